This is an optimization exercise on Yosys and OpenROAD, whose aim is small area, not a production implementation.
The RTL was checked by simulation tests, not by an equivalence proof against the original design.
The runs stand in the order in which they began. Some may have run side by side, so a run need not build on the results above it, and the first need not be the original design.
Some runs may be left out. An edit can pass the tests and still lose a function that they never use.
Power figures rest on the tool's default switching activity, not on a simulated workload.

==> design.v <==
module rx_fullsuma_error_top(
	input [31:0] rx_data,   
	input rx_clk,
	input reset,
	input trans_en,
	output reg tx_serial,
	output reg led_3c,
	input aligned,
	input [3:0] rx_k
);
wire rx_clk_1;
wire rx_rst;
reg [7:0] total_error;
reg [10:0] tx_counter;
reg tx_serial1;
reg [7:0] tx_data;
wire tx_strobe;
reg [2:0] tx_bitn;
reg tx_ready;
reg [7:0] tx_latch;
reg tx_done;
wire [31:0] rx_data1;
reg [4:0] error;
reg enable0;
wire reset1 = 1'd0;
wire k0;
reg [31:0] o;
wire enable1;
reg [6:0] state;
wire [31:0] i_data_payload;
reg i_data_strobe;
wire [19:0] o_crc;
wire reset2 = 1'd0;
wire [31:0] crc_dat;
reg [19:0] crc_cur;
reg [19:0] crc_next;
reg [31:0] data_r;
reg [31:0] error_xor;
reg k0_r;
reg [31:0] rx_data_r;
reg sop;
reg eop;
reg [15:0] wait_1;
reg error_send_done;
reg aux;
reg [1:0] clockdomainsrenamer0_state;
reg [1:0] clockdomainsrenamer0_next_state;
reg [7:0] tx_latch_clockdomainsrenamer0_t_next_value0;
reg tx_latch_clockdomainsrenamer0_t_next_value_ce0;
reg [10:0] tx_counter_clockdomainsrenamer0_t_next_value1;
reg tx_counter_clockdomainsrenamer0_t_next_value_ce1;
reg tx_serial1_clockdomainsrenamer0_f_next_value;
reg tx_serial1_clockdomainsrenamer0_f_next_value_ce;
reg [2:0] tx_bitn_clockdomainsrenamer0_t_next_value2;
reg tx_bitn_clockdomainsrenamer0_t_next_value_ce2;
reg tx_done_clockdomainsrenamer0_t_next_value3;
reg tx_done_clockdomainsrenamer0_t_next_value_ce3;
reg [1:0] clockdomainsrenamer1_state;
reg [1:0] clockdomainsrenamer1_next_state;
reg i_data_strobe_clockdomainsrenamer1_next_value;
reg i_data_strobe_clockdomainsrenamer1_next_value_ce;
reg [2:0] clockdomainsrenamer2_state;
reg [2:0] clockdomainsrenamer2_next_state;
reg enable0_clockdomainsrenamer2_t_next_value0;
reg enable0_clockdomainsrenamer2_t_next_value_ce0;
reg sop_clockdomainsrenamer2_t_next_value1;
reg sop_clockdomainsrenamer2_t_next_value_ce1;
reg [7:0] total_error_clockdomainsrenamer2_next_value0;
reg total_error_clockdomainsrenamer2_next_value_ce0;
reg aux_clockdomainsrenamer2_next_value1;
reg aux_clockdomainsrenamer2_next_value_ce1;
reg [15:0] wait_clockdomainsrenamer2_next_value2;
reg wait_clockdomainsrenamer2_next_value_ce2;
reg eop_clockdomainsrenamer2_f_next_value;
reg eop_clockdomainsrenamer2_f_next_value_ce;
reg [1:0] clockdomainsrenamer3_state;
reg [1:0] clockdomainsrenamer3_next_state;
reg error_send_done_clockdomainsrenamer3_next_value0;
reg error_send_done_clockdomainsrenamer3_next_value_ce0;
reg [7:0] tx_data_clockdomainsrenamer3_next_value1;
reg tx_data_clockdomainsrenamer3_next_value_ce1;
reg tx_ready_clockdomainsrenamer3_next_value2;
reg tx_ready_clockdomainsrenamer3_next_value_ce2;
assign rx_rst = reset;
assign rx_clk_1 = rx_clk;
assign rx_data1 = rx_data;
assign k0 = rx_k[0];
always @(*) begin
	tx_serial <= 1'd0;
	tx_serial <= tx_serial1;
	tx_serial <= tx_serial1;
end
assign tx_strobe = (tx_counter == 1'd0);
always @(*) begin
	clockdomainsrenamer0_next_state <= 2'd0;
	tx_latch_clockdomainsrenamer0_t_next_value0 <= 8'd0;
	tx_latch_clockdomainsrenamer0_t_next_value_ce0 <= 1'd0;
	tx_counter_clockdomainsrenamer0_t_next_value1 <= 11'd0;
	tx_counter_clockdomainsrenamer0_t_next_value_ce1 <= 1'd0;
	tx_serial1_clockdomainsrenamer0_f_next_value <= 1'd0;
	tx_serial1_clockdomainsrenamer0_f_next_value_ce <= 1'd0;
	tx_bitn_clockdomainsrenamer0_t_next_value2 <= 3'd0;
	tx_bitn_clockdomainsrenamer0_t_next_value_ce2 <= 1'd0;
	tx_done_clockdomainsrenamer0_t_next_value3 <= 1'd0;
	tx_done_clockdomainsrenamer0_t_next_value_ce3 <= 1'd0;
	clockdomainsrenamer0_next_state <= clockdomainsrenamer0_state;
	case (clockdomainsrenamer0_state)
		1'd1: begin
			if (tx_strobe) begin
				tx_serial1_clockdomainsrenamer0_f_next_value <= 1'd0;
				tx_serial1_clockdomainsrenamer0_f_next_value_ce <= 1'd1;
				clockdomainsrenamer0_next_state <= 2'd2;
			end
		end
		2'd2: begin
			if (tx_strobe) begin
				tx_serial1_clockdomainsrenamer0_f_next_value <= tx_latch[0];
				tx_serial1_clockdomainsrenamer0_f_next_value_ce <= 1'd1;
				tx_latch_clockdomainsrenamer0_t_next_value0 <= {1'd0, tx_latch[7:1]};
				tx_latch_clockdomainsrenamer0_t_next_value_ce0 <= 1'd1;
				tx_bitn_clockdomainsrenamer0_t_next_value2 <= (tx_bitn + 1'd1);
				tx_bitn_clockdomainsrenamer0_t_next_value_ce2 <= 1'd1;
				if ((tx_bitn == 3'd7)) begin
					clockdomainsrenamer0_next_state <= 2'd3;
					tx_bitn_clockdomainsrenamer0_t_next_value2 <= 1'd0;
					tx_bitn_clockdomainsrenamer0_t_next_value_ce2 <= 1'd1;
					tx_done_clockdomainsrenamer0_t_next_value3 <= 1'd1;
					tx_done_clockdomainsrenamer0_t_next_value_ce3 <= 1'd1;
				end
			end
		end
		2'd3: begin
			if (tx_strobe) begin
				tx_serial1_clockdomainsrenamer0_f_next_value <= 1'd1;
				tx_serial1_clockdomainsrenamer0_f_next_value_ce <= 1'd1;
				tx_done_clockdomainsrenamer0_t_next_value3 <= 1'd0;
				tx_done_clockdomainsrenamer0_t_next_value_ce3 <= 1'd1;
				clockdomainsrenamer0_next_state <= 1'd0;
			end
		end
		default: begin
			if (tx_ready) begin
				tx_latch_clockdomainsrenamer0_t_next_value0 <= tx_data;
				tx_latch_clockdomainsrenamer0_t_next_value_ce0 <= 1'd1;
				tx_counter_clockdomainsrenamer0_t_next_value1 <= 11'd1040;
				tx_counter_clockdomainsrenamer0_t_next_value_ce1 <= 1'd1;
				clockdomainsrenamer0_next_state <= 1'd1;
			end else begin
				tx_serial1_clockdomainsrenamer0_f_next_value <= 1'd1;
				tx_serial1_clockdomainsrenamer0_f_next_value_ce <= 1'd1;
			end
		end
	endcase
end
assign enable1 = enable0;
assign i_data_payload = data_r;
assign crc_dat = i_data_payload;
assign o_crc = crc_cur;
always @(*) begin
	crc_next <= 20'd151419;
	crc_next[0] <= ((((((((((((((((((((((((((((crc_dat[0] ^ crc_dat[1]) ^ crc_dat[3]) ^ crc_dat[4]) ^ crc_dat[6]) ^ crc_dat[7]) ^ crc_dat[8]) ^ crc_dat[12]) ^ crc_dat[13]) ^ crc_dat[15]) ^ crc_dat[21]) ^ crc_dat[22]) ^ crc_dat[23]) ^ crc_dat[24]) ^ crc_dat[26]) ^ crc_dat[28]) ^ crc_dat[30]) ^ crc_dat[31]) ^ crc_cur[0]) ^ crc_cur[1]) ^ crc_cur[3]) ^ crc_cur[9]) ^ crc_cur[10]) ^ crc_cur[11]) ^ crc_cur[12]) ^ crc_cur[14]) ^ crc_cur[16]) ^ crc_cur[18]) ^ crc_cur[19]);
	crc_next[1] <= (((((((((((((((((((((((((((crc_dat[0] ^ crc_dat[2]) ^ crc_dat[3]) ^ crc_dat[5]) ^ crc_dat[6]) ^ crc_dat[9]) ^ crc_dat[12]) ^ crc_dat[14]) ^ crc_dat[15]) ^ crc_dat[16]) ^ crc_dat[21]) ^ crc_dat[25]) ^ crc_dat[26]) ^ crc_dat[27]) ^ crc_dat[28]) ^ crc_dat[29]) ^ crc_dat[30]) ^ crc_cur[0]) ^ crc_cur[2]) ^ crc_cur[3]) ^ crc_cur[4]) ^ crc_cur[9]) ^ crc_cur[13]) ^ crc_cur[14]) ^ crc_cur[15]) ^ crc_cur[16]) ^ crc_cur[17]) ^ crc_cur[18]);
	crc_next[2] <= ((((((((((((((((((crc_dat[0] ^ crc_dat[8]) ^ crc_dat[10]) ^ crc_dat[12]) ^ crc_dat[16]) ^ crc_dat[17]) ^ crc_dat[21]) ^ crc_dat[23]) ^ crc_dat[24]) ^ crc_dat[27]) ^ crc_dat[29]) ^ crc_cur[0]) ^ crc_cur[4]) ^ crc_cur[5]) ^ crc_cur[9]) ^ crc_cur[11]) ^ crc_cur[12]) ^ crc_cur[15]) ^ crc_cur[17]);
	crc_next[3] <= (((((((((((((((((((((((((crc_dat[0] ^ crc_dat[3]) ^ crc_dat[4]) ^ crc_dat[6]) ^ crc_dat[7]) ^ crc_dat[8]) ^ crc_dat[9]) ^ crc_dat[11]) ^ crc_dat[12]) ^ crc_dat[15]) ^ crc_dat[17]) ^ crc_dat[18]) ^ crc_dat[21]) ^ crc_dat[23]) ^ crc_dat[25]) ^ crc_dat[26]) ^ crc_dat[31]) ^ crc_cur[0]) ^ crc_cur[3]) ^ crc_cur[5]) ^ crc_cur[6]) ^ crc_cur[9]) ^ crc_cur[11]) ^ crc_cur[13]) ^ crc_cur[14]) ^ crc_cur[19]);
	crc_next[4] <= ((((((((((((((((((((((((crc_dat[1] ^ crc_dat[4]) ^ crc_dat[5]) ^ crc_dat[7]) ^ crc_dat[8]) ^ crc_dat[9]) ^ crc_dat[10]) ^ crc_dat[12]) ^ crc_dat[13]) ^ crc_dat[16]) ^ crc_dat[18]) ^ crc_dat[19]) ^ crc_dat[22]) ^ crc_dat[24]) ^ crc_dat[26]) ^ crc_dat[27]) ^ crc_cur[0]) ^ crc_cur[1]) ^ crc_cur[4]) ^ crc_cur[6]) ^ crc_cur[7]) ^ crc_cur[10]) ^ crc_cur[12]) ^ crc_cur[14]) ^ crc_cur[15]);
	crc_next[5] <= ((((((((((((((((((((((((crc_dat[2] ^ crc_dat[5]) ^ crc_dat[6]) ^ crc_dat[8]) ^ crc_dat[9]) ^ crc_dat[10]) ^ crc_dat[11]) ^ crc_dat[13]) ^ crc_dat[14]) ^ crc_dat[17]) ^ crc_dat[19]) ^ crc_dat[20]) ^ crc_dat[23]) ^ crc_dat[25]) ^ crc_dat[27]) ^ crc_dat[28]) ^ crc_cur[1]) ^ crc_cur[2]) ^ crc_cur[5]) ^ crc_cur[7]) ^ crc_cur[8]) ^ crc_cur[11]) ^ crc_cur[13]) ^ crc_cur[15]) ^ crc_cur[16]);
	crc_next[6] <= ((((((((((((((((((((((((crc_dat[0] ^ crc_dat[1]) ^ crc_dat[4]) ^ crc_dat[8]) ^ crc_dat[9]) ^ crc_dat[10]) ^ crc_dat[11]) ^ crc_dat[13]) ^ crc_dat[14]) ^ crc_dat[18]) ^ crc_dat[20]) ^ crc_dat[22]) ^ crc_dat[23]) ^ crc_dat[29]) ^ crc_dat[30]) ^ crc_dat[31]) ^ crc_cur[1]) ^ crc_cur[2]) ^ crc_cur[6]) ^ crc_cur[8]) ^ crc_cur[10]) ^ crc_cur[11]) ^ crc_cur[17]) ^ crc_cur[18]) ^ crc_cur[19]);
	crc_next[7] <= ((((((((((((((((((((((crc_dat[0] ^ crc_dat[2]) ^ crc_dat[3]) ^ crc_dat[4]) ^ crc_dat[5]) ^ crc_dat[6]) ^ crc_dat[7]) ^ crc_dat[8]) ^ crc_dat[9]) ^ crc_dat[10]) ^ crc_dat[11]) ^ crc_dat[13]) ^ crc_dat[14]) ^ crc_dat[19]) ^ crc_dat[22]) ^ crc_dat[26]) ^ crc_dat[28]) ^ crc_cur[1]) ^ crc_cur[2]) ^ crc_cur[7]) ^ crc_cur[10]) ^ crc_cur[14]) ^ crc_cur[16]);
	crc_next[8] <= (((((((((((((((((((((((crc_dat[1] ^ crc_dat[3]) ^ crc_dat[4]) ^ crc_dat[5]) ^ crc_dat[6]) ^ crc_dat[7]) ^ crc_dat[8]) ^ crc_dat[9]) ^ crc_dat[10]) ^ crc_dat[11]) ^ crc_dat[12]) ^ crc_dat[14]) ^ crc_dat[15]) ^ crc_dat[20]) ^ crc_dat[23]) ^ crc_dat[27]) ^ crc_dat[29]) ^ crc_cur[0]) ^ crc_cur[2]) ^ crc_cur[3]) ^ crc_cur[8]) ^ crc_cur[11]) ^ crc_cur[15]) ^ crc_cur[17]);
	crc_next[9] <= (((((((((((((((((crc_dat[0] ^ crc_dat[1]) ^ crc_dat[2]) ^ crc_dat[3]) ^ crc_dat[5]) ^ crc_dat[9]) ^ crc_dat[10]) ^ crc_dat[11]) ^ crc_dat[16]) ^ crc_dat[22]) ^ crc_dat[23]) ^ crc_dat[26]) ^ crc_dat[31]) ^ crc_cur[4]) ^ crc_cur[10]) ^ crc_cur[11]) ^ crc_cur[14]) ^ crc_cur[19]);
	crc_next[10] <= ((((((((((((((((crc_dat[1] ^ crc_dat[2]) ^ crc_dat[3]) ^ crc_dat[4]) ^ crc_dat[6]) ^ crc_dat[10]) ^ crc_dat[11]) ^ crc_dat[12]) ^ crc_dat[17]) ^ crc_dat[23]) ^ crc_dat[24]) ^ crc_dat[27]) ^ crc_cur[0]) ^ crc_cur[5]) ^ crc_cur[11]) ^ crc_cur[12]) ^ crc_cur[15]);
	crc_next[11] <= ((((((((((((((((((((((((crc_dat[0] ^ crc_dat[1]) ^ crc_dat[2]) ^ crc_dat[5]) ^ crc_dat[6]) ^ crc_dat[8]) ^ crc_dat[11]) ^ crc_dat[15]) ^ crc_dat[18]) ^ crc_dat[21]) ^ crc_dat[22]) ^ crc_dat[23]) ^ crc_dat[25]) ^ crc_dat[26]) ^ crc_dat[30]) ^ crc_dat[31]) ^ crc_cur[3]) ^ crc_cur[6]) ^ crc_cur[9]) ^ crc_cur[10]) ^ crc_cur[11]) ^ crc_cur[13]) ^ crc_cur[14]) ^ crc_cur[18]) ^ crc_cur[19]);
	crc_next[12] <= ((((((((((((((((((((crc_dat[0] ^ crc_dat[2]) ^ crc_dat[4]) ^ crc_dat[8]) ^ crc_dat[9]) ^ crc_dat[13]) ^ crc_dat[15]) ^ crc_dat[16]) ^ crc_dat[19]) ^ crc_dat[21]) ^ crc_dat[27]) ^ crc_dat[28]) ^ crc_dat[30]) ^ crc_cur[1]) ^ crc_cur[3]) ^ crc_cur[4]) ^ crc_cur[7]) ^ crc_cur[9]) ^ crc_cur[15]) ^ crc_cur[16]) ^ crc_cur[18]);
	crc_next[13] <= ((((((((((((((((((((crc_dat[1] ^ crc_dat[3]) ^ crc_dat[5]) ^ crc_dat[9]) ^ crc_dat[10]) ^ crc_dat[14]) ^ crc_dat[16]) ^ crc_dat[17]) ^ crc_dat[20]) ^ crc_dat[22]) ^ crc_dat[28]) ^ crc_dat[29]) ^ crc_dat[31]) ^ crc_cur[2]) ^ crc_cur[4]) ^ crc_cur[5]) ^ crc_cur[8]) ^ crc_cur[10]) ^ crc_cur[16]) ^ crc_cur[17]) ^ crc_cur[19]);
	crc_next[14] <= ((((((((((((((((((crc_dat[2] ^ crc_dat[4]) ^ crc_dat[6]) ^ crc_dat[10]) ^ crc_dat[11]) ^ crc_dat[15]) ^ crc_dat[17]) ^ crc_dat[18]) ^ crc_dat[21]) ^ crc_dat[23]) ^ crc_dat[29]) ^ crc_dat[30]) ^ crc_cur[3]) ^ crc_cur[5]) ^ crc_cur[6]) ^ crc_cur[9]) ^ crc_cur[11]) ^ crc_cur[17]) ^ crc_cur[18]);
	crc_next[15] <= (((((((((((((((((((crc_dat[3] ^ crc_dat[5]) ^ crc_dat[7]) ^ crc_dat[11]) ^ crc_dat[12]) ^ crc_dat[16]) ^ crc_dat[18]) ^ crc_dat[19]) ^ crc_dat[22]) ^ crc_dat[24]) ^ crc_dat[30]) ^ crc_dat[31]) ^ crc_cur[0]) ^ crc_cur[4]) ^ crc_cur[6]) ^ crc_cur[7]) ^ crc_cur[10]) ^ crc_cur[12]) ^ crc_cur[18]) ^ crc_cur[19]);
	crc_next[16] <= ((((((((((((((((((crc_dat[4] ^ crc_dat[6]) ^ crc_dat[8]) ^ crc_dat[12]) ^ crc_dat[13]) ^ crc_dat[17]) ^ crc_dat[19]) ^ crc_dat[20]) ^ crc_dat[23]) ^ crc_dat[25]) ^ crc_dat[31]) ^ crc_cur[0]) ^ crc_cur[1]) ^ crc_cur[5]) ^ crc_cur[7]) ^ crc_cur[8]) ^ crc_cur[11]) ^ crc_cur[13]) ^ crc_cur[19]);
	crc_next[17] <= ((((((((((((((((crc_dat[5] ^ crc_dat[7]) ^ crc_dat[9]) ^ crc_dat[13]) ^ crc_dat[14]) ^ crc_dat[18]) ^ crc_dat[20]) ^ crc_dat[21]) ^ crc_dat[24]) ^ crc_dat[26]) ^ crc_cur[1]) ^ crc_cur[2]) ^ crc_cur[6]) ^ crc_cur[8]) ^ crc_cur[9]) ^ crc_cur[12]) ^ crc_cur[14]);
	crc_next[18] <= (((((((((((((((((((((((((((((crc_dat[0] ^ crc_dat[1]) ^ crc_dat[3]) ^ crc_dat[4]) ^ crc_dat[7]) ^ crc_dat[10]) ^ crc_dat[12]) ^ crc_dat[13]) ^ crc_dat[14]) ^ crc_dat[19]) ^ crc_dat[23]) ^ crc_dat[24]) ^ crc_dat[25]) ^ crc_dat[26]) ^ crc_dat[27]) ^ crc_dat[28]) ^ crc_dat[30]) ^ crc_dat[31]) ^ crc_cur[0]) ^ crc_cur[1]) ^ crc_cur[2]) ^ crc_cur[7]) ^ crc_cur[11]) ^ crc_cur[12]) ^ crc_cur[13]) ^ crc_cur[14]) ^ crc_cur[15]) ^ crc_cur[16]) ^ crc_cur[18]) ^ crc_cur[19]);
	crc_next[19] <= ((((((((((((((((((((((((((crc_dat[0] ^ crc_dat[2]) ^ crc_dat[3]) ^ crc_dat[5]) ^ crc_dat[6]) ^ crc_dat[7]) ^ crc_dat[11]) ^ crc_dat[12]) ^ crc_dat[14]) ^ crc_dat[20]) ^ crc_dat[21]) ^ crc_dat[22]) ^ crc_dat[23]) ^ crc_dat[25]) ^ crc_dat[27]) ^ crc_dat[29]) ^ crc_dat[30]) ^ crc_cur[0]) ^ crc_cur[2]) ^ crc_cur[8]) ^ crc_cur[9]) ^ crc_cur[10]) ^ crc_cur[11]) ^ crc_cur[13]) ^ crc_cur[15]) ^ crc_cur[17]) ^ crc_cur[18]);
end
always @(*) begin
	error_xor <= 32'd0;
	clockdomainsrenamer1_next_state <= 2'd0;
	i_data_strobe_clockdomainsrenamer1_next_value <= 1'd0;
	i_data_strobe_clockdomainsrenamer1_next_value_ce <= 1'd0;
	clockdomainsrenamer1_next_state <= clockdomainsrenamer1_state;
	case (clockdomainsrenamer1_state)
		1'd1: begin
			if (enable0) begin
				clockdomainsrenamer1_next_state <= 2'd2;
				i_data_strobe_clockdomainsrenamer1_next_value <= 1'd1;
				i_data_strobe_clockdomainsrenamer1_next_value_ce <= 1'd1;
			end
		end
		2'd2: begin
			if ((data_r[7:0] != 8'd220)) begin
				error_xor <= (data_r ^ o);
				clockdomainsrenamer1_next_state <= 2'd2;
			end else begin
				if (((data_r[7:0] == 8'd220) & k0_r)) begin
					error_xor <= (o_crc ^ data_r[27:8]);
					i_data_strobe_clockdomainsrenamer1_next_value <= 1'd0;
					i_data_strobe_clockdomainsrenamer1_next_value_ce <= 1'd1;
					clockdomainsrenamer1_next_state <= 1'd1;
				end
			end
		end
		default: begin
			if ((~reset1)) begin
				clockdomainsrenamer1_next_state <= 1'd1;
			end
		end
	endcase
end
always @(*) begin
	clockdomainsrenamer2_next_state <= 3'd0;
	enable0_clockdomainsrenamer2_t_next_value0 <= 1'd0;
	enable0_clockdomainsrenamer2_t_next_value_ce0 <= 1'd0;
	sop_clockdomainsrenamer2_t_next_value1 <= 1'd0;
	sop_clockdomainsrenamer2_t_next_value_ce1 <= 1'd0;
	total_error_clockdomainsrenamer2_next_value0 <= 8'd0;
	total_error_clockdomainsrenamer2_next_value_ce0 <= 1'd0;
	aux_clockdomainsrenamer2_next_value1 <= 1'd0;
	aux_clockdomainsrenamer2_next_value_ce1 <= 1'd0;
	wait_clockdomainsrenamer2_next_value2 <= 16'd0;
	wait_clockdomainsrenamer2_next_value_ce2 <= 1'd0;
	eop_clockdomainsrenamer2_f_next_value <= 1'd0;
	eop_clockdomainsrenamer2_f_next_value_ce <= 1'd0;
	clockdomainsrenamer2_next_state <= clockdomainsrenamer2_state;
	case (clockdomainsrenamer2_state)
		1'd1: begin
			if (((rx_data[7:0] == 6'd60) & rx_k[0])) begin
				enable0_clockdomainsrenamer2_t_next_value0 <= 1'd1;
				enable0_clockdomainsrenamer2_t_next_value_ce0 <= 1'd1;
				sop_clockdomainsrenamer2_t_next_value1 <= 1'd1;
				sop_clockdomainsrenamer2_t_next_value_ce1 <= 1'd1;
				clockdomainsrenamer2_next_state <= 2'd3;
			end
		end
		2'd2: begin
			clockdomainsrenamer2_next_state <= 2'd3;
		end
		2'd3: begin
			sop_clockdomainsrenamer2_t_next_value1 <= 1'd0;
			sop_clockdomainsrenamer2_t_next_value_ce1 <= 1'd1;
			total_error_clockdomainsrenamer2_next_value0 <= (total_error + error);
			total_error_clockdomainsrenamer2_next_value_ce0 <= 1'd1;
			if (((rx_data[7:0] == 8'd220) & rx_k[0])) begin
				enable0_clockdomainsrenamer2_t_next_value0 <= 1'd0;
				enable0_clockdomainsrenamer2_t_next_value_ce0 <= 1'd1;
				clockdomainsrenamer2_next_state <= 3'd4;
			end else begin
				clockdomainsrenamer2_next_state <= 2'd3;
				enable0_clockdomainsrenamer2_t_next_value0 <= 1'd1;
				enable0_clockdomainsrenamer2_t_next_value_ce0 <= 1'd1;
			end
		end
		3'd4: begin
			total_error_clockdomainsrenamer2_next_value0 <= (total_error + error);
			total_error_clockdomainsrenamer2_next_value_ce0 <= 1'd1;
			aux_clockdomainsrenamer2_next_value1 <= 1'd1;
			aux_clockdomainsrenamer2_next_value_ce1 <= 1'd1;
			if (aux) begin
				clockdomainsrenamer2_next_state <= 3'd5;
			end
		end
		3'd5: begin
			wait_clockdomainsrenamer2_next_value2 <= (wait_1 + 1'd1);
			wait_clockdomainsrenamer2_next_value_ce2 <= 1'd1;
			if ((wait_1 <= 16'd5200)) begin
				if (((rx_data[7:0] == 6'd60) & rx_k[0])) begin
					sop_clockdomainsrenamer2_t_next_value1 <= 1'd1;
					sop_clockdomainsrenamer2_t_next_value_ce1 <= 1'd1;
					clockdomainsrenamer2_next_state <= 2'd3;
					wait_clockdomainsrenamer2_next_value2 <= 'd0;
			        wait_clockdomainsrenamer2_next_value_ce2 <= 1'd1;
				end
			end else begin
				clockdomainsrenamer2_next_state <= 3'd6;
				eop_clockdomainsrenamer2_f_next_value <= 1'd1;
				eop_clockdomainsrenamer2_f_next_value_ce <= 1'd1;
				wait_clockdomainsrenamer2_next_value2 <= 'd0;
				wait_clockdomainsrenamer2_next_value_ce2 <= 1'd1;
			end
		end
		3'd6: begin
			if (error_send_done) begin
				eop_clockdomainsrenamer2_f_next_value <= 1'd0;
				eop_clockdomainsrenamer2_f_next_value_ce <= 1'd1;
				clockdomainsrenamer2_next_state <= 1'd1;
				total_error_clockdomainsrenamer2_next_value0 <= 1'd0;
				total_error_clockdomainsrenamer2_next_value_ce0 <= 1'd1;
			end
		end
		default: begin
			if ((~reset)) begin
				clockdomainsrenamer2_next_state <= 1'd1;
			end
		end
	endcase
end
always @(*) begin
	clockdomainsrenamer3_next_state <= 2'd0;
	error_send_done_clockdomainsrenamer3_next_value0 <= 1'd0;
	error_send_done_clockdomainsrenamer3_next_value_ce0 <= 1'd0;
	tx_data_clockdomainsrenamer3_next_value1 <= 8'd0;
	tx_data_clockdomainsrenamer3_next_value_ce1 <= 1'd0;
	tx_ready_clockdomainsrenamer3_next_value2 <= 1'd0;
	tx_ready_clockdomainsrenamer3_next_value_ce2 <= 1'd0;
	clockdomainsrenamer3_next_state <= clockdomainsrenamer3_state;
	case (clockdomainsrenamer3_state)
		1'd1: begin
			tx_ready_clockdomainsrenamer3_next_value2 <= 1'd0;
			tx_ready_clockdomainsrenamer3_next_value_ce2 <= 1'd1;
			if (tx_done) begin
				clockdomainsrenamer3_next_state <= 2'd2;
				tx_data_clockdomainsrenamer3_next_value1 <= total_error;
				tx_data_clockdomainsrenamer3_next_value_ce1 <= 1'd1;
			end
		end
		2'd2: begin
			tx_data_clockdomainsrenamer3_next_value1 <= total_error;
			tx_data_clockdomainsrenamer3_next_value_ce1 <= 1'd1;
			if (eop) begin
				if ((~tx_done)) begin
					tx_ready_clockdomainsrenamer3_next_value2 <= 1'd1;
					tx_ready_clockdomainsrenamer3_next_value_ce2 <= 1'd1;
					clockdomainsrenamer3_next_state <= 2'd3;
				end
			end else begin
				tx_ready_clockdomainsrenamer3_next_value2 <= 1'd0;
				tx_ready_clockdomainsrenamer3_next_value_ce2 <= 1'd1;
			end
		end
		2'd3: begin
			if (tx_done) begin
				clockdomainsrenamer3_next_state <= 1'd0;
				error_send_done_clockdomainsrenamer3_next_value0 <= 1'd1;
				error_send_done_clockdomainsrenamer3_next_value_ce0 <= 1'd1;
				tx_ready_clockdomainsrenamer3_next_value2 <= 1'd0;
				tx_ready_clockdomainsrenamer3_next_value_ce2 <= 1'd1;
			end
		end
		default: begin
			error_send_done_clockdomainsrenamer3_next_value0 <= 1'd0;
			error_send_done_clockdomainsrenamer3_next_value_ce0 <= 1'd1;
			if (sop) begin
				tx_data_clockdomainsrenamer3_next_value1 <= 6'd60;
				tx_data_clockdomainsrenamer3_next_value_ce1 <= 1'd1;
				tx_ready_clockdomainsrenamer3_next_value2 <= 1'd1;
				tx_ready_clockdomainsrenamer3_next_value_ce2 <= 1'd1;
				clockdomainsrenamer3_next_state <= 1'd1;
			end
		end
	endcase
end
always @(posedge rx_clk_1) begin
	rx_data_r <= rx_data;
	if ((tx_counter == 1'd0)) begin
		tx_counter <= 11'd1040;
	end else begin
		tx_counter <= (tx_counter - 1'd1);
	end
	clockdomainsrenamer0_state <= clockdomainsrenamer0_next_state;
	if (tx_latch_clockdomainsrenamer0_t_next_value_ce0) begin
		tx_latch <= tx_latch_clockdomainsrenamer0_t_next_value0;
	end
	if (tx_counter_clockdomainsrenamer0_t_next_value_ce1) begin
		tx_counter <= tx_counter_clockdomainsrenamer0_t_next_value1;
	end
	if (tx_serial1_clockdomainsrenamer0_f_next_value_ce) begin
		tx_serial1 <= tx_serial1_clockdomainsrenamer0_f_next_value;
	end
	if (tx_bitn_clockdomainsrenamer0_t_next_value_ce2) begin
		tx_bitn <= tx_bitn_clockdomainsrenamer0_t_next_value2;
	end
	if (tx_done_clockdomainsrenamer0_t_next_value_ce3) begin
		tx_done <= tx_done_clockdomainsrenamer0_t_next_value3;
	end
	k0_r <= k0;
	error <= (((((((((((((((((((((((((((((((error_xor[0] + error_xor[1]) + error_xor[2]) + error_xor[3]) + error_xor[4]) + error_xor[5]) + error_xor[6]) + error_xor[7]) + error_xor[8]) + error_xor[9]) + error_xor[10]) + error_xor[11]) + error_xor[12]) + error_xor[13]) + error_xor[14]) + error_xor[15]) + error_xor[16]) + error_xor[17]) + error_xor[18]) + error_xor[19]) + error_xor[20]) + error_xor[21]) + error_xor[22]) + error_xor[23]) + error_xor[24]) + error_xor[25]) + error_xor[26]) + error_xor[27]) + error_xor[28]) + error_xor[29]) + error_xor[30]) + error_xor[31]);
	data_r <= rx_data1;
	if (enable1) begin
		state <= {(((((state[4] ^ state[5]) ^ (state[5] ^ state[6])) ^ ((state[5] ^ state[6]) ^ state[0])) ^ (((state[5] ^ state[6]) ^ state[0]) ^ (state[0] ^ state[1]))) ^ ((((state[5] ^ state[6]) ^ state[0]) ^ (state[0] ^ state[1])) ^ ((state[0] ^ state[1]) ^ (state[1] ^ state[2])))), (((((state[3] ^ state[4]) ^ (state[4] ^ state[5])) ^ ((state[4] ^ state[5]) ^ (state[5] ^ state[6]))) ^ (((state[4] ^ state[5]) ^ (state[5] ^ state[6])) ^ ((state[5] ^ state[6]) ^ state[0]))) ^ ((((state[4] ^ state[5]) ^ (state[5] ^ state[6])) ^ ((state[5] ^ state[6]) ^ state[0])) ^ (((state[5] ^ state[6]) ^ state[0]) ^ (state[0] ^ state[1])))), (((((state[2] ^ state[3]) ^ (state[3] ^ state[4])) ^ ((state[3] ^ state[4]) ^ (state[4] ^ state[5]))) ^ (((state[3] ^ state[4]) ^ (state[4] ^ state[5])) ^ ((state[4] ^ state[5]) ^ (state[5] ^ state[6])))) ^ ((((state[3] ^ state[4]) ^ (state[4] ^ state[5])) ^ ((state[4] ^ state[5]) ^ (state[5] ^ state[6]))) ^ (((state[4] ^ state[5]) ^ (state[5] ^ state[6])) ^ ((state[5] ^ state[6]) ^ state[0])))), (((((state[1] ^ state[2]) ^ (state[2] ^ state[3])) ^ ((state[2] ^ state[3]) ^ (state[3] ^ state[4]))) ^ (((state[2] ^ state[3]) ^ (state[3] ^ state[4])) ^ ((state[3] ^ state[4]) ^ (state[4] ^ state[5])))) ^ ((((state[2] ^ state[3]) ^ (state[3] ^ state[4])) ^ ((state[3] ^ state[4]) ^ (state[4] ^ state[5]))) ^ (((state[3] ^ state[4]) ^ (state[4] ^ state[5])) ^ ((state[4] ^ state[5]) ^ (state[5] ^ state[6]))))), (((((state[0] ^ state[1]) ^ (state[1] ^ state[2])) ^ ((state[1] ^ state[2]) ^ (state[2] ^ state[3]))) ^ (((state[1] ^ state[2]) ^ (state[2] ^ state[3])) ^ ((state[2] ^ state[3]) ^ (state[3] ^ state[4])))) ^ ((((state[1] ^ state[2]) ^ (state[2] ^ state[3])) ^ ((state[2] ^ state[3]) ^ (state[3] ^ state[4]))) ^ (((state[2] ^ state[3]) ^ (state[3] ^ state[4])) ^ ((state[3] ^ state[4]) ^ (state[4] ^ state[5]))))), ((((((state[5] ^ state[6]) ^ state[0]) ^ (state[0] ^ state[1])) ^ ((state[0] ^ state[1]) ^ (state[1] ^ state[2]))) ^ (((state[0] ^ state[1]) ^ (state[1] ^ state[2])) ^ ((state[1] ^ state[2]) ^ (state[2] ^ state[3])))) ^ ((((state[0] ^ state[1]) ^ (state[1] ^ state[2])) ^ ((state[1] ^ state[2]) ^ (state[2] ^ state[3]))) ^ (((state[1] ^ state[2]) ^ (state[2] ^ state[3])) ^ ((state[2] ^ state[3]) ^ (state[3] ^ state[4]))))), ((((((state[4] ^ state[5]) ^ (state[5] ^ state[6])) ^ ((state[5] ^ state[6]) ^ state[0])) ^ (((state[5] ^ state[6]) ^ state[0]) ^ (state[0] ^ state[1]))) ^ ((((state[5] ^ state[6]) ^ state[0]) ^ (state[0] ^ state[1])) ^ ((state[0] ^ state[1]) ^ (state[1] ^ state[2])))) ^ (((((state[5] ^ state[6]) ^ state[0]) ^ (state[0] ^ state[1])) ^ ((state[0] ^ state[1]) ^ (state[1] ^ state[2]))) ^ (((state[0] ^ state[1]) ^ (state[1] ^ state[2])) ^ ((state[1] ^ state[2]) ^ (state[2] ^ state[3])))))};
		o <= {(state[5] ^ state[6]), (state[4] ^ state[5]), (state[3] ^ state[4]), (state[2] ^ state[3]), (state[1] ^ state[2]), (state[0] ^ state[1]), ((state[5] ^ state[6]) ^ state[0]), ((state[4] ^ state[5]) ^ (state[5] ^ state[6])), ((state[3] ^ state[4]) ^ (state[4] ^ state[5])), ((state[2] ^ state[3]) ^ (state[3] ^ state[4])), ((state[1] ^ state[2]) ^ (state[2] ^ state[3])), ((state[0] ^ state[1]) ^ (state[1] ^ state[2])), (((state[5] ^ state[6]) ^ state[0]) ^ (state[0] ^ state[1])), (((state[4] ^ state[5]) ^ (state[5] ^ state[6])) ^ ((state[5] ^ state[6]) ^ state[0])), (((state[3] ^ state[4]) ^ (state[4] ^ state[5])) ^ ((state[4] ^ state[5]) ^ (state[5] ^ state[6]))), (((state[2] ^ state[3]) ^ (state[3] ^ state[4])) ^ ((state[3] ^ state[4]) ^ (state[4] ^ state[5]))), (((state[1] ^ state[2]) ^ (state[2] ^ state[3])) ^ ((state[2] ^ state[3]) ^ (state[3] ^ state[4]))), (((state[0] ^ state[1]) ^ (state[1] ^ state[2])) ^ ((state[1] ^ state[2]) ^ (state[2] ^ state[3]))), ((((state[5] ^ state[6]) ^ state[0]) ^ (state[0] ^ state[1])) ^ ((state[0] ^ state[1]) ^ (state[1] ^ state[2]))), ((((state[4] ^ state[5]) ^ (state[5] ^ state[6])) ^ ((state[5] ^ state[6]) ^ state[0])) ^ (((state[5] ^ state[6]) ^ state[0]) ^ (state[0] ^ state[1]))), ((((state[3] ^ state[4]) ^ (state[4] ^ state[5])) ^ ((state[4] ^ state[5]) ^ (state[5] ^ state[6]))) ^ (((state[4] ^ state[5]) ^ (state[5] ^ state[6])) ^ ((state[5] ^ state[6]) ^ state[0]))), ((((state[2] ^ state[3]) ^ (state[3] ^ state[4])) ^ ((state[3] ^ state[4]) ^ (state[4] ^ state[5]))) ^ (((state[3] ^ state[4]) ^ (state[4] ^ state[5])) ^ ((state[4] ^ state[5]) ^ (state[5] ^ state[6])))), ((((state[1] ^ state[2]) ^ (state[2] ^ state[3])) ^ ((state[2] ^ state[3]) ^ (state[3] ^ state[4]))) ^ (((state[2] ^ state[3]) ^ (state[3] ^ state[4])) ^ ((state[3] ^ state[4]) ^ (state[4] ^ state[5])))), ((((state[0] ^ state[1]) ^ (state[1] ^ state[2])) ^ ((state[1] ^ state[2]) ^ (state[2] ^ state[3]))) ^ (((state[1] ^ state[2]) ^ (state[2] ^ state[3])) ^ ((state[2] ^ state[3]) ^ (state[3] ^ state[4])))), (((((state[5] ^ state[6]) ^ state[0]) ^ (state[0] ^ state[1])) ^ ((state[0] ^ state[1]) ^ (state[1] ^ state[2]))) ^ (((state[0] ^ state[1]) ^ (state[1] ^ state[2])) ^ ((state[1] ^ state[2]) ^ (state[2] ^ state[3])))), (((((state[4] ^ state[5]) ^ (state[5] ^ state[6])) ^ ((state[5] ^ state[6]) ^ state[0])) ^ (((state[5] ^ state[6]) ^ state[0]) ^ (state[0] ^ state[1]))) ^ ((((state[5] ^ state[6]) ^ state[0]) ^ (state[0] ^ state[1])) ^ ((state[0] ^ state[1]) ^ (state[1] ^ state[2])))), (((((state[3] ^ state[4]) ^ (state[4] ^ state[5])) ^ ((state[4] ^ state[5]) ^ (state[5] ^ state[6]))) ^ (((state[4] ^ state[5]) ^ (state[5] ^ state[6])) ^ ((state[5] ^ state[6]) ^ state[0]))) ^ ((((state[4] ^ state[5]) ^ (state[5] ^ state[6])) ^ ((state[5] ^ state[6]) ^ state[0])) ^ (((state[5] ^ state[6]) ^ state[0]) ^ (state[0] ^ state[1])))), (((((state[2] ^ state[3]) ^ (state[3] ^ state[4])) ^ ((state[3] ^ state[4]) ^ (state[4] ^ state[5]))) ^ (((state[3] ^ state[4]) ^ (state[4] ^ state[5])) ^ ((state[4] ^ state[5]) ^ (state[5] ^ state[6])))) ^ ((((state[3] ^ state[4]) ^ (state[4] ^ state[5])) ^ ((state[4] ^ state[5]) ^ (state[5] ^ state[6]))) ^ (((state[4] ^ state[5]) ^ (state[5] ^ state[6])) ^ ((state[5] ^ state[6]) ^ state[0])))), (((((state[1] ^ state[2]) ^ (state[2] ^ state[3])) ^ ((state[2] ^ state[3]) ^ (state[3] ^ state[4]))) ^ (((state[2] ^ state[3]) ^ (state[3] ^ state[4])) ^ ((state[3] ^ state[4]) ^ (state[4] ^ state[5])))) ^ ((((state[2] ^ state[3]) ^ (state[3] ^ state[4])) ^ ((state[3] ^ state[4]) ^ (state[4] ^ state[5]))) ^ (((state[3] ^ state[4]) ^ (state[4] ^ state[5])) ^ ((state[4] ^ state[5]) ^ (state[5] ^ state[6]))))), (((((state[0] ^ state[1]) ^ (state[1] ^ state[2])) ^ ((state[1] ^ state[2]) ^ (state[2] ^ state[3]))) ^ (((state[1] ^ state[2]) ^ (state[2] ^ state[3])) ^ ((state[2] ^ state[3]) ^ (state[3] ^ state[4])))) ^ ((((state[1] ^ state[2]) ^ (state[2] ^ state[3])) ^ ((state[2] ^ state[3]) ^ (state[3] ^ state[4]))) ^ (((state[2] ^ state[3]) ^ (state[3] ^ state[4])) ^ ((state[3] ^ state[4]) ^ (state[4] ^ state[5]))))), ((((((state[5] ^ state[6]) ^ state[0]) ^ (state[0] ^ state[1])) ^ ((state[0] ^ state[1]) ^ (state[1] ^ state[2]))) ^ (((state[0] ^ state[1]) ^ (state[1] ^ state[2])) ^ ((state[1] ^ state[2]) ^ (state[2] ^ state[3])))) ^ ((((state[0] ^ state[1]) ^ (state[1] ^ state[2])) ^ ((state[1] ^ state[2]) ^ (state[2] ^ state[3]))) ^ (((state[1] ^ state[2]) ^ (state[2] ^ state[3])) ^ ((state[2] ^ state[3]) ^ (state[3] ^ state[4]))))), ((((((state[4] ^ state[5]) ^ (state[5] ^ state[6])) ^ ((state[5] ^ state[6]) ^ state[0])) ^ (((state[5] ^ state[6]) ^ state[0]) ^ (state[0] ^ state[1]))) ^ ((((state[5] ^ state[6]) ^ state[0]) ^ (state[0] ^ state[1])) ^ ((state[0] ^ state[1]) ^ (state[1] ^ state[2])))) ^ (((((state[5] ^ state[6]) ^ state[0]) ^ (state[0] ^ state[1])) ^ ((state[0] ^ state[1]) ^ (state[1] ^ state[2]))) ^ (((state[0] ^ state[1]) ^ (state[1] ^ state[2])) ^ ((state[1] ^ state[2]) ^ (state[2] ^ state[3])))))};
	end
	if (i_data_strobe) begin
		crc_cur <= crc_next;
	end
	if (reset2) begin
		crc_cur <= 20'd1048575;
	end
	clockdomainsrenamer1_state <= clockdomainsrenamer1_next_state;
	if (i_data_strobe_clockdomainsrenamer1_next_value_ce) begin
		i_data_strobe <= i_data_strobe_clockdomainsrenamer1_next_value;
	end
	clockdomainsrenamer2_state <= clockdomainsrenamer2_next_state;
	if (enable0_clockdomainsrenamer2_t_next_value_ce0) begin
		enable0 <= enable0_clockdomainsrenamer2_t_next_value0;
	end
	if (sop_clockdomainsrenamer2_t_next_value_ce1) begin
		sop <= sop_clockdomainsrenamer2_t_next_value1;
	end
	if (total_error_clockdomainsrenamer2_next_value_ce0) begin
		total_error <= total_error_clockdomainsrenamer2_next_value0;
	end
	if (aux_clockdomainsrenamer2_next_value_ce1) begin
		aux <= aux_clockdomainsrenamer2_next_value1;
	end
	if (wait_clockdomainsrenamer2_next_value_ce2) begin
		wait_1 <= wait_clockdomainsrenamer2_next_value2;
	end
	if (eop_clockdomainsrenamer2_f_next_value_ce) begin
		eop <= eop_clockdomainsrenamer2_f_next_value;
	end
	clockdomainsrenamer3_state <= clockdomainsrenamer3_next_state;
	if (error_send_done_clockdomainsrenamer3_next_value_ce0) begin
		error_send_done <= error_send_done_clockdomainsrenamer3_next_value0;
	end
	if (tx_data_clockdomainsrenamer3_next_value_ce1) begin
		tx_data <= tx_data_clockdomainsrenamer3_next_value1;
	end
	if (tx_ready_clockdomainsrenamer3_next_value_ce2) begin
		tx_ready <= tx_ready_clockdomainsrenamer3_next_value2;
	end
	if ((((clockdomainsrenamer2_state == 3'd1) & (rx_data[7:0] == 6'd60)) & rx_k[0])) begin
		led_3c <= 1'd1;
	end
	if (rx_rst) begin
		led_3c <= 1'd0;
		total_error <= 8'd0;
		tx_counter <= 11'd0;
		tx_serial1 <= 1'd1;
		tx_data <= 8'd0;
		tx_bitn <= 3'd0;
		tx_ready <= 1'd0;
		tx_latch <= 8'd0;
		tx_done <= 1'd0;
		error <= 5'd0;
		enable0 <= 1'd0;
		o <= 32'd0;
		state <= 7'd1;
		i_data_strobe <= 1'd0;
		crc_cur <= 20'd1048575;
		data_r <= 32'd0;
		k0_r <= 1'd0;
		rx_data_r <= 32'd0;
		sop <= 1'd0;
		eop <= 1'd0;
		wait_1 <= 16'd0;
		error_send_done <= 1'd0;
		aux <= 1'd0;
		clockdomainsrenamer0_state <= 2'd0;
		clockdomainsrenamer1_state <= 2'd0;
		clockdomainsrenamer2_state <= 3'd0;
		clockdomainsrenamer3_state <= 2'd0;
	end
end
endmodule
==> run.sh <==
#!/bin/bash
# synth_recipe.tcl (not shown) runs the flow's synth.tcl, then flattens the netlist and writes it again
# the make line also repeats each setting of config.mk as NAME=value (left out here)
make -C /OpenROAD-flow-scripts/flow DESIGN_CONFIG=/design/flow/config.mk WORK_HOME=/design/flow/orfs CLKGATE_MAP_FILE= SYNTH_SCRIPT=/design/flow/synth_recipe.tcl finish
==> config.mk <==
export PLATFORM = sky130hd
export DESIGN_NAME = rx_fullsuma_error_top
export DESIGN_NICKNAME = rx_fullsuma_error_top
export VERILOG_FILES = /design/flow/design.v
export SDC_FILE = /design/flow/constraint.sdc
export NUM_CORES = 4
export LEC_CHECK = 0
export CAP_MARGIN = 20
export CORE_MARGIN = 2
export CORE_UTILIZATION = 40
export PLACE_DENSITY = 0.6
export SLEW_MARGIN = 20
==> constraint.sdc <==
create_clock -name core_clock -period 7.0 [get_ports {rx_clk}]
set_input_delay 1.4000 -clock core_clock [delete_from_list [all_inputs] [get_ports {rx_clk}]]
set_output_delay 1.4000 -clock core_clock [all_outputs]
set_load 0.01 [all_outputs]
==> flow_metrics.py, run 1 <==
metrics = {
    "status": {
        "status": "no timing/DRC/antenna violations",
    },
    "die": {
        "ioPinCount": 42,
        "die_w_microns": 164,
        "rows": 58,
        "fp.dieArea_sq_um": 26700,
        "core_area_sq_um": 25100,
        "start_util": 0.405,
        "die_h_microns": 164,
    },
    "logic_synthesis": {
        "synth_async_sr_flop_share": 0,
        "synth.most_common_cell": "xnor2_1",
        "synthTopCellsByArea": "dfxtp_1 (32%), xnor2_1 (14%), xor2_1 (5.8%), fa_1 (4.9%), xnor2_2 (3.5%)",
        "synth-edff-count": 0,
        "syn_area_sq_um": 10200,
        "syn_avg_cell_area_sq_um": 9.39,
        "synth_top_area_share": 0.323,
        "ys_seq_area_frac": 0.323,
        "syn_inst": 1084,
        "synth_commonest_cells": "xnor2_1 (167), dfxtp_1 (164), nor2_1 (83), xor2_1 (67), a21oi_1 (59)",
        "synth_seq_cells": 164,
        "synth_fp_nets": 1177,
        "ys.warnings.count": 1,
        "dominantRegCellSynth": "dfxtp_1",
        "synth.largest_area_cell": "dfxtp_1",
        "ys_types": 57,
    },
    "route": {
        "ant_nets": 0,
        "wl_per_cell_microns": 16.9,
        "drc": 0,
        "avgViaCountPerCell": 5.04,
        "drt_wl_total_microns": 24100,
        "drtPass1Iterations": 5,
        "vias": 7196,
        "drt-initial-drc-count": 408,
    },
    "global_route": {
        "grt_use_total": 0.188,
        "grt_max_degree": 98,
        "grt_pass1_wl_microns": 38600,
        "antenna_found_initial": 0,
        "overflow": 0,
        "grt_pass1_vias": 7113,
    },
    "timing": {
        "slew_violations": 0,
        "final-setup-viol-count": 0,
        "hold_viol_final": 0,
        "fin_tns_setup_ns": 0,
        "fin_crit_ns": 6.53,
        "worst_pin_slew_ns": 1.06,
        "timing.hold.ws_ns": 0.459,
        "fin_crit_sh": 0.933,
        "fin_skew_ns": 0.0188,
        "rsz0062_at_grt": "false",
        "slew_headroom": 0.294,
        "fmax_mhz": 153,
    },
    "clock_network": {
        "cts_root_buffer": "clkbuf_16",
        "clock_latency_ns": 0.45,
        "clock_path_buffers": 2,
        "cts_inserted_buffers": 17,
        "holdBufCountCts": 0,
        "cts.sinks": 164,
        "clk_pin_slew_ns": 0.07,
        "h-tree-depth": 4,
        "post_cts_resized": 0,
        "tritoncts": "done",
        "post-cts-setup-buffer-count": 0,
    },
    "place": {
        "gp_congestion": 0.860,
        "place_hpwl_microns": 17500,
        "place.port_buffers": 36,
        "dpl_cell_area_sq_um": 10800,
    },
    "setup_path": {
        "end_kind": "register",
        "cp_max_fo": 10,
        "path_class": "reg -> reg",
        "critPathLaunchType": "register",
        "worstPathRequired_ns": 7.27,
        "arrival_ns": 6.80,
    },
    "final_layout": {
        "fin_util": 0.452,
        "area_delta_synth_final_pct": 11.6,
        "nets": 1178,
        "design_area_sq_um": 11400,
        "drive_gt1_frac": 0.0738,
        "n_fill_cell": 2465,
        "diodes": 0,
    },
    "power": {
        "powerDensity_nw_per_um2": 248,
        "vdd_drop_max_mv": 0.197,
        "power_mw": 2.81,
        "leakage_nw": 4.20,
    },
    "min_path": {
        "hp-class": "reg -> reg",
    },
    "job": {
        "maxCapViolCount": 0,
    },
}
-- worst max-delay path, stage by stage (launching register included) --
cell	delay [ns]
dfxtp_1	0.45
inv_1	0.11
ha_1	0.14
nand3_1	0.09
nor2_1	0.42
and3_1	0.46
a22oi_1	0.19
fa_1	0.54
fa_1	0.56
inv_1	0.06
fa_1	0.49
inv_1	0.05
fa_1	0.48
fa_1	0.57
inv_1	0.06
fa_1	0.48
ha_1	0.23
fa_1	0.41
a21o_1	0.17
a21oi_1	0.17
xor2_1	0.16
nor2_1	0.06
-- metrics by stage --
stage               setup WS (ns)  std cells
finish                      0.471       1428
global route               0.0925       1428
CTS                         0.506       1428
detailed placement          0.564       1396
global placement            0.622       1396
floorplan                   0.950       1084
-- registers in the layout, summed over array words and instances (netlist names), 3 cells and up --
register / count
tx_bitn: 3
tx_latch: 8
tx_counter: 11
total_error: 8
o: 27
state: 6
tx_data: 8
crc_cur: 20
error: 5
data_r: 32
wait_1: 16
clockdomainsrenamer2_state: 3
-- placed cells by master, fill, tap and decap left out, types with 16 or more instances in the layout --
master / instances
inv_1: 47
xor2_1: 67
a22oi_1: 19
nand3_1: 19
nor2b_1: 56
dfxtp_1: 163
a211oi_1: 34
o21ai_0: 16
a21oi_1: 59
xnor2_2: 22
nand2_1: 52
clkdlybuf4s50_1: 35
xnor2_1: 167
nor2_1: 83
ha_1: 28
nor3_1: 23
clkbuf_16: 17
fa_1: 25
-- metal layers --
metal	wire length [microns]	global-route usage	up-vias
li1	-	-	3622
met1	10900	0.236	3450
met2	12000	0.322	90
met3	610	0.0330	34
met4	609	0.0702	0
met5	0	0	-
-- report_power, final --
| group | switching, mW | internal, mW |
|---|---|---|
| sequential | 0.0743 | 0.993 |
| combinational | 0.405 | 0.377 |
| clock | 0.432 | 0.532 |
-- final timing paths --
check             cells after the start                        to                startpoint  slack, ns
setup / recovery                     21       error[4]$_SDFF_PP0_      data_r[1]$_SDFF_PP0_       0.47
hold reg to reg                       2  tx_latch[5]$_SDFFE_PP0P_  tx_latch[5]$_SDFFE_PP0P_       0.46
hold / removal                        2  tx_latch[5]$_SDFFE_PP0P_  tx_latch[5]$_SDFFE_PP0P_       0.46
setup reg to reg                     21       error[4]$_SDFF_PP0_      data_r[1]$_SDFF_PP0_       0.47
-- cell type report --
type	instances	area, sq um	area share
clock inverters	12	134	0.0118
flip-flops and latches	164	3280	0.289
repair buffers	48	448	0.0394
well taps	330	413	0.0364
clock buffers	20	467	0.0411
inverters	47	176	0.0155
multi-input cells	807	6430	0.567
-- cell families after synthesis --
kind of cell	Yosys count	share of synthesized area
mux	10	0.00984
simple gates	281	0.141
compound gates	188	0.121
flops	164	0.323
fa+ha+maj	53	0.0836
xor+xnor	275	0.277
buf+inv	113	0.0454
==> run 2, diff against run 1 <==
==> design.v (replaced) <==
module rx_fullsuma_error_top(
	input [31:0] rx_data,
	input rx_clk,
	input reset,
	input trans_en,
	output reg tx_serial,
	output reg led_3c,
	input aligned,
	input [3:0] rx_k
);
localparam [2:0] S_RST = 3'd0, S_IDLE = 3'd1, S_PKT = 3'd2, S_PKTA = 3'd3,
                 S_EOP = 3'd4, S_WAIT = 3'd5, S_SEND = 3'd6;
localparam [1:0] F_IDLE = 2'd0, F_SOP = 2'd1, F_WAIT = 2'd2, F_ERR = 2'd3;
localparam [3:0] U_IDLE = 4'd0, U_WAIT = 4'd1, U_STOP = 4'd2, U_B0 = 4'd8, U_B7 = 4'd15;
reg [2:0] st;
reg aux;
reg [1:0] f3;
reg [3:0] up;
reg [10:0] bc;
reg [6:0] ps;
reg [19:0] cw;
reg [7:0] tot;
wire k0 = rx_k[0];
wire low_dc = rx_data[7:0] == 8'hDC;
wire is_sop = (rx_data[7:0] == 8'h3C) & k0;
wire is_eop = low_dc & k0;
wire en = st == S_PKT;
wire [31:0] o;
assign o[31] = ps[5] ^ ps[6];
assign o[30] = ps[4] ^ ps[5];
assign o[29] = ps[3] ^ ps[4];
assign o[28] = ps[2] ^ ps[3];
assign o[27] = ps[1] ^ ps[2];
assign o[26] = ps[0] ^ ps[1];
assign o[25] = o[31] ^ ps[0];
genvar gi;
generate for (gi = 0; gi < 25; gi = gi + 1) begin : g_prbs
	assign o[gi] = o[gi + 6] ^ o[gi + 7];
end endgenerate
wire [31:0] w = rx_data ^ {cw, 12'd0};
wire [19:0] crc_upd;
wire cx0 = w[6] ^ w[23];
wire cx1 = w[5] ^ w[9];
wire cx2 = w[4] ^ w[8];
wire cx3 = w[3] ^ w[12];
wire cx4 = w[2] ^ w[11];
wire cx5 = w[0] ^ w[30];
wire cx6 = w[1] ^ w[10];
wire cx7 = w[14] ^ w[20];
wire cx8 = w[13] ^ w[19];
wire cx9 = w[7] ^ cx3;
wire cx10 = w[15] ^ w[21];
wire cx11 = w[22] ^ w[31];
wire cx12 = cx0 ^ cx4;
wire cx13 = w[26] ^ cx1;
wire cx14 = w[27] ^ cx5;
wire cx15 = w[29] ^ cx7;
wire cx16 = cx2 ^ cx8;
wire cx17 = w[16] ^ w[28];
wire cx18 = w[27] ^ cx6;
wire cx19 = w[16] ^ w[24];
wire cx20 = w[10] ^ w[17];
wire cx21 = w[7] ^ cx13;
wire cx22 = cx0 ^ cx2;
wire cx23 = w[25] ^ cx12;
wire cx24 = w[26] ^ cx10;
wire cx25 = cx6 ^ cx11;
wire cx26 = cx9 ^ cx22;
wire cx27 = w[25] ^ w[31];
wire cx28 = w[11] ^ w[18];
wire cx29 = w[27] ^ cx20;
wire cx30 = w[4] ^ w[24];
wire cx31 = w[1] ^ cx24;
wire cx32 = w[5] ^ cx11;
wire cx33 = w[22] ^ cx21;
wire cx34 = w[0] ^ w[23];
wire cx35 = w[12] ^ cx19;
wire cx36 = w[2] ^ cx14;
wire cx37 = cx16 ^ cx33;
wire cx38 = w[28] ^ cx8;
wire cx39 = cx5 ^ cx31;
wire cx40 = w[9] ^ cx28;
wire cx41 = w[6] ^ w[14];
wire cx42 = w[3] ^ cx4;
wire cx43 = w[13] ^ w[24];
wire cx44 = w[29] ^ cx10;
wire cx45 = w[8] ^ cx29;
wire cx46 = cx1 ^ cx15;
wire cx47 = w[17] ^ cx27;
wire cx48 = cx9 ^ cx14;
wire cx49 = cx17 ^ cx36;
wire cx50 = w[28] ^ cx11;
wire cx51 = cx50 ^ cx26;
wire cx52 = cx51 ^ cx39;
wire cx53 = cx52 ^ cx43;
wire cx54 = w[25] ^ cx3;
wire cx55 = cx54 ^ cx13;
wire cx56 = cx55 ^ cx41;
wire cx57 = cx56 ^ cx44;
wire cx58 = cx57 ^ cx49;
wire cx59 = w[21] ^ w[29];
wire cx60 = cx59 ^ cx34;
wire cx61 = cx60 ^ cx35;
wire cx62 = cx61 ^ cx45;
wire cx63 = w[0] ^ cx24;
wire cx64 = cx63 ^ cx26;
wire cx65 = cx64 ^ cx40;
wire cx66 = cx65 ^ cx47;
wire cx67 = w[18] ^ cx18;
wire cx68 = cx67 ^ cx35;
wire cx69 = cx68 ^ cx37;
wire cx70 = cx1 ^ cx7;
wire cx71 = cx70 ^ cx23;
wire cx72 = cx71 ^ cx38;
wire cx73 = cx72 ^ cx45;
wire cx74 = w[13] ^ w[23];
wire cx75 = cx74 ^ cx2;
wire cx76 = cx75 ^ cx5;
wire cx77 = cx76 ^ cx15;
wire cx78 = cx77 ^ cx25;
wire cx79 = cx78 ^ cx40;
wire cx80 = w[0] ^ w[10];
wire cx81 = cx80 ^ w[28];
wire cx82 = cx81 ^ cx37;
wire cx83 = cx82 ^ cx41;
wire cx84 = cx83 ^ cx42;
wire cx85 = w[11] ^ w[15];
wire cx86 = cx85 ^ cx18;
wire cx87 = cx86 ^ cx26;
wire cx88 = cx87 ^ cx46;
wire cx89 = w[16] ^ cx13;
wire cx90 = cx89 ^ cx25;
wire cx91 = cx90 ^ cx34;
wire cx92 = cx91 ^ cx42;
wire cx93 = w[17] ^ cx3;
wire cx94 = cx93 ^ cx12;
wire cx95 = cx94 ^ cx18;
wire cx96 = cx95 ^ cx30;
wire cx97 = w[8] ^ w[18];
wire cx98 = cx97 ^ cx23;
wire cx99 = cx98 ^ cx32;
wire cx100 = cx99 ^ cx39;
wire cx101 = w[9] ^ cx10;
wire cx102 = cx101 ^ cx16;
wire cx103 = cx102 ^ cx49;
wire cx104 = w[3] ^ w[17];
wire cx105 = cx104 ^ cx17;
wire cx106 = cx105 ^ cx25;
wire cx107 = cx106 ^ cx46;
wire cx108 = w[4] ^ w[18];
wire cx109 = cx108 ^ w[30];
wire cx110 = cx109 ^ cx12;
wire cx111 = cx110 ^ cx20;
wire cx112 = cx111 ^ cx44;
wire cx113 = w[19] ^ w[30];
wire cx114 = cx113 ^ cx9;
wire cx115 = cx114 ^ cx19;
wire cx116 = cx115 ^ cx28;
wire cx117 = cx116 ^ cx32;
wire cx118 = w[12] ^ w[20];
wire cx119 = cx118 ^ cx0;
wire cx120 = cx119 ^ cx16;
wire cx121 = cx120 ^ cx47;
wire cx122 = w[18] ^ w[21];
wire cx123 = cx122 ^ cx7;
wire cx124 = cx123 ^ cx21;
wire cx125 = cx124 ^ cx43;
wire cx126 = w[14] ^ w[23];
wire cx127 = cx126 ^ w[26];
wire cx128 = cx127 ^ cx6;
wire cx129 = cx128 ^ cx27;
wire cx130 = cx129 ^ cx30;
wire cx131 = cx130 ^ cx38;
wire cx132 = cx131 ^ cx48;
wire cx133 = w[5] ^ w[21];
wire cx134 = cx133 ^ w[22];
wire cx135 = cx134 ^ cx15;
wire cx136 = cx135 ^ cx23;
wire cx137 = cx136 ^ cx48;
assign crc_upd[0] = cx53;
assign crc_upd[1] = cx58;
assign crc_upd[2] = cx62;
assign crc_upd[3] = cx66;
assign crc_upd[4] = cx69;
assign crc_upd[5] = cx73;
assign crc_upd[6] = cx79;
assign crc_upd[7] = cx84;
assign crc_upd[8] = cx88;
assign crc_upd[9] = cx92;
assign crc_upd[10] = cx96;
assign crc_upd[11] = cx100;
assign crc_upd[12] = cx103;
assign crc_upd[13] = cx107;
assign crc_upd[14] = cx112;
assign crc_upd[15] = cx117;
assign crc_upd[16] = cx121;
assign crc_upd[17] = cx125;
assign crc_upd[18] = cx132;
assign crc_upd[19] = cx137;
wire wait_done = ~cw[1] & ~cw[4] & ~cw[5] & cw[7] & cw[9] & cw[10] & cw[11] & ~cw[12] & cw[14];
wire [31:0] m = {o[31:28], low_dc ? cw : o[27:8], low_dc ? 8'hDC : o[7:0]};
wire [31:0] x = (rx_data ^ m) & {{4{~low_dc}}, 28'hfffffff};
wire cnt_en = en & (~low_dc | (k0 & ~aux));
wire [4:0] pc = x[0] + x[1] + x[2] + x[3] + x[4] + x[5] + x[6] + x[7] + x[8] + x[9] + x[10] + x[11] + x[12] + x[13] + x[14] + x[15] + x[16] + x[17] + x[18] + x[19] + x[20] + x[21] + x[22] + x[23] + x[24] + x[25] + x[26] + x[27] + x[28] + x[29] + x[30] + x[31];
wire [4:0] add = cnt_en ? pc : 5'd0;
wire tx_ready = f3[0];
wire strobe = bc[0] & bc[2] & bc[3] & ~bc[5] & bc[7] & bc[9] & ~bc[10];
wire tx_done = up == U_STOP;
wire [7:0] tx_byte = (f3 == F_ERR) ? tot : 8'h3C;
wire start = (up == U_IDLE) & tx_ready;
always @(*) begin
	led_3c = aux | (st != S_RST && st != S_IDLE);
end
always @(posedge rx_clk) begin
	tot <= (st == S_IDLE ? 8'd0 : tot) + {3'd0, add};
	if (start | strobe)
		bc <= 11'd475;
	else
		bc <= {bc[9:0], bc[10] ^ bc[8]};
	if (reset) begin
		st <= S_RST;
		aux <= 1'b0;
		f3 <= F_IDLE;
		up <= U_IDLE;
		tx_serial <= 1'b1;
		ps <= 7'd1;
		cw <= 20'hfffff;
	end else begin
		case (st)
			S_RST: st <= S_IDLE;
			S_IDLE: if (is_sop) st <= S_PKT;
			S_PKT, S_PKTA: st <= is_eop ? S_EOP : S_PKT;
			S_EOP: begin
				aux <= 1'b1;
				if (aux) st <= S_WAIT;
			end
			S_WAIT: if (wait_done) st <= S_SEND; else if (is_sop) st <= S_PKTA;
			S_SEND: if (f3 == F_IDLE) st <= S_IDLE;
			default: st <= S_RST;
		endcase
		case (f3)
			F_IDLE: if (st == S_PKT) f3 <= F_SOP;
			F_SOP: if (tx_done) f3 <= F_WAIT;
			F_WAIT: if (st == S_SEND && !tx_done) f3 <= F_ERR;
			F_ERR: if (tx_done) f3 <= F_IDLE;
		endcase
		if (up == U_IDLE) begin
			if (tx_ready) up <= U_WAIT;
		end else if (strobe) begin
			if (up == U_WAIT) begin
				up <= U_B0;
				tx_serial <= 1'b0;
			end else if (up == U_STOP) begin
				up <= U_IDLE;
				tx_serial <= 1'b1;
			end else begin
				up <= (up == U_B7) ? U_STOP : up + 4'd1;
				tx_serial <= tx_byte[up[2:0]];
			end
		end
		if (en) ps <= o[6:0];
		if (st == S_RST || st == S_IDLE || st == S_EOP)
			cw <= 20'hfffff;
		else if (st == S_WAIT)
			cw <= {crc_upd[19:16], cw[14:0], cw[4] ^ cw[15]};
		else
			cw <= crc_upd;
	end
end
endmodule
==> run 2 against run 1 <==
  * The layout now fails its checks (setup timing)
  * Clock skew down 0.0048 ns
  * Global-route usage up 3.4 points
  * Register-to-register slack worse by 0.26 ns
  * First-iteration DRC count down 14%
  * Non-clock buffer count up 41
  * Utilization up 5.9 points
  * Final cell count down 38%
  * Count of clock-buffer cells in the layout down 7
  * Critical path type is now in -> reg
  * Largest cell class unchanged
==> flow_metrics.py, run 2 <==
metrics = {
    "status": {
        "status": "complete, but fails checks",
        "check.faults": "setup timing",
    },
    "clock_network": {
        "clock_latency_ns": 0.32,
        "clock_path_buffers": 2,
        "cts_root_buffer": "clkbuf_16",
        "h-tree-depth": 3,
        "cts.sinks": 57,
        "tritoncts": "done",
        "cts_inserted_buffers": 9,
        "clk_pin_slew_ns": 0.05,
    },
    "setup_path": {
        "worstPathRequired_ns": 7.18,
        "crit_path_start": "rx_data[1]",
        "r2r-start": "ps[3]$_SDFFE_PP0N_",
        "arrival_ns": 7.65,
        "path_class": "in -> reg",
        "critPathLaunchType": "primary input",
        "cp_max_fo": 4,
        "end_kind": "register",
    },
    "die": {
        "fp.dieArea_sq_um": 15300,
        "die_w_microns": 124,
        "rows": 43,
        "ioPinCount": 42,
        "start_util": 0.411,
        "core_area_sq_um": 13900,
        "die_h_microns": 124,
    },
    "global_route": {
        "grt_pass1_vias": 4631,
        "grt_max_degree": 27,
        "grt_pass1_wl_microns": 25200,
        "overflow": 0,
        "grt_use_total": 0.222,
        "antenna_found_initial": 0,
    },
    "timing": {
        "worst_pin_slew_ns": 0.850,
        "slew_headroom": 0.434,
        "rsz0062_at_grt": "true",
        "fin_crit_sh": 1.07,
        "hold_viol_final": 0,
        "final-setup-viol-count": 6,
        "fmax_mhz": 134,
        "timing.hold.ws_ns": 0.418,
        "fin_skew_ns": 0.0140,
        "fin_tns_setup_ns": -1.79,
        "slew_violations": 0,
        "worst_slack_ns": -0.465,
        "fin_crit_ns": 7.46,
    },
    "final_layout": {
        "final_common_cell": "xnor2_1",
        "nets": 780,
        "top_register": "cw",
        "mostFrequentLayoutCells": "xnor2_1 (125), dfxtp_1 (57), xor2_1 (43)",
        "diodes": 0,
        "reg_top3": "cw: 20 flops, bc: 11 flops, tot: 8 flops",
        "largest_reg_flops": 20,
        "drive_gt1_frac": 0.173,
        "final_cells": 879,
        "area_delta_synth_final_pct": 24.3,
    },
    "logic_synthesis": {
        "ys_types": 49,
        "synth_commonest_cells": "xnor2_1 (131), dfxtp_1 (57), nor2_1 (46), xor2_1 (43), nand2_1 (41)",
        "synth_async_sr_flop_share": 0,
        "synth_top_area_share": 0.200,
        "synth_fp_nets": 712,
        "ys_seq_area_frac": 0.199,
        "synth.most_common_cell": "xnor2_1",
        "synth-edff-count": 0,
        "synth.largest_area_cell": "xnor2_1",
        "syn_avg_cell_area_sq_um": 9.13,
        "syn_inst": 627,
        "syn_area_sq_um": 5720,
        "synth_seq_cells": 57,
        "ys.warnings.count": 1,
        "synthTopCellsByArea": "xnor2_1 (20%), dfxtp_1 (20%), fa_1 (8.7%), xnor3_1 (7.1%), xor2_1 (6.6%)",
        "dominantRegCellSynth": "dfxtp_1",
    },
    "route": {
        "avgViaCountPerCell": 5.20,
        "ant_nets": 0,
        "drt_wl_total_microns": 16000,
        "wl_per_cell_microns": 18.2,
        "drtPass1Iterations": 4,
        "vias": 4567,
        "drc": 0,
        "drt-initial-drc-count": 349,
    },
    "place": {
        "gp_congestion": 0.960,
        "pre_cts_slack_ns": -1.24,
        "place.port_buffers": 36,
        "numPlacedInstances": 852,
        "place_hpwl_microns": 12700,
    },
    "job": {
        "maxCapViolCount": 0,
    },
    "min_path": {
        "min_from": "bc[6]$_SDFF_PP1_",
        "hp-class": "reg -> reg",
    },
}
run 2: cell count changes after synthesis, sizes merged, moves of 18 or more:
cell,delta
xnor2,-55
nor2b,-44
nor2,-37
a21oi,-26
dfxtp,-107
buf,-20
xor2,-28
nor3,-18
a22oi,-19
a211oi,-30
run 2: critical path, stage by stage:
cell and delay, ns:
buf_6 0.09, nor2_2 0.09, nand4_1 0.13, or2_4 0.34, buf_6 0.13, mux2i_2 0.17, xor2_1 0.20, fa_1 0.47
fa_1 0.57, inv_1 0.06, fa_1 0.49, inv_2 0.04, fa_1 0.48, fa_1 0.50, inv_2 0.04, fa_1 0.54
ha_2 0.19, fa_2 0.44, inv_2 0.08, nor2_4 0.05, fa_2 0.41, a21o_1 0.20, a21oi_4 0.14, nor2b_1 0.06
o21ai_1 0.14, xor2_1 0.16, nor2_1 0.05
run 2: kinds of logic after synthesis:
logic type	Yosys count	synth area share
xor+xnor	205	0.386
simple gates	145	0.121
compound gates	99	0.103
buf+inv	69	0.0466
flops	57	0.199
fa+ha+maj	45	0.131
mux	7	0.0125
run 2: metrics by stage:
stage / utilization / instance area [sq um]
after floorplan: - / 5800
after global placement: 0.469 / 6540
after detailed placement: 0.469 / 6540
after CTS: 0.504 / 7020
after global routing: 0.511 / 7120
final: 0.511 / 7120
run 2: timing repair:
action,CTS,global route
setup endpoints to repair,7,7
buffers inserted,9,2
resized for setup,47,28
hold buffers,0,0
gates cloned,2,0
pin swaps,33,24
run 2: path summary, 6_finish.rpt:
path	end	slack [ns]	cells past startpoint
hold reg to reg	bc[7]$_SDFF_PP1_	0.42	1
setup reg to reg	tot[6]$_DFF_P_	0.21	25
hold / removal	bc[7]$_SDFF_PP1_	0.42	1
setup / recovery	tot[6]$_DFF_P_	-0.46	27
run 2: routing by layer:
metal | part of all wire | global-route usage | vias to the layer above
met2 | 0.47 | 0.364 | 163
met4 | 0.032 | 0.0902 | 0
li1 | - | - | 2176
met1 | 0.43 | 0.288 | 2194
met5 | 0 | 0 | -
met3 | 0.064 | 0.0421 | 34
run 2: area by class of cell:
type                       instances  area [sq um]
tap                              180           225
fill                            1259          6820
sequential                        57          1140
timing repair buffer              89           797
inverter                          37           139
clock inverter                     2          60.1
multi-input combinational        501          4480
clock buffer                      13           270
Power of run 2 is not shown: default switching activity piles up to over one toggle a cycle in this logic, so the estimate is an artifact.
==> run 3, diff against run 2 <==
==> design.v (replaced) <==
module rx_fullsuma_error_top(
	input [31:0] rx_data,
	input rx_clk,
	input reset,
	input trans_en,
	output reg tx_serial,
	output reg led_3c,
	input aligned,
	input [3:0] rx_k
);
localparam [2:0] S_RST = 3'd0, S_IDLE = 3'd1, S_PKT = 3'd2, S_PKTA = 3'd3,
                 S_EOP = 3'd4, S_WAIT = 3'd5, S_SEND = 3'd6;
localparam [1:0] F_IDLE = 2'd0, F_SOP = 2'd1, F_WAIT = 2'd2, F_ERR = 2'd3;
localparam [3:0] U_IDLE = 4'd0, U_WAIT = 4'd1, U_STOP = 4'd2, U_B0 = 4'd8, U_B7 = 4'd15;
reg [2:0] st;
reg aux;
reg [1:0] f3;
reg [3:0] up;
reg [10:0] bc;
reg [6:0] ps;
reg [19:0] cw;
reg [7:0] tot;
reg [4:0] err;
wire k0 = rx_k[0];
wire low_dc = rx_data[7:0] == 8'hDC;
wire is_sop = (rx_data[7:0] == 8'h3C) & k0;
wire is_eop = low_dc & k0;
wire en = st == S_PKT;
wire [31:0] o;
bx2 u_o31 (.a(ps[5]), .b(ps[6]), .y(o[31]));
bx2 u_o30 (.a(ps[4]), .b(ps[5]), .y(o[30]));
bx2 u_o29 (.a(ps[3]), .b(ps[4]), .y(o[29]));
bx2 u_o28 (.a(ps[2]), .b(ps[3]), .y(o[28]));
bx2 u_o27 (.a(ps[1]), .b(ps[2]), .y(o[27]));
bx2 u_o26 (.a(ps[0]), .b(ps[1]), .y(o[26]));
bx2 u_o25 (.a(o[31]), .b(ps[0]), .y(o[25]));
genvar gi;
generate for (gi = 0; gi < 25; gi = gi + 1) begin : g_prbs
	bx2 u_o (.a(o[gi + 6]), .b(o[gi + 7]), .y(o[gi]));
end endgenerate
wire [31:0] x;
generate for (gi = 0; gi < 8; gi = gi + 1) begin : g_xl
	if ((8'hDC >> gi) & 1)
		bc1 u_x (.d(rx_data[gi]), .o(o[gi]), .s(low_dc), .x(x[gi]));
	else
		bc0 u_x (.d(rx_data[gi]), .o(o[gi]), .s(low_dc), .x(x[gi]));
end endgenerate
generate for (gi = 8; gi < 28; gi = gi + 1) begin : g_xm
	bcm u_x (.d(rx_data[gi]), .o(o[gi]), .c(cw[gi - 8]), .s(low_dc), .x(x[gi]));
end endgenerate
generate for (gi = 28; gi < 32; gi = gi + 1) begin : g_xh
	bcg u_x (.d(rx_data[gi]), .o(o[gi]), .s(low_dc), .x(x[gi]));
end endgenerate
wire [19:0] crc_upd;
wire [4:0] pc;
wire [154:0] cx;
bx2 u_cx0 (.a(rx_data[23]), .b(cw[11]), .y(cx[0]));
bx2 u_cx1 (.a(rx_data[12]), .b(cw[0]), .y(cx[1]));
bx2 u_cx2 (.a(rx_data[22]), .b(cw[10]), .y(cx[2]));
bx2 u_cx3 (.a(rx_data[6]), .b(cx[0]), .y(cx[3]));
bx2 u_cx4 (.a(rx_data[26]), .b(cw[14]), .y(cx[4]));
bx2 u_cx5 (.a(rx_data[14]), .b(cw[2]), .y(cx[5]));
bx2 u_cx6 (.a(rx_data[13]), .b(cw[1]), .y(cx[6]));
bx2 u_cx7 (.a(rx_data[30]), .b(cw[18]), .y(cx[7]));
bx2 u_cx8 (.a(rx_data[21]), .b(cw[9]), .y(cx[8]));
bx2 u_cx9 (.a(rx_data[27]), .b(cw[15]), .y(cx[9]));
bx2 u_cx10 (.a(rx_data[31]), .b(cw[19]), .y(cx[10]));
bx2 u_cx11 (.a(rx_data[3]), .b(cx[1]), .y(cx[11]));
bx2 u_cx12 (.a(rx_data[5]), .b(rx_data[9]), .y(cx[12]));
bx2 u_cx13 (.a(rx_data[4]), .b(rx_data[8]), .y(cx[13]));
bx2 u_cx14 (.a(rx_data[2]), .b(rx_data[11]), .y(cx[14]));
bx2 u_cx15 (.a(rx_data[17]), .b(cw[5]), .y(cx[15]));
bx2 u_cx16 (.a(rx_data[0]), .b(cx[8]), .y(cx[16]));
bx2 u_cx17 (.a(rx_data[1]), .b(rx_data[10]), .y(cx[17]));
bx2 u_cx18 (.a(rx_data[15]), .b(cw[3]), .y(cx[18]));
bx2 u_cx19 (.a(rx_data[18]), .b(cw[6]), .y(cx[19]));
bx2 u_cx20 (.a(rx_data[24]), .b(cw[12]), .y(cx[20]));
bx2 u_cx21 (.a(rx_data[25]), .b(cw[13]), .y(cx[21]));
bx2 u_cx22 (.a(rx_data[16]), .b(cw[4]), .y(cx[22]));
bx2 u_cx23 (.a(rx_data[29]), .b(cw[17]), .y(cx[23]));
bx2 u_cx24 (.a(rx_data[20]), .b(cw[8]), .y(cx[24]));
bx2 u_cx25 (.a(rx_data[28]), .b(cw[16]), .y(cx[25]));
bx2 u_cx26 (.a(rx_data[19]), .b(cw[7]), .y(cx[26]));
bx2 u_cx27 (.a(cx[6]), .b(cx[26]), .y(cx[27]));
bx2 u_cx28 (.a(cx[5]), .b(cx[24]), .y(cx[28]));
bx2 u_cx29 (.a(cx[2]), .b(cx[10]), .y(cx[29]));
bx2 u_cx30 (.a(rx_data[7]), .b(cx[11]), .y(cx[30]));
bx2 u_cx31 (.a(cx[7]), .b(cx[18]), .y(cx[31]));
bx2 u_cx32 (.a(cx[3]), .b(cx[14]), .y(cx[32]));
bx2 u_cx33 (.a(cx[4]), .b(cx[12]), .y(cx[33]));
bx2 u_cx34 (.a(cx[9]), .b(cx[22]), .y(cx[34]));
bx2 u_cx35 (.a(cx[23]), .b(cx[28]), .y(cx[35]));
bx2 u_cx36 (.a(cx[3]), .b(cx[13]), .y(cx[36]));
bx2 u_cx37 (.a(cx[16]), .b(cx[31]), .y(cx[37]));
bx2 u_cx38 (.a(cx[25]), .b(cx[27]), .y(cx[38]));
bx2 u_cx39 (.a(cx[10]), .b(cx[21]), .y(cx[39]));
bx2 u_cx40 (.a(cx[17]), .b(cx[20]), .y(cx[40]));
bx2 u_cx41 (.a(rx_data[11]), .b(cx[19]), .y(cx[41]));
bx2 u_cx42 (.a(cx[15]), .b(cx[32]), .y(cx[42]));
bx2 u_cx43 (.a(cx[7]), .b(cx[30]), .y(cx[43]));
bx2 u_cx44 (.a(rx_data[7]), .b(cx[33]), .y(cx[44]));
bx2 u_cx45 (.a(cx[17]), .b(cx[35]), .y(cx[45]));
bx2 u_cx46 (.a(rx_data[0]), .b(cx[0]), .y(cx[46]));
bx2 u_cx47 (.a(cx[22]), .b(cx[29]), .y(cx[47]));
bx2 u_cx48 (.a(cx[30]), .b(cx[36]), .y(cx[48]));
bx2 u_cx49 (.a(rx_data[8]), .b(cx[21]), .y(cx[49]));
bx2 u_cx50 (.a(cx[2]), .b(cx[13]), .y(cx[50]));
bx2 u_cx51 (.a(cx[9]), .b(cx[43]), .y(cx[51]));
bx2 u_cx52 (.a(rx_data[1]), .b(cx[4]), .y(cx[52]));
bx2 u_cx53 (.a(rx_data[10]), .b(cx[23]), .y(cx[53]));
bx2 u_cx54 (.a(cx[6]), .b(cx[20]), .y(cx[54]));
bx2 u_cx55 (.a(cx[34]), .b(cx[37]), .y(cx[55]));
bx2 u_cx56 (.a(cx[37]), .b(cx[52]), .y(cx[56]));
bx2 u_cx57 (.a(cx[15]), .b(cx[16]), .y(cx[57]));
bx2 u_cx58 (.a(cx[12]), .b(cx[45]), .y(cx[58]));
bx2 u_cx59 (.a(cx[8]), .b(cx[19]), .y(cx[59]));
bx2 u_cx60 (.a(rx_data[9]), .b(cx[13]), .y(cx[60]));
bx2 u_cx61 (.a(cx[4]), .b(cx[39]), .y(cx[61]));
bx2 u_cx62 (.a(rx_data[4]), .b(cx[40]), .y(cx[62]));
bx2 u_cx63 (.a(cx[5]), .b(cx[38]), .y(cx[63]));
bx2 u_cx64 (.a(rx_data[3]), .b(cx[47]), .y(cx[64]));
bx2 u_cx65 (.a(cx[44]), .b(cx[50]), .y(cx[65]));
bx2 u_cx66 (.a(cx[9]), .b(cx[42]), .y(cx[66]));
bx2 u_cx67 (.a(cx[1]), .b(cx[27]), .y(cx[67]));
bx2 u_cx68 (.a(rx_data[5]), .b(cx[32]), .y(cx[68]));
bx2 u_cx69 (.a(rx_data[2]), .b(cx[55]), .y(cx[69]));
bx2 u_cx70 (.a(cx[18]), .b(cx[48]), .y(cx[70]));
bx2 u_cx71 (.a(cx[29]), .b(cx[56]), .y(cx[71]));
bx2 u_cx72 (.a(cx[25]), .b(cx[48]), .y(cx[72]));
bx2 u_cx73 (.a(cx[72]), .b(cx[54]), .y(cx[73]));
bx2 u_cx74 (.a(cx[73]), .b(cx[71]), .y(cx[74]));
bx2 u_cx75 (.a(rx_data[6]), .b(cx[5]), .y(cx[75]));
bx2 u_cx76 (.a(cx[75]), .b(cx[11]), .y(cx[76]));
bx2 u_cx77 (.a(cx[76]), .b(cx[21]), .y(cx[77]));
bx2 u_cx78 (.a(cx[77]), .b(cx[23]), .y(cx[78]));
bx2 u_cx79 (.a(cx[78]), .b(cx[25]), .y(cx[79]));
bx2 u_cx80 (.a(cx[79]), .b(cx[33]), .y(cx[80]));
bx2 u_cx81 (.a(cx[80]), .b(cx[69]), .y(cx[81]));
bx2 u_cx82 (.a(rx_data[8]), .b(cx[0]), .y(cx[82]));
bx2 u_cx83 (.a(cx[82]), .b(cx[1]), .y(cx[83]));
bx2 u_cx84 (.a(cx[83]), .b(cx[20]), .y(cx[84]));
bx2 u_cx85 (.a(cx[84]), .b(cx[34]), .y(cx[85]));
bx2 u_cx86 (.a(cx[85]), .b(cx[53]), .y(cx[86]));
bx2 u_cx87 (.a(cx[86]), .b(cx[57]), .y(cx[87]));
bx2 u_cx88 (.a(rx_data[9]), .b(cx[41]), .y(cx[88]));
bx2 u_cx89 (.a(cx[88]), .b(cx[57]), .y(cx[89]));
bx2 u_cx90 (.a(cx[89]), .b(cx[61]), .y(cx[90]));
bx2 u_cx91 (.a(cx[90]), .b(cx[70]), .y(cx[91]));
bx2 u_cx92 (.a(cx[19]), .b(cx[34]), .y(cx[92]));
bx2 u_cx93 (.a(cx[92]), .b(cx[40]), .y(cx[93]));
bx2 u_cx94 (.a(cx[93]), .b(cx[65]), .y(cx[94]));
bx2 u_cx95 (.a(cx[94]), .b(cx[67]), .y(cx[95]));
bx2 u_cx96 (.a(rx_data[10]), .b(cx[12]), .y(cx[96]));
bx2 u_cx97 (.a(cx[96]), .b(cx[28]), .y(cx[97]));
bx2 u_cx98 (.a(cx[97]), .b(cx[38]), .y(cx[98]));
bx2 u_cx99 (.a(cx[98]), .b(cx[49]), .y(cx[99]));
bx2 u_cx100 (.a(cx[99]), .b(cx[66]), .y(cx[100]));
bx2 u_cx101 (.a(cx[6]), .b(cx[7]), .y(cx[101]));
bx2 u_cx102 (.a(cx[101]), .b(cx[29]), .y(cx[102]));
bx2 u_cx103 (.a(cx[102]), .b(cx[41]), .y(cx[103]));
bx2 u_cx104 (.a(cx[103]), .b(cx[45]), .y(cx[104]));
bx2 u_cx105 (.a(cx[104]), .b(cx[46]), .y(cx[105]));
bx2 u_cx106 (.a(cx[105]), .b(cx[60]), .y(cx[106]));
bx2 u_cx107 (.a(rx_data[0]), .b(rx_data[3]), .y(cx[107]));
bx2 u_cx108 (.a(cx[107]), .b(rx_data[6]), .y(cx[108]));
bx2 u_cx109 (.a(cx[108]), .b(rx_data[10]), .y(cx[109]));
bx2 u_cx110 (.a(cx[109]), .b(cx[14]), .y(cx[110]));
bx2 u_cx111 (.a(cx[110]), .b(cx[63]), .y(cx[111]));
bx2 u_cx112 (.a(cx[111]), .b(cx[65]), .y(cx[112]));
bx2 u_cx113 (.a(rx_data[11]), .b(cx[9]), .y(cx[113]));
bx2 u_cx114 (.a(cx[113]), .b(cx[58]), .y(cx[114]));
bx2 u_cx115 (.a(cx[114]), .b(cx[70]), .y(cx[115]));
bx2 u_cx116 (.a(cx[14]), .b(cx[17]), .y(cx[116]));
bx2 u_cx117 (.a(cx[116]), .b(cx[33]), .y(cx[117]));
bx2 u_cx118 (.a(cx[117]), .b(cx[46]), .y(cx[118]));
bx2 u_cx119 (.a(cx[118]), .b(cx[64]), .y(cx[119]));
bx2 u_cx120 (.a(cx[11]), .b(cx[62]), .y(cx[120]));
bx2 u_cx121 (.a(cx[120]), .b(cx[66]), .y(cx[121]));
bx2 u_cx122 (.a(cx[19]), .b(cx[49]), .y(cx[122]));
bx2 u_cx123 (.a(cx[122]), .b(cx[68]), .y(cx[123]));
bx2 u_cx124 (.a(cx[123]), .b(cx[71]), .y(cx[124]));
bx2 u_cx125 (.a(cx[38]), .b(cx[60]), .y(cx[125]));
bx2 u_cx126 (.a(cx[125]), .b(cx[69]), .y(cx[126]));
bx2 u_cx127 (.a(cx[15]), .b(cx[25]), .y(cx[127]));
bx2 u_cx128 (.a(cx[127]), .b(cx[58]), .y(cx[128]));
bx2 u_cx129 (.a(cx[128]), .b(cx[64]), .y(cx[129]));
bx2 u_cx130 (.a(rx_data[4]), .b(cx[31]), .y(cx[130]));
bx2 u_cx131 (.a(cx[130]), .b(cx[42]), .y(cx[131]));
bx2 u_cx132 (.a(cx[131]), .b(cx[53]), .y(cx[132]));
bx2 u_cx133 (.a(cx[132]), .b(cx[59]), .y(cx[133]));
bx2 u_cx134 (.a(rx_data[5]), .b(cx[20]), .y(cx[134]));
bx2 u_cx135 (.a(cx[134]), .b(cx[26]), .y(cx[135]));
bx2 u_cx136 (.a(cx[135]), .b(cx[41]), .y(cx[136]));
bx2 u_cx137 (.a(cx[136]), .b(cx[43]), .y(cx[137]));
bx2 u_cx138 (.a(cx[137]), .b(cx[47]), .y(cx[138]));
bx2 u_cx139 (.a(cx[15]), .b(cx[24]), .y(cx[139]));
bx2 u_cx140 (.a(cx[139]), .b(cx[36]), .y(cx[140]));
bx2 u_cx141 (.a(cx[140]), .b(cx[39]), .y(cx[141]));
bx2 u_cx142 (.a(cx[141]), .b(cx[67]), .y(cx[142]));
bx2 u_cx143 (.a(cx[28]), .b(cx[44]), .y(cx[143]));
bx2 u_cx144 (.a(cx[143]), .b(cx[54]), .y(cx[144]));
bx2 u_cx145 (.a(cx[144]), .b(cx[59]), .y(cx[145]));
bx2 u_cx146 (.a(cx[46]), .b(cx[51]), .y(cx[146]));
bx2 u_cx147 (.a(cx[146]), .b(cx[61]), .y(cx[147]));
bx2 u_cx148 (.a(cx[147]), .b(cx[62]), .y(cx[148]));
bx2 u_cx149 (.a(cx[148]), .b(cx[63]), .y(cx[149]));
bx2 u_cx150 (.a(cx[2]), .b(cx[16]), .y(cx[150]));
bx2 u_cx151 (.a(cx[150]), .b(cx[21]), .y(cx[151]));
bx2 u_cx152 (.a(cx[151]), .b(cx[35]), .y(cx[152]));
bx2 u_cx153 (.a(cx[152]), .b(cx[51]), .y(cx[153]));
bx2 u_cx154 (.a(cx[153]), .b(cx[68]), .y(cx[154]));
assign crc_upd[0] = cx[74];
assign crc_upd[1] = cx[81];
assign crc_upd[2] = cx[87];
assign crc_upd[3] = cx[91];
assign crc_upd[4] = cx[95];
assign crc_upd[5] = cx[100];
assign crc_upd[6] = cx[106];
assign crc_upd[7] = cx[112];
assign crc_upd[8] = cx[115];
assign crc_upd[9] = cx[119];
assign crc_upd[10] = cx[121];
assign crc_upd[11] = cx[124];
assign crc_upd[12] = cx[126];
assign crc_upd[13] = cx[129];
assign crc_upd[14] = cx[133];
assign crc_upd[15] = cx[138];
assign crc_upd[16] = cx[142];
assign crc_upd[17] = cx[145];
assign crc_upd[18] = cx[149];
assign crc_upd[19] = cx[154];
wire pf0_s, pf0_c; bfa u_pf0 (.a(x[0]), .b(x[1]), .c(x[2]), .s(pf0_s), .co(pf0_c));
wire pf1_s, pf1_c; bfa u_pf1 (.a(x[3]), .b(x[4]), .c(x[5]), .s(pf1_s), .co(pf1_c));
wire pf2_s, pf2_c; bfa u_pf2 (.a(x[6]), .b(x[7]), .c(x[8]), .s(pf2_s), .co(pf2_c));
wire pf3_s, pf3_c; bfa u_pf3 (.a(x[9]), .b(x[10]), .c(x[11]), .s(pf3_s), .co(pf3_c));
wire pf4_s, pf4_c; bfa u_pf4 (.a(x[12]), .b(x[13]), .c(x[14]), .s(pf4_s), .co(pf4_c));
wire pf5_s, pf5_c; bfa u_pf5 (.a(x[15]), .b(x[16]), .c(x[17]), .s(pf5_s), .co(pf5_c));
wire pf6_s, pf6_c; bfa u_pf6 (.a(x[18]), .b(x[19]), .c(x[20]), .s(pf6_s), .co(pf6_c));
wire pf7_s, pf7_c; bfa u_pf7 (.a(x[21]), .b(x[22]), .c(x[23]), .s(pf7_s), .co(pf7_c));
wire pf8_s, pf8_c; bfa u_pf8 (.a(x[24]), .b(x[25]), .c(x[26]), .s(pf8_s), .co(pf8_c));
wire pf9_s, pf9_c; bfa u_pf9 (.a(x[27]), .b(x[28]), .c(x[29]), .s(pf9_s), .co(pf9_c));
wire pf10_s, pf10_c; bfa u_pf10 (.a(x[30]), .b(x[31]), .c(pf0_s), .s(pf10_s), .co(pf10_c));
wire pf11_s, pf11_c; bfa u_pf11 (.a(pf1_s), .b(pf2_s), .c(pf3_s), .s(pf11_s), .co(pf11_c));
wire pf12_s, pf12_c; bfa u_pf12 (.a(pf4_s), .b(pf5_s), .c(pf6_s), .s(pf12_s), .co(pf12_c));
wire pf13_s, pf13_c; bfa u_pf13 (.a(pf7_s), .b(pf8_s), .c(pf9_s), .s(pf13_s), .co(pf13_c));
wire pf14_s, pf14_c; bfa u_pf14 (.a(pf10_s), .b(pf11_s), .c(pf12_s), .s(pf14_s), .co(pf14_c));
wire ph0_s, ph0_c; bha u_ph0 (.a(pf13_s), .b(pf14_s), .s(ph0_s), .co(ph0_c));
wire pf15_s, pf15_c; bfa u_pf15 (.a(pf0_c), .b(pf1_c), .c(pf2_c), .s(pf15_s), .co(pf15_c));
wire pf16_s, pf16_c; bfa u_pf16 (.a(pf3_c), .b(pf4_c), .c(pf5_c), .s(pf16_s), .co(pf16_c));
wire pf17_s, pf17_c; bfa u_pf17 (.a(pf6_c), .b(pf7_c), .c(pf8_c), .s(pf17_s), .co(pf17_c));
wire pf18_s, pf18_c; bfa u_pf18 (.a(pf9_c), .b(pf10_c), .c(pf11_c), .s(pf18_s), .co(pf18_c));
wire pf19_s, pf19_c; bfa u_pf19 (.a(pf12_c), .b(pf13_c), .c(pf15_s), .s(pf19_s), .co(pf19_c));
wire pf20_s, pf20_c; bfa u_pf20 (.a(pf16_s), .b(pf17_s), .c(pf14_c), .s(pf20_s), .co(pf20_c));
wire pf21_s, pf21_c; bfa u_pf21 (.a(pf18_s), .b(pf19_s), .c(ph0_c), .s(pf21_s), .co(pf21_c));
wire ph1_s, ph1_c; bha u_ph1 (.a(pf20_s), .b(pf21_s), .s(ph1_s), .co(ph1_c));
wire pf22_s, pf22_c; bfa u_pf22 (.a(pf15_c), .b(pf16_c), .c(pf17_c), .s(pf22_s), .co(pf22_c));
wire pf23_s, pf23_c; bfa u_pf23 (.a(pf18_c), .b(pf19_c), .c(pf22_s), .s(pf23_s), .co(pf23_c));
wire pf24_s, pf24_c; bfa u_pf24 (.a(pf20_c), .b(pf23_s), .c(pf21_c), .s(pf24_s), .co(pf24_c));
wire ph2_s, ph2_c; bha u_ph2 (.a(ph1_c), .b(pf24_s), .s(ph2_s), .co(ph2_c));
wire pf25_s, pf25_c; bfa u_pf25 (.a(pf22_c), .b(pf23_c), .c(pf24_c), .s(pf25_s), .co(pf25_c));
wire ph3_s, ph3_c; bha u_ph3 (.a(ph2_c), .b(pf25_s), .s(ph3_s), .co(ph3_c));
wire pcx0; bx2 u_pcx0 (.a(pf25_c), .b(ph3_c), .y(pcx0));
assign pc[0] = ph0_s;
assign pc[1] = ph1_s;
assign pc[2] = ph2_s;
assign pc[3] = ph3_s;
assign pc[4] = pcx0;
wire wait_done = ~cw[1] & ~cw[4] & ~cw[5] & cw[7] & cw[9] & cw[10] & cw[11] & ~cw[12] & cw[14];
wire cnt_en = en & (~low_dc | (k0 & ~aux));
wire tx_ready = f3[0];
wire strobe = bc[0] & bc[2] & bc[3] & ~bc[5] & bc[7] & bc[9] & ~bc[10];
wire tx_done = up == U_STOP;
wire [7:0] tx_byte = (f3 == F_ERR) ? tot : 8'h3C;
wire start = (up == U_IDLE) & tx_ready;
wire [4:0] err_d;
generate for (gi = 0; gi < 5; gi = gi + 1) begin : g_err
	band u_e (.a(pc[gi]), .b(cnt_en), .y(err_d[gi]));
end endgenerate
wire clr = st == S_IDLE;
wire [7:0] tot_s;
wire [7:0] tc;
bha u_t0 (.a(tot[0]), .b(err[0]), .s(tot_s[0]), .co(tc[0]));
generate for (gi = 1; gi < 5; gi = gi + 1) begin : g_tf
	bfa u_t (.a(tot[gi]), .b(err[gi]), .c(tc[gi - 1]), .s(tot_s[gi]), .co(tc[gi]));
end endgenerate
bha u_t5 (.a(tot[5]), .b(tc[4]), .s(tot_s[5]), .co(tc[5]));
bha u_t6 (.a(tot[6]), .b(tc[5]), .s(tot_s[6]), .co(tc[6]));
bx2 u_t7 (.a(tot[7]), .b(tc[6]), .y(tot_s[7]));
wire [7:0] tot_d;
generate for (gi = 0; gi < 8; gi = gi + 1) begin : g_tc
	bandn u_c (.a(tot_s[gi]), .bn(clr), .y(tot_d[gi]));
end endgenerate
localparam [10:0] BC_LOAD = 11'd475;
wire bc_ld = start | strobe;
wire bc_fb;
bx2 u_bcf (.a(bc[10]), .b(bc[8]), .y(bc_fb));
wire [10:0] bc_d;
wire [10:0] bc_sh = {bc[9:0], bc_fb};
generate for (gi = 0; gi < 11; gi = gi + 1) begin : g_bc
	if ((BC_LOAD >> gi) & 1)
		bor u_b (.a(bc_sh[gi]), .b(bc_ld), .y(bc_d[gi]));
	else
		bandn u_b (.a(bc_sh[gi]), .bn(bc_ld), .y(bc_d[gi]));
end endgenerate
wire [6:0] ps_d;
bps1 u_ps0 (.o(o[0]), .q(ps[0]), .en(en), .rst(reset), .d(ps_d[0]));
generate for (gi = 1; gi < 7; gi = gi + 1) begin : g_ps
	bps0 u_p (.o(o[gi]), .q(ps[gi]), .en(en), .rst(reset), .d(ps_d[gi]));
end endgenerate
wire cw_set = reset | st == S_RST | st == S_IDLE | st == S_EOP;
wire cw_wt = st == S_WAIT;
wire cw_fb;
bx2 u_cwf (.a(cw[4]), .b(cw[15]), .y(cw_fb));
wire [15:0] cw_sh = {cw[14:0], cw_fb};
wire [19:0] cw_d;
generate for (gi = 0; gi < 16; gi = gi + 1) begin : g_cw
	bcw u_c (.set(cw_set), .wt(cw_wt), .sh(cw_sh[gi]), .c(crc_upd[gi]), .d(cw_d[gi]));
end endgenerate
generate for (gi = 16; gi < 20; gi = gi + 1) begin : g_cwh
	bor u_c (.a(crc_upd[gi]), .b(cw_set), .y(cw_d[gi]));
end endgenerate
always @(*) begin
	led_3c = aux | (st != S_RST && st != S_IDLE);
end
always @(posedge rx_clk) begin
	ps <= ps_d;
	cw <= cw_d;
	err <= err_d;
	tot <= tot_d;
	bc <= bc_d;
	if (reset) begin
		st <= S_RST;
		aux <= 1'b0;
		f3 <= F_IDLE;
		up <= U_IDLE;
		tx_serial <= 1'b1;
	end else begin
		case (st)
			S_RST: st <= S_IDLE;
			S_IDLE: if (is_sop) st <= S_PKT;
			S_PKT, S_PKTA: st <= is_eop ? S_EOP : S_PKT;
			S_EOP: begin
				aux <= 1'b1;
				if (aux) st <= S_WAIT;
			end
			S_WAIT: if (wait_done) st <= S_SEND; else if (is_sop) st <= S_PKTA;
			S_SEND: if (f3 == F_IDLE) st <= S_IDLE;
			default: st <= S_RST;
		endcase
		case (f3)
			F_IDLE: if (st == S_PKT) f3 <= F_SOP;
			F_SOP: if (tx_done) f3 <= F_WAIT;
			F_WAIT: if (st == S_SEND && !tx_done) f3 <= F_ERR;
			F_ERR: if (tx_done) f3 <= F_IDLE;
		endcase
		if (up == U_IDLE) begin
			if (tx_ready) up <= U_WAIT;
		end else if (strobe) begin
			if (up == U_WAIT) begin
				up <= U_B0;
				tx_serial <= 1'b0;
			end else if (up == U_STOP) begin
				up <= U_IDLE;
				tx_serial <= 1'b1;
			end else begin
				up <= (up == U_B7) ? U_STOP : up + 4'd1;
				tx_serial <= tx_byte[up[2:0]];
			end
		end
	end
end
endmodule
module bx2(input a, input b, output y);
	assign y = a ^ b;
endmodule
module bfa(input a, input b, input c, output s, output co);
	assign s = a ^ b ^ c;
	assign co = (a & b) | (a & c) | (b & c);
endmodule
module bha(input a, input b, output s, output co);
	assign s = a ^ b;
	assign co = a & b;
endmodule
module bcm(input d, input o, input c, input s, output x);
	assign x = d ^ (s ? c : o);
endmodule
module bc1(input d, input o, input s, output x);
	assign x = d ^ (s | o);
endmodule
module bc0(input d, input o, input s, output x);
	assign x = d ^ (~s & o);
endmodule
module bcg(input d, input o, input s, output x);
	assign x = ~s & (d ^ o);
endmodule
module band(input a, input b, output y);
	assign y = a & b;
endmodule
module bandn(input a, input bn, output y);
	assign y = a & ~bn;
endmodule
module bor(input a, input b, output y);
	assign y = a | b;
endmodule
module bps1(input o, input q, input en, input rst, output d);
	assign d = rst | (en ? o : q);
endmodule
module bps0(input o, input q, input en, input rst, output d);
	assign d = ~rst & (en ? o : q);
endmodule
module bcw(input set, input wt, input sh, input c, output d);
	assign d = set | (wt ? sh : c);
endmodule
--- a/config.mk
+++ b/config.mk
@@ -10,3 +10,4 @@
 export CORE_UTILIZATION = 40
 export PLACE_DENSITY = 0.6
 export SLEW_MARGIN = 20
+export SYNTH_HIERARCHICAL = 1
==> run 3 against run 2 <==
  * Now clean on timing, DRC and antenna
  * Count of clock-buffer cells in the layout shrank 2
  * Critical path type is now reg -> reg
  * Setup slack gained 1.1 ns
  * Non-clock buffer count shrank 41
  * Synthesized cell count shrank 13%
  * Via count shrank 13%
  * Utilization shrank 3.5 points
  * Synthesized area shrank 2.4%
  * Fmax grew 17%
  * Final cell count shrank 11%
==> flow_metrics.py, run 3 <==
metrics = {
    "route": {
        "wl_per_cell_microns": 18.5,
        "avgViaCountPerCell": 5.09,
        "drt_wl_total_microns": 14500,
        "drtPass1Iterations": 5,
        "ant_nets": 0,
        "drt-initial-drc-count": 259,
        "vias": 3984,
        "drc": 0,
    },
    "setup_path": {
        "r2r_slack_ns": 0.64,
        "r2r-start": "ps[4]$_DFF_P_",
        "slowest_delay_ns": 0.59,
        "crit_family": "adder cells",
        "ff2ff_path_depth": 18,
        "timing.rr.end": "err[4]$_DFF_P_",
        "cp.depth": 18,
        "path_buf_inv": 0,
        "end_kind": "register",
        "critPathMostFrequentCell": "xor2_1",
        "worstPathRequired_ns": 7.24,
        "path_class": "reg -> reg",
        "crit_slowest_cell": "fa_1",
        "cp_max_fo": 3,
        "critPathLaunchType": "register",
        "crit_chain": "xor2_1 -> xor2_1 -> xor2_1 -> xor2_1 -> xor2_1 -> xor2_1 -> nand2b_4 -> xnor2_2 -> fa_1 -> fa_1 -> fa_1 -> ha_2 -> fa_2 -> fa_2 -> fa_1 -> ha_1 -> xor2_1 -> and2_1",
        "arrival_ns": 6.60,
    },
    "final_layout": {
        "largest_reg_flops": 20,
        "drive_gt1_frac": 0.105,
        "n_fill_cell": 1338,
        "diodes": 0,
        "area_delta_synth_final_pct": 17.4,
        "final_common_cell": "xor2_1",
        "reg_top3": "cw: 20 flops, bc: 11 flops, tot: 8 flops",
        "top_register": "cw",
        "mostFrequentLayoutCells": "xor2_1 (191), dfxtp_1 (62), clkdlybuf4s50_1 (36)",
        "nets": 682,
    },
    "logic_synthesis": {
        "synth_top_area_share": 0.299,
        "dominantRegCellSynth": "dfxtp_1",
        "synth_seq_cells": 62,
        "synth_async_sr_flop_share": 0,
        "synth.most_common_cell": "xor2_1",
        "synth.largest_area_cell": "xor2_1",
        "ys_seq_area_frac": 0.222,
        "synth_commonest_cells": "xor2_1 (191), dfxtp_1 (62), fa_1 (30), mux2i_1 (30), xnor2_1 (29)",
        "syn_inst": 544,
        "synthTopCellsByArea": "xor2_1 (30%), dfxtp_1 (22%), fa_1 (11%), mux2i_1 (5.4%), xnor2_1 (4.5%)",
        "synth-edff-count": 0,
        "ys_types": 56,
        "synth_fp_nets": 629,
        "ys.warnings.count": 7,
        "syn_area_sq_um": 5590,
        "syn_avg_cell_area_sq_um": 10.3,
    },
    "clock_network": {
        "holdBufCountCts": 0,
        "post_cts_resized": 0,
        "cts.sinks": 62,
        "cts_inserted_buffers": 9,
        "clk_pin_slew_ns": 0.05,
        "post-cts-setup-buffer-count": 0,
        "h-tree-depth": 3,
        "tritoncts": "done",
        "clock_path_buffers": 2,
        "clock_latency_ns": 0.35,
        "cts_root_buffer": "clkbuf_16",
    },
    "job": {
        "maxCapViolCount": 0,
    },
    "place": {
        "gp_congestion": 0.916,
        "place.port_buffers": 36,
        "place_hpwl_microns": 11800,
    },
    "min_path": {
        "min_from": "bc[6]$_DFF_P_",
        "hold_path_depth": 1,
        "hp-class": "reg -> reg",
        "hold_path_end": "bc[7]$_DFF_P_",
    },
    "timing": {
        "fin_skew_ns": 0.00590,
        "fin_tns_setup_ns": 0,
        "final-setup-viol-count": 0,
        "fin_crit_sh": 0.909,
        "rsz0062_at_grt": "false",
        "fmax_mhz": 157,
        "hold_viol_final": 0,
        "slew_headroom": 0.502,
        "fin_crit_ns": 6.36,
        "slew_violations": 0,
        "worst_pin_slew_ns": 0.746,
    },
    "die": {
        "die_h_microns": 122,
        "die_w_microns": 122,
        "start_util": 0.406,
        "fp.dieArea_sq_um": 14900,
        "core_area_sq_um": 13800,
        "ioPinCount": 42,
        "rows": 43,
    },
    "global_route": {
        "grt_max_degree": 36,
        "overflow": 0,
        "antenna_found_initial": 0,
        "grt_pass1_wl_microns": 23000,
        "grt_use_total": 0.208,
        "grt_pass1_vias": 4186,
    },
    "status": {
        "status": "no timing/DRC/antenna violations",
    },
}
## run 3: worst max path at each step
stage / start / endpoint
4_1_cts: ps[4]$_DFF_P_ / err[4]$_DFF_P_
3_3_place_gp: rx_data[0] / err[4]$_DFF_P_
3_5_place_dp: rx_data[0] / err[4]$_DFF_P_
6_report: ps[4]$_DFF_P_ / err[4]$_DFF_P_
5_1_grt: ps[5]$_DFF_P_ / err[4]$_DFF_P_
2_1_floorplan: rx_data[0] / err[4]$_DFF_P_
## run 3: through the flow
| stage | cell area [sq um] | cells | hold slack (ns) | utilization | setup slack, ns |
|---|---|---|---|---|---|
| 2_1_floorplan | 5600 | 544 | 0.383 | - | 0.00706 |
| 3_5_place_dp | 6260 | 766 | 0.401 | 0.454 | 0.376 |
| 4_1_cts | 6560 | 782 | 0.406 | 0.476 | 0.642 |
| 3_3_place_gp | 6260 | 766 | 0.386 | 0.454 | 0.466 |
| 5_1_grt | 6560 | 782 | 0.447 | 0.476 | 0.333 |
| 6_report | 6560 | 782 | 0.402 | 0.476 | 0.637 |
## run 3: cell type report
type / instances / area, sq um / area share
Clock inverter: 5 / 58.8 / 0.00897
Sequential cell: 62 / 1240 / 0.189
Multi-Input combinational cell: 465 / 4290 / 0.654
Clock buffer: 11 / 243 / 0.0370
Inverter: 11 / 41.3 / 0.00630
Tap cell: 180 / 225 / 0.0343
Timing Repair Buffer: 48 / 463 / 0.0706
## run 3: cell families after synthesis
group | Yosys count | synth area share
AOI/OAI and AO/OA | 51 | 0.0705
xor gates and xnor gates | 223 | 0.354
adders and majority gates | 45 | 0.141
buffers and inverters | 17 | 0.0141
DFF | 62 | 0.222
muxes | 32 | 0.0578
and+or+nand+nor | 114 | 0.141
## run 3: metal layers
metal  share of wire  vias up  GRT usage
met5               0        -          0
met4           0.020        0     0.0905
met3           0.046       15     0.0276
met2            0.49      104      0.340
met1            0.45     1949      0.275
li1                -     1916          -
## run 3: modules after synthesis, one instance, submodules excluded
module / area (sq um) / copies in the design / cells inside / flops+latches
bc1: 15.0 / 5 / 2 / 0
band: 6.26 / 5 / 1 / 0
bor: 6.26 / 11 / 1 / 0
bcm: 18.8 / 20 / 2 / 0
bha: 12.5 / 7 / 1 / 0
rx_fullsuma_error_top: 2030 / 1 / 178 / 62
bx2: 8.76 / 191 / 1 / 0
bandn: 13.8 / 12 / 1 / 0
bps0: 13.8 / 6 / 2 / 0
bps1: 15.0 / 1 / 2 / 0
bc0: 30.0 / 3 / 2 / 0
bcw: 15.0 / 16 / 2 / 0
bcg: 12.5 / 4 / 2 / 0
bfa: 20.0 / 30 / 1 / 0
Power of run 3 is left out for the same reason.
==> run 4, diff against run 3 <==
--- a/design.v
+++ b/design.v
@@ -17,39 +17,49 @@
 reg [1:0] f3;
 reg [3:0] up;
 reg [10:0] bc;
-reg [6:0] ps;
+reg [6:0] pq;       
 reg [19:0] cw;
 reg [7:0] tot;
 reg [4:0] err;
 wire k0 = rx_k[0];
 wire low_dc = rx_data[7:0] == 8'hDC;
+wire nlow_dc = ~low_dc;
 wire is_sop = (rx_data[7:0] == 8'h3C) & k0;
 wire is_eop = low_dc & k0;
 wire en = st == S_PKT;
+wire nen = ~en;
 wire [31:0] o;
-bx2 u_o31 (.a(ps[5]), .b(ps[6]), .y(o[31]));
-bx2 u_o30 (.a(ps[4]), .b(ps[5]), .y(o[30]));
-bx2 u_o29 (.a(ps[3]), .b(ps[4]), .y(o[29]));
-bx2 u_o28 (.a(ps[2]), .b(ps[3]), .y(o[28]));
-bx2 u_o27 (.a(ps[1]), .b(ps[2]), .y(o[27]));
-bx2 u_o26 (.a(ps[0]), .b(ps[1]), .y(o[26]));
-bx2 u_o25 (.a(o[31]), .b(ps[0]), .y(o[25]));
+wire [6:1] on;    
+bx2 u_o31 (.a(pq[5]), .b(pq[6]), .y(o[31]));
+bx2 u_o30 (.a(pq[4]), .b(pq[5]), .y(o[30]));
+bx2 u_o29 (.a(pq[3]), .b(pq[4]), .y(o[29]));
+bx2 u_o28 (.a(pq[2]), .b(pq[3]), .y(o[28]));
+bx2 u_o27 (.a(pq[1]), .b(pq[2]), .y(o[27]));
+bxn2 u_o26 (.a(pq[0]), .b(pq[1]), .y(o[26]));
+bx2 u_o25 (.a(o[31]), .b(pq[0]), .y(o[25]));
 genvar gi;
-generate for (gi = 0; gi < 25; gi = gi + 1) begin : g_prbs
+generate for (gi = 7; gi < 25; gi = gi + 1) begin : g_prbs
 	bx2 u_o (.a(o[gi + 6]), .b(o[gi + 7]), .y(o[gi]));
 end endgenerate
-wire [31:0] x;
-generate for (gi = 0; gi < 8; gi = gi + 1) begin : g_xl
-	if ((8'hDC >> gi) & 1)
-		bc1 u_x (.d(rx_data[gi]), .o(o[gi]), .s(low_dc), .x(x[gi]));
-	else
-		bc0 u_x (.d(rx_data[gi]), .o(o[gi]), .s(low_dc), .x(x[gi]));
+bxn2 u_on6 (.a(o[12]), .b(o[13]), .y(on[6]));
+generate for (gi = 1; gi < 6; gi = gi + 1) begin : g_prbsn
+	bxn2 u_o (.a(o[gi + 6]), .b(o[gi + 7]), .y(on[gi]));
 end endgenerate
+bxn2 u_o0 (.a(on[6]), .b(o[7]), .y(o[0]));
+wire [31:0] x;
+bc0 u_xl0 (.d(rx_data[0]), .o(o[0]), .ns(nlow_dc), .x(x[0]));
+bc0n u_xl1 (.d(rx_data[1]), .on(on[1]), .s(low_dc), .x(x[1]));
+bc1n u_xl2 (.d(rx_data[2]), .on(on[2]), .ns(nlow_dc), .x(x[2]));
+bc1n u_xl3 (.d(rx_data[3]), .on(on[3]), .ns(nlow_dc), .x(x[3]));
+bc1n u_xl4 (.d(rx_data[4]), .on(on[4]), .ns(nlow_dc), .x(x[4]));
+bc0n u_xl5 (.d(rx_data[5]), .on(on[5]), .s(low_dc), .x(x[5]));
+bc1n u_xl6 (.d(rx_data[6]), .on(on[6]), .ns(nlow_dc), .x(x[6]));
+bc1 u_xl7 (.d(rx_data[7]), .o(o[7]), .s(low_dc), .x(x[7]));
 generate for (gi = 8; gi < 28; gi = gi + 1) begin : g_xm
 	bcm u_x (.d(rx_data[gi]), .o(o[gi]), .c(cw[gi - 8]), .s(low_dc), .x(x[gi]));
 end endgenerate
 generate for (gi = 28; gi < 32; gi = gi + 1) begin : g_xh
-	bcg u_x (.d(rx_data[gi]), .o(o[gi]), .s(low_dc), .x(x[gi]));
+	bcg u_x (.d(rx_data[gi]), .o(o[gi]), .ns(nlow_dc), .x(x[gi]));
 end endgenerate
 wire [19:0] crc_upd;
 wire [4:0] pc;
@@ -266,17 +276,17 @@
 assign pc[3] = ph3_s;
 assign pc[4] = pcx0;
 wire wait_done = ~cw[1] & ~cw[4] & ~cw[5] & cw[7] & cw[9] & cw[10] & cw[11] & ~cw[12] & cw[14];
-wire cnt_en = en & (~low_dc | (k0 & ~aux));
-wire tx_ready = f3[0];
+wire cnt_en = en & (nlow_dc | (k0 & ~aux));
+wire tx_ready = f3 == F_SOP || f3 == F_ERR;
 wire strobe = bc[0] & bc[2] & bc[3] & ~bc[5] & bc[7] & bc[9] & ~bc[10];
 wire tx_done = up == U_STOP;
-wire [7:0] tx_byte = (f3 == F_ERR) ? tot : 8'h3C;
+wire f_err = f3 == F_ERR;
 wire start = (up == U_IDLE) & tx_ready;
 wire [4:0] err_d;
 generate for (gi = 0; gi < 5; gi = gi + 1) begin : g_err
 	band u_e (.a(pc[gi]), .b(cnt_en), .y(err_d[gi]));
 end endgenerate
-wire clr = st == S_IDLE;
+wire nclr = st != S_IDLE;
 wire [7:0] tot_s;
 wire [7:0] tc;
 bha u_t0 (.a(tot[0]), .b(err[0]), .s(tot_s[0]), .co(tc[0]));
@@ -288,10 +298,11 @@
 bx2 u_t7 (.a(tot[7]), .b(tc[6]), .y(tot_s[7]));
 wire [7:0] tot_d;
 generate for (gi = 0; gi < 8; gi = gi + 1) begin : g_tc
-	bandn u_c (.a(tot_s[gi]), .bn(clr), .y(tot_d[gi]));
+	band u_c (.a(tot_s[gi]), .b(nclr), .y(tot_d[gi]));
 end endgenerate
 localparam [10:0] BC_LOAD = 11'd475;
 wire bc_ld = start | strobe;
+wire nbc_ld = ~bc_ld;
 wire bc_fb;
 bx2 u_bcf (.a(bc[10]), .b(bc[8]), .y(bc_fb));
 wire [10:0] bc_d;
@@ -300,30 +311,32 @@
 	if ((BC_LOAD >> gi) & 1)
 		bor u_b (.a(bc_sh[gi]), .b(bc_ld), .y(bc_d[gi]));
 	else
-		bandn u_b (.a(bc_sh[gi]), .bn(bc_ld), .y(bc_d[gi]));
+		band u_b (.a(bc_sh[gi]), .b(nbc_ld), .y(bc_d[gi]));
 end endgenerate
-wire [6:0] ps_d;
-bps1 u_ps0 (.o(o[0]), .q(ps[0]), .en(en), .rst(reset), .d(ps_d[0]));
-generate for (gi = 1; gi < 7; gi = gi + 1) begin : g_ps
-	bps0 u_p (.o(o[gi]), .q(ps[gi]), .en(en), .rst(reset), .d(ps_d[gi]));
+wire [6:0] pq_n = {on[6:1], o[0]};
+wire [6:0] pq_d;
+generate for (gi = 0; gi < 7; gi = gi + 1) begin : g_ps
+	bsel1 u_p (.set(reset), .a(en), .an(nen), .x(pq_n[gi]), .y(pq[gi]), .d(pq_d[gi]));
 end endgenerate
-wire cw_set = reset | st == S_RST | st == S_IDLE | st == S_EOP;
+wire cw_set = reset | st == S_RST | st == S_IDLE | st == S_EOP | st == S_PKTA | st == S_SEND;
 wire cw_wt = st == S_WAIT;
+wire cw_nwt = ~cw_wt;
 wire cw_fb;
 bx2 u_cwf (.a(cw[4]), .b(cw[15]), .y(cw_fb));
 wire [15:0] cw_sh = {cw[14:0], cw_fb};
 wire [19:0] cw_d;
 generate for (gi = 0; gi < 16; gi = gi + 1) begin : g_cw
-	bcw u_c (.set(cw_set), .wt(cw_wt), .sh(cw_sh[gi]), .c(crc_upd[gi]), .d(cw_d[gi]));
+	bsel1 u_c (.set(cw_set), .a(cw_wt), .an(cw_nwt), .x(cw_sh[gi]), .y(crc_upd[gi]), .d(cw_d[gi]));
 end endgenerate
 generate for (gi = 16; gi < 20; gi = gi + 1) begin : g_cwh
 	bor u_c (.a(crc_upd[gi]), .b(cw_set), .y(cw_d[gi]));
 end endgenerate
+wire [7:0] tx_byte = f_err ? tot : 8'h3C;
 always @(*) begin
 	led_3c = aux | (st != S_RST && st != S_IDLE);
 end
 always @(posedge rx_clk) begin
-	ps <= ps_d;
+	pq <= pq_d;
 	cw <= cw_d;
 	err <= err_d;
 	tot <= tot_d;
@@ -373,6 +386,9 @@
 module bx2(input a, input b, output y);
 	assign y = a ^ b;
 endmodule
+module bxn2(input a, input b, output y);
+	assign y = ~(a ^ b);
+endmodule
 module bfa(input a, input b, input c, output s, output co);
 	assign s = a ^ b ^ c;
 	assign co = (a & b) | (a & c) | (b & c);
@@ -384,30 +400,27 @@
 module bcm(input d, input o, input c, input s, output x);
 	assign x = d ^ (s ? c : o);
 endmodule
+module bc1n(input d, input on, input ns, output x);
+	assign x = d ^ ~(ns & on);
+endmodule
+module bc0n(input d, input on, input s, output x);
+	assign x = d ^ ~(s | on);
+endmodule
 module bc1(input d, input o, input s, output x);
 	assign x = d ^ (s | o);
 endmodule
-module bc0(input d, input o, input s, output x);
-	assign x = d ^ (~s & o);
+module bc0(input d, input o, input ns, output x);
+	assign x = d ^ (ns & o);
 endmodule
-module bcg(input d, input o, input s, output x);
-	assign x = ~s & (d ^ o);
+module bcg(input d, input o, input ns, output x);
+	assign x = ns & (d ^ o);
 endmodule
 module band(input a, input b, output y);
 	assign y = a & b;
 endmodule
-module bandn(input a, input bn, output y);
-	assign y = a & ~bn;
-endmodule
 module bor(input a, input b, output y);
 	assign y = a | b;
 endmodule
-module bps1(input o, input q, input en, input rst, output d);
-	assign d = rst | (en ? o : q);
-endmodule
-module bps0(input o, input q, input en, input rst, output d);
-	assign d = ~rst & (en ? o : q);
-endmodule
-module bcw(input set, input wt, input sh, input c, output d);
-	assign d = set | (wt ? sh : c);
+module bsel1(input set, input a, input an, input x, input y, output d);
+	assign d = set | (a & x) | (an & y);
 endmodule
--- a/config.mk
+++ b/config.mk
@@ -5,9 +5,10 @@
 export SDC_FILE = /design/flow/constraint.sdc
 export NUM_CORES = 4
 export LEC_CHECK = 0
-export CAP_MARGIN = 20
+export CAP_MARGIN = 0
 export CORE_MARGIN = 2
 export CORE_UTILIZATION = 40
+export CTS_BUF_LIST = sky130_fd_sc_hd__clkbuf_4
 export PLACE_DENSITY = 0.6
-export SLEW_MARGIN = 20
+export SLEW_MARGIN = 0
 export SYNTH_HIERARCHICAL = 1
==> run 4 against run 3 <==
  * Final area decreased by 5.6%
  * Flip-flop and latch count unchanged
  * Utilization decreased by 0.70 points
  * Wire length decreased by 1.2%
  * Register-to-register slack about the same
  * Setup slack improved by 0.011 ns
  * Via count decreased by 2.9%
  * Sequential share of layout area increased by 1.1 points
==> flow_metrics.py, run 4 <==
metrics = {
    "status": {
        "status": "no timing/DRC/antenna violations",
    },
    "final_layout": {
        "mostFrequentLayoutCells": "xor2_1 (193), dfxtp_1 (62), clkdlybuf4s50_1 (36)",
        "area_delta_synth_final_pct": 14.9,
        "reg_top3": "cw: 20 flops, bc: 11 flops, tot: 8 flops",
        "largest_reg_flops": 20,
        "nets": 662,
        "drive_gt1_frac": 0.0653,
        "final_common_cell": "xor2_1",
        "top_register": "cw",
        "diodes": 0,
    },
    "job": {
        "maxCapViolCount": 0,
    },
    "logic_synthesis": {
        "synth-edff-count": 0,
        "synth.largest_area_cell": "xor2_1",
        "synth_seq_cells": 62,
        "synth_top_family_by_area": "XOR/XNOR gates",
        "synth_async_sr_flop_share": 0,
        "syn_area_sq_um": 5390,
        "synthTopCellsByArea": "xor2_1 (31%), dfxtp_1 (23%), fa_1 (11%), xnor2_1 (4.9%), a221o_1 (4.3%)",
        "syn_avg_cell_area_sq_um": 10.2,
        "synth.most_common_cell": "xor2_1",
        "dominantRegCellSynth": "dfxtp_1",
        "ys.warnings.count": 7,
        "synth-compound-area-share": 0.0862,
        "synth_xor_area_frac": 0.363,
        "ys_seq_area_frac": 0.230,
        "yosys.area_share.simple": 0.112,
        "synth_top_area_share": 0.314,
        "synth_mux_area_frac": 0.0469,
        "ys_types": 52,
        "syn_inst": 526,
        "synth_fp_nets": 611,
        "synth_commonest_cells": "xor2_1 (193), dfxtp_1 (62), fa_1 (30), xnor2_1 (30)",
        "synthAdderAreaFrac": 0.146,
    },
    "global_route": {
        "grt_pass1_vias": 4242,
        "grt_use_total": 0.214,
        "antenna_found_initial": 0,
        "use_met3": 0.0394,
        "grt_max_degree": 25,
        "grtUsageMet1": 0.258,
        "grt_busiest_layer": "met2",
        "overflow": 0,
        "met2_usage": 0.373,
        "grt_pass1_wl_microns": 23100,
    },
    "place": {
        "place.port_buffers": 36,
        "place_hpwl_microns": 12000,
        "gp_congestion": 0.952,
        "pre_cts_slack_ns": 0.323,
    },
    "route": {
        "ant_nets": 0,
        "avgViaCountPerCell": 5.10,
        "drt_wl_total_microns": 14300,
        "wl_per_cell_microns": 18.9,
        "vias": 3868,
        "drtPass1Iterations": 5,
        "drc": 0,
        "drt-initial-drc-count": 250,
    },
    "setup_path": {
        "slowest_delay_ns": 0.59,
        "crit_chain": "xor2_1 -> xor2_1 -> xor2_1 -> xor2_1 -> xor2_1 -> xnor2_1 -> nand2_1 -> xnor2_1 -> fa_1 -> fa_1 -> fa_1 -> ha_1 -> fa_1 -> fa_1 -> fa_1 -> ha_1 -> xor2_1 -> and2_1",
        "path_class": "reg -> reg",
        "cp_max_fo": 3,
        "ff2ff_path_depth": 18,
        "cp.depth": 18,
        "crit_family": "adder cells",
        "path_buf_inv": 0,
        "worstPathRequired_ns": 7.35,
        "crit_slowest_cell": "fa_1",
        "end_kind": "register",
        "critPathLaunchType": "register",
        "arrival_ns": 6.70,
    },
    "timing": {
        "rsz0062_at_grt": "false",
        "slew_headroom": 0.567,
        "fin_skew_ns": 0.0249,
        "fmax_mhz": 157,
        "hold_viol_final": 0,
        "fin_crit_sh": 0.907,
        "slew_violations": 0,
        "fin_tns_setup_ns": 0,
        "fin_crit_ns": 6.35,
        "final-setup-viol-count": 0,
        "worst_slack_ns": 0.648,
        "worst_pin_slew_ns": 0.647,
    },
    "clock_network": {
        "holdBufCountCts": 0,
        "post_cts_resized": 0,
        "clock_latency_ns": 0.45,
        "cts.sinks": 62,
        "tritoncts": "done",
        "cts_root_buffer": "clkbuf_4",
        "clk_pin_slew_ns": 0.11,
        "clock_path_buffers": 2,
        "h-tree-depth": 3,
        "post-cts-setup-buffer-count": 0,
        "cts_inserted_buffers": 9,
    },
    "die": {
        "core_area_sq_um": 13200,
        "rows": 42,
        "die_h_microns": 120,
        "start_util": 0.408,
        "ioPinCount": 42,
        "fp.dieArea_sq_um": 14400,
        "die_w_microns": 120,
    },
    "min_path": {
        "hold_path_depth": 1,
        "hp-class": "reg -> reg",
    },
}
[run 4: path summary, 6_finish.rpt]
kind,from,endpoint,slack [ns]
min,bc[6]$_DFF_P_,bc[7]$_DFF_P_,0.42
max,pq[5]$_DFF_P_,err[4]$_DFF_P_,0.65
max reg2reg,pq[5]$_DFF_P_,err[4]$_DFF_P_,0.65
min reg2reg,bc[6]$_DFF_P_,bc[7]$_DFF_P_,0.42
[run 4: metrics by stage]
step	std cells	hold slack [ns]	utilization	area, sq um
2_1_floorplan	526	0.383	-	5400
3_3_place_gp	742	0.388	0.457	6030
3_5_place_dp	742	0.403	0.457	6030
4_1_cts	758	0.428	0.469	6190
5_1_grt	758	0.439	0.469	6190
6_report	758	0.423	0.469	6190
[run 4: routing by layer]
metal	share of wire	vias up
met5	0	-
met2	0.50	85
li1	-	1873
met1	0.44	1882
met3	0.031	28
met4	0.033	0
[run 4: area by class of cell]
| type | instances | area [sq um] |
|---|---|---|
| sequential | 62 | 1240 |
| timing repair buffer | 46 | 448 |
| clock inverter | 6 | 86.3 |
| multi-input combinational | 446 | 4070 |
| tap | 176 | 220 |
| clock buffer | 10 | 75.1 |
| inverter | 12 | 45.0 |
| fill | 1265 | 7000 |
[run 4: logic make-up (layout without fill, tap and decap cells)]
family	after synthesis	in the layout
AND/OR/NAND/NOR	99	99
multiplexers	25	25
XOR/XNOR	223	223
adder cells (fa/ha/maj)	45	45
flip-flops	62	62
buffers and inverters	18	74
AO/OA/AOI/OAI	54	54
[run 4: Yosys stat by module, one instance, submodules excluded]
module | flops+latches | area, sq um | times used
band | 0 | 6.26 | 17
bc0 | 0 | 12.5 | 1
bc0n | 0 | 12.5 | 2
bc1 | 0 | 15.0 | 1
bc1n | 0 | 12.5 | 4
bcg | 0 | 15.0 | 4
bcm | 0 | 18.8 | 20
bfa | 0 | 20.0 | 30
bha | 0 | 12.5 | 7
bor | 0 | 6.26 | 11
bsel1 | 0 | 10.0 | 23
bx2 | 0 | 8.76 | 183
bxn2 | 0 | 8.76 | 8
rx_fullsuma_error_top | 62 | 2080 | 1
Power of run 4 is left out for the same reason.
==> run 5, diff against run 4 <==
--- a/config.mk
+++ b/config.mk
@@ -7,8 +7,8 @@
 export LEC_CHECK = 0
 export CAP_MARGIN = 0
 export CORE_MARGIN = 2
-export CORE_UTILIZATION = 40
-export CTS_BUF_LIST = sky130_fd_sc_hd__clkbuf_4
-export PLACE_DENSITY = 0.6
+export CORE_UTILIZATION = 60
+export CTS_BUF_LIST = sky130_fd_sc_hd__clkbuf_8
+export PLACE_DENSITY = 0.7
 export SLEW_MARGIN = 0
 export SYNTH_HIERARCHICAL = 1
==> run 5 against run 4 <==
  * Register-to-register slack improved by 0.09 ns
  * Sequential share of layout area increased by 0.27 points
  * Setup slack better by 0.079 ns
  * Worst hold slack lost 0.0062 ns
  * Critical path depth is 1 lower
  * Final area shrank 1.3%
  * Flip-flop and latch count stayed put
  * Critical path type is now in -> reg
  * Critical endpoint unchanged
  * Largest cell class unchanged
  * Highest routed layer unchanged
==> flow_metrics.py, run 5 <==
metrics = {
    "clock_network": {
        "cts_inserted_buffers": 9,
        "post-cts-setup-buffer-count": 0,
        "clock_latency_ns": 0.35,
        "tritoncts": "done",
        "h-tree-depth": 3,
        "cts_root_buffer": "clkbuf_8",
        "clock_path_buffers": 2,
        "cts.sinks": 62,
        "holdBufCountCts": 0,
        "post_cts_resized": 0,
        "clk_pin_slew_ns": 0.08,
    },
    "route": {
        "vias": 4023,
        "drt_wl_total_microns": 13700,
        "drc": 0,
        "drtPass1Iterations": 5,
        "drt-initial-drc-count": 256,
        "avgViaCountPerCell": 5.84,
        "ant_nets": 0,
        "wl_per_cell_microns": 19.9,
    },
    "final_layout": {
        "mostFrequentLayoutCells": "xor2_1 (193), dfxtp_1 (62), clkdlybuf4s50_1 (36)",
        "largest_reg_flops": 20,
        "final_cells": 689,
        "top_register": "cw",
        "nets": 661,
        "final_common_cell": "xor2_1",
        "diodes": 0,
        "n_fill_cell": 714,
        "area_delta_synth_final_pct": 13.4,
        "multi_input_area_sq_um": 4070,
        "drive_gt1_frac": 0.0637,
        "seq_area_sq_um": 1240,
        "reg_top3": "cw: 20 flops, bc: 11 flops, tot: 8 flops",
    },
    "timing": {
        "fin_crit_sh": 0.896,
        "final-setup-viol-count": 0,
        "fin_tns_setup_ns": 0,
        "worst_slack_ns": 0.726,
        "fin_crit_ns": 6.27,
        "worst_pin_slew_ns": 0.911,
        "rsz0062_at_grt": "false",
        "slew_violations": 0,
        "timing.hold.ws_ns": 0.417,
        "hold_viol_final": 0,
        "slew_headroom": 0.391,
        "fin_skew_ns": 0.0175,
        "fmax_mhz": 159,
    },
    "global_route": {
        "grt_use_total": 0.292,
        "grt_max_degree": 26,
        "grt_pass1_wl_microns": 21700,
        "antenna_found_initial": 0,
        "overflow": 0,
        "grt_pass1_vias": 4199,
    },
    "setup_path": {
        "crit_slowest_cell": "fa_1",
        "timing.rr.end": "err[4]$_DFF_P_",
        "slowest_delay_ns": 0.58,
        "path_buf_inv": 3,
        "crit_chain": "clkdlybuf4s50_1 -> nand4bb_1 -> nor3_4 -> buf_12 -> inv_1 -> nand2_1 -> xor2_1 -> fa_1 -> fa_1 -> fa_1 -> ha_1 -> fa_1 -> fa_1 -> fa_1 -> ha_1 -> xor2_1 -> and2_1",
        "critPathLaunchType": "primary input",
        "arrival_ns": 6.51,
        "worstPathRequired_ns": 7.24,
        "critPathMostFrequentCell": "fa_1",
        "path_class": "in -> reg",
        "crit_family": "adder cells",
        "cp_max_fo": 25,
        "r2r_slack_ns": 0.74,
        "r2r-start": "pq[5]$_DFF_P_",
        "ff2ff_path_depth": 18,
        "end_kind": "register",
    },
    "logic_synthesis": {
        "synth-edff-count": 0,
        "ys_types": 52,
        "ys.warnings.count": 7,
        "synth.largest_area_cell": "xor2_1",
        "ys_seq_area_frac": 0.230,
        "dominantRegCellSynth": "dfxtp_1",
        "synth_commonest_cells": "xor2_1 (193), dfxtp_1 (62), fa_1 (30), xnor2_1 (30)",
        "synth.most_common_cell": "xor2_1",
        "synth_async_sr_flop_share": 0,
        "syn_area_sq_um": 5390,
        "synthTopCellsByArea": "xor2_1 (31%), dfxtp_1 (23%), fa_1 (11%), xnor2_1 (4.9%), a221o_1 (4.3%)",
        "synth_seq_cells": 62,
        "synth_fp_nets": 611,
        "synth_top_area_share": 0.314,
        "syn_avg_cell_area_sq_um": 10.2,
        "syn_inst": 526,
    },
    "die": {
        "start_util": 0.618,
        "die_h_microns": 98.7,
        "core_area_sq_um": 8720,
        "fp.dieArea_sq_um": 9750,
        "die_w_microns": 98.7,
        "ioPinCount": 42,
        "rows": 34,
    },
    "place": {
        "place.port_buffers": 36,
        "place_hpwl_microns": 11200,
        "numPlacedInstances": 673,
        "pre_cts_slack_ns": 0.375,
        "gp_congestion": 0.986,
    },
    "min_path": {
        "hold_path_end": "bc[7]$_DFF_P_",
        "hp-class": "reg -> reg",
        "min_from": "bc[6]$_DFF_P_",
        "hold_path_depth": 1,
    },
    "status": {
        "status": "no timing/DRC/antenna violations",
    },
    "job": {
        "maxCapViolCount": 0,
    },
}
[run 5: changes by cell type in the layout (fill, tap and decap cells not counted), sizes merged]
cell,delta
inv,+1
buf,-1
bufinv,-2
clkbuf,-1
clkinv,+2
[run 5: worst max path at each step]
stage	endpoint	depth (start not counted)	startpoint
2_1_floorplan	err[4]$_DFF_P_	15	rx_data[0]
3_3_place_gp	err[4]$_DFF_P_	17	rx_data[0]
3_5_place_dp	err[4]$_DFF_P_	17	rx_data[0]
4_1_cts	err[4]$_DFF_P_	17	rx_data[0]
5_1_grt	err[4]$_DFF_P_	17	rx_data[0]
6_report	err[4]$_DFF_P_	17	rx_data[0]
[run 5: Yosys stat by module (local to each module, per instance), a selection]
module | flip-flops and latches | area, sq um | cells inside
bha | 0 | 12.5 | 1
band | 0 | 6.26 | 1
rx_fullsuma_error_top | 62 | 2080 | 183
bcg | 0 | 15.0 | 2
bfa | 0 | 20.0 | 1
bor | 0 | 6.26 | 1
bxn2 | 0 | 8.76 | 1
bc1n | 0 | 12.5 | 2
bcm | 0 | 18.8 | 2
bc0 | 0 | 12.5 | 2
bc0n | 0 | 12.5 | 2
[run 5: cell families after synthesis]
logic type	count (synthesis)	synth area share
xor+xnor	223	0.363
simple gates	99	0.112
mux	25	0.0469
fa+ha+maj	45	0.146
flops	62	0.230
compound gates	54	0.0862
buf+inv	18	0.0153
[run 5: layout make-up]
class	instances	area share
clock buffer	9	0.0203
multi-input combinational	446	0.667
timing repair buffer	45	0.0721
tap	108	0.0221
clock inverter	7	0.00799
inverter	12	0.00738
sequential	62	0.203
[run 5: layer usage]
layer | vias up | track usage | routed length (microns)
li1 | 1873 | - | -
met1 | 1956 | 0.369 | 5740
met3 | 34 | 0.0518 | 745
met2 | 160 | 0.503 | 6760
met4 | 0 | 0.105 | 465
met5 | - | 0 | 0
[run 5: stage by stage]
stage	cell area (sq um)	utilization
after floorplan	5400	-
after global placement	5930	0.680
after detailed placement	5930	0.680
after CTS	6110	0.700
after global routing	6110	0.700
final	6110	0.700
Power of run 5 is left out for the same reason.
==> run 6, diff against run 5 <==
==> flow/run.sh (new file) <==
#!/bin/bash
# The standard layout (standard.sh), with two changes:
# - the port buffers are the smallest buffer cell, buf_1, instead of the resizer's pick;
# - clock tree synthesis clusters sinks more coarsely and adds no dummy loads.
# make's output goes to make_finish.log here; ORFS keeps each step's log under orfs/logs.
set -euo pipefail
bash standard.sh \
  "BUFFER_PORTS_ARGS=-buffer_cell sky130_fd_sc_hd__buf_1" \
  "CTS_ARGS=-sink_clustering_enable -repair_clock_nets -root_buf sky130_fd_sc_hd__clkbuf_8 -buf_list sky130_fd_sc_hd__clkbuf_4 -dont_use_dummy_load" \
  finish > make_finish.log 2>&1
==> standard.sh (new file) <==
#!/bin/bash
# synth_recipe.tcl (not shown) runs the flow's synth.tcl, then flattens the netlist and writes it again
# the make line also repeats each setting of config.mk as NAME=value (left out here)
make -C /OpenROAD-flow-scripts/flow DESIGN_CONFIG=/design/flow/config.mk WORK_HOME=/design/flow/orfs CLKGATE_MAP_FILE= SYNTH_SCRIPT=/design/flow/synth_recipe.tcl "${@:-finish}"
--- a/config.mk
+++ b/config.mk
@@ -8,7 +8,6 @@
 export CAP_MARGIN = 0
 export CORE_MARGIN = 2
 export CORE_UTILIZATION = 60
-export CTS_BUF_LIST = sky130_fd_sc_hd__clkbuf_8
 export PLACE_DENSITY = 0.7
 export SLEW_MARGIN = 0
 export SYNTH_HIERARCHICAL = 1
removed: run.sh
==> run 6 against run 5 <==
  * Register-to-register slack worse by 0.06 ns
  * Largest cell class unchanged
  * Final area down 4.6%
  * Synthesized cell count unchanged
  * First-iteration DRC count down 38%
  * Global-route usage up 0.056 points
  * Wire length down 0.67%
  * Sequential share of layout area up 0.98 points
  * Non-clock buffer count down 1
  * Critical path depth up 1
  * Still clean
  * Count of clock-buffer cells in the layout unchanged
  * Fmax down 0.68%
  * Via count down 1.7%
==> flow_metrics.py, run 6 <==
metrics = {
    "timing": {
        "final-setup-viol-count": 0,
        "fmax_mhz": 158,
        "rsz0062_at_grt": "false",
        "worst_pin_slew_ns": 0.900,
        "worst_slack_ns": 0.683,
        "fin_crit_ns": 6.32,
        "fin_tns_setup_ns": 0,
        "slew_violations": 0,
        "fin_crit_sh": 0.902,
        "hold_viol_final": 0,
        "slew_headroom": 0.395,
        "fin_skew_ns": 0.0251,
    },
    "logic_synthesis": {
        "synth_commonest_cells": "xor2_1 (193), dfxtp_1 (62), fa_1 (30), xnor2_1 (30)",
        "syn_inst": 526,
        "synth-edff-count": 0,
        "ys_types": 52,
        "synth.largest_area_cell": "xor2_1",
        "synth_fp_nets": 611,
        "syn_area_sq_um": 5390,
        "synth_async_sr_flop_share": 0,
        "synth_seq_cells": 62,
        "synth.most_common_cell": "xor2_1",
        "synthTopCellsByArea": "xor2_1 (31%), dfxtp_1 (23%), fa_1 (11%), xnor2_1 (4.9%), a221o_1 (4.3%)",
        "ys_seq_area_frac": 0.230,
        "syn_avg_cell_area_sq_um": 10.2,
        "synth_top_area_share": 0.314,
        "ys.warnings.count": 7,
        "dominantRegCellSynth": "dfxtp_1",
    },
    "final_layout": {
        "top_register": "cw",
        "n_fill_cell": 753,
        "largest_reg_flops": 20,
        "diodes": 0,
        "reg_top3": "cw: 20 flops, bc: 11 flops, tot: 8 flops",
        "seq_area_sq_um": 1240,
        "drive_gt1_frac": 0.0506,
        "mostFrequentLayoutCells": "xor2_1 (193), dfxtp_1 (62), buf_1 (36)",
        "nets": 660,
        "final_common_cell": "xor2_1",
        "multi_input_area_sq_um": 4070,
        "area_delta_synth_final_pct": 8.18,
    },
    "global_route": {
        "grt_max_degree": 26,
        "grt_pass1_vias": 4031,
        "grt_pass1_wl_microns": 21800,
        "antenna_found_initial": 0,
        "grt_use_total": 0.293,
        "overflow": 0,
    },
    "clock_network": {
        "clk_pin_slew_ns": 0.05,
        "h-tree-depth": 3,
        "cts_inserted_buffers": 9,
        "post-cts-setup-buffer-count": 0,
        "tritoncts": "done",
        "clock_latency_ns": 0.34,
        "clock_path_buffers": 2,
        "post_cts_resized": 0,
        "cts_root_buffer": "clkbuf_8",
        "cts.sinks": 62,
        "holdBufCountCts": 0,
    },
    "setup_path": {
        "arrival_ns": 6.53,
        "critPathMostFrequentCell": "xor2_1",
        "crit_chain": "xor2_1 -> xor2_1 -> xor2_1 -> xor2_1 -> xor2_1 -> xnor2_1 -> nor2_1 -> xor2_1 -> fa_1 -> fa_1 -> fa_1 -> ha_1 -> fa_1 -> fa_1 -> fa_1 -> ha_1 -> xor2_1 -> and2_1",
        "worstPathRequired_ns": 7.21,
        "cp_max_fo": 3,
        "crit_family": "adder cells",
        "path_buf_inv": 0,
        "path_class": "reg -> reg",
        "critPathLaunchType": "register",
        "slowest_delay_ns": 0.51,
        "end_kind": "register",
        "crit_slowest_cell": "fa_1",
    },
    "die": {
        "ioPinCount": 42,
        "fp.dieArea_sq_um": 9750,
        "rows": 34,
        "die_w_microns": 98.7,
        "die_h_microns": 98.7,
        "start_util": 0.618,
        "core_area_sq_um": 8720,
    },
    "route": {
        "highest_layer": "met4",
        "vias": 3956,
        "ant_nets": 0,
        "wl_per_cell_microns": 20.0,
        "drt-initial-drc-count": 160,
        "drtPass1Iterations": 5,
        "wl_met1_microns": 6030,
        "wl_met2_microns": 6590,
        "drc": 0,
        "drt_wl_total_microns": 13600,
        "avgViaCountPerCell": 5.81,
        "wl_met3_microns": 705,
    },
    "min_path": {
        "hp-class": "reg -> reg",
    },
    "place": {
        "pre_cts_slack_ns": 0.633,
        "gp_congestion": 0.973,
        "place_hpwl_microns": 11100,
        "place.port_buffers": 36,
    },
    "status": {
        "status": "no timing/DRC/antenna violations",
    },
    "job": {
        "maxCapViolCount": 0,
    },
}
## run 6: cell count changes in the layout (fill, tap and decap cells not counted)
cell,delta
clkinvlp_4,-1
buf_1,+36
clkinv_2,-3
inv_6,-1
clkinv_4,-2
buf_4,-1
clkdlybuf4s50_1,-36
## run 6: worst paths after layout
| check | start | end | slack [ns] | depth (start not counted) |
|---|---|---|---|---|
| worst min-delay path | bc[6]$_DFF_P_ | bc[7]$_DFF_P_ | 0.40 | 1 |
| worst max-delay path | pq[5]$_DFF_P_ | err[4]$_DFF_P_ | 0.68 | 18 |
| worst max register to register | pq[5]$_DFF_P_ | err[4]$_DFF_P_ | 0.68 | 18 |
| worst min register to register | bc[6]$_DFF_P_ | bc[7]$_DFF_P_ | 0.40 | 1 |
## run 6: cells by family after synthesis
kind of cell | after synthesis | share of synthesized area
AO/OA/AOI/OAI | 54 | 0.0862
XOR/XNOR | 223 | 0.363
adder cells (fa/ha/maj) | 45 | 0.146
buffers and inverters | 18 | 0.0153
flip-flops | 62 | 0.230
multiplexers | 25 | 0.0469
AND/OR/NAND/NOR | 99 | 0.112
## run 6: Yosys stat by module (local to each module, per instance), excerpt
module	flip-flops and latches	cells inside	area [sq um]
rx_fullsuma_error_top	62	183	2080
bfa	0	1	20.0
bcg	0	2	15.0
bc0n	0	2	12.5
bc1n	0	2	12.5
bsel1	0	1	10.0
bx2	0	1	8.76
bor	0	1	6.26
## run 6: layout make-up
type                       count  area share
sequential                    62       0.213
timing repair buffer          44      0.0357
tap                          108      0.0232
multi-input combinational    446       0.699
clock buffer                   9      0.0213
inverter                      12     0.00773
## run 6: per-layer routing
metal / GRT usage / up-vias
met5: 0 / -
met4: 0.0822 / 0
met3: 0.0376 / 22
met2: 0.493 / 136
met1: 0.399 / 1942
li1: - / 1856
## run 6: through the flow
stage	hold WS [ns]	util	area (sq um)	cells
6_report	0.404	0.668	5830	681
5_1_grt	0.422	0.668	5830	681
4_1_cts	0.410	0.668	5830	681
3_5_place_dp	0.396	0.654	5700	672
3_3_place_gp	0.391	0.654	5700	672
2_1_floorplan	0.383	-	5400	526
Power of run 6 is left out for the same reason.
==> run 7, diff against run 6 <==
--- a/flow/run.sh
+++ b/flow/run.sh
@@ -6,5 +6,5 @@
 set -euo pipefail
 bash standard.sh \
   "BUFFER_PORTS_ARGS=-buffer_cell sky130_fd_sc_hd__buf_1" \
-  "CTS_ARGS=-sink_clustering_enable -repair_clock_nets -root_buf sky130_fd_sc_hd__clkbuf_8 -buf_list sky130_fd_sc_hd__clkbuf_4 -dont_use_dummy_load" \
+  "CTS_ARGS=-sink_clustering_enable -repair_clock_nets -sink_clustering_size 30 -sink_clustering_max_diameter 200 -buf_list sky130_fd_sc_hd__clkbuf_8 -dont_use_dummy_load" \
   finish > make_finish.log 2>&1
==> run 7 against run 6 <==
  * Final cell count is the same
  * Still clean
  * Count of clock-buffer cells in the layout is the same
  * First-iteration DRC count is the same
  * Synthesized cell count is the same
  * Sequential share of layout area is the same
  * Final area is the same
  * Register-to-register slack is essentially flat
  * Utilization is the same
  * Non-clock buffer count is the same
  * Via count is the same
  * Setup slack is the same
  * Critical endpoint unchanged
  * Critical path depth is the same
  * Largest cell class unchanged
  * Critical path type unchanged
==> flow_metrics.py, run 7 <==
metrics = {
    "status": {
        "status": "no timing/DRC/antenna violations",
    },
    "final_layout": {
        "mostFrequentLayoutCells": "xor2_1 (193), dfxtp_1 (62), buf_1 (36)",
        "area_delta_synth_final_pct": 8.18,
        "nets": 660,
        "final_common_cell": "xor2_1",
        "drive_gt1_frac": 0.0506,
        "n_fill_cell": 753,
        "diodes": 0,
        "reg_top3": "cw: 20 flops, bc: 11 flops, tot: 8 flops",
        "top_register": "cw",
        "largest_reg_flops": 20,
    },
    "clock_network": {
        "post-cts-setup-buffer-count": 0,
        "cts_inserted_buffers": 9,
        "clock_latency_ns": 0.34,
        "clk_pin_slew_ns": 0.05,
        "tritoncts": "done",
        "holdBufCountCts": 0,
        "cts.sinks": 62,
        "h-tree-depth": 3,
        "post_cts_resized": 0,
        "cts_root_buffer": "clkbuf_8",
        "clock_path_buffers": 2,
    },
    "setup_path": {
        "crit_slowest_cell": "fa_1",
        "critPathLaunchType": "register",
        "critPathMostFrequentCell": "xor2_1",
        "cp_max_fo": 3,
        "worstPathRequired_ns": 7.21,
        "path_class": "reg -> reg",
        "arrival_ns": 6.53,
        "slowest_delay_ns": 0.51,
        "crit_chain": "xor2_1 -> xor2_1 -> xor2_1 -> xor2_1 -> xor2_1 -> xnor2_1 -> nor2_1 -> xor2_1 -> fa_1 -> fa_1 -> fa_1 -> ha_1 -> fa_1 -> fa_1 -> fa_1 -> ha_1 -> xor2_1 -> and2_1",
        "r2r_slack_ns": 0.68,
        "end_kind": "register",
    },
    "timing": {
        "fin_crit_ns": 6.32,
        "fin_crit_sh": 0.902,
        "rsz0062_at_grt": "false",
        "fin_skew_ns": 0.0251,
        "fin_tns_setup_ns": 0,
        "worst_pin_slew_ns": 0.900,
        "final-setup-viol-count": 0,
        "slew_headroom": 0.395,
        "fmax_mhz": 158,
        "hold_viol_final": 0,
        "slew_violations": 0,
    },
    "place": {
        "place.port_buffers": 36,
        "gp_congestion": 0.973,
        "place_hpwl_microns": 11100,
    },
    "logic_synthesis": {
        "synth_commonest_cells": "xor2_1 (193), dfxtp_1 (62), fa_1 (30), xnor2_1 (30)",
        "syn_avg_cell_area_sq_um": 10.2,
        "synth.most_common_cell": "xor2_1",
        "dominantRegCellSynth": "dfxtp_1",
        "ys.warnings.count": 7,
        "syn_inst": 526,
        "syn_area_sq_um": 5390,
        "synthTopCellsByArea": "xor2_1 (31%), dfxtp_1 (23%), fa_1 (11%), xnor2_1 (4.9%), a221o_1 (4.3%)",
        "synth_async_sr_flop_share": 0,
        "synth_fp_nets": 611,
        "ys_types": 52,
        "synth.largest_area_cell": "xor2_1",
        "synth_seq_cells": 62,
        "ys_seq_area_frac": 0.230,
        "synth-edff-count": 0,
        "synth_top_area_share": 0.314,
    },
    "global_route": {
        "grt_use_total": 0.293,
        "grt_pass1_wl_microns": 21800,
        "antenna_found_initial": 0,
        "grt_max_degree": 26,
        "overflow": 0,
        "grt_pass1_vias": 4031,
    },
    "route": {
        "vias": 3956,
        "drc": 0,
        "drt-initial-drc-count": 160,
        "avgViaCountPerCell": 5.81,
        "wl_per_cell_microns": 20.0,
        "ant_nets": 0,
        "drtPass1Iterations": 5,
        "drt_wl_total_microns": 13600,
    },
    "die": {
        "rows": 34,
        "fp.dieArea_sq_um": 9750,
        "core_area_sq_um": 8720,
        "die_w_microns": 98.7,
        "ioPinCount": 42,
        "die_h_microns": 98.7,
        "start_util": 0.618,
    },
    "min_path": {
        "hp-class": "reg -> reg",
    },
    "job": {
        "maxCapViolCount": 0,
    },
}
## run 7: final timing paths
check,startpoint,to,depth (start not counted)
worst min-delay path,bc[6]$_DFF_P_,bc[7]$_DFF_P_,1
worst max-delay path,pq[5]$_DFF_P_,err[4]$_DFF_P_,18
worst max register to register,pq[5]$_DFF_P_,err[4]$_DFF_P_,18
worst min register to register,bc[6]$_DFF_P_,bc[7]$_DFF_P_,1
## run 7: final cells by class
class	count	area [sq um]	area share
clock buffer	9	124	0.0213
multi-input combinational	446	4070	0.699
sequential	62	1240	0.213
timing repair buffer	44	208	0.0357
tap	108	135	0.0232
inverter	12	45.0	0.00773
## run 7: modules after synthesis (local to each module, per instance)
module	area [sq um]	copies in the design	cells	flops+latches
band	6.26	17	1	0
bx2	8.76	183	1	0
bcm	18.8	20	2	0
bc0	12.5	1	2	0
bc1n	12.5	4	2	0
bxn2	8.76	8	1	0
bc0n	12.5	2	2	0
bha	12.5	7	1	0
bsel1	10.0	23	1	0
bfa	20.0	30	1	0
bc1	15.0	1	2	0
bcg	15.0	4	2	0
rx_fullsuma_error_top	2080	1	183	62
bor	6.26	11	1	0
## run 7: metal layers
| metal | wire, microns | GRT usage |
|---|---|---|
| met1 | 6030 | 0.399 |
| met2 | 6590 | 0.493 |
| met3 | 705 | 0.0376 |
| met4 | 284 | 0.0822 |
| met5 | 0 | 0 |
## run 7: logic make-up after synthesis
logic type      Yosys count  synth area share
xor+xnor                223             0.363
fa+ha+maj                45             0.146
compound gates           54            0.0862
flops                    62             0.230
simple gates             99             0.112
mux                      25            0.0469
buf+inv                  18            0.0153
## run 7: worst max-delay path: cells and delay by family, from the launching register on
family	cells	cell delay, ns
adders and majority gates	8	3.08
xor gates and xnor gates	8	2.42
DFF	1	0.38
and+or+nand+nor	2	0.31
## run 7: per-stage QoR
| stage | util | cell area (sq um) | hold slack [ns] | instances | setup slack, ns |
|---|---|---|---|---|---|
| 2_1_floorplan | - | 5400 | 0.383 | 526 | 0.445 |
| 3_3_place_gp | 0.654 | 5700 | 0.391 | 672 | 0.713 |
| 3_5_place_dp | 0.654 | 5700 | 0.396 | 672 | 0.633 |
| 4_1_cts | 0.668 | 5830 | 0.410 | 681 | 0.670 |
| 5_1_grt | 0.668 | 5830 | 0.422 | 681 | 0.295 |
| 6_report | 0.668 | 5830 | 0.404 | 681 | 0.683 |
Power of run 7 is left out for the same reason.
==> run 8, diff against run 7 <==
==> design.v (replaced) <==
module rx_fullsuma_error_top(
	input [31:0] rx_data,
	input rx_clk,
	input reset,
	input trans_en,
	output reg tx_serial,
	output reg led_3c,
	input aligned,
	input [3:0] rx_k
);
localparam [2:0] S_RST = 3'd1, S_IDLE = 3'd0, S_PKT = 3'd4, S_PKTA = 3'd5,
                 S_EOP = 3'd2, S_WAIT = 3'd6, S_SEND = 3'd7;
localparam [1:0] F_IDLE = 2'd0, F_SOP = 2'd1, F_WAIT = 2'd2, F_ERR = 2'd3;
localparam [3:0] U_IDLE = 4'd1, U_WAIT = 4'd7, U_STOP = 4'd0;
reg [2:0] st;
reg aux;
reg [1:0] f3;
reg [3:0] up;
reg [10:0] bc;
reg [6:0] pq;       
reg [19:0] cw;
reg [7:0] tot;
reg [4:0] err;
wire k0 = rx_k[0];
wire low_dc = rx_data[7:0] == 8'hDC;
wire nlow_dc = ~low_dc;
wire is_sop = (rx_data[7:0] == 8'h3C) & k0;
wire is_eop = low_dc & k0;
wire en = st == S_PKT;
wire nen = ~en;
wire [31:0] o;
wire [6:1] on;    
bx2 u_o31 (.a(pq[5]), .b(pq[6]), .y(o[31]));
bx2 u_o30 (.a(pq[4]), .b(pq[5]), .y(o[30]));
bx2 u_o29 (.a(pq[3]), .b(pq[4]), .y(o[29]));
bx2 u_o28 (.a(pq[2]), .b(pq[3]), .y(o[28]));
bx2 u_o27 (.a(pq[1]), .b(pq[2]), .y(o[27]));
bxn2 u_o26 (.a(pq[0]), .b(pq[1]), .y(o[26]));
bx2 u_o25 (.a(o[31]), .b(pq[0]), .y(o[25]));
genvar gi;
generate for (gi = 7; gi < 25; gi = gi + 1) begin : g_prbs
	bx2 u_o (.a(o[gi + 6]), .b(o[gi + 7]), .y(o[gi]));
end endgenerate
bxn2 u_on6 (.a(o[12]), .b(o[13]), .y(on[6]));
generate for (gi = 1; gi < 6; gi = gi + 1) begin : g_prbsn
	bxn2 u_o (.a(o[gi + 6]), .b(o[gi + 7]), .y(on[gi]));
end endgenerate
bxn2 u_o0 (.a(on[6]), .b(o[7]), .y(o[0]));
wire [31:0] x;
bc0 u_xl0 (.d(rx_data[0]), .o(o[0]), .ns(nlow_dc), .x(x[0]));
bc0n u_xl1 (.d(rx_data[1]), .on(on[1]), .s(low_dc), .x(x[1]));
bc1n u_xl2 (.d(rx_data[2]), .on(on[2]), .ns(nlow_dc), .x(x[2]));
bc1n u_xl3 (.d(rx_data[3]), .on(on[3]), .ns(nlow_dc), .x(x[3]));
bc1n u_xl4 (.d(rx_data[4]), .on(on[4]), .ns(nlow_dc), .x(x[4]));
bc0n u_xl5 (.d(rx_data[5]), .on(on[5]), .s(low_dc), .x(x[5]));
bc1n u_xl6 (.d(rx_data[6]), .on(on[6]), .ns(nlow_dc), .x(x[6]));
bc1 u_xl7 (.d(rx_data[7]), .o(o[7]), .s(low_dc), .x(x[7]));
generate for (gi = 8; gi < 28; gi = gi + 1) begin : g_xm
	bcm u_x (.d(rx_data[gi]), .o(o[gi]), .c(cw[gi - 8]), .s(low_dc), .x(x[gi]));
end endgenerate
generate for (gi = 28; gi < 32; gi = gi + 1) begin : g_xh
	bcg u_x (.d(rx_data[gi]), .o(o[gi]), .ns(nlow_dc), .x(x[gi]));
end endgenerate
wire [19:0] crc_upd;
wire [4:0] pc;
wire [153:0] cx;
bx2 u_cx0 (.a(rx_data[23]), .b(cw[11]), .y(cx[0]));
bx2 u_cx1 (.a(rx_data[12]), .b(cw[0]), .y(cx[1]));
bx2 u_cx2 (.a(rx_data[11]), .b(cx[0]), .y(cx[2]));
bx2 u_cx3 (.a(rx_data[31]), .b(cw[19]), .y(cx[3]));
bx2 u_cx4 (.a(rx_data[21]), .b(cw[9]), .y(cx[4]));
bx2 u_cx5 (.a(rx_data[14]), .b(cw[2]), .y(cx[5]));
bx2 u_cx6 (.a(rx_data[30]), .b(cw[18]), .y(cx[6]));
bx2 u_cx7 (.a(rx_data[13]), .b(cw[1]), .y(cx[7]));
bx2 u_cx8 (.a(rx_data[26]), .b(cw[14]), .y(cx[8]));
bx2 u_cx9 (.a(rx_data[27]), .b(cw[15]), .y(cx[9]));
bx2 u_cx10 (.a(rx_data[22]), .b(cw[10]), .y(cx[10]));
bx2 u_cx11 (.a(rx_data[4]), .b(rx_data[8]), .y(cx[11]));
bx2 u_cx12 (.a(rx_data[5]), .b(rx_data[9]), .y(cx[12]));
bx2 u_cx13 (.a(rx_data[3]), .b(cx[1]), .y(cx[13]));
bx2 u_cx14 (.a(rx_data[18]), .b(cw[6]), .y(cx[14]));
bx2 u_cx15 (.a(rx_data[2]), .b(rx_data[6]), .y(cx[15]));
bx2 u_cx16 (.a(rx_data[0]), .b(cx[8]), .y(cx[16]));
bx2 u_cx17 (.a(rx_data[17]), .b(cw[5]), .y(cx[17]));
bx2 u_cx18 (.a(rx_data[20]), .b(cw[8]), .y(cx[18]));
bx2 u_cx19 (.a(rx_data[19]), .b(cw[7]), .y(cx[19]));
bx2 u_cx20 (.a(rx_data[15]), .b(cw[3]), .y(cx[20]));
bx2 u_cx21 (.a(rx_data[16]), .b(cw[4]), .y(cx[21]));
bx2 u_cx22 (.a(rx_data[24]), .b(cw[12]), .y(cx[22]));
bx2 u_cx23 (.a(rx_data[29]), .b(cw[17]), .y(cx[23]));
bx2 u_cx24 (.a(rx_data[1]), .b(rx_data[10]), .y(cx[24]));
bx2 u_cx25 (.a(rx_data[25]), .b(cw[13]), .y(cx[25]));
bx2 u_cx26 (.a(rx_data[28]), .b(cw[16]), .y(cx[26]));
bx2 u_cx27 (.a(cx[3]), .b(cx[10]), .y(cx[27]));
bx2 u_cx28 (.a(cx[4]), .b(cx[20]), .y(cx[28]));
bx2 u_cx29 (.a(cx[5]), .b(cx[18]), .y(cx[29]));
bx2 u_cx30 (.a(rx_data[7]), .b(cx[13]), .y(cx[30]));
bx2 u_cx31 (.a(cx[7]), .b(cx[19]), .y(cx[31]));
bx2 u_cx32 (.a(cx[6]), .b(cx[28]), .y(cx[32]));
bx2 u_cx33 (.a(cx[2]), .b(cx[15]), .y(cx[33]));
bx2 u_cx34 (.a(cx[12]), .b(cx[24]), .y(cx[34]));
bx2 u_cx35 (.a(cx[9]), .b(cx[31]), .y(cx[35]));
bx2 u_cx36 (.a(cx[23]), .b(cx[29]), .y(cx[36]));
bx2 u_cx37 (.a(cx[16]), .b(cx[26]), .y(cx[37]));
bx2 u_cx38 (.a(rx_data[6]), .b(cx[11]), .y(cx[38]));
bx2 u_cx39 (.a(cx[0]), .b(cx[22]), .y(cx[39]));
bx2 u_cx40 (.a(cx[6]), .b(cx[30]), .y(cx[40]));
bx2 u_cx41 (.a(cx[25]), .b(cx[33]), .y(cx[41]));
bx2 u_cx42 (.a(cx[21]), .b(cx[27]), .y(cx[42]));
bx2 u_cx43 (.a(cx[30]), .b(cx[38]), .y(cx[43]));
bx2 u_cx44 (.a(cx[14]), .b(cx[22]), .y(cx[44]));
bx2 u_cx45 (.a(cx[3]), .b(cx[25]), .y(cx[45]));
bx2 u_cx46 (.a(rx_data[10]), .b(cx[17]), .y(cx[46]));
bx2 u_cx47 (.a(cx[5]), .b(cx[37]), .y(cx[47]));
bx2 u_cx48 (.a(rx_data[8]), .b(cx[41]), .y(cx[48]));
bx2 u_cx49 (.a(rx_data[7]), .b(cx[11]), .y(cx[49]));
bx2 u_cx50 (.a(cx[21]), .b(cx[32]), .y(cx[50]));
bx2 u_cx51 (.a(cx[17]), .b(cx[45]), .y(cx[51]));
bx2 u_cx52 (.a(rx_data[4]), .b(cx[24]), .y(cx[52]));
bx2 u_cx53 (.a(rx_data[3]), .b(cx[34]), .y(cx[53]));
bx2 u_cx54 (.a(cx[42]), .b(cx[53]), .y(cx[54]));
bx2 u_cx55 (.a(cx[2]), .b(cx[43]), .y(cx[55]));
bx2 u_cx56 (.a(cx[4]), .b(cx[9]), .y(cx[56]));
bx2 u_cx57 (.a(cx[12]), .b(cx[29]), .y(cx[57]));
bx2 u_cx58 (.a(rx_data[1]), .b(cx[27]), .y(cx[58]));
bx2 u_cx59 (.a(cx[15]), .b(cx[47]), .y(cx[59]));
bx2 u_cx60 (.a(cx[32]), .b(cx[58]), .y(cx[60]));
bx2 u_cx61 (.a(rx_data[9]), .b(cx[11]), .y(cx[61]));
bx2 u_cx62 (.a(cx[10]), .b(cx[49]), .y(cx[62]));
bx2 u_cx63 (.a(rx_data[5]), .b(cx[40]), .y(cx[63]));
bx2 u_cx64 (.a(cx[1]), .b(cx[21]), .y(cx[64]));
bx2 u_cx65 (.a(cx[26]), .b(cx[35]), .y(cx[65]));
bx2 u_cx66 (.a(cx[12]), .b(cx[59]), .y(cx[66]));
bx2 u_cx67 (.a(cx[9]), .b(cx[13]), .y(cx[67]));
bx2 u_cx68 (.a(cx[14]), .b(cx[16]), .y(cx[68]));
bx2 u_cx69 (.a(rx_data[0]), .b(cx[56]), .y(cx[69]));
bx2 u_cx70 (.a(cx[23]), .b(cx[46]), .y(cx[70]));
bx2 u_cx71 (.a(rx_data[0]), .b(cx[61]), .y(cx[71]));
bx2 u_cx72 (.a(cx[8]), .b(cx[44]), .y(cx[72]));
bx2 u_cx73 (.a(cx[7]), .b(cx[37]), .y(cx[73]));
bx2 u_cx74 (.a(cx[73]), .b(cx[39]), .y(cx[74]));
bx2 u_cx75 (.a(cx[74]), .b(cx[43]), .y(cx[75]));
bx2 u_cx76 (.a(cx[75]), .b(cx[60]), .y(cx[76]));
bx2 u_cx77 (.a(cx[23]), .b(cx[25]), .y(cx[77]));
bx2 u_cx78 (.a(cx[77]), .b(cx[50]), .y(cx[78]));
bx2 u_cx79 (.a(cx[78]), .b(cx[66]), .y(cx[79]));
bx2 u_cx80 (.a(cx[79]), .b(cx[67]), .y(cx[80]));
bx2 u_cx81 (.a(rx_data[8]), .b(cx[39]), .y(cx[81]));
bx2 u_cx82 (.a(cx[81]), .b(cx[64]), .y(cx[82]));
bx2 u_cx83 (.a(cx[82]), .b(cx[69]), .y(cx[83]));
bx2 u_cx84 (.a(cx[83]), .b(cx[70]), .y(cx[84]));
bx2 u_cx85 (.a(rx_data[9]), .b(cx[28]), .y(cx[85]));
bx2 u_cx86 (.a(cx[85]), .b(cx[51]), .y(cx[86]));
bx2 u_cx87 (.a(cx[86]), .b(cx[55]), .y(cx[87]));
bx2 u_cx88 (.a(cx[87]), .b(cx[68]), .y(cx[88]));
bx2 u_cx89 (.a(cx[34]), .b(cx[35]), .y(cx[89]));
bx2 u_cx90 (.a(cx[89]), .b(cx[62]), .y(cx[90]));
bx2 u_cx91 (.a(cx[90]), .b(cx[64]), .y(cx[91]));
bx2 u_cx92 (.a(cx[91]), .b(cx[72]), .y(cx[92]));
bx2 u_cx93 (.a(cx[46]), .b(cx[48]), .y(cx[93]));
bx2 u_cx94 (.a(cx[93]), .b(cx[57]), .y(cx[94]));
bx2 u_cx95 (.a(cx[94]), .b(cx[65]), .y(cx[95]));
bx2 u_cx96 (.a(cx[2]), .b(cx[6]), .y(cx[96]));
bx2 u_cx97 (.a(cx[96]), .b(cx[7]), .y(cx[97]));
bx2 u_cx98 (.a(cx[97]), .b(cx[14]), .y(cx[98]));
bx2 u_cx99 (.a(cx[98]), .b(cx[24]), .y(cx[99]));
bx2 u_cx100 (.a(cx[99]), .b(cx[27]), .y(cx[100]));
bx2 u_cx101 (.a(cx[100]), .b(cx[36]), .y(cx[101]));
bx2 u_cx102 (.a(cx[101]), .b(cx[71]), .y(cx[102]));
bx2 u_cx103 (.a(rx_data[3]), .b(rx_data[10]), .y(cx[103]));
bx2 u_cx104 (.a(cx[103]), .b(rx_data[11]), .y(cx[104]));
bx2 u_cx105 (.a(cx[104]), .b(cx[31]), .y(cx[105]));
bx2 u_cx106 (.a(cx[105]), .b(cx[62]), .y(cx[106]));
bx2 u_cx107 (.a(cx[106]), .b(cx[66]), .y(cx[107]));
bx2 u_cx108 (.a(cx[9]), .b(cx[20]), .y(cx[108]));
bx2 u_cx109 (.a(cx[108]), .b(cx[34]), .y(cx[109]));
bx2 u_cx110 (.a(cx[109]), .b(cx[36]), .y(cx[110]));
bx2 u_cx111 (.a(cx[110]), .b(cx[55]), .y(cx[111]));
bx2 u_cx112 (.a(rx_data[2]), .b(cx[2]), .y(cx[112]));
bx2 u_cx113 (.a(cx[112]), .b(cx[16]), .y(cx[113]));
bx2 u_cx114 (.a(cx[113]), .b(cx[54]), .y(cx[114]));
bx2 u_cx115 (.a(cx[17]), .b(cx[22]), .y(cx[115]));
bx2 u_cx116 (.a(cx[115]), .b(cx[33]), .y(cx[116]));
bx2 u_cx117 (.a(cx[116]), .b(cx[52]), .y(cx[117]));
bx2 u_cx118 (.a(cx[117]), .b(cx[67]), .y(cx[118]));
bx2 u_cx119 (.a(rx_data[5]), .b(cx[48]), .y(cx[119]));
bx2 u_cx120 (.a(cx[119]), .b(cx[60]), .y(cx[120]));
bx2 u_cx121 (.a(cx[120]), .b(cx[68]), .y(cx[121]));
bx2 u_cx122 (.a(rx_data[2]), .b(cx[50]), .y(cx[122]));
bx2 u_cx123 (.a(cx[122]), .b(cx[65]), .y(cx[123]));
bx2 u_cx124 (.a(cx[123]), .b(cx[71]), .y(cx[124]));
bx2 u_cx125 (.a(cx[17]), .b(cx[26]), .y(cx[125]));
bx2 u_cx126 (.a(cx[125]), .b(cx[36]), .y(cx[126]));
bx2 u_cx127 (.a(cx[126]), .b(cx[54]), .y(cx[127]));
bx2 u_cx128 (.a(rx_data[4]), .b(cx[14]), .y(cx[128]));
bx2 u_cx129 (.a(cx[128]), .b(cx[32]), .y(cx[129]));
bx2 u_cx130 (.a(cx[129]), .b(cx[33]), .y(cx[130]));
bx2 u_cx131 (.a(cx[130]), .b(cx[70]), .y(cx[131]));
bx2 u_cx132 (.a(rx_data[11]), .b(cx[19]), .y(cx[132]));
bx2 u_cx133 (.a(cx[132]), .b(cx[42]), .y(cx[133]));
bx2 u_cx134 (.a(cx[133]), .b(cx[44]), .y(cx[134]));
bx2 u_cx135 (.a(cx[134]), .b(cx[63]), .y(cx[135]));
bx2 u_cx136 (.a(cx[0]), .b(cx[1]), .y(cx[136]));
bx2 u_cx137 (.a(cx[136]), .b(cx[18]), .y(cx[137]));
bx2 u_cx138 (.a(cx[137]), .b(cx[31]), .y(cx[138]));
bx2 u_cx139 (.a(cx[138]), .b(cx[38]), .y(cx[139]));
bx2 u_cx140 (.a(cx[139]), .b(cx[51]), .y(cx[140]));
bx2 u_cx141 (.a(rx_data[7]), .b(cx[4]), .y(cx[141]));
bx2 u_cx142 (.a(cx[141]), .b(cx[7]), .y(cx[142]));
bx2 u_cx143 (.a(cx[142]), .b(cx[57]), .y(cx[143]));
bx2 u_cx144 (.a(cx[143]), .b(cx[72]), .y(cx[144]));
bx2 u_cx145 (.a(cx[35]), .b(cx[39]), .y(cx[145]));
bx2 u_cx146 (.a(cx[145]), .b(cx[40]), .y(cx[146]));
bx2 u_cx147 (.a(cx[146]), .b(cx[45]), .y(cx[147]));
bx2 u_cx148 (.a(cx[147]), .b(cx[47]), .y(cx[148]));
bx2 u_cx149 (.a(cx[148]), .b(cx[52]), .y(cx[149]));
bx2 u_cx150 (.a(cx[10]), .b(cx[36]), .y(cx[150]));
bx2 u_cx151 (.a(cx[150]), .b(cx[41]), .y(cx[151]));
bx2 u_cx152 (.a(cx[151]), .b(cx[63]), .y(cx[152]));
bx2 u_cx153 (.a(cx[152]), .b(cx[69]), .y(cx[153]));
assign crc_upd[0] = cx[76];
assign crc_upd[1] = cx[80];
assign crc_upd[2] = cx[84];
assign crc_upd[3] = cx[88];
assign crc_upd[4] = cx[92];
assign crc_upd[5] = cx[95];
assign crc_upd[6] = cx[102];
assign crc_upd[7] = cx[107];
assign crc_upd[8] = cx[111];
assign crc_upd[9] = cx[114];
assign crc_upd[10] = cx[118];
assign crc_upd[11] = cx[121];
assign crc_upd[12] = cx[124];
assign crc_upd[13] = cx[127];
assign crc_upd[14] = cx[131];
assign crc_upd[15] = cx[135];
assign crc_upd[16] = cx[140];
assign crc_upd[17] = cx[144];
assign crc_upd[18] = cx[149];
assign crc_upd[19] = cx[153];
wire pf0_s, pf0_c; bfa u_pf0 (.a(x[0]), .b(x[1]), .c(x[2]), .s(pf0_s), .co(pf0_c));
wire pf1_s, pf1_c; bfa u_pf1 (.a(x[3]), .b(x[4]), .c(x[5]), .s(pf1_s), .co(pf1_c));
wire pf2_s, pf2_c; bfa u_pf2 (.a(x[6]), .b(x[7]), .c(x[8]), .s(pf2_s), .co(pf2_c));
wire pf3_s, pf3_c; bfa u_pf3 (.a(x[9]), .b(x[10]), .c(x[11]), .s(pf3_s), .co(pf3_c));
wire pf4_s, pf4_c; bfa u_pf4 (.a(x[12]), .b(x[13]), .c(x[14]), .s(pf4_s), .co(pf4_c));
wire pf5_s, pf5_c; bfa u_pf5 (.a(x[15]), .b(x[16]), .c(x[17]), .s(pf5_s), .co(pf5_c));
wire pf6_s, pf6_c; bfa u_pf6 (.a(x[18]), .b(x[19]), .c(x[20]), .s(pf6_s), .co(pf6_c));
wire pf7_s, pf7_c; bfa u_pf7 (.a(x[21]), .b(x[22]), .c(x[23]), .s(pf7_s), .co(pf7_c));
wire pf8_s, pf8_c; bfa u_pf8 (.a(x[24]), .b(x[25]), .c(x[26]), .s(pf8_s), .co(pf8_c));
wire pf9_s, pf9_c; bfa u_pf9 (.a(x[27]), .b(x[28]), .c(x[29]), .s(pf9_s), .co(pf9_c));
wire pf10_s, pf10_c; bfa u_pf10 (.a(x[30]), .b(x[31]), .c(pf0_s), .s(pf10_s), .co(pf10_c));
wire pf11_s, pf11_c; bfa u_pf11 (.a(pf1_s), .b(pf2_s), .c(pf3_s), .s(pf11_s), .co(pf11_c));
wire pf12_s, pf12_c; bfa u_pf12 (.a(pf4_s), .b(pf5_s), .c(pf6_s), .s(pf12_s), .co(pf12_c));
wire pf13_s, pf13_c; bfa u_pf13 (.a(pf7_s), .b(pf8_s), .c(pf9_s), .s(pf13_s), .co(pf13_c));
wire pf14_s, pf14_c; bfa u_pf14 (.a(pf10_s), .b(pf11_s), .c(pf12_s), .s(pf14_s), .co(pf14_c));
wire ph0_s, ph0_c; bha u_ph0 (.a(pf13_s), .b(pf14_s), .s(ph0_s), .co(ph0_c));
wire pf15_s, pf15_c; bfa u_pf15 (.a(pf0_c), .b(pf1_c), .c(pf2_c), .s(pf15_s), .co(pf15_c));
wire pf16_s, pf16_c; bfa u_pf16 (.a(pf3_c), .b(pf4_c), .c(pf5_c), .s(pf16_s), .co(pf16_c));
wire pf17_s, pf17_c; bfa u_pf17 (.a(pf6_c), .b(pf7_c), .c(pf8_c), .s(pf17_s), .co(pf17_c));
wire pf18_s, pf18_c; bfa u_pf18 (.a(pf9_c), .b(pf10_c), .c(pf11_c), .s(pf18_s), .co(pf18_c));
wire pf19_s, pf19_c; bfa u_pf19 (.a(pf12_c), .b(pf13_c), .c(pf15_s), .s(pf19_s), .co(pf19_c));
wire pf20_s, pf20_c; bfa u_pf20 (.a(pf16_s), .b(pf17_s), .c(pf14_c), .s(pf20_s), .co(pf20_c));
wire pf21_s, pf21_c; bfa u_pf21 (.a(pf18_s), .b(pf19_s), .c(ph0_c), .s(pf21_s), .co(pf21_c));
wire ph1_s, ph1_c; bha u_ph1 (.a(pf20_s), .b(pf21_s), .s(ph1_s), .co(ph1_c));
wire pf22_s, pf22_c; bfa u_pf22 (.a(pf15_c), .b(pf16_c), .c(pf17_c), .s(pf22_s), .co(pf22_c));
wire pf23_s, pf23_c; bfa u_pf23 (.a(pf18_c), .b(pf19_c), .c(pf22_s), .s(pf23_s), .co(pf23_c));
wire pf24_s, pf24_c; bfa u_pf24 (.a(pf20_c), .b(pf23_s), .c(pf21_c), .s(pf24_s), .co(pf24_c));
wire ph2_s, ph2_c; bha u_ph2 (.a(ph1_c), .b(pf24_s), .s(ph2_s), .co(ph2_c));
wire pf25_s, pf25_c; bfa u_pf25 (.a(pf22_c), .b(pf23_c), .c(pf24_c), .s(pf25_s), .co(pf25_c));
wire ph3_s, ph3_c; bha u_ph3 (.a(ph2_c), .b(pf25_s), .s(ph3_s), .co(ph3_c));
wire pcx0; bx2 u_pcx0 (.a(pf25_c), .b(ph3_c), .y(pcx0));
assign pc[0] = ph0_s;
assign pc[1] = ph1_s;
assign pc[2] = ph2_s;
assign pc[3] = ph3_s;
assign pc[4] = pcx0;
wire wait_done = ~cw[1] & ~cw[4] & ~cw[5] & cw[7] & cw[9] & cw[10] & cw[11] & ~cw[12] & cw[14];
wire cnt_en = en & (nlow_dc | (k0 & ~aux));
wire tx_ready = f3 == F_SOP || f3 == F_ERR;
wire strobe = bc[0] & bc[2] & bc[3] & ~bc[5] & bc[7] & bc[9] & ~bc[10];
wire tx_done = up == U_STOP;
wire f_err = f3 == F_ERR;
wire start = (up == U_IDLE) & tx_ready;
wire [4:0] err_d;
generate for (gi = 0; gi < 5; gi = gi + 1) begin : g_err
	band u_e (.a(pc[gi]), .b(cnt_en), .y(err_d[gi]));
end endgenerate
wire nclr = st != S_IDLE;
wire [7:0] tot_s;
wire [7:0] tc;
bha u_t0 (.a(tot[0]), .b(err[0]), .s(tot_s[0]), .co(tc[0]));
generate for (gi = 1; gi < 5; gi = gi + 1) begin : g_tf
	bfa u_t (.a(tot[gi]), .b(err[gi]), .c(tc[gi - 1]), .s(tot_s[gi]), .co(tc[gi]));
end endgenerate
bha u_t5 (.a(tot[5]), .b(tc[4]), .s(tot_s[5]), .co(tc[5]));
bha u_t6 (.a(tot[6]), .b(tc[5]), .s(tot_s[6]), .co(tc[6]));
bx2 u_t7 (.a(tot[7]), .b(tc[6]), .y(tot_s[7]));
wire [7:0] tot_d;
generate for (gi = 0; gi < 8; gi = gi + 1) begin : g_tc
	band u_c (.a(tot_s[gi]), .b(nclr), .y(tot_d[gi]));
end endgenerate
localparam [10:0] BC_LOAD = 11'd475;
wire bc_ld = start | strobe;
wire nbc_ld = ~bc_ld;
wire bc_fb;
bx2 u_bcf (.a(bc[10]), .b(bc[8]), .y(bc_fb));
wire [10:0] bc_d;
wire [10:0] bc_sh = {bc[9:0], bc_fb};
generate for (gi = 0; gi < 11; gi = gi + 1) begin : g_bc
	if ((BC_LOAD >> gi) & 1)
		bor u_b (.a(bc_sh[gi]), .b(bc_ld), .y(bc_d[gi]));
	else
		band u_b (.a(bc_sh[gi]), .b(nbc_ld), .y(bc_d[gi]));
end endgenerate
wire [6:0] pq_n = {on[6:1], o[0]};
wire [6:0] pq_d;
generate for (gi = 0; gi < 7; gi = gi + 1) begin : g_ps
	bsel1 u_p (.set(reset), .a(en), .an(nen), .x(pq_n[gi]), .y(pq[gi]), .d(pq_d[gi]));
end endgenerate
wire cw_set = reset | st == S_RST | st == S_IDLE | st == S_EOP | st == S_PKTA | st == S_SEND;
wire cw_wt = st == S_WAIT;
wire cw_nwt = ~cw_wt;
wire cw_fb;
bx2 u_cwf (.a(cw[4]), .b(cw[15]), .y(cw_fb));
wire [15:0] cw_sh = {cw[14:0], cw_fb};
wire [19:0] cw_d;
generate for (gi = 0; gi < 16; gi = gi + 1) begin : g_cw
	bsel1 u_c (.set(cw_set), .a(cw_wt), .an(cw_nwt), .x(cw_sh[gi]), .y(crc_upd[gi]), .d(cw_d[gi]));
end endgenerate
generate for (gi = 16; gi < 20; gi = gi + 1) begin : g_cwh
	bor u_c (.a(crc_upd[gi]), .b(cw_set), .y(cw_d[gi]));
end endgenerate
wire tx_val = up[3] ? (f_err ? tot[up[2:0]] : up[2] ^ up[1]) : ~up[1];
always @(*) begin
	led_3c = aux | (st != S_RST && st != S_IDLE);
end
always @(posedge rx_clk) begin
	pq <= pq_d;
	cw <= cw_d;
	err <= err_d;
	tot <= tot_d;
	bc <= bc_d;
	if (reset) begin
		up <= U_IDLE;
		tx_serial <= 1'b1;
	end else begin
		if (up == U_IDLE)
			up <= tx_ready ? U_WAIT : U_IDLE;
		else if (strobe)
			up <= up + 4'd1;
		if (strobe)
			tx_serial <= tx_val;
	end
	if (reset) begin
		st <= S_RST;
		aux <= 1'b0;
		f3 <= F_IDLE;
	end else begin
		case (st)
			S_RST: st <= S_IDLE;
			S_IDLE: if (is_sop) st <= S_PKT;
			S_PKT, S_PKTA: st <= is_eop ? S_EOP : S_PKT;
			S_EOP: begin
				aux <= 1'b1;
				if (aux) st <= S_WAIT;
			end
			S_WAIT: if (wait_done) st <= S_SEND; else if (is_sop) st <= S_PKTA;
			S_SEND: if (f3 == F_IDLE) st <= S_IDLE;
			default: st <= S_RST;
		endcase
		case (f3)
			F_IDLE: if (st == S_PKT) f3 <= F_SOP;
			F_SOP: if (tx_done) f3 <= F_WAIT;
			F_WAIT: if (st == S_SEND && !tx_done) f3 <= F_ERR;
			F_ERR: if (tx_done) f3 <= F_IDLE;
		endcase
	end
end
endmodule
module bx2(input a, input b, output y);
	assign y = a ^ b;
endmodule
module bxn2(input a, input b, output y);
	assign y = ~(a ^ b);
endmodule
module bfa(input a, input b, input c, output s, output co);
	assign s = a ^ b ^ c;
	assign co = (a & b) | (a & c) | (b & c);
endmodule
module bha(input a, input b, output s, output co);
	assign s = a ^ b;
	assign co = a & b;
endmodule
module bcm(input d, input o, input c, input s, output x);
	assign x = d ^ (s ? c : o);
endmodule
module bc1n(input d, input on, input ns, output x);
	assign x = d ^ ~(ns & on);
endmodule
module bc0n(input d, input on, input s, output x);
	assign x = d ^ ~(s | on);
endmodule
module bc1(input d, input o, input s, output x);
	assign x = d ^ (s | o);
endmodule
module bc0(input d, input o, input ns, output x);
	assign x = d ^ (ns & o);
endmodule
module bcg(input d, input o, input ns, output x);
	assign x = ns & (d ^ o);
endmodule
module band(input a, input b, output y);
	assign y = a & b;
endmodule
module bor(input a, input b, output y);
	assign y = a | b;
endmodule
module bsel1(input set, input a, input an, input x, input y, output d);
	assign d = set | (a & x) | (an & y);
endmodule
==> run 8 against run 7 <==
  * Still clean
  * Flip-flop and latch count unchanged
  * Utilization up 1.7 points
  * Sequential share of layout area up 0.53 points
  * Final cell count down 3.2%
  * Critical path type unchanged
==> flow_metrics.py, run 8 <==
metrics = {
    "logic_synthesis": {
        "syn_inst": 500,
        "ys_seq_area_frac": 0.238,
        "synth_async_sr_flop_share": 0,
        "syn_avg_cell_area_sq_um": 10.4,
        "synth_fp_nets": 585,
        "synth_top_area_share": 0.323,
        "ys.warnings.count": 7,
        "synthTopCellsByArea": "xor2_1 (32%), dfxtp_1 (24%), fa_1 (12%), xnor2_1 (5.2%), a221o_1 (4.6%)",
        "synth_seq_cells": 62,
        "syn_area_sq_um": 5210,
        "synth_commonest_cells": "xor2_1 (192), dfxtp_1 (62), xnor2_1 (31), fa_1 (30), a221o_1 (24)",
        "synth-edff-count": 0,
        "synth.largest_area_cell": "xor2_1",
        "ys_types": 46,
        "synth.most_common_cell": "xor2_1",
        "dominantRegCellSynth": "dfxtp_1",
    },
    "clock_network": {
        "clock_latency_ns": 0.34,
        "h-tree-depth": 3,
        "post_cts_resized": 0,
        "post-cts-setup-buffer-count": 0,
        "clock_path_buffers": 2,
        "cts.sinks": 62,
        "cts_root_buffer": "clkbuf_8",
        "clk_pin_slew_ns": 0.06,
        "tritoncts": "done",
        "holdBufCountCts": 0,
        "cts_inserted_buffers": 9,
    },
    "route": {
        "drt-initial-drc-count": 263,
        "avgViaCountPerCell": 5.79,
        "wl_per_cell_microns": 20.2,
        "drt_wl_total_microns": 13300,
        "drtPass1Iterations": 7,
        "drc": 0,
        "vias": 3814,
        "ant_nets": 0,
    },
    "global_route": {
        "grt_max_degree": 21,
        "antenna_found_initial": 0,
        "grt_pass1_wl_microns": 21800,
        "overflow": 0,
        "grt_use_total": 0.298,
        "grt_pass1_vias": 4000,
    },
    "final_layout": {
        "top_register": "cw",
        "reg_top3": "cw: 20 flops, bc: 11 flops, tot: 8 flops",
        "area_delta_synth_final_pct": 9.13,
        "largest_reg_flops": 20,
        "diodes": 0,
        "n_fill_cell": 687,
        "nets": 641,
        "mostFrequentLayoutCells": "xor2_1 (192), dfxtp_1 (62), buf_1 (36)",
        "final_common_cell": "xor2_1",
        "drive_gt1_frac": 0.0469,
    },
    "place": {
        "place.port_buffers": 36,
        "place_hpwl_microns": 11100,
        "gp_congestion": 0.945,
    },
    "timing": {
        "fin_tns_setup_ns": 0,
        "fin_skew_ns": 0.0280,
        "rsz0062_at_grt": "false",
        "fmax_mhz": 160,
        "fin_crit_ns": 6.25,
        "worst_pin_slew_ns": 0.787,
        "final-setup-viol-count": 0,
        "slew_headroom": 0.475,
        "fin_crit_sh": 0.892,
        "hold_viol_final": 0,
        "slew_violations": 0,
    },
    "die": {
        "core_area_sq_um": 8300,
        "ioPinCount": 42,
        "die_h_microns": 97.2,
        "start_util": 0.628,
        "rows": 33,
        "fp.dieArea_sq_um": 9440,
        "die_w_microns": 97.2,
    },
    "min_path": {
        "hp-class": "reg -> reg",
    },
    "status": {
        "status": "no timing/DRC/antenna violations",
    },
    "job": {
        "maxCapViolCount": 0,
    },
    "setup_path": {
        "path_class": "reg -> reg",
        "crit_family": "adder cells",
        "arrival_ns": 6.47,
        "cp_max_fo": 3,
        "crit_chain": "xor2_1 -> xor2_1 -> xor2_1 -> xor2_1 -> xor2_1 -> xnor2_1 -> nand2_1 -> xnor2_1 -> fa_1 -> fa_1 -> fa_1 -> ha_1 -> fa_1 -> fa_1 -> fa_1 -> ha_1 -> xor2_1 -> and2_1",
        "end_kind": "register",
        "slowest_delay_ns": 0.56,
        "crit_slowest_cell": "fa_1",
        "worstPathRequired_ns": 7.23,
        "critPathLaunchType": "register",
        "path_buf_inv": 0,
    },
}
-- run 8: through the flow --
stage               cells  utilization  setup slack, ns  cell area [sq um]  hold slack, ns
detailed placement    650        0.670            0.508               5560           0.393
floorplan             500            -            0.384               5220           0.383
finish                659        0.685            0.755               5690           0.409
CTS                   659        0.685            0.763               5690           0.412
global placement      650        0.670            0.567               5560           0.394
global route          659        0.685            0.462               5690           0.450
-- run 8: cell families (layout without fill, tap and decap cells) --
kind of cell	Yosys count	count (layout)	share of synthesized area
XOR/XNOR	223	223	0.375
adder cells (fa/ha/maj)	45	45	0.151
AO/OA/AOI/OAI	47	47	0.0740
flip-flops	62	62	0.238
AND/OR/NAND/NOR	87	87	0.0999
multiplexers	25	25	0.0536
buffers and inverters	11	65	0.00816
-- run 8: per-module statistics from Yosys (local to each module, per instance), a selection --
module	flip-flops and latches	area, sq um	cells
bc1n	0	12.5	2
bcg	0	15.0	2
bcm	0	18.8	2
bfa	0	20.0	1
bha	0	12.5	1
bx2	0	8.76	1
-- run 8: worst reg2reg max path: cells and delay by family (launching register included) --
| family | cells | cell delay (ns) |
|---|---|---|
| simple gates | 2 | 0.25 |
| flops | 1 | 0.39 |
| xor+xnor | 8 | 2.40 |
| fa+ha+maj | 8 | 3.13 |
-- run 8: area by class of cell --
cell class              instances  area (sq um)  share of cell area
clock buffers                   9           124              0.0218
well taps                     105           131              0.0231
inverters                       9          33.8             0.00594
flip-flops and latches         62          1240               0.218
multi-input cells             427          3940               0.693
repair buffers                 47           218              0.0383
-- run 8: routing by layer --
| metal | vias up | wire, microns | GRT usage |
|---|---|---|---|
| li1 | 1788 | - | - |
| met1 | 1869 | 5700 | 0.383 |
| met2 | 126 | 6450 | 0.496 |
| met3 | 31 | 587 | 0.0410 |
| met4 | 0 | 580 | 0.138 |
| met5 | - | 0 | 0 |
-- run 8: path summary, 6_finish.rpt --
kind	to	cells after the start	slack, ns	startpoint
max	err[4]$_DFF_P_	18	0.75	pq[5]$_DFF_P_
min	bc[7]$_DFF_P_	1	0.41	bc[6]$_DFF_P_
max reg2reg	err[4]$_DFF_P_	18	0.75	pq[5]$_DFF_P_
min reg2reg	bc[7]$_DFF_P_	1	0.41	bc[6]$_DFF_P_
Power of run 8 is left out for the same reason.
==> run 9, diff against run 8 <==
--- a/design.v
+++ b/design.v
@@ -54,12 +54,14 @@
 bc1n u_xl4 (.d(rx_data[4]), .on(on[4]), .ns(nlow_dc), .x(x[4]));
 bc0n u_xl5 (.d(rx_data[5]), .on(on[5]), .s(low_dc), .x(x[5]));
 bc1n u_xl6 (.d(rx_data[6]), .on(on[6]), .ns(nlow_dc), .x(x[6]));
-bc1 u_xl7 (.d(rx_data[7]), .o(o[7]), .s(low_dc), .x(x[7]));
+wire xl7n; bnor u_xln7 (.a(o[7]), .b(low_dc), .y(xl7n)); bxn2 u_xl7 (.a(rx_data[7]), .b(xl7n), .y(x[7]));
 generate for (gi = 8; gi < 28; gi = gi + 1) begin : g_xm
 	bcm u_x (.d(rx_data[gi]), .o(o[gi]), .c(cw[gi - 8]), .s(low_dc), .x(x[gi]));
 end endgenerate
+wire [31:28] xhn;
 generate for (gi = 28; gi < 32; gi = gi + 1) begin : g_xh
-	bcg u_x (.d(rx_data[gi]), .o(o[gi]), .ns(nlow_dc), .x(x[gi]));
+	bxn2 u_n (.a(rx_data[gi]), .b(o[gi]), .y(xhn[gi]));
+	bnor u_x (.a(xhn[gi]), .b(low_dc), .y(x[gi]));
 end endgenerate
 wire [19:0] crc_upd;
 wire [4:0] pc;
@@ -409,6 +411,9 @@
 module bcg(input d, input o, input ns, output x);
 	assign x = ns & (d ^ o);
 endmodule
+module bnor(input a, input b, output y);
+	assign y = ~(a | b);
+endmodule
 module band(input a, input b, output y);
 	assign y = a & b;
 endmodule
==> run 9 against run 8 <==
  * Via count grew 0.29%
  * Final cell count grew 1.5%
  * Sequential share of layout area shrank 0.20 points
  * Flip-flop and latch count is the same
  * Wire length grew 3.1%
  * Utilization shrank 2.1 points
  * Clock skew shrank 0.0086 ns
  * Final area grew 0.90%
  * Register-to-register slack lost 0.10 ns
  * Critical path type unchanged
  * Highest routed layer unchanged
==> flow_metrics.py, run 9 <==
metrics = {
    "setup_path": {
        "crit_slowest_cell": "fa_1",
        "timing.rr.end": "err[4]$_DFF_P_",
        "end_kind": "register",
        "slowest_delay_ns": 0.61,
        "ff2ff_path_depth": 18,
        "worstPathRequired_ns": 7.23,
        "r2r-start": "pq[5]$_DFF_P_",
        "crit_chain": "xor2_1 -> xor2_1 -> xor2_1 -> xor2_1 -> xor2_1 -> xnor2_1 -> nand2_1 -> xnor2_1 -> fa_1 -> fa_1 -> fa_1 -> ha_1 -> fa_1 -> fa_1 -> fa_1 -> ha_1 -> xor2_1 -> and2_1",
        "arrival_ns": 6.58,
        "critPathLaunchType": "register",
        "r2r_slack_ns": 0.65,
        "cp_max_fo": 3,
        "path_class": "reg -> reg",
    },
    "logic_synthesis": {
        "synth_async_sr_flop_share": 0,
        "synth_top_area_share": 0.312,
        "synth_seq_cells": 62,
        "syn_inst": 511,
        "synth_fp_nets": 596,
        "synth-edff-count": 0,
        "ys.warnings.count": 7,
        "syn_area_sq_um": 5270,
        "synth.largest_area_cell": "xor2_1",
        "synth_commonest_cells": "xor2_1 (188), dfxtp_1 (62), xnor2_1 (35), fa_1 (30), a221o_1 (24)",
        "ys_seq_area_frac": 0.236,
        "synthTopCellsByArea": "xor2_1 (31%), dfxtp_1 (24%), fa_1 (11%), xnor2_1 (5.8%), a221o_1 (4.6%)",
        "synth.most_common_cell": "xor2_1",
        "syn_avg_cell_area_sq_um": 10.3,
        "dominantRegCellSynth": "dfxtp_1",
        "ys_types": 48,
    },
    "timing": {
        "final-setup-viol-count": 0,
        "hold_viol_final": 0,
        "fin_crit_sh": 0.907,
        "fin_tns_setup_ns": 0,
        "worst_pin_slew_ns": 0.773,
        "fin_crit_ns": 6.35,
        "fin_skew_ns": 0.0193,
        "rsz0062_at_grt": "false",
        "slew_headroom": 0.484,
        "fmax_mhz": 158,
        "slew_violations": 0,
    },
    "route": {
        "ant_nets": 0,
        "wl_per_cell_microns": 20.5,
        "drt-initial-drc-count": 203,
        "avgViaCountPerCell": 5.72,
        "drt_wl_total_microns": 13700,
        "drc": 0,
        "drtPass1Iterations": 4,
        "vias": 3825,
    },
    "global_route": {
        "grt_use_total": 0.300,
        "overflow": 0,
        "grt_max_degree": 32,
        "antenna_found_initial": 0,
        "grt_pass1_wl_microns": 21800,
        "grt_pass1_vias": 4033,
    },
    "final_layout": {
        "largest_reg_flops": 20,
        "drive_gt1_frac": 0.0410,
        "area_delta_synth_final_pct": 8.86,
        "top_register": "cw",
        "final_common_cell": "xor2_1",
        "mostFrequentLayoutCells": "xor2_1 (188), dfxtp_1 (62), buf_1 (36)",
        "nets": 648,
        "reg_top3": "cw: 20 flops, bc: 11 flops, tot: 8 flops",
        "diodes": 0,
    },
    "die": {
        "rows": 34,
        "die_w_microns": 97.7,
        "core_area_sq_um": 8640,
        "start_util": 0.610,
        "fp.dieArea_sq_um": 9550,
        "ioPinCount": 42,
        "die_h_microns": 97.7,
    },
    "clock_network": {
        "cts_inserted_buffers": 9,
        "clk_pin_slew_ns": 0.07,
        "clock_latency_ns": 0.34,
        "post-cts-setup-buffer-count": 0,
        "post_cts_resized": 0,
        "holdBufCountCts": 0,
        "clock_path_buffers": 2,
        "cts_root_buffer": "clkbuf_8",
        "h-tree-depth": 3,
        "cts.sinks": 62,
        "tritoncts": "done",
    },
    "place": {
        "place_hpwl_microns": 11200,
        "gp_congestion": 0.940,
        "place.port_buffers": 36,
    },
    "status": {
        "status": "no timing/DRC/antenna violations",
    },
    "job": {
        "maxCapViolCount": 0,
    },
    "min_path": {
        "hold_path_depth": 1,
        "hold_path_end": "bc[7]$_DFF_P_",
        "min_from": "bc[6]$_DFF_P_",
        "hp-class": "reg -> reg",
    },
}
run 9: changes by cell type after synthesis, sizes merged, moves of 3 or more:
cell | previous run | this run
and2 | 23 | 19
xnor2 | 31 | 35
xor2 | 192 | 188
nand2 | 11 | 14
nor2 | 12 | 15
nor2b | 1 | 4
run 9: area by class of cell:
| class | count | area [sq um] |
|---|---|---|
| Multi-Input combinational cell | 436 | 3990 |
| Fill cell | 749 | 2900 |
| Sequential cell | 62 | 1240 |
| Timing Repair Buffer | 45 | 215 |
| Tap cell | 108 | 135 |
| Clock buffer | 9 | 124 |
| Inverter | 9 | 33.8 |
run 9: logic make-up (layout without fill, tap and decap cells):
family | count (synthesis) | after routing | share of synthesized area
AO/OA/AOI/OAI | 51 | 51 | 0.0786
XOR/XNOR | 223 | 223 | 0.371
adder cells (fa/ha/maj) | 45 | 45 | 0.150
buffers and inverters | 13 | 63 | 0.00950
flip-flops | 62 | 62 | 0.236
multiplexers | 25 | 25 | 0.0532
AND/OR/NAND/NOR | 92 | 92 | 0.103
run 9: layer usage:
layer  vias to the layer above  GRT usage  share of wire
met1                      1868      0.376           0.41
met3                        26     0.0453          0.048
met4                         0      0.112          0.032
li1                       1819          -              -
met2                       112      0.523           0.51
met5                         -          0              0
run 9: Yosys stat by module, one instance, submodules excluded:
module                 copies in the design  cells inside  area, sq um  flip-flops and latches
rx_fullsuma_error_top                     1           169         1990                      62
bfa                                      30             1         20.0                       0
bcm                                      20             2         18.8                       0
bc0                                       1             2         12.5                       0
bc0n                                      2             2         12.5                       0
bc1n                                      4             2         12.5                       0
bha                                       7             1         12.5                       0
bsel1                                    23             1         10.0                       0
bx2                                     182             1         8.76                       0
bxn2                                     13             1         8.76                       0
band                                     17             1         6.26                       0
bor                                      11             1         6.26                       0
bnor                                      5             1         3.75                       0
run 9: metrics by stage:
stage,setup slack (ns),instances,instance area [sq um],hold slack (ns),util
detailed placement,0.577,660,5610,0.393,0.650
floorplan,0.0349,511,5280,0.383,-
finish,0.654,669,5740,0.400,0.664
global route,0.387,669,5740,0.444,0.664
global placement,0.645,660,5610,0.389,0.650
CTS,0.690,669,5740,0.405,0.664
run 9: worst max path at each step:
stage	cells after the start	slack, ns	endpoint	from
6_report	18	0.65	err[4]$_DFF_P_	pq[5]$_DFF_P_
5_1_grt	18	0.39	err[4]$_DFF_P_	pq[5]$_DFF_P_
4_1_cts	18	0.69	err[4]$_DFF_P_	pq[5]$_DFF_P_
3_5_place_dp	17	0.58	err[4]$_DFF_P_	rx_data[0]
3_3_place_gp	17	0.64	err[4]$_DFF_P_	rx_data[0]
2_1_floorplan	15	0.03	err[4]$_DFF_P_	rx_data[0]
run 9: worst max-delay path, delay by kind of cell (launching register included):
kind / cells / cell delay, ns
XOR/XNOR: 8 / 2.44
adder cells (fa/ha/maj): 8 / 3.18
flip-flops: 1 / 0.39
AND/OR/NAND/NOR: 2 / 0.25
Power of run 9 is left out for the same reason.
==> run 10, diff against run 9 <==
--- a/design.v
+++ b/design.v
@@ -332,7 +332,21 @@
 generate for (gi = 16; gi < 20; gi = gi + 1) begin : g_cwh
 	bor u_c (.a(crc_upd[gi]), .b(cw_set), .y(cw_d[gi]));
 end endgenerate
-wire tx_val = up[3] ? (f_err ? tot[up[2:0]] : up[2] ^ up[1]) : ~up[1];
+wire c3c;
+bx2 u_c3c (.a(up[2]), .b(up[1]), .y(c3c));
+wire tx_val = up[3] ? (f_err ? tot[up[2:0]] : c3c) : ~up[1];
+wire [3:0] up_s;
+wire [2:0] up_c;
+bha u_up0 (.a(up[0]), .b(strobe), .s(up_s[0]), .co(up_c[0]));
+bha u_up1 (.a(up[1]), .b(up_c[0]), .s(up_s[1]), .co(up_c[1]));
+bha u_up2 (.a(up[2]), .b(up_c[1]), .s(up_s[2]), .co(up_c[2]));
+bx2 u_up3 (.a(up[3]), .b(up_c[2]), .y(up_s[3]));
+wire up_idle = up == U_IDLE;
+wire [3:0] up_d = reset ? U_IDLE : up_idle ? (tx_ready ? U_WAIT : U_IDLE) : up_s;
+wire f3_t1;
+bx2 u_f31 (.a(f3[1]), .b(f3[0] & tx_done), .y(f3_t1));
+wire f3_n0 = f3[0] ? ~tx_done : f3[1] ? (st == S_SEND) & ~tx_done : en;
+wire [1:0] f3_d = reset ? 2'b00 : {f3_t1, f3_n0};
 always @(*) begin
 	led_3c = aux | (st != S_RST && st != S_IDLE);
 end
@@ -342,21 +356,15 @@
 	err <= err_d;
 	tot <= tot_d;
 	bc <= bc_d;
-	if (reset) begin
-		up <= U_IDLE;
+	if (reset)
 		tx_serial <= 1'b1;
-	end else begin
-		if (up == U_IDLE)
-			up <= tx_ready ? U_WAIT : U_IDLE;
-		else if (strobe)
-			up <= up + 4'd1;
-		if (strobe)
-			tx_serial <= tx_val;
-	end
+	else if (strobe)
+		tx_serial <= tx_val;
+	up <= up_d;
+	f3 <= f3_d;
 	if (reset) begin
 		st <= S_RST;
 		aux <= 1'b0;
-		f3 <= F_IDLE;
 	end else begin
 		case (st)
 			S_RST: st <= S_IDLE;
@@ -370,12 +378,6 @@
 			S_SEND: if (f3 == F_IDLE) st <= S_IDLE;
 			default: st <= S_RST;
 		endcase
-		case (f3)
-			F_IDLE: if (st == S_PKT) f3 <= F_SOP;
-			F_SOP: if (tx_done) f3 <= F_WAIT;
-			F_WAIT: if (st == S_SEND && !tx_done) f3 <= F_ERR;
-			F_ERR: if (tx_done) f3 <= F_IDLE;
-		endcase
 	end
 end
 endmodule
==> run 10 against run 9 <==
  * Die area is 3.0% lower
  * Flip-flop and latch count stayed put
  * Critical path type unchanged
  * Utilization is 1.5 points higher
  * Synthesized cell count is 4.1% lower
  * Critical path depth stayed put
  * Worst hold slack worse by 0.0042 ns
  * Fmax is 0.99% higher
  * First-iteration DRC count is 15% lower
  * Via count is 2.7% lower
  * Setup slack better by 0.062 ns
  * Still clean on timing, DRC and antenna
  * Register-to-register slack better by 0.06 ns
==> flow_metrics.py, run 10 <==
metrics = {
    "status": {
        "status": "no timing/DRC/antenna violations",
    },
    "timing": {
        "fin_skew_ns": 0.0266,
        "hold_viol_final": 0,
        "fmax_mhz": 159,
        "fin_crit_sh": 0.898,
        "rsz0062_at_grt": "false",
        "slew_violations": 0,
        "fin_crit_ns": 6.28,
        "slew_headroom": 0.481,
        "fin_tns_setup_ns": 0,
        "worst_pin_slew_ns": 0.776,
        "final-setup-viol-count": 0,
    },
    "setup_path": {
        "path_class": "reg -> reg",
        "r2r-start": "pq[5]$_DFF_P_",
        "worstPathRequired_ns": 7.22,
        "critPathLaunchType": "register",
        "cp_max_fo": 3,
        "crit_slowest_cell": "fa_1",
        "end_kind": "register",
        "crit_path_start": "pq[5]$_DFF_P_",
        "critPathMostFrequentCell": "xor2_1",
        "slowest_delay_ns": 0.51,
        "timing.rr.end": "err[4]$_DFF_P_",
        "r2r_slack_ns": 0.72,
        "crit_chain": "xor2_1 -> xor2_1 -> xor2_1 -> xor2_1 -> xor2_1 -> xnor2_1 -> nor2_1 -> xor2_1 -> fa_1 -> fa_1 -> fa_1 -> ha_1 -> fa_1 -> fa_1 -> fa_1 -> ha_1 -> xor2_1 -> and2_1",
        "crit_path_end": "err[4]$_DFF_P_",
        "ff2ff_path_depth": 18,
        "arrival_ns": 6.50,
    },
    "logic_synthesis": {
        "synth.most_common_cell": "xor2_1",
        "synth_top_area_share": 0.329,
        "synth_async_sr_flop_share": 0,
        "synth_commonest_cells": "xor2_1 (192), dfxtp_1 (62), xnor2_1 (34), fa_1 (30), a221o_1 (23)",
        "ys_types": 42,
        "synthAdderAreaFrac": 0.142,
        "synth-edff-count": 0,
        "synthTopCellsByArea": "xor2_1 (33%), dfxtp_1 (24%), fa_1 (12%), xnor2_1 (5.8%), a221o_1 (4.5%)",
        "synth-compound-area-share": 0.0715,
        "syn_inst": 490,
        "synth_mux_area_frac": 0.0500,
        "synth_top_family_by_area": "XOR/XNOR gates",
        "synth_seq_cells": 62,
        "syn_avg_cell_area_sq_um": 10.4,
        "dominantRegCellSynth": "dfxtp_1",
        "synth_xor_area_frac": 0.388,
        "ys.warnings.count": 7,
        "syn_area_sq_um": 5110,
        "synth_fp_nets": 570,
        "ys_seq_area_frac": 0.243,
        "synth.largest_area_cell": "xor2_1",
        "yosys.area_share.simple": 0.0951,
    },
    "job": {
        "maxCapViolCount": 0,
    },
    "final_layout": {
        "largest_reg_flops": 20,
        "nets": 624,
        "n_fill_cell": 709,
        "final_common_cell": "xor2_1",
        "mostFrequentLayoutCells": "xor2_1 (192), dfxtp_1 (62), buf_1 (36)",
        "diodes": 0,
        "drive_gt1_frac": 0.0461,
        "seq_area_sq_um": 1240,
        "area_delta_synth_final_pct": 9.24,
        "reg_top3": "cw: 20 flops, bc: 11 flops, tot: 8 flops",
        "multi_input_area_sq_um": 3820,
        "design_area_sq_um": 5580,
        "top_register": "cw",
    },
    "die": {
        "start_util": 0.622,
        "die_w_microns": 96.3,
        "die_h_microns": 96.3,
        "fp.dieArea_sq_um": 9270,
        "rows": 33,
        "ioPinCount": 42,
        "core_area_sq_um": 8220,
    },
    "global_route": {
        "grt_pass1_vias": 3851,
        "antenna_found_initial": 0,
        "grt_max_degree": 30,
        "met2_usage": 0.525,
        "grt_busiest_layer": "met2",
        "grt_pass1_wl_microns": 20200,
        "grt_use_total": 0.302,
        "grtUsageMet1": 0.358,
        "overflow": 0,
        "use_met3": 0.0572,
    },
    "route": {
        "drt_wl_total_microns": 13000,
        "vias": 3722,
        "drtPass1Iterations": 4,
        "wl_per_cell_microns": 20.2,
        "drt-initial-drc-count": 172,
        "avgViaCountPerCell": 5.75,
        "drc": 0,
        "ant_nets": 0,
    },
    "clock_network": {
        "tritoncts": "done",
        "post-cts-setup-buffer-count": 0,
        "post_cts_resized": 0,
        "holdBufCountCts": 0,
        "h-tree-depth": 3,
        "clock_path_buffers": 2,
        "cts_inserted_buffers": 9,
        "cts_root_buffer": "clkbuf_8",
        "clock_latency_ns": 0.33,
        "clk_pin_slew_ns": 0.07,
        "cts.sinks": 62,
    },
    "min_path": {
        "hp-class": "reg -> reg",
        "hold_path_depth": 1,
    },
    "place": {
        "dpl_cell_area_sq_um": 5460,
        "gp_congestion": 0.996,
        "place_hpwl_microns": 10800,
        "place.port_buffers": 36,
    },
}
==> run 10: changes by cell type in the layout (fill, tap and decap cells not counted), sizes merged, moves of 2 or more <==
cell	previous run	this run
nand2b	6	3
o21ai	7	2
ha	15	10
o21bai	0	2
nor2	15	13
xor2	188	192
or3	3	5
nor2b	4	2
buf	45	47
==> run 10: stage by stage <==
| stage | hold WS, ns | setup WS [ns] | cells | utilization |
|---|---|---|---|---|
| 2_1_floorplan | 0.383 | 0.401 | 490 | - |
| 3_3_place_gp | 0.391 | 0.715 | 638 | 0.664 |
| 3_5_place_dp | 0.399 | 0.595 | 638 | 0.664 |
| 4_1_cts | 0.399 | 0.743 | 647 | 0.679 |
| 5_1_grt | 0.405 | 0.494 | 647 | 0.679 |
| 6_report | 0.396 | 0.716 | 647 | 0.679 |
==> run 10: cell families (layout without fill, tap and decap cells) <==
family / count (synthesis) / after routing
AND/OR/NAND/NOR: 84 / 84
multiplexers: 23 / 23
adder cells (fa/ha/maj): 40 / 40
AO/OA/AOI/OAI: 43 / 43
XOR/XNOR: 226 / 226
buffers and inverters: 12 / 64
flip-flops: 62 / 62
==> run 10: per-layer routing <==
metal | part of all wire | routed length (microns)
met3 | 0.044 | 576
met5 | 0 | 0
met1 | 0.42 | 5460
met2 | 0.49 | 6400
met4 | 0.047 | 611
==> run 10: final cells by class <==
cell class                 instances  share of cell area
multi-input combinational        416               0.685
clock buffer                       9              0.0222
timing repair buffer              47              0.0413
tap                              105              0.0235
sequential                        62               0.222
inverter                           8             0.00538
==> run 10: how the worst min path moves through the flow <==
| stage | from | endpoint | slack, ns |
|---|---|---|---|
| 6_report | bc[6]$_DFF_P_ | bc[7]$_DFF_P_ | 0.40 |
| 2_1_floorplan | bc[6]$_DFF_P_ | bc[7]$_DFF_P_ | 0.38 |
| 4_1_cts | bc[6]$_DFF_P_ | bc[7]$_DFF_P_ | 0.40 |
| 3_5_place_dp | bc[6]$_DFF_P_ | bc[7]$_DFF_P_ | 0.40 |
| 3_3_place_gp | bc[6]$_DFF_P_ | bc[7]$_DFF_P_ | 0.39 |
| 5_1_grt | bc[6]$_DFF_P_ | bc[7]$_DFF_P_ | 0.40 |
==> run 10: Yosys stat by module (local to each module, per instance), a selection <==
module,times used,cells,flops+latches,area [sq um]
bc0,1,2,0,12.5
bsel1,23,1,0,10.0
bor,11,1,0,6.26
bcm,20,2,0,18.8
bnor,5,1,0,3.75
bx2,185,1,0,8.76
bxn2,13,1,0,8.76
bha,10,1,0,12.5
bfa,30,1,0,20.0
bc1n,4,2,0,12.5
rx_fullsuma_error_top,1,142,62,1760
==> run 10: worst max-delay path, delay by kind of cell, from the launching register on <==
family	cells	cell delay, ns
xor+xnor	8	2.37
fa+ha+maj	8	3.10
flops	1	0.42
simple gates	2	0.29
Power of run 10 is left out for the same reason.
==> run 11, diff against run 10 <==
--- a/design.v
+++ b/design.v
@@ -16,7 +16,7 @@
 reg aux;
 reg [1:0] f3;
 reg [3:0] up;
-reg [10:0] bc;
+reg [10:0] bcq;
 reg [6:0] pq;       
 reg [19:0] cw;
 reg [7:0] tot;
@@ -279,6 +279,7 @@
 wire wait_done = ~cw[1] & ~cw[4] & ~cw[5] & cw[7] & cw[9] & cw[10] & cw[11] & ~cw[12] & cw[14];
 wire cnt_en = en & (nlow_dc | (k0 & ~aux));
 wire tx_ready = f3 == F_SOP || f3 == F_ERR;
+wire [10:0] bc = bcq ^ 11'b01010101010;
 wire strobe = bc[0] & bc[2] & bc[3] & ~bc[5] & bc[7] & bc[9] & ~bc[10];
 wire tx_done = up == U_STOP;
 wire f_err = f3 == F_ERR;
@@ -302,17 +303,18 @@
 	band u_c (.a(tot_s[gi]), .b(nclr), .y(tot_d[gi]));
 end endgenerate
 localparam [10:0] BC_LOAD = 11'd475;
+localparam [10:0] BCQ_LOAD = BC_LOAD ^ 11'b01010101010;
 wire bc_ld = start | strobe;
 wire nbc_ld = ~bc_ld;
-wire bc_fb;
-bx2 u_bcf (.a(bc[10]), .b(bc[8]), .y(bc_fb));
-wire [10:0] bc_d;
-wire [10:0] bc_sh = {bc[9:0], bc_fb};
+wire bc_fbn;
+bxn2 u_bcf (.a(bcq[10]), .b(bcq[8]), .y(bc_fbn));
+wire [10:0] bcq_d;
+wire [10:0] bcq_shn = {bcq[9:0], bc_fbn};
 generate for (gi = 0; gi < 11; gi = gi + 1) begin : g_bc
-	if ((BC_LOAD >> gi) & 1)
-		bor u_b (.a(bc_sh[gi]), .b(bc_ld), .y(bc_d[gi]));
+	if ((BCQ_LOAD >> gi) & 1)
+		bnand u_b (.a(bcq_shn[gi]), .b(nbc_ld), .y(bcq_d[gi]));
 	else
-		band u_b (.a(bc_sh[gi]), .b(nbc_ld), .y(bc_d[gi]));
+		bnor u_b (.a(bcq_shn[gi]), .b(bc_ld), .y(bcq_d[gi]));
 end endgenerate
 wire [6:0] pq_n = {on[6:1], o[0]};
 wire [6:0] pq_d;
@@ -355,7 +357,7 @@
 	cw <= cw_d;
 	err <= err_d;
 	tot <= tot_d;
-	bc <= bc_d;
+	bcq <= bcq_d;
 	if (reset)
 		tx_serial <= 1'b1;
 	else if (strobe)
@@ -413,6 +415,9 @@
 module bcg(input d, input o, input ns, output x);
 	assign x = ns & (d ^ o);
 endmodule
+module bnand(input a, input b, output y);
+	assign y = ~(a & b);
+endmodule
 module bnor(input a, input b, output y);
 	assign y = ~(a | b);
 endmodule
==> run 11 against run 10 <==
  * Still clean
  * Setup slack worse by 0.042 ns
  * Global-route usage up 0.31 points
  * Register-to-register slack worse by 0.04 ns
  * Via count down 0.13%
  * Flip-flop and latch count unchanged
  * Final cell count down 0.31%
  * Final area down 0.45%
  * Fmax down 0.67%
  * Non-clock buffer count unchanged
==> flow_metrics.py, run 11 <==
metrics = {
    "status": {
        "status": "no timing/DRC/antenna violations",
    },
    "setup_path": {
        "crit_slowest_cell": "fa_1",
        "slowest_delay_ns": 0.57,
        "worstPathRequired_ns": 7.24,
        "crit_chain": "xor2_1 -> xor2_1 -> xor2_1 -> xor2_1 -> xor2_1 -> xnor2_1 -> nand2_1 -> xnor2_1 -> fa_1 -> fa_1 -> fa_1 -> ha_1 -> fa_1 -> fa_1 -> fa_1 -> ha_1 -> xor2_1 -> and2_1",
        "path_buf_inv": 0,
        "critPathLaunchType": "register",
        "end_kind": "register",
        "crit_family": "adder cells",
        "path_class": "reg -> reg",
        "cp_max_fo": 3,
        "arrival_ns": 6.57,
    },
    "global_route": {
        "grt_use_total": 0.306,
        "antenna_found_initial": 0,
        "grt_pass1_wl_microns": 20500,
        "overflow": 0,
        "grt_pass1_vias": 3803,
        "grt_max_degree": 29,
    },
    "final_layout": {
        "diodes": 0,
        "mostFrequentLayoutCells": "xor2_1 (190), dfxtp_1 (62), buf_1 (36)",
        "drive_gt1_frac": 0.0463,
        "largest_reg_flops": 20,
        "multi_input_area_sq_um": 3800,
        "top_register": "cw",
        "nets": 622,
        "n_fill_cell": 679,
        "reg_top3": "cw: 20 flops, bcq: 11 flops, tot: 8 flops",
        "final_common_cell": "xor2_1",
        "seq_area_sq_um": 1240,
        "area_delta_synth_final_pct": 9.23,
    },
    "route": {
        "drtPass1Iterations": 6,
        "wl_per_cell_microns": 20.3,
        "ant_nets": 0,
        "drc": 0,
        "drt-initial-drc-count": 220,
        "vias": 3717,
        "avgViaCountPerCell": 5.76,
        "drt_wl_total_microns": 13100,
    },
    "timing": {
        "final-setup-viol-count": 0,
        "rsz0062_at_grt": "false",
        "fin_tns_setup_ns": 0,
        "fin_skew_ns": 0.0221,
        "fin_crit_sh": 0.904,
        "slew_violations": 0,
        "fin_crit_ns": 6.33,
        "hold_viol_final": 0,
        "fmax_mhz": 158,
        "slew_headroom": 0.522,
        "worst_pin_slew_ns": 0.715,
    },
    "clock_network": {
        "cts_inserted_buffers": 9,
        "clk_pin_slew_ns": 0.08,
        "tritoncts": "done",
        "h-tree-depth": 3,
        "clock_latency_ns": 0.35,
        "clock_path_buffers": 2,
        "cts.sinks": 62,
        "holdBufCountCts": 0,
        "cts_root_buffer": "clkbuf_8",
        "post-cts-setup-buffer-count": 0,
        "post_cts_resized": 0,
    },
    "die": {
        "rows": 33,
        "core_area_sq_um": 8220,
        "start_util": 0.619,
        "fp.dieArea_sq_um": 9230,
        "ioPinCount": 42,
        "die_h_microns": 96.1,
        "die_w_microns": 96.1,
    },
    "place": {
        "gp_congestion": 0.969,
        "place_hpwl_microns": 10800,
        "place.port_buffers": 36,
    },
    "logic_synthesis": {
        "ys_seq_area_frac": 0.244,
        "synth.most_common_cell": "xor2_1",
        "dominantRegCellSynth": "dfxtp_1",
        "ys.warnings.count": 7,
        "synth_top_area_share": 0.327,
        "ys_types": 41,
        "synthTopCellsByArea": "xor2_1 (33%), dfxtp_1 (24%), fa_1 (12%), xnor2_1 (6.0%), a221o_1 (4.5%)",
        "synth_fp_nets": 568,
        "syn_avg_cell_area_sq_um": 10.4,
        "synth_seq_cells": 62,
        "synth_async_sr_flop_share": 0,
        "syn_area_sq_um": 5080,
        "synth.largest_area_cell": "xor2_1",
        "synth_commonest_cells": "xor2_1 (190), dfxtp_1 (62), xnor2_1 (35), fa_1 (30), a221o_1 (23)",
        "syn_inst": 488,
        "synth-edff-count": 0,
    },
    "min_path": {
        "hp-class": "reg -> reg",
    },
    "job": {
        "maxCapViolCount": 0,
    },
}
run 11: worst register-to-register path, stage by stage, from the launching register on:
cell and delay, ns:
dfxtp_1 0.39, xor2_1 0.33, xor2_1 0.38, xor2_1 0.41
xor2_1 0.41, xor2_1 0.36, xnor2_1 0.20, nand2_1 0.10
xnor2_1 0.17, fa_1 0.57, fa_1 0.45, fa_1 0.50
ha_1 0.20, fa_1 0.39, fa_1 0.39, fa_1 0.46
ha_1 0.21, xor2_1 0.16, and2_1 0.16
run 11: worst paths after layout:
| path | from | to | slack [ns] | cells past startpoint |
|---|---|---|---|---|
| worst min-delay path | bcq[7]$_DFF_P_ | bcq[8]$_DFF_P_ | 0.38 | 1 |
| worst max-delay path | pq[5]$_DFF_P_ | err[4]$_DFF_P_ | 0.67 | 18 |
| worst min register to register | bcq[7]$_DFF_P_ | bcq[8]$_DFF_P_ | 0.38 | 1 |
| worst max register to register | pq[5]$_DFF_P_ | err[4]$_DFF_P_ | 0.67 | 18 |
run 11: per-stage QoR:
step,setup WS [ns],utilization,std cells,area [sq um],hold slack [ns]
2_1_floorplan,0.0336,-,488,5080,0.352
3_3_place_gp,0.509,0.661,636,5430,0.365
3_5_place_dp,0.439,0.661,636,5430,0.370
4_1_cts,0.697,0.676,645,5550,0.377
5_1_grt,0.359,0.676,645,5550,0.403
6_report,0.674,0.676,645,5550,0.377
run 11: final cells by class:
class                           count  area share
Inverter                            6     0.00405
Sequential cell                    62       0.223
Tap cell                          105      0.0237
Clock buffer                        9      0.0223
Timing Repair Buffer               47      0.0415
Multi-Input combinational cell    416       0.685
run 11: cell families after synthesis:
logic type / after synthesis / synth area share
AO/OA/AOI/OAI: 43 / 0.0741
adder cells (fa/ha/maj): 40 / 0.143
flip-flops: 62 / 0.244
multiplexers: 22 / 0.0497
XOR/XNOR: 225 / 0.388
AND/OR/NAND/NOR: 86 / 0.0942
buffers and inverters: 10 / 0.00763
run 11: per-layer routing:
layer	up-vias	wire (microns)	global-route usage
met1	1823	5690	0.391
met4	0	385	0.105
met2	124	6300	0.513
li1	1743	-	-
met3	27	730	0.0619
met5	-	0	0
run 11: Yosys stat by module, one instance, submodules excluded, excerpt:
module                 copies in the design  flip-flops and latches  cell area [sq um]
rx_fullsuma_error_top                     1                      62               1770
bcm                                      20                       0               18.8
bc1n                                      4                       0               12.5
bc0n                                      2                       0               12.5
bha                                      10                       0               12.5
bsel1                                    23                       0               10.0
bx2                                     184                       0               8.76
bxn2                                     14                       0               8.76
bor                                       4                       0               6.26
band                                     13                       0               6.26
bnor                                     10                       0               3.75
bnand                                     6                       0               3.75
Power of run 11 is left out for the same reason.
==> run 12, diff against run 11 <==
--- a/flow/run.sh
+++ b/flow/run.sh
@@ -6,5 +6,5 @@
 set -euo pipefail
 bash standard.sh \
   "BUFFER_PORTS_ARGS=-buffer_cell sky130_fd_sc_hd__buf_1" \
-  "CTS_ARGS=-sink_clustering_enable -repair_clock_nets -sink_clustering_size 30 -sink_clustering_max_diameter 200 -buf_list sky130_fd_sc_hd__clkbuf_8 -dont_use_dummy_load" \
+  "CTS_ARGS=-sink_clustering_enable -repair_clock_nets -sink_clustering_size 30 -sink_clustering_max_diameter 200 -buf_list sky130_fd_sc_hd__clkbuf_4 -dont_use_dummy_load" \
   finish > make_finish.log 2>&1
==> run 12 against run 11 <==
  * Still clean on timing, DRC and antenna
  * Wire length decreased by 0.44%
  * Non-clock buffer count unchanged
  * Count of clock-buffer cells in the layout unchanged
  * Sequential share of layout area increased by 0.23 points
  * Flip-flop and latch count unchanged
  * Register-to-register slack about the same
  * Via count decreased by 0.19%
  * Fmax increased by 0.23%
  * Die area unchanged
  * Utilization decreased by 0.69 points
  * Highest routed layer unchanged
==> flow_metrics.py, run 12 <==
metrics = {
    "clock_network": {
        "clock_latency_ns": 0.41,
        "cts_inserted_buffers": 9,
        "post-cts-setup-buffer-count": 0,
        "holdBufCountCts": 0,
        "post_cts_resized": 0,
        "clock_path_buffers": 2,
        "clk_pin_slew_ns": 0.12,
        "tritoncts": "done",
        "cts_root_buffer": "clkbuf_4",
        "cts.sinks": 62,
        "h-tree-depth": 3,
    },
    "route": {
        "drt-initial-drc-count": 257,
        "drtPass1Iterations": 8,
        "drt_wl_total_microns": 13000,
        "vias": 3710,
        "wl_per_cell_microns": 20.2,
        "avgViaCountPerCell": 5.75,
        "drc": 0,
        "ant_nets": 0,
    },
    "final_layout": {
        "mostFrequentLayoutCells": "xor2_1 (190), dfxtp_1 (62), buf_1 (36)",
        "top_register": "cw",
        "final_common_cell": "xor2_1",
        "seq_area_sq_um": 1240,
        "drive_gt1_frac": 0.0463,
        "n_fill_cell": 686,
        "multi_input_area_sq_um": 3800,
        "nets": 622,
        "diodes": 0,
        "largest_reg_flops": 20,
        "reg_top3": "cw: 20 flops, bcq: 11 flops, tot: 8 flops",
        "area_delta_synth_final_pct": 8.12,
    },
    "timing": {
        "final-setup-viol-count": 0,
        "fin_crit_sh": 0.902,
        "slew_headroom": 0.522,
        "rsz0062_at_grt": "false",
        "worst_pin_slew_ns": 0.715,
        "fin_tns_setup_ns": 0,
        "fmax_mhz": 158,
        "hold_viol_final": 0,
        "fin_skew_ns": 0.0327,
        "fin_crit_ns": 6.31,
        "slew_violations": 0,
    },
    "setup_path": {
        "crit_path_start": "pq[5]$_DFF_P_",
        "end_kind": "register",
        "critPathLaunchType": "register",
        "arrival_ns": 6.62,
        "cp_max_fo": 3,
        "path_class": "reg -> reg",
        "r2r-start": "pq[5]$_DFF_P_",
        "worstPathRequired_ns": 7.31,
    },
    "min_path": {
        "hp-class": "reg -> reg",
        "min_from": "bcq[7]$_DFF_P_",
    },
    "logic_synthesis": {
        "syn_inst": 488,
        "ys_types": 41,
        "syn_area_sq_um": 5080,
        "dominantRegCellSynth": "dfxtp_1",
        "synth_top_area_share": 0.327,
        "synth_async_sr_flop_share": 0,
        "synth-edff-count": 0,
        "syn_avg_cell_area_sq_um": 10.4,
        "synth.largest_area_cell": "xor2_1",
        "synth.most_common_cell": "xor2_1",
        "synth_fp_nets": 568,
        "synthTopCellsByArea": "xor2_1 (33%), dfxtp_1 (24%), fa_1 (12%), xnor2_1 (6.0%), a221o_1 (4.5%)",
        "ys_seq_area_frac": 0.244,
        "synth_seq_cells": 62,
        "synth_commonest_cells": "xor2_1 (190), dfxtp_1 (62), xnor2_1 (35), fa_1 (30), a221o_1 (23)",
        "ys.warnings.count": 7,
    },
    "die": {
        "die_w_microns": 96.1,
        "rows": 33,
        "core_area_sq_um": 8220,
        "start_util": 0.619,
        "fp.dieArea_sq_um": 9230,
        "ioPinCount": 42,
        "die_h_microns": 96.1,
    },
    "place": {
        "place.port_buffers": 36,
        "place_hpwl_microns": 10800,
        "gp_congestion": 0.969,
    },
    "job": {
        "maxCapViolCount": 0,
    },
    "global_route": {
        "grt_max_degree": 29,
        "antenna_found_initial": 0,
        "grt_pass1_wl_microns": 20400,
        "grt_pass1_vias": 3765,
        "overflow": 0,
        "grt_use_total": 0.304,
    },
    "status": {
        "status": "no timing/DRC/antenna violations",
    },
}
## run 12: cell types whose count changed in the layout (fill, tap and decap cells not counted)
cell      previous run  this run
clkbuf_8             9         0
clkbuf_4             0         9
## run 12: path summary, 6_finish.rpt
check	endpoint	slack (ns)	cells past startpoint
max reg2reg	err[4]$_DFF_P_	0.69	18
min reg2reg	bcq[8]$_DFF_P_	0.37	1
min	bcq[8]$_DFF_P_	0.37	1
max	err[4]$_DFF_P_	0.69	18
## run 12: cells by family (layout without fill, tap and decap cells)
group,count (synthesis),in the layout,share of synthesized area
AO/OA/AOI/OAI,43,43,0.0741
AND/OR/NAND/NOR,86,86,0.0942
flip-flops,62,62,0.244
adder cells (fa/ha/maj),40,40,0.143
multiplexers,22,22,0.0497
buffers and inverters,10,62,0.00763
XOR/XNOR,225,225,0.388
## run 12: area by class of cell
| type | instances | share of cell area |
|---|---|---|
| Clock buffer | 9 | 0.0123 |
| Inverter | 6 | 0.00410 |
| Multi-Input combinational cell | 416 | 0.692 |
| Sequential cell | 62 | 0.226 |
| Tap cell | 105 | 0.0239 |
| Timing Repair Buffer | 47 | 0.0419 |
## run 12: metrics by stage
step            util  cell area [sq um]  cells  hold WS [ns]  worst slack (ns)
2_1_floorplan      -               5080    488         0.352            0.0336
3_3_place_gp   0.661               5430    636         0.365             0.509
3_5_place_dp   0.661               5430    636         0.370             0.439
4_1_cts        0.669               5500    645         0.374             0.700
5_1_grt        0.669               5500    645         0.411             0.367
6_report       0.669               5500    645         0.373             0.689
## run 12: routing by layer
metal	GRT usage	vias up	share of wire
met5	0	-	0
met4	0.0833	0	0.024
met3	0.0603	23	0.060
met2	0.514	116	0.48
met1	0.395	1824	0.43
li1	-	1747	-
## run 12: worst max-delay path, cell delays in order (launching register included)
cell and delay [ns]:
dfxtp_1 0.40, xor2_1 0.33, xor2_1 0.38, xor2_1 0.42
xor2_1 0.40, xor2_1 0.35, xnor2_1 0.20, nand2_1 0.10
xnor2_1 0.17, fa_1 0.57, fa_1 0.46, fa_1 0.50
ha_1 0.21, fa_1 0.39, fa_1 0.39, fa_1 0.45
ha_1 0.21, xor2_1 0.16, and2_1 0.16
## run 12: modules after synthesis (local to each module, per instance)
module,cell area [sq um],copies in the design,cells inside,flops+latches
bxn2,8.76,14,1,0
bnor,3.75,10,1,0
bx2,8.76,184,1,0
bha,12.5,10,1,0
bnand,3.75,6,1,0
bcm,18.8,20,2,0
bc0n,12.5,2,2,0
bsel1,10.0,23,1,0
bfa,20.0,30,1,0
band,6.26,13,1,0
bc0,12.5,1,2,0
bor,6.26,4,1,0
rx_fullsuma_error_top,1770,1,140,62
bc1n,12.5,4,2,0
Power of run 12 is left out for the same reason.
==> run 13, diff against run 12 <==
--- a/flow/run.sh
+++ b/flow/run.sh
@@ -6,5 +6,5 @@
 set -euo pipefail
 bash standard.sh \
   "BUFFER_PORTS_ARGS=-buffer_cell sky130_fd_sc_hd__buf_1" \
-  "CTS_ARGS=-sink_clustering_enable -repair_clock_nets -sink_clustering_size 30 -sink_clustering_max_diameter 200 -buf_list sky130_fd_sc_hd__clkbuf_4 -dont_use_dummy_load" \
+  "CTS_ARGS=-sink_clustering_enable -repair_clock_nets -sink_clustering_size 30 -sink_clustering_max_diameter 200 -buf_list sky130_fd_sc_hd__clkbuf_8 -dont_use_dummy_load" \
   finish > make_finish.log 2>&1
--- a/config.mk
+++ b/config.mk
@@ -8,6 +8,7 @@
 export CAP_MARGIN = 0
 export CORE_MARGIN = 2
 export CORE_UTILIZATION = 60
+export GPL_TIMING_DRIVEN = 0
 export PLACE_DENSITY = 0.7
 export SLEW_MARGIN = 0
 export SYNTH_HIERARCHICAL = 1
==> run 13 against run 12 <==
  * Synthesized cell count is the same
  * Count of clock-buffer cells in the layout is the same
  * Still clean on timing, DRC and antenna
  * Highest routed layer unchanged
  * Worst hold slack is essentially flat
  * Final area grew 0.27%
  * Wire length grew 0.18%
  * Critical path depth shrank 1
  * Largest cell class unchanged
==> flow_metrics.py, run 13 <==
metrics = {
    "status": {
        "status": "no timing/DRC/antenna violations",
    },
    "place": {
        "dpl_cell_area_sq_um": 5390,
        "pre_cts_slack_ns": 0.0400,
        "place_hpwl_microns": 10700,
        "gp_congestion": 1.01,
        "place.port_buffers": 36,
    },
    "timing": {
        "rsz0062_at_grt": "false",
        "worst_pin_slew_ns": 0.695,
        "slew_headroom": 0.534,
        "fin_skew_ns": 0.0226,
        "final-setup-viol-count": 0,
        "fin_crit_sh": 0.949,
        "fin_crit_ns": 6.64,
        "hold_viol_final": 0,
        "worst_slack_ns": 0.355,
        "slew_violations": 0,
        "timing.hold.ws_ns": 0.373,
        "fmax_mhz": 150,
    },
    "final_layout": {
        "diodes": 0,
        "reg_top3": "cw: 20 flops, bcq: 11 flops, tot: 8 flops",
        "design_area_sq_um": 5510,
        "final_common_cell": "xor2_1",
        "top_register": "cw",
        "n_fill_cell": 701,
        "drive_gt1_frac": 0.0336,
        "largest_reg_flops": 20,
        "area_delta_synth_final_pct": 8.42,
        "nets": 618,
        "mostFrequentLayoutCells": "xor2_1 (190), dfxtp_1 (62), buf_1 (36)",
    },
    "logic_synthesis": {
        "syn_avg_cell_area_sq_um": 10.4,
        "synth-edff-count": 0,
        "syn_inst": 488,
        "ys_types": 41,
        "ys_seq_area_frac": 0.244,
        "synth_top_area_share": 0.327,
        "synth_seq_cells": 62,
        "synth.most_common_cell": "xor2_1",
        "ys.warnings.count": 7,
        "dominantRegCellSynth": "dfxtp_1",
        "synthTopCellsByArea": "xor2_1 (33%), dfxtp_1 (24%), fa_1 (12%), xnor2_1 (6.0%), a221o_1 (4.5%)",
        "synth_async_sr_flop_share": 0,
        "synth_fp_nets": 568,
        "synth_commonest_cells": "xor2_1 (190), dfxtp_1 (62), xnor2_1 (35), fa_1 (30), a221o_1 (23)",
        "syn_area_sq_um": 5080,
        "synth.largest_area_cell": "xor2_1",
    },
    "clock_network": {
        "holdBufCountCts": 0,
        "cts_root_buffer": "clkbuf_8",
        "tritoncts": "done",
        "h-tree-depth": 3,
        "clock_latency_ns": 0.35,
        "post-cts-setup-buffer-count": 0,
        "cts_inserted_buffers": 9,
        "clk_pin_slew_ns": 0.06,
        "post_cts_resized": 0,
        "cts.sinks": 62,
        "clock_path_buffers": 2,
    },
    "setup_path": {
        "arrival_ns": 6.87,
        "end_kind": "register",
        "path_class": "in -> reg",
        "worstPathRequired_ns": 7.23,
        "critPathLaunchType": "primary input",
        "cp_max_fo": 14,
    },
    "global_route": {
        "grt_max_degree": 19,
        "grtUsageMet1": 0.397,
        "use_met3": 0.0454,
        "grt_pass1_vias": 3710,
        "grt_pass1_wl_microns": 20000,
        "overflow": 0,
        "met2_usage": 0.508,
        "antenna_found_initial": 0,
        "grt_busiest_layer": "met2",
        "grt_use_total": 0.299,
    },
    "die": {
        "start_util": 0.619,
        "die_w_microns": 96.1,
        "rows": 33,
        "die_h_microns": 96.1,
        "core_area_sq_um": 8220,
        "fp.dieArea_sq_um": 9230,
        "ioPinCount": 42,
    },
    "route": {
        "avgViaCountPerCell": 5.84,
        "drtPass1Iterations": 5,
        "drt-initial-drc-count": 208,
        "drc": 0,
        "drt_wl_total_microns": 13100,
        "wl_per_cell_microns": 20.4,
        "ant_nets": 0,
        "vias": 3742,
    },
    "min_path": {
        "hp-class": "reg -> reg",
    },
    "job": {
        "maxCapViolCount": 0,
    },
}
[run 13: cell count changes in the layout (fill, tap and decap cells not counted)]
cell,previous run,this run
clkbuf_1,0,3
buf_6,0,2
buf_2,0,1
clkbuf_4,9,0
buf_12,1,0
buf_4,10,0
buf_8,0,1
clkbuf_8,0,9
[run 13: cell type report]
cell class                 count  area (sq um)  share of cell area
timing repair buffer          39           173              0.0313
buffer                         4          16.3             0.00295
inverter                       6          22.5             0.00409
clock buffer                   9           124              0.0225
multi-input combinational    416          3800               0.690
sequential                    62          1240               0.225
tap                          105           131              0.0238
[run 13: cell families after synthesis]
group | Yosys count | synth area share
flip-flops | 62 | 0.244
AO/OA/AOI/OAI | 43 | 0.0741
buffers and inverters | 10 | 0.00763
adder cells (fa/ha/maj) | 40 | 0.143
multiplexers | 22 | 0.0497
AND/OR/NAND/NOR | 86 | 0.0942
XOR/XNOR | 225 | 0.388
[run 13: per-module statistics from Yosys (local to each module, per instance)]
| module | flops+latches | cells | times used | cell area (sq um) |
|---|---|---|---|---|
| bha | 0 | 1 | 10 | 12.5 |
| bfa | 0 | 1 | 30 | 20.0 |
| bx2 | 0 | 1 | 184 | 8.76 |
| bnor | 0 | 1 | 10 | 3.75 |
| bc0n | 0 | 2 | 2 | 12.5 |
| bcm | 0 | 2 | 20 | 18.8 |
| bxn2 | 0 | 1 | 14 | 8.76 |
| bc0 | 0 | 2 | 1 | 12.5 |
| bsel1 | 0 | 1 | 23 | 10.0 |
| bc1n | 0 | 2 | 4 | 12.5 |
| bor | 0 | 1 | 4 | 6.26 |
| rx_fullsuma_error_top | 62 | 140 | 1 | 1770 |
| band | 0 | 1 | 13 | 6.26 |
| bnand | 0 | 1 | 6 | 3.75 |
[run 13: final timing paths]
path / start / slack, ns / cells past startpoint / to
max: rx_data[4] / 0.36 / 17 / err[4]$_DFF_P_
min: bcq[4]$_DFF_P_ / 0.37 / 1 / bcq[5]$_DFF_P_
max reg2reg: pq[5]$_DFF_P_ / 0.64 / 18 / err[4]$_DFF_P_
min reg2reg: bcq[4]$_DFF_P_ / 0.37 / 1 / bcq[5]$_DFF_P_
[run 13: critical path: stages]
cell	delay, ns
buf_1	0.36
nand4b_1	0.28
nor4_4	0.57
buf_8	0.24
buf_6	0.20
mux2i_1	0.24
xnor2_1	0.17
fa_1	0.47
fa_1	0.54
fa_1	0.43
ha_1	0.20
fa_1	0.38
fa_1	0.39
fa_1	0.44
ha_1	0.21
xor2_1	0.17
and2_1	0.16
[run 13: per-stage QoR]
step | util | std cells | setup TNS (ns)
after floorplan | - | 488 | 0
after global placement | 0.651 | 629 | -2.27
after detailed placement | 0.656 | 632 | 0
after CTS | 0.671 | 641 | 0
after global routing | 0.671 | 641 | 0
final | 0.671 | 641 | 0
[run 13: per-layer routing]
layer	wire (microns)	vias to the layer above
met5	0	-
met1	5680	1846
li1	-	1737
met4	284	0
met3	735	26
met2	6370	133
Power of run 13 is left out for the same reason.
==> run 14, diff against run 13 <==
--- a/config.mk
+++ b/config.mk
@@ -8,6 +8,7 @@
 export CAP_MARGIN = 0
 export CORE_MARGIN = 2
 export CORE_UTILIZATION = 60
+export GPL_ROUTABILITY_DRIVEN = 0
 export GPL_TIMING_DRIVEN = 0
 export PLACE_DENSITY = 0.7
 export SLEW_MARGIN = 0
==> run 14 against run 13 <==
  * Worst hold slack better by 0.013 ns
  * Synthesized cell count unchanged
  * Final area about the same
  * Via count is 1.4% lower
  * Critical path type unchanged
==> flow_metrics.py, run 14 <==
metrics = {
    "status": {
        "status": "no timing/DRC/antenna violations",
    },
    "logic_synthesis": {
        "synth_top_area_share": 0.327,
        "synth-edff-count": 0,
        "synthTopCellsByArea": "xor2_1 (33%), dfxtp_1 (24%), fa_1 (12%), xnor2_1 (6.0%), a221o_1 (4.5%)",
        "syn_inst": 488,
        "syn_area_sq_um": 5080,
        "synth_async_sr_flop_share": 0,
        "synth_seq_cells": 62,
        "ys_seq_area_frac": 0.244,
        "synth_commonest_cells": "xor2_1 (190), dfxtp_1 (62), xnor2_1 (35), fa_1 (30), a221o_1 (23)",
        "ys.warnings.count": 7,
        "syn_avg_cell_area_sq_um": 10.4,
        "dominantRegCellSynth": "dfxtp_1",
        "ys_types": 41,
        "synth_fp_nets": 568,
        "synth.most_common_cell": "xor2_1",
        "synth.largest_area_cell": "xor2_1",
    },
    "setup_path": {
        "cp_max_fo": 15,
        "critPathLaunchType": "primary input",
        "crit_path_start": "rx_data[2]",
        "path_class": "in -> reg",
        "end_kind": "register",
        "worstPathRequired_ns": 7.25,
        "arrival_ns": 6.84,
        "r2r-start": "pq[5]$_DFF_P_",
    },
    "min_path": {
        "hp-class": "reg -> reg",
        "min_from": "bcq[1]$_DFF_P_",
    },
    "clock_network": {
        "post-cts-setup-buffer-count": 0,
        "clock_latency_ns": 0.35,
        "cts_inserted_buffers": 9,
        "holdBufCountCts": 0,
        "cts_root_buffer": "clkbuf_8",
        "clk_pin_slew_ns": 0.08,
        "cts.sinks": 62,
        "post_cts_resized": 0,
        "tritoncts": "done",
        "clock_path_buffers": 2,
        "h-tree-depth": 3,
    },
    "final_layout": {
        "fin_util": 0.670,
        "diodes": 0,
        "largest_reg_flops": 20,
        "final_common_cell": "xor2_1",
        "reg_top3": "cw: 20 flops, bcq: 11 flops, tot: 8 flops",
        "nets": 618,
        "multi_input_area_sq_um": 3800,
        "n_fill_cell": 688,
        "area_delta_synth_final_pct": 8.34,
        "top_register": "cw",
        "mostFrequentLayoutCells": "xor2_1 (190), dfxtp_1 (62), buf_1 (36)",
        "seq_area_sq_um": 1240,
        "drive_gt1_frac": 0.0336,
    },
    "route": {
        "wl_met2_microns": 6040,
        "wl_per_cell_microns": 19.7,
        "drc": 0,
        "wl_met1_microns": 5460,
        "highest_layer": "met4",
        "avgViaCountPerCell": 5.75,
        "wl_met3_microns": 790,
        "drt-initial-drc-count": 277,
        "ant_nets": 0,
        "vias": 3688,
        "drt_wl_total_microns": 12600,
        "drtPass1Iterations": 6,
    },
    "timing": {
        "slew_violations": 0,
        "worst_slack_ns": 0.417,
        "rsz0062_at_grt": "false",
        "final-setup-viol-count": 0,
        "hold_viol_final": 0,
        "fin_crit_sh": 0.940,
        "timing.hold.ws_ns": 0.386,
        "fin_crit_ns": 6.58,
        "worst_pin_slew_ns": 0.915,
        "fin_skew_ns": 0.0268,
        "fmax_mhz": 152,
        "slew_headroom": 0.386,
    },
    "global_route": {
        "grt_use_total": 0.294,
        "grt_max_degree": 19,
        "grt_pass1_vias": 3726,
        "antenna_found_initial": 0,
        "grt_pass1_wl_microns": 19700,
        "overflow": 0,
    },
    "die": {
        "die_w_microns": 96.1,
        "fp.dieArea_sq_um": 9230,
        "die_h_microns": 96.1,
        "ioPinCount": 42,
        "rows": 33,
        "core_area_sq_um": 8220,
        "start_util": 0.619,
    },
    "place": {
        "pre_cts_slack_ns": 0.0597,
        "place.port_buffers": 36,
        "place_hpwl_microns": 10400,
    },
    "job": {
        "maxCapViolCount": 0,
    },
}
## run 14: final timing paths
path	slack, ns	endpoint	cells after the start
max reg2reg	0.81	err[4]$_DFF_P_	18
min reg2reg	0.39	bcq[2]$_DFF_P_	1
min	0.39	bcq[2]$_DFF_P_	1
max	0.42	err[4]$_DFF_P_	17
## run 14: critical path, cell delays in order
cell and delay, ns:
buf_1 0.36, nand4b_1 0.30, nor4_4 0.49, buf_6 0.26, buf_6 0.21, mux2i_1 0.26, xnor2_1 0.12, fa_1 0.54
fa_1 0.54, fa_1 0.41, ha_1 0.20, fa_1 0.38, fa_1 0.39, fa_1 0.45, ha_1 0.20, xor2_1 0.16
and2_1 0.16
## run 14: kinds of logic (layout without fill, tap and decap cells)
| family | Yosys count | count (layout) | synth area share |
|---|---|---|---|
| XOR/XNOR | 225 | 225 | 0.388 |
| AND/OR/NAND/NOR | 86 | 86 | 0.0942 |
| AO/OA/AOI/OAI | 43 | 43 | 0.0741 |
| flip-flops | 62 | 62 | 0.244 |
| multiplexers | 22 | 22 | 0.0497 |
| buffers and inverters | 10 | 58 | 0.00763 |
| adder cells (fa/ha/maj) | 40 | 40 | 0.143 |
## run 14: modules after synthesis, one instance, submodules excluded, a selection
module / flops+latches / area, sq um / copies in the design
bc0: 0 / 12.5 / 1
bc0n: 0 / 12.5 / 2
bc1n: 0 / 12.5 / 4
bsel1: 0 / 10.0 / 23
bx2: 0 / 8.76 / 184
bxn2: 0 / 8.76 / 14
rx_fullsuma_error_top: 62 / 1770 / 1
## run 14: metrics by stage
step	instance area, sq um	instances	setup TNS (ns)
2_1_floorplan	5080	488	0
6_report	5510	641	0
4_1_cts	5510	641	0
3_5_place_dp	5390	632	0
5_1_grt	5510	641	0
3_3_place_gp	5350	629	-2.31
## run 14: layout make-up
type                    instances  area share
repair buffers                 39      0.0307
inverters                       6     0.00409
plain buffers                   4     0.00295
multi-input cells             416       0.691
flip-flops and latches         62       0.225
well taps                     105      0.0238
clock buffers                   9      0.0225
## run 14: metal layers
layer	global-route usage	vias to the layer above
met5	0	-
met2	0.492	137
met4	0.104	0
met1	0.379	1787
li1	-	1739
met3	0.0532	25
Power of run 14 is left out for the same reason.
==> run 15, diff against run 14 <==
--- a/design.v
+++ b/design.v
@@ -298,9 +298,12 @@
 bha u_t5 (.a(tot[5]), .b(tc[4]), .s(tot_s[5]), .co(tc[5]));
 bha u_t6 (.a(tot[6]), .b(tc[5]), .s(tot_s[6]), .co(tc[6]));
 bx2 u_t7 (.a(tot[7]), .b(tc[6]), .y(tot_s[7]));
+wire tot_sh = strobe & f_err & up[3];
+wire tot_keep = nclr & ~tot_sh;
 wire [7:0] tot_d;
+wire [8:0] tot_up = {1'b0, tot};
 generate for (gi = 0; gi < 8; gi = gi + 1) begin : g_tc
-	band u_c (.a(tot_s[gi]), .b(nclr), .y(tot_d[gi]));
+	bsel2 u_c (.a(tot_keep), .x(tot_s[gi]), .b(tot_sh), .y(tot_up[gi + 1]), .d(tot_d[gi]));
 end endgenerate
 localparam [10:0] BC_LOAD = 11'd475;
 localparam [10:0] BCQ_LOAD = BC_LOAD ^ 11'b01010101010;
@@ -336,7 +339,7 @@
 end endgenerate
 wire c3c;
 bx2 u_c3c (.a(up[2]), .b(up[1]), .y(c3c));
-wire tx_val = up[3] ? (f_err ? tot[up[2:0]] : c3c) : ~up[1];
+wire tx_val = up[3] ? (f_err ? tot[0] : c3c) : ~up[1];
 wire [3:0] up_s;
 wire [2:0] up_c;
 bha u_up0 (.a(up[0]), .b(strobe), .s(up_s[0]), .co(up_c[0]));
@@ -415,6 +418,9 @@
 module bcg(input d, input o, input ns, output x);
 	assign x = ns & (d ^ o);
 endmodule
+module bsel2(input a, input x, input b, input y, output d);
+	assign d = (a & x) | (b & y);
+endmodule
 module bnand(input a, input b, output y);
 	assign y = ~(a & b);
 endmodule
==> run 15 against run 14 <==
  * Register-to-register slack worse by 0.17 ns
  * Critical endpoint unchanged
  * First-iteration DRC count is 25% lower
  * Fmax is 2.2% lower
  * Worst hold slack worse by 0.0088 ns
==> flow_metrics.py, run 15 <==
metrics = {
    "clock_network": {
        "post_cts_resized": 0,
        "cts_root_buffer": "clkbuf_8",
        "cts.sinks": 62,
        "h-tree-depth": 3,
        "clock_latency_ns": 0.34,
        "clock_path_buffers": 2,
        "cts_inserted_buffers": 9,
        "clk_pin_slew_ns": 0.08,
        "post-cts-setup-buffer-count": 0,
        "tritoncts": "done",
        "holdBufCountCts": 0,
    },
    "route": {
        "drc": 0,
        "drt-initial-drc-count": 208,
        "vias": 3716,
        "drt_wl_total_microns": 12500,
        "drtPass1Iterations": 4,
        "ant_nets": 0,
        "avgViaCountPerCell": 5.78,
        "wl_per_cell_microns": 19.5,
    },
    "timing": {
        "rsz0062_at_grt": "false",
        "hold_viol_final": 0,
        "fmax_mhz": 149,
        "slew_violations": 0,
        "fin_crit_sh": 0.962,
        "slew_headroom": 0.469,
        "worst_pin_slew_ns": 0.791,
        "timing.hold.ws_ns": 0.377,
        "final-setup-viol-count": 0,
        "fin_skew_ns": 0.0250,
        "fin_crit_ns": 6.73,
    },
    "logic_synthesis": {
        "synth_top_area_share": 0.329,
        "synthTopCellsByArea": "xor2_1 (33%), dfxtp_1 (25%), fa_1 (12%), xnor2_1 (6.1%), a221o_1 (4.6%)",
        "ys_seq_area_frac": 0.245,
        "syn_inst": 491,
        "synth.largest_area_cell": "xor2_1",
        "ys.warnings.count": 7,
        "synth_fp_nets": 571,
        "syn_avg_cell_area_sq_um": 10.3,
        "synth_async_sr_flop_share": 0,
        "ys_types": 40,
        "synth_commonest_cells": "xor2_1 (190), dfxtp_1 (62), xnor2_1 (35), fa_1 (30), nand2_1 (26)",
        "synth.most_common_cell": "xor2_1",
        "dominantRegCellSynth": "dfxtp_1",
        "syn_area_sq_um": 5060,
        "synth-edff-count": 0,
        "synth_seq_cells": 62,
    },
    "final_layout": {
        "final_cells": 643,
        "drive_gt1_frac": 0.0297,
        "area_delta_synth_final_pct": 8.41,
        "reg_top3": "cw: 20 flops, bcq: 11 flops, tot: 8 flops",
        "diodes": 0,
        "top_register": "cw",
        "mostFrequentLayoutCells": "xor2_1 (190), dfxtp_1 (62), buf_1 (36)",
        "largest_reg_flops": 20,
        "nets": 620,
        "final_common_cell": "xor2_1",
    },
    "setup_path": {
        "crit_chain": "buf_1 -> nand4b_1 -> nor4_4 -> buf_8 -> buf_6 -> mux2i_1 -> xnor2_1 -> fa_1 -> fa_1 -> fa_1 -> ha_1 -> fa_1 -> fa_1 -> fa_1 -> ha_1 -> xor2_1 -> and2_1",
        "path_buf_inv": 3,
        "arrival_ns": 6.94,
        "path_class": "in -> reg",
        "crit_slowest_cell": "nor4_4",
        "crit_family": "adder cells",
        "worstPathRequired_ns": 7.21,
        "slowest_delay_ns": 0.73,
        "r2r_slack_ns": 0.64,
        "critPathMostFrequentCell": "fa_1",
        "critPathLaunchType": "primary input",
        "cp_max_fo": 12,
        "end_kind": "register",
    },
    "global_route": {
        "grt_pass1_wl_microns": 19600,
        "overflow": 0,
        "grt_use_total": 0.292,
        "antenna_found_initial": 0,
        "grt_max_degree": 21,
        "grt_pass1_vias": 3686,
    },
    "place": {
        "numPlacedInstances": 634,
        "place_hpwl_microns": 10400,
        "place.port_buffers": 36,
    },
    "die": {
        "fp.dieArea_sq_um": 9180,
        "ioPinCount": 42,
        "die_h_microns": 95.8,
        "die_w_microns": 95.8,
        "core_area_sq_um": 8180,
        "start_util": 0.619,
        "rows": 33,
    },
    "job": {
        "maxCapViolCount": 0,
    },
    "status": {
        "status": "no timing/DRC/antenna violations",
    },
    "min_path": {
        "hp-class": "reg -> reg",
    },
}
[run 15: cell families after synthesis]
| family | count (synthesis) | synth area share |
|---|---|---|
| AOI/OAI and AO/OA | 49 | 0.0821 |
| xor gates and xnor gates | 225 | 0.390 |
| adders and majority gates | 40 | 0.143 |
| buffers and inverters | 9 | 0.00668 |
| DFF | 62 | 0.245 |
| muxes | 23 | 0.0455 |
| other | 1 | 0.000741 |
| and+or+nand+nor | 82 | 0.0866 |
[run 15: Yosys stat by module (local to each module, per instance), excerpt]
| module | cells | area, sq um | flops+latches | times used |
|---|---|---|---|---|
| bx2 | 1 | 8.76 | 0 | 184 |
| bc0n | 2 | 12.5 | 0 | 2 |
| bsel1 | 1 | 10.0 | 0 | 23 |
| bc0 | 2 | 12.5 | 0 | 1 |
| bha | 1 | 12.5 | 0 | 10 |
| bor | 1 | 6.26 | 0 | 4 |
| bnand | 1 | 3.75 | 0 | 6 |
| band | 1 | 6.26 | 0 | 5 |
| bsel2 | 1 | 8.76 | 0 | 8 |
| rx_fullsuma_error_top | 143 | 1720 | 62 | 1 |
| bcm | 2 | 18.8 | 0 | 20 |
| bnor | 1 | 3.75 | 0 | 10 |
| bxn2 | 1 | 8.76 | 0 | 14 |
| bfa | 1 | 20.0 | 0 | 30 |
[run 15: per-stage QoR]
step	area, sq um	setup TNS [ns]	setup slack (ns)	utilization
2_1_floorplan	5070	0	0.0631	-
3_3_place_gp	5330	-2.29	-0.915	0.652
3_5_place_dp	5360	-0.0452	-0.0452	0.656
4_1_cts	5480	0	0.296	0.671
5_1_grt	5480	0	0.0450	0.671
6_report	5480	0	0.266	0.671
[run 15: worst paths after layout]
kind | start | endpoint | cells after the start
hold / removal | bcq[6]$_DFF_P_ | bcq[7]$_DFF_P_ | 1
hold reg to reg | bcq[6]$_DFF_P_ | bcq[7]$_DFF_P_ | 1
setup reg to reg | pq[5]$_DFF_P_ | err[4]$_DFF_P_ | 18
setup / recovery | rx_data[2] | err[4]$_DFF_P_ | 17
[run 15: area by class of cell]
type	count	area (sq um)
Multi-Input combinational cell	420	3790
Inverter	5	18.8
Sequential cell	62	1240
Buffer	4	15.0
Fill cell	712	2690
Timing Repair Buffer	38	161
Tap cell	105	131
Clock buffer	9	124
[run 15: metal layers]
metal | global-route usage | part of all wire | vias to the layer above
met2 | 0.488 | 0.49 | 140
met4 | 0.0964 | 0.020 | 0
met5 | 0 | 0 | -
met3 | 0.0462 | 0.059 | 24
li1 | - | - | 1742
met1 | 0.387 | 0.43 | 1810
Power of run 15 is left out for the same reason.
==> run 16, diff against run 15 <==
--- a/design.v
+++ b/design.v
@@ -301,10 +301,10 @@
 wire tot_sh = strobe & f_err & up[3];
 wire tot_keep = nclr & ~tot_sh;
 wire [7:0] tot_d;
-wire [8:0] tot_up = {1'b0, tot};
-generate for (gi = 0; gi < 8; gi = gi + 1) begin : g_tc
-	bsel2 u_c (.a(tot_keep), .x(tot_s[gi]), .b(tot_sh), .y(tot_up[gi + 1]), .d(tot_d[gi]));
+generate for (gi = 0; gi < 7; gi = gi + 1) begin : g_tc
+	bsel2 u_c (.a(tot_keep), .x(tot_s[gi]), .b(tot_sh), .y(tot[gi + 1]), .d(tot_d[gi]));
 end endgenerate
+band u_tc7 (.a(tot_keep), .b(tot_s[7]), .y(tot_d[7]));
 localparam [10:0] BC_LOAD = 11'd475;
 localparam [10:0] BCQ_LOAD = BC_LOAD ^ 11'b01010101010;
 wire bc_ld = start | strobe;
==> run 16 against run 15 <==
  * Count of clock-buffer cells in the layout unchanged
  * Critical endpoint unchanged
  * Critical path depth unchanged
  * Worst hold slack better by 0.010 ns
  * Largest cell class unchanged
  * Flip-flop and latch count unchanged
  * Utilization about the same
  * Clock skew shrank 0.0036 ns
  * First-iteration DRC count decreased by 4.8%
  * Wire length increased by 2.4%
  * Critical path type unchanged
  * Fmax increased by 0.25%
  * Register-to-register slack gained 0.02 ns
  * Die area down 0.11%
==> flow_metrics.py, run 16 <==
metrics = {
    "global_route": {
        "antenna_found_initial": 0,
        "grt_pass1_wl_microns": 19700,
        "grt_pass1_vias": 3764,
        "grt_use_total": 0.294,
        "overflow": 0,
        "grt_max_degree": 21,
    },
    "setup_path": {
        "r2r-start": "pq[5]$_DFF_P_",
        "path_class": "in -> reg",
        "r2r_slack_ns": 0.66,
        "arrival_ns": 6.95,
        "worstPathRequired_ns": 7.23,
        "cp_max_fo": 13,
        "ff2ff_path_depth": 18,
        "timing.rr.end": "err[4]$_DFF_P_",
        "end_kind": "register",
        "critPathLaunchType": "primary input",
    },
    "clock_network": {
        "clock_path_buffers": 2,
        "post-cts-setup-buffer-count": 0,
        "cts_root_buffer": "clkbuf_8",
        "post_cts_resized": 0,
        "cts_inserted_buffers": 9,
        "clock_latency_ns": 0.34,
        "holdBufCountCts": 0,
        "cts.sinks": 62,
        "h-tree-depth": 3,
        "clk_pin_slew_ns": 0.07,
        "tritoncts": "done",
    },
    "logic_synthesis": {
        "ys_seq_area_frac": 0.246,
        "synth-edff-count": 0,
        "ys_types": 39,
        "synth_seq_cells": 62,
        "syn_area_sq_um": 5050,
        "syn_inst": 490,
        "synth_commonest_cells": "xor2_1 (190), dfxtp_1 (62), xnor2_1 (35), fa_1 (30), nand2_1 (26)",
        "dominantRegCellSynth": "dfxtp_1",
        "synth_top_area_share": 0.329,
        "syn_avg_cell_area_sq_um": 10.3,
        "synth.largest_area_cell": "xor2_1",
        "synth.most_common_cell": "xor2_1",
        "ys.warnings.count": 7,
        "synthTopCellsByArea": "xor2_1 (33%), dfxtp_1 (25%), fa_1 (12%), xnor2_1 (6.1%), a221o_1 (4.6%)",
        "synth_async_sr_flop_share": 0,
        "synth_fp_nets": 570,
    },
    "final_layout": {
        "reg_top3": "cw: 20 flops, bcq: 11 flops, tot: 8 flops",
        "nets": 619,
        "diodes": 0,
        "largest_reg_flops": 20,
        "drive_gt1_frac": 0.0298,
        "top_register": "cw",
        "fin_util": 0.670,
        "mostFrequentLayoutCells": "xor2_1 (190), dfxtp_1 (62), buf_1 (36)",
        "area_delta_synth_final_pct": 8.49,
        "final_common_cell": "xor2_1",
    },
    "timing": {
        "rsz0062_at_grt": "false",
        "final-setup-viol-count": 0,
        "fmax_mhz": 149,
        "fin_crit_sh": 0.960,
        "fin_crit_ns": 6.72,
        "slew_headroom": 0.434,
        "worst_pin_slew_ns": 0.843,
        "slew_violations": 0,
        "fin_skew_ns": 0.0214,
        "worst_slack_ns": 0.283,
        "hold_viol_final": 0,
    },
    "route": {
        "ant_nets": 0,
        "wl_per_cell_microns": 20.0,
        "drtPass1Iterations": 5,
        "vias": 3726,
        "drt_wl_total_microns": 12800,
        "drt-initial-drc-count": 198,
        "drc": 0,
        "avgViaCountPerCell": 5.80,
    },
    "place": {
        "place_hpwl_microns": 10400,
        "pre_cts_slack_ns": -0.104,
        "place.port_buffers": 36,
    },
    "min_path": {
        "hp-class": "reg -> reg",
        "min_from": "bcq[4]$_DFF_P_",
        "hold_path_depth": 1,
        "hold_path_end": "bcq[5]$_DFF_P_",
    },
    "die": {
        "fp.dieArea_sq_um": 9170,
        "core_area_sq_um": 8180,
        "rows": 33,
        "ioPinCount": 42,
        "start_util": 0.618,
        "die_h_microns": 95.8,
        "die_w_microns": 95.8,
    },
    "status": {
        "status": "no timing/DRC/antenna violations",
    },
    "job": {
        "maxCapViolCount": 0,
    },
}
## run 16: cell count changes in the layout (fill, tap and decap cells not counted), sizes merged
cell	before	now
conb	1	0
a22o	8	7
and2	6	7
## run 16: how the worst max path moves through the flow
stage / start / slack (ns) / end / depth (start not counted)
CTS: rx_data[2] / 0.24 / err[4]$_DFF_P_ / 17
finish: rx_data[2] / 0.28 / err[4]$_DFF_P_ / 17
detailed placement: rx_data[2] / -0.10 / err[4]$_DFF_P_ / 17
global route: rx_data[2] / 0.02 / err[4]$_DFF_P_ / 17
global placement: rx_data[2] / -0.91 / err[4]$_DFF_P_ / 16
floorplan: rx_data[0] / 0.06 / err[4]$_DFF_P_ / 15
## run 16: through the flow
stage	hold WS (ns)	cell area, sq um	setup TNS (ns)	instances
after floorplan	0.352	5060	0	490
after global placement	0.356	5330	-2.27	631
after detailed placement	0.365	5360	-0.125	633
after CTS	0.384	5480	0	642
after global routing	0.405	5480	0	642
final	0.387	5480	0	642
## run 16: logic make-up after synthesis
group                      share of synthesized area
and+or+nand+nor                               0.0879
AOI/OAI and AO/OA                             0.0805
DFF                                            0.246
adders and majority gates                      0.144
muxes                                         0.0456
buffers and inverters                        0.00669
xor gates and xnor gates                       0.390
## run 16: routing by layer
| layer | wire length, microns | track usage |
|---|---|---|
| met5 | 0 | 0 |
| met4 | 510 | 0.131 |
| met3 | 790 | 0.0525 |
| met2 | 6000 | 0.474 |
| met1 | 5530 | 0.386 |
## run 16: area by class of cell
type / instances / area [sq um]
Fill cell: 690 / 2690
Multi-Input combinational cell: 419 / 3790
Sequential cell: 62 / 1240
Clock buffer: 9 / 124
Buffer: 4 / 15.0
Timing Repair Buffer: 38 / 165
Tap cell: 105 / 131
Inverter: 5 / 18.8
## run 16: critical path: stages
cell,delay [ns]
buf_1,0.37
nand4b_1,0.29
nor4_4,0.70
buf_8,0.24
buf_8,0.16
mux2i_1,0.22
xnor2_1,0.16
fa_1,0.47
fa_1,0.57
fa_1,0.42
ha_1,0.21
fa_1,0.38
fa_1,0.39
fa_1,0.45
ha_1,0.20
xor2_1,0.15
and2_1,0.15
## run 16: modules after synthesis, one instance, submodules excluded, excerpt
module	flip-flops and latches	times used	cells inside	area, sq um
bfa	0	30	1	20.0
bx2	0	184	1	8.76
bha	0	10	1	12.5
bsel2	0	7	1	8.76
bxn2	0	14	1	8.76
band	0	6	1	6.26
bnand	0	6	1	3.75
bnor	0	10	1	3.75
bcm	0	20	2	18.8
bc1n	0	4	2	12.5
bc0n	0	2	2	12.5
bor	0	4	1	6.26
Power of run 16 is left out for the same reason.
==> run 17, diff against run 16 <==
--- a/design.v
+++ b/design.v
@@ -65,181 +65,169 @@
 end endgenerate
 wire [19:0] crc_upd;
 wire [4:0] pc;
-wire [153:0] cx;
-bx2 u_cx0 (.a(rx_data[23]), .b(cw[11]), .y(cx[0]));
-bx2 u_cx1 (.a(rx_data[12]), .b(cw[0]), .y(cx[1]));
-bx2 u_cx2 (.a(rx_data[11]), .b(cx[0]), .y(cx[2]));
-bx2 u_cx3 (.a(rx_data[31]), .b(cw[19]), .y(cx[3]));
-bx2 u_cx4 (.a(rx_data[21]), .b(cw[9]), .y(cx[4]));
-bx2 u_cx5 (.a(rx_data[14]), .b(cw[2]), .y(cx[5]));
-bx2 u_cx6 (.a(rx_data[30]), .b(cw[18]), .y(cx[6]));
+wire [141:0] cx;
+bx2 u_cx0 (.a(rx_data[17]), .b(cw[5]), .y(cx[0]));
+bx2 u_cx1 (.a(rx_data[23]), .b(cw[11]), .y(cx[1]));
+bx2 u_cx2 (.a(rx_data[27]), .b(cw[15]), .y(cx[2]));
+bx2 u_cx3 (.a(rx_data[4]), .b(rx_data[8]), .y(cx[3]));
+bx2 u_cx4 (.a(rx_data[16]), .b(cw[4]), .y(cx[4]));
+bx2 u_cx5 (.a(cx[0]), .b(cx[1]), .y(cx[5]));
+bx2 u_cx6 (.a(rx_data[12]), .b(cw[0]), .y(cx[6]));
 bx2 u_cx7 (.a(rx_data[13]), .b(cw[1]), .y(cx[7]));
-bx2 u_cx8 (.a(rx_data[26]), .b(cw[14]), .y(cx[8]));
-bx2 u_cx9 (.a(rx_data[27]), .b(cw[15]), .y(cx[9]));
-bx2 u_cx10 (.a(rx_data[22]), .b(cw[10]), .y(cx[10]));
-bx2 u_cx11 (.a(rx_data[4]), .b(rx_data[8]), .y(cx[11]));
-bx2 u_cx12 (.a(rx_data[5]), .b(rx_data[9]), .y(cx[12]));
-bx2 u_cx13 (.a(rx_data[3]), .b(cx[1]), .y(cx[13]));
-bx2 u_cx14 (.a(rx_data[18]), .b(cw[6]), .y(cx[14]));
-bx2 u_cx15 (.a(rx_data[2]), .b(rx_data[6]), .y(cx[15]));
-bx2 u_cx16 (.a(rx_data[0]), .b(cx[8]), .y(cx[16]));
-bx2 u_cx17 (.a(rx_data[17]), .b(cw[5]), .y(cx[17]));
-bx2 u_cx18 (.a(rx_data[20]), .b(cw[8]), .y(cx[18]));
-bx2 u_cx19 (.a(rx_data[19]), .b(cw[7]), .y(cx[19]));
-bx2 u_cx20 (.a(rx_data[15]), .b(cw[3]), .y(cx[20]));
-bx2 u_cx21 (.a(rx_data[16]), .b(cw[4]), .y(cx[21]));
-bx2 u_cx22 (.a(rx_data[24]), .b(cw[12]), .y(cx[22]));
-bx2 u_cx23 (.a(rx_data[29]), .b(cw[17]), .y(cx[23]));
-bx2 u_cx24 (.a(rx_data[1]), .b(rx_data[10]), .y(cx[24]));
-bx2 u_cx25 (.a(rx_data[25]), .b(cw[13]), .y(cx[25]));
-bx2 u_cx26 (.a(rx_data[28]), .b(cw[16]), .y(cx[26]));
-bx2 u_cx27 (.a(cx[3]), .b(cx[10]), .y(cx[27]));
-bx2 u_cx28 (.a(cx[4]), .b(cx[20]), .y(cx[28]));
-bx2 u_cx29 (.a(cx[5]), .b(cx[18]), .y(cx[29]));
-bx2 u_cx30 (.a(rx_data[7]), .b(cx[13]), .y(cx[30]));
-bx2 u_cx31 (.a(cx[7]), .b(cx[19]), .y(cx[31]));
-bx2 u_cx32 (.a(cx[6]), .b(cx[28]), .y(cx[32]));
-bx2 u_cx33 (.a(cx[2]), .b(cx[15]), .y(cx[33]));
-bx2 u_cx34 (.a(cx[12]), .b(cx[24]), .y(cx[34]));
-bx2 u_cx35 (.a(cx[9]), .b(cx[31]), .y(cx[35]));
-bx2 u_cx36 (.a(cx[23]), .b(cx[29]), .y(cx[36]));
-bx2 u_cx37 (.a(cx[16]), .b(cx[26]), .y(cx[37]));
-bx2 u_cx38 (.a(rx_data[6]), .b(cx[11]), .y(cx[38]));
-bx2 u_cx39 (.a(cx[0]), .b(cx[22]), .y(cx[39]));
-bx2 u_cx40 (.a(cx[6]), .b(cx[30]), .y(cx[40]));
-bx2 u_cx41 (.a(cx[25]), .b(cx[33]), .y(cx[41]));
-bx2 u_cx42 (.a(cx[21]), .b(cx[27]), .y(cx[42]));
-bx2 u_cx43 (.a(cx[30]), .b(cx[38]), .y(cx[43]));
-bx2 u_cx44 (.a(cx[14]), .b(cx[22]), .y(cx[44]));
-bx2 u_cx45 (.a(cx[3]), .b(cx[25]), .y(cx[45]));
-bx2 u_cx46 (.a(rx_data[10]), .b(cx[17]), .y(cx[46]));
-bx2 u_cx47 (.a(cx[5]), .b(cx[37]), .y(cx[47]));
-bx2 u_cx48 (.a(rx_data[8]), .b(cx[41]), .y(cx[48]));
-bx2 u_cx49 (.a(rx_data[7]), .b(cx[11]), .y(cx[49]));
-bx2 u_cx50 (.a(cx[21]), .b(cx[32]), .y(cx[50]));
-bx2 u_cx51 (.a(cx[17]), .b(cx[45]), .y(cx[51]));
-bx2 u_cx52 (.a(rx_data[4]), .b(cx[24]), .y(cx[52]));
-bx2 u_cx53 (.a(rx_data[3]), .b(cx[34]), .y(cx[53]));
-bx2 u_cx54 (.a(cx[42]), .b(cx[53]), .y(cx[54]));
-bx2 u_cx55 (.a(cx[2]), .b(cx[43]), .y(cx[55]));
-bx2 u_cx56 (.a(cx[4]), .b(cx[9]), .y(cx[56]));
-bx2 u_cx57 (.a(cx[12]), .b(cx[29]), .y(cx[57]));
-bx2 u_cx58 (.a(rx_data[1]), .b(cx[27]), .y(cx[58]));
-bx2 u_cx59 (.a(cx[15]), .b(cx[47]), .y(cx[59]));
-bx2 u_cx60 (.a(cx[32]), .b(cx[58]), .y(cx[60]));
-bx2 u_cx61 (.a(rx_data[9]), .b(cx[11]), .y(cx[61]));
-bx2 u_cx62 (.a(cx[10]), .b(cx[49]), .y(cx[62]));
-bx2 u_cx63 (.a(rx_data[5]), .b(cx[40]), .y(cx[63]));
-bx2 u_cx64 (.a(cx[1]), .b(cx[21]), .y(cx[64]));
-bx2 u_cx65 (.a(cx[26]), .b(cx[35]), .y(cx[65]));
-bx2 u_cx66 (.a(cx[12]), .b(cx[59]), .y(cx[66]));
-bx2 u_cx67 (.a(cx[9]), .b(cx[13]), .y(cx[67]));
-bx2 u_cx68 (.a(cx[14]), .b(cx[16]), .y(cx[68]));
-bx2 u_cx69 (.a(rx_data[0]), .b(cx[56]), .y(cx[69]));
-bx2 u_cx70 (.a(cx[23]), .b(cx[46]), .y(cx[70]));
-bx2 u_cx71 (.a(rx_data[0]), .b(cx[61]), .y(cx[71]));
-bx2 u_cx72 (.a(cx[8]), .b(cx[44]), .y(cx[72]));
-bx2 u_cx73 (.a(cx[7]), .b(cx[37]), .y(cx[73]));
-bx2 u_cx74 (.a(cx[73]), .b(cx[39]), .y(cx[74]));
-bx2 u_cx75 (.a(cx[74]), .b(cx[43]), .y(cx[75]));
-bx2 u_cx76 (.a(cx[75]), .b(cx[60]), .y(cx[76]));
-bx2 u_cx77 (.a(cx[23]), .b(cx[25]), .y(cx[77]));
-bx2 u_cx78 (.a(cx[77]), .b(cx[50]), .y(cx[78]));
-bx2 u_cx79 (.a(cx[78]), .b(cx[66]), .y(cx[79]));
-bx2 u_cx80 (.a(cx[79]), .b(cx[67]), .y(cx[80]));
-bx2 u_cx81 (.a(rx_data[8]), .b(cx[39]), .y(cx[81]));
-bx2 u_cx82 (.a(cx[81]), .b(cx[64]), .y(cx[82]));
-bx2 u_cx83 (.a(cx[82]), .b(cx[69]), .y(cx[83]));
-bx2 u_cx84 (.a(cx[83]), .b(cx[70]), .y(cx[84]));
-bx2 u_cx85 (.a(rx_data[9]), .b(cx[28]), .y(cx[85]));
-bx2 u_cx86 (.a(cx[85]), .b(cx[51]), .y(cx[86]));
-bx2 u_cx87 (.a(cx[86]), .b(cx[55]), .y(cx[87]));
-bx2 u_cx88 (.a(cx[87]), .b(cx[68]), .y(cx[88]));
-bx2 u_cx89 (.a(cx[34]), .b(cx[35]), .y(cx[89]));
-bx2 u_cx90 (.a(cx[89]), .b(cx[62]), .y(cx[90]));
-bx2 u_cx91 (.a(cx[90]), .b(cx[64]), .y(cx[91]));
-bx2 u_cx92 (.a(cx[91]), .b(cx[72]), .y(cx[92]));
-bx2 u_cx93 (.a(cx[46]), .b(cx[48]), .y(cx[93]));
-bx2 u_cx94 (.a(cx[93]), .b(cx[57]), .y(cx[94]));
-bx2 u_cx95 (.a(cx[94]), .b(cx[65]), .y(cx[95]));
-bx2 u_cx96 (.a(cx[2]), .b(cx[6]), .y(cx[96]));
-bx2 u_cx97 (.a(cx[96]), .b(cx[7]), .y(cx[97]));
-bx2 u_cx98 (.a(cx[97]), .b(cx[14]), .y(cx[98]));
-bx2 u_cx99 (.a(cx[98]), .b(cx[24]), .y(cx[99]));
-bx2 u_cx100 (.a(cx[99]), .b(cx[27]), .y(cx[100]));
-bx2 u_cx101 (.a(cx[100]), .b(cx[36]), .y(cx[101]));
-bx2 u_cx102 (.a(cx[101]), .b(cx[71]), .y(cx[102]));
-bx2 u_cx103 (.a(rx_data[3]), .b(rx_data[10]), .y(cx[103]));
-bx2 u_cx104 (.a(cx[103]), .b(rx_data[11]), .y(cx[104]));
-bx2 u_cx105 (.a(cx[104]), .b(cx[31]), .y(cx[105]));
-bx2 u_cx106 (.a(cx[105]), .b(cx[62]), .y(cx[106]));
-bx2 u_cx107 (.a(cx[106]), .b(cx[66]), .y(cx[107]));
-bx2 u_cx108 (.a(cx[9]), .b(cx[20]), .y(cx[108]));
-bx2 u_cx109 (.a(cx[108]), .b(cx[34]), .y(cx[109]));
-bx2 u_cx110 (.a(cx[109]), .b(cx[36]), .y(cx[110]));
-bx2 u_cx111 (.a(cx[110]), .b(cx[55]), .y(cx[111]));
-bx2 u_cx112 (.a(rx_data[2]), .b(cx[2]), .y(cx[112]));
-bx2 u_cx113 (.a(cx[112]), .b(cx[16]), .y(cx[113]));
-bx2 u_cx114 (.a(cx[113]), .b(cx[54]), .y(cx[114]));
-bx2 u_cx115 (.a(cx[17]), .b(cx[22]), .y(cx[115]));
-bx2 u_cx116 (.a(cx[115]), .b(cx[33]), .y(cx[116]));
-bx2 u_cx117 (.a(cx[116]), .b(cx[52]), .y(cx[117]));
-bx2 u_cx118 (.a(cx[117]), .b(cx[67]), .y(cx[118]));
-bx2 u_cx119 (.a(rx_data[5]), .b(cx[48]), .y(cx[119]));
-bx2 u_cx120 (.a(cx[119]), .b(cx[60]), .y(cx[120]));
-bx2 u_cx121 (.a(cx[120]), .b(cx[68]), .y(cx[121]));
-bx2 u_cx122 (.a(rx_data[2]), .b(cx[50]), .y(cx[122]));
-bx2 u_cx123 (.a(cx[122]), .b(cx[65]), .y(cx[123]));
-bx2 u_cx124 (.a(cx[123]), .b(cx[71]), .y(cx[124]));
-bx2 u_cx125 (.a(cx[17]), .b(cx[26]), .y(cx[125]));
-bx2 u_cx126 (.a(cx[125]), .b(cx[36]), .y(cx[126]));
-bx2 u_cx127 (.a(cx[126]), .b(cx[54]), .y(cx[127]));
-bx2 u_cx128 (.a(rx_data[4]), .b(cx[14]), .y(cx[128]));
-bx2 u_cx129 (.a(cx[128]), .b(cx[32]), .y(cx[129]));
-bx2 u_cx130 (.a(cx[129]), .b(cx[33]), .y(cx[130]));
-bx2 u_cx131 (.a(cx[130]), .b(cx[70]), .y(cx[131]));
-bx2 u_cx132 (.a(rx_data[11]), .b(cx[19]), .y(cx[132]));
-bx2 u_cx133 (.a(cx[132]), .b(cx[42]), .y(cx[133]));
-bx2 u_cx134 (.a(cx[133]), .b(cx[44]), .y(cx[134]));
-bx2 u_cx135 (.a(cx[134]), .b(cx[63]), .y(cx[135]));
-bx2 u_cx136 (.a(cx[0]), .b(cx[1]), .y(cx[136]));
-bx2 u_cx137 (.a(cx[136]), .b(cx[18]), .y(cx[137]));
-bx2 u_cx138 (.a(cx[137]), .b(cx[31]), .y(cx[138]));
-bx2 u_cx139 (.a(cx[138]), .b(cx[38]), .y(cx[139]));
-bx2 u_cx140 (.a(cx[139]), .b(cx[51]), .y(cx[140]));
-bx2 u_cx141 (.a(rx_data[7]), .b(cx[4]), .y(cx[141]));
-bx2 u_cx142 (.a(cx[141]), .b(cx[7]), .y(cx[142]));
-bx2 u_cx143 (.a(cx[142]), .b(cx[57]), .y(cx[143]));
-bx2 u_cx144 (.a(cx[143]), .b(cx[72]), .y(cx[144]));
-bx2 u_cx145 (.a(cx[35]), .b(cx[39]), .y(cx[145]));
-bx2 u_cx146 (.a(cx[145]), .b(cx[40]), .y(cx[146]));
-bx2 u_cx147 (.a(cx[146]), .b(cx[45]), .y(cx[147]));
-bx2 u_cx148 (.a(cx[147]), .b(cx[47]), .y(cx[148]));
-bx2 u_cx149 (.a(cx[148]), .b(cx[52]), .y(cx[149]));
-bx2 u_cx150 (.a(cx[10]), .b(cx[36]), .y(cx[150]));
-bx2 u_cx151 (.a(cx[150]), .b(cx[41]), .y(cx[151]));
-bx2 u_cx152 (.a(cx[151]), .b(cx[63]), .y(cx[152]));
-bx2 u_cx153 (.a(cx[152]), .b(cx[69]), .y(cx[153]));
-assign crc_upd[0] = cx[76];
-assign crc_upd[1] = cx[80];
-assign crc_upd[2] = cx[84];
-assign crc_upd[3] = cx[88];
-assign crc_upd[4] = cx[92];
-assign crc_upd[5] = cx[95];
-assign crc_upd[6] = cx[102];
-assign crc_upd[7] = cx[107];
-assign crc_upd[8] = cx[111];
-assign crc_upd[9] = cx[114];
-assign crc_upd[10] = cx[118];
-assign crc_upd[11] = cx[121];
-assign crc_upd[12] = cx[124];
-assign crc_upd[13] = cx[127];
-assign crc_upd[14] = cx[131];
-assign crc_upd[15] = cx[135];
-assign crc_upd[16] = cx[140];
-assign crc_upd[17] = cx[144];
-assign crc_upd[18] = cx[149];
-assign crc_upd[19] = cx[153];
+bx2 u_cx8 (.a(rx_data[28]), .b(cw[16]), .y(cx[8]));
+bx2 u_cx9 (.a(rx_data[22]), .b(cw[10]), .y(cx[9]));
+bx2 u_cx10 (.a(rx_data[25]), .b(cw[13]), .y(cx[10]));
+bx2 u_cx11 (.a(rx_data[3]), .b(rx_data[11]), .y(cx[11]));
+bx2 u_cx12 (.a(rx_data[31]), .b(cw[19]), .y(cx[12]));
+bx2 u_cx13 (.a(rx_data[18]), .b(cw[6]), .y(cx[13]));
+bx2 u_cx14 (.a(rx_data[26]), .b(cw[14]), .y(cx[14]));
+bx2 u_cx15 (.a(rx_data[1]), .b(rx_data[10]), .y(cx[15]));
+bx2 u_cx16 (.a(rx_data[21]), .b(cw[9]), .y(cx[16]));
+bx2 u_cx17 (.a(rx_data[15]), .b(cw[3]), .y(cx[17]));
+bx2 u_cx18 (.a(cx[4]), .b(cx[8]), .y(cx[18]));
+bx2 u_cx19 (.a(rx_data[24]), .b(cw[12]), .y(cx[19]));
+bx2 u_cx20 (.a(rx_data[6]), .b(cx[5]), .y(cx[20]));
+bx2 u_cx21 (.a(rx_data[9]), .b(cx[14]), .y(cx[21]));
+bx2 u_cx22 (.a(rx_data[19]), .b(cw[7]), .y(cx[22]));
+bx2 u_cx23 (.a(rx_data[14]), .b(cw[2]), .y(cx[23]));
+bx2 u_cx24 (.a(rx_data[0]), .b(cx[3]), .y(cx[24]));
+bx2 u_cx25 (.a(rx_data[30]), .b(cw[18]), .y(cx[25]));
+bx2 u_cx26 (.a(cx[6]), .b(cx[19]), .y(cx[26]));
+bx2 u_cx27 (.a(rx_data[20]), .b(cw[8]), .y(cx[27]));
+bx2 u_cx28 (.a(rx_data[5]), .b(cx[7]), .y(cx[28]));
+bx2 u_cx29 (.a(cx[16]), .b(cx[17]), .y(cx[29]));
+bx2 u_cx30 (.a(cx[9]), .b(cx[15]), .y(cx[30]));
+bx2 u_cx31 (.a(cx[2]), .b(cx[22]), .y(cx[31]));
+bx2 u_cx32 (.a(rx_data[7]), .b(cx[13]), .y(cx[32]));
+bx2 u_cx33 (.a(rx_data[29]), .b(cw[17]), .y(cx[33]));
+bx2 u_cx34 (.a(rx_data[2]), .b(cx[11]), .y(cx[34]));
+bx2 u_cx35 (.a(cx[6]), .b(cx[12]), .y(cx[35]));
+bx2 u_cx36 (.a(cx[23]), .b(cx[27]), .y(cx[36]));
+bx2 u_cx37 (.a(rx_data[5]), .b(cx[12]), .y(cx[37]));
+bx2 u_cx38 (.a(cx[26]), .b(cx[34]), .y(cx[38]));
+bx2 u_cx39 (.a(cx[10]), .b(cx[29]), .y(cx[39]));
+bx2 u_cx40 (.a(rx_data[2]), .b(rx_data[9]), .y(cx[40]));
+bx2 u_cx41 (.a(cx[30]), .b(cx[37]), .y(cx[41]));
+bx2 u_cx42 (.a(cx[21]), .b(cx[32]), .y(cx[42]));
+bx2 u_cx43 (.a(rx_data[11]), .b(cx[20]), .y(cx[43]));
+bx2 u_cx44 (.a(cx[24]), .b(cx[25]), .y(cx[44]));
+bx2 u_cx45 (.a(rx_data[8]), .b(rx_data[10]), .y(cx[45]));
+bx2 u_cx46 (.a(rx_data[0]), .b(cx[2]), .y(cx[46]));
+bx2 u_cx47 (.a(cx[8]), .b(cx[28]), .y(cx[47]));
+bx2 u_cx48 (.a(cx[13]), .b(cx[18]), .y(cx[48]));
+bx2 u_cx49 (.a(cx[31]), .b(cx[40]), .y(cx[49]));
+bx2 u_cx50 (.a(rx_data[7]), .b(cx[18]), .y(cx[50]));
+bx2 u_cx51 (.a(cx[28]), .b(cx[42]), .y(cx[51]));
+bx2 u_cx52 (.a(cx[3]), .b(cx[35]), .y(cx[52]));
+bx2 u_cx53 (.a(cx[4]), .b(cx[26]), .y(cx[53]));
+bx2 u_cx54 (.a(cx[17]), .b(cx[50]), .y(cx[54]));
+bx2 u_cx55 (.a(cx[10]), .b(cx[47]), .y(cx[55]));
+bx2 u_cx56 (.a(rx_data[4]), .b(cx[38]), .y(cx[56]));
+bx2 u_cx57 (.a(cx[9]), .b(cx[54]), .y(cx[57]));
+bx2 u_cx58 (.a(cx[2]), .b(cx[15]), .y(cx[58]));
+bx2 u_cx59 (.a(cx[1]), .b(cx[21]), .y(cx[59]));
+bx2 u_cx60 (.a(cx[33]), .b(cx[41]), .y(cx[60]));
+bx2 u_cx61 (.a(rx_data[6]), .b(cx[23]), .y(cx[61]));
+bx2 u_cx62 (.a(cx[0]), .b(cx[60]), .y(cx[62]));
+bx2 u_cx63 (.a(cx[32]), .b(cx[55]), .y(cx[63]));
+bx2 u_cx64 (.a(cx[63]), .b(cx[56]), .y(cx[64]));
+bx2 u_cx65 (.a(rx_data[11]), .b(cx[27]), .y(cx[65]));
+bx2 u_cx66 (.a(cx[65]), .b(cx[57]), .y(cx[66]));
+bx2 u_cx67 (.a(cx[66]), .b(cx[59]), .y(cx[67]));
+bx2 u_cx68 (.a(cx[5]), .b(cx[16]), .y(cx[68]));
+bx2 u_cx69 (.a(cx[68]), .b(cx[33]), .y(cx[69]));
+bx2 u_cx70 (.a(cx[69]), .b(cx[45]), .y(cx[70]));
+bx2 u_cx71 (.a(cx[70]), .b(cx[46]), .y(cx[71]));
+bx2 u_cx72 (.a(cx[71]), .b(cx[53]), .y(cx[72]));
+bx2 u_cx73 (.a(cx[11]), .b(cx[20]), .y(cx[73]));
+bx2 u_cx74 (.a(cx[73]), .b(cx[24]), .y(cx[74]));
+bx2 u_cx75 (.a(cx[74]), .b(cx[35]), .y(cx[75]));
+bx2 u_cx76 (.a(cx[75]), .b(cx[39]), .y(cx[76]));
+bx2 u_cx77 (.a(cx[76]), .b(cx[42]), .y(cx[77]));
+bx2 u_cx78 (.a(cx[3]), .b(cx[30]), .y(cx[78]));
+bx2 u_cx79 (.a(cx[78]), .b(cx[31]), .y(cx[79]));
+bx2 u_cx80 (.a(cx[79]), .b(cx[51]), .y(cx[80]));
+bx2 u_cx81 (.a(cx[80]), .b(cx[53]), .y(cx[81]));
+bx2 u_cx82 (.a(cx[36]), .b(cx[43]), .y(cx[82]));
+bx2 u_cx83 (.a(cx[82]), .b(cx[45]), .y(cx[83]));
+bx2 u_cx84 (.a(cx[83]), .b(cx[49]), .y(cx[84]));
+bx2 u_cx85 (.a(cx[84]), .b(cx[55]), .y(cx[85]));
+bx2 u_cx86 (.a(cx[5]), .b(cx[11]), .y(cx[86]));
+bx2 u_cx87 (.a(cx[86]), .b(cx[28]), .y(cx[87]));
+bx2 u_cx88 (.a(cx[87]), .b(cx[44]), .y(cx[88]));
+bx2 u_cx89 (.a(cx[88]), .b(cx[48]), .y(cx[89]));
+bx2 u_cx90 (.a(rx_data[1]), .b(cx[38]), .y(cx[90]));
+bx2 u_cx91 (.a(cx[90]), .b(cx[46]), .y(cx[91]));
+bx2 u_cx92 (.a(cx[91]), .b(cx[48]), .y(cx[92]));
+bx2 u_cx93 (.a(cx[92]), .b(cx[61]), .y(cx[93]));
+bx2 u_cx94 (.a(cx[2]), .b(cx[43]), .y(cx[94]));
+bx2 u_cx95 (.a(cx[94]), .b(cx[52]), .y(cx[95]));
+bx2 u_cx96 (.a(cx[95]), .b(cx[57]), .y(cx[96]));
+bx2 u_cx97 (.a(rx_data[0]), .b(cx[4]), .y(cx[97]));
+bx2 u_cx98 (.a(cx[97]), .b(cx[34]), .y(cx[98]));
+bx2 u_cx99 (.a(cx[98]), .b(cx[41]), .y(cx[99]));
+bx2 u_cx100 (.a(cx[99]), .b(cx[59]), .y(cx[100]));
+bx2 u_cx101 (.a(cx[20]), .b(cx[56]), .y(cx[101]));
+bx2 u_cx102 (.a(cx[101]), .b(cx[58]), .y(cx[102]));
+bx2 u_cx103 (.a(cx[10]), .b(cx[14]), .y(cx[103]));
+bx2 u_cx104 (.a(cx[103]), .b(cx[24]), .y(cx[104]));
+bx2 u_cx105 (.a(cx[104]), .b(cx[62]), .y(cx[105]));
+bx2 u_cx106 (.a(cx[7]), .b(cx[18]), .y(cx[106]));
+bx2 u_cx107 (.a(cx[106]), .b(cx[29]), .y(cx[107]));
+bx2 u_cx108 (.a(cx[107]), .b(cx[44]), .y(cx[108]));
+bx2 u_cx109 (.a(cx[108]), .b(cx[49]), .y(cx[109]));
+bx2 u_cx110 (.a(rx_data[3]), .b(rx_data[9]), .y(cx[110]));
+bx2 u_cx111 (.a(cx[110]), .b(cx[18]), .y(cx[111]));
+bx2 u_cx112 (.a(cx[111]), .b(cx[36]), .y(cx[112]));
+bx2 u_cx113 (.a(cx[112]), .b(cx[62]), .y(cx[113]));
+bx2 u_cx114 (.a(rx_data[2]), .b(rx_data[4]), .y(cx[114]));
+bx2 u_cx115 (.a(cx[114]), .b(rx_data[10]), .y(cx[115]));
+bx2 u_cx116 (.a(cx[115]), .b(cx[13]), .y(cx[116]));
+bx2 u_cx117 (.a(cx[116]), .b(cx[25]), .y(cx[117]));
+bx2 u_cx118 (.a(cx[117]), .b(cx[29]), .y(cx[118]));
+bx2 u_cx119 (.a(cx[118]), .b(cx[33]), .y(cx[119]));
+bx2 u_cx120 (.a(cx[119]), .b(cx[43]), .y(cx[120]));
+bx2 u_cx121 (.a(cx[3]), .b(cx[7]), .y(cx[121]));
+bx2 u_cx122 (.a(cx[121]), .b(cx[11]), .y(cx[122]));
+bx2 u_cx123 (.a(cx[122]), .b(cx[12]), .y(cx[123]));
+bx2 u_cx124 (.a(cx[123]), .b(cx[21]), .y(cx[124]));
+bx2 u_cx125 (.a(cx[124]), .b(cx[25]), .y(cx[125]));
+bx2 u_cx126 (.a(cx[125]), .b(cx[58]), .y(cx[126]));
+bx2 u_cx127 (.a(cx[7]), .b(cx[10]), .y(cx[127]));
+bx2 u_cx128 (.a(cx[127]), .b(cx[20]), .y(cx[128]));
+bx2 u_cx129 (.a(cx[128]), .b(cx[22]), .y(cx[129]));
+bx2 u_cx130 (.a(cx[129]), .b(cx[27]), .y(cx[130]));
+bx2 u_cx131 (.a(cx[130]), .b(cx[52]), .y(cx[131]));
+bx2 u_cx132 (.a(cx[16]), .b(cx[19]), .y(cx[132]));
+bx2 u_cx133 (.a(cx[132]), .b(cx[36]), .y(cx[133]));
+bx2 u_cx134 (.a(cx[133]), .b(cx[51]), .y(cx[134]));
+bx2 u_cx135 (.a(cx[9]), .b(cx[31]), .y(cx[135]));
+bx2 u_cx136 (.a(cx[135]), .b(cx[39]), .y(cx[136]));
+bx2 u_cx137 (.a(cx[136]), .b(cx[45]), .y(cx[137]));
+bx2 u_cx138 (.a(cx[137]), .b(cx[61]), .y(cx[138]));
+bx2 u_cx139 (.a(cx[30]), .b(cx[39]), .y(cx[139]));
+bx2 u_cx140 (.a(cx[139]), .b(cx[40]), .y(cx[140]));
+bx2 u_cx141 (.a(cx[140]), .b(cx[44]), .y(cx[141]));
+bx2 u_cr0_0 (.a(cx[64]), .b(crc_upd[11]), .y(crc_upd[0]));
+bx2 u_cr1_0 (.a(cx[67]), .b(crc_upd[19]), .y(crc_upd[1]));
+assign crc_upd[2] = cx[72];
+assign crc_upd[3] = cx[77];
+assign crc_upd[4] = cx[81];
+assign crc_upd[5] = cx[85];
+bx2 u_cr6_0 (.a(cx[89]), .b(crc_upd[13]), .y(crc_upd[6]));
+bx2 u_cr7_0 (.a(cx[93]), .b(crc_upd[4]), .y(crc_upd[7]));
+bx2 u_cr8_0 (.a(cx[96]), .b(crc_upd[13]), .y(crc_upd[8]));
+assign crc_upd[9] = cx[100];
+assign crc_upd[10] = cx[102];
+bx2 u_cr11_0 (.a(cx[105]), .b(crc_upd[14]), .y(crc_upd[11]));
+assign crc_upd[12] = cx[109];
+assign crc_upd[13] = cx[113];
+assign crc_upd[14] = cx[120];
+bx2 u_cr15_0 (.a(cx[126]), .b(crc_upd[4]), .y(crc_upd[15]));
+assign crc_upd[16] = cx[131];
+assign crc_upd[17] = cx[134];
+bx2 u_cr18_0 (.a(cx[138]), .b(crc_upd[0]), .y(crc_upd[18]));
+bx2 u_cr19_0 (.a(cx[141]), .b(crc_upd[8]), .y(crc_upd[19]));
 wire pf0_s, pf0_c; bfa u_pf0 (.a(x[0]), .b(x[1]), .c(x[2]), .s(pf0_s), .co(pf0_c));
 wire pf1_s, pf1_c; bfa u_pf1 (.a(x[3]), .b(x[4]), .c(x[5]), .s(pf1_s), .co(pf1_c));
 wire pf2_s, pf2_c; bfa u_pf2 (.a(x[6]), .b(x[7]), .c(x[8]), .s(pf2_s), .co(pf2_c));
==> run 17 against run 16 <==
  * Utilization decreased by 0.37 points
  * Still clean on timing, DRC and antenna
  * Global-route usage about the same
  * Non-clock buffer count unchanged
  * Final area decreased by 0.55%
  * Largest cell class unchanged
  * Synthesized cell count decreased by 0.61%
  * Critical path type unchanged
  * Wire length decreased by 1.8%
  * Synthesized area decreased by 0.52%
  * Count of clock-buffer cells in the layout unchanged
  * Flip-flop and latch count unchanged
==> flow_metrics.py, run 17 <==
metrics = {
    "status": {
        "status": "no timing/DRC/antenna violations",
    },
    "logic_synthesis": {
        "synth_commonest_cells": "xor2_1 (187), dfxtp_1 (62), xnor2_1 (35), fa_1 (30), nand2_1 (26)",
        "ys.warnings.count": 7,
        "synth_seq_cells": 62,
        "synth_top_area_share": 0.326,
        "ys_types": 39,
        "syn_area_sq_um": 5030,
        "synth_async_sr_flop_share": 0,
        "synth.largest_area_cell": "xor2_1",
        "syn_avg_cell_area_sq_um": 10.3,
        "dominantRegCellSynth": "dfxtp_1",
        "synthTopCellsByArea": "xor2_1 (33%), dfxtp_1 (25%), fa_1 (12%), xnor2_1 (6.1%), a221o_1 (4.6%)",
        "synth.most_common_cell": "xor2_1",
        "syn_inst": 487,
        "ys_seq_area_frac": 0.247,
        "synth-edff-count": 0,
        "synth_fp_nets": 567,
    },
    "die": {
        "ioPinCount": 42,
        "die_w_microns": 95.5,
        "fp.dieArea_sq_um": 9130,
        "rows": 33,
        "die_h_microns": 95.5,
        "core_area_sq_um": 8180,
        "start_util": 0.615,
    },
    "route": {
        "ant_nets": 0,
        "wl_per_cell_microns": 19.7,
        "drtPass1Iterations": 5,
        "drt_wl_total_microns": 12600,
        "drt-initial-drc-count": 194,
        "drc": 0,
        "avgViaCountPerCell": 5.77,
        "vias": 3684,
    },
    "final_layout": {
        "diodes": 0,
        "area_delta_synth_final_pct": 8.46,
        "drive_gt1_frac": 0.0300,
        "largest_reg_flops": 20,
        "mostFrequentLayoutCells": "xor2_1 (187), dfxtp_1 (62), buf_1 (36)",
        "top_register": "cw",
        "final_common_cell": "xor2_1",
        "nets": 616,
        "final_cells": 639,
        "reg_top3": "cw: 20 flops, bcq: 11 flops, tot: 8 flops",
    },
    "setup_path": {
        "arrival_ns": 6.85,
        "critPathMostFrequentCell": "fa_1",
        "path_buf_inv": 3,
        "cp_max_fo": 12,
        "path_class": "in -> reg",
        "crit_path_start": "rx_data[2]",
        "crit_family": "adder cells",
        "crit_chain": "buf_1 -> nand4b_1 -> nor4_4 -> buf_6 -> buf_8 -> mux2i_1 -> xnor2_1 -> fa_1 -> fa_1 -> fa_1 -> ha_1 -> fa_1 -> fa_1 -> fa_1 -> ha_1 -> xor2_1 -> and2_1",
        "crit_slowest_cell": "nor4_4",
        "slowest_delay_ns": 0.65,
        "r2r-start": "pq[5]$_DFF_P_",
        "end_kind": "register",
        "critPathLaunchType": "primary input",
        "worstPathRequired_ns": 7.23,
    },
    "timing": {
        "fin_tns_setup_ns": 0,
        "fin_crit_sh": 0.945,
        "fin_skew_ns": 0.0169,
        "hold_viol_final": 0,
        "slew_violations": 0,
        "fin_crit_ns": 6.62,
        "worst_slack_ns": 0.382,
        "slew_headroom": 0.493,
        "rsz0062_at_grt": "false",
        "final-setup-viol-count": 0,
        "worst_pin_slew_ns": 0.761,
        "fmax_mhz": 151,
    },
    "clock_network": {
        "cts_root_buffer": "clkbuf_8",
        "post-cts-setup-buffer-count": 0,
        "cts_inserted_buffers": 9,
        "clk_pin_slew_ns": 0.07,
        "post_cts_resized": 0,
        "holdBufCountCts": 0,
        "clock_latency_ns": 0.34,
        "clock_path_buffers": 2,
        "tritoncts": "done",
        "cts.sinks": 62,
        "h-tree-depth": 3,
    },
    "global_route": {
        "overflow": 0,
        "grt_pass1_vias": 3756,
        "grt_use_total": 0.294,
        "grt_max_degree": 21,
        "grt_pass1_wl_microns": 19700,
        "antenna_found_initial": 0,
    },
    "min_path": {
        "hp-class": "reg -> reg",
        "min_from": "bcq[4]$_DFF_P_",
    },
    "place": {
        "numPlacedInstances": 630,
        "place.port_buffers": 36,
        "pre_cts_slack_ns": 0.0804,
        "place_hpwl_microns": 10300,
    },
    "job": {
        "maxCapViolCount": 0,
    },
}
run 17: Yosys stat by module (local to each module, per instance), a selection:
module	flip-flops and latches	times used
rx_fullsuma_error_top	62	1
bxn2	0	14
bcm	0	20
bc1n	0	4
bsel1	0	23
bor	0	4
bsel2	0	7
bha	0	10
bfa	0	30
run 17: cell families after synthesis:
group | count (synthesis) | synth area share
xor gates and xnor gates | 222 | 0.387
and+or+nand+nor | 83 | 0.0884
buffers and inverters | 9 | 0.00672
DFF | 62 | 0.247
adders and majority gates | 40 | 0.144
muxes | 23 | 0.0458
AOI/OAI and AO/OA | 48 | 0.0809
run 17: path summary, 6_finish.rpt:
path,to,slack [ns],cells after the start
worst min-delay path,bcq[5]$_DFF_P_,0.38,1
worst max register to register,err[4]$_DFF_P_,0.58,18
worst min register to register,bcq[5]$_DFF_P_,0.38,1
worst max-delay path,err[4]$_DFF_P_,0.38,17
run 17: final cells by class:
| cell class | count | area (sq um) |
|---|---|---|
| tap | 105 | 131 |
| fill | 703 | 2720 |
| multi-input combinational | 416 | 3760 |
| clock buffer | 9 | 124 |
| timing repair buffer | 38 | 161 |
| inverter | 5 | 18.8 |
| sequential | 62 | 1240 |
| buffer | 4 | 15.0 |
run 17: metal layers:
layer	wire length, microns	up-vias	GRT usage
met4	363	0	0.112
met5	0	-	0
met2	5920	138	0.481
met3	820	28	0.0625
met1	5510	1792	0.380
li1	-	1726	-
run 17: metrics by stage:
step | area [sq um] | util | hold WS (ns)
detailed placement | 5330 | 0.652 | 0.360
global route | 5450 | 0.667 | 0.395
floorplan | 5030 | - | 0.352
finish | 5450 | 0.667 | 0.375
global placement | 5300 | 0.648 | 0.357
CTS | 5450 | 0.667 | 0.377
Power of run 17 is left out for the same reason.

## separate check: timing with driven ports
The results above use ideal ports. As a check the final layouts listed here were re-extracted and re-timed, cells and wires unchanged.
Step 1: set_driving_cell puts a clkbuf_16 on rx_clk and a buf_2 on each other input, an assumption about the parent block.
Step 2 also shifts input and output timing later by t, the mid clock arrival at the registers, as if the neighbouring blocks saw the same clock.
Slacks: no drivers / after step 1 / after step 2; pairs: no drivers / after step 1.
run | t, ns | setup slack, ns | hold WS [ns] | latest minus earliest clock arrival (ns)
run 1 | 0.482 | 0.471 / 0.471 / 0.471 | 0.459 / 0.459 / 0.459 | 0.020 / 0.020
run 2 | 0.352 | -0.465 / -0.461 / -0.814 | 0.418 / 0.418 / 0.418 | 0.014 / 0.015
run 3 | 0.377 | 0.637 / 0.637 / 0.362 | 0.402 / 0.402 / 0.402 | 0.007 / 0.007
run 4 | 0.467 | 0.648 / 0.648 / 0.369 | 0.423 / 0.423 / 0.423 | 0.025 / 0.025
run 5 | 0.380 | 0.726 / 0.739 / 0.359 | 0.417 / 0.417 / 0.417 | 0.017 / 0.018
run 6 | 0.362 | 0.683 / 0.683 / 0.633 | 0.404 / 0.404 / 0.404 | 0.025 / 0.025
run 7 | 0.362 | 0.683 / 0.683 / 0.633 | 0.404 / 0.404 / 0.404 | 0.025 / 0.025
run 8 | 0.359 | 0.755 / 0.755 / 0.491 | 0.409 / 0.409 / 0.409 | 0.029 / 0.028
run 9 | 0.363 | 0.654 / 0.654 / 0.526 | 0.400 / 0.400 / 0.400 | 0.019 / 0.020
run 10 | 0.355 | 0.716 / 0.716 / 0.572 | 0.396 / 0.396 / 0.396 | 0.026 / 0.027
run 11 | 0.373 | 0.674 / 0.674 / 0.442 | 0.377 / 0.377 / 0.377 | 0.022 / 0.022
run 12 | 0.430 | 0.689 / 0.689 / 0.434 | 0.373 / 0.373 / 0.373 | 0.033 / 0.033
run 13 | 0.368 | 0.355 / 0.363 / -0.005 | 0.373 / 0.373 / 0.373 | 0.023 / 0.022
run 14 | 0.373 | 0.417 / 0.428 / 0.055 | 0.386 / 0.386 / 0.386 | 0.027 / 0.027
run 15 | 0.358 | 0.266 / 0.279 / -0.079 | 0.377 / 0.377 / 0.377 | 0.025 / 0.025
run 16 | 0.361 | 0.283 / 0.295 / -0.066 | 0.387 / 0.387 / 0.387 | 0.023 / 0.022
run 17 | 0.358 | 0.382 / 0.390 / 0.031 | 0.375 / 0.375 / 0.375 | 0.019 / 0.019
Met with ideal ports but missed after step 2: setup timing in run 13, run 15 and run 16. The setup slack of run 5, which loses most, moves by +0.013 ns with the drivers and by -0.367 ns with both steps.
